This is an optimization exercise on Yosys and OpenROAD, whose aim is small area, a short achievable clock period and few clock cycles, not a production implementation. At most, simulation tests tie the RTL to the original design; equivalence was not proved. The runs stand in the order in which they began. Some may have run side by side, so a run need not build on the results above it, and the first need not be the original design. The series may have gaps, and a smaller design here may also do less where the tests do not look. Function not checked in runs 7, 8, 10, 13, 14, 17, 18, 20, 24 to 26, 29, 31, 36 and 37: the RTL went through the layout flow alone. No activity file was given, so power comes from the tool's default toggle rates.

`design/flow/run.sh`:
```
#!/bin/bash
# synth_recipe.tcl (not shown) runs the flow's synth.tcl, then flattens the netlist and writes it again
# the make line also repeats each setting of config.mk as NAME=value (left out here)
make -C /OpenROAD-flow-scripts/flow DESIGN_CONFIG=/design/flow/config.mk WORK_HOME=/design/flow/orfs CLKGATE_MAP_FILE= SYNTH_SCRIPT=/design/flow/synth_recipe.tcl finish
```
`design/flow/config.mk`:
```
export PLATFORM = sky130hd
export DESIGN_NAME = zhxpu_core
export DESIGN_NICKNAME = zhxpu_core
export VERILOG_FILES = /design/flow/design.v
export SDC_FILE = /design/flow/constraint.sdc
export NUM_CORES = 4
export LEC_CHECK = 0
export CAP_MARGIN = 20
export CORE_MARGIN = 2
export CORE_UTILIZATION = 40
export SLEW_MARGIN = 20
```
`design/flow/constraint.sdc`:
```
create_clock -name core_clock -period 9.0 [get_ports {clk}]
set_input_delay 1.8000 -clock core_clock [delete_from_list [all_inputs] [get_ports {clk}]]
set_output_delay 1.8000 -clock core_clock [all_outputs]
set_load 0.01 [all_outputs]
```
`design/flow/design.v`:
```
`timescale 1ns / 1ps
module alu(
		input [15:0] opn,
		input [15:0] op1,
		input [15:0] op2,
		output reg [15:0] res,
		output reg flag
    );
	always @(*) begin
		res = 16'b0;
		flag = 1'b0;
		case (opn[15:11])
			5'b01001: begin  
				{flag,res} = op1+op2;
			end
			5'b01000: begin  
				{flag,res} = op1+op2;
			end
			5'b01100: begin
				if (opn[10:8] == 3'b011) begin  
					{flag,res} = op1+op2;
				end
				else if (opn[10:8] == 3'b000) begin  
				end
				else if ((opn[10:8] == 3'b100) && (opn[4:0] == 5'b00000)) begin  
					{flag,res} = {1'b0,op1};
				end
			end
			5'b11100: begin 
				if (opn[1:0] == 2'b01) begin 
					{flag,res} = op1+op2;
				end
				else begin  
					{flag,res} = op1-op2;
				end
			end
			5'b11101: begin
				if (opn[4:0] == 5'b01100) begin  
					{flag,res} = {1'b0,op1&op2};
				end
				else if (opn[7:0] == 8'b00000000) begin  
				end	
				else if (opn[4:0] == 5'b01010) begin  
					if (op1 == op2) {flag,res} = {1'b0,16'b0};
					else {flag,res} = {1'b0,16'b1};
				end
				else if (opn[7:0] == 8'b01000000) begin  
					{flag,res} = {1'b0,op1};
				end
				else if (opn[4:0] == 5'b01101) begin  
					{flag,res} = {1'b0,op1|op2};
				end
				else if (opn[7:0] == 8'b11000000) begin  
				end
				else if (opn[10:0] == 11'b00000100000) begin  
				end
				else if (opn[4:0] == 5'b00111) begin  
					{flag,res} = {1'b0,$signed(op2)>>>op1};
				end
			end
			5'b00010: begin  
			end
			5'b00100: begin  
			end
			5'b00101: begin  
			end
			5'b01101: begin  
				{flag,res} = {1'b0,op1};
			end
			5'b10011: begin  
				{flag,res} = op1+op2;
			end
			5'b10010: begin  
				{flag,res} = op1+op2;
			end
			5'b11110: begin
				if (opn[7:0] == 8'b00000000) begin  
					{flag,res} = {1'b0,op1};
				end
				else if (opn[4:0] == 8'b00000001) begin  
					{flag,res} = {1'b0,op1};
				end
			end
			5'b00001: begin
				if (opn[10:0] == 11'b00000000000) begin  
					{flag,res} = {1'b0,16'b0};
				end
			end
			5'b00110: begin
				if (opn[1:0] == 2'b00) begin  
					if (op2 == 0) {flag,res} = op1 << 8;
					else {flag,res} = op1 << op2;
				end
				else if (opn[1:0] == 2'b11) begin  
					if (op2 == 0) {flag,res} = {1'b0,$signed(op1) >>> 8};
					else {flag,res} = {1'b0,$signed(op1) >>> op2};
				end
				else if (opn[1:0] == 2'b10) begin  
					if (op2 == 0) {flag,res} = {1'b0,op1 >> 8};
					else {flag,res} = {1'b0,op1 >> op2};
				end
			end
			5'b11011: begin  
				{flag,res} = op1+op2;
			end
			5'b11010: begin  
				{flag,res} = op1+op2;
			end
			5'b01111: begin
				if (opn[4:0] == 5'b00000) begin  
					{flag,res} = {1'b0,op1};
				end
			end
		endcase
	end
endmodule
`timescale 1ns / 1ps
module alu_out_ctrl(
	input [15:0] res,
	input flag,
	input memwr_ctrl,
	input memrd_ctrl,
	input [15:0] mem_res,
	output reg [15:0] res_out,
	output reg flag_out
);
	always @(*) begin
		if (memwr_ctrl) begin
			res_out = res;
		end else if (memrd_ctrl) begin
			res_out = mem_res;
		end else begin
			res_out = res;
		end
		flag_out = flag;
	end
endmodule
`timescale 1ns / 1ps
module decoder(
	input [15:0] opn,
	output reg[3:0] read_addr1,
	output reg [3:0] read_addr2,
	output reg mem_read,
	output reg mem_write,
	output reg reg_write,
	output reg [3:0] reg_addr,
	output reg decoder_error
    );
	always @(*) begin
		read_addr1 = 4'b0;
		read_addr2 = 4'b0;
		reg_addr = 4'b0;
		decoder_error = 1'b0;
		case (opn[15:11])
			5'b01001: begin  
				decoder_error = 1'b0;
				read_addr1 = {1'b0,opn[10:8]};
				mem_read = 1'b0;
				mem_write = 1'b0;
				reg_write = 1'b1;
				reg_addr = {1'b0,opn[10:8]};
			end
			5'b01000: begin  
				decoder_error = 1'b0;
				read_addr1 = {1'b0,opn[10:8]};
				mem_read = 1'b0;
				mem_write = 1'b0;
				reg_write = 1'b1;
				reg_addr = {1'b0,opn[7:5]};
			end
			5'b01100: begin
				decoder_error = 1'b0;
				if (opn[10:8] == 3'b011) begin  
					read_addr1 = 4'b1111;
					mem_read = 1'b0;
					mem_write = 1'b0;
					reg_write = 1'b1;
					reg_addr = 4'b1111;
				end
				else if (opn[10:8] == 3'b000 || opn[10:8] == 3'b001) begin  
					read_addr1 = 4'b1110;
					mem_read = 1'b0;
					mem_write = 1'b0;
					reg_write = 1'b0;
				end
				else if ((opn[10:8] == 3'b100) && (opn[4:0] == 5'b00000)) begin  
					read_addr1 = {1'b0,opn[7:5]};
					mem_read = 1'b0;
					mem_write = 1'b0;
					reg_write = 1'b1;
					reg_addr = 4'b1111;
				end else begin
					mem_read = 1'b0;
					mem_write = 1'b0;
					reg_write = 1'b0;
				end
			end
			5'b11100: begin 
				decoder_error = 1'b0;
				if (opn[1:0] == 2'b01) begin 
					read_addr1 = {1'b0,opn[10:8]};
					read_addr2 = {1'b0,opn[7:5]};
					mem_read = 1'b0;
					mem_write = 1'b0;
					reg_write = 1'b1;
					reg_addr = {1'b0,opn[4:2]};
				end
				else begin  
					read_addr1 = {1'b0,opn[10:8]};
					read_addr2 = {1'b0,opn[7:5]};
					mem_read = 1'b0;
					mem_write = 1'b0;
					reg_write = 1'b1;
					reg_addr = {1'b0,opn[4:2]};
				end
			end
			5'b11101: begin
				decoder_error = 1'b0;
				if (opn[4:0] == 5'b01100) begin  
					read_addr1 = {1'b0,opn[10:8]};
					read_addr2 = {1'b0,opn[7:5]};
					mem_read = 1'b0;
					mem_write = 1'b0;
					reg_write = 1'b1;
					reg_addr = {1'b0,opn[10:8]};
				end
				else if (opn[7:0] == 8'b00000000) begin  
					read_addr1 = {1'b0,opn[10:8]};
					mem_read = 1'b0;
					mem_write = 1'b0;
					reg_write = 1'b0;
				end	
				else if (opn[4:0] == 5'b01010) begin  
					read_addr1 = {1'b0,opn[10:8]};
					read_addr2 = {1'b0,opn[7:5]};
					mem_read = 1'b0;
					mem_write = 1'b0;
					reg_write = 1'b1;
					reg_addr = 4'b1110;
				end
				else if (opn[7:0] == 8'b01000000) begin  
					mem_read = 1'b0;
					mem_write = 1'b0;
					reg_write = 1'b1;
					reg_addr = {1'b0,opn[10:8]};
				end
				else if (opn[4:0] == 5'b01101) begin  
					read_addr1 = {1'b0,opn[10:8]};
					read_addr2 = {1'b0,opn[7:5]};
					mem_read = 1'b0;
					mem_write = 1'b0;
					reg_write = 1'b1;
					reg_addr = {1'b0,opn[10:8]};
				end
				else if (opn[7:0] == 8'b11000000) begin  
					read_addr1 = {1'b0,opn[10:8]};
					mem_read = 1'b0;
					mem_write = 1'b0;
					reg_write = 1'b0;
				end
				else if (opn[10:0] == 11'b00000100000) begin  
					read_addr1 = 4'b1101;
					mem_read = 1'b0;
					mem_write = 1'b0;
					reg_write = 1'b0;
				end
				else if (opn[4:0] == 5'b00111) begin  
					read_addr1 = {1'b0,opn[10:8]};
					read_addr2 = {1'b0,opn[7:5]};
					mem_read = 1'b0;
					mem_write = 1'b0;
					reg_write = 1'b1;
					reg_addr = {1'b0,opn[7:5]};
				end else begin
					mem_read = 1'b0;
					mem_write = 1'b0;
					reg_write = 1'b0;
				end
			end
			5'b00010: begin  
				decoder_error = 1'b0;
				mem_read = 1'b0;
				mem_write = 1'b0;
				reg_write = 1'b0;
			end
			5'b00100: begin  
				decoder_error = 1'b0;
				read_addr1 = {1'b0,opn[10:8]};
				mem_read = 1'b0;
				mem_write = 1'b0;
				reg_write = 1'b0;
			end
			5'b00101: begin  
				decoder_error = 1'b0;
				read_addr1 = {1'b0,opn[10:8]};
				mem_read = 1'b0;
				mem_write = 1'b0;
				reg_write = 1'b0;
			end
			5'b01101: begin  
				decoder_error = 1'b0;
				mem_read = 1'b0;
				mem_write = 1'b0;
				reg_addr = {1'b0,opn[10:8]};
				reg_write = 1'b1;
			end
			5'b10011: begin  
				decoder_error = 1'b0;
				read_addr1 = {1'b0,opn[10:8]};
				mem_read = 1'b1;
				mem_write = 1'b0;
				reg_addr = {1'b0,opn[7:5]};
				reg_write = 1'b1;
			end
			5'b10010: begin  
				decoder_error = 1'b0;
				read_addr1 = 4'b1111;
				mem_read = 1'b1;
				mem_write = 1'b0;
				reg_write = 1'b1;
				reg_addr = {1'b0,opn[10:8]};
			end
			5'b11110: begin
				decoder_error = 1'b0;
				if (opn[7:0] == 8'b00000000) begin  
					read_addr1 = 4'b1100;
					mem_read = 1'b0;
					mem_write = 1'b0;
					reg_write = 1'b1;
					reg_addr = {1'b0,opn[10:8]};
				end
				else if (opn[4:0] == 8'b00000001) begin  
					read_addr1 = {1'b0,opn[10:8]};
					mem_read = 1'b0;
					mem_write = 1'b0;
					reg_write = 1'b1;
					reg_addr = 4'b1100;
				end else begin
					mem_read = 1'b0;
					mem_write = 1'b0;
					reg_write = 1'b0;
				end
			end
			5'b00001: begin
				decoder_error = 1'b0;
				if (opn[10:0] == 11'b00000000000) begin  
					mem_read = 1'b0;
					mem_write = 1'b0;
					reg_write = 1'b0;
				end else begin
					mem_read = 1'b0;
					mem_write = 1'b0;
					reg_write = 1'b0;
				end
			end
			5'b00110: begin
				decoder_error = 1'b0;
				if (opn[1:0] == 2'b00) begin  
					read_addr2 = {1'b0,opn[7:5]};
					mem_read = 1'b0;
					mem_write = 1'b0;
					reg_write = 1'b1;
					reg_addr = {1'b0,opn[10:8]};
				end
				else if (opn[1:0] == 2'b11) begin  
					read_addr2 = {1'b0,opn[7:5]};
					mem_read = 1'b0;
					mem_write = 1'b0;
					reg_write = 1'b1;
					reg_addr = {1'b0,opn[10:8]};
				end
				else if (opn[1:0] == 2'b10) begin  
					read_addr2 = {1'b0,opn[7:5]};
					mem_read = 1'b0;
					mem_write = 1'b0;
					reg_write = 1'b1;
					reg_addr = {1'b0,opn[10:8]};
				end else begin
					mem_read = 1'b0;
					mem_write = 1'b0;
					reg_write = 1'b0;
				end
			end
			5'b11011: begin  
				read_addr1 = {1'b0,opn[10:8]};
				read_addr2 = {1'b0,opn[7:5]};
				mem_read = 1'b0;
				mem_write = 1'b1;
				reg_write = 1'b0;
				decoder_error = 1'b0;
			end
			5'b11010: begin  
				read_addr1 = 4'b1111;
				read_addr2 = {1'b0,opn[10:8]};
				mem_read = 1'b0;
				mem_write = 1'b1;
				reg_write = 1'b0;
				decoder_error = 1'b0;
			end
			5'b01111: begin
				if (opn[4:0] == 5'b00000) begin  
					read_addr2 = {1'b0,opn[7:5]};
					mem_read = 1'b0;
					mem_write = 1'b0;
					reg_write = 1'b1;
					reg_addr = {1'b0,opn[10:8]};
					decoder_error = 1'b0;
				end else begin
					decoder_error = 1'b1;
					mem_read = 1'b0;
					mem_write = 1'b0;
					reg_write = 1'b0;
				end
			end
			default: begin
				mem_read = 1'b0;
				mem_write = 1'b0;
				reg_write = 1'b0;
				decoder_error = 1'b1;
			end
		endcase
	end
endmodule
module exe_wb(
	input [15:0] alu_res,
	input rst,
	input reg_wr,
	input [3:0]reg_addr,
	input clk,
	input hold,
	output wire write_reg_ctrl,
	output wire [3:0] write_reg_addr,
	output reg [15:0] write_reg_data
);
	reg write_reg_ctrl_c;
	reg [3:0] write_reg_addr_c;
	assign write_reg_ctrl = write_reg_ctrl_c;
	assign write_reg_addr = write_reg_addr_c;
	always @(posedge clk) begin
		if (!rst) begin
			write_reg_ctrl_c <= 1'b0;
		end else if (hold) begin
			write_reg_ctrl_c <= write_reg_ctrl_c;
		end else begin
			write_reg_ctrl_c <= reg_wr;
		end
	end
	always @(posedge clk) begin
		if (hold) begin
			write_reg_addr_c <= write_reg_addr_c;
			write_reg_data <= write_reg_data;
		end else begin
			write_reg_addr_c <= reg_addr;
			write_reg_data <= alu_res;
		end
	end
endmodule
`timescale 1ns / 1ps
module id_exe(
	input clk,
	input rst,
	input mem_write,
	input mem_read,
	input reg_write,
	input [3:0] reg_addr,
	output reg mem_write_out,
	output reg mem_read_out,
	output reg reg_write_out,
	output reg [3:0] reg_addr_out,
	input [15:0] read_value1,
	input [15:0] read_value2,
	input hold,
	input [15:0] pc,
	input [15:0] opn,
	output reg [15:0] pc_out,
	output reg [15:0] opn_out,
	output reg [15:0] op1,
	output reg [15:0] op2,
	output reg [15:0] read_value1_output,
	output reg [15:0] read_value2_output
    );
	always @(posedge clk) begin
		if (!rst) begin
			opn_out <= 16'b0;
			mem_write_out <= 1'b0;
			mem_read_out <= 1'b0;
			reg_write_out <= 1'b0;
		end else if (hold) begin
			opn_out <= opn_out;
			mem_write_out <= mem_write_out;
			mem_read_out <= mem_read_out;
			reg_write_out <= reg_write_out;
		end else begin
			opn_out <= opn;
			mem_write_out <= mem_write;
			mem_read_out <= mem_read;
			reg_write_out <= reg_write;
		end
	end
	always @(posedge clk) begin
		if (hold) begin
			pc_out <= pc_out;
			reg_addr_out <= reg_addr_out;
			read_value1_output <= read_value1_output;
			read_value2_output <= read_value2_output;
			op1 <= op1;
			op2 <= op2;
		end else begin
			pc_out <= pc;
			reg_addr_out <= reg_addr;
			read_value1_output <= read_value1;
			read_value2_output <= read_value2;
			case (opn[15:11])
				5'b01001: begin  
					op1 <= read_value1;
					if (opn[7:7] == 1'b1) op2 <= {8'b11111111,opn[7:0]};
					else op2 <= {8'b0,opn[7:0]};
				end
				5'b01000: begin  
					op1 <= read_value1;
					if (opn[3:3] == 1'b1) op2 <= {12'b111111111111,opn[3:0]};
					else op2 <= {12'b000000000000,opn[3:0]};
				end
				5'b01100: begin
					if (opn[10:8] == 3'b011) begin  
						op1 <= read_value1;
						if (opn[7:7] == 1'b1) op2 <= {8'b11111111,opn[7:0]};
						else op2 <= {8'b0,opn[7:0]};
					end
					else if (opn[10:8] == 3'b000) begin  
					end
					else if (opn[10:8] == 3'b001) begin  
					end
					else if ((opn[10:8] == 3'b100) && (opn[4:0] == 5'b00000)) begin  
						op1 <= read_value1;
					end
				end
				5'b11100: begin 
					if (opn[1:0] == 2'b01) begin 
						op1 <= read_value1;
						op2 <= read_value2;
					end
					else begin  
						op1 <= read_value1;
						op2 <= read_value2;
					end
				end
				5'b11101: begin
					if (opn[4:0] == 5'b01100) begin  
						op1 <= read_value1;
						op2 <= read_value2;
					end
					else if (opn[7:0] == 8'b00000000) begin  
					end	
					else if (opn[4:0] == 5'b01010) begin  
						op1 <= read_value1;
						op2 <= read_value2;
					end
					else if (opn[7:0] == 8'b01000000) begin  
						op1 <= pc + 16'b1;
					end
					else if (opn[4:0] == 5'b01101) begin  
						op1 <= read_value1;
						op2 <= read_value2;
					end
					else if (opn[7:0] == 8'b11000000) begin  
					end
					else if (opn[10:0] == 11'b00000100000) begin  
					end
					else if (opn[4:0] == 5'b00111) begin  
						op1 <= read_value1;
						op2 <= read_value2;
					end
				end
				5'b00010: begin  
				end
				5'b00100: begin  
				end
				5'b00101: begin  
				end
				5'b01101: begin  
					op1 <= {8'b0,opn[7:0]};
					op2 <= 16'b0;
				end
				5'b10011: begin  
					op1 <= read_value1;
					if (opn[4:4] == 1'b1) op2 <= {11'b11111111111,opn[4:0]};
					else op2 <= {11'b0,opn[4:0]};
				end
				5'b10010: begin  
					op1 <= read_value1;
					if (opn[7:7] == 1'b1) op2 <= {8'b11111111,opn[7:0]};
					else op2 <= {8'b0,opn[7:0]};
				end
				5'b11110: begin
					if (opn[7:0] == 8'b00000000) begin  
						op1 <= read_value1;
					end
					else if (opn[4:0] == 8'b00000001) begin  
						op1 <= read_value1;
					end
				end
				5'b00001: begin
					if (opn[10:0] == 11'b00000000000) begin  
						op1 <= 16'b0;
						op2 <= 16'b0;
					end
				end
				5'b00110: begin
					if (opn[1:0] == 2'b00) begin  
						op1 <= read_value2;
						op2 <= {13'b0,opn[4:2]};
					end
					else if (opn[1:0] == 2'b11) begin  
						op1 <= read_value2;
						op2 <= {13'b0,opn[4:2]};
					end
					else if (opn[1:0] == 2'b10) begin  
						op1 <= read_value2;
						op2 <= {13'b0,opn[4:2]};
					end
				end
				5'b11011: begin  
					op1 <= read_value1;
					if (opn[4:4] == 1'b1) op2 <= {11'b11111111111,opn[4:0]};
					else op2 <= {11'b0,opn[4:0]};
				end
				5'b11010: begin  
					op1 <= read_value1;
					if (opn[7:7] == 1'b1) op2 <= {8'b11111111,opn[7:0]};
					else op2 <= {8'b0,opn[7:0]};
				end
				5'b01111: begin
					if (opn[4:0] == 5'b00000) begin  
						op1 <= read_value2;
						op2 <= 16'b0;
					end
				end
			endcase
		end
	end
endmodule
`timescale 1ns / 1ps
module if_id(
	input hold,
	input rst,
	input [15:0] pc_in,
	input clk,
	input [15:0] inst_in,
	output reg [15:0] pc_out,
	output reg [15:0] inst_out
);
	always @(posedge clk) begin
		if (!rst) begin
			inst_out <= 16'b0;
			pc_out <= pc_out;
		end else if (hold == 1'b1) begin
			inst_out <= inst_out;
			pc_out <= pc_out;
		end else begin
			inst_out <= inst_in;
			pc_out <= pc_in;
		end
	end
endmodule
`timescale 1ns / 1ps
module jmp_ctrl(
	input [15:0] op1,
	input [15:0] op2,
	input [15:0] pc_in,
	input [15:0] opn,
	output reg set_pc,
	output reg [15:0] set_pc_value,
	output reg write_RA,
	output reg [15:0] write_RA_value
);
	always @(*) begin
		set_pc = 1'b0;
		set_pc_value = 16'b0;
		write_RA = 1'b0;
		write_RA_value = 16'b0;
		case (opn[15:11])
			5'b00010: begin  
				set_pc = 1'b1;
				set_pc_value = pc_in + { ((opn[10:10] == 1'b1) ? 5'b11111 : 5'b00000), opn[10:0] } + 16'b1; 
				write_RA = 1'b0;
			end
			5'b00101: begin  
				if (op1 != 0) begin
					set_pc = 1'b1;
					set_pc_value = pc_in + { ((opn[7:7] == 1'b1) ? 8'hff : 8'h00), opn[7:0] } + 16'b1; 
				end else begin
					set_pc = 1'b0;
					set_pc_value = 16'b0;
				end
				write_RA = 1'b0;
			end
			5'b01100: begin
				if (opn[10:8] == 3'b000) begin  
					if (op1 == 0) begin
						set_pc = 1'b1;
						set_pc_value = pc_in + { ((opn[7:7] == 1'b1) ? 8'hff : 8'h00), opn[7:0] } + 16'b1; 
					end else begin
						set_pc = 1'b0;
						set_pc_value = 16'b0;
					end
				end else if (opn[10:8] == 3'b001) begin  
					if (op1 != 0) begin
						set_pc = 1'b1;
						set_pc_value = pc_in + { ((opn[7:7] == 1'b1) ? 8'hff : 8'h00), opn[7:0] } + 16'b1; 
					end else begin
						set_pc = 1'b0;
						set_pc_value = 16'b0;
					end
				end
				else begin
					set_pc = 1'b0;
					set_pc_value = 16'b0;
				end
				write_RA = 1'b0;
			end
			5'b11101: begin
				if (opn[7:0] == 8'b00000000) begin  
					set_pc = 1'b1;
					set_pc_value = op1;
					write_RA = 1'b0;
				end else if (opn[7:0] == 8'b11000000) begin  
					set_pc = 1'b1;
					set_pc_value = op1;
					write_RA = 1'b1;
					write_RA_value = pc_in + 1;
				end
				else if (opn[10:0] == 11'b00000100000) begin  
					set_pc = 1'b1;
					set_pc_value = op1;
					write_RA = 1'b0;
				end
				else begin
					set_pc = 1'b0;
					set_pc_value = 1'b0;
					write_RA = 1'b0;
				end
			end
			5'b00100: begin  
				if (op1 == 0) begin
					set_pc = 1'b1;
					set_pc_value = pc_in + { ((opn[7:7] == 1'b1) ? 8'hff : 8'h00), opn[7:0] } + 16'b1;
					write_RA = 1'b0;
				end
				else begin
					set_pc = 1'b0;
					set_pc_value = 16'b0;
					write_RA = 1'b0;
				end
			end
			default: begin
				set_pc = 1'b0;
				set_pc_value = 16'b1;
				write_RA = 1'b0;
			end
		endcase
	end
endmodule
`timescale 1ns / 1ps
module pc_reg(
		input clk,
		input rst,
		input hold,
		input set_pc,
		input [15:0] set_pc_addr,
		output reg [15:0] pc
    );
	always @(posedge clk) begin
		if (!rst) begin
			pc <= 16'b0;
		end else if (hold == 1'b0) begin
			if (set_pc) begin
				pc <= set_pc_addr;
			end else  begin
				pc <= pc + 1;
			end
		end else begin
			pc <= pc;
		end
	end
endmodule
`timescale 1ns / 1ps
module register(
	input clk,
	input hold,
	input writable,
	input [3:0] write_addr,
	input [15:0] write_value,
	input alu_writable,
	input [3:0] alu_write_addr,
	input [15:0] alu_write_value,
	input [3:0] read_addr1,
	output reg [15:0] read_value1,
	input [3:0] read_addr2,
	output reg [15:0] read_value2,
	input RA_writable,
	input [15:0] RA_value
    );
	reg [15:0] reg0;
	reg [15:0] reg1;
	reg [15:0] reg2;
	reg [15:0] reg3;
	reg [15:0] reg4;
	reg [15:0] reg5;
	reg [15:0] reg6;
	reg [15:0] reg7;
	reg [15:0] reg8;
	reg [15:0] reg9;
	reg [15:0] reg10;
	reg [15:0] reg11;
	reg [15:0] reg12;
	reg [15:0] reg13;
	reg [15:0] reg14;
	reg [15:0] reg15;
	always @(posedge clk) begin
		if ((writable == 1'b1) && (write_addr != 4'b1011)) begin
			case (write_addr)
				4'b0000: begin reg0 <= write_value; end
				4'b0001: begin reg1 <= write_value; end
				4'b0010: begin reg2 <= write_value; end
				4'b0011: begin reg3 <= write_value; end
				4'b0100: begin reg4 <= write_value; end
				4'b0101: begin reg5 <= write_value; end
				4'b0110: begin reg6 <= write_value; end
				4'b0111: begin reg7 <= write_value; end
				4'b1000: begin reg8 <= write_value; end
				4'b1001: begin reg9 <= write_value; end
				4'b1010: begin reg10 <= write_value; end
				4'b1011: begin reg11 <= write_value; end
				4'b1100: begin reg12 <= write_value; end
				4'b1110: begin reg14 <= write_value; end
				4'b1111: begin reg15 <= write_value; end
			endcase
		end
	end
	always @(posedge clk) begin
		if (RA_writable == 1'b1 && !hold) begin
			reg13 <= RA_value;
		end
	end
	always @(*) begin
		if (alu_writable && (alu_write_addr == read_addr1)) begin
			read_value1 = alu_write_value;
		end else if (writable && (write_addr == read_addr1)) begin
			read_value1 = write_value;
		end else begin
			case (read_addr1)
				4'b0000: begin read_value1 = reg0; end
				4'b0001: begin read_value1 = reg1; end
				4'b0010: begin read_value1 = reg2; end
				4'b0011: begin read_value1 = reg3; end
				4'b0100: begin read_value1 = reg4; end
				4'b0101: begin read_value1 = reg5; end
				4'b0110: begin read_value1 = reg6; end
				4'b0111: begin read_value1 = reg7; end
				4'b1000: begin read_value1 = reg8; end
				4'b1001: begin read_value1 = reg9; end
				4'b1010: begin read_value1 = reg10; end
				4'b1011: begin read_value1 = reg11; end
				4'b1100: begin read_value1 = reg12; end
				4'b1101: begin read_value1 = reg13; end
				4'b1110: begin read_value1 = reg14; end
				4'b1111: begin read_value1 = reg15; end
			endcase
		end
	end
	always @(*) begin
		if (alu_writable && (alu_write_addr == read_addr2)) begin
			read_value2 = alu_write_value;
		end else if (writable && (write_addr == read_addr2)) begin
			read_value2 = write_value;
		end else begin
			case (read_addr2)
				4'b0000: begin read_value2 = reg0; end
				4'b0001: begin read_value2 = reg1; end
				4'b0010: begin read_value2 = reg2; end
				4'b0011: begin read_value2 = reg3; end
				4'b0100: begin read_value2 = reg4; end
				4'b0101: begin read_value2 = reg5; end
				4'b0110: begin read_value2 = reg6; end
				4'b0111: begin read_value2 = reg7; end
				4'b1000: begin read_value2 = reg8; end
				4'b1001: begin read_value2 = reg9; end
				4'b1010: begin read_value2 = reg10; end
				4'b1011: begin read_value2 = reg11; end
				4'b1100: begin read_value2 = reg12; end
				4'b1101: begin read_value2 = reg13; end
				4'b1110: begin read_value2 = reg14; end
				4'b1111: begin read_value2 = reg15; end
			endcase
		end
	end
endmodule
`timescale 1ns / 1ps
module zhxpu_core(
	input clk,
	input rst,
	output wire [15:0] imem_addr,
	input [15:0] imem_rdata,
	input imem_ready,
	output wire [15:0] dmem_addr,
	output wire [15:0] dmem_wdata,
	output wire dmem_we,
	output wire dmem_re,
	input [15:0] dmem_rdata,
	input dmem_ready
);
	wire hold;
	wire mem_op;
	assign hold = (mem_op && !dmem_ready) || !imem_ready;
	wire reg_writable;
	wire [3:0] reg_write_addr;
	wire [15:0] reg_write_value;
	wire [3:0] reg_read_addr1;
	wire [15:0] reg_read_value1;
	wire [3:0] reg_read_addr2;
	wire [15:0] reg_read_value2;
	wire alu_writable;
	wire [3:0] alu_write_addr;
	wire [15:0] alu_write_value;
	wire write_RA;
	wire [15:0] write_RA_value;
	register __register(
		.clk(clk),
		.hold(hold),
		.writable(reg_writable),
		.write_addr(reg_write_addr),
		.write_value(reg_write_value),
		.alu_writable(alu_writable),
		.alu_write_addr(alu_write_addr),
		.alu_write_value(alu_write_value),
		.read_addr1(reg_read_addr1),
		.read_value1(reg_read_value1),
		.read_addr2(reg_read_addr2),
		.read_value2(reg_read_value2),
		.RA_value(write_RA_value),
		.RA_writable(write_RA)
	);
	wire set_pc;
	wire [15:0] set_pc_addr;
	wire [15:0] if_pc;
	pc_reg __pc_reg(
		.clk(clk),
		.rst(rst),
		.hold(hold),
		.set_pc(set_pc),
		.set_pc_addr(set_pc_addr),
		.pc(if_pc)
	);
	assign imem_addr = if_pc;
	wire [15:0] id_inst;
	wire [15:0] id_pc;
	wire id_mem_read;
	wire id_mem_write;
	wire id_reg_write;
	wire [3:0] id_reg_addr;
	wire decoder_error;
	decoder __decoder(
		.opn(id_inst),
		.decoder_error(decoder_error),
		.read_addr1(reg_read_addr1),
		.read_addr2(reg_read_addr2),
		.mem_read(id_mem_read),
		.mem_write(id_mem_write),
		.reg_write(id_reg_write),
		.reg_addr(id_reg_addr)
	);
	jmp_ctrl __jmp_ctrl(
		.op1(reg_read_value1),
		.op2(reg_read_value2),
		.pc_in(id_pc),
		.opn(id_inst),
		.set_pc(set_pc),
		.set_pc_value(set_pc_addr),
		.write_RA(write_RA),
		.write_RA_value(write_RA_value)
	);
	wire [15:0] exe_pc;
	wire [15:0] exe_inst;
	wire exe_reg_write;
	wire [3:0] exe_reg_addr;
	wire [15:0] alu_op1;
	wire [15:0] alu_op2;
	wire [15:0] alu_res;
	wire [15:0] exe_read_value1;
	wire [15:0] exe_read_value2;
	wire alu_flag;
	alu __alu(
		.opn(exe_inst),
		.op1(alu_op1),
		.op2(alu_op2),
		.res(alu_res),
		.flag(alu_flag)
	);
	wire exe_memwr_ctrl;
	wire exe_memrd_ctrl;
	wire [15:0] wb_res;
	wire wb_flag;
	alu_out_ctrl __alu_out_ctrl(
		.res(alu_res),
		.flag(alu_flag),
		.memwr_ctrl(exe_memwr_ctrl),
		.memrd_ctrl(exe_memrd_ctrl),
		.res_out(wb_res),
		.flag_out(wb_flag),
		.mem_res(dmem_rdata)
	);
	assign alu_writable = exe_reg_write;
	assign alu_write_addr = exe_reg_addr;
	assign alu_write_value = wb_res;
	assign dmem_addr = alu_res;
	assign dmem_wdata = exe_read_value2;
	assign dmem_we = exe_memwr_ctrl;
	assign dmem_re = exe_memrd_ctrl;
	assign mem_op = exe_memwr_ctrl || exe_memrd_ctrl;
	if_id __if_id(
		.hold(hold),
		.rst(rst),
		.pc_in(if_pc),
		.clk(clk),
		.inst_in(imem_rdata),
		.pc_out(id_pc),
		.inst_out(id_inst)
	);
	id_exe __id_exe(
		.clk(clk),
		.rst(rst),
		.mem_write(id_mem_write),
		.mem_read(id_mem_read),
		.reg_write(id_reg_write),
		.reg_addr(id_reg_addr),
		.mem_write_out(exe_memwr_ctrl),
		.mem_read_out(exe_memrd_ctrl),
		.reg_write_out(exe_reg_write),
		.reg_addr_out(exe_reg_addr),
		.read_value1(reg_read_value1),
		.read_value2(reg_read_value2),
		.read_value1_output(exe_read_value1),
		.read_value2_output(exe_read_value2),
		.hold(hold),
		.pc(id_pc),
		.opn(id_inst),
		.pc_out(exe_pc),
		.opn_out(exe_inst),
		.op1(alu_op1),
		.op2(alu_op2)
	);
	exe_wb __exe_wb(
		.alu_res(wb_res),
		.rst(rst),
		.reg_wr(exe_reg_write),
		.reg_addr(exe_reg_addr),
		.clk(clk),
		.hold(hold),
		.write_reg_ctrl(reg_writable),
		.write_reg_addr(reg_write_addr),
		.write_reg_data(reg_write_value)
	);
endmodule
```
==> results of run 1 <==
cell families after synthesis:
group	share of synthesized area
adder cells (fa/ha/maj)	0.04197
flip-flops	0.3923
buffers and inverters	0.04732
AO/OA/AOI/OAI	0.2423
XOR/XNOR	0.01854
multiplexers	0.06732
AND/OR/NAND/NOR	0.1903
routing by layer:
layer	track usage	routed length, um	up-vias
li1	-	-	10300
met1	0.4409	41960	11600
met2	0.5178	46950	1666
met3	0.06581	11480	347
met4	0.1709	6651	2
met5	0	13	-
layout by cell type (no fill, tap or decap), types with 29 or more instances in the layout:
cell / n
nand3_1: 114
dfxtp_1: 52
mux2i_1: 54
inv_1: 93
xnor2_1: 32
clkdlybuf4s50_1: 85
nand4_1: 31
nor3_1: 56
edfxtp_1: 280
buf_4: 79
mux4_2: 29
a21o_1: 29
nor2_1: 194
clkbuf_16: 41
mux2_2: 33
nand2_1: 362
o21ai_0: 157
a221oi_1: 29
a21oi_1: 181
o211ai_1: 31
ha_1: 76
a211oi_1: 36
a31oi_1: 43
tightest hold or removal path, delay by kind of cell, from the launching register on:
kind	cells	cell delay, ns
AO/OA/AOI/OAI	1	0.05
flip-flops	1	0.32
AND/OR/NAND/NOR	1	0.05
area by class of cell:
| type | count | area (um^2) | area share |
|---|---|---|---|
| clock buffers | 49 | 1066 | 0.03930 |
| clock inverters | 21 | 205.2 | 0.007565 |
| inverters | 99 | 372.9 | 0.01375 |
| flip-flops and latches | 332 | 9449 | 0.3484 |
| well taps | 773 | 967.2 | 0.03566 |
| multi-input cells | 2044 | 13620 | 0.5021 |
| repair buffers | 164 | 1444 | 0.05323 |
where the power goes:
part / switching (mW) / internal [mW]
combinational: 0.454 / 0.247
clock: 0.658 / 0.932
sequential: 0.0953 / 1.71
worst paths after layout:
path	endpoint	slack (ns)	cells past startpoint	startpoint
setup reg to reg	__pc_reg.pc[14]$_SDFFE_PN0N_	1.65	16	__id_exe.op1[6]$_DFFE_PP_
hold reg to reg	__id_exe.opn_out[10]$_SDFFE_PN0N_	0.47	2	__id_exe.opn_out[10]$_SDFFE_PN0N_
setup / recovery	__pc_reg.pc[14]$_SDFFE_PN0N_	1.65	16	__id_exe.op1[6]$_DFFE_PP_
hold / removal	__id_exe.opn_out[10]$_SDFFE_PN0N_	0.47	2	__id_exe.opn_out[10]$_SDFFE_PN0N_
through the flow:
stage / power [mW] / hold WS [ns]
5_1_grt: 4.208 / 0.5044
2_1_floorplan: 2.219 / 0.4405
6_report: 4.098 / 0.4713
3_5_place_dp: 2.506 / 0.4671
3_3_place_gp: 2.505 / 0.4619
4_1_cts: 4.081 / 0.4766
==> results by group, run 1 <==
Critical path
  – CP max FO: 17
  – Crit Path Class: flop to flop
  – CP max-delay cell: mux2i_1
  – Worst EP arrival: 7.78 ns
  – Crit path buf inv count: 2
  – CP Launch Type: flop
  – CP Cell Sequence: nor4_1 -> a31oi_1 -> a221oi_1 -> mux2i_1 -> o311ai_0 -> nand4_1 -> mux2i_1 -> inv_1 -> a221oi_1 -> nand4b_1 -> or4_4 -> nor3_2 -> mux2i_1 -> buf_4 -> a41oi_1 -> o221a_2
  – Worst Path Required: 9.44 ns
  – Critical Path Sink Type: flop
  – Worst path top cell family by delay: compound AO/OA/AOI/OAI gates
  – Most used cell, CP: mux2i_1
  – Critical path's largest stage delay: 0.80 ns

Clocking
  – Post-cts repair resize count: 0
  – Sinks on Clock Net: 332
  – H-tree depth: 2
  – CTS tree: yes
  – TritonCTS Buffers: 38
  – Clk buf depth: 3
  – Setup Buffers After CTS: 0
  – Root Buffer: clkbuf_16
  – Clock latency (worst-skew pair): 0.55 ns
  – Clock transition at path regs: 0.06 ns
  – Hold-fix buffer count after cts: 0

Timing
  – Endpoints failing setup: 0
  – RSZ-0062 raised after global routing: no
  – Final count of pins violating max slew: 0
  – Final TNS setup: 0 ns
  – Actual slew at the worst max-slew pin: 1.191 ns
  – PnR worst setup slack: 1.655 ns
  – Final worst-path cycle share: 0.8161
  – Clock Skew: 0.02703 ns
  – Fmax: 136.1 MHz
  – Final Hold Viols: 0
  – Relative slew slack: 0.2010
  – Tmin final: 7.345 ns

Die
  – Die width: 249.4 um
  – Placeable Area: 59240 um^2
  – # IOs: 86
  – Chip height: 249.4 um
  – Full die area: 62200 um^2
  – Number of cell rows: 89
  – Initial Util: 0.4066

Layout
  – Antenna Cells: 0
  – Fill count: 5659
  – Final Cell Area: 27120 um^2
  – Non-Filler Instances: 3482
  – Layout Utilization: 0.4579
  – Final nets: 2794
  – Area Growth Syn to Fin: 12.61%
  – Layout cells sized above 1: 0.1000

GRT
  – Total global-route track usage: 0.3331
  – First-pass GRT wire length: 155.4 mm
  – Number of antenna violations at the first check in global routing: 1
  – GR Overflow Total: 0
  – Vias in the first global route: 22.37k
  – Largest net degree at the start of global routing: 57

Place
  – Dpl ws: 1.867 ns
  – RD Place Congestion: 1.116
  – DP HPWL: 78.34 mm
  – Placed cells: 3412
  – Placed Area: 25850 um^2
  – Port Buffers: 85

Detailed routing
  – Routed len/inst: 30.74 um
  – Drt pass-1 iters: 10
  – DRT antenna net count: 0
  – Via/cell ratio: 6.868
  – Initial DRC count: 3844
  – Via count: 23.91k
  – Final wirelength: 107.1 mm
  – DRC errors left: 0

Logic synthesis
  – Ys Warns: 9
  – Post-synth EDFFs: 280
  – Post-synth top cells: nand2_1, edfxtp_1, nor2_1
  – Ys async rst share: 0
  – Main area contributors after synthesis: edfxtp_1, nand2_1, dfxtp_1
  – Yosys top cell area share: 0.3491
  – Syn Area/Cell: 9.049 um^2
  – Top-count cell post-synth: nand2_1
  – Syn Nets: 2777
  – Mapped cell area: 24090 um^2
  – Synthesis-stage register bit count: 332
  – Area leader, netlist: edfxtp_1
  – Yosys cell types: 104
  – Syn Inst Count: 2662
  – Seq/Total Area, Yosys: 0.3923
  – Ys flop type: edfxtp_1

Pwr
  – VDD IR-drop max: 139.6 uV
  – P_leak: 9.696 nW
  – Power per cell area: 151.1 nW/um^2

Flow run
  – Max-cap viol count: 0

Status
  – Status: timing/DRC/antenna clean

Worst hold path
  – Hold Path Class: flop to flop
Testbench counts, summed over its fixed seeds: cycles 41,025.
==> inputs of run 2 (changes only) <==
==> design/flow/design.v (replaced) <==
`timescale 1ns / 1ps
module zhxpu_core(
	input clk,
	input rst,
	output wire [15:0] imem_addr,
	input [15:0] imem_rdata,
	input imem_ready,
	output wire [15:0] dmem_addr,
	output wire [15:0] dmem_wdata,
	output wire dmem_we,
	output wire dmem_re,
	input [15:0] dmem_rdata,
	input dmem_ready
);
	reg [15:0] pc;           
	reg [15:0] ir;           
	reg [15:0] id_pc1;       
	reg [15:0] gpr [0:7];
	reg [15:0] sp, ih, ra;
	reg t;
	reg [15:0] ex_a, ex_b;
	reg ex_cin;
	reg ex_and, ex_or, ex_shl, ex_shr, ex_arith;
	reg ex_ld, ex_st, ex_cmp, ex_wr;
	reg [3:0] ex_dst;        
	wire ex_mem = ex_ld | ex_st;
	wire hold = !imem_ready || (ex_mem && !dmem_ready);
	wire [15:0] sum = ex_a + ex_b + {15'b0, ex_cin};
	wire big = |ex_a[15:4];
	wire fill = ex_arith & ex_b[15];
	wire [31:0] shr_in = {{16{fill}}, ex_b};
	wire [31:0] shr_full = shr_in >> (big ? 5'd16 : {1'b0, ex_a[3:0]});
	wire [15:0] shl_res = ex_b << ex_a[3:0];
	reg [15:0] ex_res;
	always @(*) begin
		if (ex_ld) ex_res = dmem_rdata;
		else if (ex_and) ex_res = ex_a & ex_b;
		else if (ex_or) ex_res = ex_a | ex_b;
		else if (ex_shl) ex_res = shl_res;
		else if (ex_shr) ex_res = shr_full[15:0];
		else ex_res = sum;
	end
	wire ex_t = (ex_a != ex_b);
	assign dmem_addr = ex_a;
	assign dmem_wdata = ex_b;
	assign dmem_we = ex_st;
	assign dmem_re = ex_ld;
	always @(posedge clk) begin
		if (!hold) begin
			if (ex_wr) begin
				case (ex_dst)
					4'd8: sp <= ex_res;
					4'd9: ih <= ex_res;
					4'd10: ra <= ex_res;
					default: gpr[ex_dst[2:0]] <= ex_res;
				endcase
			end
			if (ex_cmp) t <= ex_t;
		end
	end
	wire [4:0] op = ir[15:11];
	wire [2:0] rx = ir[10:8];
	wire [2:0] ry = ir[7:5];
	wire [2:0] rz = ir[4:2];
	wire i_addiu  = op == 5'b01001;
	wire i_addiu3 = op == 5'b01000;
	wire g_01100  = op == 5'b01100;
	wire i_addsp  = g_01100 && rx == 3'b011;
	wire i_bteqz  = g_01100 && rx == 3'b000;
	wire i_btnez  = g_01100 && rx == 3'b001;
	wire i_mtsp   = g_01100 && rx == 3'b100;
	wire g_11100  = op == 5'b11100;        
	wire i_subu   = g_11100 && ir[1];
	wire g_11101  = op == 5'b11101;
	wire i_and    = g_11101 && ir[4:0] == 5'b01100;
	wire i_or     = g_11101 && ir[4:0] == 5'b01101;
	wire i_cmp    = g_11101 && ir[4:0] == 5'b01010;
	wire i_srav   = g_11101 && ir[4:0] == 5'b00111;
	wire g_jmp    = g_11101 && ir[4:0] == 5'b00000;
	wire i_mfpc   = g_jmp && ry == 3'b010;
	wire i_jalr   = g_jmp && ry == 3'b110;
	wire i_jrra   = g_jmp && ry == 3'b001;
	wire i_jr     = g_jmp && ry == 3'b000;
	wire i_b      = op == 5'b00010;
	wire i_beqz   = op == 5'b00100;
	wire i_bnez   = op == 5'b00101;
	wire i_li     = op == 5'b01101;
	wire i_move   = op == 5'b01111;
	wire i_lw     = op == 5'b10011;
	wire i_lwsp   = op == 5'b10010;
	wire i_sw     = op == 5'b11011;
	wire i_swsp   = op == 5'b11010;
	wire g_11110  = op == 5'b11110;
	wire i_mfih   = g_11110 && !ir[0];
	wire i_mtih   = g_11110 && ir[0];
	wire g_shift  = op == 5'b00110;        
	wire use_sp = i_addsp | i_lwsp | i_swsp;
	wire i_mem = i_lw | i_lwsp | i_sw | i_swsp;
	reg [3:0] a_idx;
	always @(*) begin
		if (use_sp) a_idx = 4'd8;
		else if (i_mfih) a_idx = 4'd9;
		else if (i_jrra) a_idx = 4'd10;
		else a_idx = {1'b0, rx};
	end
	wire [2:0] b_idx = i_swsp ? rx : ry;
	reg [15:0] a_reg;
	always @(*) begin
		case (a_idx)
			4'd8: a_reg = sp;
			4'd9: a_reg = ih;
			4'd10: a_reg = ra;
			default: a_reg = gpr[a_idx[2:0]];
		endcase
	end
	wire [15:0] b_reg = gpr[b_idx];
	wire fwd_a = ex_wr && ex_dst == a_idx;
	wire fwd_b = ex_wr && ex_dst == {1'b0, b_idx};
	wire [15:0] a_val = fwd_a ? ex_res : a_reg;
	wire [15:0] b_val = fwd_b ? ex_res : b_reg;
	wire t_val = ex_cmp ? ex_t : t;
	wire [15:0] sext8 = {{8{ir[7]}}, ir[7:0]};
	wire [15:0] sext4 = {{12{ir[3]}}, ir[3:0]};
	wire [15:0] sext5 = {{11{ir[4]}}, ir[4:0]};
	wire [15:0] sext11 = {{5{ir[10]}}, ir[10:0]};
	wire [3:0] shamt = (ir[4:2] == 3'b000) ? 4'd8 : {1'b0, ir[4:2]};
	wire [15:0] mem_off = (i_lw | i_sw) ? sext5 : sext8;
	wire [15:0] agu = a_reg + mem_off;
	wire stall = i_mem && ex_wr && ex_dst == a_idx;
	wire a_zero = (a_val == 16'b0);
	wire br_cond = i_b | (i_beqz & a_zero) | (i_bnez & !a_zero)
		| (i_bteqz & !t_val) | (i_btnez & t_val);
	wire br_jump = i_jr | i_jalr | i_jrra;
	wire [15:0] br_target = id_pc1 + (i_b ? sext11 : sext8);
	wire [15:0] pc_inc = pc + 16'd1;
	reg [15:0] pc_next;
	always @(*) begin
		if (br_jump) pc_next = a_val;
		else if (br_cond) pc_next = br_target;
		else pc_next = pc_inc;
	end
	reg [15:0] op1, op2;
	reg d_cin, d_and, d_or, d_shl, d_shr, d_arith, d_ld, d_st, d_cmp, d_wr;
	reg [3:0] d_dst;
	always @(*) begin
		op1 = 16'b0;
		op2 = 16'b0;
		d_cin = 1'b0; d_and = 1'b0; d_or = 1'b0; d_shl = 1'b0; d_shr = 1'b0;
		d_arith = 1'b0; d_ld = 1'b0; d_st = 1'b0; d_cmp = 1'b0; d_wr = 1'b0;
		d_dst = {1'b0, rx};
		if (i_addiu) begin
			op1 = a_val; op2 = sext8; d_wr = 1'b1;
		end
		if (i_addiu3) begin
			op1 = a_val; op2 = sext4; d_wr = 1'b1; d_dst = {1'b0, ry};
		end
		if (i_addsp) begin
			op1 = a_val; op2 = sext8; d_wr = 1'b1; d_dst = 4'd8;
		end
		if (i_mtsp) begin
			op2 = b_val; d_wr = 1'b1; d_dst = 4'd8;
		end
		if (g_11100) begin
			op1 = a_val; op2 = i_subu ? ~b_val : b_val; d_cin = i_subu;
			d_wr = 1'b1; d_dst = {1'b0, rz};
		end
		if (i_and | i_or | i_cmp) begin
			op1 = a_val; op2 = b_val;
			d_and = i_and; d_or = i_or; d_cmp = i_cmp; d_wr = !i_cmp;
		end
		if (i_srav) begin
			op1 = a_val; op2 = b_val; d_shr = 1'b1; d_arith = 1'b1;
			d_wr = 1'b1; d_dst = {1'b0, ry};
		end
		if (g_shift) begin
			op1 = {12'b0, shamt}; op2 = b_val;
			d_shl = !ir[1]; d_shr = ir[1]; d_arith = ir[0]; d_wr = 1'b1;
		end
		if (i_mfpc | i_jalr) begin
			op1 = id_pc1; d_wr = 1'b1; d_dst = i_jalr ? 4'd10 : {1'b0, rx};
		end
		if (i_li) begin
			op2 = {8'b0, ir[7:0]}; d_wr = 1'b1;
		end
		if (i_move) begin
			op2 = b_val; d_wr = 1'b1;
		end
		if (i_mfih) begin
			op1 = a_val; d_wr = 1'b1;
		end
		if (i_mtih) begin
			op1 = a_val; d_wr = 1'b1; d_dst = 4'd9;
		end
		if (i_lw | i_lwsp) begin
			op1 = agu; d_ld = 1'b1; d_wr = 1'b1; d_dst = i_lw ? {1'b0, ry} : {1'b0, rx};
		end
		if (i_sw | i_swsp) begin
			op1 = agu; op2 = b_val; d_st = 1'b1;
		end
	end
	assign imem_addr = pc;
	always @(posedge clk) begin
		if (!rst) begin
			pc <= 16'b0;
			ir <= 16'b0;
		end else if (!hold && !stall) begin
			pc <= pc_next;
			ir <= imem_rdata;
		end
	end
	always @(posedge clk) begin
		if (!hold && !stall) id_pc1 <= pc_inc;
	end
	always @(posedge clk) begin
		if (!rst) begin
			ex_ld <= 1'b0; ex_st <= 1'b0; ex_cmp <= 1'b0; ex_wr <= 1'b0;
		end else if (!hold) begin
			ex_ld <= d_ld & !stall;
			ex_st <= d_st & !stall;
			ex_cmp <= d_cmp & !stall;
			ex_wr <= d_wr & !stall;
		end
	end
	always @(posedge clk) begin
		if (!hold) begin
			ex_a <= op1; ex_b <= op2; ex_cin <= d_cin;
			ex_and <= d_and; ex_or <= d_or; ex_shl <= d_shl; ex_shr <= d_shr;
			ex_arith <= d_arith; ex_dst <= d_dst;
		end
	end
endmodule
==> run 2 against run 1 <==
- flip-flop and latch count is 61 lower
- worst hold slack better by 0.018 ns
- via count is 32% lower
- register-to-register slack hardly changed
- combinational power is 6.8% lower
- global-route usage is 5.5 points lower
- non-clock buffer count is 30 lower
- synthesized cell count is 31% lower
- clock-buffer cell count is 12 lower
==> results by group, run 2 <==
Die
  – Chip height: 219.9 um (-12%)
  – Full die area: 48360 um^2 (-22%)
  – Initial Util: 0.4031 (-0.003518)
  – Die width: 219.9 um (-12%)
  – # IOs: 86 (unchanged)
  – Number of cell rows: 79 (-11%)
  – Placeable Area: 46260 um^2 (-22%)

GRT
  – First-pass GRT wire length: 100.6 mm (-35%)
  – GR Overflow Total: 0 (unchanged)
  – Largest net degree at the start of global routing: 49 (-14%)
  – Vias in the first global route: 15.45k (-31%)
  – Total global-route track usage: 0.2782 (-0.05488)
  – Number of antenna violations at the first check in global routing: 0 (-1)

Pwr
  – Switch share: 0.2883 (-0.006268)
  – VDD IR-drop max: 125.6 uV (-10%)
  – P_int: 2.403 mW (-17%)
  – Clk pwr share: 0.368 (-0.020)
  – Power per cell area: 158.9 nW/um^2 (+5.2%)
  – Register share of total power: 0.439 (-0.002)
  – Sw power: 0.9735 mW (-19%)
  – P_leak: 7.704 nW (-21%)
  – Part of the power in combinational logic: 0.193 (+0.022)

Logic synthesis
  – Area leader, netlist: edfxtp_1
  – Syn Inst Count: 1849 (-31%)
  – Syn Nets: 1953 (-30%)
  – Mapped cell area: 18650 um^2 (-23%)
  – Top-count cell post-synth: edfxtp_1
  – Syn Area/Cell: 10.08 um^2 (+11%)
  – Ys async rst share: 0 (unchanged)
  – Yosys top cell area share: 0.3784 (+0.02939)
  – Main area contributors after synthesis: edfxtp_1, mux4_2, ha_1
  – Yosys cell types: 97 (-6.7%)
  – Post-synth top cells: edfxtp_1, nand2_1, a21oi_1
  – Ys flop type: edfxtp_1
  – Synthesis-stage register bit count: 271 (-18%)
  – Post-synth EDFFs: 235 (-16%)
  – Seq/Total Area, Yosys: 0.4171 (+0.02483)
  – Ys Warns: 1 (-8)

Critical path
  – Reg2reg end: ex_a[15]$_DFFE_PN_
  – Critical Path Sink Type: flop
  – CP max FO: 28 (+11)
  – R2R setup slack: 1.65 ns (about the same)
  – CP Launch Type: flop
  – Crit Path Class: flop to flop
  – Worst Reg2Reg Path Length in Cells: 20 (+4)
  – Worst Path Required: 9.29 ns (-0.15 ns)
  – Reg2reg start: ir[11]$_SDFFE_PN0P_
  – Worst EP arrival: 7.64 ns (-0.14 ns)
  – Crit path from: ir[11]$_SDFFE_PN0P_

Layout
  – Fill count: 4325 (-24%)
  – Layout Utilization: 0.4595 (+0.001618)
  – Non-Filler Instances: 2524 (-28%)
  – Largest register FFs: 128
  – FF+latch area: 7777 um^2 (-18%)
  – Area Growth Syn to Fin: 13.99%
  – Most common cell after layout, fill and taps aside: edfxtp_1
  – Final nets: 1997 (-29%)
  – Layout cells sized above 1: 0.1206 (+0.02059)
  – Multi-input gate area: 10190 um^2 (-25%)
  – Most frequent cells in the layout: edfxtp_1, nand2_1, a21oi_1

Clocking
  – Clk buf depth: 3 (unchanged)
  – CTS tree: yes
  – Post-cts repair resize count: 0 (unchanged)
  – Clock transition at path regs: 0.06 ns (about the same)
  – TritonCTS Buffers: 29 (-24%)
  – Sinks on Clock Net: 271 (-18%)
  – Clock latency (worst-skew pair): 0.59 ns (+0.04 ns)
  – Hold-fix buffer count after cts: 0 (unchanged)
  – Setup Buffers After CTS: 0 (unchanged)
  – Root Buffer: clkbuf_16
  – H-tree depth: 1 (-1)

Worst hold path
  – Min-Delay Endpoint: ex_ld$_SDFFE_PN0N_
  – Worst Hold Launch: ex_ld$_SDFFE_PN0N_
  – Hold-critical path depth: 2 (unchanged)
  – Hold Path Class: flop to flop

Place
  – Placed cells: 2469 (-28%)
  – DP HPWL: 48.17 mm (-39%)
  – Port Buffers: 85 (unchanged)
  – RD Place Congestion: 0.9423 (-16%)

Timing
  – Endpoints failing setup: 0 (unchanged)
  – Tmin final: 7.348 ns (+0.002620 ns)
  – Relative slew slack: 0.2606 (+0.05961)
  – Final count of pins violating max slew: 0 (unchanged)
  – Fmax: 136.1 MHz (about the same)
  – RSZ-0062 raised after global routing: no
  – Actual slew at the worst max-slew pin: 1.095 ns (-0.09655 ns)
  – Final Hold Viols: 0 (unchanged)
  – Clock Skew: 0.01019 ns (-0.01684 ns)
  – Final worst-path cycle share: 0.8164 (about the same)
  – Final TNS setup: 0 ns (unchanged)

Detailed routing
  – Met2 Routed Length: 29.70 mm (-37%)
  – DRT antenna net count: 0 (unchanged)
  – Via count: 16.19k (-32%)
  – WL met3: 6.312 mm (-45%)
  – Drt pass-1 iters: 6 (-4)
  – DRT met1 WL: 28.90 mm (-31%)
  – DR top layer: met4
  – DRC errors left: 0 (unchanged)
  – Routed len/inst: 26.92 um (-12%)
  – Final wirelength: 67.95 mm (-37%)
  – Initial DRC count: 2115 (-45%)
  – Via/cell ratio: 6.413 (-6.6%)

Status
  – Status: timing/DRC/antenna clean

Flow run
  – Max-cap viol count: 0 (unchanged)
-- run 2: through the flow --
stage               hold WS [ns]  setup slack, ns  total power, mW  instance area, um^2
finish                    0.4893            1.652            3.377                21260
global route              0.5141            1.171            3.486                21250
CTS                       0.4952            1.767            3.384                21240
global placement          0.4689            1.912            2.137                20250
detailed placement        0.4836            1.786            2.144                20260
floorplan                 0.4549            3.515            1.891                18650
-- run 2: how the worst max path moves through the flow --
stage / to / depth (start not counted)
final: ex_a[15]$_DFFE_PN_ / 20
after global placement: ex_a[15]$_DFFE_PN_ / 20
after global routing: ex_a[15]$_DFFE_PN_ / 20
after CTS: ex_a[15]$_DFFE_PN_ / 20
after detailed placement: ex_a[15]$_DFFE_PN_ / 20
after floorplan: ih[0]$_DFFE_PP_ / 4
-- run 2: cell families (layout without fill, tap and decap cells) --
logic type,Yosys count,in the layout,share of synthesized area
other cells,0,2,0
flops,271,271,0.4171
buf+inv,208,274,0.04435
compound gates,542,542,0.2016
simple gates,569,569,0.1541
fa+ha+maj,68,68,0.04724
xor+xnor,49,49,0.02302
mux,142,142,0.1127
-- run 2: area by class of cell --
type | count | area share
antenna | 2 | 0.0002355
multi-input combinational | 1370 | 0.4794
inverter | 87 | 0.01536
clock buffer | 37 | 0.03555
clock inverter | 16 | 0.01048
tap | 607 | 0.03573
sequential | 271 | 0.3659
timing repair buffer | 134 | 0.05733
-- run 2: power groups by stage --
stage,Combinational (mW),Clock (mW),Sequential [mW]
after global routing,0.703,1.30,1.48
after detailed placement,0.639,0,1.50
after CTS,0.643,1.26,1.48
final,0.653,1.24,1.48
after global placement,0.634,0,1.50
after floorplan,0.418,0,1.47
-- run 2: worst max-delay path, stage by stage, from the launching register on --
cell       delay, ns
dfxtp_1         0.77
nor3b_2         0.42
nand4_2         0.56
a31oi_4         1.03
mux2i_1         0.18
mux2_2          0.30
a211oi_1        0.75
ha_1            0.38
a21o_1          0.19
a21oi_1         0.22
o21ai_0         0.11
a21oi_1         0.23
o21ai_0         0.11
a21oi_1         0.24
o21bai_1        0.13
a2111oi_0       0.60
o31ai_1         0.22
a21o_1          0.21
a21oi_1         0.17
xnor2_1         0.13
a21oi_1         0.08
-- run 2: layer usage --
metal	global-route usage	vias up
met4	0.1125	0
met2	0.4266	921
met5	0	-
li1	-	7192
met1	0.3911	7922
met3	0.04596	152
Testbench counts for the RTL of run 2, summed over its fixed seeds: cycles 41,477.
==> inputs of run 3 (changes only) <==
--- a/design/flow/config.mk
+++ b/design/flow/config.mk
@@ -5,7 +5,9 @@
 export SDC_FILE = /design/flow/constraint.sdc
 export NUM_CORES = 4
 export LEC_CHECK = 0
+export ABC_CLOCK_PERIOD_IN_PS = 4000
 export CAP_MARGIN = 20
 export CORE_MARGIN = 2
 export CORE_UTILIZATION = 40
+export SETUP_SLACK_MARGIN = 5
 export SLEW_MARGIN = 20
==> run 3 against run 2 <==
- still clean on timing, DRC and antenna
- combinational power grew 37%
- worst hold slack gained 0.0013 ns
- clock power down 3%
- sequential share of layout area is 4.6 points lower
- core utilization up 6.8 points
- synthesized area unchanged
- sequential power hardly changed
- flip-flop and latch count is the same
==> results by group, run 3 <==
Die
  – Chip height: 219.9 um (unchanged)
  – Die width: 219.9 um (unchanged)
  – Placeable Area: 46260 um^2 (unchanged)
  – Number of cell rows: 79 (unchanged)
  – Full die area: 48360 um^2 (unchanged)
  – # IOs: 86 (unchanged)
  – Initial Util: 0.4031 (unchanged)

Layout
  – Most frequent cells in the layout: edfxtp_1, buf_4, nand2_1
  – Largest register FFs: 128 (unchanged)
  – Antenna Cells: 0 (-2)
  – Most common cell after layout, fill and taps aside: edfxtp_1
  – Final nets: 2210 (+11%)
  – Fill count: 4017 (-7.1%)
  – Layout cells sized above 1: 0.2836 (+0.1629)
  – Area Growth Syn to Fin: 30.81%

Logic synthesis
  – Ys flop type: edfxtp_1
  – Synthesis-stage register bit count: 271 (unchanged)
  – Syn Area/Cell: 10.08 um^2 (unchanged)
  – Syn Inst Count: 1849 (unchanged)
  – Area leader, netlist: edfxtp_1
  – Top-count cell post-synth: edfxtp_1
  – Ys Warns: 1 (unchanged)
  – Ys async rst share: 0 (unchanged)
  – Mapped cell area: 18650 um^2 (unchanged)
  – Main area contributors after synthesis: edfxtp_1, mux4_2, ha_1
  – Seq/Total Area, Yosys: 0.4171 (unchanged)
  – Yosys top cell area share: 0.3784 (unchanged)
  – Post-synth EDFFs: 235 (unchanged)
  – Syn Nets: 1953 (unchanged)
  – Yosys cell types: 97 (unchanged)
  – Post-synth top cells: edfxtp_1, nand2_1, a21oi_1

Clocking
  – H-tree depth: 1 (unchanged)
  – Clock transition at path regs: 0.06 ns (about the same)
  – Clock latency (worst-skew pair): 0.59 ns (about the same)
  – TritonCTS Buffers: 29 (unchanged)
  – Clk buf depth: 3 (unchanged)
  – Sinks on Clock Net: 271 (unchanged)
  – Hold-fix buffer count after cts: 0 (unchanged)
  – CTS tree: yes
  – Root Buffer: clkbuf_16

Detailed routing
  – Drt pass-1 iters: 6 (unchanged)
  – Via count: 17.92k (+11%)
  – Via/cell ratio: 6.563 (+2.3%)
  – DRC errors left: 0 (unchanged)
  – Initial DRC count: 2567 (+21%)
  – Routed len/inst: 28.55 um (+6.0%)
  – Final wirelength: 77.93 mm (+15%)
  – DRT antenna net count: 0 (unchanged)

Timing
  – Endpoints failing setup: 0 (unchanged)
  – Final TNS setup: 0 ns (unchanged)
  – Final count of pins violating max slew: 0 (unchanged)
  – Final worst-path cycle share: 0.5385 (-0.2779)
  – Fmax: 206.3 MHz (+52%)
  – RSZ-0062 raised after global routing: yes
  – Tmin final: 4.847 ns (-2.501 ns)
  – Relative slew slack: 0.2812 (+0.02053)
  – Clock Skew: 0.01797 ns (+0.007775 ns)
  – Fin Hold WS: 0.4906 ns (+0.001319 ns)
  – Actual slew at the worst max-slew pin: 1.078 ns (-0.01647 ns)
  – Final Hold Viols: 0 (unchanged)

Pwr
  – Power per cell area: 145.7 nW/um^2 (-8.3%)
  – VDD IR-drop max: 141.0 uV (+12%)
  – P_leak: 9.110 nW (+18%)

GRT
  – Largest net degree at the start of global routing: 49 (unchanged)
  – GR Overflow Total: 0 (unchanged)
  – Total global-route track usage: 0.3158 (+0.03757)
  – Number of antenna violations at the first check in global routing: 0 (unchanged)
  – First-pass GRT wire length: 113.7 mm (+13%)
  – Vias in the first global route: 17.30k (+12%)

Flow run
  – Max-cap viol count: 0 (unchanged)

Place
  – RD Place Congestion: 0.9454 (+0.33%)
  – Port Buffers: 85 (unchanged)
  – DP HPWL: 50.34 mm (+4.5%)

Critical path
  – CP max FO: 6 (-79%)
  – Worst EP arrival: 5.13 ns (-2.51 ns)
  – CP Launch Type: flop
  – Worst Path Required: 9.29 ns (about the same)
  – Crit Path Class: flop to flop
  – Critical Path Sink Type: flop

Status
  – Status: timing/DRC/antenna clean

Worst hold path
  – Hold Path Class: flop to flop
## run 3: cell counts after synthesis
Identical to the previous run, type by type.
## run 3: kinds of logic (layout without fill, tap and decap cells)
kind of cell | after synthesis | in the layout | share of synthesized area
simple gates | 569 | 573 | 0.1541
fa+ha+maj | 68 | 68 | 0.04724
xor+xnor | 49 | 49 | 0.02302
mux | 142 | 143 | 0.1127
compound gates | 542 | 543 | 0.2016
buf+inv | 208 | 476 | 0.04435
flops | 271 | 271 | 0.4171
## run 3: where the power goes
| group | leakage [nW] | switching (mW) | total (mW) | internal (mW) |
|---|---|---|---|---|
| registers | 2.50 | 0.0462 | 1.46 | 1.41 |
| logic | 6.17 | 0.523 | 0.897 | 0.374 |
| clock network | 0.445 | 0.507 | 1.20 | 0.689 |
| total | 9.11 | 1.08 | 3.55 | 2.48 |
## run 3: worst max-delay path, cell delays in order, from the launching register on
cell and delay (ns):
dfxtp_4 0.38, or2_4 0.29, o31a_1 0.37, buf_12 0.17
a31oi_4 0.23, buf_4 0.18, buf_4 0.13, nor2_1 0.09
a22o_1 0.25, nor3_4 0.34, ha_4 0.28, a21oi_2 0.20
o21ai_2 0.08, a21oi_2 0.15, o21ai_1 0.09, a21oi_2 0.17
o21bai_2 0.11, a2111oi_4 0.38, o31ai_2 0.12, a21o_1 0.20
a21oi_2 0.12, xnor2_1 0.13, a21oi_1 0.08
## run 3: final timing paths
| path | from | endpoint | slack [ns] | cells after the start |
|---|---|---|---|---|
| max | ir[12]$_SDFFE_PN0P_ | ex_a[15]$_DFFE_PN_ | 4.15 | 22 |
| min | ex_st$_SDFFE_PN0N_ | ex_st$_SDFFE_PN0N_ | 0.49 | 2 |
| max reg2reg | ir[12]$_SDFFE_PN0P_ | ex_a[15]$_DFFE_PN_ | 4.15 | 22 |
| min reg2reg | ex_st$_SDFFE_PN0N_ | ex_st$_SDFFE_PN0N_ | 0.49 | 2 |
## run 3: stage by stage
stage | instance area (um^2) | setup slack, ns | cells | power, mW | util
global placement | 20510 | 3.233 | 2474 | 2.166 | 0.4434
global route | 24390 | 3.938 | 2730 | 3.646 | 0.5273
CTS | 24100 | 4.315 | 2713 | 3.503 | 0.5209
finish | 24390 | 4.153 | 2730 | 3.553 | 0.5273
detailed placement | 20510 | 3.074 | 2474 | 2.170 | 0.4434
floorplan | 18940 | 4.645 | 1849 | 1.911 | -
## run 3: repair_timing
action	CTS	global route
setup endpoints to repair	252	86
gates cloned	13	1
setup buffers	178	16
gates resized for setup	218	35
pin swaps	80	42
## run 3: layer usage
layer | global-route usage | routed length [um] | vias up
li1 | - | - | 7642
met1 | 0.4324 | 31700 | 8803
met2 | 0.4817 | 33920 | 1227
met3 | 0.05079 | 7655 | 246
met4 | 0.1644 | 4655 | 0
met5 | 0 | 0 | -
## run 3: cell type report
type,count,area (um^2),share of cell area
inverters,87,345.3,0.01416
flip-flops and latches,271,7806,0.3200
clock inverters,11,142.6,0.005848
clock buffers,37,775.7,0.03180
well taps,607,759.5,0.03114
repair buffers,341,3227,0.1323
multi-input cells,1376,11340,0.4647
==> inputs of run 4 (changes only) <==
==> design/flow/config.mk (replaced) <==
export PLATFORM = sky130hd
export DESIGN_NAME = zhxpu_core
export DESIGN_NICKNAME = zhxpu_core
export VERILOG_FILES = /design/flow/design.v
export SDC_FILE = /design/flow/constraint.sdc
export NUM_CORES = 4
export LEC_CHECK = 0
export ABC_CLOCK_PERIOD_IN_PS = 5000
export CAP_MARGIN = 20
export CORE_MARGIN = 2
export CORE_UTILIZATION = 40
export SETUP_SLACK_MARGIN = 4
export SLEW_MARGIN = 20
==> run 4 against run 3 <==
- still clean on timing, DRC and antenna
- sequential power hardly changed
- synthesized cell count stayed put
- clock power grew 4%
- global-route usage down 3.1 points
- wire length down 9.3%
- cell area shrank 7.9%
- power fell by 2.6%
- clock skew is 0.0030 ns higher
- via count decreased by 6.8%
- largest cell class unchanged
==> results by group, run 4 <==
Status
  – Status: timing/DRC/antenna clean

Critical path
  – CP Cell Sequence: or2_4 -> o31a_1 -> buf_12 -> a31oi_4 -> buf_4 -> buf_12 -> mux4_2 -> nor2_2 -> nor3_4 -> ha_4 -> a21oi_4 -> o21ai_1 -> a21oi_1 -> o21ai_1 -> a21oi_2 -> o21bai_2 -> a2111oi_4 -> o31ai_2 -> a21o_1 -> a21oi_2 -> xnor2_1 -> a21oi_1
  – Crit Path Class: flop to flop
  – CP max FO: 25 (+19)
  – Worst EP arrival: 5.28 ns (+0.15 ns)
  – CP Launch Type: flop
  – Critical Path Sink Type: flop
  – Critical path's largest stage delay: 0.49 ns (+0.11 ns)
  – CP max-delay cell: mux4_2
  – Worst Path Required: 9.30 ns (about the same)

GRT
  – Number of antenna violations at the first check in global routing: 1 (+1)
  – Met2 Use GR: 0.4290 (-0.05262)
  – GR Util met1: 0.4030 (-0.02935)
  – Largest net degree at the start of global routing: 49 (unchanged)
  – Vias in the first global route: 15.83k (-8.5%)
  – GR Overflow Total: 0 (unchanged)
  – Gr busiest metal: met2
  – First-pass GRT wire length: 102.9 mm (-9.5%)
  – Total global-route track usage: 0.2848 (-0.03098)
  – Met3 Usage GRT: 0.04210 (-0.008696)

Clocking
  – Clock transition at path regs: 0.07 ns (about the same)
  – Clock latency (worst-skew pair): 0.59 ns (about the same)
  – Root Buffer: clkbuf_16
  – H-tree depth: 1 (unchanged)
  – TritonCTS Buffers: 29 (unchanged)
  – CTS tree: yes
  – Clk buf depth: 3 (unchanged)
  – Sinks on Clock Net: 271 (unchanged)
  – Hold-fix buffer count after cts: 0 (unchanged)

Pwr
  – Part of the power in combinational logic: 0.213 (-0.040)
  – VDD IR-drop max: 165.5 uV (+17%)
  – Clk pwr share: 0.361 (+0.024)
  – Sw power: 1.020 mW (-5.2%)
  – P_int: 2.442 mW (-1.4%)
  – P_leak: 8.231 nW (-9.6%)
  – Pwr Total: 3.461 mW (-2.6%)
  – Register share of total power: 0.427 (+0.016)
  – Switch share: 0.2946 (-0.008266)
  – Power per cell area: 154.1 nW/um^2 (+5.8%)

Die
  – Initial Util: 0.4031 (unchanged)
  – Die width: 219.9 um (unchanged)
  – Full die area: 48360 um^2 (unchanged)
  – Number of cell rows: 79 (unchanged)
  – Placeable Area: 46260 um^2 (unchanged)
  – Chip height: 219.9 um (unchanged)
  – # IOs: 86 (unchanged)

Timing
  – Final TNS setup: 0 ns (unchanged)
  – Final worst-path cycle share: 0.5532 (+0.01474)
  – Endpoints failing setup: 0 (unchanged)
  – RSZ-0062 raised after global routing: yes
  – Relative slew slack: 0.2127 (-0.06853)
  – Clock Skew: 0.02097 ns (+0.003006 ns)
  – Fmax: 200.8 MHz (-2.7%)
  – Actual slew at the worst max-slew pin: 1.174 ns (+0.09571 ns)
  – Final Hold Viols: 0 (unchanged)
  – Final count of pins violating max slew: 0 (unchanged)
  – Tmin final: 4.979 ns (+0.1327 ns)

Flow run
  – Max-cap viol count: 0 (unchanged)

Layout
  – Non-Filler Instances: 2595 (-4.9%)
  – Final Cell Area: 22460 um^2 (-7.9%)
  – Final nets: 2071 (-6.3%)
  – Antenna Cells: 0 (unchanged)
  – Most frequent cells in the layout: edfxtp_1, nand2_1, a21oi_1
  – Layout Utilization: 0.4855 (-0.04176)
  – Area Growth Syn to Fin: 20.45%
  – Largest register FFs: 128 (unchanged)
  – Layout cells sized above 1: 0.1916 (-0.09191)
  – Most common cell after layout, fill and taps aside: edfxtp_1

Worst hold path
  – Hold Path Class: flop to flop

Logic synthesis
  – Mapped cell area: 18650 um^2 (unchanged)
  – Yosys cell types: 97 (unchanged)
  – Top-count cell post-synth: edfxtp_1
  – Ys async rst share: 0 (unchanged)
  – Syn Nets: 1953 (unchanged)
  – Synthesis-stage register bit count: 271 (unchanged)
  – Ys Warns: 1 (unchanged)
  – Area leader, netlist: edfxtp_1
  – Post-synth top cells: edfxtp_1, nand2_1, a21oi_1
  – Yosys top cell area share: 0.3784 (unchanged)
  – Post-synth EDFFs: 235 (unchanged)
  – Syn Inst Count: 1849 (unchanged)
  – Syn Area/Cell: 10.08 um^2 (unchanged)
  – Main area contributors after synthesis: edfxtp_1, mux4_2, ha_1
  – Seq/Total Area, Yosys: 0.4171 (unchanged)
  – Ys flop type: edfxtp_1

Detailed routing
  – Initial DRC count: 1970 (-23%)
  – Via count: 16.70k (-6.8%)
  – DRT antenna net count: 0 (unchanged)
  – Via/cell ratio: 6.435 (-2.0%)
  – Final wirelength: 70.71 mm (-9.3%)
  – DRC errors left: 0 (unchanged)
  – Routed len/inst: 27.25 um (-4.5%)
  – Drt pass-1 iters: 6 (unchanged)

Place
  – Placed Area: 20330 um^2 (-0.90%)
  – Placed cells: 2473 (-0.040%)
  – DP HPWL: 48.82 mm (-3.0%)
  – Port Buffers: 85 (unchanged)
  – RD Place Congestion: 0.9529 (+0.79%)
run 4: repair_timing:
| action | CTS | global route |
|---|---|---|
| hold endpoints to repair | 0 | 0 |
| cloned | 5 | 2 |
| setup buffers | 36 | 27 |
| setup endpoints to repair | 31 | 21 |
| resized for setup | 78 | 58 |
| pin swaps | 15 | 39 |
run 4: path summary, 6_finish.rpt:
check | from | endpoint | slack, ns | depth (start not counted)
max | ir[12]$_SDFFE_PN0P_ | ex_a[15]$_DFFE_PN_ | 4.02 | 22
min reg2reg | ex_cmp$_SDFFE_PN0N_ | ex_cmp$_SDFFE_PN0N_ | 0.49 | 2
min | ex_cmp$_SDFFE_PN0N_ | ex_cmp$_SDFFE_PN0N_ | 0.49 | 2
max reg2reg | ir[12]$_SDFFE_PN0P_ | ex_a[15]$_DFFE_PN_ | 4.02 | 22
run 4: power groups by stage:
| stage | sequential, mW | clock, mW | combinational, mW |
|---|---|---|---|
| floorplan | 1.47 | 0 | 0.419 |
| global placement | 1.50 | 0 | 0.638 |
| detailed placement | 1.50 | 0 | 0.645 |
| CTS | 1.48 | 1.27 | 0.683 |
| global route | 1.48 | 1.30 | 0.782 |
| finish | 1.48 | 1.25 | 0.736 |
run 4: logic make-up after synthesis:
family                     count (synthesis)  share of synthesized area
AOI/OAI and AO/OA                        542                     0.2016
DFF                                      271                     0.4171
xor gates and xnor gates                  49                    0.02302
and+or+nand+nor                          569                     0.1541
buffers and inverters                    208                    0.04435
muxes                                    142                     0.1127
adders and majority gates                 68                    0.04724
run 4: final cells by class:
| type | instances | area, um^2 |
|---|---|---|
| Fill cell | 4277 | 23800 |
| Multi-Input combinational cell | 1373 | 10640 |
| Sequential cell | 271 | 7812 |
| Timing Repair Buffer | 204 | 1923 |
| Clock buffer | 34 | 774.5 |
| Tap cell | 607 | 759.5 |
| Inverter | 87 | 339.1 |
| Clock inverter | 18 | 209.0 |
| Timing Repair inverter | 1 | 5.005 |
run 4: through the flow:
stage          hold WS, ns  setup WS [ns]
3_3_place_gp        0.4689          1.792
5_1_grt             0.5130          3.873
4_1_cts             0.4899          3.970
6_report            0.4872          4.021
3_5_place_dp        0.4819          1.571
2_1_floorplan       0.4549          4.050
run 4: worst max-delay path: cells and delay by family (launching register included):
kind	cells	cell delay, ns
AOI/OAI and AO/OA	13	2.36
and+or+nand+nor	3	0.55
muxes	1	0.49
xor gates and xnor gates	1	0.13
buffers and inverters	3	0.45
adders and majority gates	1	0.28
DFF	1	0.39
run 4: metal layers:
metal | routed length (um) | up-vias
met5 | 0 | -
met4 | 3349 | 0
met3 | 6057 | 164
met2 | 31310 | 937
met1 | 29990 | 8238
li1 | - | 7360
==> inputs of run 5 (changes only) <==
==> design/flow/design.v (replaced) <==
`timescale 1ns / 1ps
module zhxpu_core(
	input clk,
	input rst,
	output wire [15:0] imem_addr,
	input [15:0] imem_rdata,
	input imem_ready,
	output wire [15:0] dmem_addr,
	output wire [15:0] dmem_wdata,
	output wire dmem_we,
	output wire dmem_re,
	input [15:0] dmem_rdata,
	input dmem_ready
);
	reg [15:0] pc;           
	reg [15:0] ir;           
	reg [15:0] gpr [0:7];
	reg [15:0] sp, ih, ra;
	reg t;
	reg [15:0] ex_a, ex_b;   
	reg ex_cin;
	reg ex_add, ex_and, ex_or, ex_shl, ex_sh, ex_arith;
	reg ex_ld, ex_st, ex_cmp, ex_wr, ex_br;
	reg [3:0] ex_dst;        
	wire ex_mem = ex_ld | ex_st;
	wire hold = !imem_ready || (ex_mem && !dmem_ready);
	wire [15:0] sum;
	zx_add16 u_alu_add(.a(ex_a), .b(ex_b), .cin(ex_cin), .s(sum));
	wire [15:0] add_p = ex_a ^ ex_b;
	wire [15:0] add_k = {ex_a[14:0] | ex_b[14:0], ex_cin};
	wire add_zero = &(add_p ~^ add_k);
	wire [15:0] b_rev;
	genvar gi;
	generate for (gi = 0; gi < 16; gi = gi + 1) begin : g_rev
		assign b_rev[gi] = ex_b[15 - gi];
	end endgenerate
	wire [15:0] sh_in = ex_shl ? b_rev : ex_b;
	wire fill = ex_arith & ex_b[15];
	wire big = |ex_a[15:4];
	wire [15:0] sh1 = ex_a[0] ? {fill, sh_in[15:1]} : sh_in;
	wire [15:0] sh2 = ex_a[1] ? {{2{fill}}, sh1[15:2]} : sh1;
	wire [15:0] sh4 = ex_a[2] ? {{4{fill}}, sh2[15:4]} : sh2;
	wire [15:0] sh8 = ex_a[3] ? {{8{fill}}, sh4[15:8]} : sh4;
	wire [15:0] shr = big ? {16{fill}} : sh8;
	wire [15:0] shr_rev;
	generate for (gi = 0; gi < 16; gi = gi + 1) begin : g_rev2
		assign shr_rev[gi] = shr[15 - gi];
	end endgenerate
	reg [15:0] oth;
	always @(*) begin
		if (ex_ld) oth = dmem_rdata;
		else if (ex_and) oth = ex_a & ex_b;
		else if (ex_or) oth = ex_a | ex_b;
		else if (ex_shl) oth = shr_rev;
		else oth = shr;
	end
	wire [15:0] ex_res = ex_add ? sum : oth;
	wire ex_zero = ex_add ? add_zero : ~|oth;
	wire ex_t = (ex_a != ex_b);
	assign dmem_addr = ex_a;
	assign dmem_wdata = ex_b;
	assign dmem_we = ex_st;
	assign dmem_re = ex_ld;
	always @(posedge clk) begin
		if (!hold) begin
			if (ex_wr) begin
				case (ex_dst)
					4'd8: sp <= ex_res;
					4'd9: ih <= ex_res;
					4'd10: ra <= ex_res;
					default: gpr[ex_dst[2:0]] <= ex_res;
				endcase
			end
			if (ex_cmp) t <= ex_t;
		end
	end
	wire [4:0] op = ir[15:11];
	wire [2:0] rx = ir[10:8];
	wire [2:0] ry = ir[7:5];
	wire [2:0] rz = ir[4:2];
	wire i_addiu  = op == 5'b01001;
	wire i_addiu3 = op == 5'b01000;
	wire g_01100  = op == 5'b01100;
	wire i_addsp  = g_01100 && rx == 3'b011;
	wire i_bteqz  = g_01100 && rx == 3'b000;
	wire i_btnez  = g_01100 && rx == 3'b001;
	wire i_mtsp   = g_01100 && rx == 3'b100;
	wire g_11100  = op == 5'b11100;        
	wire i_subu   = g_11100 && ir[1];
	wire g_11101  = op == 5'b11101;
	wire i_and    = g_11101 && ir[4:0] == 5'b01100;
	wire i_or     = g_11101 && ir[4:0] == 5'b01101;
	wire i_cmp    = g_11101 && ir[4:0] == 5'b01010;
	wire i_srav   = g_11101 && ir[4:0] == 5'b00111;
	wire g_jmp    = g_11101 && ir[4:0] == 5'b00000;
	wire i_mfpc   = g_jmp && ry == 3'b010;
	wire i_jalr   = g_jmp && ry == 3'b110;
	wire i_jrra   = g_jmp && ry == 3'b001;
	wire i_jr     = g_jmp && ry == 3'b000;
	wire i_b      = op == 5'b00010;
	wire i_beqz   = op == 5'b00100;
	wire i_bnez   = op == 5'b00101;
	wire i_li     = op == 5'b01101;
	wire i_move   = op == 5'b01111;
	wire i_lw     = op == 5'b10011;
	wire i_lwsp   = op == 5'b10010;
	wire i_sw     = op == 5'b11011;
	wire i_swsp   = op == 5'b11010;
	wire g_11110  = op == 5'b11110;
	wire i_mfih   = g_11110 && !ir[0];
	wire i_mtih   = g_11110 && ir[0];
	wire g_shift  = op == 5'b00110;        
	wire use_sp = i_addsp | i_lwsp | i_swsp;
	wire i_mem = i_lw | i_lwsp | i_sw | i_swsp;
	wire br_jump = i_jr | i_jalr | i_jrra;
	wire d_br = i_b | i_beqz | i_bnez | i_bteqz | i_btnez | br_jump;
	wire [15:0] a_gpr = gpr[rx];
	wire [15:0] a_reg = use_sp ? sp : i_mfih ? ih : i_jrra ? ra : a_gpr;
	wire [2:0] b_idx = i_swsp ? rx : ry;
	wire [15:0] b_reg = gpr[b_idx];
	wire ex_wr_gpr = ex_wr && !ex_dst[3];
	wire fwd_a = use_sp ? (ex_wr && ex_dst == 4'd8) :
		i_mfih ? (ex_wr && ex_dst == 4'd9) :
		i_jrra ? (ex_wr && ex_dst == 4'd10) :
		(ex_wr_gpr && ex_dst[2:0] == rx);
	wire fwd_b = ex_wr_gpr && ex_dst[2:0] == b_idx;
	wire [15:0] a_val = fwd_a ? ex_res : a_reg;
	wire [15:0] b_val = fwd_b ? ex_res : b_reg;
	wire t_val = ex_cmp ? ex_t : t;
	wire [15:0] sext8 = {{8{ir[7]}}, ir[7:0]};
	wire [15:0] sext4 = {{12{ir[3]}}, ir[3:0]};
	wire [15:0] sext5 = {{11{ir[4]}}, ir[4:0]};
	wire [15:0] sext11 = {{5{ir[10]}}, ir[10:0]};
	wire [3:0] shamt = (ir[4:2] == 3'b000) ? 4'd8 : {1'b0, ir[4:2]};
	wire [15:0] mem_off = (i_lw | i_sw) ? sext5 : sext8;
	wire [15:0] agu;
	zx_add16 u_agu(.a(a_reg), .b(mem_off), .cin(1'b0), .s(agu));
	wire stall = i_mem && fwd_a;
	wire a_zero = fwd_a ? ex_zero : (a_reg == 16'b0);
	wire taken = i_b | (i_beqz & a_zero) | (i_bnez & !a_zero)
		| (i_bteqz & !t_val) | (i_btnez & t_val) | br_jump;
	wire [15:0] br_target = pc + (i_b ? sext11 : sext8);
	wire [15:0] pc_inc = pc + 16'd1;
	wire [15:0] br_dest = br_jump ? a_val : br_target;
	wire [15:0] pc_next = taken ? br_dest : pc_inc;
	reg [15:0] op1, op2;
	reg d_cin, d_add, d_and, d_or, d_shl, d_sh, d_arith, d_ld, d_st, d_cmp, d_wr;
	reg [3:0] d_dst;
	always @(*) begin
		op1 = 16'b0;
		op2 = 16'b0;
		d_cin = 1'b0; d_add = 1'b0; d_and = 1'b0; d_or = 1'b0; d_shl = 1'b0; d_sh = 1'b0;
		d_arith = 1'b0; d_ld = 1'b0; d_st = 1'b0; d_cmp = 1'b0; d_wr = 1'b0;
		d_dst = {1'b0, rx};
		if (i_addiu) begin
			op1 = a_val; op2 = sext8; d_add = 1'b1; d_wr = 1'b1;
		end
		if (i_addiu3) begin
			op1 = a_val; op2 = sext4; d_add = 1'b1; d_wr = 1'b1; d_dst = {1'b0, ry};
		end
		if (i_addsp) begin
			op1 = a_val; op2 = sext8; d_add = 1'b1; d_wr = 1'b1; d_dst = 4'd8;
		end
		if (i_mtsp) begin
			op2 = b_val; d_add = 1'b1; d_wr = 1'b1; d_dst = 4'd8;
		end
		if (g_11100) begin
			op1 = a_val; op2 = i_subu ? ~b_val : b_val; d_cin = i_subu;
			d_add = 1'b1; d_wr = 1'b1; d_dst = {1'b0, rz};
		end
		if (i_and | i_or | i_cmp) begin
			op1 = a_val; op2 = b_val;
			d_and = i_and; d_or = i_or; d_cmp = i_cmp; d_wr = !i_cmp;
		end
		if (i_srav) begin
			op1 = a_val; op2 = b_val; d_sh = 1'b1; d_arith = 1'b1;
			d_wr = 1'b1; d_dst = {1'b0, ry};
		end
		if (g_shift) begin
			op1 = {12'b0, shamt}; op2 = b_val;
			d_shl = !ir[1]; d_sh = 1'b1; d_arith = ir[0]; d_wr = 1'b1;
		end
		if (d_br) begin
			op1 = pc; d_add = 1'b1;
		end
		if (i_jalr) begin
			d_wr = 1'b1; d_dst = 4'd10;
		end
		if (i_mfpc) begin
			op1 = ex_br ? ex_a : pc; d_cin = ex_br; d_add = 1'b1; d_wr = 1'b1;
		end
		if (i_li) begin
			op2 = {8'b0, ir[7:0]}; d_add = 1'b1; d_wr = 1'b1;
		end
		if (i_move) begin
			op2 = b_val; d_add = 1'b1; d_wr = 1'b1;
		end
		if (i_mfih) begin
			op1 = a_val; d_add = 1'b1; d_wr = 1'b1;
		end
		if (i_mtih) begin
			op1 = a_val; d_add = 1'b1; d_wr = 1'b1; d_dst = 4'd9;
		end
		if (i_lw | i_lwsp) begin
			op1 = agu; d_ld = 1'b1; d_wr = 1'b1; d_dst = i_lw ? {1'b0, ry} : {1'b0, rx};
		end
		if (i_sw | i_swsp) begin
			op1 = agu; op2 = b_val; d_st = 1'b1;
		end
	end
	assign imem_addr = pc;
	always @(posedge clk) begin
		if (!rst) begin
			pc <= 16'b0;
			ir <= 16'b0;
		end else if (!hold && !stall) begin
			pc <= pc_next;
			ir <= imem_rdata;
		end
	end
	always @(posedge clk) begin
		if (!rst) begin
			ex_ld <= 1'b0; ex_st <= 1'b0; ex_cmp <= 1'b0; ex_wr <= 1'b0;
			ex_br <= 1'b0;
		end else if (!hold) begin
			ex_ld <= d_ld & !stall;
			ex_st <= d_st & !stall;
			ex_cmp <= d_cmp & !stall;
			ex_wr <= d_wr & !stall;
			ex_br <= d_br & !stall;
		end
	end
	always @(posedge clk) begin
		if (!hold) begin
			ex_a <= op1; ex_b <= op2; ex_cin <= d_cin;
			ex_add <= d_add; ex_and <= d_and; ex_or <= d_or; ex_shl <= d_shl;
			ex_sh <= d_sh; ex_arith <= d_arith; ex_dst <= d_dst;
		end
	end
endmodule
module zx_add16(
	input [15:0] a,
	input [15:0] b,
	input cin,
	output [15:0] s
);
	wire [15:0] p = a ^ b;
	wire [15:0] g0 = a & b;
	wire [15:0] g = {g0[15:1], g0[0] | (p[0] & cin)};
	wire [15:0] g1, p1, g2, p2, g3, p3, g4, p4;
	genvar i;
	generate for (i = 0; i < 16; i = i + 1) begin : lvl
		if (i % 2 == 1) begin
			assign g1[i] = g[i] | (p[i] & g[i - 1]);
			assign p1[i] = p[i] & p[i - 1];
		end else begin
			assign g1[i] = g[i];
			assign p1[i] = p[i];
		end
		if (i % 4 >= 2) begin
			assign g2[i] = g1[i] | (p1[i] & g1[(i / 4) * 4 + 1]);
			assign p2[i] = p1[i] & p1[(i / 4) * 4 + 1];
		end else begin
			assign g2[i] = g1[i];
			assign p2[i] = p1[i];
		end
		if (i % 8 >= 4) begin
			assign g3[i] = g2[i] | (p2[i] & g2[(i / 8) * 8 + 3]);
			assign p3[i] = p2[i] & p2[(i / 8) * 8 + 3];
		end else begin
			assign g3[i] = g2[i];
			assign p3[i] = p2[i];
		end
		if (i >= 8) begin
			assign g4[i] = g3[i] | (p3[i] & g3[7]);
			assign p4[i] = p3[i] & p3[7];
		end else begin
			assign g4[i] = g3[i];
			assign p4[i] = p3[i];
		end
	end endgenerate
	assign s = p ^ {g4[14:0], cin};
endmodule
==> design/flow/config.mk (replaced) <==
export PLATFORM = sky130hd
export DESIGN_NAME = zhxpu_core
export DESIGN_NICKNAME = zhxpu_core
export VERILOG_FILES = /design/flow/design.v
export SDC_FILE = /design/flow/constraint.sdc
export NUM_CORES = 4
export LEC_CHECK = 0
export ABC_CLOCK_PERIOD_IN_PS = 4000
export CAP_MARGIN = 20
export CORE_MARGIN = 2
export CORE_UTILIZATION = 40
export SETUP_SLACK_MARGIN = 5
export SLEW_MARGIN = 20
==> run 5 against run 4 <==
- final cell count fell by 4.9%
- clock skew rose by 0.0019 ns
- worst hold slack worse by 0.014 ns
- fmax increased by 8.1%
- setup slack improved by 0.37 ns
- synthesized area fell by 3.3%
- global-route usage down 0.63 points
- critical path type unchanged
- largest power group unchanged
==> results by group, run 5 <==
Critical path
  – Critical Path Sink Type: flop
  – Worst EP arrival: 4.93 ns (-0.35 ns)
  – R2R setup slack: 4.39 ns (+0.37 ns)
  – Reg2reg end: ex_a[15]$_DFFE_PP_
  – Reg2reg start: ir[0]$_SDFFE_PN0P_
  – Crit path capture: ex_a[15]$_DFFE_PP_
  – Crit path from: ir[0]$_SDFFE_PN0P_
  – CP Launch Type: flop
  – Crit Path Class: flop to flop
  – Worst Reg2Reg Path Length in Cells: 20 (-9.1%)
  – Worst Path Required: 9.32 ns (+0.02 ns)
  – CP max FO: 4 (-84%)

GRT
  – GR Overflow Total: 0 (unchanged)
  – First-pass GRT wire length: 98.75 mm (-4.1%)
  – Total global-route track usage: 0.2784 (-0.006349)
  – Vias in the first global route: 14.94k (-5.6%)
  – Largest net degree at the start of global routing: 45 (-8.2%)
  – Number of antenna violations at the first check in global routing: 2 (+1)

Timing
  – Final count of pins violating max slew: 0 (unchanged)
  – Endpoints failing setup: 0 (unchanged)
  – RSZ-0062 raised after global routing: yes
  – Relative slew slack: 0.3619 (+0.1492)
  – Fin Hold WS: 0.4731 ns (-0.01407 ns)
  – Fmax: 217.0 MHz (+8.1%)
  – PnR worst setup slack: 4.392 ns (+0.3715 ns)
  – Actual slew at the worst max-slew pin: 0.9499 ns (-0.2241 ns)
  – Final worst-path cycle share: 0.5120 (-0.04128)
  – Clock Skew: 0.02288 ns (+0.001905 ns)
  – Final TNS setup: 0 ns (unchanged)
  – Tmin final: 4.608 ns (-0.3715 ns)
  – Final Hold Viols: 0 (unchanged)

Detailed routing
  – DRT antenna net count: 0 (unchanged)
  – Met2 Routed Length: 31.57 mm (+0.84%)
  – Via/cell ratio: 6.337 (-1.5%)
  – Via count: 15.65k (-6.3%)
  – DRT met1 WL: 26.88 mm (-10%)
  – Final wirelength: 66.75 mm (-5.6%)
  – Initial DRC count: 1850 (-6.1%)
  – DR top layer: met5
  – WL met3: 5.758 mm (-4.9%)
  – DRC errors left: 0 (unchanged)
  – Drt pass-1 iters: 5 (-1)
  – Routed len/inst: 27.04 um (-0.78%)

Place
  – Port Buffers: 85 (unchanged)
  – RD Place Congestion: 0.9832 (+3.2%)
  – Placed Area: 19600 um^2 (-3.6%)
  – Placed cells: 2309 (-6.6%)
  – Dpl ws: 3.458 ns (+1.887 ns)
  – DP HPWL: 44.52 mm (-8.8%)

Pwr
  – Power per cell area: 148.6 nW/um^2 (-3.6%)
  – VDD IR-drop max: 158.8 uV (-4.0%)
  – Pwr Total: 3.322 mW (-4.0%)
  – P_leak: 8.152 nW (-0.97%)

Layout
  – Fill count: 3963 (-7.3%)
  – Final Cell Area: 22360 um^2 (-0.46%)
  – Layout Utilization: 0.5045 (+0.01893)
  – Largest register FFs: 128 (unchanged)
  – Area Growth Syn to Fin: 24.01%
  – Most frequent cells in the layout: edfxtp_1, nand2_1, nor2_1
  – Layout cells sized above 1: 0.2520 (+0.06035)
  – Final nets: 1964 (-5.2%)
  – Most common cell after layout, fill and taps aside: edfxtp_1
  – Antenna Cells: 0 (unchanged)
  – Non-Filler Instances: 2469 (-4.9%)

Die
  – Chip height: 216.3 um (-1.6%)
  – Initial Util: 0.4068 (+0.003715)
  – Full die area: 46790 um^2 (-3.3%)
  – # IOs: 86 (unchanged)
  – Placeable Area: 44320 um^2 (-4.2%)
  – Die width: 216.3 um (-1.6%)
  – Number of cell rows: 77 (-2.5%)

Logic synthesis
  – Syn Area/Cell: 10.57 um^2 (+4.9%)
  – Ys Warns: 1 (unchanged)
  – Mapped cell area: 18030 um^2 (-3.3%)
  – Synthesis-stage register bit count: 259 (-4.4%)
  – Seq/Total Area, Yosys: 0.4092 (-0.007909)
  – Ys flop type: edfxtp_1
  – Post-synth EDFFs: 219 (-6.8%)
  – Post-synth top cells: edfxtp_1, nand2_1, nor2_1
  – Ys async rst share: 0 (unchanged)
  – Yosys cell types: 87 (-10%)
  – Yosys top cell area share: 0.3648 (-0.01368)
  – Syn Inst Count: 1705 (-7.8%)
  – Top-count cell post-synth: edfxtp_1
  – Area leader, netlist: edfxtp_1
  – Syn Nets: 1813 (-7.2%)
  – Main area contributors after synthesis: edfxtp_1, mux4_2, dfxtp_1

Status
  – Status: timing/DRC/antenna clean

Clocking
  – TritonCTS Buffers: 29 (unchanged)
  – Clk buf depth: 3 (unchanged)
  – Hold-fix buffer count after cts: 0 (unchanged)
  – Root Buffer: clkbuf_16
  – H-tree depth: 1 (unchanged)
  – CTS tree: yes
  – Clock latency (worst-skew pair): 0.59 ns (about the same)
  – Clock transition at path regs: 0.06 ns (about the same)
  – Sinks on Clock Net: 259 (-4.4%)

Flow run
  – Max-cap viol count: 0 (unchanged)

Worst hold path
  – Hold Path Class: flop to flop
## run 5: cell types whose count changed after synthesis, sizes merged, moves of 14 or more
cell    previous run  this run
nand2            188       158
a21boi            25         5
nand3             47        33
o22ai             24         9
mux4              52        94
edfxtp           235       219
nor2             123       138
a21oi            142       112
## run 5: what timing repair did
| action | 4_1_cts | 5_1_grt |
|---|---|---|
| cloned | 6 | 1 |
| pin swaps | 51 | 42 |
| buffers inserted | 78 | 23 |
| gates resized for setup | 147 | 65 |
| endpoints found under the setup margin | 71 | 63 |
## run 5: layer usage
| layer | vias to the layer above | global-route usage |
|---|---|---|
| met1 | 7810 | 0.3730 |
| met2 | 814 | 0.4594 |
| met3 | 161 | 0.04660 |
| met4 | 4 | 0.09292 |
| li1 | 6858 | - |
| met5 | - | 0 |
## run 5: final cells by class
cell class,instances,area (um^2),share of cell area
clock inverters,16,147.6,0.006604
inverters,80,311.5,0.01394
well taps,592,740.7,0.03313
multi-input cells,1241,10600,0.4743
repair buffers,244,2370,0.1060
clock buffers,36,769.5,0.03442
flip-flops and latches,259,7410,0.3314
repair inverters,1,5.005,0.0002239
## run 5: how the worst min path moves through the flow
stage | from | endpoint | cells past startpoint
final | ex_cmp$_SDFFE_PN0N_ | ex_cmp$_SDFFE_PN0N_ | 2
after global routing | ex_st$_SDFFE_PN0N_ | ex_st$_SDFFE_PN0N_ | 2
after CTS | ex_cmp$_SDFFE_PN0N_ | ex_cmp$_SDFFE_PN0N_ | 2
after detailed placement | ex_cmp$_SDFFE_PN0N_ | ex_cmp$_SDFFE_PN0N_ | 2
after global placement | ex_cmp$_SDFFE_PN0N_ | ex_cmp$_SDFFE_PN0N_ | 2
after floorplan | ex_cmp$_SDFFE_PN0N_ | ex_cmp$_SDFFE_PN0N_ | 2
## run 5: critical path, cell delays in order (launching register included)
cell and delay, ns:
dfxtp_4 0.36, or4_4 0.55, nor4_4 0.35, buf_12 0.16, a211oi_4 0.04, o21ai_2 0.20
ha_2 0.19, inv_2 0.04, fa_2 0.34, nor2b_2 0.13, o21ai_2 0.06, a21boi_1 0.15
o21ai_1 0.09, a21boi_1 0.19, o2111a_2 0.26, nor2_2 0.05, a2111o_1 0.39, a21boi_2 0.18
o21ai_2 0.09, nand4_1 0.07, or4b_4 0.45
## run 5: kinds of logic (layout without fill, tap and decap cells)
family / after synthesis / after routing / synth area share
AO/OA/AOI/OAI: 416 / 416 / 0.1539
XOR/XNOR: 58 / 58 / 0.02818
adder cells (fa/ha/maj): 72 / 72 / 0.05413
buffers and inverters: 205 / 377 / 0.04678
flip-flops: 259 / 259 / 0.4092
multiplexers: 179 / 179 / 0.1670
AND/OR/NAND/NOR: 516 / 516 / 0.1408
## run 5: where the power goes
| part | internal, mW | total (mW) | switching [mW] |
|---|---|---|---|
| logic | 0.313 | 0.759 | 0.446 |
| clock network | 0.664 | 1.16 | 0.495 |
| registers | 1.36 | 1.40 | 0.0456 |
| total | 2.33 | 3.32 | 0.987 |
Testbench counts for the RTL of run 5, summed over its fixed seeds: cycles 41,477.
==> inputs of run 6 (changes only) <==
--- a/design/flow/config.mk
+++ b/design/flow/config.mk
@@ -5,7 +5,6 @@
 export SDC_FILE = /design/flow/constraint.sdc
 export NUM_CORES = 4
 export LEC_CHECK = 0
-export ABC_CLOCK_PERIOD_IN_PS = 4000
 export CAP_MARGIN = 20
 export CORE_MARGIN = 2
 export CORE_UTILIZATION = 40
==> run 6 against run 5 <==
- global-route usage did not move
- fmax did not move
- synthesized cell count did not move
- core utilization did not move
- wire length did not move
- power did not move
- synthesized area did not move
- via count did not move
- highest routed layer unchanged
==> results by group, run 6 <==
Logic synthesis
  – Post-synthesis simple-gate area fraction: 0.1408 (unchanged)
  – Syn Area/Cell: 10.57 um^2 (unchanged)
  – Main area contributors after synthesis: edfxtp_1, mux4_2, dfxtp_1
  – Syn Inst Count: 1705 (unchanged)
  – Compound-cell area share of the yosys netlist: 0.1539 (unchanged)
  – Mux contribution to synthesized area: 0.1670 (unchanged)
  – Mapped cell area: 18030 um^2 (unchanged)
  – Ys async rst share: 0 (unchanged)
  – Top-count cell post-synth: edfxtp_1
  – Adder-Cell Fraction of Synth Area: 0.05413 (unchanged)
  – Ys flop type: edfxtp_1
  – Yosys cell types: 87 (unchanged)
  – Ys Warns: 1 (unchanged)
  – Yosys top cell area share: 0.3648 (unchanged)
  – Combinational family with the most area after synthesis: multiplexers
  – Post-synth EDFFs: 219 (unchanged)
  – Post-synth top cells: edfxtp_1, nand2_1, nor2_1
  – XOR/XNOR Fraction of Synth Area: 0.02818 (unchanged)
  – Area leader, netlist: edfxtp_1
  – Synthesis-stage register bit count: 259 (unchanged)
  – Syn Nets: 1813 (unchanged)
  – Seq/Total Area, Yosys: 0.4092 (unchanged)

Critical path
  – Worst Path Required: 9.32 ns (about the same)
  – Most used cell, CP: o21ai_2
  – Critical Path Sink Type: flop
  – CP Launch Type: flop
  – Worst path top cell family by delay: compound AO/OA/AOI/OAI gates
  – Crit path buf inv count: 2 (unchanged)
  – Worst Reg2Reg Path Length in Cells: 20 (unchanged)
  – Reg2reg end: ex_a[15]$_DFFE_PP_
  – R2R setup slack: 4.39 ns (about the same)
  – Critical path's largest stage delay: 0.55 ns (about the same)
  – Reg2reg start: ir[0]$_SDFFE_PN0P_
  – Crit Path Class: flop to flop
  – Worst EP arrival: 4.93 ns (about the same)
  – CP Cell Sequence: or4_4 -> nor4_4 -> buf_12 -> a211oi_4 -> o21ai_2 -> ha_2 -> inv_2 -> fa_2 -> nor2b_2 -> o21ai_2 -> a21boi_1 -> o21ai_1 -> a21boi_1 -> o2111a_2 -> nor2_2 -> a2111o_1 -> a21boi_2 -> o21ai_2 -> nand4_1 -> or4b_4
  – CP max-delay cell: or4_4
  – CP max FO: 4 (unchanged)

Pwr
  – P_leak: 8.152 nW (unchanged)
  – Power per cell area: 148.6 nW/um^2 (unchanged)
  – VDD IR-drop max: 158.8 uV (unchanged)

Clocking
  – Sinks on Clock Net: 259 (unchanged)
  – Root Buffer: clkbuf_16
  – TritonCTS Buffers: 29 (unchanged)
  – Clock latency (worst-skew pair): 0.59 ns (about the same)
  – CTS tree: yes
  – Clk buf depth: 3 (unchanged)
  – Clock transition at path regs: 0.06 ns (about the same)
  – H-tree depth: 1 (unchanged)

Die
  – Initial Util: 0.4068 (unchanged)
  – Die width: 216.3 um (unchanged)
  – Placeable Area: 44320 um^2 (unchanged)
  – Number of cell rows: 77 (unchanged)
  – Full die area: 46790 um^2 (unchanged)
  – # IOs: 86 (unchanged)
  – Chip height: 216.3 um (unchanged)

Detailed routing
  – Routed len/inst: 27.04 um (unchanged)
  – Final wirelength: 66.75 mm (unchanged)
  – Via/cell ratio: 6.337 (unchanged)
  – Via count: 15.65k (unchanged)
  – Drt pass-1 iters: 5 (unchanged)
  – Initial DRC count: 1850 (unchanged)
  – DRT antenna net count: 0 (unchanged)
  – DRC errors left: 0 (unchanged)

Layout
  – Layout Utilization: 0.5045 (unchanged)
  – Fill count: 3963 (unchanged)
  – Non-Filler Instances: 2469 (unchanged)
  – Antenna Cells: 0 (unchanged)
  – Layout cells sized above 1: 0.2520 (unchanged)
  – Most frequent cells in the layout: edfxtp_1, nand2_1, nor2_1
  – Area Growth Syn to Fin: 24.01% (unchanged)
  – Final nets: 1964 (unchanged)
  – Most common cell after layout, fill and taps aside: edfxtp_1
  – Largest register FFs: 128 (unchanged)

GRT
  – GR Overflow Total: 0 (unchanged)
  – Largest net degree at the start of global routing: 45 (unchanged)
  – Vias in the first global route: 14.94k (unchanged)
  – Number of antenna violations at the first check in global routing: 2 (unchanged)
  – First-pass GRT wire length: 98.75 mm (unchanged)
  – Total global-route track usage: 0.2784 (unchanged)

Place
  – RD Place Congestion: 0.9832 (unchanged)
  – DP HPWL: 44.52 mm (unchanged)
  – Placed cells: 2309 (unchanged)
  – Port Buffers: 85 (unchanged)
  – Dpl ws: 3.458 ns (unchanged)

Timing
  – Final worst-path cycle share: 0.5120 (unchanged)
  – Final Hold Viols: 0 (unchanged)
  – Final count of pins violating max slew: 0 (unchanged)
  – Endpoints failing setup: 0 (unchanged)
  – Actual slew at the worst max-slew pin: 0.9499 ns (unchanged)
  – PnR worst setup slack: 4.392 ns (unchanged)
  – Clock Skew: 0.02288 ns (unchanged)
  – Relative slew slack: 0.3619 (unchanged)
  – RSZ-0062 raised after global routing: yes
  – Fmax: 217.0 MHz (unchanged)
  – Tmin final: 4.608 ns (unchanged)
  – Final TNS setup: 0 ns (unchanged)

Worst hold path
  – Worst Hold Launch: ex_cmp$_SDFFE_PN0N_
  – Min-Delay Endpoint: ex_cmp$_SDFFE_PN0N_
  – Hold Path Class: flop to flop
  – Hold-critical path depth: 2 (unchanged)

Status
  – Status: timing/DRC/antenna clean

Flow run
  – Max-cap viol count: 0 (unchanged)
-- run 6: cell counts after synthesis --
No cell type changed its count.
-- run 6: power breakdown --
part,internal (mW),switching (mW),total [mW]
clock network,0.664,0.495,1.16
registers,1.36,0.0456,1.40
logic,0.313,0.446,0.759
total,2.33,0.987,3.32
-- run 6: timing repair --
action                     CTS  global route
pin swaps                   51            42
setup endpoints to repair   71            63
gates cloned                 6             1
setup buffers               78            23
hold buffers                 0             0
resized for setup          147            65
-- run 6: how the worst max path moves through the flow --
stage / slack, ns / from / endpoint / cells past startpoint
after global placement: 3.51 / ir[14]$_SDFFE_PN0P_ / ex_a[15]$_DFFE_PP_ / 18
after global routing: 4.25 / ir[0]$_SDFFE_PN0P_ / ex_a[15]$_DFFE_PP_ / 20
after floorplan: 4.46 / dmem_ready / gpr[6][0]$_DFFE_PP_ / 4
after CTS: 4.43 / ir[2]$_SDFFE_PN0P_ / ex_a[15]$_DFFE_PP_ / 20
final: 4.39 / ir[0]$_SDFFE_PN0P_ / ex_a[15]$_DFFE_PP_ / 20
after detailed placement: 3.46 / ir[14]$_SDFFE_PN0P_ / ex_a[15]$_DFFE_PP_ / 18
-- run 6: through the flow --
stage | area [um^2] | hold slack [ns] | power (mW)
after detailed placement | 19600 | 0.4688 | 2.065
after CTS | 21850 | 0.4770 | 3.288
final | 22360 | 0.4731 | 3.322
after global routing | 22360 | 0.5176 | 3.433
after floorplan | 18090 | 0.4501 | 1.820
after global placement | 19600 | 0.4584 | 2.061
-- run 6: worst min-delay path, delay by kind of cell (launching register included) --
family / cells / cell delay, ns
simple gates: 1 / 0.05
flops: 1 / 0.32
compound gates: 1 / 0.05
-- run 6: area by class of cell --
| class | count | area [um^2] | share of cell area |
|---|---|---|---|
| inverters | 80 | 311.5 | 0.01394 |
| repair inverters | 1 | 5.005 | 0.0002239 |
| clock buffers | 36 | 769.5 | 0.03442 |
| well taps | 592 | 740.7 | 0.03313 |
| multi-input cells | 1241 | 10600 | 0.4743 |
| flip-flops and latches | 259 | 7410 | 0.3314 |
| repair buffers | 244 | 2370 | 0.1060 |
| clock inverters | 16 | 147.6 | 0.006604 |
-- run 6: cells by family after synthesis --
group                    after synthesis
buffers and inverters                205
adder cells (fa/ha/maj)               72
XOR/XNOR                              58
flip-flops                           259
AND/OR/NAND/NOR                      516
multiplexers                         179
AO/OA/AOI/OAI                        416
-- run 6: layer usage --
| layer | vias up | part of all wire | GRT usage |
|---|---|---|---|
| li1 | 6858 | - | - |
| met4 | 4 | 0.038 | 0.09292 |
| met3 | 161 | 0.086 | 0.04660 |
| met1 | 7810 | 0.40 | 0.3730 |
| met5 | - | 0.00034 | 0 |
| met2 | 814 | 0.47 | 0.4594 |
==> inputs of run 7 (changes only) <==
--- a/design/flow/design.v
+++ b/design/flow/design.v
@@ -14,6 +14,7 @@
 );
 	reg [15:0] pc;           
 	reg [15:0] ir;           
+	reg ir_sp, ir_ih, ir_ra;  
 	reg [15:0] gpr [0:7];
 	reg [15:0] sp, ih, ra;
 	reg t;
@@ -56,7 +57,7 @@
 	end
 	wire [15:0] ex_res = ex_add ? sum : oth;
 	wire ex_zero = ex_add ? add_zero : ~|oth;
-	wire ex_t = (ex_a != ex_b);
+	wire ex_t = !add_zero;   
 	assign dmem_addr = ex_a;
 	assign dmem_wdata = ex_b;
 	assign dmem_we = ex_st;
@@ -110,18 +111,18 @@
 	wire i_mfih   = g_11110 && !ir[0];
 	wire i_mtih   = g_11110 && ir[0];
 	wire g_shift  = op == 5'b00110;        
-	wire use_sp = i_addsp | i_lwsp | i_swsp;
+	wire use_sp = ir_sp;
 	wire i_mem = i_lw | i_lwsp | i_sw | i_swsp;
 	wire br_jump = i_jr | i_jalr | i_jrra;
 	wire d_br = i_b | i_beqz | i_bnez | i_bteqz | i_btnez | br_jump;
 	wire [15:0] a_gpr = gpr[rx];
-	wire [15:0] a_reg = use_sp ? sp : i_mfih ? ih : i_jrra ? ra : a_gpr;
+	wire [15:0] a_reg = ir_sp ? sp : ir_ih ? ih : ir_ra ? ra : a_gpr;
 	wire [2:0] b_idx = i_swsp ? rx : ry;
 	wire [15:0] b_reg = gpr[b_idx];
 	wire ex_wr_gpr = ex_wr && !ex_dst[3];
-	wire fwd_a = use_sp ? (ex_wr && ex_dst == 4'd8) :
-		i_mfih ? (ex_wr && ex_dst == 4'd9) :
-		i_jrra ? (ex_wr && ex_dst == 4'd10) :
+	wire fwd_a = ir_sp ? (ex_wr && ex_dst == 4'd8) :
+		ir_ih ? (ex_wr && ex_dst == 4'd9) :
+		ir_ra ? (ex_wr && ex_dst == 4'd10) :
 		(ex_wr_gpr && ex_dst[2:0] == rx);
 	wire fwd_b = ex_wr_gpr && ex_dst[2:0] == b_idx;
 	wire [15:0] a_val = fwd_a ? ex_res : a_reg;
@@ -135,7 +136,8 @@
 	wire [15:0] mem_off = (i_lw | i_sw) ? sext5 : sext8;
 	wire [15:0] agu;
 	zx_add16 u_agu(.a(a_reg), .b(mem_off), .cin(1'b0), .s(agu));
-	wire stall = i_mem && fwd_a;
+	wire ex_slow = ex_sh | ex_ld;
+	wire stall = fwd_a && (i_mem || ((i_beqz | i_bnez | br_jump) && ex_slow));
 	wire a_zero = fwd_a ? ex_zero : (a_reg == 16'b0);
 	wire taken = i_b | (i_beqz & a_zero) | (i_bnez & !a_zero)
 		| (i_bteqz & !t_val) | (i_btnez & t_val) | br_jump;
@@ -168,9 +170,12 @@
 			op1 = a_val; op2 = i_subu ? ~b_val : b_val; d_cin = i_subu;
 			d_add = 1'b1; d_wr = 1'b1; d_dst = {1'b0, rz};
 		end
-		if (i_and | i_or | i_cmp) begin
+		if (i_and | i_or) begin
 			op1 = a_val; op2 = b_val;
-			d_and = i_and; d_or = i_or; d_cmp = i_cmp; d_wr = !i_cmp;
+			d_and = i_and; d_or = i_or; d_wr = 1'b1;
+		end
+		if (i_cmp) begin
+			op1 = a_val; op2 = ~b_val; d_cin = 1'b1; d_add = 1'b1; d_cmp = 1'b1;
 		end
 		if (i_srav) begin
 			op1 = a_val; op2 = b_val; d_sh = 1'b1; d_arith = 1'b1;
@@ -208,14 +213,20 @@
 			op1 = agu; op2 = b_val; d_st = 1'b1;
 		end
 	end
+	wire [4:0] f_op = imem_rdata[15:11];
+	wire f_sp = (f_op == 5'b01100 && imem_rdata[10:8] == 3'b011) || f_op == 5'b10010 || f_op == 5'b11010;
+	wire f_ih = f_op == 5'b11110 && !imem_rdata[0];
+	wire f_ra = f_op == 5'b11101 && imem_rdata[7:5] == 3'b001 && imem_rdata[4:0] == 5'b00000;
 	assign imem_addr = pc;
 	always @(posedge clk) begin
 		if (!rst) begin
 			pc <= 16'b0;
 			ir <= 16'b0;
+			ir_sp <= 1'b0; ir_ih <= 1'b0; ir_ra <= 1'b0;
 		end else if (!hold && !stall) begin
 			pc <= pc_next;
 			ir <= imem_rdata;
+			ir_sp <= f_sp; ir_ih <= f_ih; ir_ra <= f_ra;
 		end
 	end
 	always @(posedge clk) begin
==> run 7 against run 6 <==
- sequential share of layout area decreased by 0.63 points
- critical path depth fell by 4
- die area grew 2.3%
- highest routed layer is now met4
- largest power group unchanged
- critical path type unchanged
==> results by group, run 7 <==
Timing
  – RSZ-0062 raised after global routing: yes
  – Final Hold Viols: 0 (unchanged)
  – Endpoints failing setup: 0 (unchanged)
  – Tmin final: 4.082 ns (-0.5255 ns)
  – Final TNS setup: 0 ns (unchanged)
  – Final count of pins violating max slew: 0 (unchanged)
  – Final worst-path cycle share: 0.4536 (-0.05839)
  – Relative slew slack: 0.2650 (-0.09691)
  – Clock Skew: 0.01323 ns (-0.009652 ns)
  – Fmax: 245.0 MHz (+13%)
  – Actual slew at the worst max-slew pin: 1.103 ns (+0.1527 ns)
  – Fin Hold WS: 0.4891 ns (+0.01600 ns)

Worst hold path
  – Worst Hold Launch: ex_st$_SDFFE_PN0N_
  – Hold-critical path depth: 2 (unchanged)
  – Min-Delay Endpoint: ex_st$_SDFFE_PN0N_
  – Hold Path Class: flop to flop

GRT
  – First-pass GRT wire length: 101.2 mm (+2.5%)
  – Vias in the first global route: 15.81k (+5.8%)
  – GR Overflow Total: 0 (unchanged)
  – Largest net degree at the start of global routing: 66 (+47%)
  – Total global-route track usage: 0.2779 (-0.0005655)
  – Number of antenna violations at the first check in global routing: 1 (-1)

Layout
  – Final nets: 2222 (+13%)
  – Layout cells sized above 1: 0.2012 (-0.05078)
  – Area Growth Syn to Fin: 24.77%
  – Most frequent cells in the layout: nand2_1, edfxtp_1, buf_4
  – Most common cell after layout, fill and taps aside: nand2_1
  – Largest register FFs: 128 (unchanged)
  – Final Cell Area: 23020 um^2 (+3.0%)
  – Antenna Cells: 0 (unchanged)
  – Fill count: 4222 (+6.5%)

Die
  – Chip height: 218.8 um (+1.1%)
  – # IOs: 86 (unchanged)
  – Placeable Area: 45480 um^2 (+2.6%)
  – Number of cell rows: 78 (+1.3%)
  – Full die area: 47860 um^2 (+2.3%)
  – Die width: 218.8 um (+1.1%)
  – Initial Util: 0.4057 (-0.001115)

Logic synthesis
  – Mapped cell area: 18450 um^2 (+2.3%)
  – Ys Warns: 1 (unchanged)
  – Seq/Total Area, Yosys: 0.4047 (-0.004469)
  – Ys flop type: edfxtp_1
  – Main area contributors after synthesis: edfxtp_1, nand2_1, mux4_2
  – Syn Inst Count: 1958 (+15%)
  – Post-synth top cells: nand2_1, edfxtp_1, nor2_1
  – Syn Area/Cell: 9.423 um^2 (-11%)
  – Syn Nets: 2066 (+14%)
  – Post-synth EDFFs: 220 (+0.46%)
  – Top-count cell post-synth: nand2_1
  – Ys async rst share: 0 (unchanged)
  – Synthesis-stage register bit count: 263 (+1.5%)
  – Yosys cell types: 86 (-1.1%)
  – Yosys top cell area share: 0.3581 (-0.006709)
  – Area leader, netlist: edfxtp_1

Detailed routing
  – Initial DRC count: 2214 (+20%)
  – Via/cell ratio: 6.368 (+0.48%)
  – DR top layer: met4
  – DRT met1 WL: 29.00 mm (+7.9%)
  – DRC errors left: 0 (unchanged)
  – DRT antenna net count: 0 (unchanged)
  – Met2 Routed Length: 31.09 mm (-1.5%)
  – Routed len/inst: 25.15 um (-7.0%)
  – WL met3: 6.290 mm (+9.2%)
  – Drt pass-1 iters: 9 (+4)
  – Final wirelength: 68.85 mm (+3.1%)
  – Via count: 17.43k (+11%)

Critical path
  – Crit Path Class: flop to flop
  – Reg2reg end: pc[1]$_SDFFE_PN0P_
  – Worst Path Required: 9.46 ns (+0.14 ns)
  – Reg2reg start: ex_a[1]$_DFFE_PP_
  – Worst Reg2Reg Path Length in Cells: 16 (-20%)
  – CP Launch Type: flop
  – Critical Path Sink Type: flop
  – Worst EP arrival: 4.54 ns (-0.39 ns)
  – CP max FO: 25 (+21)
  – R2R setup slack: 4.92 ns (+0.53 ns)

Clocking
  – Clock transition at path regs: 0.06 ns (about the same)
  – Clk buf depth: 3 (unchanged)
  – Hold-fix buffer count after cts: 0 (unchanged)
  – Sinks on Clock Net: 263 (+1.5%)
  – Clock latency (worst-skew pair): 0.58 ns (about the same)
  – TritonCTS Buffers: 29 (unchanged)
  – H-tree depth: 1 (unchanged)
  – Root Buffer: clkbuf_16
  – CTS tree: yes

Place
  – RD Place Congestion: 0.9591 (-2.5%)
  – Port Buffers: 85 (unchanged)
  – Placed Area: 19940 um^2 (+1.7%)
  – DP HPWL: 44.79 mm (+0.61%)

Pwr
  – Power per cell area: 151.9 nW/um^2 (+2.2%)
  – VDD IR-drop max: 139.1 uV (-12%)
  – P_leak: 8.560 nW (+5.0%)

Flow run
  – Max-cap viol count: 0 (unchanged)

Status
  – Status: timing/DRC/antenna clean
run 7: cell types whose count changed after synthesis, moves of 13 or more:
cell      before  now
clkbuf_1      90  111
xor2_1        17   30
nand2_1      158  315
nand3_1       33   75
a31oi_1       12   32
mux2i_1       62   85
mux4_2        94   40
nor2_1       137  116
a211oi_1      24    8
and3_1         9   30
xnor2_1       41   22
run 7: layer usage:
layer / global-route usage / vias to the layer above
met5: 0 / -
met1: 0.3971 / 8555
li1: - / 7670
met2: 0.4371 / 1028
met3: 0.03299 / 176
met4: 0.09414 / 0
run 7: critical path: stages, from the launching register on:
cell and delay, ns:
edfxtp_1 0.53, buf_4 0.22, bufbuf_16 0.30, nor2_1 0.20, mux2i_2 0.31, and3_1 0.20, o31ai_1 0.10, a31oi_2 0.30
nor3b_1 0.22, nor4bb_2 0.23, nand4_1 0.14, buf_6 0.16, and4_4 0.20, nor3b_4 0.32, buf_12 0.17, a2111oi_0 0.06
a311o_1 0.30
run 7: cell families after synthesis:
family	Yosys count	synth area share
and+or+nand+nor	746	0.1931
xor gates and xnor gates	53	0.02557
DFF	263	0.4047
adders and majority gates	72	0.05290
AOI/OAI and AO/OA	457	0.1659
buffers and inverters	215	0.04645
muxes	152	0.1114
run 7: layout make-up:
class,instances,area (um^2),area share
multi-input cells,1481,10850,0.4715
flip-flops and latches,263,7483,0.3251
repair buffers,270,2636,0.1145
clock buffers,37,815.8,0.03544
well taps,600,750.7,0.03261
inverters,68,264.0,0.01147
clock inverters,17,210.2,0.009131
repair inverters,1,5.005,0.0002174
run 7: repair_timing:
action,CTS,global route
gates cloned,6,5
setup endpoints to repair,128,42
resized for setup,90,104
buffers inserted,74,55
pin swaps,17,37
run 7: where the power goes:
part | internal, mW | leakage [nW] | switching, mW | total (mW)
clock | 0.758 | 0.513 | 0.511 | 1.27
sequential | 1.37 | 2.40 | 0.0522 | 1.43
combinational | 0.332 | 5.65 | 0.469 | 0.800
run 7: how the worst max path moves through the flow:
stage,from,endpoint,cells past startpoint,slack (ns)
finish,ex_a[1]$_DFFE_PP_,pc[1]$_SDFFE_PN0P_,16,4.92
floorplan,dmem_ready,gpr[5][0]$_DFFE_PP_,4,4.54
detailed placement,ir[14]$_SDFFE_PN0P_,ex_b[5]$_DFFE_PN_,12,3.89
global placement,ir[14]$_SDFFE_PN0P_,ex_b[5]$_DFFE_PN_,12,3.94
global route,ex_a[1]$_DFFE_PP_,pc[1]$_SDFFE_PN0P_,16,4.76
CTS,ex_a[8]$_DFFE_PP_,ex_b[5]$_DFFE_PN_,10,4.97
run 7: stage by stage:
stage | instances | setup WS (ns) | util | power (mW)
after floorplan | 1958 | 4.537 | - | 1.845
after global placement | 2542 | 3.936 | 0.4382 | 2.089
after detailed placement | 2543 | 3.887 | 0.4385 | 2.095
after CTS | 2677 | 4.967 | 0.4856 | 3.430
after global routing | 2737 | 4.759 | 0.5062 | 3.612
final | 2737 | 4.918 | 0.5062 | 3.496
==> inputs of run 8 (changes only) <==
--- a/design/flow/design.v
+++ b/design/flow/design.v
@@ -115,10 +115,18 @@
 	wire i_mem = i_lw | i_lwsp | i_sw | i_swsp;
 	wire br_jump = i_jr | i_jalr | i_jrra;
 	wire d_br = i_b | i_beqz | i_bnez | i_bteqz | i_btnez | br_jump;
-	wire [15:0] a_gpr = gpr[rx];
+	wire [2:0] b_idx = i_swsp ? rx : ry;
+	reg [15:0] a_gpr, b_reg;
+	integer ri;
+	always @(*) begin
+		a_gpr = 16'b0;
+		b_reg = 16'b0;
+		for (ri = 0; ri < 8; ri = ri + 1) begin
+			a_gpr = a_gpr | (gpr[ri] & {16{rx == ri}});
+			b_reg = b_reg | (gpr[ri] & {16{b_idx == ri}});
+		end
+	end
 	wire [15:0] a_reg = ir_sp ? sp : ir_ih ? ih : ir_ra ? ra : a_gpr;
-	wire [2:0] b_idx = i_swsp ? rx : ry;
-	wire [15:0] b_reg = gpr[b_idx];
 	wire ex_wr_gpr = ex_wr && !ex_dst[3];
 	wire fwd_a = ir_sp ? (ex_wr && ex_dst == 4'd8) :
 		ir_ih ? (ex_wr && ex_dst == 4'd9) :
--- a/design/flow/config.mk
+++ b/design/flow/config.mk
@@ -5,6 +5,7 @@
 export SDC_FILE = /design/flow/constraint.sdc
 export NUM_CORES = 4
 export LEC_CHECK = 0
+export ABC_AREA = 1
 export CAP_MARGIN = 20
 export CORE_MARGIN = 2
 export CORE_UTILIZATION = 40
==> run 8 against run 7 <==
- global-route usage up 0.86 points
- critical path type unchanged
- highest routed layer unchanged
- cell area down 8.8%
- synthesized cell count up 12%
- non-clock buffer count down 67
- sequential share of layout area up 2.9 points
- power up 2.5%
- worst hold slack worse by 0.023 ns
==> results by group, run 8 <==
Layout
  – Area Growth Syn to Fin: 20.59%
  – Multi-input gate area: 8856 um^2 (-18%)
  – Non-Filler Instances: 2946 (+7.6%)
  – FF+latch area: 7421 um^2 (-0.84%)
  – Final nets: 2450 (+10%)
  – Layout cells sized above 1: 0.1182 (-0.08305)
  – Final Cell Area: 20980 um^2 (-8.8%)
  – Most frequent cells in the layout: nand2_1, inv_1, edfxtp_1
  – Largest register FFs: 128 (unchanged)
  – Antenna Cells: 0 (unchanged)
  – Fill count: 4196 (-0.62%)
  – Most common cell after layout, fill and taps aside: nand2_1

Logic synthesis
  – Post-synth EDFFs: 220 (unchanged)
  – Syn Area/Cell: 7.920 um^2 (-16%)
  – Yosys top cell area share: 0.3797 (+0.02160)
  – Top-count cell post-synth: nand2_1
  – Post-synth top cells: nand2_1, inv_1, edfxtp_1
  – Seq/Total Area, Yosys: 0.4257 (+0.02096)
  – Yosys cell types: 64 (-26%)
  – Syn Nets: 2305 (+12%)
  – Area leader, netlist: edfxtp_1
  – Main area contributors after synthesis: edfxtp_1, nand2_1, nand3_1
  – Mapped cell area: 17400 um^2 (-5.7%)
  – Ys async rst share: 0 (unchanged)
  – Syn Inst Count: 2197 (+12%)
  – Synthesis-stage register bit count: 260 (-1.1%)
  – Ys Warns: 1 (unchanged)
  – Ys flop type: edfxtp_1

Timing
  – Clock Skew: 0.03255 ns (+0.01933 ns)
  – Final Hold Viols: 0 (unchanged)
  – Relative slew slack: 0.3154 (+0.05047)
  – Tmin final: 4.246 ns (+0.1640 ns)
  – Fmax: 235.5 MHz (-3.9%)
  – Endpoints failing setup: 0 (unchanged)
  – Fin Hold WS: 0.4665 ns (-0.02263 ns)
  – Actual slew at the worst max-slew pin: 1.021 ns (-0.08201 ns)
  – Final worst-path cycle share: 0.4718 (+0.01822)
  – Final count of pins violating max slew: 0 (unchanged)
  – Final TNS setup: 0 ns (unchanged)
  – RSZ-0062 raised after global routing: yes

Critical path
  – Crit path buf inv count: 3 (-1)
  – CP Launch Type: flop
  – Worst EP arrival: 4.53 ns (about the same)
  – Most used cell, CP: nand2_2
  – Crit Path Class: flop to flop
  – Worst Path Required: 9.28 ns (-0.18 ns)
  – Worst path top cell family by delay: compound AO/OA/AOI/OAI gates
  – Critical Path Sink Type: flop
  – Critical path's largest stage delay: 0.39 ns (-0.14 ns)
  – CP max FO: 6 (-76%)
  – CP max-delay cell: dfxtp_4

Detailed routing
  – Drt pass-1 iters: 6 (-3)
  – Routed len/inst: 22.38 um (-11%)
  – DRC errors left: 0 (unchanged)
  – DRT antenna net count: 0 (unchanged)
  – Initial DRC count: 2027 (-8.4%)
  – Via/cell ratio: 5.836 (-8.4%)
  – Via count: 17.19k (-1.4%)
  – Final wirelength: 65.93 mm (-4.2%)

Clocking
  – Clock latency (worst-skew pair): 0.59 ns (about the same)
  – Hold-fix buffer count after cts: 0 (unchanged)
  – Clock transition at path regs: 0.06 ns (about the same)
  – Root Buffer: clkbuf_16
  – CTS tree: yes
  – Clk buf depth: 3 (unchanged)
  – H-tree depth: 1 (unchanged)
  – TritonCTS Buffers: 28 (-3.4%)
  – Sinks on Clock Net: 260 (-1.1%)

Worst hold path
  – Hold Path Class: flop to flop

GRT
  – Total global-route track usage: 0.2865 (+0.008620)
  – First-pass GRT wire length: 97.56 mm (-3.6%)
  – Largest net degree at the start of global routing: 43 (-35%)
  – Vias in the first global route: 15.97k (+0.99%)
  – GR Overflow Total: 0 (unchanged)
  – Number of antenna violations at the first check in global routing: 0 (-1)

Status
  – Status: timing/DRC/antenna clean

Die
  – Number of cell rows: 76 (-2.6%)
  – Placeable Area: 42980 um^2 (-5.5%)
  – Chip height: 212.6 um (-2.8%)
  – Die width: 212.6 um (-2.8%)
  – Initial Util: 0.4048 (-0.0008513)
  – # IOs: 86 (unchanged)
  – Full die area: 45190 um^2 (-5.6%)

Place
  – RD Place Congestion: 1.018 (+6.2%)
  – DP HPWL: 47.28 mm (+5.6%)
  – Placed cells: 2806 (+10%)
  – Port Buffers: 85 (unchanged)
  – Placed Area: 18830 um^2 (-5.6%)

Flow run
  – Max-cap viol count: 0 (unchanged)

Pwr
  – VDD IR-drop max: 167.4 uV (+20%)
  – Power per cell area: 170.8 nW/um^2 (+12%)
  – P_leak: 8.676 nW (+1.4%)
[run 8: changes by cell type after synthesis, moves of 42 or more]
cell      delta
mux2i_1     -85
a21oi_1     +42
nor2_1      +95
nand2_1    +128
nand3_1    +139
inv_1      +202
clkbuf_1    -61
[run 8: cell families after synthesis]
kind of cell	count (synthesis)	synth area share
AO/OA/AOI/OAI	479	0.1705
AND/OR/NAND/NOR	953	0.2344
buffers and inverters	379	0.08614
XOR/XNOR	54	0.02718
adder cells (fa/ha/maj)	72	0.05609
flip-flops	260	0.4257
[run 8: worst register-to-register path: stages (launching register included)]
cell and delay, ns:
dfxtp_4 0.39, buf_6 0.14, nand3_4 0.11, o22ai_2 0.08, a211oi_2 0.19, nand3_1 0.17, o21ai_1 0.15, nand2_1 0.09
a22oi_2 0.22, inv_2 0.10, ha_4 0.17, fa_2 0.34, nand3_2 0.08, nand2_2 0.06, nand2_2 0.07, nand2_2 0.06
a21oi_2 0.17, o21bai_1 0.12, nand3_1 0.11, nand2_2 0.06, a21o_1 0.17, a21o_1 0.21, a21o_1 0.20, nand2_1 0.07
nand2_2 0.06, buf_4 0.13, xor2_1 0.14, a22oi_1 0.08
[run 8: final timing paths]
path	startpoint	end	slack [ns]	depth (start not counted)
max	ir[8]$_SDFFE_PN0P_	ex_a[14]$_DFFE_PP_	4.75	27
min	ex_cmp$_SDFFE_PN0N_	ex_cmp$_SDFFE_PN0N_	0.47	2
max reg2reg	ir[8]$_SDFFE_PN0P_	ex_a[14]$_DFFE_PP_	4.75	27
min reg2reg	ex_cmp$_SDFFE_PN0N_	ex_cmp$_SDFFE_PN0N_	0.47	2
[run 8: final cells by class]
class                   instances  area share
clock buffers                  36     0.03584
clock inverters                13     0.01008
inverters                     289     0.05498
multi-input cells            1559      0.4220
flip-flops and latches        260      0.3536
well taps                     585     0.03488
repair buffers                203     0.08831
repair inverters                1   0.0002385
[run 8: through the flow]
step,power [mW],util,setup slack [ns]
floorplan,1.953,-,5.004
global placement,2.242,0.4380,3.849
detailed placement,2.251,0.4380,3.733
CTS,3.517,0.4759,4.856
global route,3.726,0.4882,4.550
finish,3.584,0.4882,4.754
[run 8: layer usage]
layer,global-route usage,vias to the layer above,routed length [um]
li1,-,7894,-
met3,0.03648,215,5496
met2,0.4844,928,30710
met1,0.3753,8156,26550
met5,0,-,0
met4,0.1068,0,3174
[run 8: where the power goes]
part | total, mW | internal, mW | switching (mW) | leakage, nW
clock network | 1.22 | 0.732 | 0.487 | 0.468
logic | 0.912 | 0.336 | 0.576 | 5.84
registers | 1.45 | 1.38 | 0.0687 | 2.36
[run 8: repair_timing]
item,in CTS,in global routing
cloned,2,0
hold endpoints to repair,0,0
endpoints found under the setup margin,134,60
pin swaps,16,29
buffers inserted,58,31
gates resized for setup,69,78
==> inputs of run 9 (changes only) <==
--- a/design/flow/design.v
+++ b/design/flow/design.v
@@ -141,15 +141,17 @@
 	wire [15:0] sext5 = {{11{ir[4]}}, ir[4:0]};
 	wire [15:0] sext11 = {{5{ir[10]}}, ir[10:0]};
 	wire [3:0] shamt = (ir[4:2] == 3'b000) ? 4'd8 : {1'b0, ir[4:2]};
-	wire [15:0] mem_off = (i_lw | i_sw) ? sext5 : sext8;
+	wire br_rel = i_b | i_beqz | i_bnez | i_bteqz | i_btnez;
+	wire [15:0] tgt_base = br_rel ? pc : a_reg;
+	wire [15:0] tgt_off = i_b ? sext11 : (i_lw | i_sw) ? sext5 : sext8;
 	wire [15:0] agu;
-	zx_add16 u_agu(.a(a_reg), .b(mem_off), .cin(1'b0), .s(agu));
+	zx_add16 u_agu(.a(tgt_base), .b(tgt_off), .cin(1'b0), .s(agu));
 	wire ex_slow = ex_sh | ex_ld;
 	wire stall = fwd_a && (i_mem || ((i_beqz | i_bnez | br_jump) && ex_slow));
 	wire a_zero = fwd_a ? ex_zero : (a_reg == 16'b0);
 	wire taken = i_b | (i_beqz & a_zero) | (i_bnez & !a_zero)
 		| (i_bteqz & !t_val) | (i_btnez & t_val) | br_jump;
-	wire [15:0] br_target = pc + (i_b ? sext11 : sext8);
+	wire [15:0] br_target = agu;
 	wire [15:0] pc_inc = pc + 16'd1;
 	wire [15:0] br_dest = br_jump ? a_val : br_target;
 	wire [15:0] pc_next = taken ? br_dest : pc_inc;
==> run 9 against run 8 <==
- combinational power increased by about 20%
- core utilization increased by 0.46 points
- critical path depth increased by 5
- worst hold slack got worse by 0.00084 ns
- non-clock buffer count increased by 8
- clock skew increased by 0.018 ns
- clock-buffer cell count decreased by 3
==> results by group, run 9 <==
Status
  – Status: timing/DRC/antenna clean

Die
  – Placeable Area: 41850 um^2 (-2.6%)
  – Full die area: 43950 um^2 (-2.7%)
  – Initial Util: 0.4042 (-0.0006827)
  – # IOs: 86 (unchanged)
  – Chip height: 209.6 um (-1.4%)
  – Number of cell rows: 75 (-1.3%)
  – Die width: 209.6 um (-1.4%)

Place
  – RD Place Congestion: 1.005 (-1.3%)
  – Dpl ws: 3.770 ns (+0.03697 ns)
  – DP HPWL: 46.78 mm (-1.1%)
  – Port Buffers: 85 (unchanged)
  – Placed cells: 2690 (-4.1%)

Flow run
  – Max-cap viol count: 0 (unchanged)

Clocking
  – Root Buffer: clkbuf_16
  – H-tree depth: 1 (unchanged)
  – Clk buf depth: 3 (unchanged)
  – Hold-fix buffer count after cts: 0 (unchanged)
  – TritonCTS Buffers: 28 (unchanged)
  – Clock transition at path regs: 0.06 ns (about the same)
  – Sinks on Clock Net: 260 (unchanged)
  – CTS tree: yes
  – Clock latency (worst-skew pair): 0.61 ns (+0.02 ns)

Worst hold path
  – Hold Path Class: flop to flop
  – Hold-critical path depth: 2 (unchanged)

GRT
  – GR Overflow Total: 0 (unchanged)
  – Largest net degree at the start of global routing: 40 (-7.0%)
  – Total global-route track usage: 0.2956 (+0.009079)
  – Vias in the first global route: 15.45k (-3.3%)
  – First-pass GRT wire length: 97.70 mm (+0.14%)
  – Number of antenna violations at the first check in global routing: 0 (unchanged)

Logic synthesis
  – Ys async rst share: 0 (unchanged)
  – Main area contributors after synthesis: edfxtp_1, nand2_1, nand3_1
  – Syn Area/Cell: 7.964 um^2 (+0.55%)
  – Post-synth top cells: nand2_1, inv_1, edfxtp_1
  – Yosys cell types: 57 (-11%)
  – Ys flop type: edfxtp_1
  – Yosys top cell area share: 0.3906 (+0.01090)
  – Syn Nets: 2216 (-3.9%)
  – Ys Warns: 1 (unchanged)
  – Syn Inst Count: 2124 (-3.3%)
  – Synthesis-stage register bit count: 260 (unchanged)
  – Seq/Total Area, Yosys: 0.4379 (+0.01222)
  – Top-count cell post-synth: nand2_1
  – Area leader, netlist: edfxtp_1
  – Post-synth EDFFs: 220 (unchanged)
  – Mapped cell area: 16910 um^2 (-2.8%)

Layout
  – FF+latch area: 7433 um^2 (+0.17%)
  – Final nets: 2373 (-3.1%)
  – Non-Filler Instances: 2842 (-3.5%)
  – Layout cells sized above 1: 0.1451 (+0.02692)
  – Area Growth Syn to Fin: 21.92%
  – Multi-input gate area: 8578 um^2 (-3.1%)
  – Most frequent cells in the layout: nand2_1, inv_1, edfxtp_1
  – Most common cell after layout, fill and taps aside: nand2_1
  – Largest register FFs: 128 (unchanged)
  – Fill count: 4016 (-4.3%)

Timing
  – Final TNS setup: 0 ns (unchanged)
  – Fin Hold WS: 0.4656 ns (-0.0008380 ns)
  – Tmin final: 4.130 ns (-0.1165 ns)
  – Relative slew slack: 0.3507 (+0.03522)
  – Actual slew at the worst max-slew pin: 0.9651 ns (-0.05543 ns)
  – Fmax: 242.1 MHz (+2.8%)
  – Clock Skew: 0.05050 ns (+0.01795 ns)
  – Endpoints failing setup: 0 (unchanged)
  – Final Hold Viols: 0 (unchanged)
  – RSZ-0062 raised after global routing: yes
  – PnR worst setup slack: 4.870 ns (+0.1165 ns)
  – Final count of pins violating max slew: 0 (unchanged)
  – Final worst-path cycle share: 0.4589 (-0.01294)

Critical path
  – Critical Path Sink Type: flop
  – Crit Path Class: flop to flop
  – Worst EP arrival: 4.64 ns (+0.11 ns)
  – Critical path's largest stage delay: 0.41 ns (+0.02 ns)
  – Worst Path Required: 9.51 ns (+0.23 ns)
  – CP Depth: 32 (+19%)
  – CP Launch Type: flop
  – Worst Reg2Reg Path Length in Cells: 32 (+19%)
  – Most used cell, CP: nand2_1
  – Crit path buf inv count: 5 (+2)
  – CP max-delay cell: dfxtp_4
  – Worst path top cell family by delay: simple AND/OR/NAND/NOR gates
  – CP max FO: 6 (unchanged)

Detailed routing
  – Via/cell ratio: 5.950 (+2.0%)
  – DRC errors left: 0 (unchanged)
  – Via count: 16.91k (-1.6%)
  – Routed len/inst: 23.58 um (+5.4%)
  – DRT antenna net count: 0 (unchanged)
  – Initial DRC count: 2185 (+7.8%)
  – Final wirelength: 67.03 mm (+1.7%)
  – Drt pass-1 iters: 6 (unchanged)

Pwr
  – P_leak: 8.376 nW (-3.5%)
  – Power per cell area: 180.5 nW/um^2 (+5.7%)
  – VDD IR-drop max: 186.5 uV (+11%)
  – Pwr Total: 3.722 mW (+3.9%)
[run 9: cell count changes in the layout (fill, tap and decap cells not counted), moves of 8 or more]
cell / change
ha_1: -14
o2111ai_1: -8
buf_4: +21
o21ai_0: +8
a221oi_1: -10
a21oi_1: -16
nor2_1: -33
nand3_2: +13
a21oi_2: +8
nand4_1: +9
nand3_1: -17
a211oi_1: +11
buf_6: -15
[run 9: metrics by stage]
stage | cell area (um^2) | utilization
after global placement | 18260 | 0.4364
after CTS | 19880 | 0.4750
after detailed placement | 18260 | 0.4364
after floorplan | 16960 | -
final | 20620 | 0.4928
after global routing | 20620 | 0.4927
[run 9: cell type report]
class / instances / share of cell area
Clock inverter: 18 / 0.009586
Multi-Input combinational cell: 1495 / 0.4159
Timing Repair inverter: 2 / 0.0004853
Timing Repair Buffer: 211 / 0.09100
Sequential cell: 260 / 0.3604
Inverter: 283 / 0.05484
Tap cell: 539 / 0.03270
Clock buffer: 33 / 0.03488
Antenna cell: 1 / 0.0001213
[run 9: power breakdown]
part | internal [mW] | switching [mW]
Combinational | 0.381 | 0.705
Clock | 0.660 | 0.507
Sequential | 1.40 | 0.0731
Total | 2.44 | 1.28
[run 9: logic make-up after synthesis]
group                    synth area share
buffers and inverters             0.08795
AND/OR/NAND/NOR                    0.2379
AO/OA/AOI/OAI                      0.1689
flip-flops                         0.4379
adder cells (fa/ha/maj)           0.04542
XOR/XNOR                          0.02071
multiplexers                     0.001257
[run 9: tightest hold or removal path, cell delays in order (launching register included)]
cell	delay, ns
dfxtp_1	0.31
nand2_1	0.06
a21oi_1	0.05
[run 9: repair_timing]
action,CTS,global route
cloned,2,1
pin swaps,16,55
gates resized for setup,90,110
setup endpoints to repair,111,76
setup buffers,53,43
[run 9: path summary, 6_finish.rpt]
| check | startpoint | endpoint | slack [ns] |
|---|---|---|---|
| worst min-delay path | ex_br$_SDFFE_PN0N_ | ex_br$_SDFFE_PN0N_ | 0.47 |
| worst max-delay path | ir[9]$_SDFFE_PN0P_ | pc[15]$_SDFFE_PN0P_ | 4.87 |
| worst min register to register | ex_br$_SDFFE_PN0N_ | ex_br$_SDFFE_PN0N_ | 0.47 |
| worst max register to register | ir[9]$_SDFFE_PN0P_ | pc[15]$_SDFFE_PN0P_ | 4.87 |
[run 9: per-layer routing]
metal / vias to the layer above / share of wire / wire length [um] / GRT usage
met5: - / 0 / 0 / 0
met4: 0 / 0.048 / 3213 / 0.1279
met3: 195 / 0.097 / 6531 / 0.05192
met2: 998 / 0.44 / 29330 / 0.4545
met1: 8034 / 0.42 / 27950 / 0.4106
li1: 7683 / - / - / -
Testbench counts for the RTL of run 9, summed over its fixed seeds: cycles 41,488.
==> inputs of run 10 (changes only) <==
--- a/design/flow/design.v
+++ b/design/flow/design.v
@@ -141,17 +141,15 @@
 	wire [15:0] sext5 = {{11{ir[4]}}, ir[4:0]};
 	wire [15:0] sext11 = {{5{ir[10]}}, ir[10:0]};
 	wire [3:0] shamt = (ir[4:2] == 3'b000) ? 4'd8 : {1'b0, ir[4:2]};
-	wire br_rel = i_b | i_beqz | i_bnez | i_bteqz | i_btnez;
-	wire [15:0] tgt_base = br_rel ? pc : a_reg;
-	wire [15:0] tgt_off = i_b ? sext11 : (i_lw | i_sw) ? sext5 : sext8;
+	wire [15:0] mem_off = (i_lw | i_sw) ? sext5 : sext8;
 	wire [15:0] agu;
-	zx_add16 u_agu(.a(tgt_base), .b(tgt_off), .cin(1'b0), .s(agu));
+	zx_add16 u_agu(.a(a_reg), .b(mem_off), .cin(1'b0), .s(agu));
 	wire ex_slow = ex_sh | ex_ld;
 	wire stall = fwd_a && (i_mem || ((i_beqz | i_bnez | br_jump) && ex_slow));
 	wire a_zero = fwd_a ? ex_zero : (a_reg == 16'b0);
 	wire taken = i_b | (i_beqz & a_zero) | (i_bnez & !a_zero)
 		| (i_bteqz & !t_val) | (i_btnez & t_val) | br_jump;
-	wire [15:0] br_target = agu;
+	wire [15:0] br_target = pc + (i_b ? sext11 : sext8);
 	wire [15:0] pc_inc = pc + 16'd1;
 	wire [15:0] br_dest = br_jump ? a_val : br_target;
 	wire [15:0] pc_next = taken ? br_dest : pc_inc;
--- a/design/flow/config.mk
+++ b/design/flow/config.mk
@@ -8,6 +8,8 @@
 export ABC_AREA = 1
 export CAP_MARGIN = 20
 export CORE_MARGIN = 2
-export CORE_UTILIZATION = 40
+export CORE_UTILIZATION = 60
+export CTS_BUF_LIST = sky130_fd_sc_hd__clkbuf_8
 export SETUP_SLACK_MARGIN = 5
 export SLEW_MARGIN = 20
+export TNS_END_PERCENT = 10
==> run 10 against run 9 <==
- first-iteration DRC count increased by 7.6%
- still clean on timing, DRC and antenna
- via count rose by 4.3%
- wire length is 7.5% lower
- core utilization increased by 21 points
==> results by group, run 10 <==
Status
  – Status: timing/DRC/antenna clean

Flow run
  – Max-cap viol count: 0 (unchanged)

Detailed routing
  – DR top layer: met5
  – Met2 Routed Length: 28.92 mm (-1.4%)
  – Drt pass-1 iters: 7 (+1)
  – Routed len/inst: 22.56 um (-4.3%)
  – WL met3: 6.808 mm (+4.2%)
  – DRT antenna net count: 0 (unchanged)
  – Via/cell ratio: 6.420 (+7.9%)
  – Final wirelength: 62.00 mm (-7.5%)
  – Via count: 17.64k (+4.3%)
  – Initial DRC count: 2352 (+7.6%)
  – DRC errors left: 0 (unchanged)
  – DRT met1 WL: 22.45 mm (-20%)

GRT
  – Largest net degree at the start of global routing: 43 (+7.5%)
  – Number of antenna violations at the first check in global routing: 2 (+2)
  – GR Overflow Total: 0 (unchanged)
  – Vias in the first global route: 16.48k (+6.7%)
  – Total global-route track usage: 0.3958 (+0.1002)
  – First-pass GRT wire length: 92.38 mm (-5.4%)

Place
  – Port Buffers: 85 (unchanged)
  – RD Place Congestion: 1.027 (+2.2%)
  – DP HPWL: 43.79 mm (-6.4%)
  – Dpl ws: 3.803 ns (+0.03304 ns)

Layout
  – Most frequent cells in the layout: nand2_1, inv_1, edfxtp_1
  – Final nets: 2440 (+2.8%)
  – Antenna Cells: 0 (-1)
  – Area Growth Syn to Fin: 16.29%
  – Largest register FFs: 128 (unchanged)
  – Most common cell after layout, fill and taps aside: nand2_1
  – Layout cells sized above 1: 0.1104 (-0.03469)
  – Layout Utilization: 0.7069 (+0.2142)

Logic synthesis
  – Yosys top cell area share: 0.3797 (-0.01090)
  – Mapped cell area: 17400 um^2 (+2.9%)
  – Top-count cell post-synth: nand2_1
  – Syn Area/Cell: 7.920 um^2 (-0.55%)
  – Post-synth top cells: nand2_1, inv_1, edfxtp_1
  – Synthesis-stage register bit count: 260 (unchanged)
  – Ys flop type: edfxtp_1
  – Syn Nets: 2305 (+4.0%)
  – Area leader, netlist: edfxtp_1
  – Seq/Total Area, Yosys: 0.4257 (-0.01222)
  – Ys Warns: 1 (unchanged)
  – Yosys cell types: 64 (+12%)
  – Ys async rst share: 0 (unchanged)
  – Syn Inst Count: 2197 (+3.4%)
  – Main area contributors after synthesis: edfxtp_1, nand2_1, nand3_1
  – Post-synth EDFFs: 220 (unchanged)

Timing
  – Fmax: 232.7 MHz (-3.9%)
  – Actual slew at the worst max-slew pin: 1.112 ns (+0.1469 ns)
  – RSZ-0062 raised after global routing: yes
  – Relative slew slack: 0.2509 (-0.09980)
  – Final TNS setup: 0 ns (unchanged)
  – Final Hold Viols: 0 (unchanged)
  – Final count of pins violating max slew: 0 (unchanged)
  – PnR worst setup slack: 4.703 ns (-0.1669 ns)
  – Tmin final: 4.297 ns (+0.1669 ns)
  – Clock Skew: 0.03689 ns (-0.01361 ns)
  – Endpoints failing setup: 0 (unchanged)
  – Final worst-path cycle share: 0.4774 (+0.01854)

Critical path
  – Worst path top cell family by delay: compound AO/OA/AOI/OAI gates
  – Worst EP arrival: 4.63 ns (about the same)
  – Crit Path Class: flop to flop
  – Most used cell, CP: a21oi_1
  – Critical Path Sink Type: flop
  – CP max-delay cell: a21oi_1
  – Crit path buf inv count: 4 (-1)
  – Critical path's largest stage delay: 0.62 ns (+0.21 ns)
  – Worst Path Required: 9.34 ns (-0.17 ns)
  – CP Launch Type: flop
  – CP Cell Sequence: nand3_2 -> clkinvlp_4 -> buf_4 -> buf_4 -> buf_4 -> a221oi_1 -> nand3_1 -> o211ai_1 -> a21oi_1 -> ha_1 -> a21oi_1 -> nand2_2 -> a21o_1 -> a21o_1 -> a21o_1 -> nand2_1 -> nand2_2 -> a21oi_2 -> o21ai_1 -> a21oi_1 -> a21oi_1
  – CP max FO: 8 (+2)

Die
  – Placeable Area: 28630 um^2 (-32%)
  – Full die area: 30380 um^2 (-31%)
  – Die width: 174.3 um (-17%)
  – Initial Util: 0.6079 (+0.2037)
  – # IOs: 86 (unchanged)
  – Chip height: 174.3 um (-17%)
  – Number of cell rows: 62 (-17%)

Clocking
  – H-tree depth: 2 (+1)
  – Clk buf depth: 3 (unchanged)
  – Root Buffer: clkbuf_8
  – Clock latency (worst-skew pair): 0.60 ns (about the same)
  – Clock transition at path regs: 0.07 ns (about the same)
  – Sinks on Clock Net: 260 (unchanged)
  – Hold-fix buffer count after cts: 0 (unchanged)
  – CTS tree: yes
  – TritonCTS Buffers: 43 (+54%)

Pwr
  – Power per cell area: 164.5 nW/um^2 (-8.9%)
  – VDD IR-drop max: 289.6 uV (+55%)
  – P_leak: 8.541 nW (+2.0%)

Worst hold path
  – Hold Path Class: flop to flop
-- run 10: worst paths after layout --
check / cells past startpoint / slack [ns] / to / from
worst max-delay path: 21 / 4.70 / ex_a[15]$_DFFE_PP_ / ir[9]$_SDFFE_PN0P_
worst min-delay path: 2 / 0.47 / ex_cmp$_SDFFE_PN0N_ / ex_cmp$_SDFFE_PN0N_
worst max register to register: 21 / 4.70 / ex_a[15]$_DFFE_PP_ / ir[9]$_SDFFE_PN0P_
worst min register to register: 2 / 0.47 / ex_cmp$_SDFFE_PN0N_ / ex_cmp$_SDFFE_PN0N_
-- run 10: area by class of cell --
| type | count | area [um^2] |
|---|---|---|
| Tap cell | 384 | 480.5 |
| Timing Repair Buffer | 178 | 1568 |
| Inverter | 289 | 1145 |
| Timing Repair inverter | 1 | 5.005 |
| Multi-Input combinational cell | 1559 | 8807 |
| Fill cell | 2232 | 8389 |
| Clock inverter | 34 | 219.0 |
| Clock buffer | 43 | 591.8 |
| Sequential cell | 260 | 7420 |
-- run 10: power by group --
group	switching (mW)	internal (mW)	leakage (nW)	total [mW]
logic	0.554	0.309	5.70	0.863
clock network	0.503	0.512	0.477	1.02
registers	0.0655	1.38	2.36	1.45
total	1.12	2.21	8.54	3.33
-- run 10: cells by family (layout without fill, tap and decap cells) --
| family | count (synthesis) | count (layout) | synth area share |
|---|---|---|---|
| flops | 260 | 260 | 0.4257 |
| xor+xnor | 54 | 54 | 0.02718 |
| compound gates | 479 | 479 | 0.1705 |
| simple gates | 953 | 954 | 0.2344 |
| buf+inv | 379 | 545 | 0.08614 |
| fa+ha+maj | 72 | 72 | 0.05609 |
-- run 10: per-layer routing --
| metal | GRT usage | vias to the layer above |
|---|---|---|
| met5 | 0 | - |
| met4 | 0.2111 | 2 |
| met3 | 0.07787 | 301 |
| met2 | 0.6581 | 1269 |
| met1 | 0.4880 | 8170 |
| li1 | - | 7900 |
-- run 10: metrics by stage --
step / hold slack (ns) / cell area [um^2] / std cells / total power [mW]
3_5_place_dp: 0.4569 / 18580 / 2606 / 2.227
6_report: 0.4705 / 20240 / 2748 / 3.328
3_3_place_gp: 0.4529 / 18580 / 2606 / 2.211
4_1_cts: 0.4676 / 19830 / 2715 / 3.251
5_1_grt: 0.4952 / 20240 / 2748 / 3.451
2_1_floorplan: 0.4453 / 17450 / 2197 / 1.953
-- run 10: worst register-to-register path, stage by stage, from the launching register on --
cell and delay, ns:
dfxtp_4 0.44, nand3_2 0.19, clkinvlp_4 0.15, buf_4 0.14
buf_4 0.20, buf_4 0.19, a221oi_1 0.09, nand3_1 0.12
o211ai_1 0.10, a21oi_1 0.62, ha_1 0.39, a21oi_1 0.17
nand2_2 0.08, a21o_1 0.17, a21o_1 0.17, a21o_1 0.21
nand2_1 0.10, nand2_2 0.07, a21oi_2 0.15, o21ai_1 0.10
a21oi_1 0.14, a21oi_1 0.05
-- run 10: repair_timing --
item / CTS / global route
pin swaps: 14 / 31
endpoints found under the setup margin: 131 / 48
cloned: 2 / 0
setup buffers: 30 / 33
gates resized for setup: 64 / 42
==> inputs of run 11 (changes only) <==
--- a/design/flow/design.v
+++ b/design/flow/design.v
@@ -141,15 +141,17 @@
 	wire [15:0] sext5 = {{11{ir[4]}}, ir[4:0]};
 	wire [15:0] sext11 = {{5{ir[10]}}, ir[10:0]};
 	wire [3:0] shamt = (ir[4:2] == 3'b000) ? 4'd8 : {1'b0, ir[4:2]};
-	wire [15:0] mem_off = (i_lw | i_sw) ? sext5 : sext8;
+	wire br_rel = i_b | i_beqz | i_bnez | i_bteqz | i_btnez;
+	wire [15:0] tgt_base = br_rel ? pc : a_reg;
+	wire [15:0] tgt_off = i_b ? sext11 : (i_lw | i_sw) ? sext5 : sext8;
 	wire [15:0] agu;
-	zx_add16 u_agu(.a(a_reg), .b(mem_off), .cin(1'b0), .s(agu));
+	zx_add16 u_agu(.a(tgt_base), .b(tgt_off), .cin(1'b0), .s(agu));
 	wire ex_slow = ex_sh | ex_ld;
 	wire stall = fwd_a && (i_mem || ((i_beqz | i_bnez | br_jump) && ex_slow));
 	wire a_zero = fwd_a ? ex_zero : (a_reg == 16'b0);
 	wire taken = i_b | (i_beqz & a_zero) | (i_bnez & !a_zero)
 		| (i_bteqz & !t_val) | (i_btnez & t_val) | br_jump;
-	wire [15:0] br_target = pc + (i_b ? sext11 : sext8);
+	wire [15:0] br_target = agu;
 	wire [15:0] pc_inc = pc + 16'd1;
 	wire [15:0] br_dest = br_jump ? a_val : br_target;
 	wire [15:0] pc_next = taken ? br_dest : pc_inc;
==> run 11 against run 10 <==
- synthesized cell count fell by 3.3%
- critical path type unchanged
- via count grew 0.68%
- first-iteration DRC count rose by 31%
- largest power group unchanged
- clock skew hardly changed
- synthesized area decreased by 2.8%
==> results by group, run 11 <==
Detailed routing
  – Final wirelength: 66.58 mm (+7.4%)
  – Via count: 17.76k (+0.68%)
  – Drt pass-1 iters: 8 (+1)
  – DRC errors left: 0 (unchanged)
  – Via/cell ratio: 6.566 (+2.3%)
  – Initial DRC count: 3090 (+31%)
  – DRT antenna net count: 0 (unchanged)
  – Routed len/inst: 24.61 um (+9.1%)

Layout
  – Most common cell after layout, fill and taps aside: nand2_1
  – Largest register FFs: 128 (unchanged)
  – Fill count: 2135 (-4.3%)
  – Area Growth Syn to Fin: 20.58%
  – Most frequent cells in the layout: nand2_1, inv_1, edfxtp_1
  – Layout cells sized above 1: 0.1492 (+0.03878)
  – Layout Utilization: 0.7341 (+0.02722)
  – Final nets: 2386 (-2.2%)

Timing
  – RSZ-0062 raised after global routing: yes
  – Final count of pins violating max slew: 0 (unchanged)
  – Fmax: 245.6 MHz (+5.5%)
  – Relative slew slack: 0.2470 (-0.003834)
  – Final Hold Viols: 0 (unchanged)
  – Final TNS setup: 0 ns (unchanged)
  – Endpoints failing setup: 0 (unchanged)
  – Actual slew at the worst max-slew pin: 1.119 ns (+0.007181 ns)
  – Clock Skew: 0.03715 ns (+0.0002508 ns)
  – Tmin final: 4.071 ns (-0.2256 ns)
  – Final worst-path cycle share: 0.4523 (-0.02507)

Clocking
  – Hold-fix buffer count after cts: 0 (unchanged)
  – Clk buf depth: 3 (unchanged)
  – H-tree depth: 2 (unchanged)
  – TritonCTS Buffers: 44 (+2.3%)
  – Sinks on Clock Net: 260 (unchanged)
  – Root Buffer: clkbuf_8
  – CTS tree: yes
  – Clock transition at path regs: 0.06 ns (about the same)
  – Clock latency (worst-skew pair): 0.60 ns (about the same)

Pwr
  – Power per cell area: 180.4 nW/um^2 (+9.7%)
  – Part of the power in combinational logic: 0.292 (+0.033)
  – Clk pwr share: 0.308 (+0.003)
  – Register share of total power: 0.400 (-0.036)
  – Sw power: 1.289 mW (+15%)
  – P_int: 2.390 mW (+8.4%)
  – P_leak: 8.424 nW (-1.4%)
  – VDD IR-drop max: 148.1 uV (-49%)
  – Switch share: 0.3503 (+0.01308)

Logic synthesis
  – Top-count cell post-synth: nand2_1
  – Ys flop type: edfxtp_1
  – Yosys top cell area share: 0.3906 (+0.01090)
  – Mapped cell area: 16910 um^2 (-2.8%)
  – Syn Nets: 2216 (-3.9%)
  – Ys Warns: 1 (unchanged)
  – Area leader, netlist: edfxtp_1
  – Main area contributors after synthesis: edfxtp_1, nand2_1, nand3_1
  – Syn Area/Cell: 7.964 um^2 (+0.55%)
  – Syn Inst Count: 2124 (-3.3%)
  – Yosys cell types: 57 (-11%)
  – Post-synth EDFFs: 220 (unchanged)
  – Ys async rst share: 0 (unchanged)
  – Seq/Total Area, Yosys: 0.4379 (+0.01222)
  – Synthesis-stage register bit count: 260 (unchanged)
  – Post-synth top cells: nand2_1, inv_1, edfxtp_1

Die
  – Initial Util: 0.6089 (+0.0009777)
  – Die width: 171.9 um (-1.4%)
  – Placeable Area: 27780 um^2 (-2.9%)
  – # IOs: 86 (unchanged)
  – Chip height: 171.9 um (-1.4%)
  – Full die area: 29550 um^2 (-2.7%)
  – Number of cell rows: 61 (-1.6%)

GRT
  – Number of antenna violations at the first check in global routing: 1 (-1)
  – Largest net degree at the start of global routing: 40 (-7.0%)
  – Vias in the first global route: 16.48k (+0.024%)
  – First-pass GRT wire length: 96.75 mm (+4.7%)
  – GR Overflow Total: 0 (unchanged)
  – Total global-route track usage: 0.4413 (+0.04547)

Critical path
  – CP max FO: 6 (-2)
  – Worst EP arrival: 4.47 ns (-0.16 ns)
  – CP Launch Type: flop
  – Worst Reg2Reg Path Length in Cells: 25 (+19%)
  – Crit Path Class: flop to flop
  – Critical Path Sink Type: flop
  – Worst Path Required: 9.40 ns (+0.06 ns)

Place
  – RD Place Congestion: 1.081 (+5.3%)
  – Port Buffers: 85 (unchanged)
  – DP HPWL: 44.67 mm (+2.0%)

Worst hold path
  – Hold-critical path depth: 2 (unchanged)
  – Hold Path Class: flop to flop

Status
  – Status: timing/DRC/antenna clean

Flow run
  – Max-cap viol count: 0 (unchanged)
## run 11: cell types whose count changed after synthesis, sizes merged, moves of 9 or more
cell	previous run	this run
nand4	27	36
nor2	216	183
a21oi	154	145
ha	62	47
o21ai	132	151
a221oi	44	33
a211oi	2	12
## run 11: worst max-delay path, cell delays in order (launching register included)
cell	delay [ns]
dfxtp_4	0.38
buf_12	0.15
nand3_4	0.16
clkinvlp_4	0.12
nand2_1	0.11
o21ai_2	0.09
nor4_4	0.35
o21ai_1	0.14
o211ai_1	0.10
o21a_2	0.20
o21ai_0	0.09
ha_1	0.34
nand2_1	0.08
nand3_2	0.09
nand3_2	0.08
nand2_2	0.07
a21oi_2	0.07
o21bai_1	0.17
inv_1	0.09
fa_1	0.44
xor2_1	0.19
nor2_1	0.07
a21oi_1	0.12
nand2_1	0.07
nand3_1	0.06
a21oi_1	0.07
## run 11: path summary, 6_finish.rpt
kind,startpoint,slack [ns],to
max,ir[10]$_SDFFE_PN0P_,4.93,pc[9]$_SDFFE_PN0P_
min,ex_br$_SDFFE_PN0N_,0.48,ex_br$_SDFFE_PN0N_
max reg2reg,ir[10]$_SDFFE_PN0P_,4.93,pc[9]$_SDFFE_PN0P_
min reg2reg,ex_br$_SDFFE_PN0N_,0.48,ex_br$_SDFFE_PN0N_
## run 11: per-layer routing
metal	track usage	vias to the layer above	part of all wire
li1	-	7715	-
met3	0.1316	343	0.15
met4	0.2382	2	0.064
met1	0.5916	8146	0.36
met5	0	-	0.00011
met2	0.6448	1556	0.42
## run 11: layout make-up
cell class	instances	area (um^2)	area share
flip-flops and latches	260	7441	0.3648
well taps	378	473.0	0.02319
clock buffers	45	619.3	0.03037
inverters	283	1134	0.05558
repair buffers	208	1878	0.09208
repair inverters	2	12.51	0.0006135
multi-input cells	1495	8549	0.4192
diodes	1	2.502	0.0001227
clock inverters	33	286.5	0.01405
## run 11: through the flow
stage	setup slack [ns]	power [mW]	cell area, um^2	instances	hold slack [ns]
floorplan	4.788	2.037	16950	2124	0.4453
global placement	3.986	2.364	18070	2530	0.4563
detailed placement	3.862	2.377	18070	2530	0.4632
CTS	4.959	3.537	19650	2659	0.4719
global route	4.673	3.798	20390	2704	0.4896
finish	4.929	3.679	20400	2705	0.4771
## run 11: logic make-up after synthesis
family	synth area share
flops	0.4379
buf+inv	0.08795
fa+ha+maj	0.04542
mux	0.001257
compound gates	0.1689
xor+xnor	0.02071
simple gates	0.2379
## run 11: what timing repair did
item	in CTS	in global routing
gates resized for setup	89	104
hold endpoints to repair	0	0
cloned	2	1
buffers inserted	49	44
endpoints found under the setup margin	108	72
pin swaps	20	48
## run 11: power groups by stage
stage	Sequential [mW]	Clock [mW]	Combinational, mW
after floorplan	1.46	0	0.573
after global placement	1.50	0	0.866
after detailed placement	1.50	0	0.880
after CTS	1.47	1.12	0.948
after global routing	1.47	1.18	1.15
final	1.47	1.13	1.07
Testbench counts for the RTL of run 11, summed over its fixed seeds: cycles 41,488.
==> inputs of run 12 (changes only) <==
--- a/design/flow/config.mk
+++ b/design/flow/config.mk
@@ -12,4 +12,4 @@
 export CTS_BUF_LIST = sky130_fd_sc_hd__clkbuf_8
 export SETUP_SLACK_MARGIN = 5
 export SLEW_MARGIN = 20
-export TNS_END_PERCENT = 10
+export TNS_END_PERCENT = 0
==> run 12 against run 11 <==
- sequential share of layout area grew 0.39 points
- final cell count fell by 0.52%
- largest power group unchanged
- flip-flop and latch count unchanged
- still clean on timing, DRC and antenna
- register-to-register slack got worse by 0.04 ns
- critical path type unchanged
- global-route usage down 2.4 points
- fmax shrank 1.1%
- clock-buffer cell count did not move
- synthesized cell count unchanged
- worst hold slack gained 0.00057 ns
==> results by group, run 12 <==
Logic synthesis
  – Mapped cell area: 16910 um^2 (unchanged)
  – Ys Warns: 1 (unchanged)
  – Main area contributors after synthesis: edfxtp_1, nand2_1, nand3_1
  – Yosys top cell area share: 0.3906 (unchanged)
  – Top-count cell post-synth: nand2_1
  – Syn Nets: 2216 (unchanged)
  – Syn Area/Cell: 7.964 um^2 (unchanged)
  – Syn Inst Count: 2124 (unchanged)
  – Ys async rst share: 0 (unchanged)
  – Yosys cell types: 57 (unchanged)
  – Seq/Total Area, Yosys: 0.4379 (unchanged)
  – Post-synth top cells: nand2_1, inv_1, edfxtp_1
  – Post-synth EDFFs: 220 (unchanged)
  – Area leader, netlist: edfxtp_1
  – Synthesis-stage register bit count: 260 (unchanged)
  – Ys flop type: edfxtp_1

Clocking
  – Clk buf depth: 3 (unchanged)
  – TritonCTS Buffers: 43 (-2.3%)
  – Clock latency (worst-skew pair): 0.60 ns (about the same)
  – Clock transition at path regs: 0.07 ns (about the same)
  – Sinks on Clock Net: 260 (unchanged)
  – Root Buffer: clkbuf_8
  – H-tree depth: 2 (unchanged)
  – CTS tree: yes

Layout
  – Largest register FFs: 128 (unchanged)
  – Most common cell after layout, fill and taps aside: nand2_1
  – Layout Utilization: 0.7259 (-0.008287)
  – Layout cells sized above 1: 0.1366 (-0.01256)
  – Most frequent cells in the layout: nand2_1, inv_1, edfxtp_1
  – Final Cell Area: 20170 um^2 (-1.1%)
  – Fill count: 2230 (+4.4%)
  – Antenna Cells: 0 (-1)
  – Non-Filler Instances: 2691 (-0.52%)
  – Area Growth Syn to Fin: 19.22%
  – Final nets: 2374 (-0.50%)

Timing
  – Clock Skew: 0.04781 ns (+0.01067 ns)
  – Final TNS setup: 0 ns (unchanged)
  – PnR worst setup slack: 4.885 ns (-0.04371 ns)
  – Final worst-path cycle share: 0.4572 (+0.004857)
  – Fmax: 243.0 MHz (-1.1%)
  – Tmin final: 4.115 ns (+0.04371 ns)
  – Endpoints failing setup: 0 (unchanged)
  – Final count of pins violating max slew: 0 (unchanged)
  – Relative slew slack: 0.2196 (-0.02741)
  – RSZ-0062 raised after global routing: yes
  – Actual slew at the worst max-slew pin: 1.171 ns (+0.05144 ns)
  – Final Hold Viols: 0 (unchanged)

Critical path
  – CP max FO: 7 (+1)
  – Most used cell, CP: nand2_1
  – CP Launch Type: flop
  – Worst path top cell family by delay: simple AND/OR/NAND/NOR gates
  – Reg2reg end: pc[14]$_SDFFE_PN0P_
  – CP max-delay cell: dfxtp_4
  – Worst EP arrival: 4.52 ns (+0.05 ns)
  – Critical path's largest stage delay: 0.41 ns (-0.03 ns)
  – Critical Path Sink Type: flop
  – R2R setup slack: 4.89 ns (-0.04 ns)
  – Worst Reg2Reg Path Length in Cells: 31 (+24%)
  – Reg2reg start: ir[10]$_SDFFE_PN0P_
  – Crit path buf inv count: 4 (+1)
  – Worst Path Required: 9.41 ns (about the same)
  – Crit Path Class: flop to flop

Detailed routing
  – Routed len/inst: 23.67 um (-3.8%)
  – Via/cell ratio: 6.489 (-1.2%)
  – DRC errors left: 0 (unchanged)
  – DRT antenna net count: 0 (unchanged)
  – Initial DRC count: 2705 (-12%)
  – Via count: 17.46k (-1.7%)
  – Final wirelength: 63.71 mm (-4.3%)
  – Drt pass-1 iters: 8 (unchanged)

Worst hold path
  – Worst Hold Launch: ex_cmp$_SDFFE_PN0N_
  – Hold Path Class: flop to flop
  – Min-Delay Endpoint: ex_cmp$_SDFFE_PN0N_
  – Hold-critical path depth: 2 (unchanged)

Pwr
  – Power per cell area: 173.5 nW/um^2 (-3.8%)
  – VDD IR-drop max: 139.5 uV (-5.8%)
  – P_leak: 8.309 nW (-1.4%)

GRT
  – GR Overflow Total: 0 (unchanged)
  – First-pass GRT wire length: 92.04 mm (-4.9%)
  – Number of antenna violations at the first check in global routing: 2 (+1)
  – Total global-route track usage: 0.4169 (-0.02438)
  – Largest net degree at the start of global routing: 40 (unchanged)
  – Vias in the first global route: 15.77k (-4.3%)

Die
  – # IOs: 86 (unchanged)
  – Number of cell rows: 61 (unchanged)
  – Chip height: 171.9 um (unchanged)
  – Placeable Area: 27780 um^2 (unchanged)
  – Full die area: 29550 um^2 (unchanged)
  – Die width: 171.9 um (unchanged)
  – Initial Util: 0.6089 (unchanged)

Place
  – Placed Area: 18020 um^2 (-0.26%)
  – DP HPWL: 43.95 mm (-1.6%)
  – Placed cells: 2526 (-0.16%)
  – Dpl ws: 3.731 ns (-0.1306 ns)
  – Port Buffers: 85 (unchanged)
  – RD Place Congestion: 1.022 (-5.5%)

Flow run
  – Max-cap viol count: 0 (unchanged)

Status
  – Status: timing/DRC/antenna clean
[run 12: worst max-delay path by stage]
stage / from / end / slack [ns] / cells past startpoint
after floorplan: dmem_ready / gpr[0][0]$_DFFE_PP_ / 4.79 / 6
after global placement: ir[10]$_SDFFE_PN0P_ / pc[15]$_SDFFE_PN0P_ / 3.93 / 30
after detailed placement: ir[10]$_SDFFE_PN0P_ / pc[15]$_SDFFE_PN0P_ / 3.73 / 30
after CTS: ir[8]$_SDFFE_PN0P_ / pc[14]$_SDFFE_PN0P_ / 4.91 / 32
after global routing: ir[8]$_SDFFE_PN0P_ / pc[15]$_SDFFE_PN0P_ / 4.68 / 32
final: ir[10]$_SDFFE_PN0P_ / pc[14]$_SDFFE_PN0P_ / 4.89 / 31
[run 12: kinds of logic after synthesis]
family / count (synthesis) / synth area share
xor+xnor: 40 / 0.02071
simple gates: 921 / 0.2379
mux: 2 / 0.001257
compound gates: 475 / 0.1689
fa+ha+maj: 56 / 0.04542
flops: 260 / 0.4379
buf+inv: 370 / 0.08795
[run 12: power breakdown]
| group | internal [mW] | leakage [nW] | switching, mW |
|---|---|---|---|
| Sequential | 1.40 | 2.37 | 0.0773 |
| Combinational | 0.378 | 5.48 | 0.685 |
| Clock | 0.469 | 0.459 | 0.490 |
[run 12: routing by layer]
metal,wire (um),GRT usage,vias to the layer above
met5,13,0.02261,-
met4,3532,0.1922,2
met3,9439,0.1183,268
met2,27220,0.6225,1468
met1,23500,0.5626,8026
li1,-,-,7698
[run 12: layout make-up]
class                      count  area [um^2]  area share
multi-input combinational   1496         8537      0.4233
sequential                   260         7436      0.3687
timing repair buffer         195         1799     0.08922
inverter                     283         1134     0.05621
clock buffer                  45        619.3     0.03071
tap                          378        473.0     0.02345
clock inverter                31        152.6    0.007570
timing repair inverter         3        15.01   0.0007446
[run 12: per-stage QoR]
step	power, mW	hold WS, ns
final	3.498	0.4777
after global routing	3.612	0.5078
after CTS	3.358	0.4747
after detailed placement	2.372	0.4661
after global placement	2.359	0.4589
after floorplan	2.033	0.4453
[run 12: worst reg2reg max path: cells and delay by family (launching register included)]
kind,cells,cell delay [ns]
AOI/OAI and AO/OA,8,1.09
adders and majority gates,1,0.22
buffers and inverters,4,0.40
DFF,1,0.41
and+or+nand+nor,18,1.83
[run 12: repair_timing]
| item | 4_1_cts | 5_1_grt |
|---|---|---|
| gates resized for setup | 83 | 100 |
| setup endpoints to repair | 148 | 84 |
| cloned | 3 | 2 |
| hold buffers | 0 | 0 |
| setup buffers | 38 | 46 |
| endpoints found under the hold margin | 0 | 0 |
| pin swaps | 16 | 46 |
==> inputs of run 13 (changes only) <==
--- a/design/flow/design.v
+++ b/design/flow/design.v
@@ -20,7 +20,7 @@
 	reg t;
 	reg [15:0] ex_a, ex_b;   
 	reg ex_cin;
-	reg ex_add, ex_and, ex_or, ex_shl, ex_sh, ex_arith;
+	reg ex_and, ex_or, ex_shl, ex_sh, ex_arith;
 	reg ex_ld, ex_st, ex_cmp, ex_wr, ex_br;
 	reg [3:0] ex_dst;        
 	wire ex_mem = ex_ld | ex_st;
@@ -47,14 +47,10 @@
 	generate for (gi = 0; gi < 16; gi = gi + 1) begin : g_rev2
 		assign shr_rev[gi] = shr[15 - gi];
 	end endgenerate
-	reg [15:0] oth;
-	always @(*) begin
-		if (ex_ld) oth = dmem_rdata;
-		else if (ex_and) oth = ex_a & ex_b;
-		else if (ex_or) oth = ex_a | ex_b;
-		else if (ex_shl) oth = shr_rev;
-		else oth = shr;
-	end
+	wire ex_add = !(ex_ld | ex_and | ex_or | ex_sh);
+	wire [15:0] oth = ({16{ex_ld}} & dmem_rdata) | ({16{ex_and}} & (ex_a & ex_b))
+		| ({16{ex_or}} & (ex_a | ex_b)) | ({16{ex_sh & ex_shl}} & shr_rev)
+		| ({16{ex_sh & !ex_shl}} & shr);
 	wire [15:0] ex_res = ex_add ? sum : oth;
 	wire ex_zero = ex_add ? add_zero : ~|oth;
 	wire ex_t = !add_zero;   
@@ -115,6 +111,7 @@
 	wire i_mem = i_lw | i_lwsp | i_sw | i_swsp;
 	wire br_jump = i_jr | i_jalr | i_jrra;
 	wire d_br = i_b | i_beqz | i_bnez | i_bteqz | i_btnez | br_jump;
+	wire ir_spec = ir_sp | ir_ih | ir_ra;
 	wire [2:0] b_idx = i_swsp ? rx : ry;
 	reg [15:0] a_gpr, b_reg;
 	integer ri;
@@ -122,11 +119,11 @@
 		a_gpr = 16'b0;
 		b_reg = 16'b0;
 		for (ri = 0; ri < 8; ri = ri + 1) begin
-			a_gpr = a_gpr | (gpr[ri] & {16{rx == ri}});
+			a_gpr = a_gpr | (gpr[ri] & {16{rx == ri && !ir_spec}});
 			b_reg = b_reg | (gpr[ri] & {16{b_idx == ri}});
 		end
 	end
-	wire [15:0] a_reg = ir_sp ? sp : ir_ih ? ih : ir_ra ? ra : a_gpr;
+	wire [15:0] a_reg = a_gpr | ({16{ir_sp}} & sp) | ({16{ir_ih}} & ih) | ({16{ir_ra}} & ra);
 	wire ex_wr_gpr = ex_wr && !ex_dst[3];
 	wire fwd_a = ir_sp ? (ex_wr && ex_dst == 4'd8) :
 		ir_ih ? (ex_wr && ex_dst == 4'd9) :
@@ -143,7 +140,8 @@
 	wire [3:0] shamt = (ir[4:2] == 3'b000) ? 4'd8 : {1'b0, ir[4:2]};
 	wire br_rel = i_b | i_beqz | i_bnez | i_bteqz | i_btnez;
 	wire [15:0] tgt_base = br_rel ? pc : a_reg;
-	wire [15:0] tgt_off = i_b ? sext11 : (i_lw | i_sw) ? sext5 : sext8;
+	wire off5 = i_lw | i_sw;
+	wire [15:0] tgt_off = ({16{i_b}} & sext11) | ({16{off5}} & sext5) | ({16{!i_b & !off5}} & sext8);
 	wire [15:0] agu;
 	zx_add16 u_agu(.a(tgt_base), .b(tgt_off), .cin(1'b0), .s(agu));
 	wire ex_slow = ex_sh | ex_ld;
@@ -155,73 +153,42 @@
 	wire [15:0] pc_inc = pc + 16'd1;
 	wire [15:0] br_dest = br_jump ? a_val : br_target;
 	wire [15:0] pc_next = taken ? br_dest : pc_inc;
-	reg [15:0] op1, op2;
-	reg d_cin, d_add, d_and, d_or, d_shl, d_sh, d_arith, d_ld, d_st, d_cmp, d_wr;
+	wire i_addu_subu = g_11100;
+	wire s1_a = i_addiu | i_addiu3 | i_addsp | g_11100 | i_and | i_or | i_cmp | i_srav
+		| i_mfih | i_mtih;
+	wire s1_agu = i_mem;
+	wire s1_pc = d_br | (i_mfpc & !ex_br);
+	wire s1_exa = i_mfpc & ex_br;
+	wire s1_sh = g_shift;
+	wire s2_b = i_mtsp | (g_11100 & !i_subu) | i_and | i_or | i_srav | g_shift | i_move
+		| i_sw | i_swsp;
+	wire s2_nb = i_subu | i_cmp;
+	wire s2_i8 = i_addiu | i_addsp;
+	wire s2_i4 = i_addiu3;
+	wire s2_z8 = i_li;
+	wire [15:0] op1 = ({16{s1_a}} & a_val) | ({16{s1_agu}} & agu) | ({16{s1_pc}} & pc)
+		| ({16{s1_exa}} & ex_a) | ({12'b0, {4{s1_sh}} & shamt});
+	wire [15:0] op2 = ({16{s2_b}} & b_val) | ({16{s2_nb}} & ~b_val) | ({16{s2_i8}} & sext8)
+		| ({16{s2_i4}} & sext4) | ({8'b0, {8{s2_z8}} & ir[7:0]});
+	wire d_cin = s2_nb | s1_exa;
+	wire d_and = i_and;
+	wire d_or = i_or;
+	wire d_sh = i_srav | g_shift;
+	wire d_shl = g_shift & !ir[1];
+	wire d_arith = i_srav | (g_shift & ir[0]);
+	wire d_ld = i_lw | i_lwsp;
+	wire d_st = i_sw | i_swsp;
+	wire d_cmp = i_cmp;
+	wire d_wr = i_addiu | i_addiu3 | i_addsp | i_mtsp | g_11100 | i_and | i_or | i_srav
+		| g_shift | i_mfpc | i_jalr | i_li | i_move | i_mfih | i_mtih | i_lw | i_lwsp;
 	reg [3:0] d_dst;
 	always @(*) begin
-		op1 = 16'b0;
-		op2 = 16'b0;
-		d_cin = 1'b0; d_add = 1'b0; d_and = 1'b0; d_or = 1'b0; d_shl = 1'b0; d_sh = 1'b0;
-		d_arith = 1'b0; d_ld = 1'b0; d_st = 1'b0; d_cmp = 1'b0; d_wr = 1'b0;
-		d_dst = {1'b0, rx};
-		if (i_addiu) begin
-			op1 = a_val; op2 = sext8; d_add = 1'b1; d_wr = 1'b1;
-		end
-		if (i_addiu3) begin
-			op1 = a_val; op2 = sext4; d_add = 1'b1; d_wr = 1'b1; d_dst = {1'b0, ry};
-		end
-		if (i_addsp) begin
-			op1 = a_val; op2 = sext8; d_add = 1'b1; d_wr = 1'b1; d_dst = 4'd8;
-		end
-		if (i_mtsp) begin
-			op2 = b_val; d_add = 1'b1; d_wr = 1'b1; d_dst = 4'd8;
-		end
-		if (g_11100) begin
-			op1 = a_val; op2 = i_subu ? ~b_val : b_val; d_cin = i_subu;
-			d_add = 1'b1; d_wr = 1'b1; d_dst = {1'b0, rz};
-		end
-		if (i_and | i_or) begin
-			op1 = a_val; op2 = b_val;
-			d_and = i_and; d_or = i_or; d_wr = 1'b1;
-		end
-		if (i_cmp) begin
-			op1 = a_val; op2 = ~b_val; d_cin = 1'b1; d_add = 1'b1; d_cmp = 1'b1;
-		end
-		if (i_srav) begin
-			op1 = a_val; op2 = b_val; d_sh = 1'b1; d_arith = 1'b1;
-			d_wr = 1'b1; d_dst = {1'b0, ry};
-		end
-		if (g_shift) begin
-			op1 = {12'b0, shamt}; op2 = b_val;
-			d_shl = !ir[1]; d_sh = 1'b1; d_arith = ir[0]; d_wr = 1'b1;
-		end
-		if (d_br) begin
-			op1 = pc; d_add = 1'b1;
-		end
-		if (i_jalr) begin
-			d_wr = 1'b1; d_dst = 4'd10;
-		end
-		if (i_mfpc) begin
-			op1 = ex_br ? ex_a : pc; d_cin = ex_br; d_add = 1'b1; d_wr = 1'b1;
-		end
-		if (i_li) begin
-			op2 = {8'b0, ir[7:0]}; d_add = 1'b1; d_wr = 1'b1;
-		end
-		if (i_move) begin
-			op2 = b_val; d_add = 1'b1; d_wr = 1'b1;
-		end
-		if (i_mfih) begin
-			op1 = a_val; d_add = 1'b1; d_wr = 1'b1;
-		end
-		if (i_mtih) begin
-			op1 = a_val; d_add = 1'b1; d_wr = 1'b1; d_dst = 4'd9;
-		end
-		if (i_lw | i_lwsp) begin
-			op1 = agu; d_ld = 1'b1; d_wr = 1'b1; d_dst = i_lw ? {1'b0, ry} : {1'b0, rx};
-		end
-		if (i_sw | i_swsp) begin
-			op1 = agu; op2 = b_val; d_st = 1'b1;
-		end
+		if (i_addsp | i_mtsp) d_dst = 4'd8;
+		else if (i_mtih) d_dst = 4'd9;
+		else if (i_jalr) d_dst = 4'd10;
+		else if (i_addiu3 | i_srav | i_lw) d_dst = {1'b0, ry};
+		else if (g_11100) d_dst = {1'b0, rz};
+		else d_dst = {1'b0, rx};
 	end
 	wire [4:0] f_op = imem_rdata[15:11];
 	wire f_sp = (f_op == 5'b01100 && imem_rdata[10:8] == 3'b011) || f_op == 5'b10010 || f_op == 5'b11010;
@@ -254,7 +221,7 @@
 	always @(posedge clk) begin
 		if (!hold) begin
 			ex_a <= op1; ex_b <= op2; ex_cin <= d_cin;
-			ex_add <= d_add; ex_and <= d_and; ex_or <= d_or; ex_shl <= d_shl;
+			ex_and <= d_and; ex_or <= d_or; ex_shl <= d_shl;
 			ex_sh <= d_sh; ex_arith <= d_arith; ex_dst <= d_dst;
 		end
 	end
--- a/design/flow/config.mk
+++ b/design/flow/config.mk
@@ -10,6 +10,6 @@
 export CORE_MARGIN = 2
 export CORE_UTILIZATION = 60
 export CTS_BUF_LIST = sky130_fd_sc_hd__clkbuf_8
-export SETUP_SLACK_MARGIN = 5
+export SETUP_SLACK_MARGIN = 4.5
 export SLEW_MARGIN = 20
-export TNS_END_PERCENT = 0
+export TNS_END_PERCENT = 10
==> run 13 against run 12 <==
- wire length is 4.2% lower
- sequential share of layout area is 2.5 points higher
- clock power is about 20% higher
- largest power group unchanged
- first-iteration DRC count is 1.4% lower
- cell area is 7.0% lower
- fmax is 8.5% lower
- combinational power is 15% lower
- still clean on timing, DRC and antenna
- clock-buffer cell count stayed put
- setup slack worse by 0.38 ns
- global-route usage is 0.75 points higher
- largest cell class unchanged
- power is 0.22% lower
- register-to-register slack worse by 0.38 ns
==> results by group, run 13 <==
Status
  – Status: timing/DRC/antenna clean

Critical path
  – Worst path top cell family by delay: compound AO/OA/AOI/OAI gates
  – CP max-delay cell: a211oi_2
  – CP Launch Type: flop
  – CP Depth: 21 (-32%)
  – CP Cell Sequence: inv_1 -> nand3_1 -> clkinv_4 -> nand2_2 -> inv_6 -> nand2_1 -> nand4_1 -> a211oi_2 -> nand2_1 -> nand2_1 -> o21ai_0 -> ha_1 -> a21oi_1 -> nor2_1 -> a211oi_1 -> o21ai_2 -> a21oi_1 -> xor2_1 -> o21ai_0 -> a21oi_1 -> o21ai_0
  – Crit Path Class: flop to flop
  – Worst EP arrival: 4.82 ns (+0.30 ns)
  – Critical Path Sink Type: flop
  – Worst Reg2Reg Path Length in Cells: 21 (-32%)
  – Crit path buf inv count: 3 (-1)
  – Critical path's largest stage delay: 0.54 ns (+0.13 ns)
  – Worst Path Required: 9.32 ns (-0.09 ns)
  – CP max FO: 14 (+7)

GRT
  – Total global-route track usage: 0.4244 (+0.007479)
  – Vias in the first global route: 14.89k (-5.6%)
  – First-pass GRT wire length: 89.66 mm (-2.6%)
  – Largest net degree at the start of global routing: 48 (+20%)
  – GR Overflow Total: 0 (unchanged)
  – Number of antenna violations at the first check in global routing: 3 (+1)

Flow run
  – Max-cap viol count: 0 (unchanged)

Timing
  – Final TNS setup: 0 ns (unchanged)
  – Relative slew slack: 0.2354 (+0.01582)
  – Actual slew at the worst max-slew pin: 1.143 ns (-0.02714 ns)
  – RSZ-0062 raised after global routing: yes
  – Fmax: 222.5 MHz (-8.5%)
  – Tmin final: 4.495 ns (+0.3805 ns)
  – PnR worst setup slack: 4.505 ns (-0.3805 ns)
  – Final worst-path cycle share: 0.4995 (+0.04228)
  – Final Hold Viols: 0 (unchanged)
  – Fin Hold WS: 0.4957 ns (+0.01802 ns)
  – Clock Skew: 0.02357 ns (-0.02424 ns)
  – Final count of pins violating max slew: 0 (unchanged)
  – Endpoints failing setup: 0 (unchanged)

Detailed routing
  – Routed len/inst: 24.93 um (+5.3%)
  – Via count: 16.00k (-8.4%)
  – Drt pass-1 iters: 7 (-1)
  – DRT antenna net count: 0 (unchanged)
  – Initial DRC count: 2667 (-1.4%)
  – Via/cell ratio: 6.537 (+0.74%)
  – Final wirelength: 61.01 mm (-4.2%)
  – DRC errors left: 0 (unchanged)

Die
  – Initial Util: 0.6074 (-0.001478)
  – # IOs: 86 (unchanged)
  – Number of cell rows: 60 (-1.6%)
  – Die width: 168.7 um (-1.9%)
  – Chip height: 168.7 um (-1.9%)
  – Full die area: 28460 um^2 (-3.7%)
  – Placeable Area: 26800 um^2 (-3.5%)

Logic synthesis
  – Mapped cell area: 16280 um^2 (-3.8%)
  – Syn Nets: 2050 (-7.5%)
  – Yosys cell types: 63 (+11%)
  – Post-synth top cells: nand2_1, edfxtp_1, inv_1
  – Ys async rst share: 0 (unchanged)
  – Top-count cell post-synth: nand2_1
  – Main area contributors after synthesis: edfxtp_1, nand2_1, nand3_1
  – Syn Inst Count: 1958 (-7.8%)
  – Post-synth EDFFs: 219 (-0.45%)
  – Syn Area/Cell: 8.314 um^2 (+4.4%)
  – Ys Warns: 1 (unchanged)
  – Area leader, netlist: edfxtp_1
  – Yosys top cell area share: 0.4040 (+0.01344)
  – Synthesis-stage register bit count: 259 (-0.38%)
  – Ys flop type: edfxtp_1
  – Seq/Total Area, Yosys: 0.4532 (+0.01529)

Pwr
  – VDD IR-drop max: 187.9 uV (+35%)
  – Power per cell area: 186.1 nW/um^2 (+7.3%)
  – P_leak: 7.608 nW (-8.4%)

Worst hold path
  – Hold Path Class: flop to flop
  – Hold-critical path depth: 2 (unchanged)

Place
  – Placed Area: 17430 um^2 (-3.3%)
  – RD Place Congestion: 1.000 (-2.1%)
  – Port Buffers: 85 (unchanged)
  – Dpl ws: 3.327 ns (-0.4037 ns)
  – DP HPWL: 43.42 mm (-1.2%)

Layout
  – Most frequent cells in the layout: nand2_1, inv_1, edfxtp_1
  – Most common cell after layout, fill and taps aside: nand2_1
  – Layout cells sized above 1: 0.1027 (-0.03396)
  – Fill count: 2168 (-2.8%)
  – Final Cell Area: 18760 um^2 (-7.0%)
  – Largest register FFs: 128 (unchanged)
  – Final nets: 2163 (-8.9%)
  – Area Growth Syn to Fin: 15.24%

Clocking
  – Sinks on Clock Net: 259 (-0.38%)
  – Hold-fix buffer count after cts: 0 (unchanged)
  – TritonCTS Buffers: 43 (unchanged)
  – Clk buf depth: 3 (unchanged)
  – Root Buffer: clkbuf_8
  – Clock latency (worst-skew pair): 0.59 ns (about the same)
  – H-tree depth: 2 (unchanged)
  – CTS tree: yes
  – Clock transition at path regs: 0.06 ns (about the same)
==> run 13: final cells by class <==
class	count	area, um^2	share of cell area
clock inverter	33	310.3	0.01654
multi-input combinational	1382	7764	0.4139
inverter	247	974.7	0.05196
antenna	2	5.005	0.0002668
sequential	259	7393	0.3941
tap	341	426.7	0.02274
clock buffer	45	619.3	0.03302
timing repair buffer	138	1266	0.06750
==> run 13: final timing paths <==
check,from,end,slack (ns)
setup / recovery,ir_ih$_SDFFE_PN0P_,ex_a[13]$_DFFE_PN_,4.50
hold / removal,ex_cmp$_SDFFE_PN0N_,ex_cmp$_SDFFE_PN0N_,0.50
setup reg to reg,ir_ih$_SDFFE_PN0P_,ex_a[13]$_DFFE_PN_,4.50
hold reg to reg,ex_cmp$_SDFFE_PN0N_,ex_cmp$_SDFFE_PN0N_,0.50
==> run 13: cells by family (layout without fill, tap and decap cells) <==
group,Yosys count,in the layout,synth area share
AOI/OAI and AO/OA,398,398,0.1530
adders and majority gates,56,56,0.04719
other,0,2,0
DFF,259,259,0.4532
buffers and inverters,317,463,0.07917
xor gates and xnor gates,46,46,0.02475
and+or+nand+nor,882,882,0.2427
==> run 13: worst reg2reg max path, delay by kind of cell (launching register included) <==
kind | cells | cell delay [ns]
XOR/XNOR | 1 | 0.23
flip-flops | 1 | 0.43
AND/OR/NAND/NOR | 7 | 1.17
buffers and inverters | 3 | 0.36
AO/OA/AOI/OAI | 9 | 1.72
adder cells (fa/ha/maj) | 1 | 0.34
==> run 13: per-layer routing <==
layer	part of all wire	global-route usage
met1	0.35	0.5186
met2	0.45	0.6677
met3	0.13	0.1132
met4	0.079	0.2751
met5	0.00023	0
==> run 13: stage by stage <==
stage                     utilization  total power [mW]  instances
after floorplan                     -             1.957       1958
after global placement         0.6502             2.273       2341
final                          0.7000             3.490       2447
after CTS                      0.6920             3.429       2433
after global routing           0.6998             3.595       2445
after detailed placement       0.6502             2.280       2341
==> run 13: repair_timing <==
item	4_1_cts	5_1_grt
buffers inserted	14	10
pin swaps	3	7
endpoints found under the setup margin	82	18
gates resized for setup	31	23
==> run 13: where the power goes <==
| group | internal [mW] | switching, mW |
|---|---|---|
| Combinational | 0.294 | 0.607 |
| Clock | 0.642 | 0.512 |
| Sequential | 1.37 | 0.0657 |
| Total | 2.31 | 1.18 |
==> inputs of run 14 (changes only) <==
--- a/design/flow/config.mk
+++ b/design/flow/config.mk
@@ -10,6 +10,6 @@
 export CORE_MARGIN = 2
 export CORE_UTILIZATION = 60
 export CTS_BUF_LIST = sky130_fd_sc_hd__clkbuf_8
-export SETUP_SLACK_MARGIN = 4.5
+export SETUP_SLACK_MARGIN = 5
 export SLEW_MARGIN = 20
 export TNS_END_PERCENT = 10
==> run 14 against run 13 <==
- power decreased by 1.4%
- wire length up 0.11%
- final cell count rose by 1.5%
- setup slack better by 0.13 ns
- non-clock buffer count rose by 37
- critical path type unchanged
==> results by group, run 14 <==
Status
  – Status: timing/DRC/antenna clean

Worst hold path
  – Hold-critical path depth: 2 (unchanged)
  – Hold Path Class: flop to flop
  – Worst Hold Launch: ex_cmp$_SDFFE_PN0N_

Die
  – Chip height: 168.7 um (unchanged)
  – Placeable Area: 26800 um^2 (unchanged)
  – Initial Util: 0.6074 (unchanged)
  – Full die area: 28460 um^2 (unchanged)
  – Die width: 168.7 um (unchanged)
  – Number of cell rows: 60 (unchanged)
  – # IOs: 86 (unchanged)

Critical path
  – Worst Path Required: 9.29 ns (-0.03 ns)
  – Critical Path Sink Type: flop
  – Crit path capture: ex_a[6]$_DFFE_PN_
  – Worst Reg2Reg Path Length in Cells: 24 (+14%)
  – Reg2reg end: ex_a[6]$_DFFE_PN_
  – CP Launch Type: flop
  – R2R setup slack: 4.64 ns (+0.13 ns)
  – Reg2reg start: ir_ra$_SDFFE_PN0P_
  – CP max FO: 8 (-6)
  – Worst EP arrival: 4.65 ns (-0.17 ns)
  – Crit path from: ir_ra$_SDFFE_PN0P_
  – Crit Path Class: flop to flop

Detailed routing
  – Routed len/inst: 24.60 um (-1.3%)
  – Final wirelength: 61.07 mm (+0.11%)
  – Initial DRC count: 2745 (+2.9%)
  – DRT antenna net count: 0 (unchanged)
  – DRC errors left: 0 (unchanged)
  – Drt pass-1 iters: 8 (+1)
  – Via count: 16.28k (+1.8%)
  – Via/cell ratio: 6.557 (+0.31%)

Logic synthesis
  – Post-synth EDFFs: 219 (unchanged)
  – Synthesis-stage register bit count: 259 (unchanged)
  – Syn Inst Count: 1958 (unchanged)
  – Mapped cell area: 16280 um^2 (unchanged)
  – Syn Area/Cell: 8.314 um^2 (unchanged)
  – Yosys top cell area share: 0.4040 (unchanged)
  – Main area contributors after synthesis: edfxtp_1, nand2_1, nand3_1
  – Post-synth top cells: nand2_1, edfxtp_1, inv_1
  – Ys Warns: 1 (unchanged)
  – Yosys cell types: 63 (unchanged)
  – Ys async rst share: 0 (unchanged)
  – Area leader, netlist: edfxtp_1
  – Top-count cell post-synth: nand2_1
  – Seq/Total Area, Yosys: 0.4532 (unchanged)
  – Syn Nets: 2050 (unchanged)
  – Ys flop type: edfxtp_1

Layout
  – Most common cell after layout, fill and taps aside: nand2_1
  – Most frequent cells in the layout: nand2_1, inv_1, edfxtp_1
  – Final Cell Area: 19350 um^2 (+3.2%)
  – Final nets: 2201 (+1.8%)
  – Non-Filler Instances: 2483 (+1.5%)
  – Antenna Cells: 0 (-2)
  – Layout cells sized above 1: 0.1419 (+0.03926)
  – Area Growth Syn to Fin: 18.88%
  – Layout Utilization: 0.7220 (+0.02208)
  – Largest register FFs: 128 (unchanged)

Timing
  – Final Hold Viols: 0 (unchanged)
  – RSZ-0062 raised after global routing: yes
  – Relative slew slack: 0.2525 (+0.01704)
  – Actual slew at the worst max-slew pin: 1.110 ns (-0.03388 ns)
  – Tmin final: 4.361 ns (-0.1343 ns)
  – Clock Skew: 0.03246 ns (+0.008881 ns)
  – Final TNS setup: 0 ns (unchanged)
  – Fin Hold WS: 0.4731 ns (-0.02268 ns)
  – Fmax: 229.3 MHz (+3.1%)
  – Final count of pins violating max slew: 0 (unchanged)
  – Endpoints failing setup: 0 (unchanged)
  – Final worst-path cycle share: 0.4846 (-0.01492)
  – PnR worst setup slack: 4.639 ns (+0.1343 ns)

Clocking
  – Clock latency (worst-skew pair): 0.60 ns (about the same)
  – Sinks on Clock Net: 259 (unchanged)
  – Hold-fix buffer count after cts: 0 (unchanged)
  – Clock transition at path regs: 0.07 ns (about the same)
  – Root Buffer: clkbuf_8
  – TritonCTS Buffers: 43 (unchanged)
  – CTS tree: yes
  – H-tree depth: 2 (unchanged)
  – Clk buf depth: 3 (unchanged)

Pwr
  – Pwr Total: 3.442 mW (-1.4%)
  – P_leak: 7.844 nW (+3.1%)
  – Power per cell area: 177.9 nW/um^2 (-4.4%)
  – VDD IR-drop max: 208.1 uV (+11%)

GRT
  – Met2 Use GR: 0.6552 (-0.01247)
  – GR Util met1: 0.5318 (+0.01320)
  – First-pass GRT wire length: 90.00 mm (+0.38%)
  – Total global-route track usage: 0.4216 (-0.002707)
  – Gr busiest metal: met2
  – GR Overflow Total: 0 (unchanged)
  – Largest net degree at the start of global routing: 46 (-4.2%)
  – Number of antenna violations at the first check in global routing: 1 (-2)
  – Met3 Usage GRT: 0.09797 (-0.01520)
  – Vias in the first global route: 15.23k (+2.3%)

Place
  – Placed Area: 17440 um^2 (about the same)
  – RD Place Congestion: 0.9977 (-0.25%)
  – DP HPWL: 41.13 mm (-5.3%)
  – Dpl ws: 3.635 ns (+0.3080 ns)
  – Placed cells: 2341 (unchanged)
  – Port Buffers: 85 (unchanged)

Flow run
  – Max-cap viol count: 0 (unchanged)
run 14: worst max-delay path, cell delays in order, from the launching register on:
cell and delay, ns:
dfxtp_2 0.35, buf_12 0.11, inv_6 0.03, nand3_4 0.10, clkinv_8 0.11, nand2_8 0.14
clkinvlp_4 0.16, buf_6 0.16, nand2_2 0.05, o211ai_1 0.15, nor4_4 0.39, o21ai_1 0.12
ha_1 0.36, a21oi_2 0.27, o21ai_4 0.12, nand3_2 0.09, nand2_2 0.06, buf_4 0.13
buf_4 0.12, buf_4 0.12, xor2_1 0.15, inv_1 0.08, nor2_1 0.04, a221oi_1 0.48
o21ai_0 0.19
run 14: cell families after synthesis:
kind of cell | synth area share
AOI/OAI and AO/OA | 0.1530
xor gates and xnor gates | 0.02475
adders and majority gates | 0.04719
buffers and inverters | 0.07917
DFF | 0.4532
and+or+nand+nor | 0.2427
run 14: per-layer routing:
layer | share of wire | vias up | routed length, um
met5 | 0 | - | 0
met4 | 0.081 | 0 | 4929
met3 | 0.13 | 365 | 7889
met2 | 0.44 | 1286 | 26570
met1 | 0.36 | 7492 | 21680
li1 | - | 7139 | -
run 14: where the power goes:
part           switching [mW]  internal [mW]
sequential             0.0624           1.37
clock                   0.506          0.540
combinational           0.628          0.335
total                    1.20           2.25
run 14: worst min-delay path by stage:
stage | slack, ns | to
final | 0.47 | ex_cmp$_SDFFE_PN0N_
after global routing | 0.50 | ex_cmp$_SDFFE_PN0N_
after CTS | 0.47 | ex_cmp$_SDFFE_PN0N_
after detailed placement | 0.46 | ex_cmp$_SDFFE_PN0N_
after global placement | 0.46 | ex_cmp$_SDFFE_PN0N_
after floorplan | 0.45 | ex_cmp$_SDFFE_PN0N_
run 14: area by class of cell:
cell class,instances,area (um^2)
clock inverter,35,254.0
timing repair buffer,175,1617
timing repair inverter,1,7.507
tap,341,426.7
inverter,247,1018
clock buffer,43,591.8
fill,2075,7450
sequential,259,7392
multi-input combinational,1382,8044
run 14: timing repair:
item	4_1_cts	5_1_grt
pin swaps	21	28
resized for setup	98	62
setup endpoints to repair	184	62
cloned	2	0
buffers inserted	39	23
==> inputs of run 15 (changes only) <==
--- a/design/flow/design.v
+++ b/design/flow/design.v
@@ -119,11 +119,11 @@
 		a_gpr = 16'b0;
 		b_reg = 16'b0;
 		for (ri = 0; ri < 8; ri = ri + 1) begin
-			a_gpr = a_gpr | (gpr[ri] & {16{rx == ri && !ir_spec}});
+			a_gpr = a_gpr | (gpr[ri] & {16{rx == ri}});
 			b_reg = b_reg | (gpr[ri] & {16{b_idx == ri}});
 		end
 	end
-	wire [15:0] a_reg = a_gpr | ({16{ir_sp}} & sp) | ({16{ir_ih}} & ih) | ({16{ir_ra}} & ra);
+	wire [15:0] a_reg = ({16{!ir_spec}} & a_gpr) | ({16{ir_sp}} & sp) | ({16{ir_ih}} & ih) | ({16{ir_ra}} & ra);
 	wire ex_wr_gpr = ex_wr && !ex_dst[3];
 	wire fwd_a = ir_sp ? (ex_wr && ex_dst == 4'd8) :
 		ir_ih ? (ex_wr && ex_dst == 4'd9) :
==> run 15 against run 14 <==
- synthesized cell count rose by 2.9%
- cell area rose by 0.36%
- clock-buffer cell count rose by 3
- clock power rose by 7%
- sequential power barely moved
- worst hold slack improved by 0.0051 ns
- first-iteration DRC count fell by 18%
- critical path type unchanged
- largest cell class unchanged
==> results by group, run 15 <==
Status
  – Status: timing/DRC/antenna clean

Clocking
  – Clk buf depth: 3 (unchanged)
  – Sinks on Clock Net: 259 (unchanged)
  – Root Buffer: clkbuf_8
  – Clock latency (worst-skew pair): 0.60 ns (about the same)
  – Hold-fix buffer count after cts: 0 (unchanged)
  – H-tree depth: 2 (unchanged)
  – Clock transition at path regs: 0.06 ns (about the same)
  – CTS tree: yes
  – TritonCTS Buffers: 44 (+2.3%)

Die
  – Initial Util: 0.6091 (+0.001681)
  – # IOs: 86 (unchanged)
  – Placeable Area: 26800 um^2 (unchanged)
  – Die width: 168.9 um (+0.14%)
  – Full die area: 28540 um^2 (+0.27%)
  – Number of cell rows: 60 (unchanged)
  – Chip height: 168.9 um (+0.14%)

Layout
  – Area Growth Syn to Fin: 18.97% (about the same)
  – Most common cell after layout, fill and taps aside: nand2_1
  – Layout cells sized above 1: 0.1325 (-0.009377)
  – Final nets: 2260 (+2.7%)
  – Antenna Cells: 0 (unchanged)
  – Largest register FFs: 128 (unchanged)
  – Most frequent cells in the layout: nand2_1, inv_1, edfxtp_1

Logic synthesis
  – Mux contribution to synthesized area: 0.001226 (+0.001226)
  – Syn Area/Cell: 8.105 um^2 (-2.5%)
  – Synthesis-stage register bit count: 259 (unchanged)
  – Compound-cell area share of the yosys netlist: 0.1475 (-0.005481)
  – Ys Warns: 1 (unchanged)
  – Ys async rst share: 0 (unchanged)
  – Area leader, netlist: edfxtp_1
  – Main area contributors after synthesis: edfxtp_1, nand2_1, nand3_1
  – Seq/Total Area, Yosys: 0.4519 (-0.001251)
  – Syn Inst Count: 2014 (+2.9%)
  – Top-count cell post-synth: nand2_1
  – XOR/XNOR Fraction of Synth Area: 0.02146 (-0.003288)
  – Yosys top cell area share: 0.4029 (-0.001115)
  – Mapped cell area: 16320 um^2 (+0.28%)
  – Combinational family with the most area after synthesis: simple AND/OR/NAND/NOR gates
  – Ys flop type: edfxtp_1
  – Yosys cell types: 60 (-4.8%)
  – Post-synth EDFFs: 219 (unchanged)
  – Post-synthesis simple-gate area fraction: 0.2463 (+0.003546)
  – Adder-Cell Fraction of Synth Area: 0.04706 (-0.0001302)
  – Syn Nets: 2106 (+2.7%)
  – Post-synth top cells: nand2_1, inv_1, edfxtp_1

Critical path
  – Reg2reg start: ir[12]$_SDFFE_PN0P_
  – R2R setup slack: 4.67 ns (+0.03 ns)
  – CP max-delay cell: a221oi_1
  – Crit path buf inv count: 5 (-4)
  – Most used cell, CP: inv_2
  – Worst Path Required: 9.28 ns (about the same)
  – Critical Path Sink Type: flop
  – Critical path's largest stage delay: 0.68 ns (+0.20 ns)
  – Worst path top cell family by delay: simple AND/OR/NAND/NOR gates
  – Reg2reg end: ex_b[2]$_DFFE_PN_
  – CP max FO: 12 (+4)
  – Crit Path Class: flop to flop
  – Worst Reg2Reg Path Length in Cells: 17 (-29%)
  – CP Depth: 17 (-29%)
  – Crit path from: ir[12]$_SDFFE_PN0P_
  – CP Launch Type: flop
  – CP Cell Sequence: inv_2 -> nor3_4 -> inv_2 -> nor2_4 -> inv_2 -> nor2_8 -> nand2_1 -> o21ai_2 -> inv_2 -> nand3_2 -> inv_1 -> a221oi_1 -> nand3_1 -> nand2_1 -> o21ai_1 -> nand2_1 -> o211ai_1
  – Worst EP arrival: 4.60 ns (-0.05 ns)
  – Crit path capture: ex_b[2]$_DFFE_PN_

Pwr
  – P_leak: 7.964 nW (+1.5%)
  – Clk pwr share: 0.315 (+0.011)
  – Part of the power in combinational logic: 0.278 (-0.002)
  – Power per cell area: 182.5 nW/um^2 (+2.6%)
  – Register share of total power: 0.407 (-0.009)
  – VDD IR-drop max: 278.9 uV (+34%)
  – Switch share: 0.3514 (+0.003864)
  – Sw power: 1.245 mW (+4.1%)
  – P_int: 2.299 mW (+2.4%)

Detailed routing
  – DRC errors left: 0 (unchanged)
  – Routed len/inst: 24.99 um (+1.6%)
  – Drt pass-1 iters: 10 (+2)
  – DRT antenna net count: 0 (unchanged)
  – Initial DRC count: 2252 (-18%)
  – Via/cell ratio: 6.566 (+0.14%)
  – Via count: 16.71k (+2.6%)
  – Final wirelength: 63.57 mm (+4.1%)

Flow run
  – Max-cap viol count: 0 (unchanged)

GRT
  – Vias in the first global route: 15.65k (+2.8%)
  – Total global-route track usage: 0.4318 (+0.01017)
  – First-pass GRT wire length: 91.91 mm (+2.1%)
  – GR Overflow Total: 0 (unchanged)
  – Number of antenna violations at the first check in global routing: 0 (-1)
  – Largest net degree at the start of global routing: 48 (+4.3%)

Place
  – Dpl ws: 3.892 ns (+0.2569 ns)
  – Port Buffers: 85 (unchanged)
  – RD Place Congestion: 1.107 (+11%)
  – DP HPWL: 43.68 mm (+6.2%)

Timing
  – Fmax: 231.1 MHz (+0.79%)
  – Endpoints failing setup: 0 (unchanged)
  – Final TNS setup: 0 ns (unchanged)
  – Final Hold Viols: 0 (unchanged)
  – Clock Skew: 0.03897 ns (+0.006513 ns)
  – Tmin final: 4.327 ns (-0.03436 ns)
  – Final count of pins violating max slew: 0 (unchanged)
  – Fin Hold WS: 0.4781 ns (+0.005060 ns)
  – RSZ-0062 raised after global routing: yes
  – PnR worst setup slack: 4.673 ns (+0.03436 ns)
  – Final worst-path cycle share: 0.4807 (-0.003818)
  – Relative slew slack: 0.1624 (-0.09008)
  – Actual slew at the worst max-slew pin: 1.250 ns (+0.1400 ns)

Worst hold path
  – Hold-critical path depth: 2 (unchanged)
  – Hold Path Class: flop to flop
  – Worst Hold Launch: ex_st$_SDFFE_PN0N_
==> run 15: cell count changes in the layout (fill, tap and decap cells not counted), sizes merged, moves of 5 or more <==
cell,before,now
nand2,455,493
o21ai,132,114
inv,253,264
o22ai,31,42
o2111ai,4,14
a211oi,16,7
nor2,141,150
buf,89,97
a22o,7,1
nand3,196,202
o211ai,29,35
nor3,24,19
==> run 15: worst min-delay path by stage <==
stage | slack [ns] | to
6_report | 0.48 | ex_st$_SDFFE_PN0N_
5_1_grt | 0.52 | ex_cmp$_SDFFE_PN0N_
4_1_cts | 0.48 | ex_st$_SDFFE_PN0N_
3_5_place_dp | 0.47 | ex_st$_SDFFE_PN0N_
3_3_place_gp | 0.47 | ex_st$_SDFFE_PN0N_
2_1_floorplan | 0.44 | ir_ih$_SDFFE_PN0P_
==> run 15: repair_timing <==
item	4_1_cts	5_1_grt
pin swaps	18	38
endpoints found under the setup margin	129	176
cloned	1	3
resized for setup	65	72
setup buffers	45	29
==> run 15: final cells by class <==
type,instances,area [um^2]
Fill cell,2058,7381
Sequential cell,259,7398
Timing Repair inverter,2,12.51
Clock inverter,35,277.8
Timing Repair Buffer,183,1659
Multi-Input combinational cell,1414,7966
Tap cell,341,426.7
Clock buffer,46,633.1
Inverter,264,1046
==> run 15: logic make-up (layout without fill, tap and decap cells) <==
group,after synthesis,after routing
flops,259,259
fa+ha+maj,56,56
simple gates,926,928
compound gates,388,388
mux,2,2
buf+inv,343,530
xor+xnor,40,40
==> run 15: routing by layer <==
layer	up-vias	part of all wire	wire length, um	GRT usage
li1	7286	-	-	-
met1	7759	0.35	22130	0.5186
met2	1303	0.45	28590	0.6787
met3	357	0.12	7334	0.1038
met4	0	0.087	5518	0.3212
met5	-	0	0	0
==> run 15: stage by stage <==
step	utilization	std cells	cell area, um^2	power (mW)
after floorplan	-	2014	16330	1.963
after global placement	0.6490	2383	17390	2.284
after detailed placement	0.6500	2384	17420	2.297
after CTS	0.7062	2511	18930	3.437
after global routing	0.7246	2544	19420	3.651
final	0.7246	2544	19420	3.545
==> run 15: power groups by stage <==
stage               logic, mW  clock network (mW)  registers [mW]
floorplan               0.531                   0            1.43
global placement        0.816                   0            1.47
detailed placement      0.829                   0            1.47
CTS                     0.885                1.11            1.44
global route             1.04                1.17            1.44
finish                  0.984                1.12            1.44
==> run 15: tightest hold or removal path, cell delays in order, from the launching register on <==
cell and delay (ns):
dfxtp_1 0.31, nand2_1 0.06, a21oi_1 0.05
Testbench counts for the RTL of run 15, summed over its fixed seeds: cycles 41,488.
==> inputs of run 16 (changes only) <==
==> design/flow/flow/run.sh (new file) <==
#!/bin/bash
set -euo pipefail
bash standard.sh SETUP_SLACK_MARGIN=6 finish > standard_flow.log 2>&1
==> design/flow/standard.sh (new file) <==
#!/bin/bash
# synth_recipe.tcl (not shown) runs the flow's synth.tcl, then flattens the netlist and writes it again
# the make line also repeats each setting of config.mk as NAME=value (left out here)
make -C /OpenROAD-flow-scripts/flow DESIGN_CONFIG=/design/flow/config.mk WORK_HOME=/design/flow/orfs CLKGATE_MAP_FILE= SYNTH_SCRIPT=/design/flow/synth_recipe.tcl "${@:-finish}"
removed: design/flow/run.sh
==> run 16 against run 15 <==
- clock-buffer cell count down 2
- flip-flop and latch count unchanged
- global-route usage up 5.0 points
- die area unchanged
- clock skew up 0.027 ns
- clock power down 9%
- wire length up 9.8%
- combinational power up 18%
- still clean
- setup slack better by 0.028 ns
- critical path depth up 5
- cell area up 8.6%
==> results by group, run 16 <==
Layout
  – Multi-input gate area: 8544 um^2 (+7.3%)
  – FF+latch area: 7403 um^2 (about the same)
  – Most frequent cells in the layout: nand2_1, inv_1, edfxtp_1
  – Layout Utilization: 0.7871 (+0.06246)
  – Final Cell Area: 21090 um^2 (+8.6%)
  – Most common cell after layout, fill and taps aside: nand2_1
  – Largest register FFs: 128 (unchanged)
  – Layout cells sized above 1: 0.2197 (+0.08719)
  – Fill count: 1762 (-14%)
  – Final nets: 2382 (+5.4%)
  – Area Growth Syn to Fin: 29.23%

Critical path
  – Worst EP arrival: 4.62 ns (+0.02 ns)
  – Critical Path Sink Type: flop
  – CP Launch Type: flop
  – Crit Path Class: flop to flop
  – CP max FO: 6 (-6)
  – Worst Path Required: 9.32 ns (+0.04 ns)

Logic synthesis
  – Synthesis-stage register bit count: 259 (unchanged)
  – Syn Area/Cell: 8.105 um^2 (unchanged)
  – Main area contributors after synthesis: edfxtp_1, nand2_1, nand3_1
  – Ys Warns: 1 (unchanged)
  – Yosys cell types: 60 (unchanged)
  – Ys flop type: edfxtp_1
  – Mapped cell area: 16320 um^2 (unchanged)
  – Post-synth EDFFs: 219 (unchanged)
  – Top-count cell post-synth: nand2_1
  – Syn Inst Count: 2014 (unchanged)
  – Ys async rst share: 0 (unchanged)
  – Yosys top cell area share: 0.4029 (unchanged)
  – Syn Nets: 2106 (unchanged)
  – Area leader, netlist: edfxtp_1
  – Post-synth top cells: nand2_1, inv_1, edfxtp_1
  – Seq/Total Area, Yosys: 0.4519 (unchanged)

Pwr
  – VDD IR-drop max: 190.4 uV (-32%)
  – Power per cell area: 171.0 nW/um^2 (-6.3%)
  – Pwr Total: 3.607 mW (+1.8%)
  – P_leak: 8.708 nW (+9.3%)

Clocking
  – H-tree depth: 2 (unchanged)
  – Sinks on Clock Net: 259 (unchanged)
  – Root Buffer: clkbuf_8
  – CTS tree: yes
  – Clock latency (worst-skew pair): 0.61 ns (about the same)
  – TritonCTS Buffers: 41 (-6.8%)
  – Clock transition at path regs: 0.06 ns (about the same)
  – Clk buf depth: 3 (unchanged)

GRT
  – Largest net degree at the start of global routing: 48 (unchanged)
  – First-pass GRT wire length: 102.2 mm (+11%)
  – Total global-route track usage: 0.4820 (+0.05018)
  – Number of antenna violations at the first check in global routing: 1 (+1)
  – Vias in the first global route: 17.22k (+10%)
  – GR Overflow Total: 0 (unchanged)

Detailed routing
  – Via/cell ratio: 6.725 (+2.4%)
  – Final wirelength: 69.81 mm (+9.8%)
  – DRC errors left: 0 (unchanged)
  – Via count: 17.91k (+7.2%)
  – Routed len/inst: 26.21 um (+4.9%)
  – DRT antenna net count: 0 (unchanged)
  – Drt pass-1 iters: 9 (-1)
  – Initial DRC count: 2801 (+24%)

Die
  – Chip height: 168.9 um (unchanged)
  – Full die area: 28540 um^2 (unchanged)
  – # IOs: 86 (unchanged)
  – Initial Util: 0.6091 (unchanged)
  – Die width: 168.9 um (unchanged)
  – Number of cell rows: 60 (unchanged)
  – Placeable Area: 26800 um^2 (unchanged)

Timing
  – Relative slew slack: 0.2903 (+0.1279)
  – Fmax: 232.7 MHz (+0.66%)
  – Endpoints failing setup: 0 (unchanged)
  – PnR worst setup slack: 4.702 ns (+0.02846 ns)
  – Tmin final: 4.298 ns (-0.02846 ns)
  – Final Hold Viols: 0 (unchanged)
  – Final TNS setup: 0 ns (unchanged)
  – Final worst-path cycle share: 0.4776 (-0.003162)
  – Final count of pins violating max slew: 0 (unchanged)
  – Clock Skew: 0.06577 ns (+0.02680 ns)
  – RSZ-0062 raised after global routing: yes
  – Actual slew at the worst max-slew pin: 1.061 ns (-0.1889 ns)

Place
  – Port Buffers: 85 (unchanged)
  – RD Place Congestion: 1.034 (-6.6%)
  – Placed Area: 17500 um^2 (+0.44%)
  – DP HPWL: 41.93 mm (-4.0%)
  – Dpl ws: 4.161 ns (+0.2684 ns)

Flow run
  – Max-cap viol count: 0 (unchanged)

Status
  – Status: timing/DRC/antenna clean

Worst hold path
  – Hold Path Class: flop to flop
## run 16: cell counts after synthesis
Identical to the previous run, type by type.
## run 16: stage by stage
| stage | std cells | hold slack (ns) |
|---|---|---|
| finish | 2663 | 0.4767 |
| global route | 2662 | 0.5254 |
| CTS | 2639 | 0.4893 |
| detailed placement | 2379 | 0.4802 |
| global placement | 2379 | 0.4696 |
| floorplan | 2014 | 0.4430 |
## run 16: logic make-up (layout without fill, tap and decap cells)
logic type,Yosys count,after routing,synth area share
flip-flops,259,259,0.4519
multiplexers,2,2,0.001226
other,0,1,0
buffers and inverters,343,645,0.08455
AND/OR/NAND/NOR,926,931,0.2463
AO/OA/AOI/OAI,388,388,0.1475
adder cells (fa/ha/maj),56,56,0.04706
XOR/XNOR,40,40,0.02146
## run 16: worst paths after layout
path	start	to	slack, ns	cells after the start
worst max-delay path	ir[8]$_SDFFE_PN0P_	ex_a[15]$_DFFE_PN_	4.70	22
worst min-delay path	ex_st$_SDFFE_PN0N_	ex_st$_SDFFE_PN0N_	0.48	2
worst max register to register	ir[8]$_SDFFE_PN0P_	ex_a[15]$_DFFE_PN_	4.70	22
worst min register to register	ex_st$_SDFFE_PN0N_	ex_st$_SDFFE_PN0N_	0.48	2
## run 16: report_power, final
| group | internal, mW | switching (mW) | leakage (nW) |
|---|---|---|---|
| registers | 1.37 | 0.0659 | 2.36 |
| clock network | 0.514 | 0.502 | 0.477 |
| logic | 0.420 | 0.736 | 5.87 |
## run 16: final cells by class
type,instances,share of cell area
diodes,1,0.0001186
clock inverters,30,0.009490
repair buffers,307,0.1335
clock buffers,44,0.02871
well taps,341,0.02023
multi-input cells,1417,0.4051
inverters,264,0.05196
flip-flops and latches,259,0.3510
## run 16: repair_timing
item,4_1_cts,5_1_grt
pin swaps,135,33
endpoints found under the hold margin,0,0
hold buffers,0,0
gates cloned,7,3
resized for setup,263,49
setup buffers,179,20
endpoints found under the setup margin,425,362
## run 16: worst max-delay path, cell delays in order, from the launching register on
cell        delay (ns)
dfxtp_4           0.42
clkinvlp_4        0.14
nand3_4           0.17
clkinvlp_4        0.18
buf_6             0.15
buf_6             0.12
a21oi_2           0.11
nand4_1           0.48
nand2_1           0.23
nand4_1           0.30
o21ai_2           0.27
inv_1             0.07
ha_2              0.32
nand2_2           0.07
nor2_2            0.15
nand2_2           0.08
nand2_4           0.09
nand3_4           0.07
nand2_4           0.09
nand2_2           0.06
nand2_2           0.06
nand2_2           0.05
a311o_1           0.35
## run 16: layer usage
metal  wire [um]  vias up  global-route usage
met3        9989      563              0.1482
met5          13        -                   0
met2       30340     1655              0.7557
met4        7141        2              0.3602
met1       22320     8160              0.5585
li1            -     7529                   -
==> inputs of run 17 (changes only) <==
--- a/design/flow/design.v
+++ b/design/flow/design.v
@@ -15,6 +15,7 @@
 	reg [15:0] pc;           
 	reg [15:0] ir;           
 	reg ir_sp, ir_ih, ir_ra;  
+	reg [15:0] pre;          
 	reg [15:0] gpr [0:7];
 	reg [15:0] sp, ih, ra;
 	reg t;
@@ -75,44 +76,45 @@
 	wire [2:0] rx = ir[10:8];
 	wire [2:0] ry = ir[7:5];
 	wire [2:0] rz = ir[4:2];
-	wire i_addiu  = op == 5'b01001;
-	wire i_addiu3 = op == 5'b01000;
-	wire g_01100  = op == 5'b01100;
-	wire i_addsp  = g_01100 && rx == 3'b011;
-	wire i_bteqz  = g_01100 && rx == 3'b000;
-	wire i_btnez  = g_01100 && rx == 3'b001;
-	wire i_mtsp   = g_01100 && rx == 3'b100;
-	wire g_11100  = op == 5'b11100;        
-	wire i_subu   = g_11100 && ir[1];
-	wire g_11101  = op == 5'b11101;
-	wire i_and    = g_11101 && ir[4:0] == 5'b01100;
-	wire i_or     = g_11101 && ir[4:0] == 5'b01101;
-	wire i_cmp    = g_11101 && ir[4:0] == 5'b01010;
-	wire i_srav   = g_11101 && ir[4:0] == 5'b00111;
-	wire g_jmp    = g_11101 && ir[4:0] == 5'b00000;
-	wire i_mfpc   = g_jmp && ry == 3'b010;
-	wire i_jalr   = g_jmp && ry == 3'b110;
-	wire i_jrra   = g_jmp && ry == 3'b001;
-	wire i_jr     = g_jmp && ry == 3'b000;
-	wire i_b      = op == 5'b00010;
-	wire i_beqz   = op == 5'b00100;
-	wire i_bnez   = op == 5'b00101;
-	wire i_li     = op == 5'b01101;
-	wire i_move   = op == 5'b01111;
-	wire i_lw     = op == 5'b10011;
-	wire i_lwsp   = op == 5'b10010;
-	wire i_sw     = op == 5'b11011;
-	wire i_swsp   = op == 5'b11010;
-	wire g_11110  = op == 5'b11110;
-	wire i_mfih   = g_11110 && !ir[0];
-	wire i_mtih   = g_11110 && ir[0];
-	wire g_shift  = op == 5'b00110;        
+	wire i_addiu, i_addiu3, i_addsp, i_bteqz, i_btnez, i_mtsp, g_11100, i_subu, i_and, i_or, i_cmp, i_srav, i_mfpc, i_jalr, i_jrra, i_jr, i_b, i_beqz, i_bnez, i_li, i_move, i_lw, i_lwsp, i_sw, i_swsp, i_mfih, i_mtih, g_shift;
+	zx_dec u_dec(.w(ir),
+		.i_addiu(i_addiu),
+		.i_addiu3(i_addiu3),
+		.i_addsp(i_addsp),
+		.i_bteqz(i_bteqz),
+		.i_btnez(i_btnez),
+		.i_mtsp(i_mtsp),
+		.g_11100(g_11100),
+		.i_subu(i_subu),
+		.i_and(i_and),
+		.i_or(i_or),
+		.i_cmp(i_cmp),
+		.i_srav(i_srav),
+		.i_mfpc(i_mfpc),
+		.i_jalr(i_jalr),
+		.i_jrra(i_jrra),
+		.i_jr(i_jr),
+		.i_b(i_b),
+		.i_beqz(i_beqz),
+		.i_bnez(i_bnez),
+		.i_li(i_li),
+		.i_move(i_move),
+		.i_lw(i_lw),
+		.i_lwsp(i_lwsp),
+		.i_sw(i_sw),
+		.i_swsp(i_swsp),
+		.i_mfih(i_mfih),
+		.i_mtih(i_mtih),
+		.g_shift(g_shift));
 	wire use_sp = ir_sp;
 	wire i_mem = i_lw | i_lwsp | i_sw | i_swsp;
 	wire br_jump = i_jr | i_jalr | i_jrra;
 	wire d_br = i_b | i_beqz | i_bnez | i_bteqz | i_btnez | br_jump;
+	wire p_mem = pre[15], p_dbr = pre[14], p_mfpc = pre[13], p_s1a = pre[12], p_shift = pre[11];
+	wire p_s2b = pre[10], p_s2nb = pre[9], p_s2i8 = pre[8], p_s2i4 = pre[7], p_s2z8 = pre[6];
+	wire p_brrel = pre[5], p_off5 = pre[4], p_b = pre[3], p_swsp = pre[2], p_brz = pre[1];
 	wire ir_spec = ir_sp | ir_ih | ir_ra;
-	wire [2:0] b_idx = i_swsp ? rx : ry;
+	wire [2:0] b_idx = p_swsp ? rx : ry;
 	reg [15:0] a_gpr, b_reg;
 	integer ri;
 	always @(*) begin
@@ -138,14 +140,12 @@
 	wire [15:0] sext5 = {{11{ir[4]}}, ir[4:0]};
 	wire [15:0] sext11 = {{5{ir[10]}}, ir[10:0]};
 	wire [3:0] shamt = (ir[4:2] == 3'b000) ? 4'd8 : {1'b0, ir[4:2]};
-	wire br_rel = i_b | i_beqz | i_bnez | i_bteqz | i_btnez;
-	wire [15:0] tgt_base = br_rel ? pc : a_reg;
-	wire off5 = i_lw | i_sw;
-	wire [15:0] tgt_off = ({16{i_b}} & sext11) | ({16{off5}} & sext5) | ({16{!i_b & !off5}} & sext8);
+	wire [15:0] tgt_base = p_brrel ? pc : a_reg;
+	wire [15:0] tgt_off = ({16{p_b}} & sext11) | ({16{p_off5}} & sext5) | ({16{!p_b & !p_off5}} & sext8);
 	wire [15:0] agu;
 	zx_add16 u_agu(.a(tgt_base), .b(tgt_off), .cin(1'b0), .s(agu));
 	wire ex_slow = ex_sh | ex_ld;
-	wire stall = fwd_a && (i_mem || ((i_beqz | i_bnez | br_jump) && ex_slow));
+	wire stall = fwd_a && (p_mem || (p_brz && ex_slow));
 	wire a_zero = fwd_a ? ex_zero : (a_reg == 16'b0);
 	wire taken = i_b | (i_beqz & a_zero) | (i_bnez & !a_zero)
 		| (i_bteqz & !t_val) | (i_btnez & t_val) | br_jump;
@@ -154,18 +154,16 @@
 	wire [15:0] br_dest = br_jump ? a_val : br_target;
 	wire [15:0] pc_next = taken ? br_dest : pc_inc;
 	wire i_addu_subu = g_11100;
-	wire s1_a = i_addiu | i_addiu3 | i_addsp | g_11100 | i_and | i_or | i_cmp | i_srav
-		| i_mfih | i_mtih;
-	wire s1_agu = i_mem;
-	wire s1_pc = d_br | (i_mfpc & !ex_br);
-	wire s1_exa = i_mfpc & ex_br;
-	wire s1_sh = g_shift;
-	wire s2_b = i_mtsp | (g_11100 & !i_subu) | i_and | i_or | i_srav | g_shift | i_move
-		| i_sw | i_swsp;
-	wire s2_nb = i_subu | i_cmp;
-	wire s2_i8 = i_addiu | i_addsp;
-	wire s2_i4 = i_addiu3;
-	wire s2_z8 = i_li;
+	wire s1_a = p_s1a;
+	wire s1_agu = p_mem;
+	wire s1_pc = p_dbr | (p_mfpc & !ex_br);
+	wire s1_exa = p_mfpc & ex_br;
+	wire s1_sh = p_shift;
+	wire s2_b = p_s2b;
+	wire s2_nb = p_s2nb;
+	wire s2_i8 = p_s2i8;
+	wire s2_i4 = p_s2i4;
+	wire s2_z8 = p_s2z8;
 	wire [15:0] op1 = ({16{s1_a}} & a_val) | ({16{s1_agu}} & agu) | ({16{s1_pc}} & pc)
 		| ({16{s1_exa}} & ex_a) | ({12'b0, {4{s1_sh}} & shamt});
 	wire [15:0] op2 = ({16{s2_b}} & b_val) | ({16{s2_nb}} & ~b_val) | ({16{s2_i8}} & sext8)
@@ -190,17 +188,58 @@
 		else if (g_11100) d_dst = {1'b0, rz};
 		else d_dst = {1'b0, rx};
 	end
-	wire [4:0] f_op = imem_rdata[15:11];
-	wire f_sp = (f_op == 5'b01100 && imem_rdata[10:8] == 3'b011) || f_op == 5'b10010 || f_op == 5'b11010;
-	wire f_ih = f_op == 5'b11110 && !imem_rdata[0];
-	wire f_ra = f_op == 5'b11101 && imem_rdata[7:5] == 3'b001 && imem_rdata[4:0] == 5'b00000;
+	wire f_i_addiu, f_i_addiu3, f_i_addsp, f_i_bteqz, f_i_btnez, f_i_mtsp, f_g_11100, f_i_subu, f_i_and, f_i_or, f_i_cmp, f_i_srav, f_i_mfpc, f_i_jalr, f_i_jrra, f_i_jr, f_i_b, f_i_beqz, f_i_bnez, f_i_li, f_i_move, f_i_lw, f_i_lwsp, f_i_sw, f_i_swsp, f_i_mfih, f_i_mtih, f_g_shift;
+	zx_dec u_fdec(.w(imem_rdata),
+		.i_addiu(f_i_addiu),
+		.i_addiu3(f_i_addiu3),
+		.i_addsp(f_i_addsp),
+		.i_bteqz(f_i_bteqz),
+		.i_btnez(f_i_btnez),
+		.i_mtsp(f_i_mtsp),
+		.g_11100(f_g_11100),
+		.i_subu(f_i_subu),
+		.i_and(f_i_and),
+		.i_or(f_i_or),
+		.i_cmp(f_i_cmp),
+		.i_srav(f_i_srav),
+		.i_mfpc(f_i_mfpc),
+		.i_jalr(f_i_jalr),
+		.i_jrra(f_i_jrra),
+		.i_jr(f_i_jr),
+		.i_b(f_i_b),
+		.i_beqz(f_i_beqz),
+		.i_bnez(f_i_bnez),
+		.i_li(f_i_li),
+		.i_move(f_i_move),
+		.i_lw(f_i_lw),
+		.i_lwsp(f_i_lwsp),
+		.i_sw(f_i_sw),
+		.i_swsp(f_i_swsp),
+		.i_mfih(f_i_mfih),
+		.i_mtih(f_i_mtih),
+		.g_shift(f_g_shift));
+	wire f_mem = f_i_lw | f_i_lwsp | f_i_sw | f_i_swsp;
+	wire f_jump = f_i_jr | f_i_jalr | f_i_jrra;
+	wire f_brrel = f_i_b | f_i_beqz | f_i_bnez | f_i_bteqz | f_i_btnez;
+	wire f_s1a = f_i_addiu | f_i_addiu3 | f_i_addsp | f_g_11100 | f_i_and | f_i_or | f_i_cmp | f_i_srav
+		| f_i_mfih | f_i_mtih;
+	wire f_s2b = f_i_mtsp | (f_g_11100 & !f_i_subu) | f_i_and | f_i_or | f_i_srav | f_g_shift | f_i_move
+		| f_i_sw | f_i_swsp;
+	wire [15:0] f_pre = {f_mem, f_brrel | f_jump, f_i_mfpc, f_s1a, f_g_shift, f_s2b, f_i_subu | f_i_cmp,
+		f_i_addiu | f_i_addsp, f_i_addiu3, f_i_li, f_brrel, f_i_lw | f_i_sw, f_i_b, f_i_swsp,
+		f_i_beqz | f_i_bnez | f_jump, 1'b0};
+	wire f_sp = f_i_addsp | f_i_lwsp | f_i_swsp;
+	wire f_ih = f_i_mfih;
+	wire f_ra = f_i_jrra;
 	assign imem_addr = pc;
 	always @(posedge clk) begin
 		if (!rst) begin
 			pc <= 16'b0;
 			ir <= 16'b0;
 			ir_sp <= 1'b0; ir_ih <= 1'b0; ir_ra <= 1'b0;
+			pre <= 16'b0;
 		end else if (!hold && !stall) begin
+			pre <= f_pre;
 			pc <= pc_next;
 			ir <= imem_rdata;
 			ir_sp <= f_sp; ir_ih <= f_ih; ir_ra <= f_ra;
@@ -269,3 +308,72 @@
 	end endgenerate
 	assign s = p ^ {g4[14:0], cin};
 endmodule
+module zx_dec(
+	input [15:0] w,
+	output i_addiu,
+	output i_addiu3,
+	output i_addsp,
+	output i_bteqz,
+	output i_btnez,
+	output i_mtsp,
+	output g_11100,
+	output i_subu,
+	output i_and,
+	output i_or,
+	output i_cmp,
+	output i_srav,
+	output i_mfpc,
+	output i_jalr,
+	output i_jrra,
+	output i_jr,
+	output i_b,
+	output i_beqz,
+	output i_bnez,
+	output i_li,
+	output i_move,
+	output i_lw,
+	output i_lwsp,
+	output i_sw,
+	output i_swsp,
+	output i_mfih,
+	output i_mtih,
+	output g_shift
+);
+	wire [4:0] op = w[15:11];
+	wire [2:0] rx = w[10:8];
+	wire [2:0] ry = w[7:5];
+	wire [2:0] rz = w[4:2];
+	wire [15:0] ir = w;
+	assign i_addiu  = op == 5'b01001;
+	assign i_addiu3 = op == 5'b01000;
+	wire g_01100  = op == 5'b01100;
+	assign i_addsp  = g_01100 && rx == 3'b011;
+	assign i_bteqz  = g_01100 && rx == 3'b000;
+	assign i_btnez  = g_01100 && rx == 3'b001;
+	assign i_mtsp   = g_01100 && rx == 3'b100;
+	assign g_11100  = op == 5'b11100;        
+	assign i_subu   = g_11100 && ir[1];
+	wire g_11101  = op == 5'b11101;
+	assign i_and    = g_11101 && ir[4:0] == 5'b01100;
+	assign i_or     = g_11101 && ir[4:0] == 5'b01101;
+	assign i_cmp    = g_11101 && ir[4:0] == 5'b01010;
+	assign i_srav   = g_11101 && ir[4:0] == 5'b00111;
+	wire g_jmp    = g_11101 && ir[4:0] == 5'b00000;
+	assign i_mfpc   = g_jmp && ry == 3'b010;
+	assign i_jalr   = g_jmp && ry == 3'b110;
+	assign i_jrra   = g_jmp && ry == 3'b001;
+	assign i_jr     = g_jmp && ry == 3'b000;
+	assign i_b      = op == 5'b00010;
+	assign i_beqz   = op == 5'b00100;
+	assign i_bnez   = op == 5'b00101;
+	assign i_li     = op == 5'b01101;
+	assign i_move   = op == 5'b01111;
+	assign i_lw     = op == 5'b10011;
+	assign i_lwsp   = op == 5'b10010;
+	assign i_sw     = op == 5'b11011;
+	assign i_swsp   = op == 5'b11010;
+	wire g_11110  = op == 5'b11110;
+	assign i_mfih   = g_11110 && !ir[0];
+	assign i_mtih   = g_11110 && ir[0];
+	assign g_shift  = op == 5'b00110;        
+endmodule
==> design/flow/run.sh (new file) <==
#!/bin/bash
# synth_recipe.tcl (not shown) runs the flow's synth.tcl, then flattens the netlist and writes it again
# the make line also repeats each setting of config.mk as NAME=value (left out here)
make -C /OpenROAD-flow-scripts/flow DESIGN_CONFIG=/design/flow/config.mk WORK_HOME=/design/flow/orfs CLKGATE_MAP_FILE= SYNTH_SCRIPT=/design/flow/synth_recipe.tcl finish
removed: design/flow/flow/run.sh
removed: design/flow/standard.sh
==> run 17 against run 16 <==
- still clean on timing, DRC and antenna
- flip-flop and latch count increased by 15
- die area is 4.5% higher
- sequential share of layout area rose by 3.1 points
- non-clock buffer count decreased by 127
==> results by group, run 17 <==
Critical path
  – Reg2reg end: ex_a[8]$_DFFE_PN_
  – Worst EP arrival: 4.51 ns (-0.11 ns)
  – CP max FO: 5 (-1)
  – R2R setup slack: 4.79 ns (+0.09 ns)
  – Critical path's largest stage delay: 0.57 ns (+0.09 ns)
  – Reg2reg start: ir[9]$_SDFFE_PN0P_
  – Crit path from: ir[9]$_SDFFE_PN0P_
  – Crit Path Class: flop to flop
  – Worst Path Required: 9.29 ns (-0.03 ns)
  – Critical Path Sink Type: flop
  – CP max-delay cell: fa_2
  – Worst Reg2Reg Path Length in Cells: 24 (+9.1%)
  – CP Cell Sequence: buf_6 -> nor2_4 -> nand2_4 -> buf_12 -> o22ai_2 -> a21oi_1 -> nand3_2 -> nand2_2 -> nand4_1 -> nand2_1 -> o21ai_1 -> ha_1 -> nand2_1 -> o21ai_2 -> nand3_2 -> nand2_2 -> a21o_1 -> nand2_1 -> nand2_2 -> inv_2 -> fa_2 -> o21ai_0 -> a21oi_1 -> o21ai_1
  – CP Launch Type: flop

Die
  – Chip height: 172.7 um (+2.2%)
  – # IOs: 86 (unchanged)
  – Number of cell rows: 61 (+1.7%)
  – Initial Util: 0.6113 (+0.002248)
  – Die width: 172.7 um (+2.2%)
  – Placeable Area: 27930 um^2 (+4.2%)
  – Full die area: 29830 um^2 (+4.5%)

Place
  – RD Place Congestion: 1.054 (+2.0%)
  – Port Buffers: 85 (unchanged)
  – DP HPWL: 44.35 mm (+5.8%)
  – Dpl ws: 4.136 ns (-0.02451 ns)

Clocking
  – Root Buffer: clkbuf_8
  – CTS tree: yes
  – Clock latency (worst-skew pair): 0.63 ns (+0.02 ns)
  – H-tree depth: 2 (unchanged)
  – Clock transition at path regs: 0.06 ns (about the same)
  – Hold-fix buffer count after cts: 0 (unchanged)
  – TritonCTS Buffers: 46 (+12%)
  – Clk buf depth: 3 (unchanged)
  – Sinks on Clock Net: 274 (+5.8%)

Pwr
  – Clk pwr share: 0.322 (+0.040)
  – Sw power: 1.171 mW (-10%)
  – Switch share: 0.3357 (-0.02570)
  – P_leak: 8.327 nW (-4.4%)
  – VDD IR-drop max: 142.8 uV (-25%)
  – Power per cell area: 173.2 nW/um^2 (+1.3%)
  – Part of the power in combinational logic: 0.248 (-0.072)
  – Register share of total power: 0.429 (+0.031)
  – P_int: 2.318 mW (+0.62%)

Logic synthesis
  – Main area contributors after synthesis: edfxtp_1, nand2_1, dfxtp_1
  – Syn Area/Cell: 7.972 um^2 (-1.6%)
  – Seq/Total Area, Yosys: 0.4496 (-0.002350)
  – Syn Inst Count: 2142 (+6.4%)
  – Syn Nets: 2234 (+6.1%)
  – Synthesis-stage register bit count: 274 (+5.8%)
  – Yosys cell types: 55 (-8.3%)
  – Ys flop type: edfxtp_1
  – Top-count cell post-synth: nand2_1
  – Area leader, netlist: edfxtp_1
  – Yosys top cell area share: 0.3851 (-0.01777)
  – Mapped cell area: 17080 um^2 (+4.6%)
  – Post-synth EDFFs: 219 (unchanged)
  – Ys Warns: 1 (unchanged)
  – Ys async rst share: 0 (unchanged)
  – Post-synth top cells: nand2_1, inv_1, edfxtp_1

Detailed routing
  – DRC errors left: 0 (unchanged)
  – Via/cell ratio: 6.560 (-2.5%)
  – Routed len/inst: 23.49 um (-10%)
  – Initial DRC count: 3176 (+13%)
  – Drt pass-1 iters: 8 (-1)
  – DRT antenna net count: 0 (unchanged)
  – Via count: 17.68k (-1.3%)
  – Final wirelength: 63.30 mm (-9.3%)

Timing
  – Final count of pins violating max slew: 0 (unchanged)
  – Clock Skew: 0.06996 ns (+0.004197 ns)
  – Final worst-path cycle share: 0.4679 (-0.009667)
  – Final Hold Viols: 0 (unchanged)
  – Tmin final: 4.211 ns (-0.08700 ns)
  – Final TNS setup: 0 ns (unchanged)
  – Relative slew slack: 0.2054 (-0.08491)
  – Endpoints failing setup: 0 (unchanged)
  – Fmax: 237.5 MHz (+2.1%)
  – RSZ-0062 raised after global routing: yes
  – PnR worst setup slack: 4.789 ns (+0.08700 ns)
  – Actual slew at the worst max-slew pin: 1.191 ns (+0.1300 ns)

GRT
  – Total global-route track usage: 0.4034 (-0.07856)
  – GR Overflow Total: 0 (unchanged)
  – Vias in the first global route: 16.06k (-6.7%)
  – Number of antenna violations at the first check in global routing: 0 (-1)
  – Largest net degree at the start of global routing: 63 (+31%)
  – First-pass GRT wire length: 92.60 mm (-9.4%)

Worst hold path
  – Min-Delay Endpoint: pre[6]$_SDFFE_PN0P_
  – Hold-critical path depth: 2 (unchanged)
  – Hold Path Class: flop to flop
  – Worst Hold Launch: pre[6]$_SDFFE_PN0P_

Layout
  – Most frequent cells in the layout: nand2_1, inv_1, edfxtp_1
  – Antenna Cells: 0 (-1)
  – Layout cells sized above 1: 0.1252 (-0.09457)
  – FF+latch area: 7690 um^2 (+3.9%)
  – Area Growth Syn to Fin: 17.95%
  – Multi-input gate area: 8232 um^2 (-3.7%)
  – Largest register FFs: 128 (unchanged)
  – Final nets: 2376 (-0.25%)
  – Fill count: 2248 (+28%)
  – Most common cell after layout, fill and taps aside: nand2_1

Status
  – Status: timing/DRC/antenna clean

Flow run
  – Max-cap viol count: 0 (unchanged)
==> run 17: cells by family (layout without fill, tap and decap cells) <==
logic type | after synthesis | count (layout) | synth area share
XOR/XNOR | 34 | 34 | 0.01744
flip-flops | 274 | 274 | 0.4496
AO/OA/AOI/OAI | 422 | 422 | 0.1484
multiplexers | 2 | 2 | 0.001172
adder cells (fa/ha/maj) | 56 | 56 | 0.04499
AND/OR/NAND/NOR | 966 | 966 | 0.2473
buffers and inverters | 388 | 563 | 0.09115
==> run 17: worst max-delay path by stage <==
stage	endpoint	slack [ns]	depth (start not counted)
detailed placement	gpr[6][15]$_DFFE_PP_	4.14	9
floorplan	gpr[0][0]$_DFFE_PP_	4.91	6
finish	ex_a[8]$_DFFE_PN_	4.79	24
global route	ex_a[8]$_DFFE_PN_	4.71	22
global placement	pre[9]$_SDFFE_PN0P_	3.96	9
CTS	gpr[6][13]$_DFFE_PP_	4.94	9
==> run 17: layout make-up <==
type	instances	area share
multi-input combinational	1480	0.4087
tap	378	0.02348
clock buffer	47	0.03212
clock inverter	34	0.01280
timing repair buffer	180	0.08206
sequential	274	0.3818
inverter	301	0.05883
timing repair inverter	1	0.0002485
==> run 17: through the flow <==
| stage | hold slack [ns] | std cells | power (mW) | util | cell area (um^2) |
|---|---|---|---|---|---|
| after detailed placement | 0.4775 | 2541 | 2.258 | 0.6509 | 18180 |
| final | 0.4956 | 2695 | 3.489 | 0.7210 | 20140 |
| after global placement | 0.4700 | 2541 | 2.251 | 0.6506 | 18170 |
| after global routing | 0.5096 | 2695 | 3.600 | 0.7210 | 20140 |
| after floorplan | 0.4389 | 2142 | 1.979 | - | 17100 |
| after CTS | 0.4880 | 2662 | 3.390 | 0.7003 | 19560 |
==> run 17: what timing repair did <==
action	in CTS	in global routing
setup endpoints to repair	133	73
resized for setup	43	94
buffers inserted	40	31
cloned	0	1
pin swaps	8	40
==> run 17: power groups by stage <==
stage	logic (mW)	registers [mW]	clock network [mW]
4_1_cts	0.773	1.49	1.12
3_3_place_gp	0.727	1.52	0
2_1_floorplan	0.486	1.49	0
6_report	0.866	1.50	1.12
5_1_grt	0.924	1.50	1.18
3_5_place_dp	0.734	1.52	0
==> run 17: critical path: cells and delay by family (launching register included) <==
kind | cells | cell delay (ns)
AND/OR/NAND/NOR | 11 | 1.16
AO/OA/AOI/OAI | 8 | 1.06
adder cells (fa/ha/maj) | 2 | 0.92
flip-flops | 1 | 0.42
buffers and inverters | 3 | 0.32
==> run 17: metal layers <==
| metal | GRT usage | vias to the layer above | wire [um] |
|---|---|---|---|
| met5 | 0 | - | 0 |
| met4 | 0.2129 | 0 | 3980 |
| met3 | 0.1099 | 362 | 9670 |
| met2 | 0.6084 | 1550 | 27350 |
| met1 | 0.5341 | 8074 | 22300 |
| li1 | - | 7693 | - |
==> inputs of run 18 (changes only) <==
--- a/design/flow/design.v
+++ b/design/flow/design.v
@@ -271,42 +271,10 @@
 	input cin,
 	output [15:0] s
 );
-	wire [15:0] p = a ^ b;
-	wire [15:0] g0 = a & b;
-	wire [15:0] g = {g0[15:1], g0[0] | (p[0] & cin)};
-	wire [15:0] g1, p1, g2, p2, g3, p3, g4, p4;
-	genvar i;
-	generate for (i = 0; i < 16; i = i + 1) begin : lvl
-		if (i % 2 == 1) begin
-			assign g1[i] = g[i] | (p[i] & g[i - 1]);
-			assign p1[i] = p[i] & p[i - 1];
-		end else begin
-			assign g1[i] = g[i];
-			assign p1[i] = p[i];
-		end
-		if (i % 4 >= 2) begin
-			assign g2[i] = g1[i] | (p1[i] & g1[(i / 4) * 4 + 1]);
-			assign p2[i] = p1[i] & p1[(i / 4) * 4 + 1];
-		end else begin
-			assign g2[i] = g1[i];
-			assign p2[i] = p1[i];
-		end
-		if (i % 8 >= 4) begin
-			assign g3[i] = g2[i] | (p2[i] & g2[(i / 8) * 8 + 3]);
-			assign p3[i] = p2[i] & p2[(i / 8) * 8 + 3];
-		end else begin
-			assign g3[i] = g2[i];
-			assign p3[i] = p2[i];
-		end
-		if (i >= 8) begin
-			assign g4[i] = g3[i] | (p3[i] & g3[7]);
-			assign p4[i] = p3[i] & p3[7];
-		end else begin
-			assign g4[i] = g3[i];
-			assign p4[i] = p3[i];
-		end
-	end endgenerate
-	assign s = p ^ {g4[14:0], cin};
+	wire [8:0] lo = {1'b0, a[7:0]} + {1'b0, b[7:0]} + {8'b0, cin};
+	wire [7:0] hi0 = a[15:8] + b[15:8];
+	wire [7:0] hi1 = a[15:8] + b[15:8] + 8'd1;
+	assign s = {lo[8] ? hi1 : hi0, lo[7:0]};
 endmodule
 module zx_dec(
 	input [15:0] w,
==> run 18 against run 17 <==
- sequential share of layout area up 0.066 points
- sequential power about the same
- via count down 1.0%
- global-route usage up 0.38 points
- wire length down 0.20%
- critical endpoint is now ex_b[0]$_DFFE_PN_
- largest cell class unchanged
- largest power group unchanged
==> results by group, run 18 <==
Status
  – Status: timing/DRC/antenna clean

Detailed routing
  – Via count: 17.50k (-1.0%)
  – Routed len/inst: 23.46 um (-0.13%)
  – DRC errors left: 0 (unchanged)
  – Final wirelength: 63.17 mm (-0.20%)
  – Via/cell ratio: 6.498 (-0.95%)
  – DRT antenna net count: 0 (unchanged)
  – Drt pass-1 iters: 6 (-2)
  – Initial DRC count: 3019 (-4.9%)

Timing
  – Clock Skew: 0.06851 ns (-0.001458 ns)
  – Final Hold Viols: 0 (unchanged)
  – PnR worst setup slack: 4.870 ns (+0.08113 ns)
  – Final count of pins violating max slew: 0 (unchanged)
  – Endpoints failing setup: 0 (unchanged)
  – Final TNS setup: 0 ns (unchanged)
  – Tmin final: 4.130 ns (-0.08113 ns)
  – Actual slew at the worst max-slew pin: 1.099 ns (-0.09150 ns)
  – Fmax: 242.1 MHz (+2.0%)
  – Final worst-path cycle share: 0.4589 (-0.009014)
  – Relative slew slack: 0.2595 (+0.05413)
  – RSZ-0062 raised after global routing: yes

Pwr
  – Clk pwr share: 0.293 (-0.029)
  – Register share of total power: 0.429 (about the same)
  – Power per cell area: 176.3 nW/um^2 (+1.8%)
  – Sw power: 1.241 mW (+5.9%)
  – P_leak: 8.218 nW (-1.3%)
  – Switch share: 0.3500 (+0.01433)
  – Pwr Total: 3.544 mW (+1.6%)
  – P_int: 2.304 mW (-0.61%)
  – VDD IR-drop max: 185.3 uV (+30%)
  – Part of the power in combinational logic: 0.279 (+0.031)

GRT
  – First-pass GRT wire length: 93.61 mm (+1.1%)
  – Vias in the first global route: 16.21k (+0.97%)
  – Total global-route track usage: 0.4072 (+0.003802)
  – Number of antenna violations at the first check in global routing: 1 (+1)
  – Largest net degree at the start of global routing: 59 (-6.3%)
  – GR Overflow Total: 0 (unchanged)

Clocking
  – CTS tree: yes
  – Hold-fix buffer count after cts: 0 (unchanged)
  – Clock latency (worst-skew pair): 0.62 ns (about the same)
  – H-tree depth: 2 (unchanged)
  – Clock transition at path regs: 0.07 ns (about the same)
  – Clk buf depth: 3 (unchanged)
  – Sinks on Clock Net: 274 (unchanged)
  – Root Buffer: clkbuf_8
  – TritonCTS Buffers: 45 (-2.2%)

Die
  – Number of cell rows: 61 (unchanged)
  – Chip height: 173.3 um (+0.32%)
  – # IOs: 86 (unchanged)
  – Die width: 173.3 um (+0.32%)
  – Placeable Area: 28010 um^2 (+0.27%)
  – Full die area: 30020 um^2 (+0.65%)
  – Initial Util: 0.6137 (+0.002355)

Logic synthesis
  – Synthesis-stage register bit count: 274 (unchanged)
  – Syn Nets: 2233 (-0.045%)
  – Ys async rst share: 0 (unchanged)
  – Ys flop type: edfxtp_1
  – Yosys cell types: 63 (+15%)
  – Main area contributors after synthesis: edfxtp_1, nand2_1, dfxtp_1
  – Ys Warns: 1 (unchanged)
  – Seq/Total Area, Yosys: 0.4466 (-0.002945)
  – Top-count cell post-synth: nand2_1
  – Area leader, netlist: edfxtp_1
  – Mapped cell area: 17190 um^2 (+0.66%)
  – Post-synth EDFFs: 219 (unchanged)
  – Yosys top cell area share: 0.3826 (-0.002523)
  – Syn Inst Count: 2141 (-0.047%)
  – Syn Area/Cell: 8.028 um^2 (+0.71%)
  – Post-synth top cells: nand2_1, inv_1, edfxtp_1

Flow run
  – Max-cap viol count: 0 (unchanged)

Worst hold path
  – Hold Path Class: flop to flop

Place
  – Dpl ws: 3.629 ns (-0.5073 ns)
  – DP HPWL: 43.99 mm (-0.81%)
  – RD Place Congestion: 1.009 (-4.4%)
  – Port Buffers: 85 (unchanged)
  – Placed Area: 18360 um^2 (+0.96%)

Layout
  – Final nets: 2375 (-0.042%)
  – Antenna Cells: 0 (unchanged)
  – Largest register FFs: 128 (unchanged)
  – Most frequent cells in the layout: nand2_1, inv_1, edfxtp_1
  – Most common cell after layout, fill and taps aside: nand2_1
  – Final Cell Area: 20110 um^2 (-0.17%)
  – Area Growth Syn to Fin: 16.97%
  – Layout cells sized above 1: 0.1102 (-0.01501)

Critical path
  – Crit Path Class: flop to flop
  – Worst Path Required: 9.23 ns (-0.06 ns)
  – Critical Path Sink Type: flop
  – CP max FO: 16 (+11)
  – CP Launch Type: flop
  – Worst EP arrival: 4.36 ns (-0.15 ns)
-- run 18: cell types whose count changed after synthesis, sizes merged, moves of 6 or more --
cell	before	now
o2111ai	8	22
o21ai	116	128
inv	298	274
clkbuf	48	58
or2	19	10
nand4	43	37
o22ai	63	56
xor2	21	38
nand3	223	210
buf	39	33
-- run 18: kinds of logic (layout without fill, tap and decap cells) --
kind of cell | count (synthesis) | count (layout) | synth area share
AO/OA/AOI/OAI | 448 | 448 | 0.1591
AND/OR/NAND/NOR | 937 | 937 | 0.2376
buffers and inverters | 371 | 545 | 0.08502
XOR/XNOR | 52 | 52 | 0.02650
adder cells (fa/ha/maj) | 56 | 56 | 0.04338
multiplexers | 3 | 3 | 0.001747
flip-flops | 274 | 274 | 0.4466
-- run 18: timing repair --
action / in CTS / in global routing
pin swaps: 10 / 31
endpoints found under the hold margin: 0 / 0
buffers inserted: 30 / 39
resized for setup: 45 / 60
setup endpoints to repair: 103 / 46
-- run 18: final cells by class --
cell class / instances / area [um^2]
multi-input cells: 1496 / 8303
fillers: 2243 / 7904
flip-flops and latches: 274 / 7690
repair buffers: 186 / 1710
inverters: 280 / 1104
clock buffers: 46 / 633.1
well taps: 378 / 473.0
clock inverters: 33 / 193.9
-- run 18: power by group through the flow --
| stage | registers [mW] | clock network [mW] | logic [mW] |
|---|---|---|---|
| floorplan | 1.51 | 0 | 0.565 |
| global placement | 1.54 | 0 | 0.843 |
| detailed placement | 1.55 | 0 | 0.855 |
| CTS | 1.51 | 1.03 | 0.895 |
| global route | 1.52 | 1.09 | 1.06 |
| finish | 1.52 | 1.04 | 0.988 |
-- run 18: worst max-delay path, cell delays in order (launching register included) --
cell	delay [ns]
dfxtp_1	0.43
inv_1	0.20
o21ai_2	0.58
clkinv_1	0.53
nand3_1	0.88
o22ai_1	0.22
a311oi_1	0.26
a41oi_1	0.29
nand2_1	0.15
o221ai_1	0.21
-- run 18: per-layer routing --
metal	share of wire	GRT usage
met4	0.073	0.2246
met3	0.14	0.09342
met1	0.36	0.5509
met5	0.00021	0
met2	0.42	0.6087
-- run 18: stage by stage --
stage,cells,utilization,hold slack [ns]
2_1_floorplan,2141,-,0.4450
3_3_place_gp,2544,0.6553,0.4561
3_5_place_dp,2544,0.6553,0.4753
4_1_cts,2653,0.6984,0.4836
5_1_grt,2693,0.7178,0.4935
6_report,2693,0.7178,0.4815
-- run 18: final timing paths --
check | end | start | cells after the start | slack [ns]
worst min-delay path | pre[13]$_SDFFE_PN0P_ | pre[13]$_SDFFE_PN0P_ | 2 | 0.48
worst max-delay path | ex_b[0]$_DFFE_PN_ | ir[7]$_SDFFE_PN0P_ | 9 | 4.87
worst min register to register | pre[13]$_SDFFE_PN0P_ | pre[13]$_SDFFE_PN0P_ | 2 | 0.48
worst max register to register | ex_b[0]$_DFFE_PN_ | ir[7]$_SDFFE_PN0P_ | 9 | 4.87
==> inputs of run 19 (changes only) <==
==> design/flow/design.v: back to that of run 15 <==
==> design/flow/flow/run.sh (new file) <==
#!/bin/bash
set -euo pipefail
bash standard.sh "BUFFER_PORTS_ARGS=-buffer_cell sky130_fd_sc_hd__buf_2" finish > standard_flow.log 2>&1
==> design/flow/standard.sh (new file) <==
#!/bin/bash
# synth_recipe.tcl (not shown) runs the flow's synth.tcl, then flattens the netlist and writes it again
# the make line also repeats each setting of config.mk as NAME=value (left out here)
make -C /OpenROAD-flow-scripts/flow DESIGN_CONFIG=/design/flow/config.mk WORK_HOME=/design/flow/orfs CLKGATE_MAP_FILE= SYNTH_SCRIPT=/design/flow/synth_recipe.tcl "${@:-finish}"
removed: design/flow/run.sh
==> run 19 against run 18 <==
- synthesized cell count fell by 5.9%
- sequential share of layout area rose by 1.3 points
- setup slack improved by 0.14 ns
- cell area fell by 6.8%
- combinational power fell by 7.0%
- die area fell by 4.9%
- fmax rose by 3.4%
- synthesized area fell by 5.0%
- clock skew fell by 0.033 ns
- critical endpoint is now gpr[0][2]$_DFFE_PP_
- wire length fell by 8.5%
==> results by group, run 19 <==
Status
  – Status: timing/DRC/antenna clean

Timing
  – Actual slew at the worst max-slew pin: 1.016 ns (-0.08334 ns)
  – Clock Skew: 0.03556 ns (-0.03295 ns)
  – PnR worst setup slack: 5.006 ns (+0.1359 ns)
  – Final worst-path cycle share: 0.4438 (-0.01510)
  – Final Hold Viols: 0 (unchanged)
  – RSZ-0062 raised after global routing: yes
  – Final count of pins violating max slew: 0 (unchanged)
  – Relative slew slack: 0.3219 (+0.06238)
  – Endpoints failing setup: 0 (unchanged)
  – Tmin final: 3.994 ns (-0.1359 ns)
  – Final TNS setup: 0 ns (unchanged)
  – Fmax: 250.4 MHz (+3.4%)

Pwr
  – Part of the power in combinational logic: 0.273 (-0.006)
  – Clk pwr share: 0.300 (+0.007)
  – VDD IR-drop max: 177.3 uV (-4.3%)
  – Register share of total power: 0.427 (-0.002)
  – Switch share: 0.3473 (-0.002758)
  – P_int: 2.197 mW (-4.6%)
  – Sw power: 1.169 mW (-5.8%)
  – Power per cell area: 179.7 nW/um^2 (+1.9%)
  – P_leak: 7.887 nW (-4.0%)

Critical path
  – CP max FO: 47 (+31)
  – Critical Path Sink Type: flop
  – Worst Reg2Reg Path Length in Cells: 16 (+7)
  – Crit Path Class: primary input to flop
  – CP max-delay cell: nor2_1
  – Most used cell, CP: buf_4
  – Worst EP arrival: 4.24 ns (-0.12 ns)
  – CP Cell Sequence: buf_2 -> o21ai_1 -> buf_4 -> clkinvlp_4 -> buf_4 -> nand2_1 -> a211oi_1 -> nand2_1 -> nor2_1 -> buf_4
  – CP Launch Type: primary input
  – Critical path's largest stage delay: 0.63 ns (-0.25 ns)
  – Worst Path Required: 9.25 ns (+0.02 ns)

Layout
  – Fill count: 2219 (-1.1%)
  – Most frequent cells in the layout: nand2_1, inv_1, edfxtp_1
  – Layout cells sized above 1: 0.1629 (+0.05278)
  – Area Growth Syn to Fin: 14.77%
  – Largest register FFs: 128 (unchanged)
  – FF+latch area: 7400 um^2 (-3.8%)
  – Final Cell Area: 18730 um^2 (-6.8%)
  – Multi-input gate area: 7898 um^2 (-4.9%)
  – Final nets: 2244 (-5.5%)
  – Antenna Cells: 0 (unchanged)
  – Most common cell after layout, fill and taps aside: nand2_1

Logic synthesis
  – Syn Area/Cell: 8.105 um^2 (+0.95%)
  – Syn Nets: 2106 (-5.7%)
  – Yosys top cell area share: 0.4029 (+0.02029)
  – Main area contributors after synthesis: edfxtp_1, nand2_1, nand3_1
  – Ys Warns: 1 (unchanged)
  – Mapped cell area: 16320 um^2 (-5.0%)
  – Ys flop type: edfxtp_1
  – Ys async rst share: 0 (unchanged)
  – Top-count cell post-synth: nand2_1
  – Seq/Total Area, Yosys: 0.4519 (+0.005295)
  – Synthesis-stage register bit count: 259 (-5.5%)
  – Yosys cell types: 60 (-4.8%)
  – Area leader, netlist: edfxtp_1
  – Post-synth top cells: nand2_1, inv_1, edfxtp_1
  – Syn Inst Count: 2014 (-5.9%)
  – Post-synth EDFFs: 219 (unchanged)

GRT
  – Total global-route track usage: 0.3994 (-0.007864)
  – Largest net degree at the start of global routing: 48 (-19%)
  – GR Overflow Total: 0 (unchanged)
  – Vias in the first global route: 14.73k (-9.1%)
  – Number of antenna violations at the first check in global routing: 0 (-1)
  – First-pass GRT wire length: 85.56 mm (-8.6%)

Clocking
  – CTS tree: yes
  – Clk buf depth: 3 (unchanged)
  – Root Buffer: clkbuf_8
  – Sinks on Clock Net: 259 (-5.5%)
  – Clock transition at path regs: 0.06 ns (about the same)
  – Hold-fix buffer count after cts: 0 (unchanged)
  – TritonCTS Buffers: 43 (-4.4%)
  – H-tree depth: 2 (unchanged)
  – Clock latency (worst-skew pair): 0.57 ns (-0.05 ns)

Worst hold path
  – Hold-critical path depth: 2 (unchanged)
  – Hold Path Class: flop to flop

Detailed routing
  – DRC errors left: 0 (unchanged)
  – Routed len/inst: 22.89 um (-2.4%)
  – Via count: 15.90k (-9.1%)
  – Drt pass-1 iters: 6 (unchanged)
  – Initial DRC count: 2006 (-34%)
  – Via/cell ratio: 6.296 (-3.1%)
  – DRT antenna net count: 0 (unchanged)
  – Final wirelength: 57.83 mm (-8.5%)

Place
  – Port Buffers: 85 (unchanged)
  – RD Place Congestion: 1.066 (+5.7%)
  – Placed Area: 17020 um^2 (-7.3%)
  – DP HPWL: 42.09 mm (-4.3%)
  – Dpl ws: 4.170 ns (+0.5412 ns)

Die
  – Number of cell rows: 60 (-1.6%)
  – Full die area: 28540 um^2 (-4.9%)
  – Initial Util: 0.6091 (-0.004603)
  – Chip height: 168.9 um (-2.5%)
  – Die width: 168.9 um (-2.5%)
  – # IOs: 86 (unchanged)
  – Placeable Area: 26800 um^2 (-4.3%)

Flow run
  – Max-cap viol count: 0 (unchanged)
==> run 19: changes by cell type in the layout (fill, tap and decap cells not counted), sizes merged, moves of 13 or more <==
cell / previous run / this run
inv: 287 / 266
buf: 101 / 170
dfxtp: 55 / 40
nor3: 32 / 19
o22ai: 56 / 42
clkdlybuf4s50: 85 / 0
o21ai: 128 / 114
nand2: 468 / 493
a221oi: 11 / 24
a21oi: 139 / 116
nor2: 163 / 150
==> run 19: worst max-delay path: cells and delay by family <==
| kind | cells | cell delay [ns] |
|---|---|---|
| AO/OA/AOI/OAI | 2 | 0.33 |
| buffers and inverters | 5 | 1.17 |
| AND/OR/NAND/NOR | 3 | 0.91 |
==> run 19: repair_timing <==
action,CTS,global route
pin swaps,4,38
cloned,1,0
buffers inserted,21,39
endpoints found under the setup margin,75,61
resized for setup,48,81
==> run 19: power groups by stage <==
stage | Sequential, mW | Clock, mW | Combinational, mW
2_1_floorplan | 1.43 | 0 | 0.531
3_3_place_gp | 1.46 | 0 | 0.782
3_5_place_dp | 1.47 | 0 | 0.793
4_1_cts | 1.44 | 1.01 | 0.829
5_1_grt | 1.44 | 1.06 | 0.985
6_report | 1.44 | 1.01 | 0.919
==> run 19: path summary, 6_finish.rpt <==
check                     startpoint                  end  slack (ns)
hold / removal    ex_st$_SDFFE_PN0N_   ex_st$_SDFFE_PN0N_        0.48
setup / recovery          dmem_ready  gpr[0][2]$_DFFE_PP_        5.01
hold reg to reg   ex_st$_SDFFE_PN0N_   ex_st$_SDFFE_PN0N_        0.48
setup reg to reg  ir[9]$_SDFFE_PN0P_    ex_a[2]$_DFFE_PN_        5.05
==> run 19: layout make-up <==
class,count,share of cell area
multi-input combinational,1412,0.4216
sequential,259,0.3950
timing repair buffer,172,0.06058
inverter,264,0.05563
clock buffer,45,0.03306
tap,341,0.02277
clock inverter,33,0.01142
==> run 19: cells by family (layout without fill, tap and decap cells) <==
group | count (synthesis) | after routing | share of synthesized area
AOI/OAI and AO/OA | 388 | 388 | 0.1475
xor gates and xnor gates | 40 | 40 | 0.02146
adders and majority gates | 56 | 56 | 0.04706
buffers and inverters | 343 | 514 | 0.08455
DFF | 259 | 259 | 0.4519
muxes | 2 | 2 | 0.001226
and+or+nand+nor | 926 | 926 | 0.2463
==> run 19: stage by stage <==
| step | total power, mW | util | hold slack, ns | std cells |
|---|---|---|---|---|
| after floorplan | 1.963 | - | 0.4430 | 2014 |
| after global placement | 2.247 | 0.6340 | 0.4666 | 2386 |
| after detailed placement | 2.258 | 0.6350 | 0.4713 | 2387 |
| after CTS | 3.278 | 0.6782 | 0.4801 | 2487 |
| after global routing | 3.487 | 0.6990 | 0.5007 | 2526 |
| final | 3.366 | 0.6990 | 0.4766 | 2526 |
==> run 19: routing by layer <==
layer  track usage  part of all wire  wire, um
met4        0.2433             0.070      4064
met5             0                 0         0
met1        0.5040              0.37     21180
met2        0.6393              0.46     26470
met3       0.07762              0.11      6111
Testbench counts for the RTL of run 19, summed over its fixed seeds: cycles 41,488.
==> inputs of run 20 (changes only) <==
==> design/flow/design.v: back to that of run 18 <==
==> run 20 against run 19 <==
- global-route usage rose by 1.3 points
- still clean on timing, DRC and antenna
- critical path type is now flop to flop
- fmax is 3.7% lower
- non-clock buffer count increased by 25
==> results by group, run 20 <==
Status
  – Status: timing/DRC/antenna clean

Timing
  – Fin Hold WS: 0.4763 ns (-0.0003410 ns)
  – Relative slew slack: 0.2334 (-0.08848)
  – Clock Skew: 0.04490 ns (+0.009343 ns)
  – Final count of pins violating max slew: 0 (unchanged)
  – Actual slew at the worst max-slew pin: 1.149 ns (+0.1328 ns)
  – Tmin final: 4.147 ns (+0.1530 ns)
  – Final TNS setup: 0 ns (unchanged)
  – Fmax: 241.1 MHz (-3.7%)
  – Final Hold Viols: 0 (unchanged)
  – RSZ-0062 raised after global routing: yes
  – Endpoints failing setup: 0 (unchanged)
  – Final worst-path cycle share: 0.4608 (+0.01700)

Clocking
  – Hold-fix buffer count after cts: 0 (unchanged)
  – Clock latency (worst-skew pair): 0.61 ns (+0.04 ns)
  – CTS tree: yes
  – Sinks on Clock Net: 274 (+5.8%)
  – TritonCTS Buffers: 47 (+9.3%)
  – Clk buf depth: 3 (unchanged)
  – Clock transition at path regs: 0.06 ns (about the same)
  – Root Buffer: clkbuf_8
  – H-tree depth: 2 (unchanged)

Detailed routing
  – Drt pass-1 iters: 12 (+6)
  – Routed len/inst: 23.65 um (+3.3%)
  – Initial DRC count: 3442 (+72%)
  – Via/cell ratio: 6.518 (+3.5%)
  – DRC errors left: 0 (unchanged)
  – DRT antenna net count: 0 (unchanged)
  – Via count: 17.67k (+11%)
  – Final wirelength: 64.10 mm (+11%)

Place
  – DP HPWL: 44.38 mm (+5.4%)
  – RD Place Congestion: 1.031 (-3.3%)
  – Port Buffers: 85 (unchanged)
  – Placed cells: 2544 (+6.6%)

Pwr
  – Clk pwr share: 0.332 (+0.032)
  – P_int: 2.471 mW (+12%)
  – Pwr Total: 3.735 mW (+11%)
  – Switch share: 0.3386 (-0.008698)
  – Power per cell area: 186.5 nW/um^2 (+3.8%)
  – Part of the power in combinational logic: 0.261 (-0.012)
  – Sw power: 1.265 mW (+8.2%)
  – Register share of total power: 0.407 (-0.020)
  – P_leak: 8.397 nW (+6.5%)
  – VDD IR-drop max: 218.7 uV (+23%)

Logic synthesis
  – Ys async rst share: 0 (unchanged)
  – Yosys top cell area share: 0.3826 (-0.02029)
  – Top-count cell post-synth: nand2_1
  – Syn Inst Count: 2141 (+6.3%)
  – Post-synth top cells: nand2_1, inv_1, edfxtp_1
  – Main area contributors after synthesis: edfxtp_1, nand2_1, dfxtp_1
  – Syn Nets: 2233 (+6.0%)
  – Post-synth EDFFs: 219 (unchanged)
  – Yosys cell types: 63 (+5.0%)
  – Seq/Total Area, Yosys: 0.4466 (-0.005295)
  – Area leader, netlist: edfxtp_1
  – Ys flop type: edfxtp_1
  – Syn Area/Cell: 8.028 um^2 (-0.94%)
  – Synthesis-stage register bit count: 274 (+5.8%)
  – Mapped cell area: 17190 um^2 (+5.3%)
  – Ys Warns: 1 (unchanged)

Layout
  – Most common cell after layout, fill and taps aside: nand2_1
  – Non-Filler Instances: 2710 (+7.3%)
  – Final nets: 2388 (+6.4%)
  – Largest register FFs: 128 (unchanged)
  – Fill count: 2254 (+1.6%)
  – Most frequent cells in the layout: nand2_1, inv_1, edfxtp_1
  – FF+latch area: 7690 um^2 (+3.9%)
  – Area Growth Syn to Fin: 16.54%
  – Layout cells sized above 1: 0.1582 (-0.004696)
  – Layout Utilization: 0.7151 (+0.01613)
  – Multi-input gate area: 8359 um^2 (+5.8%)
  – Antenna Cells: 0 (unchanged)

Critical path
  – Crit path capture: ex_b[4]$_DFFE_PN_
  – Reg2reg end: ex_b[4]$_DFFE_PN_
  – R2R setup slack: 4.85 ns (-0.20 ns)
  – CP max FO: 16 (-66%)
  – CP Launch Type: flop
  – Crit Path Class: flop to flop
  – Reg2reg start: ir[7]$_SDFFE_PN0P_
  – Worst Reg2Reg Path Length in Cells: 9 (-7)
  – Critical Path Sink Type: flop
  – Worst Path Required: 9.29 ns (+0.04 ns)
  – Crit path from: ir[7]$_SDFFE_PN0P_
  – Worst EP arrival: 4.43 ns (+0.19 ns)

Die
  – Initial Util: 0.6137 (+0.004603)
  – Chip height: 173.3 um (+2.6%)
  – Full die area: 30020 um^2 (+5.2%)
  – Placeable Area: 28010 um^2 (+4.5%)
  – # IOs: 86 (unchanged)
  – Die width: 173.3 um (+2.6%)
  – Number of cell rows: 61 (+1.7%)

Worst hold path
  – Hold Path Class: flop to flop

GRT
  – GR Overflow Total: 0 (unchanged)
  – First-pass GRT wire length: 94.92 mm (+11%)
  – Number of antenna violations at the first check in global routing: 0 (unchanged)
  – Total global-route track usage: 0.4124 (+0.01304)
  – Largest net degree at the start of global routing: 58 (+21%)
  – Vias in the first global route: 16.14k (+9.6%)

Flow run
  – Max-cap viol count: 0 (unchanged)
## run 20: cell types whose count changed after synthesis, moves of 10 or more
cell	change
a221oi_1	-12
nor2_1	+16
inv_1	+24
o22ai_1	+14
xor2_1	+11
o211ai_1	-11
dfxtp_1	+15
a21oi_1	+23
clkbuf_1	+23
nand2_1	-28
inv_2	-10
o21ai_0	+17
nor3_1	+11
buf_2	-15
## run 20: kinds of logic (layout without fill, tap and decap cells)
group / count (synthesis) / after routing / share of synthesized area
muxes: 3 / 3 / 0.001747
and+or+nand+nor: 937 / 937 / 0.2376
buffers and inverters: 371 / 562 / 0.08502
adders and majority gates: 56 / 56 / 0.04338
AOI/OAI and AO/OA: 448 / 448 / 0.1591
DFF: 274 / 274 / 0.4466
xor gates and xnor gates: 52 / 52 / 0.02650
## run 20: critical path, stage by stage, from the launching register on
cell,delay (ns)
dfxtp_1,0.42
inv_1,0.19
o21ai_2,0.55
clkinv_1,0.53
nand3_1,0.87
nor2_1,0.09
a21oi_1,0.17
o2111ai_1,0.13
o32ai_1,0.67
o2111ai_1,0.19
## run 20: how the worst min path moves through the flow
stage,from,cells past startpoint,slack [ns],endpoint
final,pre[13]$_SDFFE_PN0P_,2,0.48,pre[13]$_SDFFE_PN0P_
after global routing,ex_cmp$_SDFFE_PN0N_,2,0.51,ex_cmp$_SDFFE_PN0N_
after CTS,pre[13]$_SDFFE_PN0P_,2,0.47,pre[13]$_SDFFE_PN0P_
after detailed placement,pre[13]$_SDFFE_PN0P_,2,0.46,pre[13]$_SDFFE_PN0P_
after global placement,pre[13]$_SDFFE_PN0P_,2,0.46,pre[13]$_SDFFE_PN0P_
after floorplan,pre[13]$_SDFFE_PN0P_,2,0.45,pre[13]$_SDFFE_PN0P_
## run 20: power by group through the flow
stage,clock network (mW),registers (mW),logic (mW)
2_1_floorplan,0,1.51,0.565
3_3_place_gp,0,1.54,0.821
3_5_place_dp,0,1.55,0.830
4_1_cts,1.24,1.51,0.876
5_1_grt,1.29,1.52,1.05
6_report,1.24,1.52,0.977
## run 20: cell type report
cell class | count | area share
clock buffers | 50 | 0.03435
clock inverters | 35 | 0.01636
inverters | 280 | 0.05484
multi-input cells | 1496 | 0.4173
flip-flops and latches | 274 | 0.3839
well taps | 378 | 0.02361
repair buffers | 197 | 0.06964
## run 20: metrics by stage
step / area, um^2 / setup slack [ns]
floorplan: 17200 / 5.023
global placement: 17930 / 4.301
detailed placement: 17930 / 4.069
CTS: 19400 / 5.007
global route: 20030 / 4.716
finish: 20030 / 4.853
## run 20: timing repair
item                                    in CTS  in global routing
endpoints found under the setup margin      86                 36
pin swaps                                   14                 50
buffers inserted                            43                 37
resized for setup                           38                 78
## run 20: per-layer routing
metal	global-route usage	vias up	wire length [um]
li1	-	7758	-
met1	0.5744	8077	23350
met2	0.6012	1534	26970
met3	0.09079	296	9588
met4	0.2249	0	4203
met5	0	-	0
==> inputs of run 21 (changes only) <==
==> design/flow/design.v: back to that of run 15 <==
==> design/flow/flow/run.sh (replaced) <==
#!/bin/bash
set -euo pipefail
bash standard.sh "BUFFER_PORTS_ARGS=-buffer_cell sky130_fd_sc_hd__buf_1" finish > standard_flow.log 2>&1
==> run 21 against run 20 <==
- flip-flop and latch count shrank 15
- sequential share of layout area grew 1.3 points
- clock power shrank 17%
- critical path type is now primary input to flop
- core utilization shrank 2.0 points
- sequential power shrank 6%
- wire length shrank 9.2%
- setup slack gained 0.0095 ns
- highest routed layer unchanged
- power shrank 9.4%
- clock skew shrank 0.017 ns
==> results by group, run 21 <==
Status
  – Status: timing/DRC/antenna clean

GRT
  – First-pass GRT wire length: 86.04 mm (-9.4%)
  – Largest net degree at the start of global routing: 48 (-17%)
  – GR Overflow Total: 0 (unchanged)
  – Vias in the first global route: 14.74k (-8.7%)
  – Number of antenna violations at the first check in global routing: 0 (unchanged)
  – Total global-route track usage: 0.4041 (-0.008290)

Clocking
  – Root Buffer: clkbuf_8
  – Sinks on Clock Net: 259 (-5.5%)
  – TritonCTS Buffers: 42 (-11%)
  – Clock latency (worst-skew pair): 0.59 ns (-0.02 ns)
  – H-tree depth: 2 (unchanged)
  – Hold-fix buffer count after cts: 0 (unchanged)
  – CTS tree: yes
  – Clock transition at path regs: 0.06 ns (about the same)
  – Clk buf depth: 3 (unchanged)

Detailed routing
  – Drt pass-1 iters: 6 (-6)
  – Via count: 15.97k (-9.6%)
  – DRT antenna net count: 0 (unchanged)
  – Initial DRC count: 2188 (-36%)
  – Final wirelength: 58.20 mm (-9.2%)
  – DRC errors left: 0 (unchanged)
  – Routed len/inst: 22.95 um (-3.0%)
  – Via/cell ratio: 6.296 (-3.4%)

Layout
  – Most frequent cells in the layout: nand2_1, inv_1, edfxtp_1
  – FF+latch area: 7398 um^2 (-3.8%)
  – Layout cells sized above 1: 0.1212 (-0.03705)
  – Fill count: 2250 (-0.18%)
  – Multi-input gate area: 7848 um^2 (-6.1%)
  – Area Growth Syn to Fin: 14.10%
  – Most common cell after layout, fill and taps aside: nand2_1
  – Final Cell Area: 18630 um^2 (-7.0%)
  – Largest register FFs: 128 (unchanged)
  – Final nets: 2255 (-5.6%)
  – Antenna Cells: 0 (unchanged)
  – Non-Filler Instances: 2536 (-6.4%)

Logic synthesis
  – Syn Area/Cell: 8.105 um^2 (+0.95%)
  – Main area contributors after synthesis: edfxtp_1, nand2_1, nand3_1
  – Yosys top cell area share: 0.4029 (+0.02029)
  – Post-synth EDFFs: 219 (unchanged)
  – Seq/Total Area, Yosys: 0.4519 (+0.005295)
  – Ys async rst share: 0 (unchanged)
  – Syn Nets: 2106 (-5.7%)
  – Ys flop type: edfxtp_1
  – Ys Warns: 1 (unchanged)
  – Mapped cell area: 16320 um^2 (-5.0%)
  – Post-synth top cells: nand2_1, inv_1, edfxtp_1
  – Top-count cell post-synth: nand2_1
  – Area leader, netlist: edfxtp_1
  – Syn Inst Count: 2014 (-5.9%)
  – Synthesis-stage register bit count: 259 (-5.5%)
  – Yosys cell types: 60 (-4.8%)

Place
  – Port Buffers: 85 (unchanged)
  – DP HPWL: 40.82 mm (-8.0%)
  – RD Place Congestion: 1.089 (+5.6%)
  – Placed Area: 16910 um^2 (-5.7%)
  – Placed cells: 2389 (-6.1%)

Timing
  – Fin Hold WS: 0.4849 ns (+0.008595 ns)
  – Final TNS setup: 0 ns (unchanged)
  – Tmin final: 4.138 ns (-0.009500 ns)
  – Actual slew at the worst max-slew pin: 1.073 ns (-0.07525 ns)
  – Final count of pins violating max slew: 0 (unchanged)
  – Fmax: 241.7 MHz (+0.23%)
  – Final worst-path cycle share: 0.4597 (-0.001056)
  – Endpoints failing setup: 0 (unchanged)
  – Final Hold Viols: 0 (unchanged)
  – Relative slew slack: 0.2844 (+0.05101)
  – RSZ-0062 raised after global routing: yes
  – Clock Skew: 0.02779 ns (-0.01711 ns)

Critical path
  – CP max-delay cell: clkinvlp_4
  – Crit path buf inv count: 4 (+2)
  – CP Launch Type: primary input
  – Worst Path Required: 9.26 ns (-0.03 ns)
  – CP Cell Sequence: buf_1 -> o21ai_1 -> buf_4 -> clkinvlp_4 -> nand2_1 -> a211oi_1 -> nand2_1 -> nor2_1 -> buf_4
  – Worst path top cell family by delay: buffers and inverters
  – Crit Path Class: primary input to flop
  – Critical path's largest stage delay: 0.70 ns (-0.17 ns)
  – CP max FO: 47 (+31)
  – R2R setup slack: 4.90 ns (+0.05 ns)
  – Critical Path Sink Type: flop
  – Worst EP arrival: 4.40 ns (-0.03 ns)

Die
  – Full die area: 28540 um^2 (-4.9%)
  – Die width: 168.9 um (-2.5%)
  – # IOs: 86 (unchanged)
  – Placeable Area: 26800 um^2 (-4.3%)
  – Number of cell rows: 60 (-1.6%)
  – Chip height: 168.9 um (-2.5%)
  – Initial Util: 0.6091 (-0.004603)

Flow run
  – Max-cap viol count: 0 (unchanged)

Pwr
  – Power per cell area: 181.6 nW/um^2 (-2.6%)
  – P_leak: 7.679 nW (-8.6%)
  – VDD IR-drop max: 200.8 uV (-8.2%)

Worst hold path
  – Hold Path Class: flop to flop
-- run 21: changes by cell type in the layout (fill, tap and decap cells not counted), moves of 17 or more --
cell,delta
buf_1,+85
inv_1,-20
nand2_1,+31
dfxtp_1,-18
a21oi_1,-29
nor2_1,-17
buf_2,-84
-- run 21: cells by family (layout without fill, tap and decap cells) --
family	Yosys count	in the layout	synth area share
adders and majority gates	56	56	0.04706
buffers and inverters	343	524	0.08455
xor gates and xnor gates	40	40	0.02146
and+or+nand+nor	926	926	0.2463
DFF	259	259	0.4519
muxes	2	2	0.001226
AOI/OAI and AO/OA	388	388	0.1475
-- run 21: final cells by class --
cell class              count  share of cell area
clock buffers              44             0.03251
flip-flops and latches    259              0.3972
clock inverters            32             0.01236
inverters                 264             0.05603
well taps                 341             0.02291
repair buffers            184             0.05764
multi-input cells        1412              0.4213
-- run 21: repair_timing --
action / 4_1_cts / 5_1_grt
buffers inserted: 38 / 32
setup endpoints to repair: 62 / 52
hold endpoints to repair: 0 / 0
resized for setup: 56 / 48
pin swaps: 8 / 29
gates cloned: 1 / 0
-- run 21: power by group --
part / internal, mW / leakage, nW / switching (mW)
Sequential: 1.37 / 2.36 / 0.0632
Clock: 0.544 / 0.476 / 0.482
Combinational: 0.294 / 4.84 / 0.628
-- run 21: worst reg2reg max path, cell delays in order, from the launching register on --
cell      delay, ns
dfxtp_2        0.41
inv_2          0.07
nor3_4         0.56
inv_2          0.28
nor2_4         0.18
inv_2          0.09
nor2_8         0.15
nand2_1        0.08
o21ai_2        0.18
nand3_1        0.72
o22ai_1        0.45
a21oi_1        0.09
nand3_1        0.15
nand2_1        0.08
o21ai_1        0.13
o221ai_1       0.15
-- run 21: metal layers --
layer	up-vias	wire length (um)	GRT usage
met4	0	4112	0.2470
met2	1061	26240	0.6477
li1	7265	-	-
met1	7384	21620	0.5027
met5	-	0	0
met3	257	6219	0.08791
-- run 21: metrics by stage --
stage | total power [mW] | util | setup WS, ns
finish | 3.382 | 0.6950 | 4.862
global route | 3.506 | 0.6950 | 4.738
CTS | 3.305 | 0.6799 | 4.918
detailed placement | 2.248 | 0.6309 | 4.201
global placement | 2.237 | 0.6309 | 4.365
floorplan | 1.963 | - | 4.876
-- run 21: final timing paths --
kind,from,endpoint,cells past startpoint
setup / recovery,dmem_ready,gpr[6][11]$_DFFE_PP_,9
hold / removal,ex_st$_SDFFE_PN0N_,ex_st$_SDFFE_PN0N_,2
setup reg to reg,ir[12]$_SDFFE_PN0P_,ex_b[0]$_DFFE_PN_,15
hold reg to reg,ex_st$_SDFFE_PN0N_,ex_st$_SDFFE_PN0N_,2
Testbench counts for the RTL of run 21, summed over its fixed seeds: cycles 41,488.
==> inputs of run 22 (changes only) <==
==> design/flow/flow/run.sh (replaced) <==
#!/bin/bash
set -euo pipefail
bash standard.sh "BUFFER_PORTS_ARGS=-buffer_cell sky130_fd_sc_hd__buf_2" finish > standard_flow.log 2>&1
--- a/design/flow/config.mk
+++ b/design/flow/config.mk
@@ -9,7 +9,7 @@
 export CAP_MARGIN = 20
 export CORE_MARGIN = 2
 export CORE_UTILIZATION = 60
-export CTS_BUF_LIST = sky130_fd_sc_hd__clkbuf_8
+export CTS_BUF_LIST = sky130_fd_sc_hd__clkbuf_4 sky130_fd_sc_hd__clkbuf_8
 export SETUP_SLACK_MARGIN = 5
 export SLEW_MARGIN = 20
 export TNS_END_PERCENT = 10
==> run 22 against run 21 <==
- critical path depth increased by 1
- sequential power about the same
- synthesized cell count unchanged
- critical endpoint is now gpr[0][1]$_DFFE_PP_
- synthesized area unchanged
- critical path type unchanged
- first-iteration DRC count decreased by 3.9%
- sequential share of layout area decreased by 0.36 points
==> results by group, run 22 <==
Status
  – Status: timing/DRC/antenna clean

Detailed routing
  – Via/cell ratio: 6.301 (about the same)
  – Drt pass-1 iters: 6 (unchanged)
  – DRT antenna net count: 0 (unchanged)
  – Via count: 15.93k (-0.21%)
  – Initial DRC count: 2102 (-3.9%)
  – Routed len/inst: 23.01 um (+0.27%)
  – Final wirelength: 58.20 mm (about the same)
  – DRC errors left: 0 (unchanged)

Critical path
  – Worst EP arrival: 4.25 ns (-0.15 ns)
  – Crit Path Class: primary input to flop
  – Reg2reg end: ex_a[15]$_DFFE_PN_
  – Critical path's largest stage delay: 0.65 ns (-0.05 ns)
  – CP Cell Sequence: buf_2 -> o21ai_1 -> buf_4 -> clkinvlp_4 -> buf_4 -> nand2_1 -> a211oi_1 -> nand2_1 -> nor2_1 -> buf_4
  – Reg2reg start: ir[9]$_SDFFE_PN0P_
  – CP max FO: 47 (unchanged)
  – Worst Reg2Reg Path Length in Cells: 25 (+10)
  – Critical Path Sink Type: flop
  – Worst Path Required: 9.25 ns (about the same)
  – Most used cell, CP: buf_4
  – Crit path capture: gpr[0][1]$_DFFE_PP_
  – Crit path from: dmem_ready
  – CP max-delay cell: nor2_1
  – R2R setup slack: 5.05 ns (+0.15 ns)
  – CP Launch Type: primary input

Logic synthesis
  – Main area contributors after synthesis: edfxtp_1, nand2_1, nand3_1
  – Area leader, netlist: edfxtp_1
  – Yosys top cell area share: 0.4029 (unchanged)
  – Synthesis-stage register bit count: 259 (unchanged)
  – Mapped cell area: 16320 um^2 (unchanged)
  – Syn Nets: 2106 (unchanged)
  – Yosys cell types: 60 (unchanged)
  – Syn Area/Cell: 8.105 um^2 (unchanged)
  – Syn Inst Count: 2014 (unchanged)
  – Ys Warns: 1 (unchanged)
  – Ys async rst share: 0 (unchanged)
  – Post-synth EDFFs: 219 (unchanged)
  – Post-synth top cells: nand2_1, inv_1, edfxtp_1
  – Ys flop type: edfxtp_1
  – Top-count cell post-synth: nand2_1
  – Seq/Total Area, Yosys: 0.4519 (unchanged)

Clocking
  – Hold-fix buffer count after cts: 0 (unchanged)
  – CTS tree: yes
  – Root Buffer: clkbuf_8
  – Sinks on Clock Net: 259 (unchanged)
  – Clock transition at path regs: 0.06 ns (about the same)
  – Clk buf depth: 3 (unchanged)
  – Clock latency (worst-skew pair): 0.57 ns (-0.02 ns)
  – TritonCTS Buffers: 43 (+2.4%)
  – H-tree depth: 2 (unchanged)

GRT
  – Gr busiest metal: met2
  – Number of antenna violations at the first check in global routing: 0 (unchanged)
  – Vias in the first global route: 14.77k (+0.22%)
  – GR Util met1: 0.5020 (-0.0006956)
  – Met3 Usage GRT: 0.08230 (-0.005611)
  – Largest net degree at the start of global routing: 48 (unchanged)
  – Total global-route track usage: 0.4004 (-0.003716)
  – First-pass GRT wire length: 85.79 mm (-0.30%)
  – GR Overflow Total: 0 (unchanged)
  – Met2 Use GR: 0.6431 (-0.004633)

Timing
  – Actual slew at the worst max-slew pin: 1.020 ns (-0.05293 ns)
  – PnR worst setup slack: 4.995 ns (+0.1328 ns)
  – Final Hold Viols: 0 (unchanged)
  – Clock Skew: 0.03515 ns (+0.007360 ns)
  – Endpoints failing setup: 0 (unchanged)
  – Tmin final: 4.005 ns (-0.1328 ns)
  – Final count of pins violating max slew: 0 (unchanged)
  – Relative slew slack: 0.3188 (+0.03435)
  – Final TNS setup: 0 ns (unchanged)
  – Fmax: 249.7 MHz (+3.3%)
  – Final worst-path cycle share: 0.4450 (-0.01476)
  – RSZ-0062 raised after global routing: yes

Layout
  – Fill count: 2215 (-1.6%)
  – Final nets: 2247 (-0.35%)
  – Most common cell after layout, fill and taps aside: nand2_1
  – Antenna Cells: 0 (unchanged)
  – Most frequent cells in the layout: nand2_1, inv_1, edfxtp_1
  – FF+latch area: 7400 um^2 (about the same)
  – Largest register FFs: 128 (unchanged)
  – Multi-input gate area: 7901 um^2 (+0.69%)
  – Layout Utilization: 0.7015 (+0.006536)
  – Layout cells sized above 1: 0.1686 (+0.04746)
  – Area Growth Syn to Fin: 15.18%

Die
  – # IOs: 86 (unchanged)
  – Full die area: 28540 um^2 (unchanged)
  – Die width: 168.9 um (unchanged)
  – Number of cell rows: 60 (unchanged)
  – Initial Util: 0.6091 (unchanged)
  – Chip height: 168.9 um (unchanged)
  – Placeable Area: 26800 um^2 (unchanged)

Flow run
  – Max-cap viol count: 0 (unchanged)

Place
  – Dpl ws: 4.170 ns (-0.03077 ns)
  – DP HPWL: 42.09 mm (+3.1%)
  – RD Place Congestion: 1.066 (-2.1%)
  – Port Buffers: 85 (unchanged)

Pwr
  – Power per cell area: 181.4 nW/um^2 (about the same)
  – P_leak: 7.882 nW (+2.6%)
  – VDD IR-drop max: 166.3 uV (-17%)

Worst hold path
  – Hold Path Class: flop to flop
==> run 22: cell types whose count changed in the layout (fill, tap and decap cells not counted), sizes merged, moves of 5 or more <==
| cell | before | now |
|---|---|---|
| buf | 182 | 172 |
| inv | 268 | 255 |
| clkbuf | 45 | 56 |
| clkinv | 18 | 23 |
==> run 22: power breakdown <==
group | total [mW] | switching (mW) | internal [mW]
Combinational | 0.926 | 0.623 | 0.303
Clock | 1.05 | 0.479 | 0.569
Sequential | 1.44 | 0.0675 | 1.37
==> run 22: kinds of logic after synthesis <==
kind of cell / after synthesis / synth area share
and+or+nand+nor: 926 / 0.2463
AOI/OAI and AO/OA: 388 / 0.1475
buffers and inverters: 343 / 0.08455
DFF: 259 / 0.4519
adders and majority gates: 56 / 0.04706
xor gates and xnor gates: 40 / 0.02146
muxes: 2 / 0.001226
==> run 22: timing repair <==
action	4_1_cts	5_1_grt
setup endpoints to repair	75	61
resized for setup	48	81
cloned	1	1
pin swaps	4	35
setup buffers	21	41
==> run 22: routing by layer <==
metal	routed length, um	vias up
met2	26510	1043
met5	0	-
met4	4299	0
met3	6225	273
li1	-	7257
met1	21160	7361
==> run 22: worst min-delay path by stage <==
stage | slack, ns | to | cells past startpoint | start
floorplan | 0.44 | ir_ih$_SDFFE_PN0P_ | 2 | ir_ih$_SDFFE_PN0P_
global placement | 0.47 | ex_st$_SDFFE_PN0N_ | 2 | ex_st$_SDFFE_PN0N_
detailed placement | 0.47 | ex_st$_SDFFE_PN0N_ | 2 | ex_st$_SDFFE_PN0N_
global route | 0.50 | ex_st$_SDFFE_PN0N_ | 2 | ex_st$_SDFFE_PN0N_
CTS | 0.48 | ex_st$_SDFFE_PN0N_ | 2 | ex_st$_SDFFE_PN0N_
finish | 0.48 | ex_st$_SDFFE_PN0N_ | 2 | ex_st$_SDFFE_PN0N_
==> run 22: through the flow <==
stage / power (mW) / instances / hold slack, ns / cell area (um^2)
floorplan: 1.963 / 2014 / 0.4430 / 16330
global placement: 2.247 / 2386 / 0.4666 / 16990
detailed placement: 2.258 / 2387 / 0.4713 / 17020
CTS: 3.320 / 2487 / 0.4801 / 18210
global route: 3.536 / 2529 / 0.5007 / 18800
finish: 3.411 / 2529 / 0.4760 / 18800
==> run 22: critical path, delay by kind of cell <==
family	cells	cell delay, ns
AO/OA/AOI/OAI	2	0.32
buffers and inverters	5	1.18
AND/OR/NAND/NOR	3	0.93
==> run 22: area by class of cell <==
cell class,instances,share of cell area
well taps,341,0.02269
clock buffers,55,0.03694
flip-flops and latches,259,0.3936
clock inverters,23,0.009384
repair buffers,174,0.06136
inverters,264,0.05577
multi-input cells,1413,0.4203
==> inputs of run 23 (changes only) <==
==> design/flow/flow/run.sh (replaced) <==
#!/bin/bash
set -euo pipefail
bash standard.sh "BUFFER_PORTS_ARGS=-buffer_cell sky130_fd_sc_hd__buf_2" SETUP_SLACK_MARGIN=5.5 finish > standard_flow.log 2>&1
--- a/design/flow/config.mk
+++ b/design/flow/config.mk
@@ -9,7 +9,7 @@
 export CAP_MARGIN = 20
 export CORE_MARGIN = 2
 export CORE_UTILIZATION = 60
-export CTS_BUF_LIST = sky130_fd_sc_hd__clkbuf_4 sky130_fd_sc_hd__clkbuf_8
+export CTS_BUF_LIST = sky130_fd_sc_hd__clkbuf_8
 export SETUP_SLACK_MARGIN = 5
 export SLEW_MARGIN = 20
 export TNS_END_PERCENT = 10
==> run 23 against run 22 <==
- via count rose by 4.2%
- core utilization rose by 0.87 points
- largest power group unchanged
- sequential share of layout area fell by 0.47 points
- final cell count rose by 0.32%
- still clean on timing, DRC and antenna
==> results by group, run 23 <==
Status
  – Status: timing/DRC/antenna clean

Critical path
  – CP max FO: 6 (-87%)
  – Reg2reg start: ir[8]$_SDFFE_PN0P_
  – Crit Path Class: flop to flop
  – CP max-delay cell: dfxtp_4
  – Worst path top cell family by delay: simple AND/OR/NAND/NOR gates
  – Most used cell, CP: nand2_2
  – Critical Path Sink Type: flop
  – CP Launch Type: flop
  – Critical path's largest stage delay: 0.39 ns (-0.26 ns)
  – Crit path from: ir[8]$_SDFFE_PN0P_
  – Worst Path Required: 9.43 ns (+0.18 ns)
  – Crit path buf inv count: 3 (-2)
  – Worst EP arrival: 4.55 ns (+0.30 ns)

Pwr
  – Switch share: 0.3548 (+0.01212)
  – VDD IR-drop max: 154.1 uV (-7.3%)
  – Part of the power in combinational logic: 0.282 (+0.011)
  – Clk pwr share: 0.302 (-0.005)
  – Sw power: 1.224 mW (+4.7%)
  – Register share of total power: 0.416 (-0.006)
  – Power per cell area: 181.3 nW/um^2 (about the same)
  – P_int: 2.226 mW (-0.72%)
  – P_leak: 8.017 nW (+1.7%)

Logic synthesis
  – Mapped cell area: 16320 um^2 (unchanged)
  – Seq/Total Area, Yosys: 0.4519 (unchanged)
  – Main area contributors after synthesis: edfxtp_1, nand2_1, nand3_1
  – Post-synth top cells: nand2_1, inv_1, edfxtp_1
  – Area leader, netlist: edfxtp_1
  – Syn Nets: 2106 (unchanged)
  – Synthesis-stage register bit count: 259 (unchanged)
  – Syn Area/Cell: 8.105 um^2 (unchanged)
  – Ys flop type: edfxtp_1
  – Post-synth EDFFs: 219 (unchanged)
  – Syn Inst Count: 2014 (unchanged)
  – Top-count cell post-synth: nand2_1
  – Ys async rst share: 0 (unchanged)
  – Yosys top cell area share: 0.4029 (unchanged)
  – Yosys cell types: 60 (unchanged)
  – Ys Warns: 1 (unchanged)

Timing
  – Final worst-path cycle share: 0.4576 (+0.01265)
  – Relative slew slack: 0.2039 (-0.1149)
  – Endpoints failing setup: 0 (unchanged)
  – Fmax: 242.8 MHz (-2.8%)
  – Tmin final: 4.119 ns (+0.1138 ns)
  – Final count of pins violating max slew: 0 (unchanged)
  – PnR worst setup slack: 4.881 ns (-0.1138 ns)
  – RSZ-0062 raised after global routing: yes
  – Final Hold Viols: 0 (unchanged)
  – Clock Skew: 0.03477 ns (-0.0003834 ns)
  – Actual slew at the worst max-slew pin: 1.194 ns (+0.1737 ns)
  – Final TNS setup: 0 ns (unchanged)

GRT
  – Number of antenna violations at the first check in global routing: 0 (unchanged)
  – GR Overflow Total: 0 (unchanged)
  – Total global-route track usage: 0.4254 (+0.02497)
  – Vias in the first global route: 15.53k (+5.1%)
  – Largest net degree at the start of global routing: 48 (unchanged)
  – First-pass GRT wire length: 90.99 mm (+6.1%)

Place
  – Dpl ws: 4.271 ns (+0.1010 ns)
  – Port Buffers: 85 (unchanged)
  – RD Place Congestion: 1.001 (-6.0%)
  – Placed cells: 2377 (-0.42%)
  – DP HPWL: 42.13 mm (about the same)

Layout
  – Area Growth Syn to Fin: 16.60%
  – Most frequent cells in the layout: nand2_1, inv_1, edfxtp_1
  – Non-Filler Instances: 2537 (+0.32%)
  – Largest register FFs: 128 (unchanged)
  – Most common cell after layout, fill and taps aside: nand2_1
  – Layout Utilization: 0.7102 (+0.008683)
  – Antenna Cells: 0 (unchanged)
  – Final nets: 2255 (+0.36%)
  – Layout cells sized above 1: 0.1799 (+0.01123)

Die
  – Die width: 168.9 um (unchanged)
  – # IOs: 86 (unchanged)
  – Full die area: 28540 um^2 (unchanged)
  – Chip height: 168.9 um (unchanged)
  – Number of cell rows: 60 (unchanged)
  – Placeable Area: 26800 um^2 (unchanged)
  – Initial Util: 0.6091 (unchanged)

Worst hold path
  – Hold Path Class: flop to flop
  – Worst Hold Launch: ex_st$_SDFFE_PN0N_

Detailed routing
  – Via count: 16.60k (+4.2%)
  – Initial DRC count: 2405 (+14%)
  – Final wirelength: 62.07 mm (+6.7%)
  – Routed len/inst: 24.47 um (+6.3%)
  – Drt pass-1 iters: 6 (unchanged)
  – DRT antenna net count: 0 (unchanged)
  – Via/cell ratio: 6.544 (+3.9%)
  – DRC errors left: 0 (unchanged)

Clocking
  – Sinks on Clock Net: 259 (unchanged)
  – H-tree depth: 2 (unchanged)
  – Root Buffer: clkbuf_8
  – Clk buf depth: 3 (unchanged)
  – CTS tree: yes
  – Clock latency (worst-skew pair): 0.59 ns (+0.02 ns)
  – TritonCTS Buffers: 43 (unchanged)
  – Clock transition at path regs: 0.06 ns (about the same)

Flow run
  – Max-cap viol count: 0 (unchanged)
[run 23: area by class of cell]
type / count / area, um^2
fill: 2104 / 7767
inverter: 264 / 1046
timing repair buffer: 180 / 1207
clock buffer: 43 / 591.8
multi-input combinational: 1415 / 8120
tap: 341 / 426.7
clock inverter: 35 / 240.2
sequential: 259 / 7401
[run 23: path summary, 6_finish.rpt]
path                              end  slack, ns  cells past startpoint
setup / recovery  pc[15]$_SDFFE_PN0P_       4.88                     31
hold / removal     ex_st$_SDFFE_PN0N_       0.48                      2
setup reg to reg  pc[15]$_SDFFE_PN0P_       4.88                     31
hold reg to reg    ex_st$_SDFFE_PN0N_       0.48                      2
[run 23: stage by stage]
stage | hold slack (ns) | instance area, um^2 | total power, mW
global route | 0.5056 | 19030 | 3.558
detailed placement | 0.4730 | 17080 | 2.261
finish | 0.4797 | 19030 | 3.450
global placement | 0.4672 | 17040 | 2.248
CTS | 0.4812 | 18740 | 3.357
floorplan | 0.4430 | 16510 | 1.977
[run 23: power groups by stage]
stage	combinational (mW)	clock [mW]	sequential [mW]
final	0.973	1.04	1.43
after floorplan	0.545	0	1.43
after CTS	0.888	1.04	1.43
after detailed placement	0.796	0	1.47
after global placement	0.783	0	1.46
after global routing	1.03	1.09	1.44
[run 23: what timing repair did]
item,4_1_cts,5_1_grt
hold buffers,0,0
endpoints found under the setup margin,344,190
resized for setup,102,29
setup buffers,53,24
pin swaps,35,23
cloned,4,0
[run 23: cell families after synthesis]
kind of cell,Yosys count,synth area share
AOI/OAI and AO/OA,388,0.1475
DFF,259,0.4519
and+or+nand+nor,926,0.2463
muxes,2,0.001226
buffers and inverters,343,0.08455
adders and majority gates,56,0.04706
xor gates and xnor gates,40,0.02146
[run 23: metal layers]
layer,track usage,vias up,share of wire
met4,0.2414,0,0.066
li1,-,7279,-
met3,0.1040,321,0.13
met2,0.6636,1317,0.44
met5,0,-,0
met1,0.5449,7685,0.36
[run 23: worst register-to-register path, delay by kind of cell (launching register included)]
kind / cells / cell delay (ns)
DFF: 1 / 0.39
and+or+nand+nor: 21 / 2.16
adders and majority gates: 1 / 0.33
AOI/OAI and AO/OA: 6 / 0.68
buffers and inverters: 3 / 0.44
==> inputs of run 24 (changes only) <==
--- a/design/flow/design.v
+++ b/design/flow/design.v
@@ -59,17 +59,15 @@
 	assign dmem_we = ex_st;
 	assign dmem_re = ex_ld;
 	always @(posedge clk) begin
-		if (!hold) begin
-			if (ex_wr) begin
-				case (ex_dst)
-					4'd8: sp <= ex_res;
-					4'd9: ih <= ex_res;
-					4'd10: ra <= ex_res;
-					default: gpr[ex_dst[2:0]] <= ex_res;
-				endcase
-			end
-			if (ex_cmp) t <= ex_t;
-		end
+		if (ex_wr) begin
+			case (ex_dst)
+				4'd8: sp <= ex_res;
+				4'd9: ih <= ex_res;
+				4'd10: ra <= ex_res;
+				default: gpr[ex_dst[2:0]] <= ex_res;
+			endcase
+		end
+		if (ex_cmp) t <= ex_t;
 	end
 	wire [4:0] op = ir[15:11];
 	wire [2:0] rx = ir[10:8];
==> design/flow/flow/run.sh (replaced) <==
#!/bin/bash
set -euo pipefail
bash standard.sh "BUFFER_PORTS_ARGS=-buffer_cell sky130_fd_sc_hd__buf_2" finish > standard_flow.log 2>&1
==> run 24 against run 23 <==
- setup slack gained 0.0081 ns
- still clean on timing, DRC and antenna
- global-route usage shrank 1.0 points
- via count decreased by 2.0%
- highest routed layer is now met5
- sequential share of layout area increased by 0.76 points
- synthesized cell count fell by 0.50%
- combinational power fell by 2.1%
==> results by group, run 24 <==
Pwr
  – Part of the power in combinational logic: 0.285 (+0.003)
  – Sw power: 1.221 mW (-0.27%)
  – P_int: 2.127 mW (-4.5%)
  – Power per cell area: 179.6 nW/um^2 (-0.90%)
  – Register share of total power: 0.432 (+0.016)
  – P_leak: 7.932 nW (-1.1%)
  – Clk pwr share: 0.283 (-0.019)
  – VDD IR-drop max: 160.3 uV (+4.0%)
  – Switch share: 0.3647 (+0.009906)

Timing
  – Endpoints failing setup: 0 (unchanged)
  – RSZ-0062 raised after global routing: yes
  – Fmax: 243.3 MHz (+0.20%)
  – Final worst-path cycle share: 0.4567 (-0.0008989)
  – Clock Skew: 0.06323 ns (+0.02846 ns)
  – Final count of pins violating max slew: 0 (unchanged)
  – Final Hold Viols: 0 (unchanged)
  – Final TNS setup: 0 ns (unchanged)
  – Relative slew slack: 0.2231 (+0.01925)
  – Tmin final: 4.111 ns (-0.008090 ns)
  – Actual slew at the worst max-slew pin: 1.161 ns (-0.03317 ns)

Die
  – Number of cell rows: 60 (unchanged)
  – Placeable Area: 27030 um^2 (+0.84%)
  – Initial Util: 0.6138 (+0.004786)
  – # IOs: 86 (unchanged)
  – Full die area: 29000 um^2 (+1.6%)
  – Chip height: 170.3 um (+0.79%)
  – Die width: 170.3 um (+0.79%)

Logic synthesis
  – Combinational family with the most area after synthesis: simple AND/OR/NAND/NOR gates
  – Post-synth EDFFs: 218 (-0.46%)
  – Yosys top cell area share: 0.3946 (-0.008282)
  – Synthesis-stage register bit count: 259 (unchanged)
  – Syn Nets: 2096 (-0.47%)
  – Seq/Total Area, Yosys: 0.4441 (-0.007864)
  – Post-synth top cells: nand2_1, inv_1, edfxtp_1
  – Main area contributors after synthesis: edfxtp_1, nand2_1, nand3_1
  – Post-synthesis simple-gate area fraction: 0.2522 (+0.005924)
  – Mapped cell area: 16590 um^2 (+1.6%)
  – Area leader, netlist: edfxtp_1
  – XOR/XNOR Fraction of Synth Area: 0.02323 (+0.001767)
  – Adder-Cell Fraction of Synth Area: 0.04631 (-0.0007561)
  – Compound-cell area share of the yosys netlist: 0.1432 (-0.004255)
  – Ys Warns: 1 (unchanged)
  – Yosys cell types: 62 (+3.3%)
  – Ys flop type: edfxtp_1
  – Mux contribution to synthesized area: 0.001207 (-0.00001970)
  – Syn Inst Count: 2004 (-0.50%)
  – Ys async rst share: 0 (unchanged)
  – Top-count cell post-synth: nand2_1
  – Syn Area/Cell: 8.278 um^2 (+2.1%)

Detailed routing
  – Via/cell ratio: 6.491 (-0.81%)
  – Initial DRC count: 2332 (-3.0%)
  – Drt pass-1 iters: 8 (+2)
  – DRT antenna net count: 0 (unchanged)
  – Routed len/inst: 24.23 um (-0.97%)
  – DRC errors left: 0 (unchanged)
  – Via count: 16.27k (-2.0%)
  – Final wirelength: 60.74 mm (-2.1%)

Clocking
  – TritonCTS Buffers: 43 (unchanged)
  – Clock transition at path regs: 0.06 ns (about the same)
  – H-tree depth: 2 (unchanged)
  – Sinks on Clock Net: 259 (unchanged)
  – Root Buffer: clkbuf_8
  – CTS tree: yes
  – Clock latency (worst-skew pair): 0.61 ns (+0.02 ns)
  – Clk buf depth: 3 (unchanged)
  – Hold-fix buffer count after cts: 0 (unchanged)

Layout
  – Non-Filler Instances: 2507 (-1.2%)
  – Most frequent cells in the layout: nand2_1, inv_1, edfxtp_1
  – Antenna Cells: 0 (unchanged)
  – Area Growth Syn to Fin: 12.33%
  – Fill count: 2218 (+5.4%)
  – Most common cell after layout, fill and taps aside: nand2_1
  – Final nets: 2226 (-1.3%)
  – Largest register FFs: 128 (unchanged)
  – Layout cells sized above 1: 0.1607 (-0.01921)

GRT
  – GR Overflow Total: 0 (unchanged)
  – Number of antenna violations at the first check in global routing: 1 (+1)
  – Total global-route track usage: 0.4154 (-0.009994)
  – First-pass GRT wire length: 88.98 mm (-2.2%)
  – Largest net degree at the start of global routing: 51 (+6.3%)
  – Vias in the first global route: 15.16k (-2.4%)

Place
  – RD Place Congestion: 1.046 (+4.4%)
  – Placed cells: 2374 (-0.13%)
  – Port Buffers: 85 (unchanged)
  – DP HPWL: 42.18 mm (+0.10%)

Critical path
  – Critical path's largest stage delay: 0.55 ns (+0.16 ns)
  – CP max FO: 10 (+4)
  – Worst EP arrival: 4.42 ns (-0.13 ns)
  – Critical Path Sink Type: flop
  – Worst Path Required: 9.30 ns (-0.13 ns)
  – CP max-delay cell: fa_1
  – CP Launch Type: flop
  – Most used cell, CP: nand2_2
  – Crit Path Class: flop to flop
  – CP Cell Sequence: buf_4 -> nand3_4 -> inv_2 -> a22oi_1 -> nand4_1 -> nand2_1 -> nand2_1 -> o21ai_1 -> fa_2 -> o21ai_2 -> nand3_2 -> nand2_2 -> nand2_2 -> nand2_2 -> nand2_2 -> nand2_2 -> inv_1 -> fa_1 -> o22ai_1 -> a21oi_1 -> o21ai_0

Status
  – Status: timing/DRC/antenna clean

Flow run
  – Max-cap viol count: 0 (unchanged)

Worst hold path
  – Hold Path Class: flop to flop
run 24: cell count changes after synthesis, moves of 11 or more:
cell,delta
nor2_1,-11
buf_2,-11
nand3_1,-14
o21ai_0,-13
nand2_1,-16
buf_6,+13
nand3_2,+11
run 24: cell type report:
cell class	instances	area [um^2]	area share
Multi-Input combinational cell	1401	7963	0.4273
Tap cell	341	426.7	0.02290
Clock buffer	43	591.8	0.03176
Timing Repair Buffer	162	1050	0.05633
Inverter	265	1042	0.05593
Sequential cell	259	7387	0.3964
Clock inverter	34	161.4	0.008661
Timing Repair inverter	2	13.76	0.0007386
run 24: path summary, 6_finish.rpt:
| check | cells after the start | start | slack, ns | end |
|---|---|---|---|---|
| min | 2 | ex_br$_SDFFE_PN0N_ | 0.49 | ex_br$_SDFFE_PN0N_ |
| max | 21 | ir[8]$_SDFFE_PN0P_ | 4.89 | ex_a[8]$_DFFE_PN_ |
| min reg2reg | 2 | ex_br$_SDFFE_PN0N_ | 0.49 | ex_br$_SDFFE_PN0N_ |
| max reg2reg | 21 | ir[8]$_SDFFE_PN0P_ | 4.89 | ex_a[8]$_DFFE_PN_ |
run 24: per-layer routing:
metal | global-route usage | part of all wire | vias to the layer above
li1 | - | - | 7205
met5 | 0 | 0.00030 | -
met1 | 0.5182 | 0.36 | 7554
met2 | 0.6757 | 0.46 | 1229
met4 | 0.2378 | 0.068 | 2
met3 | 0.08326 | 0.12 | 282
run 24: cells by family after synthesis:
logic type      after synthesis
compound gates              374
simple gates                925
xor+xnor                     44
flops                       259
fa+ha+maj                    56
mux                           2
buf+inv                     344
run 24: stage by stage:
stage	power, mW	util	setup WS (ns)	cell area (um^2)	hold WS, ns
after CTS	3.270	0.6800	4.805	18380	0.4872
after global routing	3.464	0.6895	4.764	18640	0.5223
final	3.348	0.6895	4.889	18640	0.4920
after global placement	2.293	0.6346	4.315	17150	0.4845
after floorplan	2.003	-	5.064	16600	0.4453
after detailed placement	2.303	0.6346	4.212	17150	0.4789
run 24: critical path: cells and delay by family, from the launching register on:
kind / cells / cell delay, ns
flops: 1 / 0.43
fa+ha+maj: 2 / 0.97
simple gates: 10 / 1.15
compound gates: 6 / 0.80
buf+inv: 3 / 0.50
run 24: power groups by stage:
stage	Combinational (mW)	Sequential, mW	Clock [mW]
final	0.953	1.45	0.949
after global routing	1.02	1.45	0.998
after CTS	0.883	1.44	0.946
after detailed placement	0.831	1.47	0
after global placement	0.822	1.47	0
after floorplan	0.566	1.44	0
run 24: what timing repair did:
item                       CTS  global route
setup endpoints to repair   97            46
cloned                       2             1
gates resized for setup     46            38
buffers inserted            37            16
pin swaps                    9            18
==> inputs of run 25 (changes only) <==
--- a/design/flow/design.v
+++ b/design/flow/design.v
@@ -15,6 +15,7 @@
 	reg [15:0] pc;           
 	reg [15:0] ir;           
 	reg ir_sp, ir_ih, ir_ra;  
+	reg [7:0] a_sel, b_sel;   
 	reg [15:0] gpr [0:7];
 	reg [15:0] sp, ih, ra;
 	reg t;
@@ -117,8 +118,8 @@
 		a_gpr = 16'b0;
 		b_reg = 16'b0;
 		for (ri = 0; ri < 8; ri = ri + 1) begin
-			a_gpr = a_gpr | (gpr[ri] & {16{rx == ri}});
-			b_reg = b_reg | (gpr[ri] & {16{b_idx == ri}});
+			a_gpr = a_gpr | (gpr[ri] & {16{a_sel[ri]}});
+			b_reg = b_reg | (gpr[ri] & {16{b_sel[ri]}});
 		end
 	end
 	wire [15:0] a_reg = ({16{!ir_spec}} & a_gpr) | ({16{ir_sp}} & sp) | ({16{ir_ih}} & ih) | ({16{ir_ra}} & ra);
@@ -192,6 +193,10 @@
 	wire f_sp = (f_op == 5'b01100 && imem_rdata[10:8] == 3'b011) || f_op == 5'b10010 || f_op == 5'b11010;
 	wire f_ih = f_op == 5'b11110 && !imem_rdata[0];
 	wire f_ra = f_op == 5'b11101 && imem_rdata[7:5] == 3'b001 && imem_rdata[4:0] == 5'b00000;
+	wire [4:0] fw_op = imem_rdata[15:11];
+	wire [2:0] f_bidx = (fw_op == 5'b11010) ? imem_rdata[10:8] : imem_rdata[7:5];
+	wire [7:0] f_asel = 8'b1 << imem_rdata[10:8];
+	wire [7:0] f_bsel = 8'b1 << f_bidx;
 	assign imem_addr = pc;
 	always @(posedge clk) begin
 		if (!rst) begin
@@ -199,6 +204,8 @@
 			ir <= 16'b0;
 			ir_sp <= 1'b0; ir_ih <= 1'b0; ir_ra <= 1'b0;
 		end else if (!hold && !stall) begin
+			a_sel <= f_asel;
+			b_sel <= f_bsel;
 			pc <= pc_next;
 			ir <= imem_rdata;
 			ir_sp <= f_sp; ir_ih <= f_ih; ir_ra <= f_ra;
==> run 25 against run 24 <==
- still clean on timing, DRC and antenna
- first-iteration DRC count grew 1.8%
- via count shrank 1.9%
- critical path depth grew 3
- setup slack gained 0.14 ns
- flip-flop and latch count grew 16
- clock skew shrank 0.0038 ns
- register-to-register slack gained 0.14 ns
- final cell count grew 0.64%
- critical path type unchanged
- largest cell class unchanged
- highest routed layer is now met4
==> results by group, run 25 <==
Status
  – Status: timing/DRC/antenna clean

Layout
  – Final Cell Area: 18960 um^2 (+1.7%)
  – Area Growth Syn to Fin: 13.98%
  – Antenna Cells: 0 (unchanged)
  – Layout cells sized above 1: 0.1590 (-0.001669)
  – Most common cell after layout, fill and taps aside: nand2_1
  – Largest register FFs: 128 (unchanged)
  – Final nets: 2210 (-0.72%)
  – Fill count: 2178 (-1.8%)
  – Most frequent cells in the layout: nand2_1, edfxtp_1, inv_1

GRT
  – First-pass GRT wire length: 84.43 mm (-5.1%)
  – GR Overflow Total: 0 (unchanged)
  – Number of antenna violations at the first check in global routing: 1 (unchanged)
  – Total global-route track usage: 0.3873 (-0.02808)
  – Vias in the first global route: 14.76k (-2.7%)
  – Largest net degree at the start of global routing: 45 (-12%)

Logic synthesis
  – Syn Area/Cell: 8.357 um^2 (+0.95%)
  – Syn Inst Count: 1990 (-0.70%)
  – Synthesis-stage register bit count: 275 (+6.2%)
  – Area leader, netlist: edfxtp_1
  – Post-synth top cells: nand2_1, edfxtp_1, inv_1
  – Post-synth EDFFs: 234 (+7.3%)
  – Syn Nets: 2082 (-0.67%)
  – Seq/Total Area, Yosys: 0.4719 (+0.02779)
  – Ys async rst share: 0 (unchanged)
  – Main area contributors after synthesis: edfxtp_1, nand2_1, nand3_1
  – Top-count cell post-synth: nand2_1
  – Ys flop type: edfxtp_1
  – Mapped cell area: 16630 um^2 (+0.25%)
  – Yosys cell types: 61 (-1.6%)
  – Ys Warns: 1 (unchanged)
  – Yosys top cell area share: 0.4225 (+0.02791)

Pwr
  – Power per cell area: 176.9 nW/um^2 (-1.5%)
  – Switch share: 0.3294 (-0.03531)
  – Register share of total power: 0.455 (+0.023)
  – Part of the power in combinational logic: 0.223 (-0.062)
  – P_int: 2.249 mW (+5.8%)
  – Sw power: 1.105 mW (-9.5%)
  – Clk pwr share: 0.322 (+0.039)
  – VDD IR-drop max: 189.9 uV (+18%)
  – P_leak: 7.806 nW (-1.6%)

Die
  – Die width: 170.5 um (+0.12%)
  – Chip height: 170.5 um (+0.12%)
  – Placeable Area: 27100 um^2 (+0.28%)
  – Full die area: 29070 um^2 (+0.24%)
  – Initial Util: 0.6137 (about the same)
  – Number of cell rows: 60 (unchanged)
  – # IOs: 86 (unchanged)

Detailed routing
  – DRT antenna net count: 0 (unchanged)
  – Met2 Routed Length: 26.08 mm (-6.3%)
  – Routed len/inst: 22.58 um (-6.8%)
  – WL met3: 6.569 mm (-8.5%)
  – Drt pass-1 iters: 7 (-1)
  – Via count: 15.97k (-1.9%)
  – Final wirelength: 56.96 mm (-6.2%)
  – DRT met1 WL: 21.08 mm (-2.4%)
  – DR top layer: met4
  – Via/cell ratio: 6.330 (-2.5%)
  – Initial DRC count: 2373 (+1.8%)
  – DRC errors left: 0 (unchanged)

Timing
  – RSZ-0062 raised after global routing: yes
  – Final count of pins violating max slew: 0 (unchanged)
  – Fin Hold WS: 0.4757 ns (-0.01630 ns)
  – Final worst-path cycle share: 0.4413 (-0.01538)
  – PnR worst setup slack: 5.028 ns (+0.1384 ns)
  – Relative slew slack: 0.3617 (+0.1385)
  – Final TNS setup: 0 ns (unchanged)
  – Actual slew at the worst max-slew pin: 0.9562 ns (-0.2048 ns)
  – Endpoints failing setup: 0 (unchanged)
  – Final Hold Viols: 0 (unchanged)
  – Tmin final: 3.972 ns (-0.1384 ns)
  – Clock Skew: 0.05943 ns (-0.003797 ns)
  – Fmax: 251.8 MHz (+3.5%)

Clocking
  – CTS tree: yes
  – Hold-fix buffer count after cts: 0 (unchanged)
  – Clock transition at path regs: 0.06 ns (about the same)
  – Clk buf depth: 3 (unchanged)
  – Root Buffer: clkbuf_8
  – Sinks on Clock Net: 275 (+6.2%)
  – H-tree depth: 2 (unchanged)
  – Clock latency (worst-skew pair): 0.62 ns (about the same)
  – TritonCTS Buffers: 46 (+7.0%)

Critical path
  – CP Launch Type: flop
  – Worst Path Required: 9.51 ns (+0.21 ns)
  – Worst EP arrival: 4.48 ns (+0.06 ns)
  – Crit Path Class: flop to flop
  – CP max FO: 4 (-6)
  – Critical Path Sink Type: flop

Flow run
  – Max-cap viol count: 0 (unchanged)

Place
  – Placed Area: 17380 um^2 (+1.3%)
  – Dpl ws: 4.091 ns (-0.1213 ns)
  – Port Buffers: 85 (unchanged)
  – RD Place Congestion: 1.014 (-3.0%)
  – DP HPWL: 39.60 mm (-6.1%)

Worst hold path
  – Hold Path Class: flop to flop
-- run 25: changes by cell type in the layout (fill, tap and decap cells not counted), moves of 12 or more --
cell / change
edfxtp_1: +16
nand2_1: +79
inv_1: -57
a21oi_1: -15
nand3_1: +13
nor2_1: -37
a221oi_1: +14
o21ai_0: +17
nor3_1: +12
o22ai_1: -28
-- run 25: final timing paths --
path / endpoint / from / slack (ns) / cells past startpoint
max: pc[13]$_SDFFE_PN0P_ / a_sel[1]$_SDFFCE_PP0P_ / 5.03 / 24
min reg2reg: t$_DFF_P_ / t$_DFF_P_ / 0.48 / 2
min: t$_DFF_P_ / t$_DFF_P_ / 0.48 / 2
max reg2reg: pc[13]$_SDFFE_PN0P_ / a_sel[1]$_SDFFCE_PP0P_ / 5.03 / 24
-- run 25: kinds of logic (layout without fill, tap and decap cells) --
kind of cell,count (synthesis),count (layout),share of synthesized area
adder cells (fa/ha/maj),56,56,0.04619
flip-flops,275,275,0.4719
AO/OA/AOI/OAI,335,335,0.1239
buffers and inverters,293,454,0.07087
AND/OR/NAND/NOR,978,978,0.2587
multiplexers,8,8,0.004815
XOR/XNOR,45,45,0.02370
-- run 25: final cells by class --
class,count,area (um^2),area share
Clock buffer,49,674.4,0.03558
Clock inverter,32,196.4,0.01036
Inverter,207,790.8,0.04172
Multi-Input combinational cell,1422,7889,0.4162
Sequential cell,275,7858,0.4145
Tap cell,372,465.4,0.02455
Timing Repair Buffer,166,1082,0.05710
-- run 25: power by group through the flow --
stage | combinational [mW] | sequential, mW | clock [mW]
after floorplan | 0.452 | 1.52 | 0
after global placement | 0.638 | 1.55 | 0
after detailed placement | 0.646 | 1.55 | 0
after CTS | 0.690 | 1.52 | 1.08
after global routing | 0.811 | 1.52 | 1.13
final | 0.749 | 1.52 | 1.08
-- run 25: timing repair --
item / CTS / global route
pin swaps: 12 / 35
buffers inserted: 32 / 17
setup endpoints to repair: 74 / 51
gates resized for setup: 42 / 57
gates cloned: 2 / 0
-- run 25: metal layers --
metal	GRT usage	vias to the layer above
li1	-	7171
met2	0.6288	1139
met3	0.06977	253
met4	0.1962	0
met5	0	-
met1	0.5007	7407
-- run 25: critical path, stage by stage, from the launching register on --
cell and delay (ns):
edfxtp_1 0.46, buf_4 0.19, buf_4 0.16, nand2_1 0.09, nand2_1 0.06, a21oi_1 0.12
nand4_1 0.10, o21ai_0 0.29, nand4_1 0.31, nand2_1 0.19, o21ai_0 0.11, ha_1 0.35
nand2_1 0.09, nor2_1 0.05, a211oi_1 0.21, a21boi_4 0.28, inv_2 0.05, a21oi_2 0.17
xnor2_2 0.14, nand2_1 0.08, o21ai_2 0.08, inv_1 0.05, nand2_1 0.07, nand3_2 0.07
a21oi_2 0.13
-- run 25: metrics by stage --
step	power [mW]	utilization	std cells
5_1_grt	3.471	0.6994	2523
3_3_place_gp	2.188	0.6412	2391
2_1_floorplan	1.967	-	1990
6_report	3.354	0.6994	2523
3_5_place_dp	2.198	0.6412	2391
4_1_cts	3.291	0.6884	2506
==> inputs of run 26 (changes only) <==
==> design/flow/flow/run.sh (replaced) <==
#!/bin/bash
set -euo pipefail
bash standard.sh "BUFFER_PORTS_ARGS=-buffer_cell sky130_fd_sc_hd__buf_2" SETUP_SLACK_MARGIN=5.5 finish > standard_flow.log 2>&1
==> run 26 against run 25 <==
- worst hold slack gained 0.0034 ns
- wire length down 0.89%
- global-route usage decreased by 0.47 points
- cell area rose by 0.57%
- clock power down 5%
- sequential power is essentially flat
==> results by group, run 26 <==
Critical path
  – Critical Path Sink Type: flop
  – Crit path from: a_sel[2]$_SDFFCE_PP0P_
  – Reg2reg end: ex_a[9]$_DFFE_PN_
  – Reg2reg start: a_sel[2]$_SDFFCE_PP0P_
  – Worst Path Required: 9.30 ns (-0.21 ns)
  – Crit Path Class: flop to flop
  – Worst EP arrival: 4.26 ns (-0.22 ns)
  – Worst Reg2Reg Path Length in Cells: 22 (-8.3%)
  – CP max FO: 8 (+4)
  – Crit path capture: ex_a[9]$_DFFE_PN_
  – R2R setup slack: 5.05 ns (+0.02 ns)
  – CP Launch Type: flop

GRT
  – Largest net degree at the start of global routing: 45 (unchanged)
  – Total global-route track usage: 0.3826 (-0.004694)
  – Vias in the first global route: 14.60k (-1.1%)
  – GR Overflow Total: 0 (unchanged)
  – Number of antenna violations at the first check in global routing: 0 (-1)
  – First-pass GRT wire length: 83.61 mm (-0.96%)

Place
  – Placed cells: 2391 (unchanged)
  – Port Buffers: 85 (unchanged)
  – Dpl ws: 3.960 ns (-0.1315 ns)
  – DP HPWL: 39.29 mm (-0.78%)
  – RD Place Congestion: 1.027 (+1.2%)

Layout
  – Final nets: 2209 (-0.045%)
  – Antenna Cells: 0 (unchanged)
  – Most common cell after layout, fill and taps aside: nand2_1
  – Fill count: 2215 (+1.7%)
  – Most frequent cells in the layout: nand2_1, edfxtp_1, inv_1
  – Largest register FFs: 128 (unchanged)
  – Area Growth Syn to Fin: 14.63%
  – Layout cells sized above 1: 0.1660 (+0.006974)
  – Non-Filler Instances: 2523 (unchanged)

Logic synthesis
  – Adder-Cell Fraction of Synth Area: 0.04619 (unchanged)
  – Syn Area/Cell: 8.357 um^2 (unchanged)
  – Post-synth top cells: nand2_1, edfxtp_1, inv_1
  – Area leader, netlist: edfxtp_1
  – Post-synth EDFFs: 234 (unchanged)
  – Yosys top cell area share: 0.4225 (unchanged)
  – Main area contributors after synthesis: edfxtp_1, nand2_1, nand3_1
  – Syn Inst Count: 1990 (unchanged)
  – Mapped cell area: 16630 um^2 (unchanged)
  – Ys flop type: edfxtp_1
  – Yosys cell types: 61 (unchanged)
  – Ys Warns: 1 (unchanged)
  – Syn Nets: 2082 (unchanged)
  – XOR/XNOR Fraction of Synth Area: 0.02370 (unchanged)
  – Ys async rst share: 0 (unchanged)
  – Seq/Total Area, Yosys: 0.4719 (unchanged)
  – Post-synthesis simple-gate area fraction: 0.2587 (unchanged)
  – Top-count cell post-synth: nand2_1
  – Mux contribution to synthesized area: 0.004815 (unchanged)
  – Compound-cell area share of the yosys netlist: 0.1239 (unchanged)
  – Combinational family with the most area after synthesis: simple AND/OR/NAND/NOR gates
  – Synthesis-stage register bit count: 275 (unchanged)

Die
  – Die width: 170.5 um (unchanged)
  – Initial Util: 0.6137 (unchanged)
  – Chip height: 170.5 um (unchanged)
  – Number of cell rows: 60 (unchanged)
  – # IOs: 86 (unchanged)
  – Placeable Area: 27100 um^2 (unchanged)
  – Full die area: 29070 um^2 (unchanged)

Timing
  – Final TNS setup: 0 ns (unchanged)
  – Endpoints failing setup: 0 (unchanged)
  – Final count of pins violating max slew: 0 (unchanged)
  – Actual slew at the worst max-slew pin: 0.9500 ns (-0.006145 ns)
  – Final Hold Viols: 0 (unchanged)
  – Tmin final: 3.952 ns (-0.01982 ns)
  – Final worst-path cycle share: 0.4391 (-0.002202)
  – PnR worst setup slack: 5.048 ns (+0.01982 ns)
  – Relative slew slack: 0.3660 (+0.004287)
  – RSZ-0062 raised after global routing: yes
  – Fmax: 253.0 MHz (+0.50%)
  – Clock Skew: 0.05705 ns (-0.002381 ns)

Clocking
  – Clock transition at path regs: 0.08 ns (+0.02 ns)
  – CTS tree: yes
  – Sinks on Clock Net: 275 (unchanged)
  – H-tree depth: 2 (unchanged)
  – Clock latency (worst-skew pair): 0.60 ns (-0.02 ns)
  – Clk buf depth: 3 (unchanged)
  – TritonCTS Buffers: 45 (-2.2%)
  – Root Buffer: clkbuf_8
  – Hold-fix buffer count after cts: 0 (unchanged)

Detailed routing
  – Via/cell ratio: 6.329 (about the same)
  – Via count: 15.97k (-0.013%)
  – Initial DRC count: 1776 (-25%)
  – Routed len/inst: 22.38 um (-0.89%)
  – DRC errors left: 0 (unchanged)
  – Final wirelength: 56.46 mm (-0.89%)
  – Drt pass-1 iters: 6 (-1)
  – DRT antenna net count: 0 (unchanged)

Flow run
  – Max-cap viol count: 0 (unchanged)

Pwr
  – Pwr Total: 3.321 mW (-0.99%)
  – VDD IR-drop max: 146.1 uV (-23%)
  – P_leak: 7.839 nW (+0.42%)
  – Power per cell area: 174.2 nW/um^2 (-1.6%)

Status
  – Status: timing/DRC/antenna clean

Worst hold path
  – Hold Path Class: flop to flop
run 26: changes by cell type in the layout (fill, tap and decap cells not counted), moves of 4 or more:
cell      delta
nand2_1      -7
o21ai_2      +4
inv_2        -5
nand3_1      -4
nand3_2      +4
nand2_2      +4
o21ai_0      -6
clkinv_1     +5
run 26: kinds of logic after synthesis:
| logic type | Yosys count |
|---|---|
| adder cells (fa/ha/maj) | 56 |
| AO/OA/AOI/OAI | 335 |
| AND/OR/NAND/NOR | 978 |
| multiplexers | 8 |
| buffers and inverters | 293 |
| flip-flops | 275 |
| XOR/XNOR | 45 |
run 26: critical path, cell delays in order (launching register included):
cell and delay (ns):
edfxtp_1 0.42, buf_12 0.18, nand2_4 0.05, nand3_2 0.07, a221oi_2 0.18, nand4_1 0.14, nand2_1 0.12, nand4_1 0.26
nand2_1 0.15, o21ai_1 0.08, ha_1 0.34, nand2_1 0.09, o21ai_2 0.18, nand3_2 0.10, nand2_2 0.07, a21o_1 0.15
nand2_1 0.07, nand2_2 0.11, inv_2 0.06, fa_2 0.37, xnor2_2 0.15, a221oi_2 0.23, o21ai_1 0.10
run 26: report_power, final:
part	leakage (nW)	switching, mW	internal [mW]
sequential	2.52	0.0708	1.45
combinational	4.85	0.500	0.268
clock	0.468	0.520	0.510
total	7.84	1.09	2.23
run 26: final cells by class:
| type | count | area [um^2] | area share |
|---|---|---|---|
| Sequential cell | 275 | 7863 | 0.4124 |
| Clock buffer | 46 | 633.1 | 0.03321 |
| Timing Repair Buffer | 164 | 1090 | 0.05716 |
| Clock inverter | 35 | 195.2 | 0.01024 |
| Tap cell | 372 | 465.4 | 0.02441 |
| Inverter | 207 | 802.0 | 0.04207 |
| Multi-Input combinational cell | 1424 | 8016 | 0.4205 |
run 26: through the flow:
step	area (um^2)	hold slack [ns]	util
floorplan	16800	0.4344	-
global placement	17520	0.4458	0.6463
detailed placement	17520	0.4564	0.6463
CTS	18740	0.4663	0.6915
global route	19060	0.4986	0.7035
finish	19060	0.4792	0.7035
run 26: what timing repair did:
action | in CTS | in global routing
setup endpoints to repair | 176 | 106
buffers inserted | 29 | 20
pin swaps | 33 | 48
cloned | 2 | 0
resized for setup | 53 | 46
run 26: worst min path at each step:
| stage | from | endpoint | depth (start not counted) |
|---|---|---|---|
| after floorplan | t$_DFF_P_ | t$_DFF_P_ | 2 |
| after global placement | t$_DFF_P_ | t$_DFF_P_ | 2 |
| after detailed placement | t$_DFF_P_ | t$_DFF_P_ | 2 |
| after CTS | t$_DFF_P_ | t$_DFF_P_ | 2 |
| after global routing | t$_DFF_P_ | t$_DFF_P_ | 2 |
| final | t$_DFF_P_ | t$_DFF_P_ | 2 |
run 26: metal layers:
layer	track usage	vias to the layer above	part of all wire
met5	0	-	0
li1	-	7182	-
met4	0.2066	0	0.065
met3	0.06047	256	0.11
met2	0.6177	1079	0.46
met1	0.4979	7451	0.37
==> inputs of run 27 (changes only) <==
--- a/design/flow/design.v
+++ b/design/flow/design.v
@@ -138,17 +138,21 @@
 	wire [15:0] sext11 = {{5{ir[10]}}, ir[10:0]};
 	wire [3:0] shamt = (ir[4:2] == 3'b000) ? 4'd8 : {1'b0, ir[4:2]};
 	wire br_rel = i_b | i_beqz | i_bnez | i_bteqz | i_btnez;
-	wire [15:0] tgt_base = br_rel ? pc : a_reg;
 	wire off5 = i_lw | i_sw;
-	wire [15:0] tgt_off = ({16{i_b}} & sext11) | ({16{off5}} & sext5) | ({16{!i_b & !off5}} & sext8);
-	wire [15:0] agu;
-	zx_add16 u_agu(.a(tgt_base), .b(tgt_off), .cin(1'b0), .s(agu));
+	wire [7:0] mem_off = off5 ? {{3{ir[4]}}, ir[4:0]} : ir[7:0];
+	wire off_neg = off5 ? ir[4] : ir[7];
+	wire [8:0] agu_lo = {1'b0, a_reg[7:0]} + {1'b0, mem_off};
+	wire [7:0] agu_inc = a_reg[15:8] + 8'd1;
+	wire [7:0] agu_dec = a_reg[15:8] - 8'd1;
+	wire [7:0] agu_hi = (agu_lo[8] == off_neg) ? a_reg[15:8] : (off_neg ? agu_dec : agu_inc);
+	wire [15:0] agu = {agu_hi, agu_lo[7:0]};
+	wire [15:0] br_off = i_b ? sext11 : sext8;
+	wire [15:0] br_target = pc + br_off;
 	wire ex_slow = ex_sh | ex_ld;
 	wire stall = fwd_a && (i_mem || ((i_beqz | i_bnez | br_jump) && ex_slow));
 	wire a_zero = fwd_a ? ex_zero : (a_reg == 16'b0);
 	wire taken = i_b | (i_beqz & a_zero) | (i_bnez & !a_zero)
 		| (i_bteqz & !t_val) | (i_btnez & t_val) | br_jump;
-	wire [15:0] br_target = agu;
 	wire [15:0] pc_inc = pc + 16'd1;
 	wire [15:0] br_dest = br_jump ? a_val : br_target;
 	wire [15:0] pc_next = taken ? br_dest : pc_inc;
==> run 27 against run 26 <==
- still clean
- clock-buffer cell count stayed put
- synthesized cell count up 7.3%
- clock skew is 0.011 ns lower
- clock power increased by 5%
- largest power group unchanged
- highest routed layer unchanged
==> results by group, run 27 <==
Status
  – Status: timing/DRC/antenna clean

Layout
  – Most frequent cells in the layout: nand2_1, edfxtp_1, inv_1
  – Layout cells sized above 1: 0.1313 (-0.03464)
  – Area Growth Syn to Fin: 13.09%
  – Non-Filler Instances: 2676 (+6.1%)
  – Most common cell after layout, fill and taps aside: nand2_1
  – Final Cell Area: 19510 um^2 (+2.3%)
  – Largest register FFs: 128 (unchanged)
  – Antenna Cells: 0 (unchanged)
  – Final nets: 2363 (+7.0%)

Detailed routing
  – Via/cell ratio: 6.409 (+1.3%)
  – DRC errors left: 0 (unchanged)
  – DRT antenna net count: 0 (unchanged)
  – Initial DRC count: 2384 (+34%)
  – Drt pass-1 iters: 8 (+2)
  – Routed len/inst: 22.79 um (+1.9%)
  – Via count: 17.15k (+7.4%)
  – Final wirelength: 60.99 mm (+8.0%)

Place
  – Placed cells: 2541 (+6.3%)
  – Placed Area: 17990 um^2 (+2.7%)
  – DP HPWL: 41.97 mm (+6.8%)
  – RD Place Congestion: 0.9731 (-5.2%)
  – Port Buffers: 85 (unchanged)

Critical path
  – Worst Path Required: 9.39 ns (+0.09 ns)
  – Reg2reg start: a_sel[1]$_SDFFCE_PP0P_
  – CP Launch Type: flop
  – Crit Path Class: flop to flop
  – CP max FO: 7 (-1)
  – Worst Reg2Reg Path Length in Cells: 20 (-9.1%)
  – Worst EP arrival: 4.05 ns (-0.21 ns)
  – Critical Path Sink Type: flop
  – Crit path from: a_sel[1]$_SDFFCE_PP0P_

Pwr
  – P_leak: 8.218 nW (+4.8%)
  – Register share of total power: 0.464 (+0.006)
  – Power per cell area: 169.1 nW/um^2 (-2.9%)
  – Part of the power in combinational logic: 0.209 (-0.022)
  – P_int: 2.221 mW (-0.37%)
  – Clk pwr share: 0.327 (+0.017)
  – Sw power: 1.076 mW (-1.4%)
  – Switch share: 0.3264 (-0.002237)
  – VDD IR-drop max: 181.9 uV (+24%)

Timing
  – Actual slew at the worst max-slew pin: 1.139 ns (+0.1895 ns)
  – Final worst-path cycle share: 0.4063 (-0.03284)
  – Final TNS setup: 0 ns (unchanged)
  – RSZ-0062 raised after global routing: yes
  – Endpoints failing setup: 0 (unchanged)
  – Final Hold Viols: 0 (unchanged)
  – Fmax: 273.5 MHz (+8.1%)
  – Clock Skew: 0.04655 ns (-0.01050 ns)
  – Relative slew slack: 0.2375 (-0.1284)
  – Final count of pins violating max slew: 0 (unchanged)
  – Tmin final: 3.657 ns (-0.2956 ns)

Worst hold path
  – Hold-critical path depth: 2 (unchanged)
  – Worst Hold Launch: t$_DFF_P_
  – Hold Path Class: flop to flop

GRT
  – Vias in the first global route: 16.08k (+10%)
  – Total global-route track usage: 0.3970 (+0.01438)
  – Number of antenna violations at the first check in global routing: 0 (unchanged)
  – GR Overflow Total: 0 (unchanged)
  – First-pass GRT wire length: 90.96 mm (+8.8%)
  – Largest net degree at the start of global routing: 45 (unchanged)

Clocking
  – Clock latency (worst-skew pair): 0.60 ns (about the same)
  – TritonCTS Buffers: 46 (+2.2%)
  – Sinks on Clock Net: 275 (unchanged)
  – Clock transition at path regs: 0.06 ns (-0.02 ns)
  – CTS tree: yes
  – H-tree depth: 2 (unchanged)
  – Clk buf depth: 3 (unchanged)
  – Root Buffer: clkbuf_8

Logic synthesis
  – Synthesis-stage register bit count: 275 (unchanged)
  – Syn Inst Count: 2135 (+7.3%)
  – Yosys top cell area share: 0.4074 (-0.01511)
  – Yosys cell types: 61 (unchanged)
  – Area leader, netlist: edfxtp_1
  – Post-synth top cells: nand2_1, edfxtp_1, inv_1
  – Seq/Total Area, Yosys: 0.4550 (-0.01688)
  – Ys flop type: edfxtp_1
  – Ys Warns: 1 (unchanged)
  – Top-count cell post-synth: nand2_1
  – Ys async rst share: 0 (unchanged)
  – Post-synth EDFFs: 234 (unchanged)
  – Mapped cell area: 17250 um^2 (+3.7%)
  – Main area contributors after synthesis: edfxtp_1, nand2_1, nand3_1
  – Syn Nets: 2242 (+7.7%)
  – Syn Area/Cell: 8.079 um^2 (-3.3%)

Die
  – # IOs: 86 (unchanged)
  – Placeable Area: 28470 um^2 (+5.1%)
  – Chip height: 173.5 um (+1.8%)
  – Die width: 173.5 um (+1.8%)
  – Number of cell rows: 62 (+3.3%)
  – Full die area: 30120 um^2 (+3.6%)
  – Initial Util: 0.6058 (-0.007838)

Flow run
  – Max-cap viol count: 0 (unchanged)
-- run 27: cell count changes in the layout (fill, tap and decap cells not counted), sizes merged, moves of 7 or more --
cell,change
nor2,+50
inv,+22
buf,-9
xnor2,-9
nand4,+16
clkinv,-7
a221oi,-11
nand2,+50
mux2i,-7
ha,+16
o211ai,+8
a22oi,+7
-- run 27: layout make-up --
| type | count | area [um^2] |
|---|---|---|
| fill | 2380 | 8965 |
| inverter | 223 | 852.1 |
| clock buffer | 46 | 633.1 |
| timing repair buffer | 155 | 1011 |
| sequential | 275 | 7859 |
| tap | 384 | 480.5 |
| multi-input combinational | 1552 | 8407 |
| clock inverter | 38 | 242.7 |
| timing repair inverter | 3 | 20.02 |
-- run 27: power by group through the flow --
stage                     logic [mW]  clock network [mW]  registers, mW
after global routing           0.747                1.13           1.53
final                          0.688                1.08           1.53
after floorplan                0.428                   0           1.52
after detailed placement       0.598                   0           1.56
after global placement         0.591                   0           1.56
after CTS                      0.657                1.08           1.52
-- run 27: path summary, 6_finish.rpt --
check | end | slack [ns]
max | ex_a[12]$_DFFE_PN_ | 5.34
max reg2reg | ex_a[12]$_DFFE_PN_ | 5.34
min reg2reg | t$_DFF_P_ | 0.48
min | t$_DFF_P_ | 0.48
-- run 27: worst max-delay path: stages (launching register included) --
cell        delay [ns]
edfxtp_1          0.47
buf_4             0.19
buf_4             0.19
nand2_1           0.08
o21ai_0           0.11
a21oi_1           0.18
nand4_1           0.18
nand2_1           0.15
nand4_1           0.32
ha_1              0.43
inv_1             0.08
nor2_1            0.05
nor2_1            0.09
inv_1             0.09
nand2_1           0.07
inv_2             0.06
nor2_4            0.18
clkinvlp_4        0.17
nand2_1           0.09
o21ai_1           0.06
o221ai_1          0.20
-- run 27: through the flow --
step	setup slack, ns	hold WS (ns)	power, mW	util
finish	5.343	0.4844	3.298	0.6851
global placement	4.117	0.4610	2.155	0.6319
floorplan	5.486	0.4407	1.943	-
detailed placement	4.104	0.4594	2.163	0.6319
CTS	5.441	0.4745	3.261	0.6825
global route	5.127	0.5306	3.406	0.6851
-- run 27: routing by layer --
| layer | routed length, um | up-vias | part of all wire | GRT usage |
|---|---|---|---|---|
| li1 | - | 7650 | - | - |
| met1 | 22250 | 7892 | 0.36 | 0.5020 |
| met2 | 27620 | 1299 | 0.45 | 0.6425 |
| met3 | 6923 | 310 | 0.11 | 0.06667 |
| met4 | 4192 | 0 | 0.069 | 0.2415 |
| met5 | 0 | - | 0 | 0 |
-- run 27: cells by family (layout without fill, tap and decap cells) --
group                    Yosys count  in the layout  synth area share
AO/OA/AOI/OAI                    356            356            0.1272
XOR/XNOR                          37             37           0.01879
adder cells (fa/ha/maj)           71             71           0.05499
buffers and inverters            309            465           0.07167
flip-flops                       275            275            0.4550
multiplexers                       1              1         0.0005804
AND/OR/NAND/NOR                 1086           1087            0.2718
-- run 27: repair_timing --
item | in CTS | in global routing
hold buffers | 0 | 0
buffers inserted | 46 | 1
gates cloned | 4 | 0
gates resized for setup | 69 | 13
pin swaps | 25 | 18
endpoints found under the setup margin | 196 | 65
Testbench counts for the RTL of run 27, summed over its fixed seeds: cycles 41,488.
==> inputs of run 28 (changes only) <==
==> design/flow/flow/run.sh (replaced) <==
#!/bin/bash
set -euo pipefail
bash standard.sh "BUFFER_PORTS_ARGS=-buffer_cell sky130_fd_sc_hd__buf_2" SETUP_SLACK_MARGIN=6 finish > standard_flow.log 2>&1
==> run 28 against run 27 <==
- still clean on timing, DRC and antenna
- fmax fell by 0.83%
- sequential share of layout area down 1.9 points
- wire length is 4.3% higher
- critical endpoint is now ex_a[14]$_DFFE_PN_
==> results by group, run 28 <==
Status
  – Status: timing/DRC/antenna clean

Clocking
  – Root Buffer: clkbuf_8
  – Clk buf depth: 3 (unchanged)
  – H-tree depth: 2 (unchanged)
  – Clock latency (worst-skew pair): 0.59 ns (about the same)
  – Clock transition at path regs: 0.06 ns (about the same)
  – TritonCTS Buffers: 46 (unchanged)
  – Hold-fix buffer count after cts: 0 (unchanged)
  – CTS tree: yes
  – Sinks on Clock Net: 275 (unchanged)

Critical path
  – Critical Path Sink Type: flop
  – Worst EP arrival: 3.98 ns (-0.07 ns)
  – Crit path buf inv count: 7 (+1)
  – CP Cell Sequence: buf_6 -> buf_4 -> buf_6 -> nand2_1 -> nand4_1 -> o21ai_1 -> nand4_1 -> ha_1 -> inv_1 -> o21ai_1 -> inv_1 -> nor2_2 -> nor2_1 -> nor2_1 -> nor2_1 -> inv_1 -> nor2_2 -> nor2_4 -> buf_4 -> a21oi_2 -> o21ai_1 -> o211ai_1
  – CP Launch Type: flop
  – Worst Path Required: 9.30 ns (-0.09 ns)
  – Crit path from: a_sel[5]$_SDFFCE_PN0P_
  – Reg2reg start: a_sel[5]$_SDFFCE_PN0P_
  – Worst path top cell family by delay: simple AND/OR/NAND/NOR gates
  – Crit Path Class: flop to flop
  – Critical path's largest stage delay: 0.55 ns (+0.08 ns)
  – CP max-delay cell: edfxtp_1
  – CP max FO: 10 (+3)

Pwr
  – Power per cell area: 164.9 nW/um^2 (-2.5%)
  – P_leak: 8.678 nW (+5.6%)
  – VDD IR-drop max: 214.2 uV (+18%)
  – Register share of total power: 0.449 (-0.015)
  – Sw power: 1.083 mW (+0.59%)
  – Clk pwr share: 0.326 (about the same)
  – Part of the power in combinational logic: 0.225 (+0.016)
  – P_int: 2.287 mW (+3.0%)
  – Switch share: 0.3213 (-0.005153)

Layout
  – Largest register FFs: 128 (unchanged)
  – Final nets: 2443 (+3.4%)
  – Layout Utilization: 0.7180 (+0.03287)
  – Antenna Cells: 0 (unchanged)
  – Layout cells sized above 1: 0.1689 (+0.03759)
  – Most frequent cells in the layout: nand2_1, edfxtp_1, inv_1
  – Area Growth Syn to Fin: 18.51%
  – Most common cell after layout, fill and taps aside: nand2_1

Logic synthesis
  – Mapped cell area: 17250 um^2 (unchanged)
  – Yosys cell types: 61 (unchanged)
  – Syn Inst Count: 2135 (unchanged)
  – Post-synth EDFFs: 234 (unchanged)
  – Post-synth top cells: nand2_1, edfxtp_1, inv_1
  – Ys flop type: edfxtp_1
  – Synthesis-stage register bit count: 275 (unchanged)
  – Syn Area/Cell: 8.079 um^2 (unchanged)
  – Seq/Total Area, Yosys: 0.4550 (unchanged)
  – Main area contributors after synthesis: edfxtp_1, nand2_1, nand3_1
  – Ys Warns: 1 (unchanged)
  – Area leader, netlist: edfxtp_1
  – Ys async rst share: 0 (unchanged)
  – Syn Nets: 2242 (unchanged)
  – Top-count cell post-synth: nand2_1
  – Yosys top cell area share: 0.4074 (unchanged)

Die
  – # IOs: 86 (unchanged)
  – Chip height: 173.5 um (unchanged)
  – Number of cell rows: 62 (unchanged)
  – Placeable Area: 28470 um^2 (unchanged)
  – Die width: 173.5 um (unchanged)
  – Initial Util: 0.6058 (unchanged)
  – Full die area: 30120 um^2 (unchanged)

Timing
  – Final worst-path cycle share: 0.4097 (+0.003408)
  – Relative slew slack: 0.2293 (-0.008241)
  – RSZ-0062 raised after global routing: yes
  – Fmax: 271.2 MHz (-0.83%)
  – Endpoints failing setup: 0 (unchanged)
  – Final TNS setup: 0 ns (unchanged)
  – PnR worst setup slack: 5.313 ns (-0.03067 ns)
  – Actual slew at the worst max-slew pin: 1.127 ns (-0.01257 ns)
  – Tmin final: 3.687 ns (+0.03067 ns)
  – Final count of pins violating max slew: 0 (unchanged)
  – Final Hold Viols: 0 (unchanged)
  – Clock Skew: 0.05369 ns (+0.007148 ns)

GRT
  – Number of antenna violations at the first check in global routing: 0 (unchanged)
  – Largest net degree at the start of global routing: 45 (unchanged)
  – Vias in the first global route: 16.51k (+2.7%)
  – GR Overflow Total: 0 (unchanged)
  – Total global-route track usage: 0.4154 (+0.01841)
  – First-pass GRT wire length: 95.16 mm (+4.6%)

Detailed routing
  – Drt pass-1 iters: 9 (+1)
  – Routed len/inst: 23.06 um (+1.2%)
  – Via/cell ratio: 6.374 (-0.55%)
  – Via count: 17.58k (+2.5%)
  – Initial DRC count: 2492 (+4.5%)
  – Final wirelength: 63.60 mm (+4.3%)
  – DRC errors left: 0 (unchanged)
  – DRT antenna net count: 0 (unchanged)

Place
  – RD Place Congestion: 0.9803 (+0.74%)
  – Port Buffers: 85 (unchanged)
  – DP HPWL: 41.66 mm (-0.76%)
  – Dpl ws: 4.199 ns (+0.09491 ns)

Flow run
  – Max-cap viol count: 0 (unchanged)

Worst hold path
  – Worst Hold Launch: ex_cmp$_SDFFE_PN0N_
  – Hold Path Class: flop to flop
-- run 28: cell families after synthesis --
| group | after synthesis | share of synthesized area |
|---|---|---|
| AND/OR/NAND/NOR | 1086 | 0.2718 |
| AO/OA/AOI/OAI | 356 | 0.1272 |
| buffers and inverters | 309 | 0.07167 |
| flip-flops | 275 | 0.4550 |
| adder cells (fa/ha/maj) | 71 | 0.05499 |
| XOR/XNOR | 37 | 0.01879 |
| multiplexers | 1 | 0.0005804 |
-- run 28: layout make-up --
cell class / count / area (um^2)
inverters: 223 / 868.3
repair inverters: 4 / 27.53
multi-input cells: 1557 / 8613
clock inverters: 39 / 252.7
repair buffers: 229 / 1694
flip-flops and latches: 275 / 7858
fillers: 2263 / 8029
well taps: 384 / 480.5
clock buffers: 47 / 646.9
-- run 28: routing by layer --
| metal | wire length, um | part of all wire | GRT usage | vias to the layer above |
|---|---|---|---|---|
| met2 | 28890 | 0.45 | 0.6680 | 1367 |
| met3 | 7544 | 0.12 | 0.07149 | 356 |
| li1 | - | - | - | 7817 |
| met1 | 22560 | 0.35 | 0.5265 | 8040 |
| met4 | 4607 | 0.072 | 0.2564 | 0 |
| met5 | 0 | 0 | 0 | - |
-- run 28: through the flow --
stage               power (mW)  hold slack (ns)  area (um^2)  cells
floorplan                1.947           0.4407        17400   2135
global placement         2.160           0.4683        18060   2549
detailed placement       2.168           0.4817        18060   2549
CTS                      3.324           0.4906        20190   2736
global route             3.495           0.5365        20440   2758
finish                   3.370           0.4975        20440   2758
-- run 28: worst paths after layout --
kind | to | slack, ns | cells past startpoint
max reg2reg | ex_a[14]$_DFFE_PN_ | 5.31 | 22
min | ex_cmp$_SDFFE_PN0N_ | 0.50 | 2
max | ex_a[14]$_DFFE_PN_ | 5.31 | 22
min reg2reg | ex_cmp$_SDFFE_PN0N_ | 0.50 | 2
-- run 28: worst reg2reg max path: cells and delay by family (launching register included) --
family	cells	cell delay, ns
simple gates	9	0.98
buf+inv	7	0.82
compound gates	5	0.62
flops	1	0.55
fa+ha+maj	1	0.41
-- run 28: repair_timing --
item	in CTS	in global routing
endpoints found under the setup margin	299	169
pin swaps	41	22
resized for setup	107	19
buffers inserted	90	20
gates cloned	11	2
-- run 28: power groups by stage --
| stage | sequential (mW) | combinational (mW) | clock, mW |
|---|---|---|---|
| floorplan | 1.52 | 0.431 | 0 |
| global placement | 1.55 | 0.605 | 0 |
| detailed placement | 1.56 | 0.612 | 0 |
| CTS | 1.51 | 0.712 | 1.10 |
| global route | 1.51 | 0.820 | 1.16 |
| finish | 1.51 | 0.759 | 1.10 |
==> inputs of run 29 (changes only) <==
--- a/design/flow/design.v
+++ b/design/flow/design.v
@@ -49,11 +49,12 @@
 		assign shr_rev[gi] = shr[15 - gi];
 	end endgenerate
 	wire ex_add = !(ex_ld | ex_and | ex_or | ex_sh);
-	wire [15:0] oth = ({16{ex_ld}} & dmem_rdata) | ({16{ex_and}} & (ex_a & ex_b))
-		| ({16{ex_or}} & (ex_a | ex_b)) | ({16{ex_sh & ex_shl}} & shr_rev)
-		| ({16{ex_sh & !ex_shl}} & shr);
+	wire [15:0] oth_fast = ({16{ex_and}} & (ex_a & ex_b)) | ({16{ex_or}} & (ex_a | ex_b));
+	wire [15:0] oth = oth_fast | ({16{ex_ld}} & dmem_rdata)
+		| ({16{ex_sh & ex_shl}} & shr_rev) | ({16{ex_sh & !ex_shl}} & shr);
 	wire [15:0] ex_res = ex_add ? sum : oth;
-	wire ex_zero = ex_add ? add_zero : ~|oth;
+	wire [15:0] ex_jres = ex_add ? sum : oth_fast;
+	wire ex_zero = ex_add ? add_zero : ~|oth_fast;
 	wire ex_t = !add_zero;   
 	assign dmem_addr = ex_a;
 	assign dmem_wdata = ex_b;
@@ -154,7 +155,8 @@
 	wire taken = i_b | (i_beqz & a_zero) | (i_bnez & !a_zero)
 		| (i_bteqz & !t_val) | (i_btnez & t_val) | br_jump;
 	wire [15:0] pc_inc = pc + 16'd1;
-	wire [15:0] br_dest = br_jump ? a_val : br_target;
+	wire [15:0] a_jmp = fwd_a ? ex_jres : a_reg;
+	wire [15:0] br_dest = br_jump ? a_jmp : br_target;
 	wire [15:0] pc_next = taken ? br_dest : pc_inc;
 	wire i_addu_subu = g_11100;
 	wire s1_a = i_addiu | i_addiu3 | i_addsp | g_11100 | i_and | i_or | i_cmp | i_srav
==> design/flow/flow/run.sh (replaced) <==
#!/bin/bash
set -euo pipefail
bash standard.sh "BUFFER_PORTS_ARGS=-buffer_cell sky130_fd_sc_hd__buf_2" SETUP_SLACK_MARGIN=5.5 finish > standard_flow.log 2>&1
==> run 29 against run 28 <==
- largest power group unchanged
- non-clock buffer count decreased by 95
- highest routed layer is now met5
- still clean
- largest cell class unchanged
- global-route usage down 0.41 points
- wire length is 2.9% higher
- register-to-register slack improved by 0.21 ns
- clock-buffer cell count decreased by 2
==> results by group, run 29 <==
Detailed routing
  – Via/cell ratio: 6.229 (-2.3%)
  – Via count: 18.24k (+3.7%)
  – Final wirelength: 65.46 mm (+2.9%)
  – Drt pass-1 iters: 8 (-1)
  – Initial DRC count: 2426 (-2.6%)
  – DRC errors left: 0 (unchanged)
  – DRT antenna net count: 0 (unchanged)
  – Routed len/inst: 22.36 um (-3.0%)

Critical path
  – Crit Path Class: flop to flop
  – Reg2reg end: ex_b[1]$_DFFE_PN_
  – R2R setup slack: 5.53 ns (+0.21 ns)
  – Worst Path Required: 9.33 ns (+0.03 ns)
  – Critical Path Sink Type: flop
  – CP max FO: 13 (+3)
  – Reg2reg start: ex_b[9]$_DFFE_PN_
  – Worst EP arrival: 3.81 ns (-0.17 ns)
  – CP Launch Type: flop
  – Crit path from: ex_b[9]$_DFFE_PN_
  – Worst Reg2Reg Path Length in Cells: 12 (-45%)

Clocking
  – TritonCTS Buffers: 44 (-4.3%)
  – Root Buffer: clkbuf_8
  – Clock transition at path regs: 0.06 ns (about the same)
  – Clock latency (worst-skew pair): 0.60 ns (about the same)
  – Sinks on Clock Net: 275 (unchanged)
  – H-tree depth: 2 (unchanged)
  – CTS tree: yes
  – Clk buf depth: 3 (unchanged)

Logic synthesis
  – Post-synthesis simple-gate area fraction: 0.3122 (+0.04034)
  – Mux contribution to synthesized area: 0.002750 (+0.002170)
  – Area leader, netlist: edfxtp_1
  – XOR/XNOR Fraction of Synth Area: 0.01973 (+0.0009447)
  – Syn Area/Cell: 7.554 um^2 (-6.5%)
  – Post-synth top cells: nand2_1, edfxtp_1, inv_1
  – Top-count cell post-synth: nand2_1
  – Ys async rst share: 0 (unchanged)
  – Yosys cell types: 54 (-11%)
  – Mapped cell area: 18200 um^2 (+5.5%)
  – Syn Inst Count: 2409 (+13%)
  – Compound-cell area share of the yosys netlist: 0.1124 (-0.01475)
  – Main area contributors after synthesis: edfxtp_1, nand2_1, nand3_1
  – Yosys top cell area share: 0.3861 (-0.02126)
  – Post-synth EDFFs: 234 (unchanged)
  – Synthesis-stage register bit count: 275 (unchanged)
  – Ys Warns: 1 (unchanged)
  – Adder-Cell Fraction of Synth Area: 0.05212 (-0.002870)
  – Ys flop type: edfxtp_1
  – Seq/Total Area, Yosys: 0.4312 (-0.02374)
  – Combinational family with the most area after synthesis: simple AND/OR/NAND/NOR gates
  – Syn Nets: 2516 (+12%)

Pwr
  – Power per cell area: 168.8 nW/um^2 (+2.4%)
  – P_leak: 9.318 nW (+7.4%)
  – Register share of total power: 0.451 (+0.002)
  – Clk pwr share: 0.311 (-0.015)
  – Part of the power in combinational logic: 0.239 (+0.014)
  – VDD IR-drop max: 140.0 uV (-35%)
  – Switch share: 0.3427 (+0.02143)
  – P_int: 2.239 mW (-2.1%)
  – Sw power: 1.168 mW (+7.8%)

Layout
  – FF+latch area: 7858 um^2 (unchanged)
  – Layout cells sized above 1: 0.1104 (-0.05855)
  – Multi-input gate area: 9308 um^2 (+8.1%)
  – Fill count: 2456 (+8.5%)
  – Non-Filler Instances: 2928 (+6.2%)
  – Largest register FFs: 128 (unchanged)
  – Most frequent cells in the layout: nand2_1, edfxtp_1, inv_1
  – Most common cell after layout, fill and taps aside: nand2_1
  – Final nets: 2610 (+6.8%)
  – Area Growth Syn to Fin: 10.93%

Timing
  – Relative slew slack: 0.3357 (+0.1064)
  – Tmin final: 3.473 ns (-0.2149 ns)
  – Fmax: 288.0 MHz (+6.2%)
  – Final count of pins violating max slew: 0 (unchanged)
  – Actual slew at the worst max-slew pin: 0.9954 ns (-0.1315 ns)
  – Fin Hold WS: 0.4844 ns (-0.01310 ns)
  – Endpoints failing setup: 0 (unchanged)
  – Final worst-path cycle share: 0.3858 (-0.02387)
  – RSZ-0062 raised after global routing: yes
  – Final TNS setup: 0 ns (unchanged)
  – Final Hold Viols: 0 (unchanged)
  – Clock Skew: 0.02770 ns (-0.02599 ns)

GRT
  – Total global-route track usage: 0.4113 (-0.004131)
  – Largest net degree at the start of global routing: 46 (+2.2%)
  – GR Overflow Total: 0 (unchanged)
  – Vias in the first global route: 16.87k (+2.2%)
  – First-pass GRT wire length: 97.15 mm (+2.1%)
  – Number of antenna violations at the first check in global routing: 1 (+1)

Die
  – # IOs: 86 (unchanged)
  – Full die area: 31740 um^2 (+5.4%)
  – Die width: 178.2 um (+2.7%)
  – Chip height: 178.2 um (+2.7%)
  – Number of cell rows: 63 (+1.6%)
  – Placeable Area: 29720 um^2 (+4.4%)
  – Initial Util: 0.6124 (+0.006526)

Worst hold path
  – Worst Hold Launch: t$_DFF_P_
  – Hold-critical path depth: 2 (unchanged)
  – Min-Delay Endpoint: t$_DFF_P_
  – Hold Path Class: flop to flop

Place
  – RD Place Congestion: 1.029 (+4.9%)
  – Port Buffers: 85 (unchanged)
  – Placed cells: 2821 (+11%)
  – DP HPWL: 47.39 mm (+14%)

Flow run
  – Max-cap viol count: 0 (unchanged)

Status
  – Status: timing/DRC/antenna clean
[run 29: per-layer routing]
| layer | vias to the layer above | track usage | routed length (um) |
|---|---|---|---|
| met3 | 243 | 0.1002 | 8941 |
| met2 | 1370 | 0.6315 | 28520 |
| li1 | 8284 | - | - |
| met5 | - | 0 | 13 |
| met1 | 8340 | 0.5482 | 24480 |
| met4 | 2 | 0.1974 | 3510 |
[run 29: cell families (layout without fill, tap and decap cells)]
kind of cell | count (synthesis) | after routing
xor gates and xnor gates | 41 | 41
buffers and inverters | 313 | 439
other | 0 | 1
adders and majority gates | 71 | 71
AOI/OAI and AO/OA | 352 | 352
and+or+nand+nor | 1352 | 1354
muxes | 5 | 5
DFF | 275 | 275
[run 29: layout make-up]
class | instances | share of cell area
multi-input combinational | 1823 | 0.4611
sequential | 275 | 0.3893
inverter | 223 | 0.04203
timing repair buffer | 134 | 0.04110
clock buffer | 45 | 0.03068
tap | 390 | 0.02417
clock inverter | 35 | 0.01103
timing repair inverter | 2 | 0.0004959
antenna | 1 | 0.0001240
[run 29: worst max-delay path by stage]
stage,endpoint,cells after the start
after global placement,pc[5]$_SDFFE_PN0P_,10
after floorplan,ex_a[9]$_DFFE_PN_,18
after global routing,pc[9]$_SDFFE_PN0P_,18
final,ex_b[1]$_DFFE_PN_,12
after detailed placement,pc[5]$_SDFFE_PN0P_,10
after CTS,ex_a[9]$_DFFE_PN_,16
[run 29: repair_timing]
action,CTS,global route
setup buffers,5,17
pin swaps,2,4
cloned,1,3
endpoints found under the setup margin,228,102
hold endpoints to repair,0,0
hold buffers,0,0
resized for setup,21,28
[run 29: critical path: stages, from the launching register on]
cell      delay, ns
edfxtp_1       0.61
inv_1          0.14
o21ai_0        0.58
mux2i_1        0.31
or2_2          0.36
nand3_1        0.11
nand3_1        0.09
nand3_1        0.11
nand2_1        0.06
nand3_1        0.52
nand2_1        0.14
nand3_1        0.11
nand3_1        0.08
[run 29: power groups by stage]
stage	Sequential (mW)	Combinational, mW	Clock [mW]
after floorplan	1.52	0.515	0
after global placement	1.56	0.729	0
after detailed placement	1.56	0.739	0
after CTS	1.53	0.755	1.06
after global routing	1.54	0.885	1.11
final	1.54	0.813	1.06
[run 29: metrics by stage]
| stage | total power, mW | setup slack, ns | area [um^2] | utilization |
|---|---|---|---|---|
| floorplan | 2.033 | 5.494 | 18240 | - |
| global placement | 2.290 | 4.925 | 18950 | 0.6376 |
| detailed placement | 2.300 | 4.855 | 18950 | 0.6376 |
| CTS | 3.341 | 5.438 | 19910 | 0.6700 |
| global route | 3.526 | 5.374 | 20180 | 0.6792 |
| finish | 3.407 | 5.527 | 20190 | 0.6793 |
==> inputs of run 30 (changes only) <==
--- a/design/flow/design.v
+++ b/design/flow/design.v
@@ -53,7 +53,6 @@
 	wire [15:0] oth = oth_fast | ({16{ex_ld}} & dmem_rdata)
 		| ({16{ex_sh & ex_shl}} & shr_rev) | ({16{ex_sh & !ex_shl}} & shr);
 	wire [15:0] ex_res = ex_add ? sum : oth;
-	wire [15:0] ex_jres = ex_add ? sum : oth_fast;
 	wire ex_zero = ex_add ? add_zero : ~|oth_fast;
 	wire ex_t = !add_zero;   
 	assign dmem_addr = ex_a;
@@ -155,8 +154,7 @@
 	wire taken = i_b | (i_beqz & a_zero) | (i_bnez & !a_zero)
 		| (i_bteqz & !t_val) | (i_btnez & t_val) | br_jump;
 	wire [15:0] pc_inc = pc + 16'd1;
-	wire [15:0] a_jmp = fwd_a ? ex_jres : a_reg;
-	wire [15:0] br_dest = br_jump ? a_jmp : br_target;
+	wire [15:0] br_dest = br_jump ? a_val : br_target;
 	wire [15:0] pc_next = taken ? br_dest : pc_inc;
 	wire i_addu_subu = g_11100;
 	wire s1_a = i_addiu | i_addiu3 | i_addsp | g_11100 | i_and | i_or | i_cmp | i_srav
==> run 30 against run 29 <==
- final cell count is 5.9% lower
- power is 3.0% lower
- global-route usage shrank 3.0 points
- synthesized area decreased by 2.4%
- register-to-register slack about the same
- non-clock buffer count down 17
- setup slack gained 0.0035 ns
- clock-buffer cell count grew 5
- critical path depth rose by 1
- combinational power shrank 17%
- critical endpoint is now pc[5]$_SDFFE_PN0P_
- sequential share of layout area is 1.5 points higher
- die area is 2.4% lower
==> results by group, run 30 <==
Flow run
  – Max-cap viol count: 0 (unchanged)

Pwr
  – VDD IR-drop max: 131.3 uV (-6.3%)
  – Pwr Total: 3.305 mW (-3.0%)
  – Power per cell area: 170.2 nW/um^2 (+0.85%)
  – P_leak: 8.561 nW (-8.1%)

Critical path
  – Most used cell, CP: nor2_1
  – Worst Path Required: 9.50 ns (+0.17 ns)
  – Reg2reg end: pc[5]$_SDFFE_PN0P_
  – CP Cell Sequence: inv_1 -> nand3_1 -> inv_2 -> nor3_1 -> nand3_1 -> o21ai_1 -> nand2_1 -> nand3_2 -> nand3_4 -> nand2_1 -> nor2_1 -> nor2_1 -> nor2_1
  – Critical Path Sink Type: flop
  – Crit Path Class: flop to flop
  – Worst EP arrival: 3.97 ns (+0.16 ns)
  – Reg2reg start: ex_and$_DFFE_PN_
  – Worst Reg2Reg Path Length in Cells: 13 (+1)
  – CP max FO: 22 (+9)
  – R2R setup slack: 5.53 ns (about the same)
  – Critical path's largest stage delay: 0.72 ns (+0.11 ns)
  – Crit path from: ex_and$_DFFE_PN_
  – Crit path capture: pc[5]$_SDFFE_PN0P_
  – CP Launch Type: flop
  – CP max-delay cell: edfxtp_1

Detailed routing
  – Via/cell ratio: 6.181 (-0.77%)
  – Final wirelength: 58.94 mm (-10%)
  – Drt pass-1 iters: 6 (-2)
  – DRC errors left: 0 (unchanged)
  – DRT antenna net count: 0 (unchanged)
  – Initial DRC count: 2499 (+3.0%)
  – Routed len/inst: 21.39 um (-4.3%)
  – Via count: 17.03k (-6.6%)

Layout
  – Final nets: 2444 (-6.4%)
  – Layout cells sized above 1: 0.1050 (-0.005348)
  – Largest register FFs: 128 (unchanged)
  – Most frequent cells in the layout: nand2_1, edfxtp_1, nand3_1
  – Layout Utilization: 0.6711 (-0.008150)
  – Non-Filler Instances: 2755 (-5.9%)
  – Antenna Cells: 0 (-1)
  – Fill count: 2504 (+2.0%)
  – Most common cell after layout, fill and taps aside: nand2_1
  – Area Growth Syn to Fin: 9.350%

Logic synthesis
  – Syn Nets: 2366 (-6.0%)
  – Ys Warns: 1 (unchanged)
  – Synthesis-stage register bit count: 275 (unchanged)
  – Syn Inst Count: 2259 (-6.2%)
  – Ys flop type: edfxtp_1
  – Yosys cell types: 58 (+7.4%)
  – Post-synth top cells: nand2_1, edfxtp_1, nand3_1
  – Top-count cell post-synth: nand2_1
  – Post-synth EDFFs: 234 (unchanged)
  – Main area contributors after synthesis: edfxtp_1, nand2_1, nand3_1
  – Mapped cell area: 17760 um^2 (-2.4%)
  – Area leader, netlist: edfxtp_1
  – Yosys top cell area share: 0.3957 (+0.009549)
  – Syn Area/Cell: 7.861 um^2 (+4.1%)
  – Ys async rst share: 0 (unchanged)
  – Seq/Total Area, Yosys: 0.4419 (+0.01066)

Clocking
  – Root Buffer: clkbuf_8
  – Clock transition at path regs: 0.07 ns (about the same)
  – Sinks on Clock Net: 275 (unchanged)
  – TritonCTS Buffers: 46 (+4.5%)
  – Clock latency (worst-skew pair): 0.60 ns (about the same)
  – CTS tree: yes
  – Clk buf depth: 3 (unchanged)
  – H-tree depth: 2 (unchanged)

Timing
  – Actual slew at the worst max-slew pin: 1.080 ns (+0.08430 ns)
  – Final worst-path cycle share: 0.3854 (-0.0003911)
  – Final Hold Viols: 0 (unchanged)
  – Fmax: 288.3 MHz (+0.10%)
  – Final count of pins violating max slew: 0 (unchanged)
  – Clock Skew: 0.03663 ns (+0.008930 ns)
  – Relative slew slack: 0.2775 (-0.05813)
  – Fin Hold WS: 0.4657 ns (-0.01874 ns)
  – Tmin final: 3.469 ns (-0.003520 ns)
  – RSZ-0062 raised after global routing: yes
  – Final TNS setup: 0 ns (unchanged)
  – Endpoints failing setup: 0 (unchanged)

Place
  – Placed cells: 2662 (-5.6%)
  – Port Buffers: 85 (unchanged)
  – RD Place Congestion: 1.004 (-2.4%)
  – DP HPWL: 41.89 mm (-12%)

GRT
  – Number of antenna violations at the first check in global routing: 1 (unchanged)
  – Vias in the first global route: 16.00k (-5.1%)
  – Largest net degree at the start of global routing: 41 (-11%)
  – Total global-route track usage: 0.3813 (-0.02999)
  – First-pass GRT wire length: 90.10 mm (-7.3%)
  – GR Overflow Total: 0 (unchanged)

Die
  – Number of cell rows: 62 (-1.6%)
  – # IOs: 86 (unchanged)
  – Die width: 176.0 um (-1.2%)
  – Chip height: 176.0 um (-1.2%)
  – Full die area: 30990 um^2 (-2.4%)
  – Initial Util: 0.6137 (+0.001372)
  – Placeable Area: 28940 um^2 (-2.6%)

Worst hold path
  – Hold-critical path depth: 2 (unchanged)
  – Hold Path Class: flop to flop

Status
  – Status: timing/DRC/antenna clean
run 30: cell count changes in the layout (fill, tap and decap cells not counted), moves of 10 or more:
| cell | change |
|---|---|
| a21oi_1 | -25 |
| buf_4 | -19 |
| inv_1 | -35 |
| nand2_1 | -128 |
| nand3_1 | +74 |
| nand4_1 | -12 |
| o21ai_1 | +18 |
| or2_2 | -10 |
run 30: layout make-up:
type / instances / area [um^2] / share of cell area
Clock buffer: 50 / 688.2 / 0.03544
Clock inverter: 32 / 221.5 / 0.01140
Inverter: 198 / 767.0 / 0.03950
Multi-Input combinational cell: 1697 / 8705 / 0.4483
Sequential cell: 275 / 7849 / 0.4042
Tap cell: 384 / 480.5 / 0.02474
Timing Repair Buffer: 117 / 695.7 / 0.03582
Timing Repair inverter: 2 / 12.51 / 0.0006443
run 30: how the worst min path moves through the flow:
| stage | start | slack [ns] | endpoint |
|---|---|---|---|
| 2_1_floorplan | t$_DFF_P_ | 0.44 | t$_DFF_P_ |
| 3_3_place_gp | t$_DFF_P_ | 0.46 | t$_DFF_P_ |
| 3_5_place_dp | ir_ra$_SDFFE_PN0P_ | 0.46 | ir_ra$_SDFFE_PN0P_ |
| 4_1_cts | ir_ra$_SDFFE_PN0P_ | 0.47 | ir_ra$_SDFFE_PN0P_ |
| 5_1_grt | ir_ra$_SDFFE_PN0P_ | 0.49 | ir_ra$_SDFFE_PN0P_ |
| 6_report | ir_ra$_SDFFE_PN0P_ | 0.47 | ir_ra$_SDFFE_PN0P_ |
run 30: kinds of logic after synthesis:
family,count (synthesis),synth area share
xor gates and xnor gates,40,0.01973
DFF,275,0.4419
buffers and inverters,287,0.07377
and+or+nand+nor,1250,0.2992
AOI/OAI and AO/OA,336,0.1120
adders and majority gates,71,0.05341
run 30: where the power goes:
group,leakage (nW),total (mW),switching [mW],internal (mW)
Clock,0.516,1.10,0.524,0.578
Sequential,2.53,1.53,0.0764,1.45
Combinational,5.52,0.678,0.465,0.213
run 30: repair_timing:
action | 4_1_cts | 5_1_grt
hold buffers | 0 | 0
setup buffers | 8 | 1
resized for setup | 9 | 24
setup endpoints to repair | 250 | 68
cloned | 1 | 1
pin swaps | 3 | 1
run 30: routing by layer:
| layer | global-route usage | part of all wire | up-vias |
|---|---|---|---|
| li1 | - | - | 7833 |
| met1 | 0.5522 | 0.40 | 7909 |
| met2 | 0.5758 | 0.44 | 1146 |
| met3 | 0.07321 | 0.13 | 141 |
| met4 | 0.1319 | 0.035 | 0 |
| met5 | 0 | 0 | - |
run 30: critical path: cells and delay by family (launching register included):
kind                   cells  cell delay, ns
AO/OA/AOI/OAI              1            0.41
buffers and inverters      2            0.54
flip-flops                 1            0.72
AND/OR/NAND/NOR           10            1.70
run 30: stage by stage:
step	setup slack, ns	instance area, um^2
after floorplan	5.528	17780
after global placement	4.244	18320
after detailed placement	4.143	18320
after CTS	5.382	19330
after global routing	5.352	19420
final	5.531	19420
Testbench counts for the RTL of run 30, summed over its fixed seeds: cycles 41,488.
==> inputs of run 31 (changes only) <==
--- a/design/flow/design.v
+++ b/design/flow/design.v
@@ -21,7 +21,7 @@
 	reg t;
 	reg [15:0] ex_a, ex_b;   
 	reg ex_cin;
-	reg ex_and, ex_or, ex_shl, ex_sh, ex_arith;
+	reg ex_add, ex_and, ex_or, ex_shl, ex_shr, ex_sh, ex_arith;
 	reg ex_ld, ex_st, ex_cmp, ex_wr, ex_br;
 	reg [3:0] ex_dst;        
 	wire ex_mem = ex_ld | ex_st;
@@ -48,10 +48,9 @@
 	generate for (gi = 0; gi < 16; gi = gi + 1) begin : g_rev2
 		assign shr_rev[gi] = shr[15 - gi];
 	end endgenerate
-	wire ex_add = !(ex_ld | ex_and | ex_or | ex_sh);
 	wire [15:0] oth_fast = ({16{ex_and}} & (ex_a & ex_b)) | ({16{ex_or}} & (ex_a | ex_b));
 	wire [15:0] oth = oth_fast | ({16{ex_ld}} & dmem_rdata)
-		| ({16{ex_sh & ex_shl}} & shr_rev) | ({16{ex_sh & !ex_shl}} & shr);
+		| ({16{ex_shl}} & shr_rev) | ({16{ex_shr}} & shr);
 	wire [15:0] ex_res = ex_add ? sum : oth;
 	wire ex_zero = ex_add ? add_zero : ~|oth_fast;
 	wire ex_t = !add_zero;   
@@ -230,6 +229,8 @@
 	always @(posedge clk) begin
 		if (!hold) begin
 			ex_a <= op1; ex_b <= op2; ex_cin <= d_cin;
+			ex_add <= !(d_ld | d_and | d_or | d_sh);
+			ex_shr <= d_sh & !d_shl;
 			ex_and <= d_and; ex_or <= d_or; ex_shl <= d_shl;
 			ex_sh <= d_sh; ex_arith <= d_arith; ex_dst <= d_dst;
 		end
==> run 31 against run 30 <==
- combinational power grew 17%
- final cell count increased by 4.1%
- non-clock buffer count increased by 6
- still clean
- largest cell class unchanged
==> results by group, run 31 <==
Status
  – Status: timing/DRC/antenna clean

GRT
  – Number of antenna violations at the first check in global routing: 0 (-1)
  – GR Overflow Total: 0 (unchanged)
  – Vias in the first global route: 16.59k (+3.7%)
  – First-pass GRT wire length: 93.54 mm (+3.8%)
  – Total global-route track usage: 0.3906 (+0.009286)
  – Largest net degree at the start of global routing: 51 (+24%)

Worst hold path
  – Hold-critical path depth: 2 (unchanged)
  – Min-Delay Endpoint: t$_DFF_P_
  – Hold Path Class: flop to flop
  – Worst Hold Launch: t$_DFF_P_

Layout
  – Largest register FFs: 128 (unchanged)
  – Antenna Cells: 0 (unchanged)
  – FF+latch area: 7913 um^2 (+0.81%)
  – Most common cell after layout, fill and taps aside: nand2_1
  – Layout Utilization: 0.6704 (-0.0007440)
  – Multi-input gate area: 9029 um^2 (+3.7%)
  – Layout cells sized above 1: 0.1077 (+0.002729)
  – Area Growth Syn to Fin: 9.320% (about the same)
  – Most frequent cells in the layout: nand2_1, edfxtp_1, nand3_1
  – Fill count: 2572 (+2.7%)
  – Final nets: 2550 (+4.3%)

Logic synthesis
  – Syn Area/Cell: 7.726 um^2 (-1.7%)
  – Ys async rst share: 0 (unchanged)
  – Post-synth EDFFs: 236 (+0.85%)
  – Top-count cell post-synth: nand2_1
  – Adder-Cell Fraction of Synth Area: 0.05191 (-0.001499)
  – Ys Warns: 1 (unchanged)
  – Syn Inst Count: 2365 (+4.7%)
  – Area leader, netlist: edfxtp_1
  – Combinational family with the most area after synthesis: simple AND/OR/NAND/NOR gates
  – Yosys cell types: 64 (+10%)
  – Mapped cell area: 18270 um^2 (+2.9%)
  – Syn Nets: 2472 (+4.5%)
  – XOR/XNOR Fraction of Synth Area: 0.01774 (-0.001992)
  – Yosys top cell area share: 0.3879 (-0.007823)
  – Seq/Total Area, Yosys: 0.4328 (-0.009120)
  – Mux contribution to synthesized area: 0 (unchanged)
  – Post-synth top cells: nand2_1, edfxtp_1, nand3_1
  – Synthesis-stage register bit count: 277 (+0.73%)
  – Ys flop type: edfxtp_1
  – Post-synthesis simple-gate area fraction: 0.3103 (+0.01119)
  – Compound-cell area share of the yosys netlist: 0.1094 (-0.002666)
  – Main area contributors after synthesis: edfxtp_1, nand2_1, nand3_1

Place
  – Dpl ws: 4.572 ns (+0.4293 ns)
  – RD Place Congestion: 1.007 (+0.32%)
  – DP HPWL: 44.02 mm (+5.1%)
  – Port Buffers: 85 (unchanged)

Timing
  – RSZ-0062 raised after global routing: yes
  – Fmax: 286.8 MHz (-0.52%)
  – Final Hold Viols: 0 (unchanged)
  – Final worst-path cycle share: 0.3874 (+0.002001)
  – Relative slew slack: 0.2892 (+0.01169)
  – Clock Skew: 0.02540 ns (-0.01124 ns)
  – Endpoints failing setup: 0 (unchanged)
  – Final count of pins violating max slew: 0 (unchanged)
  – Tmin final: 3.487 ns (+0.01801 ns)
  – Actual slew at the worst max-slew pin: 1.065 ns (-0.01472 ns)
  – PnR worst setup slack: 5.513 ns (-0.01801 ns)
  – Final TNS setup: 0 ns (unchanged)

Critical path
  – Reg2reg end: a_sel[1]$_SDFFCE_PP0P_
  – R2R setup slack: 5.51 ns (-0.02 ns)
  – Reg2reg start: ir[2]$_SDFFE_PN0P_
  – CP max-delay cell: dfxtp_1
  – Crit path from: ir[2]$_SDFFE_PN0P_
  – Critical path's largest stage delay: 0.55 ns (-0.17 ns)
  – Crit Path Class: flop to flop
  – Worst Reg2Reg Path Length in Cells: 14 (+1)
  – Critical Path Sink Type: flop
  – CP max FO: 26 (+18%)
  – CP Launch Type: flop
  – Worst path top cell family by delay: buffers and inverters
  – Crit path buf inv count: 4 (+2)
  – CP Cell Sequence: inv_1 -> nand2_1 -> nor2_1 -> nand3_2 -> nand3b_4 -> nand2_4 -> inv_4 -> nand2_1 -> o21ai_1 -> nand2_2 -> a21oi_4 -> buf_16 -> nand2_4 -> clkinvlp_4
  – Worst EP arrival: 3.73 ns (-0.24 ns)
  – Worst Path Required: 9.24 ns (-0.26 ns)

Clocking
  – Clock transition at path regs: 0.06 ns (about the same)
  – H-tree depth: 2 (unchanged)
  – TritonCTS Buffers: 45 (-2.2%)
  – Clock latency (worst-skew pair): 0.58 ns (-0.02 ns)
  – Sinks on Clock Net: 277 (+0.73%)
  – Root Buffer: clkbuf_8
  – Clk buf depth: 3 (unchanged)
  – CTS tree: yes

Detailed routing
  – Via count: 17.74k (+4.2%)
  – Drt pass-1 iters: 6 (unchanged)
  – Routed len/inst: 21.49 um (+0.45%)
  – Final wirelength: 61.63 mm (+4.6%)
  – Initial DRC count: 2499 (unchanged)
  – DRT antenna net count: 0 (unchanged)
  – DRC errors left: 0 (unchanged)
  – Via/cell ratio: 6.187 (about the same)

Die
  – Placeable Area: 29800 um^2 (+3.0%)
  – Chip height: 178.5 um (+1.4%)
  – Number of cell rows: 63 (+1.6%)
  – Full die area: 31860 um^2 (+2.8%)
  – # IOs: 86 (unchanged)
  – Die width: 178.5 um (+1.4%)
  – Initial Util: 0.6132 (about the same)

Pwr
  – P_leak: 8.928 nW (+4.3%)
  – Power per cell area: 176.8 nW/um^2 (+3.9%)
  – VDD IR-drop max: 148.0 uV (+13%)

Flow run
  – Max-cap viol count: 0 (unchanged)
-- run 31: kinds of logic after synthesis --
group / count (synthesis)
compound gates: 333
xor+xnor: 37
fa+ha+maj: 71
buf+inv: 309
flops: 277
simple gates: 1338
-- run 31: worst max path at each step --
stage / endpoint / slack [ns] / cells past startpoint
after floorplan: a_sel[0]$_SDFFCE_PP0P_ / 5.39 / 7
after global placement: b_sel[0]$_SDFFCE_PP0P_ / 4.67 / 8
after detailed placement: ir[3]$_SDFFE_PN0P_ / 4.57 / 9
after CTS: ir[11]$_SDFFE_PN0P_ / 5.18 / 9
after global routing: a_sel[0]$_SDFFCE_PP0P_ / 5.38 / 15
final: a_sel[1]$_SDFFCE_PP0P_ / 5.51 / 14
-- run 31: worst reg2reg max path: stages (launching register included) --
cell and delay, ns:
dfxtp_1 0.55, inv_1 0.26, nand2_1 0.17, nor2_1 0.08
nand3_2 0.15, nand3b_4 0.18, nand2_4 0.13, inv_4 0.25
nand2_1 0.09, o21ai_1 0.10, nand2_2 0.12, a21oi_4 0.44
buf_16 0.22, nand2_4 0.09, clkinvlp_4 0.31
-- run 31: metrics by stage --
| step | instances | power (mW) | hold slack, ns | instance area [um^2] |
|---|---|---|---|---|
| floorplan | 2365 | 2.098 | 0.4362 | 18300 |
| global placement | 2774 | 2.344 | 0.4580 | 18820 |
| CTS | 2862 | 3.505 | 0.4851 | 19830 |
| global route | 2868 | 3.670 | 0.5467 | 19970 |
| finish | 2868 | 3.531 | 0.5182 | 19970 |
| detailed placement | 2774 | 2.356 | 0.4685 | 18820 |
-- run 31: final cells by class --
type                            instances  share of cell area
Clock buffer                           47             0.03239
Clock inverter                         35             0.01503
Tap cell                              390             0.02443
Sequential cell                       277              0.3961
Timing Repair Buffer                  123             0.03865
Inverter                              216             0.04134
Multi-Input combinational cell       1780              0.4520
-- run 31: layer usage --
layer | up-vias | global-route usage | wire [um]
met1 | 8215 | 0.5658 | 24380
li1 | 8131 | - | -
met2 | 1217 | 0.5829 | 26610
met4 | 0 | 0.1589 | 2642
met3 | 181 | 0.06671 | 8003
met5 | - | 0 | 0
-- run 31: repair_timing --
item | in CTS | in global routing
setup endpoints to repair | 173 | 54
setup buffers | 6 | 4
gates resized for setup | 8 | 22
pin swaps | 2 | 3
cloned | 0 | 1
hold buffers | 0 | 0
-- run 31: where the power goes --
part / leakage (nW) / total (mW) / switching (mW) / internal, mW
clock network: 0.524 / 1.16 / 0.522 / 0.636
registers: 2.53 / 1.58 / 0.0845 / 1.49
logic: 5.88 / 0.796 / 0.556 / 0.239
==> inputs of run 32 (changes only) <==
--- a/design/flow/design.v
+++ b/design/flow/design.v
@@ -21,7 +21,7 @@
 	reg t;
 	reg [15:0] ex_a, ex_b;   
 	reg ex_cin;
-	reg ex_add, ex_and, ex_or, ex_shl, ex_shr, ex_sh, ex_arith;
+	reg ex_and, ex_or, ex_shl, ex_sh, ex_arith;
 	reg ex_ld, ex_st, ex_cmp, ex_wr, ex_br;
 	reg [3:0] ex_dst;        
 	wire ex_mem = ex_ld | ex_st;
@@ -48,9 +48,10 @@
 	generate for (gi = 0; gi < 16; gi = gi + 1) begin : g_rev2
 		assign shr_rev[gi] = shr[15 - gi];
 	end endgenerate
+	wire ex_add = !(ex_ld | ex_and | ex_or | ex_sh);
 	wire [15:0] oth_fast = ({16{ex_and}} & (ex_a & ex_b)) | ({16{ex_or}} & (ex_a | ex_b));
 	wire [15:0] oth = oth_fast | ({16{ex_ld}} & dmem_rdata)
-		| ({16{ex_shl}} & shr_rev) | ({16{ex_shr}} & shr);
+		| ({16{ex_sh & ex_shl}} & shr_rev) | ({16{ex_sh & !ex_shl}} & shr);
 	wire [15:0] ex_res = ex_add ? sum : oth;
 	wire ex_zero = ex_add ? add_zero : ~|oth_fast;
 	wire ex_t = !add_zero;   
@@ -229,8 +230,6 @@
 	always @(posedge clk) begin
 		if (!hold) begin
 			ex_a <= op1; ex_b <= op2; ex_cin <= d_cin;
-			ex_add <= !(d_ld | d_and | d_or | d_sh);
-			ex_shr <= d_sh & !d_shl;
 			ex_and <= d_and; ex_or <= d_or; ex_shl <= d_shl;
 			ex_sh <= d_sh; ex_arith <= d_arith; ex_dst <= d_dst;
 		end
--- a/design/flow/config.mk
+++ b/design/flow/config.mk
@@ -8,7 +8,7 @@
 export ABC_AREA = 1
 export CAP_MARGIN = 20
 export CORE_MARGIN = 2
-export CORE_UTILIZATION = 60
+export CORE_UTILIZATION = 50
 export CTS_BUF_LIST = sky130_fd_sc_hd__clkbuf_8
 export SETUP_SLACK_MARGIN = 5
 export SLEW_MARGIN = 20
==> run 32 against run 31 <==
- flip-flop and latch count decreased by 2
- non-clock buffer count increased by 2
- die area increased by 16%
- synthesized cell count decreased by 4.5%
- worst hold slack got worse by 0.028 ns
- combinational power decreased by 14%
- synthesized area decreased by 2.8%
- fmax decreased by 2.0%
- largest power group unchanged
- highest routed layer unchanged
==> results by group, run 32 <==
Critical path
  – Worst EP arrival: 4.13 ns (+0.40 ns)
  – CP max FO: 22 (-15%)
  – Crit Path Class: flop to flop
  – Worst Path Required: 9.57 ns (+0.33 ns)
  – CP Launch Type: flop
  – Critical Path Sink Type: flop

Die
  – Full die area: 37040 um^2 (+16%)
  – Placeable Area: 35310 um^2 (+19%)
  – Number of cell rows: 69 (+9.5%)
  – # IOs: 86 (unchanged)
  – Chip height: 192.5 um (+7.8%)
  – Initial Util: 0.5029 (-0.1103)
  – Die width: 192.5 um (+7.8%)

Detailed routing
  – DRT antenna net count: 0 (unchanged)
  – Drt pass-1 iters: 5 (-1)
  – Via count: 16.84k (-5.1%)
  – Final wirelength: 62.12 mm (+0.80%)
  – DRC errors left: 0 (unchanged)
  – Initial DRC count: 1981 (-21%)
  – Via/cell ratio: 5.922 (-4.3%)
  – Routed len/inst: 21.85 um (+1.7%)

Clocking
  – Sinks on Clock Net: 275 (-0.72%)
  – Root Buffer: clkbuf_8
  – H-tree depth: 2 (unchanged)
  – Clock latency (worst-skew pair): 0.64 ns (+0.06 ns)
  – TritonCTS Buffers: 47 (+4.4%)
  – CTS tree: yes
  – Clk buf depth: 3 (unchanged)
  – Clock transition at path regs: 0.06 ns (about the same)

Timing
  – Final Hold Viols: 0 (unchanged)
  – Tmin final: 3.558 ns (+0.07137 ns)
  – Final count of pins violating max slew: 0 (unchanged)
  – Actual slew at the worst max-slew pin: 0.9598 ns (-0.1052 ns)
  – PnR worst setup slack: 5.442 ns (-0.07137 ns)
  – Endpoints failing setup: 0 (unchanged)
  – Final TNS setup: 0 ns (unchanged)
  – Fmax: 281.0 MHz (-2.0%)
  – RSZ-0062 raised after global routing: yes
  – Final worst-path cycle share: 0.3954 (+0.007930)
  – Clock Skew: 0.04031 ns (+0.01491 ns)
  – Relative slew slack: 0.3602 (+0.07094)

Layout
  – Largest register FFs: 128 (unchanged)
  – Most common cell after layout, fill and taps aside: nand2_1
  – Final nets: 2451 (-3.9%)
  – Layout cells sized above 1: 0.1071 (-0.0006503)
  – Most frequent cells in the layout: nand2_1, edfxtp_1, nand3_1
  – Area Growth Syn to Fin: 10.19%

Logic synthesis
  – Yosys cell types: 58 (-9.4%)
  – Syn Nets: 2366 (-4.3%)
  – Syn Area/Cell: 7.861 um^2 (+1.8%)
  – Ys async rst share: 0 (unchanged)
  – Ys Warns: 1 (unchanged)
  – Post-synth top cells: nand2_1, edfxtp_1, nand3_1
  – Ys flop type: edfxtp_1
  – Seq/Total Area, Yosys: 0.4419 (+0.009120)
  – Yosys top cell area share: 0.3957 (+0.007823)
  – Synthesis-stage register bit count: 275 (-0.72%)
  – Post-synth EDFFs: 234 (-0.85%)
  – Mapped cell area: 17760 um^2 (-2.8%)
  – Main area contributors after synthesis: edfxtp_1, nand2_1, nand3_1
  – Syn Inst Count: 2259 (-4.5%)
  – Area leader, netlist: edfxtp_1
  – Top-count cell post-synth: nand2_1

Place
  – Dpl ws: 4.359 ns (-0.2131 ns)
  – Port Buffers: 85 (unchanged)
  – RD Place Congestion: 0.9799 (-2.7%)
  – DP HPWL: 44.33 mm (+0.71%)

Flow run
  – Max-cap viol count: 0 (unchanged)

Pwr
  – VDD IR-drop max: 104.4 uV (-29%)
  – P_leak: 8.611 nW (-3.5%)
  – Pwr Total: 3.362 mW (-4.8%)
  – Power per cell area: 171.8 nW/um^2 (-2.8%)

Worst hold path
  – Hold Path Class: flop to flop

GRT
  – Met2 Use GR: 0.4956 (-0.08728)
  – First-pass GRT wire length: 93.13 mm (-0.44%)
  – Total global-route track usage: 0.3387 (-0.05186)
  – Met3 Usage GRT: 0.04819 (-0.01852)
  – Largest net degree at the start of global routing: 43 (-16%)
  – Vias in the first global route: 15.51k (-6.5%)
  – Number of antenna violations at the first check in global routing: 1 (+1)
  – GR Util met1: 0.5059 (-0.05990)
  – Gr busiest metal: met1
  – GR Overflow Total: 0 (unchanged)

Status
  – Status: timing/DRC/antenna clean
==> run 32: cell count changes in the layout (fill, tap and decap cells not counted), sizes merged, moves of 5 or more <==
cell    delta
a211oi     -5
a22o       +5
clkinv     +7
inv       -21
nand2     -49
nand4      +6
nor2      -38
nor3       +7
o21ai      +6
or2        -5
==> run 32: through the flow <==
step                cells  hold WS (ns)    util  area (um^2)
floorplan            2259        0.4407       -        17780
detailed placement   2746        0.4670  0.5230        18470
CTS                  2842        0.4833  0.5527        19520
global placement     2746        0.4571  0.5230        18470
finish               2843        0.4901  0.5542        19570
global route         2842        0.5156  0.5541        19570
==> run 32: final timing paths <==
path	startpoint	to	slack, ns	depth (start not counted)
setup / recovery	ex_and$_DFFE_PN_	pc[11]$_SDFFE_PN0P_	5.44	12
hold / removal	t$_DFF_P_	t$_DFF_P_	0.49	2
setup reg to reg	ex_and$_DFFE_PN_	pc[11]$_SDFFE_PN0P_	5.44	12
hold reg to reg	t$_DFF_P_	t$_DFF_P_	0.49	2
==> run 32: kinds of logic after synthesis <==
| family | share of synthesized area |
|---|---|
| buf+inv | 0.07377 |
| simple gates | 0.2992 |
| flops | 0.4419 |
| fa+ha+maj | 0.05341 |
| compound gates | 0.1120 |
| xor+xnor | 0.01973 |
==> run 32: worst max-delay path: stages, from the launching register on <==
cell	delay, ns
edfxtp_1	0.77
inv_1	0.34
nand3_1	0.34
inv_2	0.25
nor3_1	0.19
nand3_1	0.16
o21ai_1	0.26
nand2_1	0.20
nand3_2	0.30
nand3_4	0.28
o21ai_0	0.26
nor2_1	0.06
nor2_1	0.08
==> run 32: where the power goes <==
group          switching, mW  internal, mW  total (mW)  leakage (nW)
clock                  0.542         0.613        1.15         0.531
sequential            0.0745          1.45        1.52          2.53
combinational          0.470         0.214       0.683          5.55
==> run 32: cell type report <==
type / count / area [um^2]
flip-flops and latches: 275 / 7850
inverters: 198 / 772.0
fillers: 3357 / 15740
multi-input cells: 1697 / 8675
diodes: 1 / 2.502
well taps: 461 / 576.8
repair buffers: 125 / 749.5
clock buffers: 51 / 701.9
clock inverters: 35 / 240.2
==> run 32: per-layer routing <==
| metal | vias up | share of wire |
|---|---|---|
| met5 | - | 0 |
| met1 | 7982 | 0.44 |
| met2 | 888 | 0.42 |
| li1 | 7839 | - |
| met3 | 128 | 0.10 |
| met4 | 0 | 0.034 |
==> run 32: repair_timing <==
action,CTS,global route
buffers inserted,10,0
resized for setup,8,15
hold buffers,0,0
endpoints found under the setup margin,195,64
pin swaps,3,0
Testbench counts for the RTL of run 32, summed over its fixed seeds: cycles 41,488.
==> inputs of run 33 (changes only) <==
==> design/flow/flow/run.sh (replaced) <==
#!/bin/bash
set -euo pipefail
bash standard.sh "BUFFER_PORTS_ARGS=-buffer_cell sky130_fd_sc_hd__buf_2" SETUP_SLACK_MARGIN=5.75 finish > standard_flow.log 2>&1
--- a/design/flow/config.mk
+++ b/design/flow/config.mk
@@ -8,7 +8,7 @@
 export ABC_AREA = 1
 export CAP_MARGIN = 20
 export CORE_MARGIN = 2
-export CORE_UTILIZATION = 50
+export CORE_UTILIZATION = 60
 export CTS_BUF_LIST = sky130_fd_sc_hd__clkbuf_8
 export SETUP_SLACK_MARGIN = 5
 export SLEW_MARGIN = 20
==> run 33 against run 32 <==
- clock power down 3%
- sequential share of layout area down 0.25 points
- via count up 2.5%
- worst hold slack better by 0.0092 ns
- combinational power up 2%
- register-to-register slack better by 0.22 ns
- critical endpoint is now pc[6]$_SDFFE_PN0P_
- global-route usage up 4.7 points
- clock skew up 0.012 ns
- first-iteration DRC count up 20%
- die area down 16%
- highest routed layer unchanged
- sequential power about the same
- non-clock buffer count up 18
==> results by group, run 33 <==
Status
  – Status: timing/DRC/antenna clean

Clocking
  – Sinks on Clock Net: 275 (unchanged)
  – Clock latency (worst-skew pair): 0.59 ns (-0.05 ns)
  – Clk buf depth: 3 (unchanged)
  – Hold-fix buffer count after cts: 0 (unchanged)
  – Clock transition at path regs: 0.07 ns (about the same)
  – Root Buffer: clkbuf_8
  – CTS tree: yes
  – TritonCTS Buffers: 45 (-4.3%)
  – H-tree depth: 2 (unchanged)

Detailed routing
  – Via count: 17.25k (+2.5%)
  – DRT antenna net count: 0 (unchanged)
  – Final wirelength: 59.40 mm (-4.4%)
  – Drt pass-1 iters: 8 (+3)
  – DRC errors left: 0 (unchanged)
  – Initial DRC count: 2377 (+20%)
  – Routed len/inst: 21.39 um (-2.1%)
  – Via/cell ratio: 6.212 (+4.9%)

Die
  – Die width: 176.0 um (-8.5%)
  – Chip height: 176.0 um (-8.5%)
  – Full die area: 30990 um^2 (-16%)
  – Initial Util: 0.6137 (+0.1108)
  – # IOs: 86 (unchanged)
  – Placeable Area: 28940 um^2 (-18%)
  – Number of cell rows: 62 (-10%)

GRT
  – Number of antenna violations at the first check in global routing: 1 (unchanged)
  – Vias in the first global route: 16.09k (+3.7%)
  – Total global-route track usage: 0.3858 (+0.04709)
  – First-pass GRT wire length: 91.19 mm (-2.1%)
  – Largest net degree at the start of global routing: 41 (-4.7%)
  – GR Overflow Total: 0 (unchanged)

Timing
  – Final count of pins violating max slew: 0 (unchanged)
  – Final TNS setup: 0 ns (unchanged)
  – Final worst-path cycle share: 0.3708 (-0.02457)
  – Relative slew slack: 0.3059 (-0.05428)
  – RSZ-0062 raised after global routing: yes
  – Actual slew at the worst max-slew pin: 1.041 ns (+0.08142 ns)
  – Clock Skew: 0.05187 ns (+0.01156 ns)
  – Endpoints failing setup: 0 (unchanged)
  – Final Hold Viols: 0 (unchanged)
  – Fin Hold WS: 0.4993 ns (+0.009229 ns)
  – Tmin final: 3.337 ns (-0.2212 ns)
  – Fmax: 299.7 MHz (+6.6%)

Logic synthesis
  – Yosys top cell area share: 0.3957 (unchanged)
  – Yosys cell types: 58 (unchanged)
  – Area leader, netlist: edfxtp_1
  – Ys async rst share: 0 (unchanged)
  – Adder-Cell Fraction of Synth Area: 0.05341 (unchanged)
  – Syn Inst Count: 2259 (unchanged)
  – Top-count cell post-synth: nand2_1
  – Syn Nets: 2366 (unchanged)
  – Ys Warns: 1 (unchanged)
  – Syn Area/Cell: 7.861 um^2 (unchanged)
  – Ys flop type: edfxtp_1
  – Seq/Total Area, Yosys: 0.4419 (unchanged)
  – Mux contribution to synthesized area: 0 (unchanged)
  – Mapped cell area: 17760 um^2 (unchanged)
  – Combinational family with the most area after synthesis: simple AND/OR/NAND/NOR gates
  – Synthesis-stage register bit count: 275 (unchanged)
  – Post-synth top cells: nand2_1, edfxtp_1, nand3_1
  – Main area contributors after synthesis: edfxtp_1, nand2_1, nand3_1
  – Post-synthesis simple-gate area fraction: 0.2992 (unchanged)
  – Compound-cell area share of the yosys netlist: 0.1120 (unchanged)
  – XOR/XNOR Fraction of Synth Area: 0.01973 (unchanged)
  – Post-synth EDFFs: 234 (unchanged)

Flow run
  – Max-cap viol count: 0 (unchanged)

Layout
  – Layout Utilization: 0.6805 (+0.1263)
  – Most frequent cells in the layout: nand2_1, edfxtp_1, nand3_1
  – Final Cell Area: 19690 um^2 (+0.63%)
  – Area Growth Syn to Fin: 10.88%
  – Layout cells sized above 1: 0.1212 (+0.01414)
  – Most common cell after layout, fill and taps aside: nand2_1
  – Largest register FFs: 128 (unchanged)
  – Final nets: 2469 (+0.73%)

Critical path
  – Worst Path Required: 9.48 ns (-0.09 ns)
  – CP Cell Sequence: inv_1 -> nand3_1 -> inv_2 -> nor3_1 -> nand3_1 -> o21ai_1 -> nand2_1 -> nand2_1 -> nand2_2 -> nand3_4 -> nand2_1 -> nor2_1 -> nor2_1 -> nor2_1
  – CP Launch Type: flop
  – CP max-delay cell: inv_1
  – Crit path buf inv count: 2 (unchanged)
  – Crit Path Class: flop to flop
  – Critical Path Sink Type: flop
  – Worst EP arrival: 3.81 ns (-0.32 ns)
  – Worst path top cell family by delay: simple AND/OR/NAND/NOR gates
  – CP max FO: 22 (unchanged)
  – Critical path's largest stage delay: 0.52 ns (-0.25 ns)

Pwr
  – P_leak: 8.701 nW (+1.0%)
  – Power per cell area: 169.2 nW/um^2 (-1.5%)
  – VDD IR-drop max: 130.8 uV (+25%)
  – Pwr Total: 3.332 mW (-0.90%)

Place
  – Placed Area: 18360 um^2 (-0.58%)
  – Port Buffers: 85 (unchanged)
  – RD Place Congestion: 1.006 (+2.7%)
  – DP HPWL: 42.31 mm (-4.6%)

Worst hold path
  – Hold Path Class: flop to flop
run 33: cell types whose count changed in the layout (fill, tap and decap cells not counted), sizes merged:
| cell | change |
|---|---|
| buf | +18 |
| clkinvlp | +1 |
| clkinv | -4 |
| clkbuf | -5 |
| bufinv | +1 |
run 33: per-stage QoR:
step           worst slack [ns]  cells
6_report                  5.663   2777
3_5_place_dp              4.246   2665
4_1_cts                   5.703   2772
2_1_floorplan             5.604   2259
3_3_place_gp              4.343   2665
5_1_grt                   5.487   2776
run 33: worst paths after layout:
path	startpoint	to	slack [ns]	cells after the start
max	ex_or$_DFFE_PN_	pc[6]$_SDFFE_PN0P_	5.66	14
min	ex_cmp$_SDFFE_PN0N_	ex_cmp$_SDFFE_PN0N_	0.50	2
max reg2reg	ex_or$_DFFE_PN_	pc[6]$_SDFFE_PN0P_	5.66	14
min reg2reg	ex_cmp$_SDFFE_PN0N_	ex_cmp$_SDFFE_PN0N_	0.50	2
run 33: layout make-up:
cell class / count / area (um^2)
repair buffers: 143 / 913.4
multi-input cells: 1697 / 8762
well taps: 384 / 480.5
clock inverters: 31 / 264.0
clock buffers: 46 / 633.1
diodes: 1 / 2.502
fillers: 2508 / 9245
repair inverters: 2 / 12.51
flip-flops and latches: 275 / 7850
inverters: 198 / 772.0
run 33: cells by family (layout without fill, tap and decap cells):
group | after synthesis | count (layout)
AOI/OAI and AO/OA | 336 | 336
adders and majority gates | 71 | 71
buffers and inverters | 287 | 420
DFF | 275 | 275
other | 0 | 1
xor gates and xnor gates | 40 | 40
and+or+nand+nor | 1250 | 1250
run 33: what timing repair did:
action,4_1_cts,5_1_grt
pin swaps,4,2
gates cloned,2,0
buffers inserted,28,4
setup endpoints to repair,254,78
gates resized for setup,39,13
run 33: routing by layer:
| layer | global-route usage | part of all wire |
|---|---|---|
| met5 | 0 | 0 |
| met4 | 0.1522 | 0.042 |
| met3 | 0.06848 | 0.12 |
| met2 | 0.5765 | 0.43 |
| met1 | 0.5605 | 0.41 |
run 33: report_power, final:
| group | switching (mW) | internal, mW |
|---|---|---|
| combinational | 0.475 | 0.224 |
| sequential | 0.0711 | 1.45 |
| clock | 0.515 | 0.597 |
run 33: tightest hold or removal path, stage by stage, from the launching register on:
cell,delay (ns)
dfxtp_1,0.31
inv_1,0.08
o21ai_1,0.07
==> inputs of run 34 (changes only) <==
==> design/flow/flow/run.sh (replaced) <==
#!/bin/bash
set -euo pipefail
bash standard.sh "BUFFER_PORTS_ARGS=-buffer_cell sky130_fd_sc_hd__buf_2" SETUP_SLACK_MARGIN=6.5 finish > standard_flow.log 2>&1
==> run 34 against run 33 <==
- wire length grew 12%
- first-iteration DRC count grew 22%
- cell area grew 12%
==> results by group, run 34 <==
Status
  – Status: timing/DRC/antenna clean

Clocking
  – Hold-fix buffer count after cts: 0 (unchanged)
  – Root Buffer: clkbuf_8
  – H-tree depth: 2 (unchanged)
  – CTS tree: yes
  – Clock transition at path regs: 0.06 ns (about the same)
  – TritonCTS Buffers: 46 (+2.2%)
  – Clock latency (worst-skew pair): 0.63 ns (+0.04 ns)
  – Sinks on Clock Net: 275 (unchanged)
  – Clk buf depth: 3 (unchanged)

Timing
  – Final Hold Viols: 0 (unchanged)
  – Fin Hold WS: 0.5234 ns (+0.02411 ns)
  – Clock Skew: 0.05813 ns (+0.006260 ns)
  – Actual slew at the worst max-slew pin: 1.069 ns (+0.02755 ns)
  – RSZ-0062 raised after global routing: yes
  – PnR worst setup slack: 5.800 ns (+0.1372 ns)
  – Final count of pins violating max slew: 0 (unchanged)
  – Tmin final: 3.200 ns (-0.1372 ns)
  – Final worst-path cycle share: 0.3556 (-0.01524)
  – Endpoints failing setup: 0 (unchanged)
  – Final TNS setup: 0 ns (unchanged)
  – Fmax: 312.5 MHz (+4.3%)
  – Relative slew slack: 0.2849 (-0.02100)

Die
  – Chip height: 176.0 um (unchanged)
  – Number of cell rows: 62 (unchanged)
  – Initial Util: 0.6137 (unchanged)
  – Full die area: 30990 um^2 (unchanged)
  – Placeable Area: 28940 um^2 (unchanged)
  – Die width: 176.0 um (unchanged)
  – # IOs: 86 (unchanged)

Place
  – DP HPWL: 42.70 mm (+0.93%)
  – Port Buffers: 85 (unchanged)
  – Dpl ws: 4.235 ns (-0.01061 ns)
  – Placed Area: 18320 um^2 (-0.20%)
  – RD Place Congestion: 0.9880 (-1.8%)

Logic synthesis
  – Syn Area/Cell: 7.861 um^2 (unchanged)
  – Ys flop type: edfxtp_1
  – Syn Nets: 2366 (unchanged)
  – Mapped cell area: 17760 um^2 (unchanged)
  – Syn Inst Count: 2259 (unchanged)
  – Yosys top cell area share: 0.3957 (unchanged)
  – Synthesis-stage register bit count: 275 (unchanged)
  – Seq/Total Area, Yosys: 0.4419 (unchanged)
  – Area leader, netlist: edfxtp_1
  – Yosys cell types: 58 (unchanged)
  – Post-synth EDFFs: 234 (unchanged)
  – Top-count cell post-synth: nand2_1
  – Ys Warns: 1 (unchanged)
  – Post-synth top cells: nand2_1, edfxtp_1, nand3_1
  – Ys async rst share: 0 (unchanged)
  – Main area contributors after synthesis: edfxtp_1, nand2_1, nand3_1

Critical path
  – CP max FO: 5 (-77%)
  – Worst Reg2Reg Path Length in Cells: 21 (+7)
  – CP Launch Type: flop
  – Reg2reg end: ex_a[11]$_DFFE_PN_
  – R2R setup slack: 5.80 ns (+0.14 ns)
  – Worst EP arrival: 3.51 ns (-0.30 ns)
  – Crit path from: a_sel[5]$_SDFFCE_PN0P_
  – Reg2reg start: a_sel[5]$_SDFFCE_PN0P_
  – Worst Path Required: 9.31 ns (-0.17 ns)
  – CP Cell Sequence: buf_4 -> nand2_1 -> nand2_1 -> nor2_1 -> nand2_1 -> nand2_1 -> nand2_2 -> ha_4 -> inv_2 -> fa_2 -> inv_2 -> nand3_2 -> nand2_2 -> nand2_2 -> o311ai_4 -> nand2_1 -> clkinv_2 -> nor2_4 -> clkinvlp_4 -> o211ai_1 -> nand3_1
  – Most used cell, CP: nand2_1
  – Crit path capture: ex_a[11]$_DFFE_PN_
  – Crit path buf inv count: 5 (+3)
  – CP max-delay cell: edfxtp_1
  – Critical Path Sink Type: flop
  – Critical path's largest stage delay: 0.48 ns (-0.04 ns)
  – Worst path top cell family by delay: simple AND/OR/NAND/NOR gates
  – CP Depth: 21 (+7)
  – Crit Path Class: flop to flop

Detailed routing
  – Initial DRC count: 2894 (+22%)
  – Via count: 18.54k (+7.5%)
  – Routed len/inst: 22.67 um (+6.0%)
  – DRC errors left: 0 (unchanged)
  – Via/cell ratio: 6.313 (+1.6%)
  – Final wirelength: 66.58 mm (+12%)
  – Drt pass-1 iters: 7 (-1)
  – DRT antenna net count: 0 (unchanged)

Layout
  – Largest register FFs: 128 (unchanged)
  – Most common cell after layout, fill and taps aside: nand2_1
  – Final Cell Area: 22090 um^2 (+12%)
  – Layout Utilization: 0.7634 (+0.08289)
  – Final nets: 2622 (+6.2%)
  – Most frequent cells in the layout: nand2_1, edfxtp_1, nand3_1
  – Area Growth Syn to Fin: 24.39%
  – Layout cells sized above 1: 0.2358 (+0.1146)
  – Antenna Cells: 0 (-1)

GRT
  – Number of antenna violations at the first check in global routing: 1 (unchanged)
  – Total global-route track usage: 0.4104 (+0.02458)
  – First-pass GRT wire length: 96.17 mm (+5.5%)
  – Largest net degree at the start of global routing: 41 (unchanged)
  – Vias in the first global route: 16.64k (+3.4%)
  – GR Overflow Total: 0 (unchanged)

Flow run
  – Max-cap viol count: 0 (unchanged)

Worst hold path
  – Worst Hold Launch: ex_cmp$_SDFFE_PN0N_
  – Hold Path Class: flop to flop

Pwr
  – P_leak: 9.734 nW (+12%)
  – Power per cell area: 161.6 nW/um^2 (-4.5%)
  – VDD IR-drop max: 167.4 uV (+28%)
==> run 34: cells by family after synthesis <==
kind of cell,after synthesis,share of synthesized area
AND/OR/NAND/NOR,1250,0.2992
XOR/XNOR,40,0.01973
adder cells (fa/ha/maj),71,0.05341
buffers and inverters,287,0.07377
AO/OA/AOI/OAI,336,0.1120
flip-flops,275,0.4419
==> run 34: layout make-up <==
cell class / instances / area, um^2
sequential: 275 / 7901
clock inverter: 39 / 282.8
tap: 384 / 480.5
fill: 2078 / 6847
timing repair inverter: 4 / 21.27
clock buffer: 47 / 646.9
timing repair buffer: 288 / 2288
inverter: 198 / 828.3
multi-input combinational: 1702 / 9639
==> run 34: worst min-delay path by stage <==
stage                          endpoint  slack [ns]  cells after the start
floorplan                     t$_DFF_P_        0.44                      2
global placement              t$_DFF_P_        0.46                      2
detailed placement            t$_DFF_P_        0.47                      2
CTS                           t$_DFF_P_        0.50                      2
global route        ex_cmp$_SDFFE_PN0N_        0.54                      2
finish              ex_cmp$_SDFFE_PN0N_        0.52                      2
==> run 34: report_power, final <==
group          leakage [nW]  total (mW)  switching, mW  internal, mW
registers              2.54        1.52         0.0677          1.45
logic                  6.67       0.923          0.579         0.344
clock network         0.529        1.13          0.542         0.587
total                  9.73        3.57           1.19          2.38
==> run 34: what timing repair did <==
| action | in CTS | in global routing |
|---|---|---|
| pin swaps | 65 | 54 |
| setup endpoints to repair | 365 | 394 |
| gates cloned | 9 | 3 |
| buffers inserted | 91 | 87 |
| resized for setup | 225 | 123 |
==> run 34: worst reg2reg max path, cell delays in order, from the launching register on <==
cell	delay, ns
edfxtp_1	0.48
buf_4	0.20
nand2_1	0.05
nand2_1	0.05
nor2_1	0.11
nand2_1	0.09
nand2_1	0.08
nand2_2	0.11
ha_4	0.20
inv_2	0.05
fa_2	0.18
inv_2	0.05
nand3_2	0.06
nand2_2	0.08
nand2_2	0.09
o311ai_4	0.11
nand2_1	0.11
clkinv_2	0.08
nor2_4	0.17
clkinvlp_4	0.17
o211ai_1	0.31
nand3_1	0.12
==> run 34: stage by stage <==
step	cells	power (mW)
after floorplan	2259	1.976
after global placement	2660	2.185
after detailed placement	2660	2.196
after CTS	2846	3.434
after global routing	2937	3.683
final	2937	3.569
==> run 34: metal layers <==
layer / global-route usage / up-vias / routed length, um
li1: - / 8208 / -
met1: 0.5850 / 8523 / 24740
met2: 0.6172 / 1506 / 28610
met3: 0.07623 / 301 / 9640
met4: 0.1760 / 2 / 3570
met5: 0 / - / 12
==> inputs of run 35 (changes only) <==
==> design/flow/flow/run.sh (replaced) <==
#!/bin/bash
set -euo pipefail
bash standard.sh "BUFFER_PORTS_ARGS=-buffer_cell sky130_fd_sc_hd__buf_2" SETUP_SLACK_MARGIN=6 finish > standard_flow.log 2>&1
==> run 35 against run 34 <==
- wire length shrank 8.2%
- via count shrank 5.4%
- die area is the same
- power shrank 4.2%
- critical path type is now flop to primary output
- critical endpoint is now dmem_addr[3]
==> results by group, run 35 <==
Status
  – Status: timing/DRC/antenna clean

Die
  – Placeable Area: 28940 um^2 (unchanged)
  – Die width: 176.0 um (unchanged)
  – # IOs: 86 (unchanged)
  – Initial Util: 0.6137 (unchanged)
  – Chip height: 176.0 um (unchanged)
  – Number of cell rows: 62 (unchanged)
  – Full die area: 30990 um^2 (unchanged)

Critical path
  – Critical Path Sink Type: primary output
  – CP Cell Sequence: buf_4 -> buf_2
  – Worst Path Required: 7.20 ns (-2.11 ns)
  – Worst path top cell family by delay: flip-flops
  – Worst EP arrival: 1.41 ns (-2.10 ns)
  – CP Launch Type: flop
  – CP max-delay cell: edfxtp_1
  – Critical path's largest stage delay: 0.50 ns (+0.02 ns)
  – CP max FO: 5 (unchanged)
  – Crit path buf inv count: 2 (-3)
  – Crit Path Class: flop to primary output

Logic synthesis
  – Ys flop type: edfxtp_1
  – Top-count cell post-synth: nand2_1
  – Compound-cell area share of the yosys netlist: 0.1120 (unchanged)
  – Area leader, netlist: edfxtp_1
  – XOR/XNOR Fraction of Synth Area: 0.01973 (unchanged)
  – Ys Warns: 1 (unchanged)
  – Post-synth EDFFs: 234 (unchanged)
  – Syn Nets: 2366 (unchanged)
  – Post-synthesis simple-gate area fraction: 0.2992 (unchanged)
  – Ys async rst share: 0 (unchanged)
  – Post-synth top cells: nand2_1, edfxtp_1, nand3_1
  – Adder-Cell Fraction of Synth Area: 0.05341 (unchanged)
  – Main area contributors after synthesis: edfxtp_1, nand2_1, nand3_1
  – Syn Area/Cell: 7.861 um^2 (unchanged)
  – Seq/Total Area, Yosys: 0.4419 (unchanged)
  – Synthesis-stage register bit count: 275 (unchanged)
  – Mux contribution to synthesized area: 0 (unchanged)
  – Yosys cell types: 58 (unchanged)
  – Mapped cell area: 17760 um^2 (unchanged)
  – Combinational family with the most area after synthesis: simple AND/OR/NAND/NOR gates
  – Yosys top cell area share: 0.3957 (unchanged)
  – Syn Inst Count: 2259 (unchanged)

Timing
  – Final worst-path cycle share: 0.3567 (+0.001128)
  – Final count of pins violating max slew: 0 (unchanged)
  – RSZ-0062 raised after global routing: yes
  – Tmin final: 3.210 ns (+0.01015 ns)
  – Final Hold Viols: 0 (unchanged)
  – Relative slew slack: 0.2995 (+0.01461)
  – Clock Skew: 0.04964 ns (-0.008486 ns)
  – Actual slew at the worst max-slew pin: 1.051 ns (-0.01797 ns)
  – PnR worst setup slack: 5.790 ns (-0.01015 ns)
  – Endpoints failing setup: 0 (unchanged)
  – Final TNS setup: 0 ns (unchanged)
  – Fmax: 311.5 MHz (-0.32%)

Detailed routing
  – Initial DRC count: 2677 (-7.5%)
  – Routed len/inst: 21.58 um (-4.8%)
  – Drt pass-1 iters: 8 (+1)
  – DRT antenna net count: 0 (unchanged)
  – Final wirelength: 61.11 mm (-8.2%)
  – Via/cell ratio: 6.196 (-1.9%)
  – Via count: 17.55k (-5.4%)
  – DRC errors left: 0 (unchanged)

Worst hold path
  – Hold Path Class: flop to flop

GRT
  – Largest net degree at the start of global routing: 41 (unchanged)
  – First-pass GRT wire length: 92.51 mm (-3.8%)
  – Total global-route track usage: 0.3910 (-0.01934)
  – Number of antenna violations at the first check in global routing: 0 (-1)
  – GR Overflow Total: 0 (unchanged)
  – Vias in the first global route: 16.34k (-1.8%)

Layout
  – Layout cells sized above 1: 0.1683 (-0.06750)
  – Largest register FFs: 128 (unchanged)
  – Layout Utilization: 0.7122 (-0.05120)
  – Most common cell after layout, fill and taps aside: nand2_1
  – Non-Filler Instances: 2832 (-3.6%)
  – Final nets: 2525 (-3.7%)
  – Most frequent cells in the layout: nand2_1, edfxtp_1, nand3_1
  – Area Growth Syn to Fin: 16.04%
  – Antenna Cells: 0 (unchanged)

Pwr
  – Part of the power in combinational logic: 0.229 (-0.030)
  – P_leak: 9.086 nW (-6.7%)
  – Register share of total power: 0.445 (+0.020)
  – Sw power: 1.099 mW (-7.6%)
  – VDD IR-drop max: 131.2 uV (-22%)
  – Power per cell area: 166.0 nW/um^2 (+2.7%)
  – P_int: 2.321 mW (-2.5%)
  – Switch share: 0.3213 (-0.01185)
  – Pwr Total: 3.420 mW (-4.2%)
  – Clk pwr share: 0.326 (+0.010)

Clocking
  – Clock latency (worst-skew pair): 0.60 ns (-0.03 ns)
  – TritonCTS Buffers: 45 (-2.2%)
  – Root Buffer: clkbuf_8
  – Sinks on Clock Net: 275 (unchanged)
  – CTS tree: yes
  – Clk buf depth: 3 (unchanged)
  – H-tree depth: 2 (unchanged)
  – Clock transition at path regs: 0.06 ns (about the same)

Place
  – Placed cells: 2665 (+0.19%)
  – RD Place Congestion: 1.006 (+1.8%)
  – Dpl ws: 4.246 ns (+0.01061 ns)
  – Port Buffers: 85 (unchanged)
  – DP HPWL: 42.31 mm (-0.92%)

Flow run
  – Max-cap viol count: 0 (unchanged)
run 35: path summary, 6_finish.rpt:
| check | startpoint | endpoint | slack, ns | cells after the start |
|---|---|---|---|---|
| max | ex_a[3]$_DFFE_PN_ | dmem_addr[3] | 5.79 | 2 |
| max reg2reg | a_sel[3]$_SDFFCE_PP0P_ | ex_a[13]$_DFFE_PN_ | 5.85 | 20 |
| min reg2reg | ex_cmp$_SDFFE_PN0N_ | ex_cmp$_SDFFE_PN0N_ | 0.51 | 2 |
| min | ex_cmp$_SDFFE_PN0N_ | ex_cmp$_SDFFE_PN0N_ | 0.51 | 2 |
run 35: what timing repair did:
action	4_1_cts	5_1_grt
resized for setup	95	73
pin swaps	18	29
endpoints found under the setup margin	301	175
gates cloned	3	2
hold buffers	0	0
buffers inserted	60	25
run 35: final cells by class:
type / instances / area, um^2
Multi-Input combinational cell: 1699 / 9135
Clock inverter: 31 / 264.0
Timing Repair Buffer: 197 / 1429
Inverter: 198 / 795.8
Tap cell: 384 / 480.5
Fill cell: 2388 / 8328
Clock buffer: 46 / 633.1
Timing Repair inverter: 2 / 12.51
Sequential cell: 275 / 7858
run 35: stage by stage:
| stage | hold slack, ns | area, um^2 |
|---|---|---|
| 6_report | 0.5099 | 20610 |
| 3_3_place_gp | 0.4569 | 18360 |
| 4_1_cts | 0.4908 | 20110 |
| 3_5_place_dp | 0.4804 | 18360 |
| 2_1_floorplan | 0.4407 | 17800 |
| 5_1_grt | 0.5139 | 20610 |
run 35: kinds of logic after synthesis:
logic type      after synthesis
buf+inv                     287
simple gates               1250
fa+ha+maj                    71
xor+xnor                     40
compound gates              336
flops                       275
run 35: power groups by stage:
stage	Clock [mW]	Combinational, mW	Sequential [mW]
finish	1.12	0.784	1.52
global route	1.17	0.853	1.52
CTS	1.11	0.720	1.52
detailed placement	0	0.639	1.55
global placement	0	0.631	1.55
floorplan	0	0.459	1.52
run 35: metal layers:
metal	part of all wire	global-route usage	vias to the layer above	routed length, um
met5	0	0	-	0
met4	0.042	0.1436	0	2592
met3	0.13	0.07192	200	7757
met2	0.43	0.5856	1179	26340
met1	0.40	0.5698	8174	24420
li1	-	-	7993	-
run 35: worst register-to-register path, delay by kind of cell, from the launching register on:
family	cells	cell delay, ns
and+or+nand+nor	11	1.16
AOI/OAI and AO/OA	4	0.39
adders and majority gates	1	0.32
buffers and inverters	4	0.59
DFF	1	0.42
==> inputs of run 36 (changes only) <==
--- a/design/flow/design.v
+++ b/design/flow/design.v
@@ -21,7 +21,7 @@
 	reg t;
 	reg [15:0] ex_a, ex_b;   
 	reg ex_cin;
-	reg ex_and, ex_or, ex_shl, ex_sh, ex_arith;
+	reg ex_add, ex_and, ex_or, ex_shl, ex_shr, ex_sh, ex_arith;
 	reg ex_ld, ex_st, ex_cmp, ex_wr, ex_br;
 	reg [3:0] ex_dst;        
 	wire ex_mem = ex_ld | ex_st;
@@ -48,10 +48,9 @@
 	generate for (gi = 0; gi < 16; gi = gi + 1) begin : g_rev2
 		assign shr_rev[gi] = shr[15 - gi];
 	end endgenerate
-	wire ex_add = !(ex_ld | ex_and | ex_or | ex_sh);
 	wire [15:0] oth_fast = ({16{ex_and}} & (ex_a & ex_b)) | ({16{ex_or}} & (ex_a | ex_b));
 	wire [15:0] oth = oth_fast | ({16{ex_ld}} & dmem_rdata)
-		| ({16{ex_sh & ex_shl}} & shr_rev) | ({16{ex_sh & !ex_shl}} & shr);
+		| ({16{ex_shl}} & shr_rev) | ({16{ex_shr}} & shr);
 	wire [15:0] ex_res = ex_add ? sum : oth;
 	wire ex_zero = ex_add ? add_zero : ~|oth_fast;
 	wire ex_t = !add_zero;   
@@ -230,6 +229,8 @@
 	always @(posedge clk) begin
 		if (!hold) begin
 			ex_a <= op1; ex_b <= op2; ex_cin <= d_cin;
+			ex_add <= !(d_ld | d_and | d_or | d_sh);
+			ex_shr <= d_sh & !d_shl;
 			ex_and <= d_and; ex_or <= d_or; ex_shl <= d_shl;
 			ex_sh <= d_sh; ex_arith <= d_arith; ex_dst <= d_dst;
 		end
==> run 36 against run 35 <==
- still clean on timing, DRC and antenna
- combinational power up 17%
- power up 7.0%
- cell area up 2.9%
- final cell count up 4.3%
- non-clock buffer count up 6
==> results by group, run 36 <==
GRT
  – Number of antenna violations at the first check in global routing: 3 (+3)
  – First-pass GRT wire length: 96.43 mm (+4.2%)
  – Largest net degree at the start of global routing: 47 (+15%)
  – Total global-route track usage: 0.4037 (+0.01267)
  – GR Overflow Total: 0 (unchanged)
  – Vias in the first global route: 16.90k (+3.4%)

Clocking
  – H-tree depth: 2 (unchanged)
  – Clock transition at path regs: 0.07 ns (about the same)
  – Clock latency (worst-skew pair): 0.59 ns (about the same)
  – Root Buffer: clkbuf_8
  – Clk buf depth: 3 (unchanged)
  – Hold-fix buffer count after cts: 0 (unchanged)
  – TritonCTS Buffers: 45 (unchanged)
  – Sinks on Clock Net: 277 (+0.73%)
  – CTS tree: yes

Detailed routing
  – Final wirelength: 65.12 mm (+6.6%)
  – Routed len/inst: 22.05 um (+2.2%)
  – Via/cell ratio: 6.237 (+0.67%)
  – DRT antenna net count: 0 (unchanged)
  – DRC errors left: 0 (unchanged)
  – Via count: 18.42k (+5.0%)
  – Drt pass-1 iters: 6 (-2)
  – Initial DRC count: 2604 (-2.7%)

Pwr
  – Clk pwr share: 0.319 (-0.007)
  – Part of the power in combinational logic: 0.251 (+0.022)
  – P_leak: 9.449 nW (+4.0%)
  – Power per cell area: 172.5 nW/um^2 (+4.0%)
  – P_int: 2.438 mW (+5.0%)
  – Switch share: 0.3338 (+0.01250)
  – VDD IR-drop max: 154.0 uV (+17%)
  – Register share of total power: 0.430 (-0.015)
  – Sw power: 1.222 mW (+11%)

Layout
  – Final Cell Area: 21210 um^2 (+2.9%)
  – Layout Utilization: 0.7117 (about the same)
  – Fill count: 2411 (+0.96%)
  – Most common cell after layout, fill and taps aside: nand2_1
  – Final nets: 2636 (+4.4%)
  – Layout cells sized above 1: 0.1669 (-0.001374)
  – Most frequent cells in the layout: nand2_1, edfxtp_1, nand3_1
  – Antenna Cells: 0 (unchanged)
  – Non-Filler Instances: 2954 (+4.3%)
  – Area Growth Syn to Fin: 16.07% (about the same)
  – Largest register FFs: 128 (unchanged)

Critical path
  – Worst EP arrival: 1.39 ns (-0.02 ns)
  – Worst path top cell family by delay: flip-flops
  – Critical Path Sink Type: primary output
  – Crit path buf inv count: 2 (unchanged)
  – Critical path's largest stage delay: 0.51 ns (about the same)
  – CP Cell Sequence: buf_6 -> buf_6
  – Reg2reg start: ir_ra$_SDFFE_PN0P_
  – CP Depth: 2 (unchanged)
  – R2R setup slack: 5.95 ns (+0.10 ns)
  – Crit path capture: dmem_addr[3]
  – Worst Reg2Reg Path Length in Cells: 16 (-20%)
  – Crit path from: ex_a[3]$_DFFE_PN_
  – Crit Path Class: flop to primary output
  – CP max FO: 3 (-2)
  – Reg2reg end: ex_a[14]$_DFFE_PN_
  – CP Launch Type: flop
  – Most used cell, CP: buf_6
  – CP max-delay cell: edfxtp_1
  – Worst Path Required: 7.20 ns (about the same)

Flow run
  – Max-cap viol count: 0 (unchanged)

Die
  – # IOs: 86 (unchanged)
  – Full die area: 31860 um^2 (+2.8%)
  – Placeable Area: 29800 um^2 (+3.0%)
  – Die width: 178.5 um (+1.4%)
  – Chip height: 178.5 um (+1.4%)
  – Initial Util: 0.6132 (about the same)
  – Number of cell rows: 63 (+1.6%)

Logic synthesis
  – Post-synth EDFFs: 236 (+0.85%)
  – Adder-Cell Fraction of Synth Area: 0.05191 (-0.001499)
  – Post-synthesis simple-gate area fraction: 0.3103 (+0.01119)
  – Post-synth top cells: nand2_1, edfxtp_1, nand3_1
  – Synthesis-stage register bit count: 277 (+0.73%)
  – Syn Area/Cell: 7.726 um^2 (-1.7%)
  – Main area contributors after synthesis: edfxtp_1, nand2_1, nand3_1
  – Compound-cell area share of the yosys netlist: 0.1094 (-0.002666)
  – Top-count cell post-synth: nand2_1
  – Yosys cell types: 64 (+10%)
  – Syn Inst Count: 2365 (+4.7%)
  – Mux contribution to synthesized area: 0 (unchanged)
  – Seq/Total Area, Yosys: 0.4328 (-0.009120)
  – Ys async rst share: 0 (unchanged)
  – Syn Nets: 2472 (+4.5%)
  – Combinational family with the most area after synthesis: simple AND/OR/NAND/NOR gates
  – Yosys top cell area share: 0.3879 (-0.007823)
  – Ys flop type: edfxtp_1
  – Mapped cell area: 18270 um^2 (+2.9%)
  – Area leader, netlist: edfxtp_1
  – Ys Warns: 1 (unchanged)
  – XOR/XNOR Fraction of Synth Area: 0.01774 (-0.001992)

Timing
  – Relative slew slack: 0.2742 (-0.02528)
  – Tmin final: 3.191 ns (-0.01946 ns)
  – Final count of pins violating max slew: 0 (unchanged)
  – RSZ-0062 raised after global routing: yes
  – Final worst-path cycle share: 0.3545 (-0.002162)
  – Fin Hold WS: 0.4964 ns (-0.01348 ns)
  – Actual slew at the worst max-slew pin: 1.087 ns (+0.03673 ns)
  – Final Hold Viols: 0 (unchanged)
  – Fmax: 313.4 MHz (+0.61%)
  – Final TNS setup: 0 ns (unchanged)
  – Clock Skew: 0.02742 ns (-0.02222 ns)
  – Endpoints failing setup: 0 (unchanged)

Place
  – RD Place Congestion: 1.007 (+0.12%)
  – Placed Area: 18820 um^2 (+2.5%)
  – Port Buffers: 85 (unchanged)
  – DP HPWL: 44.02 mm (+4.0%)
  – Placed cells: 2774 (+4.1%)

Status
  – Status: timing/DRC/antenna clean

Worst hold path
  – Hold Path Class: flop to flop
==> run 36: cell types whose count changed after synthesis, sizes merged, moves of 6 or more <==
cell | before | now
nor2 | 174 | 212
inv | 193 | 213
nor3 | 34 | 27
nand4 | 38 | 32
nand2 | 752 | 801
o21ai | 115 | 109
==> run 36: timing repair <==
action / CTS / global route
gates cloned: 3 / 4
hold endpoints to repair: 0 / 0
setup endpoints to repair: 298 / 252
resized for setup: 80 / 97
buffers inserted: 49 / 42
pin swaps: 18 / 19
==> run 36: worst min-delay path by stage <==
stage          startpoint        end  slack [ns]  cells past startpoint
3_3_place_gp    t$_DFF_P_  t$_DFF_P_        0.46                      2
2_1_floorplan   t$_DFF_P_  t$_DFF_P_        0.44                      2
6_report        t$_DFF_P_  t$_DFF_P_        0.50                      2
4_1_cts         t$_DFF_P_  t$_DFF_P_        0.49                      2
3_5_place_dp    t$_DFF_P_  t$_DFF_P_        0.47                      2
5_1_grt         t$_DFF_P_  t$_DFF_P_        0.51                      2
==> run 36: power groups by stage <==
| stage | Combinational [mW] | Sequential [mW] | Clock, mW |
|---|---|---|---|
| finish | 0.920 | 1.57 | 1.17 |
| global route | 0.999 | 1.57 | 1.21 |
| CTS | 0.820 | 1.57 | 1.16 |
| detailed placement | 0.754 | 1.60 | 0 |
| global placement | 0.743 | 1.60 | 0 |
| floorplan | 0.536 | 1.56 | 0 |
==> run 36: kinds of logic (layout without fill, tap and decap cells) <==
kind of cell / count (synthesis) / in the layout
AOI/OAI and AO/OA: 333 / 336
xor gates and xnor gates: 37 / 37
adders and majority gates: 71 / 71
buffers and inverters: 309 / 501
DFF: 277 / 277
and+or+nand+nor: 1338 / 1342
==> run 36: cell type report <==
type,count,area [um^2],area share
multi-input combinational,1786,9458,0.4460
sequential,277,7929,0.3739
timing repair buffer,203,1531,0.07222
inverter,216,853.3,0.04024
clock buffer,47,646.9,0.03050
tap,390,488.0,0.02301
clock inverter,35,300.3,0.01416
==> run 36: routing by layer <==
metal  track usage  part of all wire  vias up
li1              -                 -     8320
met1        0.5774              0.38     8488
met2        0.6057              0.44     1395
met3       0.07587              0.13      215
met4        0.1643             0.046        6
met5             0           0.00074        -
==> run 36: metrics by stage <==
| stage | power [mW] | worst slack (ns) |
|---|---|---|
| 6_report | 3.659 | 5.809 |
| 5_1_grt | 3.787 | 5.795 |
| 4_1_cts | 3.551 | 5.850 |
| 3_5_place_dp | 2.356 | 4.572 |
| 3_3_place_gp | 2.344 | 4.667 |
| 2_1_floorplan | 2.098 | 5.394 |
==> run 36: tightest hold or removal path, stage by stage (launching register included) <==
cell	delay (ns)
dfxtp_1	0.31
nand2_1	0.08
nand2_1	0.06
==> inputs of run 37 (changes only) <==
--- a/design/flow/design.v
+++ b/design/flow/design.v
@@ -21,9 +21,9 @@
 	reg t;
 	reg [15:0] ex_a, ex_b;   
 	reg ex_cin;
-	reg ex_add, ex_and, ex_or, ex_shl, ex_shr, ex_sh, ex_arith;
-	reg ex_ld, ex_st, ex_cmp, ex_wr, ex_br;
-	reg [3:0] ex_dst;        
+	reg ex_and, ex_or, ex_shl, ex_sh, ex_arith;
+	reg ex_ld, ex_st, ex_cmp, ex_br;
+	reg [10:0] ex_wsel;      
 	wire ex_mem = ex_ld | ex_st;
 	wire hold = !imem_ready || (ex_mem && !dmem_ready);
 	wire [15:0] sum;
@@ -48,9 +48,10 @@
 	generate for (gi = 0; gi < 16; gi = gi + 1) begin : g_rev2
 		assign shr_rev[gi] = shr[15 - gi];
 	end endgenerate
+	wire ex_add = !(ex_ld | ex_and | ex_or | ex_sh);
 	wire [15:0] oth_fast = ({16{ex_and}} & (ex_a & ex_b)) | ({16{ex_or}} & (ex_a | ex_b));
 	wire [15:0] oth = oth_fast | ({16{ex_ld}} & dmem_rdata)
-		| ({16{ex_shl}} & shr_rev) | ({16{ex_shr}} & shr);
+		| ({16{ex_sh & ex_shl}} & shr_rev) | ({16{ex_sh & !ex_shl}} & shr);
 	wire [15:0] ex_res = ex_add ? sum : oth;
 	wire ex_zero = ex_add ? add_zero : ~|oth_fast;
 	wire ex_t = !add_zero;   
@@ -59,14 +60,17 @@
 	assign dmem_we = ex_st;
 	assign dmem_re = ex_ld;
 	always @(posedge clk) begin
-		if (ex_wr) begin
-			case (ex_dst)
-				4'd8: sp <= ex_res;
-				4'd9: ih <= ex_res;
-				4'd10: ra <= ex_res;
-				default: gpr[ex_dst[2:0]] <= ex_res;
-			endcase
-		end
+		if (ex_wsel[0]) gpr[0] <= ex_res;
+		if (ex_wsel[1]) gpr[1] <= ex_res;
+		if (ex_wsel[2]) gpr[2] <= ex_res;
+		if (ex_wsel[3]) gpr[3] <= ex_res;
+		if (ex_wsel[4]) gpr[4] <= ex_res;
+		if (ex_wsel[5]) gpr[5] <= ex_res;
+		if (ex_wsel[6]) gpr[6] <= ex_res;
+		if (ex_wsel[7]) gpr[7] <= ex_res;
+		if (ex_wsel[8]) sp <= ex_res;
+		if (ex_wsel[9]) ih <= ex_res;
+		if (ex_wsel[10]) ra <= ex_res;
 		if (ex_cmp) t <= ex_t;
 	end
 	wire [4:0] op = ir[15:11];
@@ -122,12 +126,9 @@
 		end
 	end
 	wire [15:0] a_reg = ({16{!ir_spec}} & a_gpr) | ({16{ir_sp}} & sp) | ({16{ir_ih}} & ih) | ({16{ir_ra}} & ra);
-	wire ex_wr_gpr = ex_wr && !ex_dst[3];
-	wire fwd_a = ir_sp ? (ex_wr && ex_dst == 4'd8) :
-		ir_ih ? (ex_wr && ex_dst == 4'd9) :
-		ir_ra ? (ex_wr && ex_dst == 4'd10) :
-		(ex_wr_gpr && ex_dst[2:0] == rx);
-	wire fwd_b = ex_wr_gpr && ex_dst[2:0] == b_idx;
+	wire fwd_a = (!ir_spec && |(ex_wsel[7:0] & a_sel)) | (ir_sp & ex_wsel[8])
+		| (ir_ih & ex_wsel[9]) | (ir_ra & ex_wsel[10]);
+	wire fwd_b = |(ex_wsel[7:0] & b_sel);
 	wire [15:0] a_val = fwd_a ? ex_res : a_reg;
 	wire [15:0] b_val = fwd_b ? ex_res : b_reg;
 	wire t_val = ex_cmp ? ex_t : t;
@@ -216,23 +217,21 @@
 	end
 	always @(posedge clk) begin
 		if (!rst) begin
-			ex_ld <= 1'b0; ex_st <= 1'b0; ex_cmp <= 1'b0; ex_wr <= 1'b0;
+			ex_ld <= 1'b0; ex_st <= 1'b0; ex_cmp <= 1'b0; ex_wsel <= 11'b0;
 			ex_br <= 1'b0;
 		end else if (!hold) begin
 			ex_ld <= d_ld & !stall;
 			ex_st <= d_st & !stall;
 			ex_cmp <= d_cmp & !stall;
-			ex_wr <= d_wr & !stall;
+			ex_wsel <= (11'b1 << d_dst) & {11{d_wr & !stall}};
 			ex_br <= d_br & !stall;
 		end
 	end
 	always @(posedge clk) begin
 		if (!hold) begin
 			ex_a <= op1; ex_b <= op2; ex_cin <= d_cin;
-			ex_add <= !(d_ld | d_and | d_or | d_sh);
-			ex_shr <= d_sh & !d_shl;
 			ex_and <= d_and; ex_or <= d_or; ex_shl <= d_shl;
-			ex_sh <= d_sh; ex_arith <= d_arith; ex_dst <= d_dst;
+			ex_sh <= d_sh; ex_arith <= d_arith;
 		end
 	end
 endmodule
==> run 37 against run 36 <==
- still clean on timing, DRC and antenna
- flip-flop and latch count rose by 4
- non-clock buffer count rose by 20
- synthesized cell count fell by 3.5%
- final cell count fell by 2.0%
- register-to-register slack got worse by 0.03 ns
- synthesized area fell by 2.4%
- die area fell by 2.4%
- first-iteration DRC count fell by 8.0%
- critical path type unchanged
- critical endpoint is now dmem_addr[8]
- largest power group unchanged
==> results by group, run 37 <==
Status
  – Status: timing/DRC/antenna clean

Place
  – Dpl ws: 4.578 ns (+0.005700 ns)
  – Placed cells: 2700 (-2.7%)
  – DP HPWL: 43.73 mm (-0.66%)
  – Port Buffers: 85 (unchanged)
  – RD Place Congestion: 0.9866 (-2.0%)

Critical path
  – Worst EP arrival: 1.39 ns (about the same)
  – Crit Path Class: flop to primary output
  – CP Launch Type: flop
  – Crit path capture: dmem_addr[8]
  – Reg2reg end: pc[10]$_SDFFE_PN0P_
  – Critical path's largest stage delay: 0.58 ns (+0.07 ns)
  – R2R setup slack: 5.92 ns (-0.03 ns)
  – Crit path buf inv count: 1 (-1)
  – Critical Path Sink Type: primary output
  – Worst Reg2Reg Path Length in Cells: 16 (unchanged)
  – Reg2reg start: ex_and$_DFFE_PN_
  – Worst Path Required: 7.20 ns (about the same)
  – Crit path from: ex_a[8]$_DFFE_PN_
  – Worst path top cell family by delay: flip-flops
  – CP Depth: 1 (-1)
  – CP max FO: 5 (+2)
  – CP Cell Sequence: buf_2
  – CP max-delay cell: edfxtp_1

Layout
  – Antenna Cells: 0 (unchanged)
  – Non-Filler Instances: 2895 (-2.0%)
  – Layout cells sized above 1: 0.1944 (+0.02748)
  – Largest register FFs: 128 (unchanged)
  – Layout Utilization: 0.7224 (+0.01063)
  – Most frequent cells in the layout: nand2_1, nand3_1, edfxtp_1
  – Most common cell after layout, fill and taps aside: nand2_1
  – Final nets: 2577 (-2.2%)
  – Area Growth Syn to Fin: 19.45%

Die
  – Number of cell rows: 63 (unchanged)
  – Full die area: 31110 um^2 (-2.4%)
  – # IOs: 86 (unchanged)
  – Initial Util: 0.6047 (-0.008466)
  – Chip height: 176.4 um (-1.2%)
  – Die width: 176.4 um (-1.2%)
  – Placeable Area: 29480 um^2 (-1.1%)

GRT
  – GR Overflow Total: 0 (unchanged)
  – Total global-route track usage: 0.4005 (-0.003239)
  – Vias in the first global route: 16.57k (-1.9%)
  – First-pass GRT wire length: 94.34 mm (-2.2%)
  – Largest net degree at the start of global routing: 52 (+11%)
  – Number of antenna violations at the first check in global routing: 0 (-3)

Clocking
  – Clock transition at path regs: 0.06 ns (about the same)
  – TritonCTS Buffers: 46 (+2.2%)
  – H-tree depth: 2 (unchanged)
  – Root Buffer: clkbuf_8
  – Clock latency (worst-skew pair): 0.61 ns (+0.02 ns)
  – Clk buf depth: 3 (unchanged)
  – Sinks on Clock Net: 281 (+1.4%)
  – CTS tree: yes
  – Hold-fix buffer count after cts: 0 (unchanged)

Detailed routing
  – Drt pass-1 iters: 5 (-1)
  – Final wirelength: 64.06 mm (-1.6%)
  – Via/cell ratio: 6.259 (+0.35%)
  – DRC errors left: 0 (unchanged)
  – Initial DRC count: 2396 (-8.0%)
  – DRT antenna net count: 0 (unchanged)
  – Routed len/inst: 22.13 um (+0.37%)
  – Via count: 18.12k (-1.7%)

Worst hold path
  – Hold Path Class: flop to flop
  – Hold-critical path depth: 2 (unchanged)

Pwr
  – VDD IR-drop max: 150.2 uV (-2.5%)
  – Power per cell area: 170.6 nW/um^2 (-1.1%)
  – P_leak: 9.360 nW (-0.95%)

Logic synthesis
  – Yosys cell types: 61 (-4.7%)
  – Ys Warns: 2 (+1)
  – Syn Nets: 2389 (-3.4%)
  – Seq/Total Area, Yosys: 0.4447 (+0.01188)
  – Area leader, netlist: edfxtp_1
  – Ys async rst share: 0 (unchanged)
  – Synthesis-stage register bit count: 281 (+1.4%)
  – Post-synth EDFFs: 230 (-2.5%)
  – Yosys top cell area share: 0.3874 (-0.0004699)
  – Post-synth top cells: nand2_1, nand3_1, edfxtp_1
  – Main area contributors after synthesis: edfxtp_1, nand2_1, nand3_1
  – Top-count cell post-synth: nand2_1
  – Syn Area/Cell: 7.813 um^2 (+1.1%)
  – Ys flop type: edfxtp_1
  – Mapped cell area: 17830 um^2 (-2.4%)
  – Syn Inst Count: 2282 (-3.5%)

Timing
  – RSZ-0062 raised after global routing: yes
  – Endpoints failing setup: 0 (unchanged)
  – Final Hold Viols: 0 (unchanged)
  – Fmax: 313.5 MHz (about the same)
  – Clock Skew: 0.04524 ns (+0.01782 ns)
  – Tmin final: 3.190 ns (-0.0009200 ns)
  – Final worst-path cycle share: 0.3544 (about the same)
  – Relative slew slack: 0.2726 (-0.001625)
  – Final TNS setup: 0 ns (unchanged)
  – Actual slew at the worst max-slew pin: 1.087 ns (-0.0003807 ns)
  – PnR worst setup slack: 5.810 ns (+0.0009200 ns)
  – Final count of pins violating max slew: 0 (unchanged)

Flow run
  – Max-cap viol count: 0 (unchanged)
==> run 37: changes by cell type after synthesis, moves of 13 or more <==
| cell | previous run | this run |
|---|---|---|
| nand2_1 | 788 | 755 |
| a21oi_1 | 118 | 138 |
| nor2_1 | 206 | 133 |
| o21ai_1 | 20 | 7 |
| o21ai_0 | 85 | 103 |
| buf_6 | 27 | 7 |
| nand4_1 | 31 | 48 |
| nand3_1 | 233 | 266 |
| inv_1 | 201 | 185 |
==> run 37: per-stage QoR <==
stage          hold WS, ns  instance area (um^2)  power, mW
2_1_floorplan       0.4594                 17860      2.056
3_3_place_gp        0.4688                 18560      2.293
3_5_place_dp        0.4774                 18560      2.307
4_1_cts             0.5008                 20030      3.477
5_1_grt             0.5248                 21300      3.761
6_report            0.5084                 21300      3.634
==> run 37: cell type report <==
class	count	area [um^2]
inverter	198	794.5
tap	390	488.0
clock buffer	52	715.7
timing repair inverter	2	10.01
timing repair buffer	223	1594
sequential	281	7949
multi-input combinational	1718	9520
fill	2339	8185
clock inverter	31	224.0
==> run 37: repair_timing <==
item,4_1_cts,5_1_grt
gates resized for setup,63,182
buffers inserted,36,73
pin swaps,7,58
setup endpoints to repair,320,199
gates cloned,2,1
==> run 37: cell families after synthesis <==
group / synth area share
AO/OA/AOI/OAI: 0.1190
XOR/XNOR: 0.01621
adder cells (fa/ha/maj): 0.05320
buffers and inverters: 0.06611
flip-flops: 0.4447
AND/OR/NAND/NOR: 0.3008
==> run 37: report_power, final <==
group	internal [mW]	leakage (nW)	switching [mW]
clock network	0.620	0.528	0.533
registers	1.48	2.55	0.0690
logic	0.330	6.28	0.598
total	2.43	9.36	1.20
==> run 37: how the worst min path moves through the flow <==
stage               startpoint         to  slack [ns]
finish               t$_DFF_P_  t$_DFF_P_        0.51
CTS                  t$_DFF_P_  t$_DFF_P_        0.50
global placement     t$_DFF_P_  t$_DFF_P_        0.47
global route         t$_DFF_P_  t$_DFF_P_        0.52
floorplan            t$_DFF_P_  t$_DFF_P_        0.46
detailed placement   t$_DFF_P_  t$_DFF_P_        0.48
==> run 37: routing by layer <==
metal  track usage  vias to the layer above  part of all wire
met3       0.07730                      192              0.13
li1              -                     8196                 -
met5             0                        -                 0
met1        0.5671                     8418              0.39
met4        0.1601                        0             0.042
met2        0.6088                     1314              0.44
==> inputs of run 38 (changes only) <==
==> design/flow/design.v: back to that of run 30 <==
--- a/design/flow/config.mk
+++ b/design/flow/config.mk
@@ -12,4 +12,4 @@
 export CTS_BUF_LIST = sky130_fd_sc_hd__clkbuf_8
 export SETUP_SLACK_MARGIN = 5
 export SLEW_MARGIN = 20
-export TNS_END_PERCENT = 10
+export TNS_END_PERCENT = 3
==> run 38 against run 37 <==
- wire length decreased by 5.1%
- setup slack got worse by 0.038 ns
- highest routed layer is now met5
- die area decreased by 0.38%
- clock power about the same
- combinational power decreased by 16%
- core utilization decreased by 1.1 points
- worst hold slack improved by 0.0032 ns
- critical path type unchanged
==> results by group, run 38 <==
Logic synthesis
  – Synthesis-stage register bit count: 275 (-2.1%)
  – Post-synth EDFFs: 234 (+1.7%)
  – Syn Area/Cell: 7.861 um^2 (+0.62%)
  – Yosys cell types: 58 (-4.9%)
  – Syn Nets: 2366 (-0.96%)
  – Mapped cell area: 17760 um^2 (-0.39%)
  – Top-count cell post-synth: nand2_1
  – Ys flop type: edfxtp_1
  – Main area contributors after synthesis: edfxtp_1, nand2_1, nand3_1
  – Seq/Total Area, Yosys: 0.4419 (-0.002755)
  – Yosys top cell area share: 0.3957 (+0.008292)
  – Syn Inst Count: 2259 (-1.0%)
  – Ys async rst share: 0 (unchanged)
  – Area leader, netlist: edfxtp_1
  – Ys Warns: 1 (-1)
  – Post-synth top cells: nand2_1, edfxtp_1, nand3_1

Place
  – RD Place Congestion: 1.006 (+2.0%)
  – Placed cells: 2665 (-1.3%)
  – DP HPWL: 42.31 mm (-3.3%)
  – Port Buffers: 85 (unchanged)

Status
  – Status: timing/DRC/antenna clean

Pwr
  – Part of the power in combinational logic: 0.227 (-0.028)
  – P_leak: 9.077 nW (-3.0%)
  – Sw power: 1.094 mW (-8.8%)
  – Switch share: 0.3206 (-0.009560)
  – Clk pwr share: 0.327 (+0.010)
  – Power per cell area: 165.8 nW/um^2 (-2.8%)
  – P_int: 2.318 mW (-4.8%)
  – VDD IR-drop max: 132.0 uV (-12%)
  – Register share of total power: 0.445 (+0.018)

GRT
  – Number of antenna violations at the first check in global routing: 1 (+1)
  – First-pass GRT wire length: 91.64 mm (-2.9%)
  – Total global-route track usage: 0.3876 (-0.01283)
  – Largest net degree at the start of global routing: 41 (-21%)
  – GR Util met1: 0.5676 (about the same)
  – Met3 Usage GRT: 0.06654 (-0.01077)
  – Met2 Use GR: 0.5802 (-0.02859)
  – GR Overflow Total: 0 (unchanged)
  – Gr busiest metal: met2
  – Vias in the first global route: 16.19k (-2.3%)

Clocking
  – Root Buffer: clkbuf_8
  – Sinks on Clock Net: 275 (-2.1%)
  – Clock latency (worst-skew pair): 0.60 ns (about the same)
  – Clock transition at path regs: 0.06 ns (about the same)
  – H-tree depth: 2 (unchanged)
  – Clk buf depth: 3 (unchanged)
  – TritonCTS Buffers: 45 (-2.2%)
  – CTS tree: yes

Critical path
  – CP Cell Sequence: buf_6 -> buf_2
  – Crit Path Class: flop to primary output
  – Critical path's largest stage delay: 0.54 ns (-0.04 ns)
  – CP max-delay cell: edfxtp_1
  – Worst Path Required: 7.20 ns (about the same)
  – CP Launch Type: flop
  – CP max FO: 6 (+1)
  – Critical Path Sink Type: primary output
  – Worst EP arrival: 1.43 ns (+0.04 ns)

Die
  – Initial Util: 0.6137 (+0.008980)
  – Number of cell rows: 62 (-1.6%)
  – Die width: 176.0 um (-0.19%)
  – Chip height: 176.0 um (-0.19%)
  – Full die area: 30990 um^2 (-0.38%)
  – Placeable Area: 28940 um^2 (-1.9%)
  – # IOs: 86 (unchanged)

Timing
  – Final count of pins violating max slew: 0 (unchanged)
  – Final TNS setup: 0 ns (unchanged)
  – Actual slew at the worst max-slew pin: 1.074 ns (-0.01267 ns)
  – Relative slew slack: 0.2837 (+0.01113)
  – Endpoints failing setup: 0 (unchanged)
  – Final Hold Viols: 0 (unchanged)
  – Clock Skew: 0.05100 ns (+0.005755 ns)
  – Fmax: 309.8 MHz (-1.2%)
  – RSZ-0062 raised after global routing: yes
  – Final worst-path cycle share: 0.3586 (+0.004201)
  – Tmin final: 3.228 ns (+0.03781 ns)

Detailed routing
  – Via count: 17.53k (-3.2%)
  – Initial DRC count: 2507 (+4.6%)
  – Via/cell ratio: 6.184 (-1.2%)
  – Routed len/inst: 21.45 um (-3.1%)
  – DRT antenna net count: 0 (unchanged)
  – DRC errors left: 0 (unchanged)
  – Drt pass-1 iters: 6 (+1)
  – Final wirelength: 60.81 mm (-5.1%)

Layout
  – Fill count: 2371 (+1.4%)
  – Most common cell after layout, fill and taps aside: nand2_1
  – Layout cells sized above 1: 0.1628 (-0.03162)
  – Non-Filler Instances: 2835 (-2.1%)
  – Antenna Cells: 0 (unchanged)
  – Most frequent cells in the layout: nand2_1, edfxtp_1, nand3_1
  – Area Growth Syn to Fin: 15.83%
  – Final nets: 2528 (-1.9%)
  – Largest register FFs: 128 (unchanged)

Worst hold path
  – Hold Path Class: flop to flop

Flow run
  – Max-cap viol count: 0 (unchanged)
-- run 38: critical path: cells and delay by family, from the launching register on --
kind / cells / cell delay (ns)
buf+inv: 2 / 0.32
flops: 1 / 0.54
-- run 38: layout make-up --
cell class / count / area, um^2 / share of cell area
Tap cell: 384 / 480.5 / 0.02336
Sequential cell: 275 / 7856 / 0.3819
Timing Repair Buffer: 200 / 1408 / 0.06843
Multi-Input combinational cell: 1699 / 9121 / 0.4434
Inverter: 198 / 794.5 / 0.03863
Timing Repair inverter: 2 / 12.51 / 0.0006083
Clock buffer: 46 / 633.1 / 0.03078
Clock inverter: 31 / 264.0 / 0.01283
-- run 38: path summary, 6_finish.rpt --
path | from | end | cells past startpoint | slack [ns]
setup reg to reg | ex_a[0]$_DFFE_PN_ | ex_b[9]$_DFFE_PN_ | 15 | 5.87
setup / recovery | ex_a[3]$_DFFE_PN_ | dmem_addr[3] | 2 | 5.77
hold / removal | ex_cmp$_SDFFE_PN0N_ | ex_cmp$_SDFFE_PN0N_ | 2 | 0.51
hold reg to reg | ex_cmp$_SDFFE_PN0N_ | ex_cmp$_SDFFE_PN0N_ | 2 | 0.51
-- run 38: power groups by stage --
stage | clock network, mW | registers, mW | logic (mW)
after floorplan | 0 | 1.52 | 0.459
after global placement | 0 | 1.55 | 0.631
after detailed placement | 0 | 1.55 | 0.639
after CTS | 1.11 | 1.52 | 0.698
after global routing | 1.17 | 1.52 | 0.844
final | 1.12 | 1.52 | 0.776
-- run 38: cells by family after synthesis --
| logic type | count (synthesis) | share of synthesized area |
|---|---|---|
| compound gates | 336 | 0.1120 |
| xor+xnor | 40 | 0.01973 |
| fa+ha+maj | 71 | 0.05341 |
| buf+inv | 287 | 0.07377 |
| flops | 275 | 0.4419 |
| simple gates | 1250 | 0.2992 |
-- run 38: per-stage QoR --
| step | area, um^2 | worst slack [ns] | total power [mW] | hold slack, ns | utilization |
|---|---|---|---|---|---|
| 3_3_place_gp | 18360 | 4.343 | 2.180 | 0.4569 | 0.6345 |
| 5_1_grt | 20570 | 5.745 | 3.537 | 0.5139 | 0.7109 |
| 6_report | 20570 | 5.772 | 3.411 | 0.5115 | 0.7109 |
| 2_1_floorplan | 17800 | 5.604 | 1.976 | 0.4407 | - |
| 3_5_place_dp | 18360 | 4.246 | 2.190 | 0.4804 | 0.6345 |
| 4_1_cts | 19870 | 5.655 | 3.325 | 0.4908 | 0.6868 |
-- run 38: repair_timing --
item | in CTS | in global routing
hold buffers | 0 | 0
resized for setup | 59 | 93
pin swaps | 14 | 26
setup endpoints to repair | 301 | 186
setup buffers | 50 | 39
cloned | 2 | 2
-- run 38: per-layer routing --
layer / vias up / share of wire
met5: - / 0.00021
met4: 2 / 0.038
met3: 174 / 0.13
met2: 1183 / 0.43
met1: 8169 / 0.40
li1: 8005 / -
Testbench counts for the RTL of run 38, summed over its fixed seeds: cycles 41,488.
==> inputs of run 39 (changes only) <==
--- a/design/flow/config.mk
+++ b/design/flow/config.mk
@@ -8,8 +8,8 @@
 export ABC_AREA = 1
 export CAP_MARGIN = 20
 export CORE_MARGIN = 2
-export CORE_UTILIZATION = 60
+export CORE_UTILIZATION = 70
 export CTS_BUF_LIST = sky130_fd_sc_hd__clkbuf_8
 export SETUP_SLACK_MARGIN = 5
 export SLEW_MARGIN = 20
-export TNS_END_PERCENT = 3
+export TNS_END_PERCENT = 10
==> run 39 against run 38 <==
- cell area fell by 0.40%
- critical endpoint is now ex_a[10]$_DFFE_PN_
- power shrank 0.61%
- global-route usage up 7.3 points
- highest routed layer unchanged
- flip-flop and latch count unchanged
- first-iteration DRC count rose by 26%
- clock-buffer cell count is 1 lower
- critical path depth grew 19
- combinational power grew 3.7%
- via count increased by 6.7%
- register-to-register slack lost 0.23 ns
- clock power shrank 5%
- largest power group unchanged
==> results by group, run 39 <==
Place
  – DP HPWL: 41.42 mm (-2.1%)
  – Port Buffers: 85 (unchanged)
  – RD Place Congestion: 1.058 (+5.2%)
  – Dpl ws: 4.274 ns (+0.02834 ns)
  – Placed cells: 2604 (-2.3%)

Logic synthesis
  – Ys async rst share: 0 (unchanged)
  – Seq/Total Area, Yosys: 0.4419 (unchanged)
  – Syn Inst Count: 2259 (unchanged)
  – Ys flop type: edfxtp_1
  – Syn Nets: 2366 (unchanged)
  – Syn Area/Cell: 7.861 um^2 (unchanged)
  – Mapped cell area: 17760 um^2 (unchanged)
  – Synthesis-stage register bit count: 275 (unchanged)
  – Post-synth EDFFs: 234 (unchanged)
  – Top-count cell post-synth: nand2_1
  – Yosys cell types: 58 (unchanged)
  – Area leader, netlist: edfxtp_1
  – Yosys top cell area share: 0.3957 (unchanged)
  – Ys Warns: 1 (unchanged)
  – Main area contributors after synthesis: edfxtp_1, nand2_1, nand3_1
  – Post-synth top cells: nand2_1, edfxtp_1, nand3_1

Layout
  – Fill count: 1583 (-33%)
  – Area Growth Syn to Fin: 15.37%
  – Final nets: 2530 (+0.079%)
  – Most common cell after layout, fill and taps aside: nand2_1
  – Layout cells sized above 1: 0.1661 (+0.003333)
  – Antenna Cells: 0 (unchanged)
  – Most frequent cells in the layout: nand2_1, edfxtp_1, nand3_1
  – Non-Filler Instances: 2786 (-1.7%)
  – Largest register FFs: 128 (unchanged)

Timing
  – PnR worst setup slack: 5.642 ns (-0.1303 ns)
  – Final TNS setup: 0 ns (unchanged)
  – Final Hold Viols: 0 (unchanged)
  – Actual slew at the worst max-slew pin: 1.149 ns (+0.07498 ns)
  – Tmin final: 3.358 ns (+0.1303 ns)
  – Final worst-path cycle share: 0.3731 (+0.01448)
  – Clock Skew: 0.03995 ns (-0.01105 ns)
  – RSZ-0062 raised after global routing: yes
  – Final count of pins violating max slew: 0 (unchanged)
  – Fmax: 297.8 MHz (-3.9%)
  – Endpoints failing setup: 0 (unchanged)
  – Relative slew slack: 0.2309 (-0.05282)

Detailed routing
  – Final wirelength: 63.74 mm (+4.8%)
  – Drt pass-1 iters: 12 (+6)
  – Initial DRC count: 3157 (+26%)
  – DRC errors left: 0 (unchanged)
  – Via/cell ratio: 6.715 (+8.6%)
  – DRT antenna net count: 0 (unchanged)
  – Via count: 18.71k (+6.7%)
  – Routed len/inst: 22.88 um (+6.7%)

Die
  – Initial Util: 0.7093 (+0.09557)
  – Placeable Area: 25040 um^2 (-13%)
  – Die width: 163.3 um (-7.3%)
  – Full die area: 26660 um^2 (-14%)
  – Number of cell rows: 58 (-6.5%)
  – Chip height: 163.3 um (-7.3%)
  – # IOs: 86 (unchanged)

Clocking
  – Root Buffer: clkbuf_8
  – Sinks on Clock Net: 275 (unchanged)
  – Clock transition at path regs: 0.06 ns (about the same)
  – H-tree depth: 2 (unchanged)
  – TritonCTS Buffers: 45 (unchanged)
  – Clock latency (worst-skew pair): 0.59 ns (about the same)
  – CTS tree: yes
  – Clk buf depth: 3 (unchanged)

Flow run
  – Max-cap viol count: 0 (unchanged)

Critical path
  – R2R setup slack: 5.64 ns (-0.23 ns)
  – Worst path top cell family by delay: simple AND/OR/NAND/NOR gates
  – Worst EP arrival: 3.64 ns (+2.21 ns)
  – Critical path's largest stage delay: 0.50 ns (-0.04 ns)
  – Crit Path Class: flop to flop
  – CP max-delay cell: edfxtp_1
  – Worst Path Required: 9.28 ns (+2.08 ns)
  – CP Cell Sequence: buf_6 -> buf_8 -> nand2_1 -> nand2_1 -> nor2_1 -> nand2_1 -> nand2_2 -> nand2_4 -> ha_4 -> nand2_1 -> nor3_4 -> nand2_4 -> o311ai_4 -> nand2_1 -> clkinv_2 -> nor2_4 -> buf_4 -> inv_4 -> o21ai_1 -> o211ai_1 -> o2111ai_1
  – Most used cell, CP: nand2_1
  – Critical Path Sink Type: flop
  – Crit path buf inv count: 5 (+3)
  – CP Launch Type: flop
  – CP max FO: 9 (+3)

Pwr
  – Register share of total power: 0.450 (+0.005)
  – Switch share: 0.3340 (+0.01332)
  – Pwr Total: 3.391 mW (-0.61%)
  – P_leak: 9.091 nW (+0.15%)
  – P_int: 2.258 mW (-2.6%)
  – Sw power: 1.132 mW (+3.5%)
  – Part of the power in combinational logic: 0.237 (+0.010)
  – Power per cell area: 165.5 nW/um^2 (-0.21%)
  – VDD IR-drop max: 189.9 uV (+44%)
  – Clk pwr share: 0.312 (-0.015)

GRT
  – First-pass GRT wire length: 93.33 mm (+1.8%)
  – Vias in the first global route: 17.23k (+6.4%)
  – Largest net degree at the start of global routing: 41 (unchanged)
  – Number of antenna violations at the first check in global routing: 1 (unchanged)
  – Total global-route track usage: 0.4610 (+0.07331)
  – GR Overflow Total: 0 (unchanged)

Worst hold path
  – Hold Path Class: flop to flop

Status
  – Status: timing/DRC/antenna clean
## run 39: cell type report
cell class | instances | area (um^2) | area share
clock buffer | 45 | 619.3 | 0.03023
clock inverter | 35 | 222.7 | 0.01087
inverter | 198 | 797.0 | 0.03890
multi-input combinational | 1698 | 9125 | 0.4454
sequential | 275 | 7856 | 0.3835
tap | 330 | 412.9 | 0.02015
timing repair buffer | 202 | 1435 | 0.07005
timing repair inverter | 3 | 20.02 | 0.0009771
## run 39: cell families (layout without fill, tap and decap cells)
| logic type | Yosys count | after routing | synth area share |
|---|---|---|---|
| flip-flops | 275 | 275 | 0.4419 |
| AND/OR/NAND/NOR | 1250 | 1251 | 0.2992 |
| adder cells (fa/ha/maj) | 71 | 71 | 0.05341 |
| AO/OA/AOI/OAI | 336 | 336 | 0.1120 |
| buffers and inverters | 287 | 483 | 0.07377 |
| XOR/XNOR | 40 | 40 | 0.01973 |
## run 39: routing by layer
metal / up-vias / track usage / wire length, um
met3: 422 / 0.1270 / 10710
met5: - / 0 / 15
met4: 2 / 0.2333 / 4237
li1: 8015 / - / -
met2: 1841 / 0.6880 / 27130
met1: 8428 / 0.6204 / 21650
## run 39: timing repair
action,in CTS,in global routing
setup buffers,67,30
cloned,4,1
endpoints found under the setup margin,312,172
pin swaps,22,35
hold endpoints to repair,0,0
hold buffers,0,0
resized for setup,96,64
## run 39: final timing paths
kind / from / to / cells past startpoint
worst max-delay path: a_sel[7]$_SDFFCE_PN0P_ / ex_a[10]$_DFFE_PN_ / 21
worst max register to register: a_sel[7]$_SDFFCE_PN0P_ / ex_a[10]$_DFFE_PN_ / 21
worst min-delay path: ex_cmp$_SDFFE_PN0N_ / ex_cmp$_SDFFE_PN0N_ / 2
worst min register to register: ex_cmp$_SDFFE_PN0N_ / ex_cmp$_SDFFE_PN0N_ / 2
## run 39: metrics by stage
step | hold slack, ns | utilization | instance area (um^2)
after floorplan | 0.4407 | - | 17800
after global placement | 0.4519 | 0.7285 | 18240
after detailed placement | 0.4715 | 0.7285 | 18240
after CTS | 0.4801 | 0.7989 | 20000
after global routing | 0.5026 | 0.8183 | 20490
final | 0.4811 | 0.8183 | 20490
## run 39: tightest hold or removal path, delay by kind of cell (launching register included)
family,cells,cell delay [ns]
flops,1,0.31
buf+inv,1,0.07
compound gates,1,0.06
## run 39: power groups by stage
stage          combinational [mW]  clock, mW  sequential (mW)
4_1_cts                     0.721       1.04             1.52
6_report                    0.805       1.06             1.53
5_1_grt                     0.856       1.09             1.53
2_1_floorplan               0.459          0             1.52
3_3_place_gp                0.612          0             1.55
3_5_place_dp                0.630          0             1.56
==> inputs of run 40 (changes only) <==
--- a/design/flow/config.mk
+++ b/design/flow/config.mk
@@ -5,10 +5,10 @@
 export SDC_FILE = /design/flow/constraint.sdc
 export NUM_CORES = 4
 export LEC_CHECK = 0
-export ABC_AREA = 1
+export ABC_AREA = 0
 export CAP_MARGIN = 20
 export CORE_MARGIN = 2
-export CORE_UTILIZATION = 70
+export CORE_UTILIZATION = 60
 export CTS_BUF_LIST = sky130_fd_sc_hd__clkbuf_8
 export SETUP_SLACK_MARGIN = 5
 export SLEW_MARGIN = 20
==> run 40 against run 39 <==
- still clean
- worst hold slack better by 0.033 ns
- register-to-register slack worse by 0.32 ns
- synthesized area is 0.59% lower
- fmax is 8.7% lower
- synthesized cell count is 25% lower
- final cell count is 14% lower
- die area is 16% higher
- combinational power is 1% higher
- largest power group unchanged
==> results by group, run 40 <==
Critical path
  – Worst EP arrival: 4.19 ns (+0.55 ns)
  – Worst path top cell family by delay: compound AO/OA/AOI/OAI gates
  – Crit Path Class: flop to flop
  – CP Cell Sequence: inv_4 -> fa_2 -> inv_2 -> fa_2 -> a211oi_4 -> o21ai_2 -> nand3_2 -> nand2b_4 -> fa_2 -> xor2_2 -> o21ai_2 -> o221ai_4 -> mux2_4 -> o21ai_2 -> mux2i_1 -> a32o_1
  – Reg2reg start: ex_a[0]$_DFFE_PN_
  – Critical path's largest stage delay: 0.44 ns (-0.06 ns)
  – CP max-delay cell: edfxtp_1
  – CP max FO: 2 (-7)
  – Reg2reg end: pc[9]$_SDFFE_PN0P_
  – Worst Reg2Reg Path Length in Cells: 16 (-24%)
  – R2R setup slack: 5.32 ns (-0.32 ns)
  – CP Launch Type: flop
  – Critical Path Sink Type: flop
  – Worst Path Required: 9.51 ns (+0.23 ns)
  – Crit path buf inv count: 2 (-3)

Clocking
  – Root Buffer: clkbuf_8
  – H-tree depth: 2 (unchanged)
  – CTS tree: yes
  – Clock transition at path regs: 0.07 ns (about the same)
  – Clock latency (worst-skew pair): 0.62 ns (+0.03 ns)
  – Sinks on Clock Net: 275 (unchanged)
  – TritonCTS Buffers: 46 (+2.2%)
  – Clk buf depth: 3 (unchanged)

Logic synthesis
  – Top-count cell post-synth: edfxtp_1
  – Mapped cell area: 17650 um^2 (-0.59%)
  – Yosys cell types: 96 (+66%)
  – Ys async rst share: 0 (unchanged)
  – Mux contribution to synthesized area: 0.08293 (+0.08293)
  – Ys Warns: 1 (unchanged)
  – Compound-cell area share of the yosys netlist: 0.2049 (+0.09288)
  – Seq/Total Area, Yosys: 0.4445 (+0.002631)
  – Combinational family with the most area after synthesis: compound AO/OA/AOI/OAI gates
  – Adder-Cell Fraction of Synth Area: 0.05372 (+0.0003180)
  – XOR/XNOR Fraction of Synth Area: 0.02608 (+0.006355)
  – Syn Area/Cell: 10.44 um^2 (+33%)
  – Post-synth EDFFs: 234 (unchanged)
  – Post-synth top cells: edfxtp_1, nand2_1, a22oi_1
  – Syn Nets: 1798 (-24%)
  – Main area contributors after synthesis: edfxtp_1, a22oi_1, dfxtp_1
  – Ys flop type: edfxtp_1
  – Post-synthesis simple-gate area fraction: 0.1447 (-0.1545)
  – Syn Inst Count: 1691 (-25%)
  – Synthesis-stage register bit count: 275 (unchanged)
  – Yosys top cell area share: 0.3980 (+0.002356)
  – Area leader, netlist: edfxtp_1

Die
  – # IOs: 86 (unchanged)
  – Full die area: 30810 um^2 (+16%)
  – Placeable Area: 28860 um^2 (+15%)
  – Die width: 175.5 um (+7.5%)
  – Chip height: 175.5 um (+7.5%)
  – Number of cell rows: 62 (+6.9%)
  – Initial Util: 0.6117 (-0.09756)

Pwr
  – Pwr Total: 3.439 mW (+1.4%)
  – VDD IR-drop max: 154.4 uV (-19%)
  – Power per cell area: 151.6 nW/um^2 (-8.4%)
  – P_leak: 8.910 nW (-2.0%)

Timing
  – Relative slew slack: 0.3331 (+0.1022)
  – Final Hold Viols: 0 (unchanged)
  – Final TNS setup: 0 ns (unchanged)
  – Final count of pins violating max slew: 0 (unchanged)
  – Fmax: 271.8 MHz (-8.7%)
  – Endpoints failing setup: 0 (unchanged)
  – Final worst-path cycle share: 0.4088 (+0.03569)
  – RSZ-0062 raised after global routing: yes
  – Clock Skew: 0.04394 ns (+0.003991 ns)
  – Tmin final: 3.679 ns (+0.3212 ns)
  – Actual slew at the worst max-slew pin: 0.9993 ns (-0.1502 ns)

Place
  – Port Buffers: 85 (unchanged)
  – RD Place Congestion: 0.9843 (-7.0%)
  – DP HPWL: 41.83 mm (+0.99%)
  – Placed Area: 18440 um^2 (+1.1%)

Worst hold path
  – Hold Path Class: flop to flop
  – Hold-critical path depth: 1 (-1)
  – Min-Delay Endpoint: ex_br$_SDFFE_PN0N_
  – Worst Hold Launch: ex_br$_SDFFE_PN0N_

Detailed routing
  – DRT antenna net count: 0 (unchanged)
  – Drt pass-1 iters: 12 (unchanged)
  – Via count: 17.74k (-5.2%)
  – Routed len/inst: 29.48 um (+29%)
  – Final wirelength: 70.51 mm (+11%)
  – Initial DRC count: 3501 (+11%)
  – Via/cell ratio: 7.418 (+10%)
  – DRC errors left: 0 (unchanged)

GRT
  – First-pass GRT wire length: 100.7 mm (+7.9%)
  – Vias in the first global route: 16.10k (-6.6%)
  – Number of antenna violations at the first check in global routing: 1 (unchanged)
  – Total global-route track usage: 0.4358 (-0.02515)
  – GR Overflow Total: 0 (unchanged)
  – Largest net degree at the start of global routing: 32 (-22%)

Layout
  – Layout cells sized above 1: 0.3367 (+0.1705)
  – Final nets: 2077 (-18%)
  – Layout Utilization: 0.7861 (-0.03222)
  – Most frequent cells in the layout: edfxtp_1, buf_4, nand2_1
  – Final Cell Area: 22690 um^2 (+11%)
  – Antenna Cells: 0 (unchanged)
  – Area Growth Syn to Fin: 28.51%
  – Largest register FFs: 128 (unchanged)
  – Most common cell after layout, fill and taps aside: edfxtp_1

Status
  – Status: timing/DRC/antenna clean

Flow run
  – Max-cap viol count: 0 (unchanged)
==> run 40: cells by family (layout without fill, tap and decap cells) <==
family / count (synthesis) / after routing
buffers and inverters: 181 / 495
multiplexers: 105 / 105
adder cells (fa/ha/maj): 71 / 71
XOR/XNOR: 51 / 51
AO/OA/AOI/OAI: 501 / 502
AND/OR/NAND/NOR: 507 / 509
flip-flops: 275 / 275
==> run 40: where the power goes <==
part           switching (mW)  total [mW]  internal (mW)
clock network           0.562        1.14          0.581
logic                   0.450       0.814          0.365
registers              0.0539        1.48           1.43
==> run 40: through the flow <==
stage / std cells / setup WS [ns] / hold slack [ns]
3_5_place_dp: 2074 / 4.208 / 0.4925
3_3_place_gp: 2074 / 4.254 / 0.4819
2_1_floorplan: 1691 / 5.332 / 0.4646
4_1_cts: 2311 / 5.457 / 0.5068
5_1_grt: 2392 / 5.272 / 0.5321
6_report: 2392 / 5.321 / 0.5145
==> run 40: how the worst max path moves through the flow <==
stage / to / from / slack [ns] / cells past startpoint
after floorplan: ex_a[12]$_DFFE_PN_ / a_sel[5]$_SDFFCE_PN0P_ / 5.33 / 16
after detailed placement: ex_a[11]$_DFFE_PN_ / ir_ra$_SDFFE_PN0P_ / 4.21 / 14
final: pc[9]$_SDFFE_PN0P_ / ex_a[0]$_DFFE_PN_ / 5.32 / 16
after global placement: ex_b[3]$_DFFE_PN_ / ex_a[10]$_DFFE_PN_ / 4.25 / 8
after global routing: pc[9]$_SDFFE_PN0P_ / ex_a[0]$_DFFE_PN_ / 5.27 / 16
after CTS: pc[9]$_SDFFE_PN0P_ / ex_a[0]$_DFFE_PN_ / 5.46 / 16
==> run 40: layout make-up <==
type	count	area [um^2]
multi-input combinational	1238	10350
sequential	275	7866
fill	1881	6172
timing repair buffer	348	2806
clock buffer	46	633.1
tap	384	480.5
clock inverter	40	290.3
inverter	61	262.8
==> run 40: worst reg2reg max path, delay by kind of cell (launching register included) <==
kind / cells / cell delay (ns)
AOI/OAI and AO/OA: 6 / 1.17
xor gates and xnor gates: 1 / 0.17
adders and majority gates: 3 / 1.00
buffers and inverters: 2 / 0.14
DFF: 1 / 0.44
muxes: 2 / 0.45
and+or+nand+nor: 2 / 0.20
==> run 40: routing by layer <==
| metal | share of wire | vias to the layer above | global-route usage | wire (um) |
|---|---|---|---|---|
| li1 | - | 7217 | - | - |
| met1 | 0.36 | 8443 | 0.6053 | 25220 |
| met2 | 0.43 | 1695 | 0.6414 | 29980 |
| met3 | 0.15 | 386 | 0.1149 | 10880 |
| met4 | 0.063 | 2 | 0.2042 | 4418 |
| met5 | 0.00018 | - | 0 | 13 |
==> run 40: timing repair <==
item | in CTS | in global routing
buffers inserted | 144 | 78
pin swaps | 54 | 63
cloned | 7 | 3
hold buffers | 0 | 0
endpoints found under the setup margin | 313 | 245
gates resized for setup | 202 | 92
hold endpoints to repair | 0 | 0
==> inputs of run 41 (changes only) <==
==> design/flow/config.mk (replaced) <==
export PLATFORM = sky130hd
export DESIGN_NAME = zhxpu_core
export DESIGN_NICKNAME = zhxpu_core
export VERILOG_FILES = /design/flow/design.v
export SDC_FILE = /design/flow/constraint.sdc
export NUM_CORES = 4
export LEC_CHECK = 0
export ABC_AREA = 1
export CAP_MARGIN = 20
export CORE_MARGIN = 2
export CORE_UTILIZATION = 60
export CTS_BUF_LIST = sky130_fd_sc_hd__clkbuf_16
export SETUP_SLACK_MARGIN = 5
export SLEW_MARGIN = 20
export TNS_END_PERCENT = 10
==> run 41 against run 40 <==
- combinational power fell by 2%
- worst hold slack got worse by 0.0069 ns
- fmax rose by 14%
- clock-buffer cell count fell by 17
- synthesized cell count rose by 34%
- die area rose by 0.58%
- final cell count rose by 18%
==> results by group, run 41 <==
Die
  – Initial Util: 0.6137 (+0.001992)
  – Die width: 176.0 um (+0.29%)
  – Chip height: 176.0 um (+0.29%)
  – Number of cell rows: 62 (unchanged)
  – Placeable Area: 28940 um^2 (+0.27%)
  – Full die area: 30990 um^2 (+0.58%)
  – # IOs: 86 (unchanged)

Timing
  – Final worst-path cycle share: 0.3599 (-0.04886)
  – Fmax: 308.7 MHz (+14%)
  – Endpoints failing setup: 0 (unchanged)
  – Relative slew slack: 0.2916 (-0.04146)
  – Fin Hold WS: 0.5077 ns (-0.006885 ns)
  – Clock Skew: 0.01539 ns (-0.02854 ns)
  – Final TNS setup: 0 ns (unchanged)
  – Final Hold Viols: 0 (unchanged)
  – Tmin final: 3.239 ns (-0.4398 ns)
  – RSZ-0062 raised after global routing: yes
  – Actual slew at the worst max-slew pin: 1.063 ns (+0.06329 ns)
  – Final count of pins violating max slew: 0 (unchanged)

Logic synthesis
  – Syn Area/Cell: 7.861 um^2 (-25%)
  – XOR/XNOR Fraction of Synth Area: 0.01973 (-0.006355)
  – Syn Nets: 2366 (+32%)
  – Post-synth top cells: nand2_1, edfxtp_1, nand3_1
  – Main area contributors after synthesis: edfxtp_1, nand2_1, nand3_1
  – Post-synthesis simple-gate area fraction: 0.2992 (+0.1545)
  – Mux contribution to synthesized area: 0 (-0.08293)
  – Seq/Total Area, Yosys: 0.4419 (-0.002631)
  – Combinational family with the most area after synthesis: simple AND/OR/NAND/NOR gates
  – Top-count cell post-synth: nand2_1
  – Ys Warns: 1 (unchanged)
  – Post-synth EDFFs: 234 (unchanged)
  – Area leader, netlist: edfxtp_1
  – Ys async rst share: 0 (unchanged)
  – Synthesis-stage register bit count: 275 (unchanged)
  – Ys flop type: edfxtp_1
  – Compound-cell area share of the yosys netlist: 0.1120 (-0.09288)
  – Mapped cell area: 17760 um^2 (+0.60%)
  – Yosys cell types: 58 (-40%)
  – Adder-Cell Fraction of Synth Area: 0.05341 (-0.0003180)
  – Syn Inst Count: 2259 (+34%)
  – Yosys top cell area share: 0.3957 (-0.002356)

GRT
  – Met2 Use GR: 0.5941 (-0.04729)
  – Largest net degree at the start of global routing: 41 (+28%)
  – GR Util met1: 0.5668 (-0.03852)
  – First-pass GRT wire length: 92.09 mm (-8.6%)
  – Total global-route track usage: 0.3891 (-0.04667)
  – Number of antenna violations at the first check in global routing: 1 (unchanged)
  – Vias in the first global route: 16.27k (+1.1%)
  – Met3 Usage GRT: 0.06288 (-0.05206)
  – Gr busiest metal: met2
  – GR Overflow Total: 0 (unchanged)

Critical path
  – Worst path top cell family by delay: flip-flops
  – CP max-delay cell: edfxtp_1
  – CP Cell Sequence: buf_4 -> buf_2
  – CP max FO: 6 (+4)
  – Critical Path Sink Type: primary output
  – Worst Path Required: 7.20 ns (-2.31 ns)
  – Crit Path Class: flop to primary output
  – Crit path buf inv count: 2 (unchanged)
  – CP Launch Type: flop
  – Critical path's largest stage delay: 0.53 ns (+0.09 ns)
  – Worst EP arrival: 1.44 ns (-2.75 ns)

Detailed routing
  – Final wirelength: 60.97 mm (-14%)
  – Via/cell ratio: 6.242 (-16%)
  – Initial DRC count: 2541 (-27%)
  – Drt pass-1 iters: 8 (-4)
  – Via count: 17.60k (-0.83%)
  – DRC errors left: 0 (unchanged)
  – Routed len/inst: 21.63 um (-27%)
  – DRT antenna net count: 0 (unchanged)

Place
  – DP HPWL: 42.31 mm (+1.1%)
  – Port Buffers: 85 (unchanged)
  – RD Place Congestion: 1.006 (+2.2%)
  – Placed Area: 18360 um^2 (-0.42%)

Status
  – Status: timing/DRC/antenna clean

Layout
  – Final nets: 2519 (+21%)
  – Area Growth Syn to Fin: 16.77%
  – Most common cell after layout, fill and taps aside: nand2_1
  – Final Cell Area: 20740 um^2 (-8.6%)
  – Largest register FFs: 128 (unchanged)
  – Antenna Cells: 0 (unchanged)
  – Layout cells sized above 1: 0.1667 (-0.1699)
  – Most frequent cells in the layout: nand2_1, edfxtp_1, nand3_1

Clocking
  – Clk buf depth: 3 (unchanged)
  – Clock transition at path regs: 0.06 ns (about the same)
  – Root Buffer: clkbuf_16
  – TritonCTS Buffers: 29 (-37%)
  – H-tree depth: 1 (-1)
  – CTS tree: yes
  – Clock latency (worst-skew pair): 0.57 ns (-0.05 ns)
  – Sinks on Clock Net: 275 (unchanged)

Pwr
  – P_leak: 9.098 nW (+2.1%)
  – Power per cell area: 167.2 nW/um^2 (+10%)
  – VDD IR-drop max: 177.5 uV (+15%)

Worst hold path
  – Hold Path Class: flop to flop

Flow run
  – Max-cap viol count: 0 (unchanged)
run 41: changes by cell type after synthesis, sizes merged, moves of 21 or more:
cell    previous run  this run
a222oi            31         0
mux4              31         0
inv               60       193
o21ai             70       115
nor2              85       174
nand3             28       233
nand2b            21         0
a21oi             81       118
a22oi            131         7
mux2i             54         0
clkbuf           101        34
nand2            173       752
buf               18        55
run 41: final cells by class:
cell class / instances / area [um^2]
multi-input combinational: 1699 / 9225
fill: 2364 / 8199
sequential: 275 / 7855
timing repair buffer: 206 / 1453
inverter: 198 / 800.8
clock buffer: 29 / 725.7
tap: 384 / 480.5
clock inverter: 25 / 176.4
timing repair inverter: 3 / 20.02
run 41: path summary, 6_finish.rpt:
| check | startpoint | endpoint | slack [ns] | depth (start not counted) |
|---|---|---|---|---|
| min | ex_cmp$_SDFFE_PN0N_ | ex_cmp$_SDFFE_PN0N_ | 0.51 | 2 |
| max | ex_a[3]$_DFFE_PN_ | dmem_addr[3] | 5.76 | 2 |
| min reg2reg | ex_cmp$_SDFFE_PN0N_ | ex_cmp$_SDFFE_PN0N_ | 0.51 | 2 |
| max reg2reg | ex_b[5]$_DFFE_PN_ | ex_b[9]$_DFFE_PN_ | 5.88 | 13 |
run 41: per-layer routing:
layer | wire (um) | vias up
met5 | 10 | -
met4 | 2421 | 2
met3 | 8163 | 188
met1 | 23880 | 8146
met2 | 26490 | 1276
li1 | - | 7983
run 41: cells by family after synthesis:
family	after synthesis
adder cells (fa/ha/maj)	71
AO/OA/AOI/OAI	336
flip-flops	275
AND/OR/NAND/NOR	1250
buffers and inverters	287
XOR/XNOR	40
run 41: where the power goes:
| part | internal [mW] | switching [mW] |
|---|---|---|
| combinational | 0.282 | 0.516 |
| clock | 0.644 | 0.505 |
| sequential | 1.45 | 0.0707 |
| total | 2.38 | 1.09 |
run 41: through the flow:
stage	power [mW]	std cells	util	setup slack, ns
after CTS	3.384	2791	0.6984	5.744
after floorplan	1.976	2259	-	5.604
final	3.467	2819	0.7166	5.761
after global placement	2.180	2665	0.6345	4.343
after detailed placement	2.190	2665	0.6345	4.246
after global routing	3.584	2819	0.7166	5.744
run 41: what timing repair did:
item / in CTS / in global routing
resized for setup: 102 / 75
pin swaps: 28 / 33
buffers inserted: 69 / 25
hold endpoints to repair: 0 / 0
hold buffers: 0 / 0
endpoints found under the setup margin: 301 / 162
cloned: 3 / 3
run 41: tightest hold or removal path, delay by kind of cell (launching register included):
kind | cells | cell delay (ns)
flops | 1 | 0.31
buf+inv | 1 | 0.08
compound gates | 1 | 0.07
==> inputs of run 42 (changes only) <==
==> design/flow/flow/run.sh (replaced) <==
#!/bin/bash
set -euo pipefail
bash standard.sh "BUFFER_PORTS_ARGS=-buffer_cell sky130_fd_sc_hd__buf_2" SETUP_SLACK_MARGIN=6.25 finish > standard_flow.log 2>&1
--- a/design/flow/config.mk
+++ b/design/flow/config.mk
@@ -9,7 +9,7 @@
 export CAP_MARGIN = 20
 export CORE_MARGIN = 2
 export CORE_UTILIZATION = 60
-export CTS_BUF_LIST = sky130_fd_sc_hd__clkbuf_16
+export CTS_BUF_LIST = sky130_fd_sc_hd__clkbuf_8
 export SETUP_SLACK_MARGIN = 5
 export SLEW_MARGIN = 20
 export TNS_END_PERCENT = 10
==> run 42 against run 41 <==
- global-route usage is 1.4 points higher
- flip-flop and latch count stayed put
- setup slack worse by 0.12 ns
- sequential power hardly changed
- still clean
- highest routed layer is now met4
- wire length is 5.2% higher
- clock skew is 0.031 ns higher
==> results by group, run 42 <==
Status
  – Status: timing/DRC/antenna clean

Detailed routing
  – DRC errors left: 0 (unchanged)
  – Final wirelength: 64.12 mm (+5.2%)
  – Via count: 18.17k (+3.3%)
  – Drt pass-1 iters: 10 (+2)
  – Routed len/inst: 22.05 um (+1.9%)
  – Initial DRC count: 2927 (+15%)
  – Via/cell ratio: 6.249 (+0.12%)
  – DRT antenna net count: 0 (unchanged)

Critical path
  – CP Depth: 22 (+20)
  – Critical path's largest stage delay: 0.50 ns (-0.03 ns)
  – Reg2reg end: ex_a[10]$_DFFE_PN_
  – Critical Path Sink Type: flop
  – Worst Path Required: 9.30 ns (+2.10 ns)
  – Crit path from: a_sel[7]$_SDFFCE_PN0P_
  – Worst Reg2Reg Path Length in Cells: 22 (+9)
  – Worst path top cell family by delay: simple AND/OR/NAND/NOR gates
  – Crit Path Class: flop to flop
  – R2R setup slack: 5.64 ns (-0.24 ns)
  – CP Cell Sequence: buf_6 -> buf_6 -> nand2_4 -> nand2_2 -> nor2_2 -> nand2_1 -> nand2_1 -> nand2_2 -> ha_4 -> inv_2 -> fa_2 -> inv_2 -> nand3_2 -> nand2_2 -> nand2_2 -> o311ai_4 -> nand2_1 -> clkinv_2 -> nor2_4 -> clkinvlp_4 -> o211ai_1 -> o2111ai_1
  – Crit path buf inv count: 6 (+4)
  – CP max FO: 5 (-1)
  – CP max-delay cell: edfxtp_1
  – Reg2reg start: a_sel[7]$_SDFFCE_PN0P_
  – Most used cell, CP: nand2_2
  – Crit path capture: ex_a[10]$_DFFE_PN_
  – Worst EP arrival: 3.66 ns (+2.22 ns)
  – CP Launch Type: flop

Timing
  – Relative slew slack: 0.3489 (+0.05725)
  – Final Hold Viols: 0 (unchanged)
  – RSZ-0062 raised after global routing: yes
  – Actual slew at the worst max-slew pin: 0.9756 ns (-0.08694 ns)
  – Final TNS setup: 0 ns (unchanged)
  – Endpoints failing setup: 0 (unchanged)
  – Fin Hold WS: 0.4877 ns (-0.01996 ns)
  – Clock Skew: 0.04655 ns (+0.03115 ns)
  – Final count of pins violating max slew: 0 (unchanged)
  – Tmin final: 3.361 ns (+0.1219 ns)
  – Final worst-path cycle share: 0.3735 (+0.01354)
  – Fmax: 297.5 MHz (-3.6%)

Flow run
  – Max-cap viol count: 0 (unchanged)

Logic synthesis
  – Yosys top cell area share: 0.3957 (unchanged)
  – Adder-Cell Fraction of Synth Area: 0.05341 (unchanged)
  – Compound-cell area share of the yosys netlist: 0.1120 (unchanged)
  – Mux contribution to synthesized area: 0 (unchanged)
  – Syn Inst Count: 2259 (unchanged)
  – Ys Warns: 1 (unchanged)
  – Post-synthesis simple-gate area fraction: 0.2992 (unchanged)
  – Ys async rst share: 0 (unchanged)
  – Post-synth EDFFs: 234 (unchanged)
  – Seq/Total Area, Yosys: 0.4419 (unchanged)
  – Post-synth top cells: nand2_1, edfxtp_1, nand3_1
  – Area leader, netlist: edfxtp_1
  – Combinational family with the most area after synthesis: simple AND/OR/NAND/NOR gates
  – Syn Area/Cell: 7.861 um^2 (unchanged)
  – Main area contributors after synthesis: edfxtp_1, nand2_1, nand3_1
  – Syn Nets: 2366 (unchanged)
  – Synthesis-stage register bit count: 275 (unchanged)
  – Mapped cell area: 17760 um^2 (unchanged)
  – Yosys cell types: 58 (unchanged)
  – XOR/XNOR Fraction of Synth Area: 0.01973 (unchanged)
  – Ys flop type: edfxtp_1
  – Top-count cell post-synth: nand2_1

Place
  – Port Buffers: 85 (unchanged)
  – Placed Area: 18300 um^2 (-0.33%)
  – Placed cells: 2657 (-0.30%)
  – RD Place Congestion: 1.039 (+3.3%)
  – DP HPWL: 42.36 mm (+0.12%)

Clocking
  – Clock latency (worst-skew pair): 0.61 ns (+0.04 ns)
  – TritonCTS Buffers: 45 (+55%)
  – Sinks on Clock Net: 275 (unchanged)
  – Clock transition at path regs: 0.06 ns (about the same)
  – Root Buffer: clkbuf_8
  – CTS tree: yes
  – H-tree depth: 2 (+1)
  – Clk buf depth: 3 (unchanged)

Layout
  – Multi-input gate area: 9542 um^2 (+3.4%)
  – Fill count: 2196 (-7.1%)
  – Most frequent cells in the layout: nand2_1, edfxtp_1, nand3_1
  – Area Growth Syn to Fin: 21.64%
  – Layout Utilization: 0.7465 (+0.02988)
  – FF+latch area: 7873 um^2 (+0.22%)
  – Non-Filler Instances: 2908 (+3.2%)
  – Final Cell Area: 21600 um^2 (+4.2%)
  – Final nets: 2601 (+3.3%)
  – Largest register FFs: 128 (unchanged)
  – Layout cells sized above 1: 0.2196 (+0.05284)
  – Most common cell after layout, fill and taps aside: nand2_1

Die
  – Placeable Area: 28940 um^2 (unchanged)
  – Number of cell rows: 62 (unchanged)
  – # IOs: 86 (unchanged)
  – Full die area: 30990 um^2 (unchanged)
  – Initial Util: 0.6137 (unchanged)
  – Die width: 176.0 um (unchanged)
  – Chip height: 176.0 um (unchanged)

GRT
  – Total global-route track usage: 0.4033 (+0.01420)
  – First-pass GRT wire length: 95.70 mm (+3.9%)
  – Vias in the first global route: 16.86k (+3.6%)
  – Gr busiest metal: met2
  – GR Util met1: 0.5770 (+0.01021)
  – Largest net degree at the start of global routing: 41 (unchanged)
  – GR Overflow Total: 0 (unchanged)
  – Number of antenna violations at the first check in global routing: 0 (-1)
  – Met3 Usage GRT: 0.07967 (+0.01680)
  – Met2 Use GR: 0.5962 (+0.002124)

Pwr
  – P_leak: 9.558 nW (+5.1%)
  – VDD IR-drop max: 139.7 uV (-21%)
  – Power per cell area: 159.7 nW/um^2 (-4.5%)

Worst hold path
  – Hold-critical path depth: 2 (unchanged)
  – Hold Path Class: flop to flop
-- run 42: cell count changes in the layout (fill, tap and decap cells not counted), sizes merged --
| cell | delta |
|---|---|
| nand3 | +1 |
| clkbuf | +19 |
| buf | +62 |
| clkinvlp | +3 |
| nor2 | +1 |
| diode | +1 |
| inv | +2 |
-- run 42: per-stage QoR --
step           power (mW)  setup WS, ns
6_report            3.449         5.639
5_1_grt             3.567         5.348
4_1_cts             3.324         5.824
3_5_place_dp        2.189         4.242
3_3_place_gp        2.179         4.347
2_1_floorplan       1.976         5.604
-- run 42: cells by family (layout without fill, tap and decap cells) --
kind of cell / Yosys count / count (layout)
buffers and inverters: 287 / 547
AND/OR/NAND/NOR: 1250 / 1254
AO/OA/AOI/OAI: 336 / 336
flip-flops: 275 / 275
XOR/XNOR: 40 / 40
adder cells (fa/ha/maj): 71 / 71
other: 0 / 1
-- run 42: power breakdown --
part | switching (mW) | internal (mW)
clock | 0.519 | 0.537
sequential | 0.0731 | 1.45
combinational | 0.550 | 0.320
-- run 42: worst reg2reg max path: cells and delay by family (launching register included) --
family / cells / cell delay (ns)
compound gates: 3 / 0.59
fa+ha+maj: 2 / 0.38
buf+inv: 6 / 0.63
flops: 1 / 0.50
simple gates: 11 / 0.98
-- run 42: area by class of cell --
type / count / share of cell area
timing repair inverter: 3 / 0.0009268
antenna: 1 / 0.0001158
inverter: 198 / 0.03765
clock inverter: 30 / 0.009615
sequential: 275 / 0.3645
tap: 384 / 0.02224
timing repair buffer: 270 / 0.09395
multi-input combinational: 1701 / 0.4417
clock buffer: 46 / 0.02931
-- run 42: per-layer routing --
metal,wire (um),vias to the layer above,share of wire
met1,24460,8364,0.38
met5,0,-,0
li1,-,8147,-
met2,27440,1391,0.43
met3,8923,271,0.14
met4,3291,0,0.051
-- run 42: how the worst min path moves through the flow --
stage                         from                  end  slack [ns]
6_report       ex_cmp$_SDFFE_PN0N_  ex_cmp$_SDFFE_PN0N_        0.49
2_1_floorplan            t$_DFF_P_            t$_DFF_P_        0.44
4_1_cts        ex_cmp$_SDFFE_PN0N_  ex_cmp$_SDFFE_PN0N_        0.49
3_3_place_gp             t$_DFF_P_            t$_DFF_P_        0.45
3_5_place_dp             t$_DFF_P_            t$_DFF_P_        0.47
5_1_grt                  t$_DFF_P_            t$_DFF_P_        0.50
-- run 42: timing repair --
item                       4_1_cts  5_1_grt
hold buffers                     0        0
gates cloned                     6        3
setup buffers                   91       74
hold endpoints to repair         0        0
setup endpoints to repair      357      281
gates resized for setup        166      131
pin swaps                       39       51

==> static timing again, ports no longer ideal <==
No port has a modelled driver above. Below, the same layouts with a new extraction and two added sets of constraints. Step 1: set_driving_cell puts a clkbuf_16 on clk and a buf_2 on each other input, an assumption about the parent block. Step 2 also shifts input and output timing later by t, the mid clock arrival at the registers, as if the neighbouring blocks saw the same clock. Slacks: no drivers / after step 1 / after step 2; pairs: no drivers / after step 1.
run | t, ns | slack for setup (ns) | worst data-port slew with drivers (ns)
run 1 | 0.597 | 1.655 / 1.655 / 1.655 | 0.05
run 2 | 0.635 | 1.652 / 1.652 / 1.652 | 0.04
run 3 | 0.636 | 4.153 / 4.153 / 3.993 | 0.06
run 4 | 0.633 | 4.021 / 4.021 / 3.478 | 0.04
run 5 | 0.627 | 4.392 / 4.392 / 4.098 | 0.04
run 6 | 0.627 | 4.392 / 4.392 / 4.098 | 0.04
run 7 | 0.622 | 4.918 / 4.918 / 4.447 | 0.04
run 8 | 0.623 | 4.754 / 4.754 / 4.740 | 0.05
run 9 | 0.639 | 4.870 / 4.870 / 4.591 | 0.04
run 10 | 0.631 | 4.703 / 4.703 / 4.703 | 0.05
run 11 | 0.631 | 4.929 / 4.929 / 4.752 | 0.04
run 12 | 0.623 | 4.885 / 4.885 / 4.726 | 0.04
run 13 | 0.630 | 4.505 / 4.505 / 3.926 | 0.05
run 14 | 0.631 | 4.639 / 4.639 / 4.236 | 0.05
run 15 | 0.635 | 4.673 / 4.673 / 4.340 | 0.04
run 16 | 0.625 | 4.702 / 4.702 / 4.702 | 0.04
run 17 | 0.647 | 4.789 / 4.789 / 4.366 | 0.04
run 18 | 0.630 | 4.870 / 4.870 / 4.356 | 0.04
run 19 | 0.602 | 5.006 / 5.024 / 4.422 | 0.04
run 20 | 0.633 | 4.853 / 4.853 / 4.682 | 0.03
run 21 | 0.621 | 4.862 / 4.883 / 4.262 | 0.04
run 22 | 0.601 | 4.995 / 5.013 / 4.412 | 0.04
run 23 | 0.617 | 4.881 / 4.881 / 4.619 | 0.04
run 24 | 0.628 | 4.889 / 4.889 / 4.577 | 0.04
run 25 | 0.635 | 5.028 / 5.028 / 4.653 | 0.03
run 26 | 0.615 | 5.048 / 5.048 / 4.605 | 0.04
run 27 | 0.623 | 5.343 / 5.343 / 4.763 | 0.03
run 28 | 0.611 | 5.313 / 5.313 / 5.003 | 0.04
run 29 | 0.637 | 5.527 / 5.527 / 5.193 | 0.03
run 30 | 0.636 | 5.531 / 5.531 / 5.086 | 0.03
run 31 | 0.621 | 5.513 / 5.513 / 5.018 | 0.04
run 32 | 0.678 | 5.442 / 5.442 / 5.348 | 0.05
run 33 | 0.616 | 5.663 / 5.663 / 5.266 | 0.04
run 34 | 0.649 | 5.800 / 5.754 / 5.526 | 0.04
run 35 | 0.620 | 5.790 / 5.740 / 5.516 | 0.04
run 36 | 0.623 | 5.809 / 5.759 / 5.441 | 0.04
run 37 | 0.639 | 5.810 / 5.756 / 5.476 | 0.04
run 38 | 0.623 | 5.772 / 5.723 / 5.482 | 0.04
run 39 | 0.625 | 5.642 / 5.642 / 5.525 | 0.04
run 40 | 0.650 | 5.321 / 5.321 / 5.107 | 0.06
run 41 | 0.615 | 5.761 / 5.709 / 5.514 | 0.04
run 42 | 0.635 | 5.639 / 5.639 / 5.608 | 0.04
After both steps every run listed still meets setup and hold. For run 21, which loses most, drivers alone change the setup slack by +0.021 ns; drivers and shift together by -0.600 ns.
